Context: an optimization exercise on an open-source flow, tuned for small area. The choices shown serve that exercise and are no tape-out recipe. RTL that was checked went through simulation tests only; none was proved equivalent to the original. The runs stand in the order in which they began. Some may have run side by side, so a run need not build on the results above it, and the first need not be the original design. Not every run is shown, and edits may drop behaviour that the tests do not exercise. For runs 4 to 6 and 14, only the layout was checked, not whether the RTL still works. Power and IR drop assume default switching activity.

File: flow/config.mk
export PLATFORM = sky130hd
export DESIGN_NAME = udp_ip_mac_top
export DESIGN_NICKNAME = udp_ip_mac_top
export VERILOG_FILES = /design/flow/design.v
export SDC_FILE = /design/flow/constraint.sdc
export NUM_CORES = 4
export LEC_CHECK = 0
export CAP_MARGIN = 20
export CORE_MARGIN = 2
export CORE_UTILIZATION = 40
export PLACE_DENSITY = 0.6
export SLEW_MARGIN = 20
File: flow/constraint.sdc
create_clock -name core_clock -period 8.0 [get_ports {rgmii_clk}]
set_input_delay 1.6000 -clock core_clock [delete_from_list [all_inputs] [get_ports {rgmii_clk}]]
set_output_delay 1.6000 -clock core_clock [all_outputs]
set_load 0.01 [all_outputs]
File: flow/design.v
`timescale 1ns / 1ps
module crc32_gen(
	input         clk,
    input         rstn,
	input         crc32_init,       
	input         crc32_en,         
	input         crc_read, 
    input  [7:0]  data,	 
	output [7:0]  crc_out 
);
    reg [31:0]   crc_temp;
    assign crc_out = crc_read ? ~{crc_temp[24], crc_temp[25], crc_temp[26], crc_temp[27],
    	                          crc_temp[28], crc_temp[29], crc_temp[30], crc_temp[31]} : 8'h00;			  
    always@(posedge clk) 
    begin        
       if(!rstn)
    	    crc_temp <= 32'hffffffff;		  
       else if(crc32_init)
    	    crc_temp <= 32'hffffffff;
       else if(crc32_en)
    	  begin
    		 crc_temp[0]  <= crc_temp[24] ^ crc_temp[30] ^ data[1] ^ data[7];
    		 crc_temp[1]  <= crc_temp[25] ^ crc_temp[31] ^ data[0] ^ data[6] ^ crc_temp[24] ^ crc_temp[30] ^ data[1] ^ data[7];
    		 crc_temp[2]  <= crc_temp[26] ^ data[5]      ^ crc_temp[25] ^ crc_temp[31]^data[0] ^ data[6]^crc_temp[24]^crc_temp[30]^data[1]^data[7];
    		 crc_temp[3]  <= crc_temp[27] ^ data[4]      ^ crc_temp[26] ^ data[5]^crc_temp[25] ^ crc_temp[31]^data[0]^data[6];
    		 crc_temp[4]  <= crc_temp[28] ^ data[3]      ^ crc_temp[27] ^ data[4]^crc_temp[26] ^ data[5]^crc_temp[24]^crc_temp[30]^data[1]^data[7];
    		 crc_temp[5]  <= crc_temp[29] ^ data[2]      ^ crc_temp[28] ^ data[3]^crc_temp[27] ^ data[4]^crc_temp[25]^crc_temp[31]^data[0]^data[6]^crc_temp[24]^crc_temp[30]^data[1]^data[7];
    		 crc_temp[6]  <= crc_temp[30] ^ data[1]      ^ crc_temp[29] ^ data[2]^crc_temp[28] ^ data[3]^crc_temp[26]^data[5]^crc_temp[25]^crc_temp[31]^data[0]^data[6];
    		 crc_temp[7]  <= crc_temp[31] ^ data[0]      ^ crc_temp[29] ^ data[2]^crc_temp[27] ^ data[4]^crc_temp[26]^data[5]^crc_temp[24]^data[7];
    		 crc_temp[8]  <= crc_temp[ 0] ^ crc_temp[28] ^ data[3] ^crc_temp[27] ^ data[4] ^ crc_temp[25]^data[6]^crc_temp[24]^data[7];
    		 crc_temp[9]  <= crc_temp[ 1] ^ crc_temp[29] ^ data[2] ^crc_temp[28] ^ data[3] ^ crc_temp[26]^data[5]^crc_temp[25]^data[6];
    		 crc_temp[10] <= crc_temp[ 2] ^ crc_temp[29] ^ data[2] ^crc_temp[27] ^ data[4] ^ crc_temp[26]^data[5]^crc_temp[24]^data[7];
    		 crc_temp[11] <= crc_temp[ 3] ^ crc_temp[28] ^ data[3] ^crc_temp[27] ^ data[4] ^ crc_temp[25]^data[6]^crc_temp[24]^data[7];
    		 crc_temp[12] <= crc_temp[ 4] ^ crc_temp[29] ^ data[2] ^crc_temp[28] ^ data[3] ^ crc_temp[26]^data[5]^crc_temp[25]^data[6]^crc_temp[24]^crc_temp[30]^data[1]^data[7];
    		 crc_temp[13] <= crc_temp[ 5] ^ crc_temp[30] ^ data[1] ^crc_temp[29] ^ data[2] ^ crc_temp[27]^data[4]^crc_temp[26]^data[5]^crc_temp[25]^crc_temp[31]^data[0]^data[6];
    		 crc_temp[14] <= crc_temp[ 6] ^ crc_temp[31] ^ data[0] ^crc_temp[30] ^ data[1] ^ crc_temp[28]^data[3]^crc_temp[27]^data[4]^crc_temp[26]^data[5];
    		 crc_temp[15] <= crc_temp[ 7] ^ crc_temp[31] ^ data[0] ^crc_temp[29] ^ data[2] ^ crc_temp[28]^data[3]^crc_temp[27]^data[4];
    		 crc_temp[16] <= crc_temp[ 8] ^ crc_temp[29] ^ data[2] ^crc_temp[28] ^ data[3] ^ crc_temp[24]^data[7];
    		 crc_temp[17] <= crc_temp[ 9] ^ crc_temp[30] ^ data[1] ^crc_temp[29] ^ data[2] ^ crc_temp[25]^data[6];
    		 crc_temp[18] <= crc_temp[10] ^ crc_temp[31] ^ data[0] ^crc_temp[30] ^ data[1] ^ crc_temp[26]^data[5];
    		 crc_temp[19] <= crc_temp[11] ^ crc_temp[31] ^ data[0] ^crc_temp[27] ^ data[4];
    		 crc_temp[20] <= crc_temp[12] ^ crc_temp[28] ^ data[3];                    
    		 crc_temp[21] <= crc_temp[13] ^ crc_temp[29] ^ data[2];                    
    		 crc_temp[22] <= crc_temp[14] ^ crc_temp[24] ^ data[7];                    
    		 crc_temp[23] <= crc_temp[15] ^ crc_temp[25] ^ data[6] ^crc_temp[24] ^ crc_temp[30] ^ data[1] ^ data[7];
    		 crc_temp[24] <= crc_temp[16] ^ crc_temp[26] ^ data[5] ^crc_temp[25] ^ crc_temp[31] ^ data[0] ^ data[6];
    		 crc_temp[25] <= crc_temp[17] ^ crc_temp[27] ^ data[4] ^crc_temp[26] ^ data[5];
    		 crc_temp[26] <= crc_temp[18] ^ crc_temp[28] ^ data[3] ^crc_temp[27] ^ data[4] ^ crc_temp[24] ^ crc_temp[30]^data[1]^data[7];
    		 crc_temp[27] <= crc_temp[19] ^ crc_temp[29] ^ data[2] ^crc_temp[28] ^ data[3] ^ crc_temp[25] ^ crc_temp[31]^data[0]^data[6];
    		 crc_temp[28] <= crc_temp[20] ^ crc_temp[30] ^ data[1] ^crc_temp[29] ^ data[2] ^ crc_temp[26] ^ data[5];
    		 crc_temp[29] <= crc_temp[21] ^ crc_temp[31] ^ data[0] ^crc_temp[30] ^ data[1] ^ crc_temp[27] ^ data[4];
    		 crc_temp[30] <= crc_temp[22] ^ crc_temp[31] ^ data[0] ^crc_temp[28] ^ data[3];
    		 crc_temp[31] <= crc_temp[23] ^ crc_temp[29] ^ data[2];
    	  end
    	else if(crc_read)
    	    crc_temp <= {crc_temp[23:0], 8'hff};
    end
endmodule
`timescale 1ns / 1ps
module mac_tx_mode(
    input               clk ,
    input               rstn,
    input               mac_send_end,
    input               arp_tx_req,
    input               arp_tx_ready ,
    input      [7:0]    arp_tx_data,
    input               arp_tx_end,
    output reg          arp_tx_ack,
    input               ip_tx_req,
    input               ip_tx_ready,
    input      [7:0]    ip_tx_data,
    input               ip_tx_end,
    output reg          ip_tx_ack,
    input               mac_tx_ack,
    output reg          mac_tx_req,         
    output reg          mac_tx_ready,
    output reg [7:0]    mac_tx_data,
    output reg          mac_tx_end
);
    reg [15:0]    timeout ;
    parameter IDLE       = 5'b00001 ;
    parameter ARP_WAIT   = 5'b00010 ;
    parameter ARP        = 5'b00100 ;
    parameter IP_WAIT    = 5'b01000 ;
    parameter IP         = 5'b10000 ;
    reg [4:0]    state  ;
    reg [4:0]    state_n ;
    always @(posedge clk)
    begin
        if (~rstn)
          state  <=  IDLE  ;
        else
          state  <= state_n ;
    end
    always @(*)
    begin
        case(state)
            IDLE        :
            begin
                if (arp_tx_req)
                    state_n = ARP_WAIT ;
                else if (ip_tx_req)
                    state_n = IP_WAIT  ;
                else
                    state_n = IDLE ;
            end
            ARP_WAIT  :
            begin
                if (mac_tx_ack)
                    state_n = ARP ;
                else
                    state_n = ARP_WAIT ;
            end        
            ARP         :
            begin
                if (mac_send_end)
                    state_n = IDLE ;
                else if (timeout == 16'hffff)
                    state_n = IDLE ;
                else
                    state_n = ARP ;
            end
            IP_WAIT  :
            begin
                if (mac_tx_ack)
                    state_n = IP ;
                else
                    state_n = IP_WAIT ;
            end    
            IP          :
            begin
                if (mac_send_end)
                    state_n = IDLE ;
                else if (timeout == 16'hffff)
                    state_n = IDLE ;
                else
                    state_n = IP ;
            end
            default     :
                state_n = IDLE ;
      endcase
    end
    always @(posedge clk)
    begin
        if (~rstn)
            timeout <= 16'd0 ;
        else if (state == ARP || state == IP)
            timeout <= timeout + 1'b1 ;
        else
            timeout <= 16'd0 ;
    end
    always @(posedge clk)
    begin
        if (~rstn)
            arp_tx_ack <= 1'b0 ;
        else if (state == ARP)
            arp_tx_ack <= 1'b1 ;
        else
            arp_tx_ack <= 1'b0 ;
    end  
    always @(posedge clk)
    begin
        if (~rstn)
            ip_tx_ack <= 1'b0 ;
        else if (state == IP)
            ip_tx_ack <= 1'b1 ;
        else
            ip_tx_ack <= 1'b0 ;
    end 
    always @(posedge clk)
    begin
        if (~rstn)
            mac_tx_req <= 1'b0 ;
        else if (state == ARP_WAIT || state == IP_WAIT)
            mac_tx_req <= 1'b1 ;
        else
            mac_tx_req <= 1'b0 ;
    end   
    always @(posedge clk)
    begin
        if (~rstn)
        begin
            mac_tx_ready      <= 1'b0  ;
            mac_tx_data       <= 8'h00 ;
            mac_tx_end        <= 1'b0  ;
        end
        else if (state == ARP)
        begin
            mac_tx_ready      <= arp_tx_ready ;
            mac_tx_data       <= arp_tx_data ;
            mac_tx_end        <= arp_tx_end ;
        end
        else if (state == IP)
        begin
            mac_tx_ready      <= ip_tx_ready ;
            mac_tx_data       <= ip_tx_data ;
            mac_tx_end        <= ip_tx_end ;
        end
        else
        begin
            mac_tx_ready      <= 1'b0  ;
            mac_tx_data       <= 8'h00 ;
            mac_tx_end        <= 1'b0  ;
        end
    end
endmodule
`timescale 1ns / 1ps
module mac_tx(
    input                  clk,
    input                  rstn,
    input                  mac_tx_req,       
    input                  mac_tx_ready,     
    input      [7:0]       mac_frame_data,   
    input                  mac_tx_end,       
    output reg             mac_tx_ack,       
    output reg             mac_data_req,     
    output reg             mac_send_end,     
    output reg [7:0]       mac_tx_data,      
    output reg             mac_data_valid    
) ;
    reg  [3:0]          mac_tx_cnt    ;     
    reg  [7:0]          mac_frame_data_1d ; 
    reg                 mac_tx_end_dly_1d,mac_tx_end_dly_2d ; 
    reg  [7:0]          mac_tx_data_tmp ;   
    reg                 mac_data_valid_tmp ;
    reg  [15:0]         timeout ;           
    parameter SEND_IDLE         =  6'b000_001  ;
    parameter SEND_START        =  6'b000_010  ;
    parameter SEND_PREAMBLE     =  6'b000_100  ;
    parameter SEND_DATA         =  6'b001_000  ;
    parameter SEND_FCS          =  6'b010_000  ;
    parameter SEND_END          =  6'b100_000  ;
    reg [5:0]     send_state   ;
    reg [5:0]     send_state_n ;
    always @(posedge clk)
    begin
        if (~rstn)
            send_state <= SEND_IDLE ;
        else
            send_state <= send_state_n ;
    end
    always @(*)
    begin
        case(send_state)
          SEND_IDLE    :
          begin
              if (mac_tx_req)
                  send_state_n = SEND_START ;
              else
                  send_state_n = SEND_IDLE ;
          end
          SEND_START     :
          begin
              if (mac_tx_ready)
                  send_state_n = SEND_PREAMBLE ;
              else
                  send_state_n = SEND_START ;
          end
          SEND_PREAMBLE   :
          begin
              if (mac_tx_cnt == 7)
                  send_state_n = SEND_DATA ;
              else
                  send_state_n = SEND_PREAMBLE ;
          end
          SEND_DATA       :
          begin
              if (mac_tx_end_dly_2d)
                  send_state_n = SEND_FCS ;
              else if (timeout == 16'hffff)
                  send_state_n = SEND_END ;
              else
                  send_state_n = SEND_DATA ;
          end
          SEND_FCS        :
          begin
              if (mac_tx_cnt == 4)
                  send_state_n = SEND_END ;
              else
                  send_state_n = SEND_FCS ;
          end
          SEND_END        :
              send_state_n = SEND_IDLE  ;
          default         :
              send_state_n = SEND_IDLE  ;
        endcase
    end
    always @(posedge clk)
    begin
       if (~rstn)
           mac_tx_ack <= 1'b0 ;
       else if (send_state == SEND_START)
           mac_tx_ack <= 1'b1 ;
       else
           mac_tx_ack <= 1'b0 ;
    end 
    always @(posedge clk)
    begin
        if (~rstn)
            mac_send_end <= 1'b0 ;
        else if (send_state == SEND_END)
            mac_send_end <= 1'b1 ;
        else
            mac_send_end <= 1'b0 ;
    end
    reg             crcen;
    reg             crcre;
    reg [7:0]       crc_din;
    always @(posedge clk)
    begin
        if (~rstn)
        begin
            crcre   <= 1'b1 ;
            crcen   <= 1'b0 ;
            crc_din <= 8'd0 ;
        end
        else if (send_state == SEND_DATA)
        begin
            crcre   <= 1'b0 ;
            crcen   <= 1'b1 ;
            crc_din <= mac_frame_data_1d;
        end
        else if(mac_send_end)
        begin
            crcre   <= 1'b1 ;
            crcen   <= 1'b0 ;
            crc_din <= 8'd0 ;
        end
        else
        begin
            crcre   <= 1'b0 ;
            crcen   <= 1'b0 ;
            crc_din <= 8'd0 ;
        end
    end
    wire [7:0] crc_data;
    wire       crc_out_en;
    assign crc_out_en = (send_state == SEND_FCS);
    crc32_gen crc32_gen(
        .clk           (  clk        ), 
        .rstn          (  rstn       ), 
        .crc32_init    (  crcre      ), 
        .crc32_en      (  crcen      ), 
        .crc_read      (  crc_out_en ), 
        .data          (  crc_din    ), 
        .crc_out       (  crc_data   )  
    );
    always @(posedge clk)
    begin
        if (~rstn)
            mac_data_valid_tmp <= 1'b0 ;
        else if (send_state == SEND_PREAMBLE || send_state == SEND_DATA || (send_state == SEND_FCS && mac_tx_cnt < 4))
            mac_data_valid_tmp <= 1'b1 ;
        else
            mac_data_valid_tmp <= 1'b0 ;
    end
    always @(posedge clk)
    begin
        if (~rstn)
            mac_data_valid <= 1'b0 ;
        else
            mac_data_valid <= mac_data_valid_tmp ;
    end
    always @(posedge clk)
    begin
        if (~rstn)
            mac_data_req <= 1'b0 ;
        else if (send_state == SEND_PREAMBLE && mac_tx_cnt == 4'd3)
            mac_data_req <= 1'b1 ;
        else
            mac_data_req <= 1'b0 ;
    end
    always @(posedge clk)
    begin
        if (~rstn)
            timeout <= 16'd0 ;
        else if (send_state == SEND_DATA)
            timeout <= timeout + 1'b1 ;
        else
            timeout <= 16'd0 ;
    end
    always @(posedge clk)
    begin
        if (~rstn)
        begin
            mac_frame_data_1d <= 8'd0 ;
            mac_tx_end_dly_1d <= 1'b0 ;
            mac_tx_end_dly_2d <= 1'b0;
        end
        else
        begin
            mac_frame_data_1d <= mac_frame_data ;
            mac_tx_end_dly_1d     <= mac_tx_end ;
            mac_tx_end_dly_2d     <= mac_tx_end_dly_1d ;
        end
    end
    always @(posedge clk)
    begin
        if (~rstn)
            mac_tx_cnt <= 4'd0 ;
        else if (send_state == SEND_PREAMBLE || send_state == SEND_FCS)
            mac_tx_cnt <= mac_tx_cnt + 1'b1 ;
        else
            mac_tx_cnt <= 4'd0 ;
    end
    always @(posedge clk)
    begin
        if (~rstn)
            mac_tx_data_tmp <= 8'h00 ;
        else if (send_state == SEND_PREAMBLE)
        begin
            if (mac_tx_cnt < 7)
                mac_tx_data_tmp <= 8'h55 ;
            else
                mac_tx_data_tmp <= 8'hd5 ;
        end
        else if (send_state == SEND_DATA)
            mac_tx_data_tmp <= mac_frame_data_1d ;
    end
    always @(posedge clk)
    begin
        if (~rstn)
            mac_tx_data <= 8'h00 ;
        else if (send_state == SEND_FCS)
        begin
            case(mac_tx_cnt)
                4'd0    : mac_tx_data <= mac_tx_data_tmp ;
                4'd1    , 
                4'd2    , 
                4'd3    , 
                4'd4    : mac_tx_data <= crc_data;
                default : mac_tx_data <= 8'h00 ;
            endcase
        end
        else
            mac_tx_data <= mac_tx_data_tmp ;
    end
endmodule
`timescale 1ns / 1ps
module mac_rx(
    input                  clk,   
    input                  rstn,    
    input                  rx_en,
    input      [7:0]       mac_rx_datain,
    input                  checksum_err,      
    input                  ip_rx_end,         
    input                  arp_rx_end,        
    output reg             ip_rx_req,         
    output reg             arp_rx_req,        
    output     [7:0]       mac_rx_dataout,
    output reg             mac_rec_error ,
    output reg [47:0]      mac_rx_dest_mac_addr,
    output reg [47:0]      mac_rx_sour_mac_addr
);
    reg [4:0]               mac_rx_cnt        ;
    reg [15:0]              mac_crc_cnt      ;
    reg [63:0]              preamble         ;        
    reg [3:0]               preamble_cnt     ;
    reg [15:0]              frame_type       ;    
    wire                    rx_en_posedge    ;
    reg                     rx_en_1d         ;
    reg                     rx_en_2d         ;
    reg [7:0]               mac_rx_data_1d   ;
    reg [7:0]               mac_rx_data_2d   ;
    reg [7:0]               mac_rx_data_3d   ;
    reg  [15:0]             timeout          ;   
    reg                     crc_error        ;
    assign mac_rx_dataout = mac_rx_data_3d ;
    assign rx_en_posedge  = ~rx_en_1d & rx_en ;
    parameter IDLE                =  8'b0000_0001 ;
    parameter REC_PREAMBLE        =  8'b0000_0010 ;
    parameter REC_MAC_HEAD        =  8'b0000_0100 ;
    parameter REC_IDENTIFY        =  8'b0000_1000 ;
    parameter REC_DATA            =  8'b0001_0000 ;
    parameter REC_FCS             =  8'b0010_0000 ;
    parameter REC_ERROR           =  8'b0100_0000 ;
    parameter REC_END             =  8'b1000_0000 ;
    reg [7:0]     rec_state    ;
    reg [7:0]     rec_state_n ;
    always @(posedge clk)
    begin
        if (~rstn)
            rec_state <= IDLE ;
        else 
            rec_state <= rec_state_n ;
    end
    always @(*)
    begin
        case(rec_state)
            IDLE            :  
            begin
                if (rx_en_posedge == 1'b1)
                    rec_state_n = REC_PREAMBLE ;
                else
                    rec_state_n = IDLE ;
            end
            REC_PREAMBLE    :  
            begin
                if (mac_rx_cnt == 7)
                    rec_state_n =  REC_MAC_HEAD  ;
                else
                    rec_state_n =  REC_PREAMBLE    ;
            end
            REC_MAC_HEAD    : 
            begin
                if (preamble != 64'h55_55_55_55_55_55_55_d5)
                    rec_state_n = REC_ERROR ;
                else if ( mac_rx_cnt == 16'd21)
                    rec_state_n = REC_IDENTIFY ;
                else
                    rec_state_n = REC_MAC_HEAD ; 
            end
            REC_IDENTIFY    : 
            begin
                if (frame_type == 16'h0800 || frame_type == 16'h0806)
                    rec_state_n = REC_DATA ;
                else
                    rec_state_n = REC_ERROR ;
            end
            REC_DATA        : 
            begin
                if (checksum_err)
                    rec_state_n = REC_ERROR ;
                else if (ip_rx_end|arp_rx_end)
                    rec_state_n = REC_FCS ;
                else if (timeout == 16'hffff)
                    rec_state_n = REC_ERROR ;
                else
                    rec_state_n = REC_DATA ;
            end                               
            REC_FCS         : 
            begin
                if (crc_error)
                    rec_state_n = REC_ERROR ;
                else if (mac_rx_cnt == 5'd27)
                    rec_state_n = REC_END ;
                else
                    rec_state_n = REC_FCS ;
            end
            REC_ERROR :  rec_state_n = IDLE  ;
            REC_END   :  rec_state_n = IDLE  ;
            default   :  rec_state_n = IDLE  ;
        endcase
    end
    always @(posedge clk)
    begin
        if (~rstn)
        begin
            rx_en_1d       <= 1'b0 ;
            rx_en_2d       <= 1'b0 ;
            mac_rx_data_1d <= 8'd0 ;
            mac_rx_data_2d <= 8'd0 ;
            mac_rx_data_3d <= 8'd0 ;
        end
        else
        begin
            rx_en_1d        <= rx_en ;                         
            rx_en_2d        <= rx_en_1d ;                      
            mac_rx_data_1d  <= mac_rx_datain ;                 
            mac_rx_data_2d  <= mac_rx_data_1d ;                
            mac_rx_data_3d  <= mac_rx_data_2d ;                
        end
    end
    always @(posedge clk)
    begin
        if (~rstn)
           timeout <= 16'd0 ;
        else if (rec_state == REC_DATA)
           timeout <= timeout + 1'b1 ;
        else
           timeout <= 16'd0 ;
    end
    always @(posedge clk)
    begin
        if (~rstn)
            mac_rx_cnt <= 5'd0 ;
        else if (rec_state == REC_PREAMBLE || rec_state == REC_MAC_HEAD || rec_state == REC_FCS)
            mac_rx_cnt <= mac_rx_cnt + 1'b1 ;
        else
            mac_rx_cnt <= 5'd0 ;
    end
    always @(posedge clk)
    begin
        if (~rstn)
            mac_crc_cnt <= 16'd0 ;
        else if (rx_en_2d)
            mac_crc_cnt <= mac_crc_cnt + 1'b1 ;
        else
            mac_crc_cnt <= 16'd0 ;
    end
    always @(posedge clk)
    begin
        if (~rstn)
            mac_rec_error <= 1'b0 ;
        else if (rx_en_posedge)
            mac_rec_error <= 1'b0 ;
        else if (rec_state == REC_ERROR)
            mac_rec_error <= 1'b1 ;
    end
    reg  [31:0] crc_check    ;                      
    reg         crcen        ;          
    reg         crcre        ; 
    reg  [7:0]  crc_din      ;
    reg  [31:0] crc_rec      ;
    always @(posedge clk)
    begin
        if (~rstn)
        begin
            crcen   <= 1'b0 ;
            crcre   <= 1'b1 ;
            crc_din <= 8'd0 ;
        end
        else if ((rec_state == REC_MAC_HEAD && mac_rx_cnt >8) || rec_state == REC_IDENTIFY || rec_state == REC_DATA)
        begin
            crcen   <= 1'b1 ;
            crcre   <= 1'b0 ;
            crc_din <= mac_rx_data_2d ;
        end
        else if(rec_state == REC_FCS && mac_rx_cnt == 5)
        begin
            crcen   <= 1'b0 ;
            crcre   <= 1'b1 ;
            crc_din <= 8'd0 ;
        end
        else
        begin
            crcen   <= 1'b0 ;
            crcre   <= 1'b0 ;
            crc_din <= 8'd0 ;
        end
    end
    wire [7:0] crc_data;
    wire       crc_out_en;
    assign crc_out_en = rec_state == REC_FCS;
    crc32_gen crc32_gen(
        .clk           (  clk        ), 
        .rstn          (  rstn       ), 
        .crc32_init    (  crcre      ), 
        .crc32_en      (  crcen      ), 
        .crc_read      (  crc_out_en ), 
        .data          (  crc_din    ), 
        .crc_out       (  crc_data   )  
    );
    always @(posedge clk)
    begin
        if (~rstn)
            crc_check <= 32'd0 ;
        else if (rec_state == REC_FCS)
        begin
            case(mac_rx_cnt)
                5'd1  :  crc_check[31:24] <= crc_data ;
                5'd2  :  crc_check[23:16] <= crc_data;
                5'd3  :  crc_check[15:8]  <= crc_data;
                5'd4  :  crc_check[7:0]   <= crc_data;
                default :  crc_check <= crc_check ;
            endcase
        end
        else 
            crc_check <= 32'd0 ;
    end
    always @(posedge clk)
    begin
        if (~rstn) 
            crc_rec  <= 48'd0 ;
        else if (rec_state == REC_FCS)
        begin
            case(mac_rx_cnt)
                5'd1   : crc_rec[31:24]      <= mac_rx_data_3d ;
                5'd2   : crc_rec[23:16]      <= mac_rx_data_3d ;
                5'd3   : crc_rec[15:8]       <= mac_rx_data_3d ;
                5'd4   : crc_rec[7:0]        <= mac_rx_data_3d ;
                default : crc_rec            <= crc_rec     ;
            endcase
        end
        else
            crc_rec <= crc_rec ;
    end 
    always @(posedge clk)
    begin
        if (~rstn)
            crc_error <= 1'b0 ;
        else if (rec_state == REC_FCS && mac_rx_cnt == 5)
        begin
            if (crc_check == crc_rec)
                crc_error <= 1'b0 ;
            else
                crc_error <= 1'b1 ;
        end
        else
            crc_error <= 1'b0 ;
    end
    always @(posedge clk)
    begin
        if (~rstn) 
            preamble_cnt  <= 4'd0 ;
        else if (rx_en)
        begin
            if (preamble_cnt < 8)
                preamble_cnt <= preamble_cnt + 1'b1 ;
        end
        else
            preamble_cnt <= 4'd0 ;
    end
    always @(posedge clk)
    begin
        if (~rstn) 
          preamble  <= 64'd0 ;
        else if (rx_en)
        begin
            case(preamble_cnt)
                4'd0: preamble[63:56] <= mac_rx_datain ;
                4'd1: preamble[55:48] <= mac_rx_datain ;
                4'd2: preamble[47:40] <= mac_rx_datain ;
                4'd3: preamble[39:32] <= mac_rx_datain ;
                4'd4: preamble[31:24] <= mac_rx_datain ;
                4'd5: preamble[23:16] <= mac_rx_datain ; 
                4'd6: preamble[15:8]  <= mac_rx_datain ;
                4'd7: preamble[7:0]   <= mac_rx_datain ; 
            endcase
        end
        else
            preamble <= 64'd0 ;
    end   
    always @(posedge clk)
    begin
      if (~rstn) 
          mac_rx_dest_mac_addr  <= 48'd0 ;
      else if (rec_state == REC_MAC_HEAD)
      begin
          case(mac_rx_cnt)
              5'd8    : mac_rx_dest_mac_addr[47:40] <= mac_rx_data_1d ;
              5'd9    : mac_rx_dest_mac_addr[39:32] <= mac_rx_data_1d ;
              5'd10   : mac_rx_dest_mac_addr[31:24] <= mac_rx_data_1d ;
              5'd11   : mac_rx_dest_mac_addr[23:16] <= mac_rx_data_1d ;
              5'd12   : mac_rx_dest_mac_addr[15:8]  <= mac_rx_data_1d ;
              5'd13   : mac_rx_dest_mac_addr[7:0]   <= mac_rx_data_1d ;
              default : mac_rx_dest_mac_addr <= mac_rx_dest_mac_addr ;
          endcase
      end
      else
          mac_rx_dest_mac_addr <= mac_rx_dest_mac_addr ;
    end
    always @(posedge clk)
    begin
        if (~rstn) 
            mac_rx_sour_mac_addr  <= 48'd0 ;
        else if (rec_state == REC_MAC_HEAD)
        begin
            case(mac_rx_cnt)
                5'd14   : mac_rx_sour_mac_addr[47:40] <= mac_rx_data_1d ;
                5'd15   : mac_rx_sour_mac_addr[39:32] <= mac_rx_data_1d ;
                5'd16   : mac_rx_sour_mac_addr[31:24] <= mac_rx_data_1d ;
                5'd17   : mac_rx_sour_mac_addr[23:16] <= mac_rx_data_1d ;
                5'd18   : mac_rx_sour_mac_addr[15:8]  <= mac_rx_data_1d ;
                5'd19   : mac_rx_sour_mac_addr[7:0]   <= mac_rx_data_1d ;
                default : mac_rx_sour_mac_addr        <= mac_rx_sour_mac_addr ;
            endcase
        end
        else
            mac_rx_sour_mac_addr <= mac_rx_sour_mac_addr ;
    end
    always @(posedge clk)
    begin
        if (~rstn) 
            frame_type  <= 16'd0 ;
        else if (rec_state == REC_MAC_HEAD)
        begin
            case(mac_rx_cnt)
                5'd20   : frame_type[15:8] <= mac_rx_data_1d ;
                5'd21   : frame_type[7:0]  <= mac_rx_data_1d ;
                default : frame_type       <= frame_type     ;
            endcase
        end
        else
            frame_type <= frame_type ;
    end 
    always @(posedge clk)
    begin
        if (~rstn)
            ip_rx_req <=     1'b0 ;
        else if (rec_state == REC_IDENTIFY &&  frame_type == 16'h0800)
            ip_rx_req <=  1'b1 ;
        else
            ip_rx_req <=  1'b0 ;
    end
    always @(posedge clk)
    begin
        if (~rstn)
            arp_rx_req <= 1'b0 ;
        else if (rec_state == REC_IDENTIFY &&  frame_type == 16'h0806)
            arp_rx_req <= 1'b1 ;
        else
            arp_rx_req <= 1'b0 ;
    end
endmodule
`timescale 1ns / 1ps
module mac_layer(
    input           clk,          
    input           rstn,         
    input           arp_tx_req,   
    input           arp_tx_ready,
    input  [7:0]    arp_tx_data,  
    input           arp_tx_end,   
    output          arp_tx_ack,   
    input           ip_tx_req,    
    input           ip_tx_ready,  
    input  [7:0]    ip_tx_data,   
    input           ip_tx_end,    
    output          ip_tx_ack,    
    output          mac_data_req, 
    output          mac_send_end,  
    output  [7:0]   mac_tx_data,  
    output          mac_data_valid, 
    input           rx_en,               
    input   [7:0]   mac_rx_datain,       
    input           checksum_err,        
    input           ip_rx_end,          
    output          ip_rx_req,          
    input           arp_rx_end,            
    output          arp_rx_req,          
    output  [7:0]   mac_rx_dataout,      
    output          mac_rec_error ,      
    output  [47:0]  mac_rx_dest_mac_addr,
    output  [47:0]  mac_rx_sour_mac_addr 
);
    wire               mac_tx_req;   
    wire     [7:0]     mac_frame_data;
    wire               mac_tx_ready; 
    wire               mac_tx_end;   
    wire               mac_tx_ack;  
    mac_tx_mode mac_tx_mode(
        .clk                  (  clk              ), 
        .rstn                 (  rstn             ), 
        .mac_send_end         (  mac_send_end     ), 
        .arp_tx_req           (  arp_tx_req       ), 
        .arp_tx_ready         (  arp_tx_ready     ), 
        .arp_tx_data          (  arp_tx_data      ), 
        .arp_tx_end           (  arp_tx_end       ), 
        .arp_tx_ack           (  arp_tx_ack       ), 
        .ip_tx_req            (  ip_tx_req        ), 
        .ip_tx_ready          (  ip_tx_ready      ), 
        .ip_tx_data           (  ip_tx_data       ), 
        .ip_tx_end            (  ip_tx_end        ), 
        .ip_tx_ack            (  ip_tx_ack        ), 
        .mac_tx_ack           (  mac_tx_ack       ), 
        .mac_tx_req           (  mac_tx_req       ), 
        .mac_tx_ready         (  mac_tx_ready     ), 
        .mac_tx_data          (  mac_frame_data   ), 
        .mac_tx_end           (  mac_tx_end       )  
    );
    mac_tx mac_tx(
        .clk                  (  clk                   ), 
        .rstn                 (  rstn                  ), 
        .mac_tx_req           (  mac_tx_req            ), 
        .mac_frame_data       (  mac_frame_data        ), 
        .mac_tx_ready         (  mac_tx_ready          ), 
        .mac_tx_end           (  mac_tx_end            ), 
        .mac_tx_ack           (  mac_tx_ack            ), 
        .mac_data_req         (  mac_data_req          ), 
        .mac_tx_data          (  mac_tx_data           ), 
        .mac_send_end         (  mac_send_end          ), 
        .mac_data_valid       (  mac_data_valid        )  
    ) ;
    mac_rx mac_rx(
        .clk                  (  clk                   ), 
        .rstn                 (  rstn                  ), 
        .rx_en                (  rx_en                 ), 
        .mac_rx_datain        (  mac_rx_datain         ), 
        .checksum_err         (  checksum_err          ), 
        .ip_rx_end            (  ip_rx_end             ), 
        .arp_rx_end           (  arp_rx_end            ), 
        .ip_rx_req            (  ip_rx_req             ), 
        .arp_rx_req           (  arp_rx_req            ), 
        .mac_rx_dataout       (  mac_rx_dataout        ), 
        .mac_rec_error        (  mac_rec_error         ), 
        .mac_rx_dest_mac_addr (  mac_rx_dest_mac_addr  ), 
        .mac_rx_sour_mac_addr (  mac_rx_sour_mac_addr  )  
    );
endmodule
`timescale 1ns / 1ps
module arp_cache(
    input                clk ,
    input                rst_n ,
    input                arp_found,
    input      [31:0]    arp_rec_source_ip_addr,
    input      [47:0]    arp_rec_source_mac_addr,
    input      [31:0]    dest_ip_addr,
    output reg [47:0]    dest_mac_addr,
    output reg           mac_not_exist
) ;
    reg [79:0]  arp_cache ;
    always @(posedge clk or negedge rst_n)
    begin
        if (~rst_n)
            arp_cache  <= 80'h00_00_00_00_ff_ff_ff_ff_ff_ff ;
        else if (arp_found)
            arp_cache  <= {arp_rec_source_ip_addr, arp_rec_source_mac_addr} ;
        else
            arp_cache  <= arp_cache ;
    end
    always @(posedge clk or negedge rst_n)
    begin
        if (~rst_n)
            dest_mac_addr  <= 48'hff_ff_ff_ff_ff_ff ;
        else if (dest_ip_addr == arp_cache[79:48])
            dest_mac_addr  <= arp_cache[47:0] ;
        else
            dest_mac_addr  <= 48'hff_ff_ff_ff_ff_ff ;
    end
    always @(posedge clk or negedge rst_n)
    begin
        if (~rst_n)
            mac_not_exist  <= 1'b0 ;
        else if (dest_ip_addr != arp_cache[79:48])
            mac_not_exist  <= 1'b1 ;
        else if (dest_ip_addr == arp_cache[79:48] && arp_cache[47:0] == 48'hff_ff_ff_ff_ff_ff)
            mac_not_exist  <= 1'b1 ;
        else
            mac_not_exist  <= 1'b0 ;
    end
endmodule
`timescale 1ns / 1ps
module arp_tx(
    input                clk             ,                 
    input                rstn            ,                 
    input  [47:0]        sour_mac_addr   ,      
    input  [31:0]        sour_ip_addr    ,  
    input  [47:0]        dest_mac_addr   ,        
    input  [31:0]        dest_ip_addr    , 
    input                arp_request_req,         
    input                arp_reply_req,           
    output reg           arp_reply_ack,           
    input  [31:0]        arp_rec_sour_ip_addr,
    input  [47:0]        arp_rec_sour_mac_addr ,
    input                mac_data_req,           
    output reg           arp_tx_req,
    input                mac_send_end,
    input                mac_tx_ack,
    output reg           arp_tx_ready,
    output reg [7:0]     arp_tx_data,
    output reg           arp_tx_end
) ;
    localparam MAC_TYPE         = 16'h0806 ;
    localparam HARDWARE_TYPE    = 16'h0001 ;
    localparam PROTOCOL_TYPE    = 16'h0800 ;
    localparam MAC_LENGTH       = 8'h06    ;
    localparam IP_LENGTH        = 8'h04    ;
    localparam ARP_REQUEST_CODE = 16'h0001 ;
    localparam ARP_REPLY_CODE   = 16'h0002 ;
    reg  [15:0]        op ;
    reg  [31:0]        arp_dest_ip_addr ;
    reg  [47:0]        arp_dest_mac_addr  ;
    reg  [15:0]        arp_send_cnt ;
    reg  [15:0]        timeout ;
    reg                mac_send_end_d0 ;
    parameter IDLE               = 8'b00000001 ;
    parameter ARP_REQUEST_WAIT_0 = 8'b00000010 ;
    parameter ARP_REQUEST_WAIT_1 = 8'b00000100 ;
    parameter ARP_REQUEST        = 8'b00001000 ;
    parameter ARP_REPLY_WAIT_0   = 8'b00010000 ;
    parameter ARP_REPLY_WAIT_1   = 8'b00100000 ;
    parameter ARP_REPLY          = 8'b01000000 ;
    parameter ARP_END            = 8'b10000000 ;
    reg [7:0]    state  ;
    reg [7:0]    next_state ;
    always @(posedge clk)
    begin
        if (~rstn)
            state  <=  IDLE  ;
        else
            state  <= next_state ;
    end
    always @(*)
    begin
        case(state)
            IDLE             :
            begin
                if (arp_request_req)
                    next_state = ARP_REQUEST_WAIT_0 ;
                else if (arp_reply_req)
                    next_state = ARP_REPLY_WAIT_0  ;
                else
                    next_state = IDLE ;
            end
    	    ARP_REQUEST_WAIT_0 :
            begin
                if (mac_tx_ack)
                    next_state = ARP_REQUEST_WAIT_1     ;
                else
                    next_state = ARP_REQUEST_WAIT_0 ;
            end
            ARP_REQUEST_WAIT_1 :
            begin
                if (mac_data_req)
                    next_state = ARP_REQUEST     ;
                else if (timeout == 16'hffff)
                    next_state = IDLE ;
                else
                    next_state = ARP_REQUEST_WAIT_1 ;
            end
            ARP_REQUEST      :
            begin
                if (arp_tx_end)
                    next_state = ARP_END     ;
                else
                    next_state = ARP_REQUEST ;
            end
    	    ARP_REPLY_WAIT_0   :
            begin
                if (mac_tx_ack)
                    next_state = ARP_REPLY_WAIT_1     ;
                else
                    next_state = ARP_REPLY_WAIT_0 ;
            end
            ARP_REPLY_WAIT_1   :
            begin
                if (mac_data_req)
                    next_state = ARP_REPLY     ;
                else if (timeout == 16'hffff)
                    next_state = IDLE ;
                else
                    next_state = ARP_REPLY_WAIT_1 ;
            end
            ARP_REPLY        :
            begin
                if (arp_tx_end)
                    next_state = ARP_END ;
                else
                    next_state = ARP_REPLY ;
            end
    	    ARP_END :
    		begin
                if (mac_send_end_d0)
                    next_state = IDLE ;
                else
                    next_state = ARP_END ;
            end
            default          :
                next_state = IDLE ;
        endcase
    end
    always @(posedge clk)
    begin
        if (~rstn)
            mac_send_end_d0 <= 1'b0 ;
        else 
            mac_send_end_d0 <= mac_send_end ;
    end  
     always @(posedge clk)
    begin
        if (~rstn)
            arp_tx_req <= 1'b0 ;
        else if (state == ARP_REQUEST_WAIT_0 || state == ARP_REPLY_WAIT_0)
            arp_tx_req <= 1'b1  ;
        else
            arp_tx_req <= 1'b0 ;
    end 
    always @(posedge clk)
    begin
        if (~rstn)
            op <= 16'd0 ;
        else if (state == ARP_REPLY)
            op <= ARP_REPLY_CODE  ;
        else
            op <= ARP_REQUEST_CODE ;
    end
    always @(posedge clk)
    begin
        if (~rstn)
            arp_tx_ready <= 1'b0 ;
        else if (state == ARP_REQUEST_WAIT_1 || state == ARP_REPLY_WAIT_1)
            arp_tx_ready <= 1'b1 ;
        else
            arp_tx_ready <= 1'b0 ;
    end
    always @(posedge clk)
    begin
        if (~rstn)
            arp_tx_end <= 1'b0 ;
        else if ((state == ARP_REQUEST && arp_send_cnt == 13 + 46 ) || (state == ARP_REPLY && arp_send_cnt == 13 + 46 ))
            arp_tx_end <= 1'b1 ;
        else
            arp_tx_end <= 1'b0 ;
    end
    always @(posedge clk)
    begin
        if (~rstn)
            timeout <= 16'd0 ;
        else if (state == ARP_REQUEST_WAIT_1 || state == ARP_REPLY_WAIT_1)
            timeout <= timeout + 1'b1 ;
        else
            timeout <= 16'd0 ;
    end
    always @(posedge clk)
    begin
        if (~rstn)
            arp_dest_ip_addr  <=  32'd0  ;
        else if (state == ARP_REQUEST_WAIT_1)
            arp_dest_ip_addr  <= dest_ip_addr ;
        else if (state == ARP_REPLY_WAIT_1)
            arp_dest_ip_addr  <= arp_rec_sour_ip_addr ;
    end
    always @(posedge clk)
    begin
        if (~rstn)
            arp_dest_mac_addr  <=  48'd0  ;
        else if (state == ARP_REQUEST_WAIT_1)
            arp_dest_mac_addr  <= dest_mac_addr ;
        else if (state == ARP_REPLY_WAIT_1)
            arp_dest_mac_addr  <= arp_rec_sour_mac_addr ;
    end
    always @(posedge clk)
    begin
        if (~rstn)
            arp_reply_ack  <=  1'b0 ;
        else if (state == ARP_REPLY_WAIT_1)
            arp_reply_ack  <= 1'b1 ;
        else
            arp_reply_ack  <=  1'b0 ;
    end
    always @(posedge clk)
    begin
        if (~rstn)
            arp_send_cnt  <= 16'd0 ;
        else if (state == ARP_REQUEST || state == ARP_REPLY)
            arp_send_cnt <= arp_send_cnt + 1'b1 ;
        else
            arp_send_cnt <= 16'd0 ;
    end
    always @(posedge clk)
    begin
        if (~rstn)
            arp_tx_data <= 8'd0 ;
        else if(state == ARP_REQUEST || state == ARP_REPLY)
        begin
            case(arp_send_cnt)
                16'd0   :  arp_tx_data <= arp_dest_mac_addr[47:40];
                16'd1   :  arp_tx_data <= arp_dest_mac_addr[39:32];
                16'd2   :  arp_tx_data <= arp_dest_mac_addr[31:24];
                16'd3   :  arp_tx_data <= arp_dest_mac_addr[23:16];
                16'd4   :  arp_tx_data <= arp_dest_mac_addr[15:8] ;
                16'd5   :  arp_tx_data <= arp_dest_mac_addr[7:0]  ;
                16'd6   :  arp_tx_data <= sour_mac_addr[47:40]    ;
                16'd7   :  arp_tx_data <= sour_mac_addr[39:32]    ;
                16'd8   :  arp_tx_data <= sour_mac_addr[31:24]    ;
                16'd9   :  arp_tx_data <= sour_mac_addr[23:16]    ;
                16'd10  :  arp_tx_data <= sour_mac_addr[15:8]     ;
                16'd11  :  arp_tx_data <= sour_mac_addr[7:0]      ;
                16'd12  :  arp_tx_data <= MAC_TYPE[15:8]          ;     
                16'd13  :  arp_tx_data <= MAC_TYPE[7:0]           ;
                16'd14  :  arp_tx_data <= HARDWARE_TYPE[15:8]     ;      
                16'd15  :  arp_tx_data <= HARDWARE_TYPE[7:0]      ;
                16'd16  :  arp_tx_data <= PROTOCOL_TYPE[15:8]     ;      
                16'd17  :  arp_tx_data <= PROTOCOL_TYPE[7:0]      ;
                16'd18  :  arp_tx_data <= MAC_LENGTH              ;      
                16'd19  :  arp_tx_data <= IP_LENGTH               ;     
                16'd20  :  arp_tx_data <= op[15:8]                ;
                16'd21  :  arp_tx_data <= op[7:0]                 ;
                16'd22  :  arp_tx_data <= sour_mac_addr[47:40]    ;
                16'd23  :  arp_tx_data <= sour_mac_addr[39:32]    ;
                16'd24  :  arp_tx_data <= sour_mac_addr[31:24]    ;
                16'd25  :  arp_tx_data <= sour_mac_addr[23:16]    ;
                16'd26  :  arp_tx_data <= sour_mac_addr[15:8]     ;
                16'd27  :  arp_tx_data <= sour_mac_addr[7:0]      ;
                16'd28  :  arp_tx_data <= sour_ip_addr[31:24]     ;
                16'd29  :  arp_tx_data <= sour_ip_addr[23:16]     ;
                16'd30  :  arp_tx_data <= sour_ip_addr[15:8]      ;
                16'd31  :  arp_tx_data <= sour_ip_addr[7:0]       ;
                16'd32  :  arp_tx_data <= arp_dest_mac_addr[47:40];
                16'd33  :  arp_tx_data <= arp_dest_mac_addr[39:32];
                16'd34  :  arp_tx_data <= arp_dest_mac_addr[31:24];
                16'd35  :  arp_tx_data <= arp_dest_mac_addr[23:16];
                16'd36  :  arp_tx_data <= arp_dest_mac_addr[15:8] ;
                16'd37  :  arp_tx_data <= arp_dest_mac_addr[7:0]  ;
                16'd38  :  arp_tx_data <= arp_dest_ip_addr[31:24] ;
                16'd39  :  arp_tx_data <= arp_dest_ip_addr[23:16] ;
                16'd40  :  arp_tx_data <= arp_dest_ip_addr[15:8]  ;
                16'd41  :  arp_tx_data <= arp_dest_ip_addr[7:0]   ;
                default :  arp_tx_data <= 8'd0                    ;
            endcase
        end
        else if(state == ARP_END)
            arp_tx_data  <= 8'hA5 ;
        else
            arp_tx_data  <= 8'd0 ;
    end
endmodule
`timescale 1ns / 1ps
module arp_rx(
    input                  clk,   
    input                  rstn,    
    input       [31:0]     local_ip_addr,
    input       [47:0]     local_mac_addr,
    input       [ 7:0]     arp_rx_data,                            
    input                  arp_rx_req,                          
    output reg             arp_rx_end,                                      
    input                  arp_reply_ack,           
    output reg             arp_reply_req,           
    output reg [31:0]      arp_rec_sour_ip_addr,          
    output reg [47:0]      arp_rec_sour_mac_addr,               
    output reg             arp_found                       
) ;
    localparam ARP_REQUEST_CODE = 16'h0001 ;
    localparam ARP_REPLY_CODE   = 16'h0002 ;
    reg [31:0]              arp_rec_dest_ip_addr ;
    reg [47:0]              arp_rec_dest_mac_addr ;
    reg [15:0]              arp_rec_op ;
    reg [7:0]               arp_rx_cnt ;
    parameter IDLE          = 4'b0001 ;
    parameter ARP_REC_DATA  = 4'b0010 ;
    parameter ARP_WAIT      = 4'b0100 ;
    parameter ARP_END       = 4'b1000 ;
    reg [3:0]    state  ;
    reg [3:0]    state_n ;
    always @(posedge clk)
    begin
        if (~rstn)
            state  <=  IDLE  ;
        else
            state  <= state_n ;
    end
    always @(*)
    begin
        case(state)
            IDLE         : 
            begin
                if (arp_rx_req)
                    state_n = ARP_REC_DATA ;
                else
                    state_n = IDLE ;
            end
            ARP_REC_DATA : 
            begin
                if (arp_rx_cnt == 45)
                    state_n = ARP_WAIT     ;
                else
                    state_n = ARP_REC_DATA ;
            end    
            ARP_WAIT     : 
            begin
                if (arp_rx_cnt == 99)
                    state_n = ARP_END     ;
                else
                    state_n = ARP_WAIT ;
            end              
            ARP_END      : state_n = IDLE ; 
            default      : state_n = IDLE ;
        endcase
    end
    always @(posedge clk)
    begin
        if (~rstn)
            arp_rx_end <= 1'b0 ;
        else if (state == ARP_REC_DATA && arp_rx_cnt == 44)
            arp_rx_end <= 1'b1 ;
        else
            arp_rx_end <= 1'b0 ;
    end
    always @(posedge clk)
    begin
        if (~rstn)
            arp_reply_req  <= 1'b0 ;
        else if (arp_rx_req)
            arp_reply_req  <= 1'b0 ;
        else if (arp_reply_ack)
            arp_reply_req  <= 1'b0 ;
        else if (state == ARP_END)
        begin 
            if (arp_rec_op == ARP_REQUEST_CODE && (arp_rec_dest_ip_addr | local_ip_addr) == local_ip_addr)          
                arp_reply_req <= 1'b1 ;
        end
    end
    always @(posedge clk)
    begin
      if (~rstn)
        arp_found  <= 1'b0 ;
      else if (state == ARP_END)
      begin 
          if (arp_rec_op == ARP_REPLY_CODE && (arp_rec_dest_ip_addr == local_ip_addr) && (arp_rec_dest_mac_addr == local_mac_addr))          
              arp_found <= 1'b1 ;
          else
              arp_found  <= 1'b0 ;
      end
      else
          arp_found  <= 1'b0 ;
    end
    always @(posedge clk)
    begin
        if (~rstn)
            arp_rx_cnt  <= 8'd0 ;
        else if (state == ARP_REC_DATA || state == ARP_WAIT)
            arp_rx_cnt <= arp_rx_cnt + 1'b1 ;
        else
            arp_rx_cnt <= 8'd0 ;
    end
    always @(posedge clk)
    begin
        if (~rstn)
            arp_rec_op <= 16'd0 ;
        else if (state == ARP_REC_DATA && arp_rx_cnt == 8'd6)
            arp_rec_op[15:8] <= arp_rx_data ;
        else if (state == ARP_REC_DATA && arp_rx_cnt == 8'd7)
            arp_rec_op[7:0] <= arp_rx_data ;
    end
    always @(posedge clk)
    begin
        if (~rstn)
            arp_rec_sour_mac_addr <= 48'd0 ;
        else if (state == ARP_REC_DATA && arp_rx_cnt == 8'd8)
            arp_rec_sour_mac_addr[47:40] <= arp_rx_data ;
        else if (state == ARP_REC_DATA && arp_rx_cnt == 8'd9)
            arp_rec_sour_mac_addr[39:32] <= arp_rx_data ;
        else if (state == ARP_REC_DATA && arp_rx_cnt == 8'd10)
            arp_rec_sour_mac_addr[31:24] <= arp_rx_data ;
        else if (state == ARP_REC_DATA && arp_rx_cnt == 8'd11)
            arp_rec_sour_mac_addr[23:16] <= arp_rx_data ;
        else if (state == ARP_REC_DATA && arp_rx_cnt == 8'd12)
            arp_rec_sour_mac_addr[15:8] <= arp_rx_data ;
        else if (state == ARP_REC_DATA && arp_rx_cnt == 8'd13)
            arp_rec_sour_mac_addr[7:0] <= arp_rx_data ;
    end
    always @(posedge clk)
    begin
        if (~rstn)
            arp_rec_sour_ip_addr <= 32'd0 ;
        else if (state == ARP_REC_DATA && arp_rx_cnt == 8'd14)
            arp_rec_sour_ip_addr[31:24] <= arp_rx_data ;
        else if (state == ARP_REC_DATA && arp_rx_cnt == 8'd15)
            arp_rec_sour_ip_addr[23:16] <= arp_rx_data ;
        else if (state == ARP_REC_DATA && arp_rx_cnt == 8'd16)
            arp_rec_sour_ip_addr[15:8] <= arp_rx_data ;
        else if (state == ARP_REC_DATA && arp_rx_cnt == 8'd17)
            arp_rec_sour_ip_addr[7:0] <= arp_rx_data ;
    end
    always @(posedge clk)
    begin
        if (~rstn)
            arp_rec_dest_mac_addr <= 48'd0 ;
        else if (state == ARP_REC_DATA && arp_rx_cnt == 8'd18)
            arp_rec_dest_mac_addr[47:40] <= arp_rx_data ;
        else if (state == ARP_REC_DATA && arp_rx_cnt == 8'd19)
            arp_rec_dest_mac_addr[39:32] <= arp_rx_data ;
        else if (state == ARP_REC_DATA && arp_rx_cnt == 8'd20)
            arp_rec_dest_mac_addr[31:24] <= arp_rx_data ;
        else if (state == ARP_REC_DATA && arp_rx_cnt == 8'd21)
            arp_rec_dest_mac_addr[23:16] <= arp_rx_data ;
        else if (state == ARP_REC_DATA && arp_rx_cnt == 8'd22)
            arp_rec_dest_mac_addr[15:8] <= arp_rx_data ;
        else if (state == ARP_REC_DATA && arp_rx_cnt == 8'd23)
            arp_rec_dest_mac_addr[7:0] <= arp_rx_data ;
    end
    always @(posedge clk)
    begin
        if (~rstn)
            arp_rec_dest_ip_addr <= 32'd0 ;
        else if (state == ARP_REC_DATA && arp_rx_cnt == 8'd24)
            arp_rec_dest_ip_addr[31:24] <= arp_rx_data ;
        else if (state == ARP_REC_DATA && arp_rx_cnt == 8'd25)
            arp_rec_dest_ip_addr[23:16] <= arp_rx_data ;
        else if (state == ARP_REC_DATA && arp_rx_cnt == 8'd26)
            arp_rec_dest_ip_addr[15:8] <= arp_rx_data ;
        else if (state == ARP_REC_DATA && arp_rx_cnt == 8'd27)
            arp_rec_dest_ip_addr[7:0] <= arp_rx_data ;
    end
endmodule
`timescale 1ns / 1ps
module arp_mac_top#(
    parameter LOCAL_MAC_ADDR = 48'h3C_2B_1A_09_4D_5E,
    parameter LOCAL_IP_ADDR  = 32'hC0_A8_00_02
) (
    input           clk,
    input           rstn,
    input           checksum_err,
    input           ip_tx_req  ,
    input           ip_tx_ready,
    input  [7:0]    ip_tx_data ,
    input           ip_tx_end  ,
    output          ip_tx_ack  ,
    output          mac_data_req,  
    output          mac_send_end,
    input           ip_rx_end  ,
    output          ip_rx_req,
    output  [7:0]   mac_rx_dataout,
    output  [47:0]  mac_rx_dest_mac_addr, 
    output  [47:0]  mac_rx_sour_mac_addr,
    input           arp_request_req, 
    output          arp_found,
    output          mac_not_exist,
    output [47:0]   arp_dest_mac_addr,
    input   [31:0]  dest_ip_addr,
    output          mac_rec_error,
    output  [7:0]   mac_tx_data,  
    output          mac_data_valid, 
    input           rx_en,               
    input   [7:0]   mac_rx_datain 
);    
    wire          arp_tx_req;  
    wire          arp_tx_ready;
    wire [7:0]    arp_tx_data; 
    wire          arp_tx_end;  
    wire          arp_tx_ack;  
    wire          arp_rx_end;
    wire          arp_rx_req;
    wire [31:0]   arp_rec_source_ip; 
    wire [47:0]   arp_rec_source_mac;
    wire [47:0]   dest_mac_addr;
    assign arp_dest_mac_addr = dest_mac_addr;
    arp_cache arp_cache(
        .clk                    (  clk                   ), 
        .rst_n                  (  rstn                  ), 
        .arp_found              (  arp_found             ), 
        .arp_rec_source_ip_addr (  arp_rec_source_ip     ), 
        .arp_rec_source_mac_addr(  arp_rec_source_mac    ), 
        .dest_ip_addr           (  dest_ip_addr          ), 
        .dest_mac_addr          (  dest_mac_addr         ), 
        .mac_not_exist          (  mac_not_exist         )  
    ) ;
    wire    arp_reply_req; 
    arp_tx arp_tx(
        .clk                    (  clk                   ), 
        .rstn                   (  rstn                  ), 
        .dest_mac_addr          (  48'hFF_FF_FF_FF_FF_FF ), 
        .sour_mac_addr          (  LOCAL_MAC_ADDR        ), 
        .sour_ip_addr           (  LOCAL_IP_ADDR         ), 
        .dest_ip_addr           (  dest_ip_addr          ), 
        .mac_data_req           (  mac_data_req          ), 
        .arp_request_req        (  arp_request_req       ), 
        .arp_reply_ack          (  arp_reply_ack         ), 
        .arp_reply_req          (  arp_reply_req         ), 
        .arp_tx_req             (  arp_tx_req            ), 
        .arp_rec_sour_ip_addr   (  arp_rec_source_ip     ), 
        .arp_rec_sour_mac_addr  (  arp_rec_source_mac    ), 
        .mac_send_end           (  mac_send_end          ), 
        .mac_tx_ack             (  arp_tx_ack            ), 
        .arp_tx_ready           (  arp_tx_ready          ), 
        .arp_tx_data            (  arp_tx_data           ), 
        .arp_tx_end             (  arp_tx_end            )  
    ) ;                         
    arp_rx arp_rx(              
        .clk                    (  clk                   ), 
        .rstn                   (  rstn                  ), 
        .local_ip_addr          (  LOCAL_IP_ADDR         ), 
        .local_mac_addr         (  LOCAL_MAC_ADDR        ), 
        .arp_rx_data            (  mac_rx_dataout        ), 
        .arp_rx_req             (  arp_rx_req            ), 
        .arp_rx_end             (  arp_rx_end            ), 
        .arp_reply_ack          (  arp_reply_ack         ), 
        .arp_reply_req          (  arp_reply_req         ), 
        .arp_rec_sour_ip_addr   (  arp_rec_source_ip     ), 
        .arp_rec_sour_mac_addr  (  arp_rec_source_mac    ), 
        .arp_found              (  arp_found             )  
    ) ;                         
    mac_layer mac_layer(        
        .clk                    (  clk                   ), 
        .rstn                   (  rstn                  ), 
        .arp_tx_req             (  arp_tx_req            ), 
        .arp_tx_ready           (  arp_tx_ready          ), 
        .arp_tx_data            (  arp_tx_data           ), 
        .arp_tx_end             (  arp_tx_end            ), 
        .arp_tx_ack             (  arp_tx_ack            ), 
        .ip_tx_req              (  ip_tx_req             ), 
        .ip_tx_ready            (  ip_tx_ready           ), 
        .ip_tx_data             (  ip_tx_data            ), 
        .ip_tx_end              (  ip_tx_end             ), 
        .ip_tx_ack              (  ip_tx_ack             ), 
        .mac_data_req           (  mac_data_req          ), 
        .mac_send_end           (  mac_send_end          ), 
        .mac_tx_data            (  mac_tx_data           ), 
        .mac_data_valid         (  mac_data_valid        ), 
        .rx_en                  (  rx_en                 ), 
        .mac_rx_datain          (  mac_rx_datain         ), 
        .checksum_err           (  checksum_err          ), 
        .ip_rx_end              (  ip_rx_end             ), 
        .arp_rx_end             (  arp_rx_end            ), 
        .ip_rx_req              (  ip_rx_req             ), 
        .arp_rx_req             (  arp_rx_req            ), 
        .mac_rx_dataout         (  mac_rx_dataout        ), 
        .mac_rec_error          (  mac_rec_error         ), 
        .mac_rx_dest_mac_addr   (  mac_rx_dest_mac_addr  ), 
        .mac_rx_sour_mac_addr   (  mac_rx_sour_mac_addr  )  
    );
endmodule
`timescale 1ns / 1ps
module icmp_rx_ram_8_256 (
    input  [7:0]  wr_data,
    input  [10:0] wr_addr,
    input         wr_en,
    input         wr_clk,
    input         wr_rst,
    output reg [7:0] rd_data,
    input  [10:0] rd_addr,
    input         rd_clk,
    input         rd_rst
);
    reg [7:0] mem [0:255];
    reg [7:0] rd_data_0;
    always @(posedge wr_clk)
    begin
        if (wr_en)
            mem[wr_addr[7:0]] <= wr_data;
    end
    always @(posedge rd_clk)
    begin
        if (rd_rst)
        begin
            rd_data_0 <= 8'd0;
            rd_data   <= 8'd0;
        end
        else
        begin
            rd_data_0 <= mem[rd_addr[7:0]];
            rd_data   <= rd_data_0;
        end
    end
endmodule
`timescale 1ns / 1ps
module icmp(
    input                  clk,
    input                  rstn,
    input                  mac_send_end,
    input                  ip_tx_ack,
    input  [7:0]           icmp_rx_data ,              
    input                  icmp_rx_req,               
    input                  icmp_rev_error ,            
    input  [15:0]          upper_layer_data_length,   
    input                  icmp_data_req,             
    output reg             icmp_tx_ready,             
    output reg [7:0]       icmp_tx_data,              
    output                 icmp_tx_end,               
    output reg             icmp_tx_req                
);
    localparam ECHO_REQUEST = 8'h08 ;
    localparam ECHO_REPLY   = 8'h00 ;
    reg  [15:0]             icmp_rx_cnt ;
    reg                     icmp_rx_end ;
    reg                     icmp_checksum_error ;      
    reg                     icmp_type_error ;          
    reg  [15:0]             icmp_data_length ;         
    reg  [15:0]             icmp_data_length_1d ;
    reg  [10:0]             icmp_rec_ram_read_addr ;   
    wire [7:0]              icmp_rec_ram_rdata ;       
    reg  [7:0]              icmp_code  ;               
    reg  [15:0]             icmp_id  ;                 
    reg  [15:0]             icmp_seq ;                 
    reg                     checksum_finish ;          
    reg [10:0]              ram_write_addr ;           
    reg                     ram_wr_en ;                
    reg                     icmp_rev_error_1d ;
    reg  [15:0]             timeout ;                  
    reg  [7:0]              icmp_rx_data_1d ;          
    reg                     mac_send_end_1d ;
    parameter IDLE             =  12'b00000_0000_001  ;
    parameter REC_DATA         =  12'b00000_0000_010  ;
    parameter REC_ODD_DATA     =  12'b00000_0000_100  ;
    parameter VERIFY_CHECKSUM  =  12'b00000_0001_000  ;
    parameter REC_ERROR        =  12'b00000_0010_000  ;
    parameter REC_END_WAIT     =  12'b00000_0100_000  ;
    parameter GEN_CHECKSUM     =  12'b00000_1000_000  ;
    parameter SEND_WAIT_0      =  12'b00001_0000_000  ;
    parameter SEND_WAIT_1      =  12'b00010_0000_000  ;
    parameter SEND             =  12'b00100_0000_000  ;
    parameter REC_END          =  12'b01000_0000_000  ;
    parameter SEND_END         =  12'b10000_0000_000  ;
    reg [11:0]     state      ;
    reg [11:0]     state_n ;
    always @(posedge clk)
    begin
        if (~rstn)
            state <= IDLE ;
        else
            state <= state_n ;
    end
    always @(*)
    begin
        case(state)
          IDLE            :
          begin
              if (icmp_rx_req == 1'b1)
                  state_n = REC_DATA ;
              else
                  state_n = IDLE ;
          end
          REC_DATA       :
          begin
              if (icmp_rev_error_1d || icmp_type_error)
                  state_n = REC_ERROR ;
              else if (icmp_data_length[0] == 1'b0 && icmp_rx_cnt == icmp_data_length - 1)
                  state_n = VERIFY_CHECKSUM ;
              else if (icmp_data_length[0] == 1'b1 && icmp_rx_cnt == icmp_data_length - 2)
                  state_n = REC_ODD_DATA ;
              else if (icmp_rx_cnt == 16'hffff)
                  state_n = IDLE ;
              else
                  state_n = REC_DATA ;
          end
          REC_ODD_DATA   :
          begin
              if (icmp_rev_error_1d || icmp_type_error)
                  state_n = REC_ERROR ;
              else if (icmp_rx_cnt == icmp_data_length - 1)
                  state_n = VERIFY_CHECKSUM ;
              else
                  state_n = REC_ODD_DATA ;
          end
          VERIFY_CHECKSUM:
          begin
              if (icmp_checksum_error)
                  state_n = REC_ERROR ;
              else if (icmp_rx_end && checksum_finish)
                  state_n = REC_END_WAIT ;
              else if (icmp_rx_cnt == 16'hffff)
                  state_n = IDLE ;
              else
                  state_n = VERIFY_CHECKSUM ;
          end
          REC_ERROR      :
              state_n = IDLE  ;
          REC_END_WAIT   :
          begin
              if (icmp_rx_cnt == 16'd63)
                  state_n = REC_END ;
              else
                  state_n = REC_END_WAIT ;
          end
    	  SEND_WAIT_0      :
          begin
              if (ip_tx_ack)
                  state_n = SEND_WAIT_1 ;
              else
                  state_n = SEND_WAIT_0 ;
          end
          SEND_WAIT_1      :
          begin
              if (icmp_data_req)
                  state_n = SEND ;
              else if (timeout == 16'hffff)
                  state_n = IDLE ;
              else
                  state_n = SEND_WAIT_1 ;
          end
          SEND           :
          begin
              if (icmp_rx_cnt == icmp_data_length)
                  state_n = SEND_END ;
              else if (icmp_rx_cnt == 16'hffff)
                  state_n = IDLE ;
              else
                  state_n = SEND ;
          end
          REC_END        :
              state_n = SEND_WAIT_0  ;
          SEND_END       :
    	  begin
    		  if (mac_send_end_1d)
    		      state_n = IDLE  ;
    		  else
    		      state_n = SEND_END  ;
    	  end        
          default        :
              state_n = IDLE  ;
      endcase
    end
    always @(posedge clk)
    begin
        if (~rstn)
            mac_send_end_1d <= 1'b0 ;
        else 
            mac_send_end_1d <= mac_send_end ;
    end   
    always @(posedge clk)
    begin
        if (~rstn)
            icmp_tx_req <=  1'b0 ;
    	else if (state == SEND_WAIT_1)
    	    icmp_tx_req <=  1'b0 ;
        else if (state == REC_END)
            icmp_tx_req <=  1'b1 ;
    end
    always @(posedge clk)
    begin
        if (~rstn)
            icmp_tx_ready <=  1'b0 ;
        else if (state == SEND_WAIT_1)
            icmp_tx_ready <=  1'b1 ;
        else
            icmp_tx_ready <=  1'b0 ;
    end
    always @(posedge clk)
    begin
        if (~rstn)
            ram_wr_en <=  1'b0 ;
        else if (state == REC_DATA  || state == REC_ODD_DATA)
        begin
            if (icmp_rx_cnt < icmp_data_length && icmp_rx_cnt > 16'd7)
                ram_wr_en <=  1'b1 ;
            else
                ram_wr_en <=  1'b0 ;
        end
        else
            ram_wr_en <=  1'b0 ;
    end
    always @(posedge clk)
    begin
        if (~rstn)
            ram_write_addr <=  11'b0 ;
        else if (state == REC_DATA  || state == REC_ODD_DATA)
            ram_write_addr <=  icmp_rx_cnt - 8 ;
        else
            ram_write_addr <=  11'b0 ;
    end
    always @(posedge clk)
    begin
        if (~rstn)
            timeout <= 16'd0 ;
        else if (state == SEND_WAIT_1)
            timeout <= timeout + 1'b1 ;
        else
            timeout <= 16'd0 ;
    end
    always @(posedge clk)
    begin
        if (~rstn)
            icmp_rx_data_1d <= 8'd0 ;
        else
            icmp_rx_data_1d <= icmp_rx_data ;
    end
    always @(posedge clk)
    begin
        if (~rstn)
            icmp_rev_error_1d <= 1'b0 ;
        else
            icmp_rev_error_1d <= icmp_rev_error ;
    end
    always @(posedge clk)
    begin
        if (~rstn)
            icmp_data_length <= 16'd0 ;
        else if (state == IDLE)
            icmp_data_length <= upper_layer_data_length ;
    end
    always @(posedge clk)
    begin
        if (~rstn)
            icmp_rx_cnt <= 16'd0 ;
        else if (state == REC_DATA  || state == REC_END_WAIT ||  state == SEND)
            icmp_rx_cnt <= icmp_rx_cnt + 1'b1 ;
        else
            icmp_rx_cnt <= 16'd0 ;
    end
    always @(posedge clk)
    begin
        if (~rstn)
            icmp_type_error <= 1'b0 ;
        else if (state == REC_DATA && icmp_rx_cnt == 16'd0 && icmp_rx_data != ECHO_REQUEST)
            icmp_type_error <= 1'b1 ;
        else
            icmp_type_error <= 1'b0 ;
    end
    always @(posedge clk)
    begin
        if (~rstn)
            icmp_code <= 8'd0 ;
        else if (state == REC_DATA && icmp_rx_cnt == 16'd1)
            icmp_code <= icmp_rx_data ;
    end
    always @(posedge clk)
    begin
        if (~rstn)
            icmp_id <= 16'd0 ;
        else if (state == REC_DATA && icmp_rx_cnt == 16'd4)
            icmp_id[15:8] <= icmp_rx_data ;
        else if (state == REC_DATA && icmp_rx_cnt == 16'd5)
            icmp_id[7:0] <= icmp_rx_data ;
    end
    always @(posedge clk)
    begin
        if (~rstn)
            icmp_seq <= 16'd0 ;
        else if (state == REC_DATA && icmp_rx_cnt == 16'd6)
            icmp_seq[15:8] <= icmp_rx_data ;
        else if (state == REC_DATA && icmp_rx_cnt == 16'd7)
            icmp_seq[7:0] <= icmp_rx_data ;
    end
    always @(posedge clk)
    begin
        if (~rstn)
            icmp_rec_ram_read_addr <= 11'd0 ;
        else if (state == SEND && icmp_rx_cnt > 5)
            icmp_rec_ram_read_addr <= icmp_rx_cnt - 6 ;
        else
            icmp_rec_ram_read_addr <= 11'd0 ;
    end
    icmp_rx_ram_8_256 icmp_receive_ram(		 
        .wr_data        (  icmp_rx_data_1d         ), 
        .wr_addr        (  ram_write_addr          ), 
        .wr_en          (  ram_wr_en               ), 
        .wr_clk         (  clk                     ), 
        .wr_rst         (  ~rstn                   ), 
        .rd_addr        (  icmp_rec_ram_read_addr  ), 
        .rd_data        (  icmp_rec_ram_rdata      ), 
        .rd_clk         (  clk                     ), 
        .rd_rst         (  ~rstn                   )  
    );
    reg  [31:0] checksum_tmp ;
    reg  [31:0] checksum_buf ;
    reg  [31:0] check_out ;
    reg  [31:0] checkout_buf ;
    wire [15:0] checksum ;
    reg  [2:0]  checksum_cnt ;
    function [31:0] checksum_adder;
        input [31:0] dataina;
        input [31:0] datainb;
        begin
            checksum_adder = dataina + datainb;
        end
    endfunction
    function [31:0] checksum_out;
        input [31:0] dataina;
        begin
            checksum_out = dataina[15:0] + dataina[31:16];
        end
    endfunction
    always @(posedge clk)
    begin
        if(rstn == 1'b0)
            checksum_tmp <= 32'd0;
        else if (state == REC_DATA)
        begin
            if(icmp_rx_cnt[0] == 1'b1)
                checksum_tmp <= checksum_adder({icmp_rx_data_1d,icmp_rx_data},checksum_buf);
        end
        else if (state == REC_ODD_DATA)
            checksum_tmp <= checksum_adder({icmp_rx_data,8'h00},checksum_tmp);    
        else if (state == IDLE)
            checksum_tmp <= 32'd0;
    end
    always @(posedge clk)
    begin
        if(rstn == 1'b0)
            checksum_cnt <= 3'd0 ;
        else if (state ==  VERIFY_CHECKSUM)
            checksum_cnt <= checksum_cnt + 1'b1 ;
        else
            checksum_cnt <= 3'd0 ;
    end
    always @(posedge clk)
    begin
        if(rstn == 1'b0)
            check_out <= 32'd0;
        else if (state ==  VERIFY_CHECKSUM)
        begin
            if (checksum_cnt == 3'd0)
                check_out <= checksum_out(checksum_tmp) ;
            else if (checksum_cnt == 3'd1)
                check_out <= checksum_out(check_out) ;
        end
    end
    always @(posedge clk)
    begin
        if (~rstn)
            checksum_buf <= 32'd0 ;
        else if (state == REC_DATA)
            checksum_buf <= checksum_tmp ;
        else
            checksum_buf <= 32'd0 ;
    end
    always @(posedge clk)
    begin
        if (~rstn)
            checkout_buf <= 32'd0 ;
        else
            checkout_buf <= check_out ;
    end
    assign checksum = ~checkout_buf[15:0] ;
    always @(posedge clk)
    begin
        if (~rstn)
        begin
            icmp_checksum_error <= 1'b0 ;
            icmp_rx_end <= 1'b0 ;
        end
        else if (state == VERIFY_CHECKSUM && checksum_cnt == 3'd3)
        begin
            if (checksum == 16'd0)
            begin
                icmp_checksum_error <= 1'b0 ;
                icmp_rx_end <= 1'b1 ;
            end
            else
            begin
                icmp_checksum_error <= 1'b1 ;
                icmp_rx_end <= 1'b0 ;
            end
        end
        else
        begin
            icmp_checksum_error <= 1'b0 ;
            icmp_rx_end <= 1'b0 ;
        end
    end
    reg  [31:0] reply_checksum_tmp ;
    reg  [31:0] reply_checksum_buf ;
    reg  [31:0] reply_check_out ;
    reg  [31:0] reply_checkout_buf ;
    wire [15:0] reply_checksum ;
    always @(posedge clk)
    begin
        if(rstn == 1'b0)
            reply_checksum_tmp <= 32'd0;
        else if (state == REC_DATA)
        begin
            if (icmp_rx_cnt == 16'd1)
                reply_checksum_tmp <= checksum_adder({8'h00,icmp_rx_data}, 16'h0000);   
            else if (icmp_rx_cnt == 16'd3)
                reply_checksum_tmp <= reply_checksum_tmp ;   
            else
            begin
                if(icmp_rx_cnt[0] == 1'b1)
                    reply_checksum_tmp <= checksum_adder({icmp_rx_data_1d,icmp_rx_data},reply_checksum_buf);
            end
        end
        else if (state == REC_ODD_DATA)
            reply_checksum_tmp <= checksum_adder({icmp_rx_data,8'h00},reply_checksum_tmp);    
        else if (state == IDLE)
            reply_checksum_tmp <= 32'd0;
    end
    always @(posedge clk)
    begin
        if(rstn == 1'b0)
            reply_check_out <= 32'd0;
        else if (state ==  VERIFY_CHECKSUM)
        begin
            if (checksum_cnt == 3'd0)
                reply_check_out <= checksum_out(reply_checksum_tmp) ;
            else if (checksum_cnt == 3'd1)
                reply_check_out <= checksum_out(reply_check_out) ;
        end
    end
    always @(posedge clk)
    begin
        if (~rstn)
            reply_checksum_buf <= 32'd0 ;
        else if (state == REC_DATA)
            reply_checksum_buf <= reply_checksum_tmp ;
        else
            reply_checksum_buf <= 32'd0 ;
    end
    always @(posedge clk)
    begin
        if (~rstn)
            reply_checkout_buf <= 32'd0 ;
        else if (state == VERIFY_CHECKSUM)
            reply_checkout_buf <= reply_check_out ;
    end
    assign reply_checksum = ~reply_checkout_buf[15:0] ;
    always @(posedge clk)
    begin
        if (~rstn)
            checksum_finish <= 1'b0 ;
        else if (state == VERIFY_CHECKSUM && checksum_cnt == 3'd3)
            checksum_finish <= 1'b1 ;
        else
            checksum_finish <= 1'b0 ;
    end
    always @(posedge clk)
    begin
        if (~rstn)
           icmp_tx_data <= 8'h00  ;
        else if (state == SEND)
        begin
            case(icmp_rx_cnt)
                16'd1    :   icmp_tx_data <= ECHO_REPLY ;
                16'd2    :   icmp_tx_data <= icmp_code ;
                16'd3    :   icmp_tx_data <= reply_checksum[15:8];
                16'd4    :   icmp_tx_data <= reply_checksum[7:0] ;
                16'd5    :   icmp_tx_data <= icmp_id[15:8] ;
                16'd6    :   icmp_tx_data <= icmp_id[7:0] ;
                16'd7    :   icmp_tx_data <= icmp_seq[15:8] ;
                16'd8    :   icmp_tx_data <= icmp_seq[7:0] ;
                default  :   icmp_tx_data <= icmp_rec_ram_rdata ;
            endcase
        end
        else
           icmp_tx_data <= 8'h00 ;
    end
endmodule
`timescale 1ns / 1ps
module ip_tx_mode(
    input                    clk ,
    input                    rstn,
    input                    mac_send_end,
    input                    udp_tx_req,
    input                    udp_tx_ready ,
    input      [7:0]         udp_tx_data,
    input      [15:0]        udp_send_data_length,
    output reg               udp_tx_ack,
    input                    icmp_tx_req,
    input                    icmp_tx_ready,
    input      [7:0]         icmp_tx_data,
    input      [15:0]        icmp_send_data_length,
    output reg               icmp_tx_ack,
    input                    ip_tx_ack,
    output reg               ip_tx_req,
    output reg               ip_tx_ready,
    output reg [7:0]         ip_tx_data,
    output reg [7:0]         ip_send_type,
    output reg [15:0]        ip_send_data_length
);
    localparam ip_udp_type  = 8'h11 ;
    localparam ip_icmp_type = 8'h01 ;
    reg [15:0]    timeout ;
    parameter IDLE      = 5'b00001 ;
    parameter UDP_WAIT  = 5'b00010 ;
    parameter UDP       = 5'b00100 ;
    parameter ICMP_WAIT = 5'b01000 ;
    parameter ICMP      = 5'b10000 ;
    reg [4:0]    state  ;
    reg [4:0]    next_state ;
    always @(posedge clk)
    begin
        if (~rstn)
            state  <=  IDLE  ;
        else
            state  <= next_state ;
    end
    always @(*)
    begin
        case(state)
          IDLE        :
          begin
              if (udp_tx_req)
                  next_state = UDP_WAIT ;
              else if (icmp_tx_req)
                  next_state = ICMP_WAIT  ;
              else
                  next_state = IDLE ;
          end
          UDP_WAIT    :
          begin
    		  if (ip_tx_ack)
    		      next_state = UDP ;
    		  else
    		      next_state = UDP_WAIT ;
          end		
          UDP         :
          begin
              if (mac_send_end)
                  next_state = IDLE ;
              else if (timeout == 16'hffff)
                  next_state = IDLE ;
              else
                  next_state = UDP ;
          end
    	  ICMP_WAIT    :
          begin
    		  if (ip_tx_ack)
    		      next_state = ICMP ;
    		  else
    		      next_state = ICMP_WAIT ;
          end	
          ICMP        :
          begin
              if (mac_send_end)
                  next_state = IDLE ;
              else if (timeout == 16'hffff)
                  next_state = IDLE ;
              else
                  next_state = ICMP ;
          end
          default     :
              next_state = IDLE ;
      endcase
    end
    always @(posedge clk)
    begin
        if (~rstn)
            timeout <= 16'd0 ;
        else if (state == UDP || state == ICMP)
            timeout <= timeout + 1'b1 ;
        else
            timeout <= 16'd0 ;
    end
    always @(posedge clk)
    begin
        if (~rstn)
            ip_send_data_length <= 16'd0 ;
        else if (state == ICMP_WAIT || state == ICMP)
            ip_send_data_length <= icmp_send_data_length ;
        else
            ip_send_data_length <= udp_send_data_length + 16'd20 ;
    end
    always @(posedge clk)
    begin
        if (~rstn)
            ip_tx_req  <= 1'b0  ;
        else if (state == UDP_WAIT || state == ICMP_WAIT)
    	    ip_tx_req  <= 1'b1  ;
        else 
    	    ip_tx_req  <= 1'b0  ;
    end
    always @(posedge clk)
    begin
        if (~rstn)
            udp_tx_ack  <= 1'b0  ;
        else if (state == UDP)
    	    udp_tx_ack  <= ip_tx_ack  ;
        else 
    	    udp_tx_ack  <= 1'b0  ;
    end
    always @(posedge clk)
    begin
        if (~rstn)
            icmp_tx_ack  <= 1'b0  ;
        else if (state == ICMP)
    	    icmp_tx_ack  <= ip_tx_ack  ;
        else 
    	    icmp_tx_ack  <= 1'b0  ;
    end
    always @(posedge clk)
    begin
        if (~rstn)
        begin
            ip_tx_ready       <= 1'b0 ;
            ip_tx_data        <= 8'h00 ;
            ip_send_type      <= ip_udp_type ;
        end
        else if (state == UDP)
        begin
            ip_tx_ready       <= udp_tx_ready ;
            ip_tx_data        <= udp_tx_data ;
            ip_send_type      <= ip_udp_type ;
        end
        else if (state == ICMP)
        begin
            ip_tx_ready       <= icmp_tx_ready ;
            ip_tx_data        <= icmp_tx_data ;
            ip_send_type      <= ip_icmp_type ;
        end
        else
        begin
            ip_tx_ready       <= 1'b0 ;
            ip_tx_data        <= 8'h00 ;
            ip_send_type      <= ip_udp_type ;
        end
    end
endmodule
`timescale 1ns / 1ps
module ip_tx(
    input                clk         ,
    input                rstn        ,
    input  [47:0]        dest_mac_addr,   
    input  [47:0]        sour_mac_addr,   
    input  [7:0]         ttl,
    input  [7:0]         ip_send_type,
    input  [31:0]        sour_ip_addr,
    input  [31:0]        dest_ip_addr,
    input  [7:0]         upper_layer_data, 
    output reg           upper_data_req,   
    input                upper_tx_ready,
    input                ip_tx_req,  
    output reg           ip_tx_ack,
    input  [15:0]        ip_send_data_length ,
    input                mac_tx_ack,
    input                mac_send_end,
    input                mac_data_req,
    output reg           ip_tx_ready,
    output reg [7:0]     ip_tx_data,
    output reg           ip_tx_end
) ;
    function [31:0] checksum_adder;
        input [31:0] dataina;
        input [31:0] datainb;
        begin
            checksum_adder = dataina + datainb;
        end
    endfunction
    function [31:0] checksum_out;
        input [31:0] dataina;
        begin
            checksum_out = dataina[15:0] + dataina[31:16];
        end
    endfunction
    localparam MAC_TYPE      = 16'h0800 ;
    localparam IP_VERSION    = 4'h4     ;   
    localparam HEADER_LEN    = 4'h5     ;   
    reg            checksum_finish ;
    reg  [15:0]    identify_code ;
    reg  [15:0]    send_length_1d ;
    reg  [15:0]    ip_send_cnt ;
    reg  [15:0]    timeout ;
    reg  [3:0]     wait_cnt ;
    reg            mac_send_end_1d ;
    parameter IDLE             = 8'b0000_0001 ;
    parameter START            = 8'b0000_0010 ;
    parameter WAIT_DATA_LENGTH = 8'b0000_0100 ;
    parameter GEN_CHECKSUM     = 8'b0000_1000 ;
    parameter SEND_WAIT        = 8'b0001_0000 ;
    parameter WAIT_MAC         = 8'b0010_0000 ;
    parameter IP_SEND          = 8'b0100_0000 ;
    parameter IP_END           = 8'b1000_0000 ;
    reg [7:0]    state  ;
    reg [7:0]    next_state ;
    always @(posedge clk )
    begin
        if (~rstn)
            state  <=  IDLE  ;
        else
            state  <= next_state ;
    end
    always @(*)
    begin
        case(state)
            IDLE            :
            begin
                if (ip_tx_req)
                    next_state = START ;
                else
                    next_state = IDLE ;
            end
            START            :
            begin
                if (mac_tx_ack)
                    next_state = WAIT_DATA_LENGTH ;
                else
                    next_state = START ;
            end  
            WAIT_DATA_LENGTH   :
            begin
                if (wait_cnt == 4'd7)
                    next_state = GEN_CHECKSUM ;
                else
                    next_state = WAIT_DATA_LENGTH ;
            end
            GEN_CHECKSUM     :
            begin
                if (checksum_finish)
                    next_state = SEND_WAIT ;
                else
                    next_state = GEN_CHECKSUM ;
            end
            SEND_WAIT       :
            begin
                if (upper_tx_ready)
                    next_state = WAIT_MAC ;
                else if (timeout == 16'hffff)
                    next_state = IDLE ;
                else
                    next_state = SEND_WAIT ;
            end
            WAIT_MAC         :
            begin
                if (mac_data_req)
                    next_state = IP_SEND ;
                else if (timeout == 16'hffff)
                    next_state = IDLE ;
                else
                    next_state = WAIT_MAC ;
            end
            IP_SEND         :
            begin
                if (ip_send_cnt == 14 + send_length_1d)
                    next_state = IP_END ;
                else
                    next_state = IP_SEND ;
            end
    	    IP_END         :
            begin
                if (mac_send_end_1d)
                    next_state = IDLE ;
                else
                    next_state = IP_END ;
            end
            default          :
                next_state = IDLE ;
        endcase
    end
    always @(posedge clk )
    begin
        if (~rstn)
          mac_send_end_1d <= 1'b0 ;
        else 
          mac_send_end_1d <= mac_send_end ;
    end  
    always @(posedge clk )
    begin
        if (~rstn)
            ip_tx_ack <= 1'b0 ;
        else if (state == WAIT_DATA_LENGTH)
            ip_tx_ack <= 1'b1 ;
        else
            ip_tx_ack <= 1'b0 ;
    end  
    always @(posedge clk )
    begin
        if (~rstn)
            ip_tx_ready <= 1'b0 ;
        else if (state == WAIT_MAC)
            ip_tx_ready <= upper_tx_ready ;
        else
            ip_tx_ready <= 1'b0 ;
    end
    always @(posedge clk )
    begin
        if (~rstn)
            ip_tx_end <= 1'b0 ;
        else if ((state == IP_SEND) && (ip_send_cnt == 12 + send_length_1d))
            ip_tx_end <= 1'b1 ;
        else
            ip_tx_end <= 1'b0 ;
    end
    always @(posedge clk )
    begin
        if (~rstn)
            upper_data_req <= 1'b0 ;
        else if (state == IP_SEND && ip_send_cnt == 16'd29)
            upper_data_req <= 1'b1 ;
        else
            upper_data_req <= 1'b0 ;
    end
    always @(posedge clk )
    begin
        if (~rstn)
            timeout <= 16'd0 ;
        else if (upper_tx_ready)
            timeout <= 16'd0 ;
        else if (state == SEND_WAIT || state == WAIT_MAC)
            timeout <= timeout + 1'b1 ;
        else
            timeout <= 16'd0 ;
    end
    always @(posedge clk )
    begin
        if (~rstn)
            wait_cnt <= 4'd0 ;
        else if (state == WAIT_DATA_LENGTH)
            wait_cnt <= wait_cnt + 1'b1 ;
        else
            wait_cnt <= 4'd0 ;
    end
    always @(posedge clk )
    begin
        if (~rstn)
            identify_code  <= 16'd0 ;
        else if (ip_tx_end)
            identify_code  <= identify_code + 1'b1 ;
    end
    always @(posedge clk )
    begin
        if (~rstn)
            send_length_1d  <= 16'd0 ;
        else
        begin
            if (ip_send_data_length < 46)
                send_length_1d  <= 16'd46 ;
            else
                send_length_1d  <= ip_send_data_length ;
        end
    end
    always @(posedge clk )
    begin
        if (~rstn)
          ip_send_cnt  <= 16'd0 ;
        else if (state == GEN_CHECKSUM || state == IP_SEND)
          ip_send_cnt <= ip_send_cnt + 1'b1 ;
        else
          ip_send_cnt <= 16'd0 ;
    end
    reg  [16:0] checksum_tmp0 ;
    reg  [16:0] checksum_tmp1 ;
    reg  [16:0] checksum_tmp2 ;
    reg  [16:0] checksum_tmp3 ;
    reg  [16:0] checksum_tmp4 ;
    reg  [17:0] checksum_tmp5 ;
    reg  [17:0] checksum_tmp6 ;
    reg  [18:0] checksum_tmp7 ;
    reg  [19:0] checksum_tmp8 ;
    reg  [19:0] check_out ;
    reg  [19:0] checkout_buf ;
    reg  [15:0] checksum ;
    always @(posedge clk )
    begin
        if (~rstn)
        begin
            checksum_tmp0 <= 17'd0 ;
            checksum_tmp1 <= 17'd0 ;
            checksum_tmp2 <= 17'd0 ;
            checksum_tmp3 <= 17'd0 ;
            checksum_tmp4 <= 17'd0 ;
            checksum_tmp5 <= 18'd0 ;
            checksum_tmp6 <= 18'd0 ;
            checksum_tmp7 <= 19'd0 ;
            checksum_tmp8 <= 20'd0 ;
            check_out     <= 20'd0 ;
            checkout_buf  <= 20'd0 ;
        end
        else if (state == GEN_CHECKSUM)
        begin
            checksum_tmp0 <= checksum_adder(16'h4500,ip_send_data_length);
            checksum_tmp1 <= checksum_adder(identify_code, 16'h4000) ;
            checksum_tmp2 <= checksum_adder({ttl,ip_send_type}, 16'h0000) ;
            checksum_tmp3 <= checksum_adder(sour_ip_addr[31:16], sour_ip_addr[15:0]) ;
            checksum_tmp4 <= checksum_adder(dest_ip_addr[31:16], dest_ip_addr[15:0]) ;
            checksum_tmp5 <= checksum_adder(checksum_tmp0, checksum_tmp1) ;
            checksum_tmp6 <= checksum_adder(checksum_tmp2, checksum_tmp3) ;
            checksum_tmp7 <= checksum_adder(checksum_tmp5, checksum_tmp6) ;
            checksum_tmp8 <= checksum_adder(checksum_tmp4, checksum_tmp7) ;
            check_out     <= checksum_out(checksum_tmp8) ;
            checkout_buf  <= checksum_out(check_out) ;
        end
        else if (state == IDLE)
        begin
            checksum_tmp0 <= 17'd0 ;
            checksum_tmp1 <= 17'd0 ;
            checksum_tmp2 <= 17'd0 ;
            checksum_tmp3 <= 17'd0 ;
            checksum_tmp4 <= 17'd0 ;
            checksum_tmp5 <= 18'd0 ;
            checksum_tmp6 <= 18'd0 ;
            checksum_tmp7 <= 19'd0 ;
            checksum_tmp8 <= 20'd0 ;
            check_out     <= 20'd0 ;
            checkout_buf  <= 20'd0 ;
        end
    end
    always @(posedge clk )
    begin
        if (~rstn)
            checksum <= 32'd0 ;
        else if (state == GEN_CHECKSUM)
            checksum <= ~checkout_buf[15:0] ;
    end
    always @(posedge clk )
    begin
        if (~rstn)
            checksum_finish <= 1'b0 ;
        else if (state == GEN_CHECKSUM && ip_send_cnt == 16'd13)
            checksum_finish <= 1'b1 ;
        else
            checksum_finish <= 1'b0 ;
    end
    always @(posedge clk )
    begin
        if (~rstn)
            ip_tx_data <= 8'h00 ;
        else if (state == IP_SEND)
        begin
            case(ip_send_cnt)
                16'd0   :  ip_tx_data <= dest_mac_addr[47:40]     ;
                16'd1   :  ip_tx_data <= dest_mac_addr[39:32]     ;
                16'd2   :  ip_tx_data <= dest_mac_addr[31:24]     ;
                16'd3   :  ip_tx_data <= dest_mac_addr[23:16]     ;
                16'd4   :  ip_tx_data <= dest_mac_addr[15:8]      ;
                16'd5   :  ip_tx_data <= dest_mac_addr[7:0]       ;
                16'd6   :  ip_tx_data <= sour_mac_addr[47:40]     ;
                16'd7   :  ip_tx_data <= sour_mac_addr[39:32]     ;
                16'd8   :  ip_tx_data <= sour_mac_addr[31:24]     ;
                16'd9   :  ip_tx_data <= sour_mac_addr[23:16]     ;
                16'd10  :  ip_tx_data <= sour_mac_addr[15:8]      ;
                16'd11  :  ip_tx_data <= sour_mac_addr[7:0]       ;
                16'd12  :  ip_tx_data <= MAC_TYPE[15:8]           ;
                16'd13  :  ip_tx_data <= MAC_TYPE[7:0]            ; 
                16'd14  :  ip_tx_data <= {IP_VERSION, HEADER_LEN} ;
                16'd15  :  ip_tx_data <= 8'h00                    ;
                16'd16  :  ip_tx_data <= ip_send_data_length[15:8];
                16'd17  :  ip_tx_data <= ip_send_data_length[7:0] ;
                16'd18  :  ip_tx_data <= identify_code[15:8]      ;
                16'd19  :  ip_tx_data <= identify_code[7:0]       ;
                16'd20  :  ip_tx_data <= 8'h40                    ;
                16'd21  :  ip_tx_data <= 8'h00                    ;
                16'd22  :  ip_tx_data <= ttl                      ;
                16'd23  :  ip_tx_data <= ip_send_type             ;
                16'd24  :  ip_tx_data <= checksum[15:8]           ;
                16'd25  :  ip_tx_data <= checksum[7:0]            ;
                16'd26  :  ip_tx_data <= sour_ip_addr[31:24]      ;
                16'd27  :  ip_tx_data <= sour_ip_addr[23:16]      ;
                16'd28  :  ip_tx_data <= sour_ip_addr[15:8]       ;
                16'd29  :  ip_tx_data <= sour_ip_addr[7:0]        ;
                16'd30  :  ip_tx_data <= dest_ip_addr[31:24]      ;
                16'd31  :  ip_tx_data <= dest_ip_addr[23:16]      ;
                16'd32  :  ip_tx_data <= dest_ip_addr[15:8]       ;
                16'd33  :  ip_tx_data <= dest_ip_addr[7:0]        ; 
                default :  ip_tx_data <= upper_layer_data         ;
            endcase
        end
        else
            ip_tx_data  <= 8'h00 ;
    end
endmodule
`timescale 1ns / 1ps
module ip_rx(
    input                  clk,   
    input                  rstn,  
    input    [31:0]        local_ip_addr,
    input    [47:0]        local_mac_addr,
    input  [7:0]           ip_rx_data,
    input                  ip_rx_req,  
    input  [47:0]          mac_rx_dest_mac_addr, 
    output reg             udp_rx_req,                    
    output reg             icmp_rx_req,                   
    output reg             ip_addr_check_error,           
    output reg [15:0]      upper_layer_data_length,       
    output reg [15:0]      ip_total_data_length,          
    output reg [7:0]       net_protocol,                  
    output reg [31:0]      ip_rec_source_addr,            
    output reg [31:0]      ip_rec_dest_addr,       
    output reg             ip_rx_end,
    output reg             ip_checksum_error
) ;
    function [31:0] checksum_adder;
        input [31:0] dataina;
        input [31:0] datainb;
        begin
            checksum_adder = dataina + datainb;
        end
    endfunction
    function [31:0] checksum_out;
        input [31:0] dataina;
        begin
            checksum_out = dataina[15:0] + dataina[31:16];
        end
    endfunction
    reg  [15:0]            ip_rx_cnt ;
    reg  [15:0]            ip_rec_data_length ;
    reg  [7:0]             ip_rx_data_1d ;
    reg  [7:0]             ip_rx_data_2d ;
    reg  [3:0]             header_length_buf ;
    wire [5:0]             header_length ;
    parameter IDLE             =  5'b00001  ;
    parameter REC_HEADER0      =  5'b00010  ;
    parameter REC_HEADER1      =  5'b00100  ;
    parameter REC_DATA         =  5'b01000  ;
    parameter REC_END          =  5'b10000  ;
    reg [4:0]     state      ;
    reg [4:0]     state_n ;
    always @(posedge clk)
    begin
      if (~rstn)
        state <= IDLE ;
      else 
        state <= state_n ;
    end
    always @(*)
    begin
        case(state)
         IDLE            :  
         begin
             if (ip_rx_req == 1'b1)
                 state_n = REC_HEADER0 ;
             else
                 state_n = IDLE ;
         end
         REC_HEADER0    :      
         begin
             if (ip_rx_cnt == 16'd3)
                 state_n = REC_HEADER1 ;
             else
                 state_n = REC_HEADER0 ;
         end
         REC_HEADER1    :      
         begin
             if (ip_rx_cnt == header_length - 1)
                 state_n = REC_DATA ;
             else
                 state_n = REC_HEADER1 ;
         end
         REC_DATA       :   
         begin
             if (ip_checksum_error || ip_rx_end)
                 state_n = REC_END ;        
             else if (ip_rx_cnt == 16'hffff)
                 state_n = REC_END ;                         
             else
                state_n = REC_DATA ;
         end    
         REC_END        :   state_n = IDLE  ;
         default        :   state_n = IDLE  ;
         endcase
    end
    assign header_length = {header_length_buf,2'd0} ; 
    always @(posedge clk)
    begin
        if (~rstn)
            ip_rx_end <= 1'b0 ;
        else if (state == REC_DATA && ip_rx_cnt == ip_total_data_length - 3)
            ip_rx_end <= 1'b1 ;
        else
            ip_rx_end <= 1'b0 ;
    end
    always @(posedge clk)
    begin
        if (~rstn)
            ip_addr_check_error <= 1'b0 ;
        else if (state == REC_DATA)
        begin
            if (mac_rx_dest_mac_addr == local_mac_addr && ip_rec_dest_addr == local_ip_addr)                        
                ip_addr_check_error <= 1'b0 ;
            else
                ip_addr_check_error <= 1'b1 ;
        end
        else
            ip_addr_check_error <= 1'b0 ;
    end
    always @(posedge clk)
    begin
        if (~rstn)
            udp_rx_req <= 1'b0 ;
        else if (state == REC_HEADER1 && net_protocol == 8'h11 && ip_rx_cnt == header_length - 2)
            udp_rx_req <= 1'b1 ;
        else
            udp_rx_req <= 1'b0 ;
    end
    always @(posedge clk)
    begin
        if (~rstn)
            icmp_rx_req <= 1'b0 ;
        else if (state == REC_HEADER1 && net_protocol == 8'h01 && ip_rx_cnt == header_length - 2)
            icmp_rx_req <= 1'b1 ;
        else
            icmp_rx_req <= 1'b0 ;
    end
    always @(posedge clk)
    begin
        if (~rstn)
            upper_layer_data_length <= 16'd0 ;
        else
            upper_layer_data_length <= ip_rec_data_length - header_length  ;
    end 
    always @(posedge clk)
    begin
        if (~rstn)
        begin
            ip_rx_data_1d <= 8'd0 ;
            ip_rx_data_2d <= 8'd0 ;
        end
        else
        begin
            ip_rx_data_1d <= ip_rx_data ;
            ip_rx_data_2d <= ip_rx_data_1d ;
        end
    end  
    always @(posedge clk)
    begin
        if (~rstn)
            ip_rx_cnt <= 16'd0 ;
        else if (state == REC_HEADER0 || state == REC_HEADER1 || state == REC_DATA)
            ip_rx_cnt <= ip_rx_cnt + 1'b1 ;
        else
            ip_rx_cnt <= 16'd0 ;
    end
    always @(posedge clk)
    begin
        if (~rstn)
            ip_total_data_length <= 16'd0 ;
        else if (state == REC_HEADER1)
        begin
            if (ip_rec_data_length < 16'd46)
                ip_total_data_length <= 16'd46 ;
            else
                ip_total_data_length <= ip_rec_data_length ;
        end
    end
    always @(posedge clk)
    begin
        if (~rstn)
            header_length_buf <= 4'd0 ;
        else if (state == REC_HEADER0 && ip_rx_cnt == 16'd0)
            header_length_buf <= ip_rx_data[3:0] ;
    end
    always @(posedge clk)
    begin
        if (~rstn)
            ip_rec_data_length <= 16'd0 ;
        else if (state == REC_HEADER0 && ip_rx_cnt == 16'd2)
            ip_rec_data_length[15:8] <= ip_rx_data  ;
        else if (state == REC_HEADER0 && ip_rx_cnt == 16'd3)
            ip_rec_data_length[7:0] <= ip_rx_data  ;
    end
    always @(posedge clk)
    begin
        if (~rstn)
            net_protocol <= 8'd0 ;
        else if (state == REC_HEADER1 && ip_rx_cnt == 16'd9)
            net_protocol <= ip_rx_data ;
    end
    always @(posedge clk)
    begin
        if (~rstn)
            ip_rec_source_addr <= 32'd0 ;
        else if (state == REC_HEADER1 && ip_rx_cnt == 16'd12)
            ip_rec_source_addr[31:24] <= ip_rx_data ;
        else if (state == REC_HEADER1 && ip_rx_cnt == 16'd13)
            ip_rec_source_addr[23:16] <= ip_rx_data ;
        else if (state == REC_HEADER1 && ip_rx_cnt == 16'd14)
            ip_rec_source_addr[15:8] <= ip_rx_data ;
        else if (state == REC_HEADER1 && ip_rx_cnt == 16'd15)
            ip_rec_source_addr[7:0] <= ip_rx_data ;
    end
    always @(posedge clk)
    begin
        if (~rstn)
            ip_rec_dest_addr <= 32'd0 ;
        else if (state == REC_HEADER1 && ip_rx_cnt == 16'd16)
            ip_rec_dest_addr[31:24] <= ip_rx_data ;
        else if (state == REC_HEADER1 && ip_rx_cnt == 16'd17)
            ip_rec_dest_addr[23:16] <= ip_rx_data ;
        else if (state == REC_HEADER1 && ip_rx_cnt == 16'd18)
            ip_rec_dest_addr[15:8] <= ip_rx_data ;
        else if (state == REC_HEADER1 && ip_rx_cnt == 16'd19)
            ip_rec_dest_addr[7:0] <= ip_rx_data ;
    end
    reg  [31:0] checksum_tmp ;
    reg  [31:0] checksum_buf ;
    reg  [31:0] check_out ;
    reg  [31:0] checkout_buf ;
    wire [15:0] checksum ;
    reg  [2:0]  checksum_cnt ;
    always @(posedge clk)
    begin
        if (~rstn)
            checksum_tmp <= 32'd0; 
        else if (state == REC_HEADER0 || state == REC_HEADER1)
        begin
            if (ip_rx_cnt[0] == 1'b1)
                checksum_tmp <= checksum_adder({ip_rx_data_1d, ip_rx_data},checksum_buf);
        end
        else if (state == IDLE)
            checksum_tmp <= 32'd0; 
    end
    always @(posedge clk)
    begin
      if (~rstn)
          check_out <= 32'd0; 
      else if (state == REC_DATA)   
          check_out <= checksum_out(checksum_tmp) ;
    end
    always @(posedge clk)
    begin
      if(rstn == 1'b0)
          checksum_cnt <= 3'd0 ; 
      else if (state ==     REC_DATA)
      begin
          if (checksum_cnt == 3'd7)
              checksum_cnt <= checksum_cnt ;    
          else    
              checksum_cnt <= checksum_cnt + 1'b1 ;
      end
      else
          checksum_cnt <= 3'd0 ;    
    end
    always @(posedge clk)
    begin
        if (~rstn)
            checksum_buf <= 32'd0 ;
        else
            checksum_buf <= checksum_tmp ;
    end
    always @(posedge clk)
    begin
        if (~rstn)
            checkout_buf <= 32'd0 ;
        else
            checkout_buf <= check_out ;
    end
    assign checksum = ~checkout_buf[15:0] ;
    always @(posedge clk)
    begin
        if (~rstn)
            ip_checksum_error <= 1'b0 ;
        else if (state == REC_DATA && checksum_cnt == 3'd2)
        begin
            if (checksum == 16'd0)     
                ip_checksum_error <= 1'b0 ;
            else
                ip_checksum_error <= 1'b1 ;
        end
        else
            ip_checksum_error <= 1'b0 ;
    end 
endmodule
`timescale 1ns / 1ps
module ip_layer#(
    parameter    LOCAL_IP  = 32'hC0_A8_00_02,
    parameter    LOCAL_MAC = 48'h3C_2B_1A_09_4D_5E
) (
    input              clk, 
    input              rstn,
    input              mac_tx_ack,  
    input              mac_send_end,
    input              mac_data_req,
    output             ip_tx_req, 
    output             ip_tx_ready, 
    output [7:0]       ip_tx_data,  
    output             ip_tx_end,    
    input  [7:0]       ip_rx_data,          
    input              ip_rx_req,           
    input  [47:0]      mac_rx_dest_mac_addr,
    output             ip_rx_end,  
    input              mac_rec_err ,  
    input  [47:0]      dest_mac_addr,
    input  [31:0]      dest_ip_addr,
    input              udp_tx_req,          
    input              udp_tx_ready ,       
    input      [7:0]   udp_tx_data,         
    input      [15:0]  udp_send_data_length,
    output             udp_tx_ack,     
    output             upper_data_req,    
    output             udp_rx_req,
    output             ip_addr_check_error ,                                                       
    output [7:0]       net_protocol,           
    output [31:0]      ip_rec_source_addr,     
    output [31:0]      ip_rec_dest_addr,   
    output [15:0]      upper_layer_data_length,
    output             ip_checksum_error        
);
    wire [7:0]         upper_layer_data;      
    wire               upper_tx_ready;                             
    wire               icmp_rx_req;
    wire [15:0]        ip_send_data_length;                                  
    wire               ip_tx_ack;
    wire               icmp_tx_ready;
    wire [7:0]         icmp_tx_data; 
    wire               icmp_tx_end;  
    wire               icmp_tx_req;
    wire               icmp_tx_ack;  
    wire  [7:0]        ip_send_type;
    wire [15:0]        icmp_send_data_length;  
    wire               icmp_rev_error;
    assign  icmp_rev_error = (mac_rec_err | ip_addr_check_error | ip_checksum_error);
    icmp icmp(
        .clk                      (  clk                      ), 
        .rstn                     (  rstn                     ), 
        .mac_send_end             (  mac_send_end             ), 
        .ip_tx_ack                (  icmp_tx_ack              ), 
        .icmp_rx_data             (  ip_rx_data               ), 
        .icmp_rx_req              (  icmp_rx_req              ), 
        .icmp_rev_error           (  icmp_rev_error           ), 
        .upper_layer_data_length  (  upper_layer_data_length  ), 
        .icmp_data_req            (  upper_data_req           ), 
        .icmp_tx_ready            (  icmp_tx_ready            ), 
        .icmp_tx_data             (  icmp_tx_data             ), 
        .icmp_tx_end              (                           ), 
        .icmp_tx_req              (  icmp_tx_req              )  
    );
    wire       tx_ack;  
    wire       tx_req;  
    wire       tx_ready ;
    wire[7:0]  tx_data; 
    assign ip_tx_req= tx_req;
    ip_tx_mode ip_tx_mode(
        .clk                      (  clk                      ), 
        .rstn                     (  rstn                     ), 
        .mac_send_end             (  mac_send_end             ), 
        .udp_tx_req               (  udp_tx_req               ), 
        .udp_tx_ready             (  udp_tx_ready             ), 
        .udp_tx_data              (  udp_tx_data              ), 
        .udp_send_data_length     (  udp_send_data_length     ), 
        .udp_tx_ack               (  udp_tx_ack               ), 
        .icmp_tx_req              (  icmp_tx_req              ), 
        .icmp_tx_ready            (  icmp_tx_ready            ), 
        .icmp_tx_data             (  icmp_tx_data             ), 
        .icmp_send_data_length    (  icmp_send_data_length    ), 
        .icmp_tx_ack              (  icmp_tx_ack              ), 
        .ip_tx_ack                (  tx_ack                   ), 
        .ip_tx_req                (  tx_req                   ), 
        .ip_tx_ready              (  tx_ready                 ), 
        .ip_tx_data               (  tx_data                  ), 
        .ip_send_type             (  ip_send_type             ), 
        .ip_send_data_length      (  ip_send_data_length      )  
    );
    ip_tx ip_tx(
        .clk                      (  clk                      ), 
        .rstn                     (  rstn                     ), 
        .dest_mac_addr            (  dest_mac_addr            ), 
        .sour_mac_addr            (  LOCAL_MAC                ), 
        .ttl                      (  8'h80                    ), 
        .ip_send_type             (  ip_send_type             ), 
        .sour_ip_addr             (  LOCAL_IP                 ), 
        .dest_ip_addr             (  dest_ip_addr             ), 
        .upper_layer_data         (  tx_data                  ), 
        .upper_data_req           (  upper_data_req           ), 
        .upper_tx_ready           (  tx_ready                 ), 
        .ip_tx_req                (  tx_req                   ), 
        .ip_tx_ack                (  tx_ack                   ), 
        .ip_send_data_length      (  ip_send_data_length      ), 
        .mac_tx_ack               (  mac_tx_ack               ), 
        .mac_send_end             (  mac_send_end             ), 
        .mac_data_req             (  mac_data_req             ), 
        .ip_tx_ready              (  ip_tx_ready              ), 
        .ip_tx_data               (  ip_tx_data               ), 
        .ip_tx_end                (  ip_tx_end                )  
    ) ;
    ip_rx ip_rx(
        .clk                      (  clk                      ), 
        .rstn                     (  rstn                     ), 
        .local_ip_addr            (  LOCAL_IP                 ), 
        .local_mac_addr           (  LOCAL_MAC                ), 
        .ip_rx_data               (  ip_rx_data               ), 
        .ip_rx_req                (  ip_rx_req                ), 
        .mac_rx_dest_mac_addr     (  mac_rx_dest_mac_addr     ), 
        .udp_rx_req               (  udp_rx_req               ), 
        .icmp_rx_req              (  icmp_rx_req              ), 
        .ip_addr_check_error      (  ip_addr_check_error      ), 
        .upper_layer_data_length  (  upper_layer_data_length  ), 
        .ip_total_data_length     (  icmp_send_data_length    ), 
        .net_protocol             (  net_protocol             ), 
        .ip_rec_source_addr       (  ip_rec_source_addr       ), 
        .ip_rec_dest_addr         (  ip_rec_dest_addr         ), 
        .ip_rx_end                (  ip_rx_end                ), 
        .ip_checksum_error        (  ip_checksum_error        )  
    ) ;
endmodule
`timescale 1ns / 1ps
module udp_shift_register (
    input  [7:0] din,
    input        clk,
    input        rst,
    output [7:0] dout
);
    reg [7:0] sr [0:7];
    integer i;
    always @(posedge clk)
    begin
        sr[0] <= din;
        for (i = 1; i < 8; i = i + 1)
            sr[i] <= sr[i-1];
    end
    assign dout = sr[7];
endmodule
`timescale 1ns / 1ps
module udp_tx #(
    parameter LOCAL_PORT_NUM = 16'hf000    
) (
    input wire         udp_send_clk,                                                                                                                                                                                                                                                                                                                                                                    
    input wire         rstn,                                                                                                                                                                                                                                                                                                                                                              
    input wire         app_data_in_valid,                                                                                                                                                                                                                                                                                                                    
    input wire [7:0]   app_data_in,                                                                                                                                                                                                                                                                                                                                          
    input wire [15:0]  app_data_length,                                                                                                                                                                                                                                                                                               
    input wire [15:0]  udp_dest_port,                                                                                                                                                                                                                                                                                                                                      
    input wire         app_data_request,                                                                                                                                                                                                                                                                                                                                    
    output wire        udp_send_ready,                                                                                                                                                                                                                                                                                                                          
    output wire        udp_send_ack,                                                                                                                                                                                                                                                                                                                             
    input wire         ip_send_ready,                                                                                                                                                                                                                                                                                                                             
    input wire         ip_send_ack,                                                                                                                                                                                                                                                                                                                              
    output wire        udp_send_request,                                                                                                                                                                                                                                                                                                                                        
    output reg         udp_data_out_valid,                                                                                                                                                                                                                                                                                                                                  
    output reg [7:0]   udp_data_out,                                                                                                                                                                                                                                                                                                                                               
    output reg [15:0]  udp_packet_length                                                                                                                                                                                                                                                                                                                    
);
    reg [3:0]   cnt; 
    wire [7:0]  shift_data_out;
    reg  [15:0] trans_data_cnt;
    localparam  CHECKSUM = 16'h0000;        
    assign udp_send_ready = state != IDLE; 
    assign udp_send_request = app_data_request;
    assign udp_send_ack = ip_send_ready;
    udp_shift_register udp_shift_register    (           
          .din  (   app_data_in           ), 
          .clk  (   udp_send_clk          ), 
          .rst  (   ~rstn                 ), 
          .dout (   shift_data_out        )  
    );
    localparam  IDLE = 2'd0;
    localparam  WAIT_ACK = 2'd1;
    localparam  SEND_UDP_HEADER = 2'd2;
    localparam  SEND_UDP_PACKET = 2'd3;
    reg  [1:0]  state;
    reg  [1:0]  state_n;
    always @(posedge udp_send_clk) 
    begin
        if(~rstn)
            state <= IDLE;
        else
            state <= state_n;
    end
    always @(*) 
    begin
        case(state)
            IDLE:
            begin
                if(udp_send_request) 
                    state_n = WAIT_ACK;
                else
                    state_n = IDLE;
            end
            WAIT_ACK:
            begin
                if(ip_send_ready)
                    state_n = SEND_UDP_HEADER;
                else
                    state_n = WAIT_ACK;
            end
            SEND_UDP_HEADER:
            begin
                if(cnt == 4'd7)
                    state_n = SEND_UDP_PACKET;
                else
                    state_n = SEND_UDP_HEADER;
            end
            SEND_UDP_PACKET:
            begin
                if (trans_data_cnt != (udp_packet_length - 16'd8)) 
                    state_n = SEND_UDP_PACKET;
                else 
                    state_n = IDLE;
            end
            default: state_n = IDLE;
        endcase  
    end
    always @(posedge udp_send_clk) 
    begin
        if(~rstn) 
            udp_packet_length <= 16'h0008;       
        else
            udp_packet_length <= app_data_length + 16'h0008;       
    end
    always @(posedge udp_send_clk) 
    begin
        if(~rstn) 
        begin
             cnt <= 4'h0;
             udp_data_out_valid <= 1'b0;
             udp_data_out <= 8'd0;
             trans_data_cnt <= 16'd0;
        end
        else 
        begin
            if(state == SEND_UDP_HEADER)
            begin
                case (cnt) 
                    4'd0: 
                    begin
                        if(app_data_in_valid) begin
                            udp_data_out <= LOCAL_PORT_NUM[15:8];
                            udp_data_out_valid <= 1'b1;
                            cnt <= cnt + 1'b1;
                        end
                        else
                            cnt <= 4'd0;
                    end
                    4'd1: 
                    begin
                        udp_data_out <= LOCAL_PORT_NUM[7:0];
                        cnt <= cnt + 1'b1;
                    end
                    4'd2: 
                    begin
                        udp_data_out <= udp_dest_port[15:8];
                        cnt <= cnt + 1'b1;
                    end
                    4'd3: 
                    begin
                        udp_data_out <= udp_dest_port[7:0];
                        cnt <= cnt + 1'b1;
                    end
                    4'd4: 
                    begin
                        udp_data_out <= udp_packet_length[15:8];
                        cnt <= cnt + 1'b1;
                    end
                    4'd5: 
                    begin
                        udp_data_out <= udp_packet_length[7:0];
                        cnt <= cnt + 1'b1;
                    end
                    4'd6: 
                    begin    
                        udp_data_out <= CHECKSUM[15:8];
                        cnt <= cnt + 1'b1;
                    end
                    4'd7:
                    begin
                        udp_data_out <= CHECKSUM[7:0];
                        cnt <= 4'h0;
                    end
                    default: cnt <= 4'h0;
                endcase
            end
            else if(state == SEND_UDP_PACKET)
            begin
                if (trans_data_cnt != (udp_packet_length - 16'd8)) 
                begin
                    udp_data_out_valid <= 1'b1;
                    udp_data_out <= shift_data_out;
                    trans_data_cnt <= trans_data_cnt + 1'b1;
                end
                else 
                begin
                    trans_data_cnt <= 16'd0;
                    udp_data_out_valid <= 1'b0;
                    udp_data_out <= 8'd0;
                    cnt <= 4'h0;
                end
            end
        end    
    end
endmodule
`timescale 1ns / 1ps
module udp_rx #(
    parameter              LOCAL_PORT= 16'hF000
)(
    input                  clk,   
    input                  rstn,  
    input      [7:0]       udp_rx_data,
    input                  udp_rx_req,
    input                  ip_checksum_error,
    input                  ip_addr_check_error,
    output reg [7:0]       udp_rec_rdata ,       
    output reg [15:0]      udp_rec_data_length,      
    output reg             udp_rec_data_valid        
);
    reg  [15:0]             udp_rx_cnt ;
    reg  [15:0]             udp_data_length ;
    reg  [15:0]             udp_dest_port;
    localparam IDLE             =  8'b0000_0001  ;
    localparam REC_HEAD         =  8'b0000_0010  ;
    localparam REC_DATA         =  8'b0000_0100  ;
    localparam REC_ODD_DATA     =  8'b0000_1000  ;
    localparam VERIFY_CHECKSUM  =  8'b0001_0000  ;
    localparam REC_ERROR        =  8'b0010_0000  ;
    localparam REC_END_WAIT     =  8'b0100_0000  ;
    localparam REC_END          =  8'b1000_0000  ;
    reg [7:0]     state      ;
    reg [7:0]     state_n ;
    always @(posedge clk)
    begin
      if (~rstn)
        state <= IDLE ;
      else 
        state <= state_n ;
    end
    always @(*)
    begin
        case(state)
         IDLE            :
         begin
             if (udp_rx_req == 1'b1)
                 state_n = REC_HEAD ;
             else
                 state_n = IDLE ;
         end
         REC_HEAD       :
         begin
             if (ip_checksum_error | ip_addr_check_error)
                 state_n = REC_ERROR ;
             else if (udp_rx_cnt == 16'd7)
             begin
                 if(udp_dest_port == LOCAL_PORT)
                     state_n = REC_DATA ;
                 else
                     state_n = REC_ERROR ;
             end
             else
                 state_n = REC_HEAD ;
         end
         REC_DATA       :
         begin
             if (udp_rx_cnt == udp_data_length - 1)
                 state_n = REC_END ;
             else
                 state_n = REC_DATA ;
         end
         REC_ERROR      : state_n = IDLE  ; 
         REC_END        : state_n = IDLE  ;
         default        : state_n = IDLE  ;
         endcase
    end
    always @(posedge clk)
    begin
        if (~rstn)
            udp_dest_port <= 16'd0 ;
        else if (state == REC_HEAD && udp_rx_cnt > 16'd1 && udp_rx_cnt < 16'd4)
            udp_dest_port <= {udp_dest_port[7:0],udp_rx_data};
    end
    always @(posedge clk)
    begin
        if (~rstn)
            udp_data_length <= 16'd0 ;
        else if (state == REC_HEAD && udp_rx_cnt > 16'd3 && udp_rx_cnt < 16'd6)
            udp_data_length <= {udp_data_length[7:0],udp_rx_data};
    end
    always @(posedge clk)
    begin
        if (~rstn)
            udp_rec_data_length <= 16'd0 ;
        else if (state == REC_END)
            udp_rec_data_length <= udp_data_length - 16'd8;
    end
    always @(posedge clk)
    begin
        if (~rstn)
            udp_rx_cnt <= 16'd0 ;
        else if (state == REC_HEAD || state == REC_DATA)
            udp_rx_cnt <= udp_rx_cnt + 1'b1 ;
        else
            udp_rx_cnt <= 16'd0 ;
    end
    always @(posedge clk)
    begin
        if (~rstn)
            udp_rec_rdata <= 8'd0 ;
        else if(udp_rx_cnt > 16'd7 && udp_rx_cnt < udp_data_length)
            udp_rec_rdata <= udp_rx_data ;
    end
    reg  udp_rx_end;
    always @(posedge clk)
    begin
        if (~rstn)
            udp_rx_end <= 1'b0 ;       
        else if (state == REC_END)    
            udp_rx_end <= 1'b1 ;   
        else
            udp_rx_end <= 1'b0 ;    
    end 
    always @(posedge clk)
    begin
        if (~rstn)
            udp_rec_data_valid <= 1'b0 ;
        else if (state == REC_DATA)
            udp_rec_data_valid <= 1'b1 ;
        else
            udp_rec_data_valid <= 1'b0 ;
    end
endmodule
`timescale 1ns / 1ps
module udp_layer #(
    parameter LOCAL_PORT_NUM = 16'hf000    
) (
    input              udp_send_clk,                                                                                                                                                                                                                                                                                                                                                                  
    input              rstn,                                                                                                                                                                                                                                                                                                                                                              
    input              app_data_in_valid,                                                                                                                                                                                                                                                                                                                       
    input      [7:0]   app_data_in,                                                                                                                                                                                                                                                                                                                                        
    input      [15:0]  app_data_length,                                                                                                                                                                                                                                                                                               
    input      [15:0]  udp_dest_port,                                                                                                                                                                                                                                                                                                                              
    input              app_data_request,                                                                                                                                                                                                                                                                                                                                 
    output             udp_send_ready,                                                                                                                                                                                                                                                                                                                      
    output             udp_send_ack,                                                                                                                                                                                                                                                                                                                          
    input              ip_send_ready,                                                                                                                                                                                                                                                                                                                         
    input              ip_send_ack,                                                                                                                                                                                                                                                                                                                              
    output             udp_send_request,                                                                                                                                                                                                                                                                                                                                       
    output             udp_data_out_valid,                                                                                                                                                                                                                                                                                                                                    
    output     [7:0]   udp_data_out,                                                                                                                                                                                                                                                                                                                                                             
    output     [15:0]  udp_packet_length, 
    input      [7:0]   udp_rx_data,
    input              udp_rx_req,
    input              ip_checksum_error,
    input              ip_addr_check_error,
    output     [7:0]   udp_rec_rdata ,      
    output     [15:0]  udp_rec_data_length, 
    output             udp_rec_data_valid   
);
    udp_tx #(
        .LOCAL_PORT_NUM        (  LOCAL_PORT_NUM      )  
    )udp_tx (
        .udp_send_clk          (  udp_send_clk        ), 
        .rstn                  (  rstn                ), 
        .app_data_in_valid     (  app_data_in_valid   ), 
        .app_data_in           (  app_data_in         ), 
        .app_data_length       (  app_data_length     ), 
        .udp_dest_port         (  udp_dest_port       ), 
        .app_data_request      (  app_data_request    ), 
        .udp_send_ready        (  udp_send_ready      ), 
        .udp_send_ack          (  udp_send_ack        ), 
        .ip_send_ready         (  ip_send_ready       ), 
        .ip_send_ack           (  ip_send_ack         ), 
        .udp_send_request      (  udp_send_request    ), 
        .udp_data_out_valid    (  udp_data_out_valid  ), 
        .udp_data_out          (  udp_data_out        ), 
        .udp_packet_length     (  udp_packet_length   )  
    );
    udp_rx #(
        .LOCAL_PORT            (  LOCAL_PORT_NUM      )  
    )udp_rx (
        .clk                   (  udp_send_clk        ), 
        .rstn                  (  rstn                ), 
        .udp_rx_data           (  udp_rx_data         ), 
        .udp_rx_req            (  udp_rx_req          ), 
        .ip_checksum_error     (  ip_checksum_error   ), 
        .ip_addr_check_error   (  ip_addr_check_error ), 
        .udp_rec_rdata         (  udp_rec_rdata       ), 
        .udp_rec_data_length   (  udp_rec_data_length ), 
        .udp_rec_data_valid    (  udp_rec_data_valid  )  
    );
endmodule
`timescale 1ns / 1ps
module udp_ip_mac_top #(
    parameter       LOCAL_MAC = 48'h3C_2B_1A_09_4D_5E,
    parameter       LOCAL_IP  = 32'hC0_A8_01_6E,
    parameter       LOCL_PORT = 16'hF0F0,
    parameter       DEST_MAC  = 48'h04_D9_F5_89_43_66,
    parameter       DEST_IP   = 32'hC0_A8_01_69,
    parameter       DEST_PORT = 16'hA0A0 
)(
    input           rgmii_clk,
    input           rstn,
    input           app_data_in_valid,
    input   [7:0]   app_data_in,      
    input   [15:0]  app_data_length,    
    input           app_data_request, 
    output          udp_send_ack,   
    input           arp_req,
    output          arp_found,
    output          mac_not_exist,
    output          mac_send_end,
    output  [7:0]   udp_rec_rdata ,       
    output  [15:0]  udp_rec_data_length,      
    output          udp_rec_data_valid,        
    output          mac_data_valid,
    output  [7:0]   mac_tx_data,   
    input           rx_en,         
    input   [7:0]   mac_rx_datain
);
    wire             udp_tx_req;         
    wire             udp_tx_ready;       
    wire     [7:0]   udp_tx_data;         
    wire     [15:0]  udp_send_data_length;
    wire             udp_tx_ack;         
    wire             upper_data_req;  
    wire             udp_rx_req; 
    wire             ip_addr_check_error;
    wire [7:0]       net_protocol;      
    wire [31:0]      ip_rec_source_addr;
    wire [31:0]      ip_rec_dest_addr; 
    wire             ip_checksum_error;
    wire [15:0]      upper_layer_data_length;
    wire             mac_data_req;
    wire             mac_rec_err;
    wire  [7:0]      mac_rx_dataout;   
    udp_layer #(
        .LOCAL_PORT_NUM          (  LOCL_PORT                )  
    )udp_layer (                                             
        .udp_send_clk            (  rgmii_clk                ), 
        .rstn                    (  rstn                     ), 
        .app_data_in_valid       (  app_data_in_valid        ), 
        .app_data_in             (  app_data_in              ), 
        .app_data_length         (  app_data_length          ), 
        .udp_dest_port           (  DEST_PORT                ), 
        .app_data_request        (  app_data_request         ), 
        .udp_send_ack            (  udp_send_ack             ), 
        .udp_send_ready          (  udp_tx_ready             ), 
        .ip_send_ready           (  upper_data_req           ), 
        .ip_send_ack             (  udp_tx_ack               ), 
        .udp_send_request        (  udp_tx_req               ), 
        .udp_data_out_valid      (                           ), 
        .udp_data_out            (  udp_tx_data              ), 
        .udp_packet_length       (  udp_send_data_length     ), 
        .udp_rx_data             (  mac_rx_dataout           ), 
        .udp_rx_req              (  udp_rx_req               ), 
        .ip_checksum_error       (  ip_checksum_error        ), 
        .ip_addr_check_error     (  ip_addr_check_error      ), 
        .udp_rec_rdata           (  udp_rec_rdata            ), 
        .udp_rec_data_length     (  udp_rec_data_length      ), 
        .udp_rec_data_valid      (  udp_rec_data_valid       )  
    );
    wire          ip_tx_ready;
    wire [7:0]    ip_tx_data ;
    wire          ip_tx_end  ;
    wire          ip_tx_ack  ; 
    wire          mac_tx_req;
    wire          ip_rx_end  ;
    wire          ip_rx_req  ;       
    wire  [47:0]  mac_rx_dest_mac_addr;
    wire  [47:0]  mac_rx_sour_mac_addr;
    wire  [47:0]  arp_dest_mac_addr;
    ip_layer#(
        .LOCAL_IP                (  LOCAL_IP                 ), 
        .LOCAL_MAC               (  LOCAL_MAC                )  
    ) ip_layer (                                              
        .clk                     (  rgmii_clk                ), 
        .rstn                    (  rstn                     ), 
        .mac_tx_ack              (  ip_tx_ack                ), 
        .mac_send_end            (  mac_send_end             ), 
        .mac_data_req            (  mac_data_req             ), 
        .ip_tx_req               (  ip_tx_req               ), 
        .ip_tx_ready             (  ip_tx_ready              ), 
        .ip_tx_data              (  ip_tx_data               ), 
        .ip_tx_end               (  ip_tx_end                ), 
        .ip_rx_data              (  mac_rx_dataout           ), 
        .ip_rx_req               (  ip_rx_req                ), 
        .mac_rx_dest_mac_addr    (  mac_rx_dest_mac_addr     ), 
        .ip_rx_end               (  ip_rx_end                ), 
        .mac_rec_err             (  mac_rec_err              ), 
        .dest_mac_addr           (  arp_dest_mac_addr        ), 
        .dest_ip_addr            (  DEST_IP                  ), 
        .udp_tx_req              (  udp_tx_req               ), 
        .udp_tx_ready            (  udp_tx_ready             ), 
        .udp_tx_data             (  udp_tx_data              ), 
        .udp_send_data_length    (  udp_send_data_length     ), 
        .udp_tx_ack              (  udp_tx_ack               ), 
        .upper_data_req          (  upper_data_req           ), 
        .udp_rx_req              (  udp_rx_req               ), 
        .ip_addr_check_error     (  ip_addr_check_error      ), 
        .net_protocol            (  net_protocol             ), 
        .ip_rec_source_addr      (  ip_rec_source_addr       ), 
        .ip_rec_dest_addr        (  ip_rec_dest_addr         ), 
        .upper_layer_data_length (  upper_layer_data_length  ), 
        .ip_checksum_error       (  ip_checksum_error        )  
    );                                                       
    arp_mac_top#(                                            
        .LOCAL_MAC_ADDR          (  LOCAL_MAC                ), 
        .LOCAL_IP_ADDR           (  LOCAL_IP                 )  
    ) arp_mac_top_U1 (                                       
        .clk                     (  rgmii_clk                ), 
        .rstn                    (  rstn                     ), 
        .checksum_err            (  ip_checksum_error        ), 
        .ip_tx_req               (  ip_tx_req                ), 
        .ip_tx_ready             (  ip_tx_ready              ), 
        .ip_tx_data              (  ip_tx_data               ), 
        .ip_tx_end               (  ip_tx_end                ), 
        .ip_tx_ack               (  ip_tx_ack                ), 
        .mac_data_req            (  mac_data_req             ), 
        .mac_send_end            (  mac_send_end             ), 
        .ip_rx_end               (  ip_rx_end                ), 
        .ip_rx_req               (  ip_rx_req                ), 
        .mac_rx_dataout          (  mac_rx_dataout           ), 
        .mac_rx_dest_mac_addr    (  mac_rx_dest_mac_addr     ), 
        .mac_rx_sour_mac_addr    (  mac_rx_sour_mac_addr     ), 
        .arp_request_req         (  arp_req                  ), 
        .arp_found               (  arp_found                ), 
        .mac_not_exist           (  mac_not_exist            ), 
        .arp_dest_mac_addr       (  arp_dest_mac_addr        ), 
        .dest_ip_addr            (  DEST_IP                  ), 
        .mac_rec_error           (  mac_rec_err              ), 
        .mac_data_valid          (  mac_data_valid           ), 
        .mac_tx_data             (  mac_tx_data              ), 
        .rx_en                   (  rx_en                    ), 
        .mac_rx_datain           (  mac_rx_datain            )  
    );
endmodule
File: flow/run.sh
#!/bin/bash
# synth_recipe.tcl (not shown) runs the flow's synth.tcl, then flattens the netlist and writes it again
# the make line also repeats each setting of config.mk as NAME=value (left out here)
make -C /OpenROAD-flow-scripts/flow DESIGN_CONFIG=/design/flow/config.mk WORK_HOME=/design/flow/orfs CLKGATE_MAP_FILE= SYNTH_SCRIPT=/design/flow/synth_recipe.tcl finish
==> results.py, run 1 <==
metrics = {
    "floorplan": {
        "die_width_um": 647,
        "num_rows": 236,
        "die_area_um2": 418000,
        "initial_core_util_pct": 40.1,
        "ios": 76,
        "die_y_um": 647,
        "design.core.area_um2": 412000,
    },
    "sta": {
        "tns_ns": 0,
        "rsz0062_at_grt": "false",
        "fmax_ghz": 0.226,
        "hold_viol_final": 0,
        "whs_ns": 0.309,
        "tightestPinTransition_ns": 1.14,
        "drv_slew": 0,
        "slew_headroom_pct": 23.4,
        "fin_skew_ns": 0.0911,
        "setup_viol": 0,
        "min_period_ns": 4.42,
        "post-route-period-util_pct": 55.2,
    },
    "min_path": {
        "min_from": "udp_layer.udp_tx.udp_shift_register.sr[5][5]",
        "hp-class": "reg -> reg",
        "min_to": "udp_layer.udp_tx.udp_shift_register.sr[6][5]",
        "hold_depth": 0,
    },
    "run_status": {
        "outcome": "complete, no violations",
    },
    "synth": {
        "synth_edf_count": 2048,
        "synth_fp_nets": 13546,
        "syn_area_um2": 165000,
        "postSynthAreaPerCell_um2": 12.5,
        "syn_inst": 13229,
        "synth_cell_types": 99,
        "synth_seq_cells": 3972,
        "ys_async_sr_fraction_pct": 3.25,
        "ys.warnings.count": 18,
        "synth_seq_area_share_pct": 61.0,
        "ys.flop_type": "edfxtp_1",
    },
    "routing": {
        "drt_iter0_markers": 9592,
        "wl_per_cell_um": 22.2,
        "route.detailed.drc": 0,
        "firstDrtPassIters": 8,
        "antenna_left": 0,
        "vias": 104071,
        "routed_wl_mm": 421,
        "vias_per_cell": 5.49,
    },
    "critical_path": {
        "r2r-end": "ip_layer.icmp.icmp_receive_ram.rd_data_0[6]",
        "cp_top_family": "multiplexers",
        "crit_fanout": 106,
        "crit_path_end_kind": "flip-flop",
        "worstSetupPathType": "reg -> reg",
        "critPathMaxStageDelay_ns": 0.83,
        "startpoint_type": "flip-flop",
        "reg2reg_slack_ns": 3.58,
        "worstPathRequired_ns": 8.88,
        "crit_arrival_ns": 5.29,
        "cpMaxStageDelayCell": "dfxtp_4",
        "rr_worst_depth": 7,
        "path_buf_inv": 2,
        "reg2reg_from": "ip_layer.icmp.icmp_rec_ram_read_addr[1]",
        "crit_chain": "buf_12 > buf_12 > mux4_2 > mux4_2 > mux2i_1 > o22ai_1 > or4_1",
    },
    "clocking": {
        "htreeDepth": 5,
        "cts_resized": 0,
        "cts_sinks": 3972,
        "cts_setup_buffers": 0,
        "cts_made_buffers": 415,
        "cts.path.max_buffers": 4,
        "cts_tree": "done",
        "path_clk_slew_ns": 0.06,
        "clk_latency_ns": 1.00,
        "hold_buffers": 0,
        "root_buffer": "clkbuf_16",
    },
    "grt": {
        "grt_pass1_wl_mm": 640,
        "grt_pass1_vias": 101237,
        "grt_usage_pct": 19.7,
        "globalRoute.totalOverflow": 0,
        "grt_max_degree": 203,
        "antenna_found_initial": 9,
    },
    "final_layout": {
        "ff_latch_area_um2": 101000,
        "syn2layout_area_growth_pct": 12.4,
        "fillers": 37139,
        "nNetsFinal": 13452,
        "multi_input_area_um2": 61100,
        "drive_gt1_share_pct": 12.8,
    },
    "placement": {
        "numPortBuffers": 75,
        "place_congestion": 0.864,
        "dp_hpwl_mm": 267,
    },
    "pwr": {
        "p_leak_nw": 66.6,
        "power.density_nw_per_um2": 224,
        "ir_worst_vdd_mv": 0.198,
    },
    "job": {
        "drv_cap": 0,
    },
}
-- flip-flops by register name (all words and copies together), names as in the netlist, 48 cells and up --
name,cells
ip_layer.icmp.icmp_receive_ram.mem,2048
arp_mac_top_U1.arp_cache.arp_cache,80
arp_mac_top_U1.mac_layer.mac_rx.preamble,64
udp_layer.udp_tx.udp_shift_register.sr,64
arp_mac_top_U1.arp_cache.dest_mac_addr,48
arp_mac_top_U1.arp_rx.arp_rec_dest_mac_addr,48
arp_mac_top_U1.arp_rx.arp_rec_sour_mac_addr,48
arp_mac_top_U1.arp_tx.arp_dest_mac_addr,48
arp_mac_top_U1.mac_layer.mac_rx.mac_rx_dest_mac_addr,48
-- stage by stage --
stage / std cells / power (W) / util [%] / instance area (um^2) / setup slack [ns]
after floorplan: 13229 / 0.0221 / - / 165000 / 2.18
after global placement: 18188 / 0.0222 / 41.7 / 172000 / 3.31
after detailed placement: 18188 / 0.0223 / 41.7 / 172000 / 3.35
after CTS: 18954 / 0.0419 / 45.1 / 186000 / 3.52
after global routing: 18960 / 0.0428 / 45.1 / 186000 / 3.32
final: 18961 / 0.0415 / 45.1 / 186000 / 3.58
-- cells in the mapped netlist, drive strengths merged, types with 43 or more instances --
library cell  count  area (um^2)
a21oi           662         3310
nor2           1492         5600
buf             124          549
nor2b            88          551
a211oi          102          766
nand4           142          888
nand3           355         1780
mux2             82          923
o22ai           144          901
and3            220         1380
edfxtp         2048        61500
xnor2           397         3480
or3             123          769
dfxtp          1795        35900
nor4             89          624
dfstp            96         2520
ha              267         3340
o21ai           369         1850
a31oi            59          375
a22o             61          534
o211ai           43          323
xor2            306         2680
nand2b           50          313
a21o             49          368
mux4            641        14400
nor3            180          906
nand2          1208         4540
and2            178         1110
a22oi            70          526
inv             188          706
mux2i           329         3290
clkbuf          633         2380
-- cell usage in the layout (no fill, tap or decap), types with 144 or more instances in the layout --
master	count
xor2_1	306
xnor2_1	397
o21ai_0	365
edfxtp_1	2048
inv_1	187
nand2_1	1204
clkbuf_16	418
ha_1	267
buf_4	146
mux2i_1	329
o22ai_1	144
mux4_2	641
dfxtp_1	1773
and3_1	220
and2_1	176
a21oi_1	661
nand3_1	355
nor3_1	173
nor2_1	1474
-- routing by layer --
metal	up-vias	wire length (um)	GRT usage, %
met5	-	13	0
met4	2	13200	6.16
met1	51781	184000	27.0
met2	2921	198000	32.0
met3	693	25900	3.09
li1	48674	-	-
-- layout make-up --
class	count	share of cell area, %
Antenna cell	3	0.00404
Timing Repair Buffer	246	1.25
Inverter	190	0.388
Clock buffer	544	6.08
Tap cell	5474	3.69
Sequential cell	3972	54.3
Multi-Input combinational cell	8310	32.9
Clock inverter	222	1.46
-- power breakdown --
group,switching [W],internal (W)
registers,0.0000838,0.0213
logic,0.000309,0.000111
clock network,0.00827,0.0115
total,0.00866,0.0329
-- cells by family after synthesis --
kind of cell             count (synthesis)  share of synthesized area (%)
AND/OR/NAND/NOR                       4366                           12.4
flip-flops                            3972                           61.0
AO/OA/AOI/OAI                         1909                           7.25
buffers and inverters                  947                           2.20
adder cells (fa/ha/maj)                279                           2.17
multiplexers                          1052                           11.3
XOR/XNOR                               704                           3.74
-- worst max path at each step --
stage / slack [ns] / from / cells past startpoint / endpoint
3_5_place_dp: 3.35 / rstn / 7 / arp_mac_top_U1.mac_layer.mac_rx.arp_rx_req
6_report: 3.58 / ip_layer.icmp.icmp_rec_ram_read_addr[1] / 7 / ip_layer.icmp.icmp_receive_ram.rd_data_0[6]
3_3_place_gp: 3.31 / rstn / 7 / arp_mac_top_U1.mac_layer.mac_rx.arp_rx_req
5_1_grt: 3.32 / ip_layer.icmp.icmp_rec_ram_read_addr[0] / 6 / ip_layer.icmp.icmp_receive_ram.rd_data_0[1]
2_1_floorplan: 2.18 / ip_layer.icmp.icmp_rx_data_1d[2] / 11 / ip_layer.icmp.checksum_tmp[27]
4_1_cts: 3.52 / ip_layer.icmp.icmp_rec_ram_read_addr[0] / 6 / ip_layer.icmp.icmp_receive_ram.rd_data_0[6]
==> inputs of run 2 (changes only) <==
--- a/flow/design.v
+++ b/flow/design.v
@@ -1483,34 +1483,47 @@
 `timescale 1ns / 1ps
 module icmp_rx_ram_8_256 (
-    input  [7:0]  wr_data,
-    input  [10:0] wr_addr,
+    input         clk,
     input         wr_en,
-    input         wr_clk,
-    input         wr_rst,
-    output reg [7:0] rd_data,
-    input  [10:0] rd_addr,
-    input         rd_clk,
-    input         rd_rst
+    input         wr_first,    
+    input  [7:0]  wr_data,
+    input         rd_start,    
+    output [7:0]  rd_data      
 );
-    reg [7:0] mem [0:255];
-    reg [7:0] rd_data_0;
-    always @(posedge wr_clk)
+    reg [7:0] ring [0:255];
+    reg [7:0] pos0;            
+    reg [4:0] csel;
+    reg [2:0] ksel;
+    reg [7:0] dly [1:7];
+    wire [7:0] pstart = pos0 + 8'd9;
+    integer i;
+    always @(posedge clk)
     begin
-        if (wr_en)
-            mem[wr_addr[7:0]] <= wr_data;
+        ring[0] <= wr_en ? wr_data : ring[255];
+        for (i = 1; i < 256; i = i + 1)
+            ring[i] <= ring[i-1];
     end
-    always @(posedge rd_clk)
+    always @(posedge clk)
     begin
-        if (rd_rst)
-        begin
-            rd_data_0 <= 8'd0;
-            rd_data   <= 8'd0;
-        end
+        if (wr_en && wr_first)
+            pos0 <= 8'd0;
         else
+            pos0 <= pos0 + 8'd1;
+    end
+    always @(posedge clk)
+    begin
+        if (rd_start)
         begin
-            rd_data_0 <= mem[rd_addr[7:0]];
-            rd_data   <= rd_data_0;
+            csel <= pstart[7:3];
+            ksel <= pstart[2:0];
         end
     end
+    wire [7:0] tap = ring[{csel, 3'b000}];
+    always @(posedge clk)
+    begin
+        dly[1] <= tap;
+        for (i = 2; i < 8; i = i + 1)
+            dly[i] <= dly[i-1];
+    end
+    assign rd_data = (ksel == 3'd0) ? tap : dly[ksel];
 endmodule
 `timescale 1ns / 1ps
@@ -1538,5 +1551,4 @@
     reg  [15:0]             icmp_data_length ;         
     reg  [15:0]             icmp_data_length_1d ;
-    reg  [10:0]             icmp_rec_ram_read_addr ;   
     wire [7:0]              icmp_rec_ram_rdata ;       
     reg  [7:0]              icmp_code  ;               
@@ -1544,5 +1556,4 @@
     reg  [15:0]             icmp_seq ;                 
     reg                     checksum_finish ;          
-    reg [10:0]              ram_write_addr ;           
     reg                     ram_wr_en ;                
     reg                     icmp_rev_error_1d ;
@@ -1703,13 +1714,4 @@
     begin
         if (~rstn)
-            ram_write_addr <=  11'b0 ;
-        else if (state == REC_DATA  || state == REC_ODD_DATA)
-            ram_write_addr <=  icmp_rx_cnt - 8 ;
-        else
-            ram_write_addr <=  11'b0 ;
-    end
-    always @(posedge clk)
-    begin
-        if (~rstn)
             timeout <= 16'd0 ;
         else if (state == SEND_WAIT_1)
@@ -1782,23 +1784,19 @@
             icmp_seq[7:0] <= icmp_rx_data ;
     end
+    reg ram_wr_first ;
     always @(posedge clk)
     begin
         if (~rstn)
-            icmp_rec_ram_read_addr <= 11'd0 ;
-        else if (state == SEND && icmp_rx_cnt > 5)
-            icmp_rec_ram_read_addr <= icmp_rx_cnt - 6 ;
+            ram_wr_first <= 1'b0 ;
         else
-            icmp_rec_ram_read_addr <= 11'd0 ;
+            ram_wr_first <= (icmp_rx_cnt[7:0] == 8'd8) ;
     end
-    icmp_rx_ram_8_256 icmp_receive_ram(		 
-        .wr_data        (  icmp_rx_data_1d         ), 
-        .wr_addr        (  ram_write_addr          ), 
-        .wr_en          (  ram_wr_en               ), 
-        .wr_clk         (  clk                     ), 
-        .wr_rst         (  ~rstn                   ), 
-        .rd_addr        (  icmp_rec_ram_read_addr  ), 
-        .rd_data        (  icmp_rec_ram_rdata      ), 
-        .rd_clk         (  clk                     ), 
-        .rd_rst         (  ~rstn                   )  
+    icmp_rx_ram_8_256 icmp_receive_ram(
+        .clk      (  clk                          ),
+        .wr_en    (  ram_wr_en                    ),
+        .wr_first (  ram_wr_first                 ),
+        .wr_data  (  icmp_rx_data_1d              ),
+        .rd_start (  state == SEND && icmp_rx_cnt == 16'd0 ),
+        .rd_data  (  icmp_rec_ram_rdata           )
     );
     reg  [31:0] checksum_tmp ;
==> run 2 against run 1 <==
  * Still clean on timing, DRC and antenna
  * Synthesized cell count decreased by 7.6%
  * Non-clock buffer count decreased by 58
  * First-iteration DRC count decreased by 31%
  * Utilization increased by 0.75 points
  * Design area decreased by 20%
  * Sequential cell count increased by 41
  * Worst setup slack improved by 0.40 ns
  * Area after synthesis decreased by 21%
  * Hold slack got worse by 0.032 ns
  * Sequential power decreased by 6%
  * Largest cell class unchanged
  * Highest routed layer unchanged
==> results.py, run 2 <==
metrics = {
    "critical_path": {
        "crit_fanout": 5,
        "cp_top_family": "buffers and inverters",
        "worstPathRequired_ns": 6.40,
        "path_buf_inv": 1,
        "crit_arrival_ns": 2.42,
        "worstSetupPathType": "reg -> out",
        "crit_path_end_kind": "primary output",
        "critPathMaxStageDelay_ns": 0.77,
        "reg2reg_from": "arp_mac_top_U1.mac_layer.mac_rx.mac_rx_data_3d[3]",
        "reg2reg_slack_ns": 4.00,
        "cpMaxStageDelayCell": "clkdlybuf4s50_1",
        "startpoint_type": "flip-flop",
        "crit_chain": "clkdlybuf4s50_1",
        "critPathLaunch": "ip_layer.ip_tx.upper_data_req",
    },
    "routing": {
        "antenna_left": 0,
        "vias_per_cell": 5.04,
        "wl_per_cell_um": 18.1,
        "vias": 85094,
        "drt_iter0_markers": 6666,
        "firstDrtPassIters": 24,
        "route.detailed.drc": 0,
        "routed_wl_mm": 305,
    },
    "sta": {
        "setup_viol": 0,
        "hold_viol_final": 0,
        "tightestPinTransition_ns": 1.19,
        "drv_slew": 0,
        "tns_ns": 0,
        "fin_skew_ns": 0.0565,
        "fmax_ghz": 0.249,
        "rsz0062_at_grt": "false",
        "post-route-period-util_pct": 50.2,
        "slew_headroom_pct": 19.9,
        "min_period_ns": 4.02,
    },
    "grt": {
        "grt_max_degree": 195,
        "antenna_found_initial": 7,
        "use_met1_pct": 26.7,
        "grt_pass1_wl_mm": 476,
        "grt_usage_pct": 18.0,
        "globalRoute.totalOverflow": 0,
        "grt_pass1_vias": 80603,
        "met2_usage_pct": 27.0,
        "grt.met3_usage_pct": 2.89,
        "top_usage_layer": "met2",
    },
    "pwr": {
        "seqPwrFrac_pct": 51.2,
        "clkPwrFrac_pct": 47.9,
        "p_leak_nw": 56.9,
        "pwr-share-comb_pct": 0.9,
        "switching_power_w": 0.00812,
        "p_sw_share_pct": 20.7,
        "ir_worst_vdd_mv": 0.206,
        "power.density_nw_per_um2": 265,
        "cell_internal_pwr_w": 0.0312,
    },
    "clocking": {
        "clk_latency_ns": 0.97,
        "cts_made_buffers": 388,
        "cts_tree": "done",
        "cts.path.max_buffers": 4,
        "root_buffer": "clkbuf_16",
        "cts_setup_buffers": 0,
        "hold_buffers": 0,
        "cts_resized": 0,
        "path_clk_slew_ns": 0.06,
        "htreeDepth": 5,
        "cts_sinks": 4013,
    },
    "synth": {
        "synth_seq_cells": 4013,
        "ys.warnings.count": 28,
        "syn_area_um2": 130000,
        "ys_async_sr_fraction_pct": 3.21,
        "syn_inst": 12226,
        "synth_fp_nets": 12537,
        "synthMostInstantiatedCell": "dfxtp_1",
        "synth_top_area_cell": "dfxtp_1",
        "yosysTopAreaCellShare_pct": 59.7,
        "synth_commonest_cells": "3876 x dfxtp_1, 1355 x nor2_1, 1024 x nand2_1",
        "ys.flop_type": "dfxtp_1",
        "synth_cell_types": 92,
        "synth_edf_count": 8,
        "postSynthAreaPerCell_um2": 10.6,
        "synth_seq_area_share_pct": 62.4,
        "synthTopCellsByArea": "dfxtp_1 60%, nor2_1 3.9%, nand2_1 3.0%, mux2i_1 2.7%, xnor2_1 2.7%",
    },
    "floorplan": {
        "die_y_um": 574,
        "num_rows": 209,
        "die_area_um2": 330000,
        "initial_core_util_pct": 40.1,
        "ios": 76,
        "design.core.area_um2": 324000,
        "die_width_um": 574,
    },
    "min_path": {
        "hp-class": "reg -> reg",
        "min_from": "ip_layer.icmp.icmp_receive_ram.ring[196][5]",
    },
    "final_layout": {
        "layoutNonFillerInstCount": 16880,
        "syn2layout_area_growth_pct": 14.2,
        "fin_util_pct": 45.8,
        "final_common_cell": "dfxtp_1",
        "layout_common_cells": "3867 x dfxtp_1, 1345 x nor2_1, 1021 x nand2_1, 638 x a21oi_1, 406 x o21ai_0",
        "largest_reg_flops": 2048,
        "nNetsFinal": 12545,
        "drive_gt1_share_pct": 8.23,
    },
    "job": {
        "drv_cap": 0,
    },
    "placement": {
        "place_congestion": 0.903,
        "dp_hpwl_mm": 201,
        "dp_cells": 16169,
        "numPortBuffers": 75,
    },
    "run_status": {
        "outcome": "complete, no violations",
    },
}
run 2: cell types whose count changed after synthesis, sizes merged, moves of 26 or more:
cell / before / now
clkbuf: 633 / 544
a211oi: 102 / 61
mux4: 641 / 2
dfxtp: 1795 / 3876
nand2: 1208 / 1024
o22ai: 144 / 118
nor2: 1492 / 1355
edfxtp: 2048 / 8
a22oi: 70 / 197
buf: 124 / 26
o21ai: 369 / 409
run 2: layout make-up:
| cell class | count | area [um^2] |
|---|---|---|
| fillers | 29966 | 175000 |
| flip-flops and latches | 4013 | 81200 |
| multi-input cells | 7453 | 46100 |
| clock buffers | 566 | 11400 |
| well taps | 4325 | 5410 |
| clock inverters | 143 | 2010 |
| repair buffers | 188 | 1640 |
| inverters | 190 | 721 |
| diodes | 2 | 5.00 |
run 2: path summary, 6_finish.rpt:
check	to	depth (start not counted)
setup / recovery	udp_send_ack	1
hold / removal	ip_layer.icmp.icmp_receive_ram.ring[197][5]	0
setup reg to reg	ip_layer.icmp.checksum_tmp[28]	10
hold reg to reg	ip_layer.icmp.icmp_receive_ram.ring[197][5]	0
max in group asynchronous	arp_mac_top_U1.arp_cache.arp_cache[79]	2
min in group asynchronous	arp_mac_top_U1.arp_cache.arp_cache[63]	2
run 2: stage by stage:
stage | setup slack, ns | hold WS, ns | cell area (um^2) | total power, W
final | 3.98 | 0.277 | 149000 | 0.0393
after global routing | 3.69 | 0.299 | 149000 | 0.0406
after CTS | 3.92 | 0.283 | 148000 | 0.0397
after detailed placement | 3.54 | 0.312 | 135000 | 0.0209
after global placement | 3.49 | 0.310 | 135000 | 0.0209
after floorplan | 4.73 | 0.310 | 130000 | 0.0207
run 2: cell families after synthesis:
logic type | after synthesis | synth area share (%)
buffers and inverters | 760 | 2.20
muxes | 443 | 3.52
and+or+nand+nor | 4023 | 14.6
DFF | 4013 | 62.4
AOI/OAI and AO/OA | 2002 | 9.74
xor gates and xnor gates | 712 | 4.79
adders and majority gates | 273 | 2.70
run 2: power by group through the flow:
stage                     combinational (W)  clock [W]  sequential (W)
after global routing               0.000387     0.0201          0.0201
after global placement             0.000352          0          0.0206
after detailed placement           0.000351          0          0.0206
final                              0.000351     0.0188          0.0201
after floorplan                    0.000243          0          0.0205
after CTS                          0.000353     0.0192          0.0201
run 2: metal layers:
| layer | share of wire (%) | wire, um |
|---|---|---|
| met1 | 50 | 152000 |
| met4 | 2.3 | 6970 |
| met3 | 5.5 | 16900 |
| met5 | 0.0062 | 19 |
| met2 | 42 | 130000 |
==> inputs of run 3 (changes only) <==
--- a/flow/design.v
+++ b/flow/design.v
@@ -306,5 +306,4 @@
     reg             crcen;
     reg             crcre;
-    reg [7:0]       crc_din;
     always @(posedge clk)
     begin
@@ -313,5 +312,4 @@
             crcre   <= 1'b1 ;
             crcen   <= 1'b0 ;
-            crc_din <= 8'd0 ;
         end
         else if (send_state == SEND_DATA)
@@ -319,5 +317,4 @@
             crcre   <= 1'b0 ;
             crcen   <= 1'b1 ;
-            crc_din <= mac_frame_data_1d;
         end
         else if(mac_send_end)
@@ -325,5 +322,4 @@
             crcre   <= 1'b1 ;
             crcen   <= 1'b0 ;
-            crc_din <= 8'd0 ;
         end
         else
@@ -331,5 +327,4 @@
             crcre   <= 1'b0 ;
             crcen   <= 1'b0 ;
-            crc_din <= 8'd0 ;
         end
     end
@@ -343,5 +338,5 @@
         .crc32_en      (  crcen      ), 
         .crc_read      (  crc_out_en ), 
-        .data          (  crc_din    ), 
+        .data          (  mac_tx_data_tmp ),   
         .crc_out       (  crc_data   )  
     );
@@ -438,5 +433,7 @@
 endmodule
 `timescale 1ns / 1ps
-module mac_rx(
+module mac_rx #(
+    parameter              LOCAL_MAC = 48'h3C_2B_1A_09_4D_5E
+)(
     input                  clk,   
     input                  rstn,    
@@ -450,15 +447,15 @@
     output     [7:0]       mac_rx_dataout,
     output reg             mac_rec_error ,
-    output reg [47:0]      mac_rx_dest_mac_addr,
-    output reg [47:0]      mac_rx_sour_mac_addr
+    output                 mac_rx_dest_mac_ok     
 );
     reg [4:0]               mac_rx_cnt        ;
-    reg [15:0]              mac_crc_cnt      ;
-    reg [63:0]              preamble         ;        
+    reg                     preamble_m       ;    
     reg [3:0]               preamble_cnt     ;
-    reg [15:0]              frame_type       ;    
+    reg                     ft_hi08, ft_lo00, ft_lo06 ;    
+    wire                    ft_ip  = ft_hi08 & ft_lo00 ;
+    wire                    ft_arp = ft_hi08 & ft_lo06 ;
+    wire                    preamble_ok = preamble_m & (preamble_cnt == 4'd8) ;
     wire                    rx_en_posedge    ;
     reg                     rx_en_1d         ;
-    reg                     rx_en_2d         ;
     reg [7:0]               mac_rx_data_1d   ;
     reg [7:0]               mac_rx_data_2d   ;
@@ -504,5 +501,5 @@
             REC_MAC_HEAD    : 
             begin
-                if (preamble != 64'h55_55_55_55_55_55_55_d5)
+                if (!preamble_ok)
                     rec_state_n = REC_ERROR ;
                 else if ( mac_rx_cnt == 16'd21)
@@ -513,5 +510,5 @@
             REC_IDENTIFY    : 
             begin
-                if (frame_type == 16'h0800 || frame_type == 16'h0806)
+                if (ft_ip || ft_arp)
                     rec_state_n = REC_DATA ;
                 else
@@ -548,5 +545,4 @@
         begin
             rx_en_1d       <= 1'b0 ;
-            rx_en_2d       <= 1'b0 ;
             mac_rx_data_1d <= 8'd0 ;
             mac_rx_data_2d <= 8'd0 ;
@@ -556,5 +552,4 @@
         begin
             rx_en_1d        <= rx_en ;                         
-            rx_en_2d        <= rx_en_1d ;                      
             mac_rx_data_1d  <= mac_rx_datain ;                 
             mac_rx_data_2d  <= mac_rx_data_1d ;                
@@ -583,13 +578,4 @@
     begin
         if (~rstn)
-            mac_crc_cnt <= 16'd0 ;
-        else if (rx_en_2d)
-            mac_crc_cnt <= mac_crc_cnt + 1'b1 ;
-        else
-            mac_crc_cnt <= 16'd0 ;
-    end
-    always @(posedge clk)
-    begin
-        if (~rstn)
             mac_rec_error <= 1'b0 ;
         else if (rx_en_posedge)
@@ -598,9 +584,7 @@
             mac_rec_error <= 1'b1 ;
     end
-    reg  [31:0] crc_check    ;                      
-    reg         crcen        ;          
-    reg         crcre        ; 
-    reg  [7:0]  crc_din      ;
-    reg  [31:0] crc_rec      ;
+    reg         crcen        ;
+    reg         crcre        ;
+    reg         crc_eq       ;
     always @(posedge clk)
     begin
@@ -609,5 +593,4 @@
             crcen   <= 1'b0 ;
             crcre   <= 1'b1 ;
-            crc_din <= 8'd0 ;
         end
         else if ((rec_state == REC_MAC_HEAD && mac_rx_cnt >8) || rec_state == REC_IDENTIFY || rec_state == REC_DATA)
@@ -615,5 +598,4 @@
             crcen   <= 1'b1 ;
             crcre   <= 1'b0 ;
-            crc_din <= mac_rx_data_2d ;
         end
         else if(rec_state == REC_FCS && mac_rx_cnt == 5)
@@ -621,5 +603,4 @@
             crcen   <= 1'b0 ;
             crcre   <= 1'b1 ;
-            crc_din <= 8'd0 ;
         end
         else
@@ -627,5 +608,4 @@
             crcen   <= 1'b0 ;
             crcre   <= 1'b0 ;
-            crc_din <= 8'd0 ;
         end
     end
@@ -634,57 +614,25 @@
     assign crc_out_en = rec_state == REC_FCS;
     crc32_gen crc32_gen(
-        .clk           (  clk        ), 
-        .rstn          (  rstn       ), 
-        .crc32_init    (  crcre      ), 
-        .crc32_en      (  crcen      ), 
-        .crc_read      (  crc_out_en ), 
-        .data          (  crc_din    ), 
-        .crc_out       (  crc_data   )  
+        .clk           (  clk            ),
+        .rstn          (  rstn           ),
+        .crc32_init    (  crcre          ),
+        .crc32_en      (  crcen          ),
+        .crc_read      (  crc_out_en     ),
+        .data          (  mac_rx_data_3d ),
+        .crc_out       (  crc_data       )
     );
     always @(posedge clk)
     begin
         if (~rstn)
-            crc_check <= 32'd0 ;
-        else if (rec_state == REC_FCS)
-        begin
-            case(mac_rx_cnt)
-                5'd1  :  crc_check[31:24] <= crc_data ;
-                5'd2  :  crc_check[23:16] <= crc_data;
-                5'd3  :  crc_check[15:8]  <= crc_data;
-                5'd4  :  crc_check[7:0]   <= crc_data;
-                default :  crc_check <= crc_check ;
-            endcase
-        end
-        else 
-            crc_check <= 32'd0 ;
+            crc_eq <= 1'b1 ;
+        else if (rec_state == REC_FCS && mac_rx_cnt >= 5'd1 && mac_rx_cnt <= 5'd4)
+            crc_eq <= (crc_eq | (mac_rx_cnt == 5'd1)) & (crc_data == mac_rx_data_3d) ;
     end
     always @(posedge clk)
     begin
-        if (~rstn) 
-            crc_rec  <= 48'd0 ;
-        else if (rec_state == REC_FCS)
-        begin
-            case(mac_rx_cnt)
-                5'd1   : crc_rec[31:24]      <= mac_rx_data_3d ;
-                5'd2   : crc_rec[23:16]      <= mac_rx_data_3d ;
-                5'd3   : crc_rec[15:8]       <= mac_rx_data_3d ;
-                5'd4   : crc_rec[7:0]        <= mac_rx_data_3d ;
-                default : crc_rec            <= crc_rec     ;
-            endcase
-        end
-        else
-            crc_rec <= crc_rec ;
-    end 
-    always @(posedge clk)
-    begin
         if (~rstn)
             crc_error <= 1'b0 ;
         else if (rec_state == REC_FCS && mac_rx_cnt == 5)
-        begin
-            if (crc_check == crc_rec)
-                crc_error <= 1'b0 ;
-            else
-                crc_error <= 1'b1 ;
-        end
+            crc_error <= ~crc_eq ;
         else
             crc_error <= 1'b0 ;
@@ -704,80 +652,58 @@
     always @(posedge clk)
     begin
-        if (~rstn) 
-          preamble  <= 64'd0 ;
+        if (~rstn)
+            preamble_m <= 1'b0 ;
         else if (rx_en)
         begin
-            case(preamble_cnt)
-                4'd0: preamble[63:56] <= mac_rx_datain ;
-                4'd1: preamble[55:48] <= mac_rx_datain ;
-                4'd2: preamble[47:40] <= mac_rx_datain ;
-                4'd3: preamble[39:32] <= mac_rx_datain ;
-                4'd4: preamble[31:24] <= mac_rx_datain ;
-                4'd5: preamble[23:16] <= mac_rx_datain ; 
-                4'd6: preamble[15:8]  <= mac_rx_datain ;
-                4'd7: preamble[7:0]   <= mac_rx_datain ; 
-            endcase
+            if (preamble_cnt < 8)
+                preamble_m <= (preamble_m | (preamble_cnt == 4'd0)) &
+                              (mac_rx_datain == ((preamble_cnt == 4'd7) ? 8'hd5 : 8'h55)) ;
         end
         else
-            preamble <= 64'd0 ;
-    end   
-    always @(posedge clk)
-    begin
-      if (~rstn) 
-          mac_rx_dest_mac_addr  <= 48'd0 ;
-      else if (rec_state == REC_MAC_HEAD)
-      begin
-          case(mac_rx_cnt)
-              5'd8    : mac_rx_dest_mac_addr[47:40] <= mac_rx_data_1d ;
-              5'd9    : mac_rx_dest_mac_addr[39:32] <= mac_rx_data_1d ;
-              5'd10   : mac_rx_dest_mac_addr[31:24] <= mac_rx_data_1d ;
-              5'd11   : mac_rx_dest_mac_addr[23:16] <= mac_rx_data_1d ;
-              5'd12   : mac_rx_dest_mac_addr[15:8]  <= mac_rx_data_1d ;
-              5'd13   : mac_rx_dest_mac_addr[7:0]   <= mac_rx_data_1d ;
-              default : mac_rx_dest_mac_addr <= mac_rx_dest_mac_addr ;
-          endcase
-      end
-      else
-          mac_rx_dest_mac_addr <= mac_rx_dest_mac_addr ;
+            preamble_m <= 1'b0 ;
     end
+    reg [5:0] dmac_m ;
     always @(posedge clk)
     begin
-        if (~rstn) 
-            mac_rx_sour_mac_addr  <= 48'd0 ;
+        if (~rstn)
+            dmac_m <= 6'd0 ;
         else if (rec_state == REC_MAC_HEAD)
         begin
             case(mac_rx_cnt)
-                5'd14   : mac_rx_sour_mac_addr[47:40] <= mac_rx_data_1d ;
-                5'd15   : mac_rx_sour_mac_addr[39:32] <= mac_rx_data_1d ;
-                5'd16   : mac_rx_sour_mac_addr[31:24] <= mac_rx_data_1d ;
-                5'd17   : mac_rx_sour_mac_addr[23:16] <= mac_rx_data_1d ;
-                5'd18   : mac_rx_sour_mac_addr[15:8]  <= mac_rx_data_1d ;
-                5'd19   : mac_rx_sour_mac_addr[7:0]   <= mac_rx_data_1d ;
-                default : mac_rx_sour_mac_addr        <= mac_rx_sour_mac_addr ;
+                5'd8    : dmac_m[5] <= (mac_rx_data_1d == LOCAL_MAC[47:40]) ;
+                5'd9    : dmac_m[4] <= (mac_rx_data_1d == LOCAL_MAC[39:32]) ;
+                5'd10   : dmac_m[3] <= (mac_rx_data_1d == LOCAL_MAC[31:24]) ;
+                5'd11   : dmac_m[2] <= (mac_rx_data_1d == LOCAL_MAC[23:16]) ;
+                5'd12   : dmac_m[1] <= (mac_rx_data_1d == LOCAL_MAC[15:8]) ;
+                5'd13   : dmac_m[0] <= (mac_rx_data_1d == LOCAL_MAC[7:0]) ;
+                default : ;
             endcase
         end
-        else
-            mac_rx_sour_mac_addr <= mac_rx_sour_mac_addr ;
     end
+    assign mac_rx_dest_mac_ok = &dmac_m ;
     always @(posedge clk)
     begin
-        if (~rstn) 
-            frame_type  <= 16'd0 ;
+        if (~rstn)
+        begin
+            ft_hi08 <= 1'b0 ;
+            ft_lo00 <= 1'b1 ;
+            ft_lo06 <= 1'b0 ;
+        end
         else if (rec_state == REC_MAC_HEAD)
         begin
-            case(mac_rx_cnt)
-                5'd20   : frame_type[15:8] <= mac_rx_data_1d ;
-                5'd21   : frame_type[7:0]  <= mac_rx_data_1d ;
-                default : frame_type       <= frame_type     ;
-            endcase
+            if (mac_rx_cnt == 5'd20)
+                ft_hi08 <= (mac_rx_data_1d == 8'h08) ;
+            if (mac_rx_cnt == 5'd21)
+            begin
+                ft_lo00 <= (mac_rx_data_1d == 8'h00) ;
+                ft_lo06 <= (mac_rx_data_1d == 8'h06) ;
+            end
         end
-        else
-            frame_type <= frame_type ;
-    end 
+    end
     always @(posedge clk)
     begin
         if (~rstn)
             ip_rx_req <=     1'b0 ;
-        else if (rec_state == REC_IDENTIFY &&  frame_type == 16'h0800)
+        else if (rec_state == REC_IDENTIFY &&  ft_ip)
             ip_rx_req <=  1'b1 ;
         else
@@ -788,5 +714,5 @@
         if (~rstn)
             arp_rx_req <= 1'b0 ;
-        else if (rec_state == REC_IDENTIFY &&  frame_type == 16'h0806)
+        else if (rec_state == REC_IDENTIFY &&  ft_arp)
             arp_rx_req <= 1'b1 ;
         else
@@ -795,5 +721,7 @@
 endmodule
 `timescale 1ns / 1ps
-module mac_layer(
+module mac_layer #(
+    parameter       LOCAL_MAC = 48'h3C_2B_1A_09_4D_5E
+)(
     input           clk,          
     input           rstn,         
@@ -821,6 +749,5 @@
     output  [7:0]   mac_rx_dataout,      
     output          mac_rec_error ,      
-    output  [47:0]  mac_rx_dest_mac_addr,
-    output  [47:0]  mac_rx_sour_mac_addr 
+    output          mac_rx_dest_mac_ok
 );
     wire               mac_tx_req;   
@@ -862,5 +789,5 @@
         .mac_data_valid       (  mac_data_valid        )  
     ) ;
-    mac_rx mac_rx(
+    mac_rx #(.LOCAL_MAC(LOCAL_MAC)) mac_rx(
         .clk                  (  clk                   ), 
         .rstn                 (  rstn                  ), 
@@ -874,6 +801,5 @@
         .mac_rx_dataout       (  mac_rx_dataout        ), 
         .mac_rec_error        (  mac_rec_error         ), 
-        .mac_rx_dest_mac_addr (  mac_rx_dest_mac_addr  ), 
-        .mac_rx_sour_mac_addr (  mac_rx_sour_mac_addr  )  
+        .mac_rx_dest_mac_ok   (  mac_rx_dest_mac_ok    )
     );
 endmodule
@@ -889,22 +815,33 @@
     output reg           mac_not_exist
 ) ;
-    reg [79:0]  arp_cache ;
-    always @(posedge clk or negedge rst_n)
+    reg  ip_match ;       
+    reg  mac_ones ;       
+    reg  arp_found_1d ;
+    always @(posedge clk)
     begin
         if (~rst_n)
-            arp_cache  <= 80'h00_00_00_00_ff_ff_ff_ff_ff_ff ;
+        begin
+            ip_match <= (dest_ip_addr == 32'h00_00_00_00) ;
+            mac_ones <= 1'b1 ;
+        end
         else if (arp_found)
-            arp_cache  <= {arp_rec_source_ip_addr, arp_rec_source_mac_addr} ;
-        else
-            arp_cache  <= arp_cache ;
+        begin
+            ip_match <= (dest_ip_addr == arp_rec_source_ip_addr) ;
+            mac_ones <= (arp_rec_source_mac_addr == 48'hff_ff_ff_ff_ff_ff) ;
+        end
     end
-    always @(posedge clk or negedge rst_n)
+    always @(posedge clk)
     begin
         if (~rst_n)
-            dest_mac_addr  <= 48'hff_ff_ff_ff_ff_ff ;
-        else if (dest_ip_addr == arp_cache[79:48])
-            dest_mac_addr  <= arp_cache[47:0] ;
+            arp_found_1d <= 1'b0 ;
         else
+            arp_found_1d <= arp_found ;
+    end
+    always @(posedge clk)
+    begin
+        if (~rst_n)
             dest_mac_addr  <= 48'hff_ff_ff_ff_ff_ff ;
+        else if (arp_found_1d)
+            dest_mac_addr  <= ip_match ? arp_rec_source_mac_addr : 48'hff_ff_ff_ff_ff_ff ;
     end
     always @(posedge clk or negedge rst_n)
@@ -912,10 +849,6 @@
         if (~rst_n)
             mac_not_exist  <= 1'b0 ;
-        else if (dest_ip_addr != arp_cache[79:48])
-            mac_not_exist  <= 1'b1 ;
-        else if (dest_ip_addr == arp_cache[79:48] && arp_cache[47:0] == 48'hff_ff_ff_ff_ff_ff)
-            mac_not_exist  <= 1'b1 ;
         else
-            mac_not_exist  <= 1'b0 ;
+            mac_not_exist  <= ~ip_match | mac_ones ;
     end
 endmodule
@@ -951,5 +884,5 @@
     reg  [31:0]        arp_dest_ip_addr ;
     reg  [47:0]        arp_dest_mac_addr  ;
-    reg  [15:0]        arp_send_cnt ;
+    reg  [5:0]         arp_send_cnt ;
     reg  [15:0]        timeout ;
     reg                mac_send_end_d0 ;
@@ -1122,9 +1055,9 @@
     begin
         if (~rstn)
-            arp_send_cnt  <= 16'd0 ;
+            arp_send_cnt  <= 6'd0 ;
         else if (state == ARP_REQUEST || state == ARP_REPLY)
             arp_send_cnt <= arp_send_cnt + 1'b1 ;
         else
-            arp_send_cnt <= 16'd0 ;
+            arp_send_cnt <= 6'd0 ;
     end
     always @(posedge clk)
@@ -1203,8 +1136,11 @@
     localparam ARP_REQUEST_CODE = 16'h0001 ;
     localparam ARP_REPLY_CODE   = 16'h0002 ;
-    reg [31:0]              arp_rec_dest_ip_addr ;
-    reg [47:0]              arp_rec_dest_mac_addr ;
-    reg [15:0]              arp_rec_op ;
-    reg [7:0]               arp_rx_cnt ;
+    reg [3:0]               dip_eq ;       
+    reg [3:0]               dip_sub ;      
+    reg [5:0]               dmac_eq ;      
+    reg                     op_hi0, op_lo1, op_lo2 ;
+    reg [6:0]               arp_rx_cnt ;
+    wire                    op_request = op_hi0 & op_lo1 ;
+    wire                    op_reply   = op_hi0 & op_lo2 ;
     parameter IDLE          = 4'b0001 ;
     parameter ARP_REC_DATA  = 4'b0010 ;
@@ -1267,5 +1203,5 @@
         else if (state == ARP_END)
         begin 
-            if (arp_rec_op == ARP_REQUEST_CODE && (arp_rec_dest_ip_addr | local_ip_addr) == local_ip_addr)          
+            if (op_request && (&dip_sub))          
                 arp_reply_req <= 1'b1 ;
         end
@@ -1277,5 +1213,5 @@
       else if (state == ARP_END)
       begin 
-          if (arp_rec_op == ARP_REPLY_CODE && (arp_rec_dest_ip_addr == local_ip_addr) && (arp_rec_dest_mac_addr == local_mac_addr))          
+          if (op_reply && (&dip_eq) && (&dmac_eq))          
               arp_found <= 1'b1 ;
           else
@@ -1288,18 +1224,25 @@
     begin
         if (~rstn)
-            arp_rx_cnt  <= 8'd0 ;
+            arp_rx_cnt  <= 7'd0 ;
         else if (state == ARP_REC_DATA || state == ARP_WAIT)
             arp_rx_cnt <= arp_rx_cnt + 1'b1 ;
         else
-            arp_rx_cnt <= 8'd0 ;
+            arp_rx_cnt <= 7'd0 ;
     end
     always @(posedge clk)
     begin
         if (~rstn)
-            arp_rec_op <= 16'd0 ;
-        else if (state == ARP_REC_DATA && arp_rx_cnt == 8'd6)
-            arp_rec_op[15:8] <= arp_rx_data ;
-        else if (state == ARP_REC_DATA && arp_rx_cnt == 8'd7)
-            arp_rec_op[7:0] <= arp_rx_data ;
+        begin
+            op_hi0 <= 1'b1 ;
+            op_lo1 <= 1'b0 ;
+            op_lo2 <= 1'b0 ;
+        end
+        else if (state == ARP_REC_DATA && arp_rx_cnt == 7'd6)
+            op_hi0 <= (arp_rx_data == 8'h00) ;
+        else if (state == ARP_REC_DATA && arp_rx_cnt == 7'd7)
+        begin
+            op_lo1 <= (arp_rx_data == 8'h01) ;
+            op_lo2 <= (arp_rx_data == 8'h02) ;
+        end
     end
     always @(posedge clk)
@@ -1307,15 +1250,15 @@
         if (~rstn)
             arp_rec_sour_mac_addr <= 48'd0 ;
-        else if (state == ARP_REC_DATA && arp_rx_cnt == 8'd8)
+        else if (state == ARP_REC_DATA && arp_rx_cnt == 7'd8)
             arp_rec_sour_mac_addr[47:40] <= arp_rx_data ;
-        else if (state == ARP_REC_DATA && arp_rx_cnt == 8'd9)
+        else if (state == ARP_REC_DATA && arp_rx_cnt == 7'd9)
             arp_rec_sour_mac_addr[39:32] <= arp_rx_data ;
-        else if (state == ARP_REC_DATA && arp_rx_cnt == 8'd10)
+        else if (state == ARP_REC_DATA && arp_rx_cnt == 7'd10)
             arp_rec_sour_mac_addr[31:24] <= arp_rx_data ;
-        else if (state == ARP_REC_DATA && arp_rx_cnt == 8'd11)
+        else if (state == ARP_REC_DATA && arp_rx_cnt == 7'd11)
             arp_rec_sour_mac_addr[23:16] <= arp_rx_data ;
-        else if (state == ARP_REC_DATA && arp_rx_cnt == 8'd12)
+        else if (state == ARP_REC_DATA && arp_rx_cnt == 7'd12)
             arp_rec_sour_mac_addr[15:8] <= arp_rx_data ;
-        else if (state == ARP_REC_DATA && arp_rx_cnt == 8'd13)
+        else if (state == ARP_REC_DATA && arp_rx_cnt == 7'd13)
             arp_rec_sour_mac_addr[7:0] <= arp_rx_data ;
     end
@@ -1324,42 +1267,66 @@
         if (~rstn)
             arp_rec_sour_ip_addr <= 32'd0 ;
-        else if (state == ARP_REC_DATA && arp_rx_cnt == 8'd14)
+        else if (state == ARP_REC_DATA && arp_rx_cnt == 7'd14)
             arp_rec_sour_ip_addr[31:24] <= arp_rx_data ;
-        else if (state == ARP_REC_DATA && arp_rx_cnt == 8'd15)
+        else if (state == ARP_REC_DATA && arp_rx_cnt == 7'd15)
             arp_rec_sour_ip_addr[23:16] <= arp_rx_data ;
-        else if (state == ARP_REC_DATA && arp_rx_cnt == 8'd16)
+        else if (state == ARP_REC_DATA && arp_rx_cnt == 7'd16)
             arp_rec_sour_ip_addr[15:8] <= arp_rx_data ;
-        else if (state == ARP_REC_DATA && arp_rx_cnt == 8'd17)
+        else if (state == ARP_REC_DATA && arp_rx_cnt == 7'd17)
             arp_rec_sour_ip_addr[7:0] <= arp_rx_data ;
     end
+    function [5:0] mac_byte_eq_rst;
+        input [47:0] m;
+        integer k;
+        begin
+            for (k = 0; k < 6; k = k + 1)
+                mac_byte_eq_rst[k] = (m[8*k +: 8] == 8'h00);
+        end
+    endfunction
     always @(posedge clk)
     begin
         if (~rstn)
-            arp_rec_dest_mac_addr <= 48'd0 ;
-        else if (state == ARP_REC_DATA && arp_rx_cnt == 8'd18)
-            arp_rec_dest_mac_addr[47:40] <= arp_rx_data ;
-        else if (state == ARP_REC_DATA && arp_rx_cnt == 8'd19)
-            arp_rec_dest_mac_addr[39:32] <= arp_rx_data ;
-        else if (state == ARP_REC_DATA && arp_rx_cnt == 8'd20)
-            arp_rec_dest_mac_addr[31:24] <= arp_rx_data ;
-        else if (state == ARP_REC_DATA && arp_rx_cnt == 8'd21)
-            arp_rec_dest_mac_addr[23:16] <= arp_rx_data ;
-        else if (state == ARP_REC_DATA && arp_rx_cnt == 8'd22)
-            arp_rec_dest_mac_addr[15:8] <= arp_rx_data ;
-        else if (state == ARP_REC_DATA && arp_rx_cnt == 8'd23)
-            arp_rec_dest_mac_addr[7:0] <= arp_rx_data ;
+            dmac_eq <= mac_byte_eq_rst(local_mac_addr) ;
+        else if (state == ARP_REC_DATA && arp_rx_cnt == 7'd18)
+            dmac_eq[5] <= (arp_rx_data == local_mac_addr[47:40]) ;
+        else if (state == ARP_REC_DATA && arp_rx_cnt == 7'd19)
+            dmac_eq[4] <= (arp_rx_data == local_mac_addr[39:32]) ;
+        else if (state == ARP_REC_DATA && arp_rx_cnt == 7'd20)
+            dmac_eq[3] <= (arp_rx_data == local_mac_addr[31:24]) ;
+        else if (state == ARP_REC_DATA && arp_rx_cnt == 7'd21)
+            dmac_eq[2] <= (arp_rx_data == local_mac_addr[23:16]) ;
+        else if (state == ARP_REC_DATA && arp_rx_cnt == 7'd22)
+            dmac_eq[1] <= (arp_rx_data == local_mac_addr[15:8]) ;
+        else if (state == ARP_REC_DATA && arp_rx_cnt == 7'd23)
+            dmac_eq[0] <= (arp_rx_data == local_mac_addr[7:0]) ;
     end
     always @(posedge clk)
     begin
         if (~rstn)
-            arp_rec_dest_ip_addr <= 32'd0 ;
-        else if (state == ARP_REC_DATA && arp_rx_cnt == 8'd24)
-            arp_rec_dest_ip_addr[31:24] <= arp_rx_data ;
-        else if (state == ARP_REC_DATA && arp_rx_cnt == 8'd25)
-            arp_rec_dest_ip_addr[23:16] <= arp_rx_data ;
-        else if (state == ARP_REC_DATA && arp_rx_cnt == 8'd26)
-            arp_rec_dest_ip_addr[15:8] <= arp_rx_data ;
-        else if (state == ARP_REC_DATA && arp_rx_cnt == 8'd27)
-            arp_rec_dest_ip_addr[7:0] <= arp_rx_data ;
+        begin
+            dip_eq  <= {local_ip_addr[31:24] == 8'h00, local_ip_addr[23:16] == 8'h00,
+                        local_ip_addr[15:8]  == 8'h00, local_ip_addr[7:0]   == 8'h00} ;
+            dip_sub <= 4'hf ;
+        end
+        else if (state == ARP_REC_DATA && arp_rx_cnt == 7'd24)
+        begin
+            dip_eq[3]  <= (arp_rx_data == local_ip_addr[31:24]) ;
+            dip_sub[3] <= ((arp_rx_data | local_ip_addr[31:24]) == local_ip_addr[31:24]) ;
+        end
+        else if (state == ARP_REC_DATA && arp_rx_cnt == 7'd25)
+        begin
+            dip_eq[2]  <= (arp_rx_data == local_ip_addr[23:16]) ;
+            dip_sub[2] <= ((arp_rx_data | local_ip_addr[23:16]) == local_ip_addr[23:16]) ;
+        end
+        else if (state == ARP_REC_DATA && arp_rx_cnt == 7'd26)
+        begin
+            dip_eq[1]  <= (arp_rx_data == local_ip_addr[15:8]) ;
+            dip_sub[1] <= ((arp_rx_data | local_ip_addr[15:8]) == local_ip_addr[15:8]) ;
+        end
+        else if (state == ARP_REC_DATA && arp_rx_cnt == 7'd27)
+        begin
+            dip_eq[0]  <= (arp_rx_data == local_ip_addr[7:0]) ;
+            dip_sub[0] <= ((arp_rx_data | local_ip_addr[7:0]) == local_ip_addr[7:0]) ;
+        end
     end
 endmodule
@@ -1382,6 +1349,5 @@
     output          ip_rx_req,
     output  [7:0]   mac_rx_dataout,
-    output  [47:0]  mac_rx_dest_mac_addr, 
-    output  [47:0]  mac_rx_sour_mac_addr,
+    output          mac_rx_dest_mac_ok,
     input           arp_request_req, 
     output          arp_found,
@@ -1451,5 +1417,5 @@
         .arp_found              (  arp_found             )  
     ) ;                         
-    mac_layer mac_layer(        
+    mac_layer #(.LOCAL_MAC(LOCAL_MAC_ADDR)) mac_layer(        
         .clk                    (  clk                   ), 
         .rstn                   (  rstn                  ), 
@@ -1477,6 +1443,5 @@
         .mac_rx_dataout         (  mac_rx_dataout        ), 
         .mac_rec_error          (  mac_rec_error         ), 
-        .mac_rx_dest_mac_addr   (  mac_rx_dest_mac_addr  ), 
-        .mac_rx_sour_mac_addr   (  mac_rx_sour_mac_addr  )  
+        .mac_rx_dest_mac_ok     (  mac_rx_dest_mac_ok    )
     );
 endmodule
@@ -1800,36 +1765,24 @@
         .rd_data  (  icmp_rec_ram_rdata           )
     );
-    reg  [31:0] checksum_tmp ;
-    reg  [31:0] checksum_buf ;
-    reg  [31:0] check_out ;
-    reg  [31:0] checkout_buf ;
-    wire [15:0] checksum ;
+    reg  [16:0] checksum_acc ;         
+    reg  [16:0] reply_acc ;            
     reg  [2:0]  checksum_cnt ;
-    function [31:0] checksum_adder;
-        input [31:0] dataina;
-        input [31:0] datainb;
-        begin
-            checksum_adder = dataina + datainb;
-        end
-    endfunction
-    function [31:0] checksum_out;
-        input [31:0] dataina;
-        begin
-            checksum_out = dataina[15:0] + dataina[31:16];
-        end
-    endfunction
+    wire [15:0] rx_word = {icmp_rx_data_1d, icmp_rx_data} ;
+    wire [15:0] odd_word = {icmp_rx_data, 8'h00} ;
+    wire        checksum_ok = checksum_acc[16] ? (checksum_acc[15:0] == 16'hfffe) : (checksum_acc[15:0] == 16'hffff) ;
+    wire [15:0] reply_checksum = ~reply_acc[15:0] ;
     always @(posedge clk)
     begin
         if(rstn == 1'b0)
-            checksum_tmp <= 32'd0;
+            checksum_acc <= 17'd0;
         else if (state == REC_DATA)
         begin
             if(icmp_rx_cnt[0] == 1'b1)
-                checksum_tmp <= checksum_adder({icmp_rx_data_1d,icmp_rx_data},checksum_buf);
+                checksum_acc <= {1'b0, checksum_acc[15:0]} + checksum_acc[16] + rx_word;
         end
         else if (state == REC_ODD_DATA)
-            checksum_tmp <= checksum_adder({icmp_rx_data,8'h00},checksum_tmp);    
+            checksum_acc <= {1'b0, checksum_acc[15:0]} + checksum_acc[16] + odd_word;
         else if (state == IDLE)
-            checksum_tmp <= 32'd0;
+            checksum_acc <= 17'd0;
     end
     always @(posedge clk)
@@ -1844,33 +1797,4 @@
     always @(posedge clk)
     begin
-        if(rstn == 1'b0)
-            check_out <= 32'd0;
-        else if (state ==  VERIFY_CHECKSUM)
-        begin
-            if (checksum_cnt == 3'd0)
-                check_out <= checksum_out(checksum_tmp) ;
-            else if (checksum_cnt == 3'd1)
-                check_out <= checksum_out(check_out) ;
-        end
-    end
-    always @(posedge clk)
-    begin
-        if (~rstn)
-            checksum_buf <= 32'd0 ;
-        else if (state == REC_DATA)
-            checksum_buf <= checksum_tmp ;
-        else
-            checksum_buf <= 32'd0 ;
-    end
-    always @(posedge clk)
-    begin
-        if (~rstn)
-            checkout_buf <= 32'd0 ;
-        else
-            checkout_buf <= check_out ;
-    end
-    assign checksum = ~checkout_buf[15:0] ;
-    always @(posedge clk)
-    begin
         if (~rstn)
         begin
@@ -1880,14 +1804,6 @@
         else if (state == VERIFY_CHECKSUM && checksum_cnt == 3'd3)
         begin
-            if (checksum == 16'd0)
-            begin
-                icmp_checksum_error <= 1'b0 ;
-                icmp_rx_end <= 1'b1 ;
-            end
-            else
-            begin
-                icmp_checksum_error <= 1'b1 ;
-                icmp_rx_end <= 1'b0 ;
-            end
+            icmp_checksum_error <= ~checksum_ok ;
+            icmp_rx_end <= checksum_ok ;
         end
         else
@@ -1897,62 +1813,27 @@
         end
     end
-    reg  [31:0] reply_checksum_tmp ;
-    reg  [31:0] reply_checksum_buf ;
-    reg  [31:0] reply_check_out ;
-    reg  [31:0] reply_checkout_buf ;
-    wire [15:0] reply_checksum ;
     always @(posedge clk)
     begin
         if(rstn == 1'b0)
-            reply_checksum_tmp <= 32'd0;
+            reply_acc <= 17'd0;
         else if (state == REC_DATA)
         begin
             if (icmp_rx_cnt == 16'd1)
-                reply_checksum_tmp <= checksum_adder({8'h00,icmp_rx_data}, 16'h0000);   
+                reply_acc <= {9'h000, icmp_rx_data};
             else if (icmp_rx_cnt == 16'd3)
-                reply_checksum_tmp <= reply_checksum_tmp ;   
-            else
-            begin
-                if(icmp_rx_cnt[0] == 1'b1)
-                    reply_checksum_tmp <= checksum_adder({icmp_rx_data_1d,icmp_rx_data},reply_checksum_buf);
-            end
+                reply_acc <= reply_acc ;
+            else if(icmp_rx_cnt[0] == 1'b1)
+                reply_acc <= {1'b0, reply_acc[15:0]} + reply_acc[16] + rx_word;
         end
         else if (state == REC_ODD_DATA)
-            reply_checksum_tmp <= checksum_adder({icmp_rx_data,8'h00},reply_checksum_tmp);    
+            reply_acc <= {1'b0, reply_acc[15:0]} + reply_acc[16] + odd_word;
+        else if (state == VERIFY_CHECKSUM && checksum_cnt == 3'd0)
+            reply_acc <= {1'b0, reply_acc[15:0]} + reply_acc[16];
         else if (state == IDLE)
-            reply_checksum_tmp <= 32'd0;
-    end
-    always @(posedge clk)
-    begin
-        if(rstn == 1'b0)
-            reply_check_out <= 32'd0;
-        else if (state ==  VERIFY_CHECKSUM)
-        begin
-            if (checksum_cnt == 3'd0)
-                reply_check_out <= checksum_out(reply_checksum_tmp) ;
-            else if (checksum_cnt == 3'd1)
-                reply_check_out <= checksum_out(reply_check_out) ;
-        end
-    end
-    always @(posedge clk)
-    begin
-        if (~rstn)
-            reply_checksum_buf <= 32'd0 ;
-        else if (state == REC_DATA)
-            reply_checksum_buf <= reply_checksum_tmp ;
-        else
-            reply_checksum_buf <= 32'd0 ;
+            reply_acc <= 17'd0;
     end
     always @(posedge clk)
     begin
         if (~rstn)
-            reply_checkout_buf <= 32'd0 ;
-        else if (state == VERIFY_CHECKSUM)
-            reply_checkout_buf <= reply_check_out ;
-    end
-    assign reply_checksum = ~reply_checkout_buf[15:0] ;
-    always @(posedge clk)
-    begin
-        if (~rstn)
             checksum_finish <= 1'b0 ;
         else if (state == VERIFY_CHECKSUM && checksum_cnt == 3'd3)
@@ -2364,67 +2245,15 @@
           ip_send_cnt <= 16'd0 ;
     end
-    reg  [16:0] checksum_tmp0 ;
-    reg  [16:0] checksum_tmp1 ;
-    reg  [16:0] checksum_tmp2 ;
-    reg  [16:0] checksum_tmp3 ;
-    reg  [16:0] checksum_tmp4 ;
-    reg  [17:0] checksum_tmp5 ;
-    reg  [17:0] checksum_tmp6 ;
-    reg  [18:0] checksum_tmp7 ;
-    reg  [19:0] checksum_tmp8 ;
-    reg  [19:0] check_out ;
-    reg  [19:0] checkout_buf ;
     reg  [15:0] checksum ;
+    wire [31:0] hdr_sum = 32'h4500 + ip_send_data_length + identify_code + 32'h4000 + {ttl,ip_send_type}
+                        + sour_ip_addr[31:16] + sour_ip_addr[15:0] + dest_ip_addr[31:16] + dest_ip_addr[15:0] ;
+    wire [16:0] hdr_fold1 = hdr_sum[15:0] + hdr_sum[31:16] ;
+    wire [15:0] hdr_fold2 = hdr_fold1[15:0] + hdr_fold1[16] ;
     always @(posedge clk )
     begin
         if (~rstn)
-        begin
-            checksum_tmp0 <= 17'd0 ;
-            checksum_tmp1 <= 17'd0 ;
-            checksum_tmp2 <= 17'd0 ;
-            checksum_tmp3 <= 17'd0 ;
-            checksum_tmp4 <= 17'd0 ;
-            checksum_tmp5 <= 18'd0 ;
-            checksum_tmp6 <= 18'd0 ;
-            checksum_tmp7 <= 19'd0 ;
-            checksum_tmp8 <= 20'd0 ;
-            check_out     <= 20'd0 ;
-            checkout_buf  <= 20'd0 ;
-        end
-        else if (state == GEN_CHECKSUM)
-        begin
-            checksum_tmp0 <= checksum_adder(16'h4500,ip_send_data_length);
-            checksum_tmp1 <= checksum_adder(identify_code, 16'h4000) ;
-            checksum_tmp2 <= checksum_adder({ttl,ip_send_type}, 16'h0000) ;
-            checksum_tmp3 <= checksum_adder(sour_ip_addr[31:16], sour_ip_addr[15:0]) ;
-            checksum_tmp4 <= checksum_adder(dest_ip_addr[31:16], dest_ip_addr[15:0]) ;
-            checksum_tmp5 <= checksum_adder(checksum_tmp0, checksum_tmp1) ;
-            checksum_tmp6 <= checksum_adder(checksum_tmp2, checksum_tmp3) ;
-            checksum_tmp7 <= checksum_adder(checksum_tmp5, checksum_tmp6) ;
-            checksum_tmp8 <= checksum_adder(checksum_tmp4, checksum_tmp7) ;
-            check_out     <= checksum_out(checksum_tmp8) ;
-            checkout_buf  <= checksum_out(check_out) ;
-        end
-        else if (state == IDLE)
-        begin
-            checksum_tmp0 <= 17'd0 ;
-            checksum_tmp1 <= 17'd0 ;
-            checksum_tmp2 <= 17'd0 ;
-            checksum_tmp3 <= 17'd0 ;
-            checksum_tmp4 <= 17'd0 ;
-            checksum_tmp5 <= 18'd0 ;
-            checksum_tmp6 <= 18'd0 ;
-            checksum_tmp7 <= 19'd0 ;
-            checksum_tmp8 <= 20'd0 ;
-            check_out     <= 20'd0 ;
-            checkout_buf  <= 20'd0 ;
-        end
-    end
-    always @(posedge clk )
-    begin
-        if (~rstn)
-            checksum <= 32'd0 ;
-        else if (state == GEN_CHECKSUM)
-            checksum <= ~checkout_buf[15:0] ;
+            checksum <= 16'd0 ;
+        else if (state == GEN_CHECKSUM && ip_send_cnt == 16'd8)
+            checksum <= ~hdr_fold2 ;
     end
     always @(posedge clk )
@@ -2493,13 +2322,11 @@
     input  [7:0]           ip_rx_data,
     input                  ip_rx_req,  
-    input  [47:0]          mac_rx_dest_mac_addr, 
+    input                  mac_rx_dest_mac_ok, 
     output reg             udp_rx_req,                    
     output reg             icmp_rx_req,                   
     output reg             ip_addr_check_error,           
-    output reg [15:0]      upper_layer_data_length,       
+    output     [15:0]      upper_layer_data_length,       
     output reg [15:0]      ip_total_data_length,          
     output reg [7:0]       net_protocol,                  
-    output reg [31:0]      ip_rec_source_addr,            
-    output reg [31:0]      ip_rec_dest_addr,       
     output reg             ip_rx_end,
     output reg             ip_checksum_error
@@ -2521,5 +2348,4 @@
     reg  [15:0]            ip_rec_data_length ;
     reg  [7:0]             ip_rx_data_1d ;
-    reg  [7:0]             ip_rx_data_2d ;
     reg  [3:0]             header_length_buf ;
     wire [5:0]             header_length ;
@@ -2591,5 +2417,5 @@
         else if (state == REC_DATA)
         begin
-            if (mac_rx_dest_mac_addr == local_mac_addr && ip_rec_dest_addr == local_ip_addr)                        
+            if (mac_rx_dest_mac_ok && (&dip_m))                        
                 ip_addr_check_error <= 1'b0 ;
             else
@@ -2617,11 +2443,5 @@
             icmp_rx_req <= 1'b0 ;
     end
-    always @(posedge clk)
-    begin
-        if (~rstn)
-            upper_layer_data_length <= 16'd0 ;
-        else
-            upper_layer_data_length <= ip_rec_data_length - header_length  ;
-    end 
+    assign upper_layer_data_length = ip_rec_data_length - header_length ;
     always @(posedge clk)
     begin
@@ -2629,10 +2449,8 @@
         begin
             ip_rx_data_1d <= 8'd0 ;
-            ip_rx_data_2d <= 8'd0 ;
         end
         else
         begin
             ip_rx_data_1d <= ip_rx_data ;
-            ip_rx_data_2d <= ip_rx_data_1d ;
         end
     end  
@@ -2681,98 +2499,55 @@
             net_protocol <= ip_rx_data ;
     end
+    reg [3:0] dip_m ;
     always @(posedge clk)
     begin
         if (~rstn)
-            ip_rec_source_addr <= 32'd0 ;
-        else if (state == REC_HEADER1 && ip_rx_cnt == 16'd12)
-            ip_rec_source_addr[31:24] <= ip_rx_data ;
-        else if (state == REC_HEADER1 && ip_rx_cnt == 16'd13)
-            ip_rec_source_addr[23:16] <= ip_rx_data ;
-        else if (state == REC_HEADER1 && ip_rx_cnt == 16'd14)
-            ip_rec_source_addr[15:8] <= ip_rx_data ;
-        else if (state == REC_HEADER1 && ip_rx_cnt == 16'd15)
-            ip_rec_source_addr[7:0] <= ip_rx_data ;
+            dip_m <= 4'd0 ;
+        else if (state == REC_HEADER1)
+        begin
+            if (ip_rx_cnt == 16'd16) dip_m[3] <= (ip_rx_data == local_ip_addr[31:24]) ;
+            if (ip_rx_cnt == 16'd17) dip_m[2] <= (ip_rx_data == local_ip_addr[23:16]) ;
+            if (ip_rx_cnt == 16'd18) dip_m[1] <= (ip_rx_data == local_ip_addr[15:8]) ;
+            if (ip_rx_cnt == 16'd19) dip_m[0] <= (ip_rx_data == local_ip_addr[7:0]) ;
+        end
     end
-    always @(posedge clk)
-    begin
-        if (~rstn)
-            ip_rec_dest_addr <= 32'd0 ;
-        else if (state == REC_HEADER1 && ip_rx_cnt == 16'd16)
-            ip_rec_dest_addr[31:24] <= ip_rx_data ;
-        else if (state == REC_HEADER1 && ip_rx_cnt == 16'd17)
-            ip_rec_dest_addr[23:16] <= ip_rx_data ;
-        else if (state == REC_HEADER1 && ip_rx_cnt == 16'd18)
-            ip_rec_dest_addr[15:8] <= ip_rx_data ;
-        else if (state == REC_HEADER1 && ip_rx_cnt == 16'd19)
-            ip_rec_dest_addr[7:0] <= ip_rx_data ;
-    end
-    reg  [31:0] checksum_tmp ;
-    reg  [31:0] checksum_buf ;
-    reg  [31:0] check_out ;
-    reg  [31:0] checkout_buf ;
-    wire [15:0] checksum ;
+    reg  [16:0] checksum_acc ;
     reg  [2:0]  checksum_cnt ;
+    wire        checksum_ok = checksum_acc[16] ? (checksum_acc[15:0] == 16'hfffe) : (checksum_acc[15:0] == 16'hffff) ;
     always @(posedge clk)
     begin
         if (~rstn)
-            checksum_tmp <= 32'd0; 
+            checksum_acc <= 17'd0;
         else if (state == REC_HEADER0 || state == REC_HEADER1)
         begin
             if (ip_rx_cnt[0] == 1'b1)
-                checksum_tmp <= checksum_adder({ip_rx_data_1d, ip_rx_data},checksum_buf);
+                checksum_acc <= {1'b0, checksum_acc[15:0]} + checksum_acc[16] + {ip_rx_data_1d, ip_rx_data};
         end
         else if (state == IDLE)
-            checksum_tmp <= 32'd0; 
-    end
-    always @(posedge clk)
-    begin
-      if (~rstn)
-          check_out <= 32'd0; 
-      else if (state == REC_DATA)   
-          check_out <= checksum_out(checksum_tmp) ;
+            checksum_acc <= 17'd0;
     end
     always @(posedge clk)
     begin
       if(rstn == 1'b0)
-          checksum_cnt <= 3'd0 ; 
+          checksum_cnt <= 3'd0 ;
       else if (state ==     REC_DATA)
       begin
           if (checksum_cnt == 3'd7)
-              checksum_cnt <= checksum_cnt ;    
-          else    
+              checksum_cnt <= checksum_cnt ;
+          else
               checksum_cnt <= checksum_cnt + 1'b1 ;
       end
       else
-          checksum_cnt <= 3'd0 ;    
+          checksum_cnt <= 3'd0 ;
     end
     always @(posedge clk)
     begin
         if (~rstn)
-            checksum_buf <= 32'd0 ;
-        else
-            checksum_buf <= checksum_tmp ;
-    end
-    always @(posedge clk)
-    begin
-        if (~rstn)
-            checkout_buf <= 32'd0 ;
-        else
-            checkout_buf <= check_out ;
-    end
-    assign checksum = ~checkout_buf[15:0] ;
-    always @(posedge clk)
-    begin
-        if (~rstn)
             ip_checksum_error <= 1'b0 ;
         else if (state == REC_DATA && checksum_cnt == 3'd2)
-        begin
-            if (checksum == 16'd0)     
-                ip_checksum_error <= 1'b0 ;
-            else
-                ip_checksum_error <= 1'b1 ;
-        end
+            ip_checksum_error <= ~checksum_ok ;
         else
             ip_checksum_error <= 1'b0 ;
-    end 
+    end
 endmodule
 `timescale 1ns / 1ps
@@ -2792,5 +2567,5 @@
     input  [7:0]       ip_rx_data,          
     input              ip_rx_req,           
-    input  [47:0]      mac_rx_dest_mac_addr,
+    input              mac_rx_dest_mac_ok,
     output             ip_rx_end,  
     input              mac_rec_err ,  
@@ -2806,6 +2581,4 @@
     output             ip_addr_check_error ,                                                       
     output [7:0]       net_protocol,           
-    output [31:0]      ip_rec_source_addr,     
-    output [31:0]      ip_rec_dest_addr,   
     output [15:0]      upper_layer_data_length,
     output             ip_checksum_error        
@@ -2895,5 +2668,5 @@
         .ip_rx_data               (  ip_rx_data               ), 
         .ip_rx_req                (  ip_rx_req                ), 
-        .mac_rx_dest_mac_addr     (  mac_rx_dest_mac_addr     ), 
+        .mac_rx_dest_mac_ok       (  mac_rx_dest_mac_ok       ),
         .udp_rx_req               (  udp_rx_req               ), 
         .icmp_rx_req              (  icmp_rx_req              ), 
@@ -2902,6 +2675,4 @@
         .ip_total_data_length     (  icmp_send_data_length    ), 
         .net_protocol             (  net_protocol             ), 
-        .ip_rec_source_addr       (  ip_rec_source_addr       ), 
-        .ip_rec_dest_addr         (  ip_rec_dest_addr         ), 
         .ip_rx_end                (  ip_rx_end                ), 
         .ip_checksum_error        (  ip_checksum_error        )  
@@ -3109,5 +2880,5 @@
     reg  [15:0]             udp_rx_cnt ;
     reg  [15:0]             udp_data_length ;
-    reg  [15:0]             udp_dest_port;
+    reg                     port_hi_eq, port_lo_eq ;    
     localparam IDLE             =  8'b0000_0001  ;
     localparam REC_HEAD         =  8'b0000_0010  ;
@@ -3143,5 +2914,5 @@
              else if (udp_rx_cnt == 16'd7)
              begin
-                 if(udp_dest_port == LOCAL_PORT)
+                 if(port_hi_eq && port_lo_eq)
                      state_n = REC_DATA ;
                  else
@@ -3166,7 +2937,12 @@
     begin
         if (~rstn)
-            udp_dest_port <= 16'd0 ;
-        else if (state == REC_HEAD && udp_rx_cnt > 16'd1 && udp_rx_cnt < 16'd4)
-            udp_dest_port <= {udp_dest_port[7:0],udp_rx_data};
+        begin
+            port_hi_eq <= (LOCAL_PORT == 16'd0) ;
+            port_lo_eq <= (LOCAL_PORT == 16'd0) ;
+        end
+        else if (state == REC_HEAD && udp_rx_cnt == 16'd2)
+            port_hi_eq <= (udp_rx_data == LOCAL_PORT[15:8]) ;
+        else if (state == REC_HEAD && udp_rx_cnt == 16'd3)
+            port_lo_eq <= (udp_rx_data == LOCAL_PORT[7:0]) ;
     end
     always @(posedge clk)
@@ -3357,6 +3133,5 @@
     wire          ip_rx_end  ;
     wire          ip_rx_req  ;       
-    wire  [47:0]  mac_rx_dest_mac_addr;
-    wire  [47:0]  mac_rx_sour_mac_addr;
+    wire          mac_rx_dest_mac_ok;
     wire  [47:0]  arp_dest_mac_addr;
     ip_layer#(
@@ -3375,5 +3150,5 @@
         .ip_rx_data              (  mac_rx_dataout           ), 
         .ip_rx_req               (  ip_rx_req                ), 
-        .mac_rx_dest_mac_addr    (  mac_rx_dest_mac_addr     ), 
+        .mac_rx_dest_mac_ok      (  mac_rx_dest_mac_ok       ),
         .ip_rx_end               (  ip_rx_end                ), 
         .mac_rec_err             (  mac_rec_err              ), 
@@ -3389,6 +3164,4 @@
         .ip_addr_check_error     (  ip_addr_check_error      ), 
         .net_protocol            (  net_protocol             ), 
-        .ip_rec_source_addr      (  ip_rec_source_addr       ), 
-        .ip_rec_dest_addr        (  ip_rec_dest_addr         ), 
         .upper_layer_data_length (  upper_layer_data_length  ), 
         .ip_checksum_error       (  ip_checksum_error        )  
@@ -3411,6 +3184,5 @@
         .ip_rx_req               (  ip_rx_req                ), 
         .mac_rx_dataout          (  mac_rx_dataout           ), 
-        .mac_rx_dest_mac_addr    (  mac_rx_dest_mac_addr     ), 
-        .mac_rx_sour_mac_addr    (  mac_rx_sour_mac_addr     ), 
+        .mac_rx_dest_mac_ok      (  mac_rx_dest_mac_ok       ),                
         .arp_request_req         (  arp_req                  ), 
         .arp_found               (  arp_found                ), 
==> run 3 against run 2 <==
  * Still clean
  * Maximum frequency down 38%
  * Area after synthesis shrank 24%
  * Via count is 25% lower
  * Clock-buffer cell count shrank 133
  * Final cell count down 26%
  * Sequential share of layout area rose by 2.2 points
  * Utilization is 0.38 points higher
  * Design area fell by 24%
  * Worst setup slack worse by 2.4 ns
  * Largest cell class unchanged
  * Highest routed layer is now met4
==> results.py, run 3 <==
metrics = {
    "routing": {
        "drt_iter0_markers": 4518,
        "vias_per_cell": 5.08,
        "vias": 63718,
        "routed_wl_mm": 236,
        "route.detailed.drc": 0,
        "wl_per_cell_um": 18.8,
        "antenna_left": 0,
        "firstDrtPassIters": 6,
    },
    "sta": {
        "fmax_ghz": 0.155,
        "tns_ns": 0,
        "worst_slack_ns": 1.55,
        "min_period_ns": 6.45,
        "whs_ns": 0.271,
        "tightestPinTransition_ns": 1.07,
        "drv_slew": 0,
        "rsz0062_at_grt": "false",
        "hold_viol_final": 0,
        "slew_headroom_pct": 28.3,
        "fin_skew_ns": 0.0727,
        "setup_viol": 0,
        "post-route-period-util_pct": 80.6,
    },
    "synth": {
        "syn_area_um2": 98700,
        "syn_inst": 8967,
        "postSynthAreaPerCell_um2": 11.0,
        "synthTopCellsByArea": "dfxtp_1 65%, nor2_1 3.6%, xnor2_1 2.9%, nand2_1 2.8%, ha_1 2.6%",
        "synth_fp_nets": 9220,
        "synth_cell_types": 106,
        "yosysTopAreaCellShare_pct": 65.2,
        "synth_seq_area_share_pct": 65.4,
        "ys_async_sr_fraction_pct": 0.0310,
        "synth_top_area_cell": "dfxtp_1",
        "synth_seq_cells": 3223,
        "synthMostInstantiatedCell": "dfxtp_1",
        "ys.flop_type": "dfxtp_1",
        "synth_commonest_cells": "3214 x dfxtp_1, 946 x nor2_1, 731 x nand2_1",
        "ys.warnings.count": 28,
        "synth_edf_count": 8,
    },
    "critical_path": {
        "path_buf_inv": 0,
        "crit_arrival_ns": 7.20,
        "worstSetupPathType": "reg -> reg",
        "crit_fanout": 5,
        "crit_path_end_kind": "flip-flop",
        "cp.depth": 26,
        "cpMostUsedCell": "a21oi_1",
        "startpoint_type": "flip-flop",
        "worstPathRequired_ns": 8.75,
        "cpMaxStageDelayCell": "fa_1",
        "cp_top_family": "simple AND/OR/NAND/NOR gates",
        "critPathMaxStageDelay_ns": 0.49,
        "reg2reg_slack_ns": 1.55,
        "rr_worst_depth": 26,
    },
    "placement": {
        "place_congestion": 0.863,
        "numPortBuffers": 75,
        "place_ws_ns": 1.55,
        "dp_hpwl_mm": 158,
    },
    "grt": {
        "grt_pass1_vias": 62043,
        "grt_pass1_wl_mm": 364,
        "grt_max_degree": 184,
        "grt_usage_pct": 18.3,
        "globalRoute.totalOverflow": 0,
        "antenna_found_initial": 2,
    },
    "final_layout": {
        "layout_common_cells": "3206 x dfxtp_1, 916 x nor2_1, 730 x nand2_1, 443 x a21oi_1",
        "fin_util_pct": 46.2,
        "final_common_cell": "dfxtp_1",
        "syn2layout_area_growth_pct": 15.0,
        "largest_reg_flops": 2048,
        "nNetsFinal": 9340,
        "drive_gt1_share_pct": 7.72,
        "fillers": 22281,
    },
    "clocking": {
        "hold_buffers": 0,
        "cts_setup_buffers": 0,
        "root_buffer": "clkbuf_16",
        "cts_tree": "done",
        "cts_resized": 0,
        "cts_sinks": 3223,
        "cts.path.max_buffers": 4,
        "htreeDepth": 5,
        "clk_latency_ns": 0.94,
        "cts_made_buffers": 319,
        "path_clk_slew_ns": 0.06,
    },
    "pwr": {
        "switching_power_w": 0.00638,
        "clkPwrFrac_pct": 47.5,
        "p_total_w": 0.0316,
        "seqPwrFrac_pct": 51.2,
        "p_sw_share_pct": 20.2,
        "p_leak_nw": 43.4,
        "pwr-share-comb_pct": 1.3,
        "ir_worst_vdd_mv": 0.237,
        "power.density_nw_per_um2": 278,
        "cell_internal_pwr_w": 0.0252,
    },
    "floorplan": {
        "num_rows": 182,
        "ios": 76,
        "die_width_um": 501,
        "initial_core_util_pct": 40.2,
        "die_area_um2": 251000,
        "die_y_um": 501,
        "design.core.area_um2": 246000,
    },
    "min_path": {
        "hp-class": "reg -> reg",
        "hold_depth": 0,
    },
    "run_status": {
        "outcome": "complete, no violations",
    },
    "job": {
        "drv_cap": 0,
    },
}
[run 3: cell types whose count changed in the layout (fill, tap and decap cells not counted), moves of 78 or more]
cell,delta
a21oi_1,-195
and3_1,-97
and2_1,-86
mux2i_1,-230
dfstp_2,-96
o21ai_0,-163
dfxtp_1,-661
a22oi_1,-115
nor2_1,-429
mux2_2,-78
nand2_1,-291
nand3_1,-100
nor3_1,-82
[run 3: layout make-up]
type	instances	area, um^2	area share [%]
repair buffers	158	1410	1.24
clock buffers	433	9130	8.04
diodes	3	7.51	0.00661
well taps	3220	4030	3.55
clock inverters	124	1470	1.29
flip-flops and latches	3223	64600	56.9
inverters	189	717	0.631
multi-input cells	5196	32200	28.3
[run 3: routing by layer]
layer | routed length [um] | vias up | track usage, %
met5 | 0 | - | 0
met4 | 7680 | 0 | 6.27
met3 | 11200 | 464 | 2.71
met2 | 109000 | 1579 | 30.2
met1 | 108000 | 30614 | 24.6
li1 | - | 31061 | -
[run 3: power groups by stage]
| stage | clock (W) | combinational (W) | sequential (W) |
|---|---|---|---|
| global placement | 0 | 0.000410 | 0.0165 |
| floorplan | 0 | 0.000290 | 0.0165 |
| finish | 0.0150 | 0.000413 | 0.0161 |
| global route | 0.0160 | 0.000453 | 0.0161 |
| detailed placement | 0 | 0.000412 | 0.0165 |
| CTS | 0.0153 | 0.000414 | 0.0161 |
[run 3: worst paths after layout]
check | from | to
worst max-delay path | ip_layer.ip_tx.identify_code[4] | ip_layer.ip_tx.checksum[11]
worst min-delay path | ip_layer.icmp.icmp_receive_ram.ring[3][1] | ip_layer.icmp.icmp_receive_ram.ring[4][1]
worst max register to register | ip_layer.ip_tx.identify_code[4] | ip_layer.ip_tx.checksum[11]
worst min register to register | ip_layer.icmp.icmp_receive_ram.ring[3][1] | ip_layer.icmp.icmp_receive_ram.ring[4][1]
max in group asynchronous | rstn | arp_mac_top_U1.arp_cache.mac_not_exist
min in group asynchronous | rstn | arp_mac_top_U1.arp_cache.mac_not_exist
[run 3: cell families (layout without fill, tap and decap cells)]
| kind of cell | count (synthesis) | count (layout) | share of synthesized area, % |
|---|---|---|---|
| AO/OA/AOI/OAI | 1486 | 1486 | 9.85 |
| other | 0 | 3 | 0 |
| AND/OR/NAND/NOR | 2788 | 2788 | 13.3 |
| buffers and inverters | 548 | 904 | 2.11 |
| adder cells (fa/ha/maj) | 215 | 215 | 2.80 |
| multiplexers | 133 | 133 | 1.37 |
| XOR/XNOR | 574 | 574 | 5.11 |
| flip-flops | 3223 | 3223 | 65.4 |
[run 3: stage by stage]
step | cell area [um^2] | instances
after CTS | 114000 | 12541
after floorplan | 98700 | 8967
final | 114000 | 12546
after detailed placement | 103000 | 11984
after global routing | 114000 | 12544
after global placement | 103000 | 11983
==> inputs of run 4 (changes only) <==
--- a/flow/design.v
+++ b/flow/design.v
@@ -14,7 +14,5 @@
     always@(posedge clk) 
     begin        
-       if(!rstn)
-    	    crc_temp <= 32'hffffffff;		  
-       else if(crc32_init)
+       if(crc32_init)
     	    crc_temp <= 32'hffffffff;
        else if(crc32_en)
@@ -57,4 +55,20 @@
     end
 endmodule
+module timeout_lfsr (
+    input  clk,
+    input  rstn,
+    input  run,
+    output hit
+);
+    reg [16:0] lfsr ;
+    always @(posedge clk)
+    begin
+        if (run)
+            lfsr <= {lfsr[15:0], ~(lfsr[16] ^ lfsr[13])} ;
+        else
+            lfsr <= 17'd0 ;
+    end
+    assign hit = (lfsr == 17'h1ff01) ;
+endmodule
 `timescale 1ns / 1ps
 module mac_tx_mode(
@@ -78,12 +92,12 @@
     output reg          mac_tx_end
 );
-    reg [15:0]    timeout ;
-    parameter IDLE       = 5'b00001 ;
-    parameter ARP_WAIT   = 5'b00010 ;
-    parameter ARP        = 5'b00100 ;
-    parameter IP_WAIT    = 5'b01000 ;
-    parameter IP         = 5'b10000 ;
-    reg [4:0]    state  ;
-    reg [4:0]    state_n ;
+    wire timeout_hit ;
+    parameter IDLE       = 3'd0 ;
+    parameter ARP_WAIT   = 3'd1 ;
+    parameter ARP        = 3'd2 ;
+    parameter IP_WAIT    = 3'd3 ;
+    parameter IP         = 3'd4 ;
+    reg [2:0]    state  ;
+    reg [2:0]    state_n ;
     always @(posedge clk)
     begin
@@ -116,5 +130,5 @@
                 if (mac_send_end)
                     state_n = IDLE ;
-                else if (timeout == 16'hffff)
+                else if (timeout_hit)
                     state_n = IDLE ;
                 else
@@ -132,5 +146,5 @@
                 if (mac_send_end)
                     state_n = IDLE ;
-                else if (timeout == 16'hffff)
+                else if (timeout_hit)
                     state_n = IDLE ;
                 else
@@ -141,13 +155,10 @@
       endcase
     end
-    always @(posedge clk)
-    begin
-        if (~rstn)
-            timeout <= 16'd0 ;
-        else if (state == ARP || state == IP)
-            timeout <= timeout + 1'b1 ;
-        else
-            timeout <= 16'd0 ;
-    end
+    timeout_lfsr timeout_cnt (
+        .clk  ( clk ),
+        .rstn ( rstn ),
+        .run  ( state == ARP || state == IP ),
+        .hit  ( timeout_hit )
+    );
     always @(posedge clk)
     begin
@@ -224,13 +235,13 @@
     reg  [7:0]          mac_tx_data_tmp ;   
     reg                 mac_data_valid_tmp ;
-    reg  [15:0]         timeout ;           
-    parameter SEND_IDLE         =  6'b000_001  ;
-    parameter SEND_START        =  6'b000_010  ;
-    parameter SEND_PREAMBLE     =  6'b000_100  ;
-    parameter SEND_DATA         =  6'b001_000  ;
-    parameter SEND_FCS          =  6'b010_000  ;
-    parameter SEND_END          =  6'b100_000  ;
-    reg [5:0]     send_state   ;
-    reg [5:0]     send_state_n ;
+    wire timeout_hit ;
+    parameter SEND_IDLE         =  3'd0  ;
+    parameter SEND_START        =  3'd1  ;
+    parameter SEND_PREAMBLE     =  3'd2  ;
+    parameter SEND_DATA         =  3'd3  ;
+    parameter SEND_FCS          =  3'd4  ;
+    parameter SEND_END          =  3'd5  ;
+    reg [2:0]     send_state   ;
+    reg [2:0]     send_state_n ;
     always @(posedge clk)
     begin
@@ -268,5 +279,5 @@
               if (mac_tx_end_dly_2d)
                   send_state_n = SEND_FCS ;
-              else if (timeout == 16'hffff)
+              else if (timeout_hit)
                   send_state_n = SEND_END ;
               else
@@ -366,18 +377,14 @@
             mac_data_req <= 1'b0 ;
     end
-    always @(posedge clk)
-    begin
-        if (~rstn)
-            timeout <= 16'd0 ;
-        else if (send_state == SEND_DATA)
-            timeout <= timeout + 1'b1 ;
-        else
-            timeout <= 16'd0 ;
-    end
+    timeout_lfsr timeout_cnt (
+        .clk  ( clk ),
+        .rstn ( rstn ),
+        .run  ( send_state == SEND_DATA ),
+        .hit  ( timeout_hit )
+    );
     always @(posedge clk)
     begin
         if (~rstn)
         begin
-            mac_frame_data_1d <= 8'd0 ;
             mac_tx_end_dly_1d <= 1'b0 ;
             mac_tx_end_dly_2d <= 1'b0;
@@ -385,5 +392,4 @@
         else
         begin
-            mac_frame_data_1d <= mac_frame_data ;
             mac_tx_end_dly_1d     <= mac_tx_end ;
             mac_tx_end_dly_2d     <= mac_tx_end_dly_1d ;
@@ -391,4 +397,6 @@
     end
     always @(posedge clk)
+        mac_frame_data_1d <= mac_frame_data ;
+    always @(posedge clk)
     begin
         if (~rstn)
@@ -461,18 +469,18 @@
     reg [7:0]               mac_rx_data_2d   ;
     reg [7:0]               mac_rx_data_3d   ;
-    reg  [15:0]             timeout          ;   
+    wire timeout_hit ;
     reg                     crc_error        ;
     assign mac_rx_dataout = mac_rx_data_3d ;
     assign rx_en_posedge  = ~rx_en_1d & rx_en ;
-    parameter IDLE                =  8'b0000_0001 ;
-    parameter REC_PREAMBLE        =  8'b0000_0010 ;
-    parameter REC_MAC_HEAD        =  8'b0000_0100 ;
-    parameter REC_IDENTIFY        =  8'b0000_1000 ;
-    parameter REC_DATA            =  8'b0001_0000 ;
-    parameter REC_FCS             =  8'b0010_0000 ;
-    parameter REC_ERROR           =  8'b0100_0000 ;
-    parameter REC_END             =  8'b1000_0000 ;
-    reg [7:0]     rec_state    ;
-    reg [7:0]     rec_state_n ;
+    parameter IDLE                =  3'd0 ;
+    parameter REC_PREAMBLE        =  3'd1 ;
+    parameter REC_MAC_HEAD        =  3'd2 ;
+    parameter REC_IDENTIFY        =  3'd3 ;
+    parameter REC_DATA            =  3'd4 ;
+    parameter REC_FCS             =  3'd5 ;
+    parameter REC_ERROR           =  3'd6 ;
+    parameter REC_END             =  3'd7 ;
+    reg [2:0]     rec_state    ;
+    reg [2:0]     rec_state_n ;
     always @(posedge clk)
     begin
@@ -521,5 +529,5 @@
                 else if (ip_rx_end|arp_rx_end)
                     rec_state_n = REC_FCS ;
-                else if (timeout == 16'hffff)
+                else if (timeout_hit)
                     rec_state_n = REC_ERROR ;
                 else
@@ -545,25 +553,22 @@
         begin
             rx_en_1d       <= 1'b0 ;
-            mac_rx_data_1d <= 8'd0 ;
-            mac_rx_data_2d <= 8'd0 ;
-            mac_rx_data_3d <= 8'd0 ;
         end
         else
         begin
             rx_en_1d        <= rx_en ;                         
-            mac_rx_data_1d  <= mac_rx_datain ;                 
-            mac_rx_data_2d  <= mac_rx_data_1d ;                
-            mac_rx_data_3d  <= mac_rx_data_2d ;                
         end
     end
     always @(posedge clk)
     begin
-        if (~rstn)
-           timeout <= 16'd0 ;
-        else if (rec_state == REC_DATA)
-           timeout <= timeout + 1'b1 ;
-        else
-           timeout <= 16'd0 ;
-    end
+        mac_rx_data_1d  <= mac_rx_datain ;
+        mac_rx_data_2d  <= mac_rx_data_1d ;
+        mac_rx_data_3d  <= mac_rx_data_2d ;
+    end
+    timeout_lfsr timeout_cnt (
+        .clk  ( clk ),
+        .rstn ( rstn ),
+        .run  ( rec_state == REC_DATA ),
+        .hit  ( timeout_hit )
+    );
     always @(posedge clk)
     begin
@@ -885,16 +890,16 @@
     reg  [47:0]        arp_dest_mac_addr  ;
     reg  [5:0]         arp_send_cnt ;
-    reg  [15:0]        timeout ;
+    wire timeout_hit ;
     reg                mac_send_end_d0 ;
-    parameter IDLE               = 8'b00000001 ;
-    parameter ARP_REQUEST_WAIT_0 = 8'b00000010 ;
-    parameter ARP_REQUEST_WAIT_1 = 8'b00000100 ;
-    parameter ARP_REQUEST        = 8'b00001000 ;
-    parameter ARP_REPLY_WAIT_0   = 8'b00010000 ;
-    parameter ARP_REPLY_WAIT_1   = 8'b00100000 ;
-    parameter ARP_REPLY          = 8'b01000000 ;
-    parameter ARP_END            = 8'b10000000 ;
-    reg [7:0]    state  ;
-    reg [7:0]    next_state ;
+    parameter IDLE               = 3'd0 ;
+    parameter ARP_REQUEST_WAIT_0 = 3'd1 ;
+    parameter ARP_REQUEST_WAIT_1 = 3'd2 ;
+    parameter ARP_REQUEST        = 3'd3 ;
+    parameter ARP_REPLY_WAIT_0   = 3'd4 ;
+    parameter ARP_REPLY_WAIT_1   = 3'd5 ;
+    parameter ARP_REPLY          = 3'd6 ;
+    parameter ARP_END            = 3'd7 ;
+    reg [2:0]    state  ;
+    reg [2:0]    next_state ;
     always @(posedge clk)
     begin
@@ -927,5 +932,5 @@
                 if (mac_data_req)
                     next_state = ARP_REQUEST     ;
-                else if (timeout == 16'hffff)
+                else if (timeout_hit)
                     next_state = IDLE ;
                 else
@@ -950,5 +955,5 @@
                 if (mac_data_req)
                     next_state = ARP_REPLY     ;
-                else if (timeout == 16'hffff)
+                else if (timeout_hit)
                     next_state = IDLE ;
                 else
@@ -1016,18 +1021,13 @@
             arp_tx_end <= 1'b0 ;
     end
+    timeout_lfsr timeout_cnt (
+        .clk  ( clk ),
+        .rstn ( rstn ),
+        .run  ( state == ARP_REQUEST_WAIT_1 || state == ARP_REPLY_WAIT_1 ),
+        .hit  ( timeout_hit )
+    );
     always @(posedge clk)
     begin
-        if (~rstn)
-            timeout <= 16'd0 ;
-        else if (state == ARP_REQUEST_WAIT_1 || state == ARP_REPLY_WAIT_1)
-            timeout <= timeout + 1'b1 ;
-        else
-            timeout <= 16'd0 ;
-    end
-    always @(posedge clk)
-    begin
-        if (~rstn)
-            arp_dest_ip_addr  <=  32'd0  ;
-        else if (state == ARP_REQUEST_WAIT_1)
+        if (state == ARP_REQUEST_WAIT_1)
             arp_dest_ip_addr  <= dest_ip_addr ;
         else if (state == ARP_REPLY_WAIT_1)
@@ -1036,7 +1036,5 @@
     always @(posedge clk)
     begin
-        if (~rstn)
-            arp_dest_mac_addr  <=  48'd0  ;
-        else if (state == ARP_REQUEST_WAIT_1)
+        if (state == ARP_REQUEST_WAIT_1)
             arp_dest_mac_addr  <= dest_mac_addr ;
         else if (state == ARP_REPLY_WAIT_1)
@@ -1143,10 +1141,10 @@
     wire                    op_request = op_hi0 & op_lo1 ;
     wire                    op_reply   = op_hi0 & op_lo2 ;
-    parameter IDLE          = 4'b0001 ;
-    parameter ARP_REC_DATA  = 4'b0010 ;
-    parameter ARP_WAIT      = 4'b0100 ;
-    parameter ARP_END       = 4'b1000 ;
-    reg [3:0]    state  ;
-    reg [3:0]    state_n ;
+    parameter IDLE          = 2'd0 ;
+    parameter ARP_REC_DATA  = 2'd1 ;
+    parameter ARP_WAIT      = 2'd2 ;
+    parameter ARP_END       = 2'd3 ;
+    reg [1:0]    state  ;
+    reg [1:0]    state_n ;
     always @(posedge clk)
     begin
@@ -1248,7 +1246,5 @@
     always @(posedge clk)
     begin
-        if (~rstn)
-            arp_rec_sour_mac_addr <= 48'd0 ;
-        else if (state == ARP_REC_DATA && arp_rx_cnt == 7'd8)
+        if (state == ARP_REC_DATA && arp_rx_cnt == 7'd8)
             arp_rec_sour_mac_addr[47:40] <= arp_rx_data ;
         else if (state == ARP_REC_DATA && arp_rx_cnt == 7'd9)
@@ -1265,7 +1261,5 @@
     always @(posedge clk)
     begin
-        if (~rstn)
-            arp_rec_sour_ip_addr <= 32'd0 ;
-        else if (state == ARP_REC_DATA && arp_rx_cnt == 7'd14)
+        if (state == ARP_REC_DATA && arp_rx_cnt == 7'd14)
             arp_rec_sour_ip_addr[31:24] <= arp_rx_data ;
         else if (state == ARP_REC_DATA && arp_rx_cnt == 7'd15)
@@ -1523,21 +1517,21 @@
     reg                     ram_wr_en ;                
     reg                     icmp_rev_error_1d ;
-    reg  [15:0]             timeout ;                  
+    wire timeout_hit ;
     reg  [7:0]              icmp_rx_data_1d ;          
     reg                     mac_send_end_1d ;
-    parameter IDLE             =  12'b00000_0000_001  ;
-    parameter REC_DATA         =  12'b00000_0000_010  ;
-    parameter REC_ODD_DATA     =  12'b00000_0000_100  ;
-    parameter VERIFY_CHECKSUM  =  12'b00000_0001_000  ;
-    parameter REC_ERROR        =  12'b00000_0010_000  ;
-    parameter REC_END_WAIT     =  12'b00000_0100_000  ;
-    parameter GEN_CHECKSUM     =  12'b00000_1000_000  ;
-    parameter SEND_WAIT_0      =  12'b00001_0000_000  ;
-    parameter SEND_WAIT_1      =  12'b00010_0000_000  ;
-    parameter SEND             =  12'b00100_0000_000  ;
-    parameter REC_END          =  12'b01000_0000_000  ;
-    parameter SEND_END         =  12'b10000_0000_000  ;
-    reg [11:0]     state      ;
-    reg [11:0]     state_n ;
+    parameter IDLE             =  4'd0  ;
+    parameter REC_DATA         =  4'd1  ;
+    parameter REC_ODD_DATA     =  4'd2  ;
+    parameter VERIFY_CHECKSUM  =  4'd3  ;
+    parameter REC_ERROR        =  4'd4  ;
+    parameter REC_END_WAIT     =  4'd5  ;
+    parameter GEN_CHECKSUM     =  4'd6  ;
+    parameter SEND_WAIT_0      =  4'd7  ;
+    parameter SEND_WAIT_1      =  4'd8  ;
+    parameter SEND             =  4'd9  ;
+    parameter REC_END          =  4'd10  ;
+    parameter SEND_END         =  4'd11  ;
+    reg [3:0]     state      ;
+    reg [3:0]     state_n ;
     always @(posedge clk)
     begin
@@ -1610,5 +1604,5 @@
               if (icmp_data_req)
                   state_n = SEND ;
-              else if (timeout == 16'hffff)
+              else if (timeout_hit)
                   state_n = IDLE ;
               else
@@ -1676,19 +1670,13 @@
             ram_wr_en <=  1'b0 ;
     end
+    timeout_lfsr timeout_cnt (
+        .clk  ( clk ),
+        .rstn ( rstn ),
+        .run  ( state == SEND_WAIT_1 ),
+        .hit  ( timeout_hit )
+    );
     always @(posedge clk)
     begin
-        if (~rstn)
-            timeout <= 16'd0 ;
-        else if (state == SEND_WAIT_1)
-            timeout <= timeout + 1'b1 ;
-        else
-            timeout <= 16'd0 ;
-    end
-    always @(posedge clk)
-    begin
-        if (~rstn)
-            icmp_rx_data_1d <= 8'd0 ;
-        else
-            icmp_rx_data_1d <= icmp_rx_data ;
+        icmp_rx_data_1d <= icmp_rx_data ;
     end
     always @(posedge clk)
@@ -1701,7 +1689,5 @@
     always @(posedge clk)
     begin
-        if (~rstn)
-            icmp_data_length <= 16'd0 ;
-        else if (state == IDLE)
+        if (state == IDLE)
             icmp_data_length <= upper_layer_data_length ;
     end
@@ -1726,14 +1712,10 @@
     always @(posedge clk)
     begin
-        if (~rstn)
-            icmp_code <= 8'd0 ;
-        else if (state == REC_DATA && icmp_rx_cnt == 16'd1)
+        if (state == REC_DATA && icmp_rx_cnt == 16'd1)
             icmp_code <= icmp_rx_data ;
     end
     always @(posedge clk)
     begin
-        if (~rstn)
-            icmp_id <= 16'd0 ;
-        else if (state == REC_DATA && icmp_rx_cnt == 16'd4)
+        if (state == REC_DATA && icmp_rx_cnt == 16'd4)
             icmp_id[15:8] <= icmp_rx_data ;
         else if (state == REC_DATA && icmp_rx_cnt == 16'd5)
@@ -1742,7 +1724,5 @@
     always @(posedge clk)
     begin
-        if (~rstn)
-            icmp_seq <= 16'd0 ;
-        else if (state == REC_DATA && icmp_rx_cnt == 16'd6)
+        if (state == REC_DATA && icmp_rx_cnt == 16'd6)
             icmp_seq[15:8] <= icmp_rx_data ;
         else if (state == REC_DATA && icmp_rx_cnt == 16'd7)
@@ -1774,7 +1754,5 @@
     always @(posedge clk)
     begin
-        if(rstn == 1'b0)
-            checksum_acc <= 17'd0;
-        else if (state == REC_DATA)
+        if (state == REC_DATA)
         begin
             if(icmp_rx_cnt[0] == 1'b1)
@@ -1815,7 +1793,5 @@
     always @(posedge clk)
     begin
-        if(rstn == 1'b0)
-            reply_acc <= 17'd0;
-        else if (state == REC_DATA)
+        if (state == REC_DATA)
         begin
             if (icmp_rx_cnt == 16'd1)
@@ -1888,12 +1864,12 @@
     localparam ip_udp_type  = 8'h11 ;
     localparam ip_icmp_type = 8'h01 ;
-    reg [15:0]    timeout ;
-    parameter IDLE      = 5'b00001 ;
-    parameter UDP_WAIT  = 5'b00010 ;
-    parameter UDP       = 5'b00100 ;
-    parameter ICMP_WAIT = 5'b01000 ;
-    parameter ICMP      = 5'b10000 ;
-    reg [4:0]    state  ;
-    reg [4:0]    next_state ;
+    wire timeout_hit ;
+    parameter IDLE      = 3'd0 ;
+    parameter UDP_WAIT  = 3'd1 ;
+    parameter UDP       = 3'd2 ;
+    parameter ICMP_WAIT = 3'd3 ;
+    parameter ICMP      = 3'd4 ;
+    reg [2:0]    state  ;
+    reg [2:0]    next_state ;
     always @(posedge clk)
     begin
@@ -1926,5 +1902,5 @@
               if (mac_send_end)
                   next_state = IDLE ;
-              else if (timeout == 16'hffff)
+              else if (timeout_hit)
                   next_state = IDLE ;
               else
@@ -1942,5 +1918,5 @@
               if (mac_send_end)
                   next_state = IDLE ;
-              else if (timeout == 16'hffff)
+              else if (timeout_hit)
                   next_state = IDLE ;
               else
@@ -1951,18 +1927,13 @@
       endcase
     end
+    timeout_lfsr timeout_cnt (
+        .clk  ( clk ),
+        .rstn ( rstn ),
+        .run  ( state == UDP || state == ICMP ),
+        .hit  ( timeout_hit )
+    );
     always @(posedge clk)
     begin
-        if (~rstn)
-            timeout <= 16'd0 ;
-        else if (state == UDP || state == ICMP)
-            timeout <= timeout + 1'b1 ;
-        else
-            timeout <= 16'd0 ;
-    end
-    always @(posedge clk)
-    begin
-        if (~rstn)
-            ip_send_data_length <= 16'd0 ;
-        else if (state == ICMP_WAIT || state == ICMP)
+        if (state == ICMP_WAIT || state == ICMP)
             ip_send_data_length <= icmp_send_data_length ;
         else
@@ -2067,17 +2038,17 @@
     reg  [15:0]    send_length_1d ;
     reg  [15:0]    ip_send_cnt ;
-    reg  [15:0]    timeout ;
+    wire timeout_hit ;
     reg  [3:0]     wait_cnt ;
     reg            mac_send_end_1d ;
-    parameter IDLE             = 8'b0000_0001 ;
-    parameter START            = 8'b0000_0010 ;
-    parameter WAIT_DATA_LENGTH = 8'b0000_0100 ;
-    parameter GEN_CHECKSUM     = 8'b0000_1000 ;
-    parameter SEND_WAIT        = 8'b0001_0000 ;
-    parameter WAIT_MAC         = 8'b0010_0000 ;
-    parameter IP_SEND          = 8'b0100_0000 ;
-    parameter IP_END           = 8'b1000_0000 ;
-    reg [7:0]    state  ;
-    reg [7:0]    next_state ;
+    parameter IDLE             = 3'd0 ;
+    parameter START            = 3'd1 ;
+    parameter WAIT_DATA_LENGTH = 3'd2 ;
+    parameter GEN_CHECKSUM     = 3'd3 ;
+    parameter SEND_WAIT        = 3'd4 ;
+    parameter WAIT_MAC         = 3'd5 ;
+    parameter IP_SEND          = 3'd6 ;
+    parameter IP_END           = 3'd7 ;
+    reg [2:0]    state  ;
+    reg [2:0]    next_state ;
     always @(posedge clk )
     begin
@@ -2122,5 +2093,5 @@
                 if (upper_tx_ready)
                     next_state = WAIT_MAC ;
-                else if (timeout == 16'hffff)
+                else if (timeout_hit)
                     next_state = IDLE ;
                 else
@@ -2131,5 +2102,5 @@
                 if (mac_data_req)
                     next_state = IP_SEND ;
-                else if (timeout == 16'hffff)
+                else if (timeout_hit)
                     next_state = IDLE ;
                 else
@@ -2197,15 +2168,10 @@
             upper_data_req <= 1'b0 ;
     end
-    always @(posedge clk )
-    begin
-        if (~rstn)
-            timeout <= 16'd0 ;
-        else if (upper_tx_ready)
-            timeout <= 16'd0 ;
-        else if (state == SEND_WAIT || state == WAIT_MAC)
-            timeout <= timeout + 1'b1 ;
-        else
-            timeout <= 16'd0 ;
-    end
+    timeout_lfsr timeout_cnt (
+        .clk  ( clk ),
+        .rstn ( rstn ),
+        .run  ( ~upper_tx_ready && (state == SEND_WAIT || state == WAIT_MAC) ),
+        .hit  ( timeout_hit )
+    );
     always @(posedge clk )
     begin
@@ -2226,7 +2192,4 @@
     always @(posedge clk )
     begin
-        if (~rstn)
-            send_length_1d  <= 16'd0 ;
-        else
         begin
             if (ip_send_data_length < 46)
@@ -2252,7 +2215,5 @@
     always @(posedge clk )
     begin
-        if (~rstn)
-            checksum <= 16'd0 ;
-        else if (state == GEN_CHECKSUM && ip_send_cnt == 16'd8)
+        if (state == GEN_CHECKSUM && ip_send_cnt == 16'd8)
             checksum <= ~hdr_fold2 ;
     end
@@ -2328,5 +2289,4 @@
     output     [15:0]      upper_layer_data_length,       
     output reg [15:0]      ip_total_data_length,          
-    output reg [7:0]       net_protocol,                  
     output reg             ip_rx_end,
     output reg             ip_checksum_error
@@ -2346,15 +2306,16 @@
     endfunction
     reg  [15:0]            ip_rx_cnt ;
+    reg                    proto_udp, proto_icmp ;    
     reg  [15:0]            ip_rec_data_length ;
     reg  [7:0]             ip_rx_data_1d ;
     reg  [3:0]             header_length_buf ;
     wire [5:0]             header_length ;
-    parameter IDLE             =  5'b00001  ;
-    parameter REC_HEADER0      =  5'b00010  ;
-    parameter REC_HEADER1      =  5'b00100  ;
-    parameter REC_DATA         =  5'b01000  ;
-    parameter REC_END          =  5'b10000  ;
-    reg [4:0]     state      ;
-    reg [4:0]     state_n ;
+    parameter IDLE             =  3'd0  ;
+    parameter REC_HEADER0      =  3'd1  ;
+    parameter REC_HEADER1      =  3'd2  ;
+    parameter REC_DATA         =  3'd3  ;
+    parameter REC_END          =  3'd4  ;
+    reg [2:0]     state      ;
+    reg [2:0]     state_n ;
     always @(posedge clk)
     begin
@@ -2429,5 +2390,5 @@
         if (~rstn)
             udp_rx_req <= 1'b0 ;
-        else if (state == REC_HEADER1 && net_protocol == 8'h11 && ip_rx_cnt == header_length - 2)
+        else if (state == REC_HEADER1 && proto_udp && ip_rx_cnt == header_length - 2)
             udp_rx_req <= 1'b1 ;
         else
@@ -2438,5 +2399,5 @@
         if (~rstn)
             icmp_rx_req <= 1'b0 ;
-        else if (state == REC_HEADER1 && net_protocol == 8'h01 && ip_rx_cnt == header_length - 2)
+        else if (state == REC_HEADER1 && proto_icmp && ip_rx_cnt == header_length - 2)
             icmp_rx_req <= 1'b1 ;
         else
@@ -2445,14 +2406,5 @@
     assign upper_layer_data_length = ip_rec_data_length - header_length ;
     always @(posedge clk)
-    begin
-        if (~rstn)
-        begin
-            ip_rx_data_1d <= 8'd0 ;
-        end
-        else
-        begin
-            ip_rx_data_1d <= ip_rx_data ;
-        end
-    end  
+        ip_rx_data_1d <= ip_rx_data ;
     always @(posedge clk)
     begin
@@ -2466,7 +2418,5 @@
     always @(posedge clk)
     begin
-        if (~rstn)
-            ip_total_data_length <= 16'd0 ;
-        else if (state == REC_HEADER1)
+        if (state == REC_HEADER1)
         begin
             if (ip_rec_data_length < 16'd46)
@@ -2478,14 +2428,10 @@
     always @(posedge clk)
     begin
-        if (~rstn)
-            header_length_buf <= 4'd0 ;
-        else if (state == REC_HEADER0 && ip_rx_cnt == 16'd0)
+        if (state == REC_HEADER0 && ip_rx_cnt == 16'd0)
             header_length_buf <= ip_rx_data[3:0] ;
     end
     always @(posedge clk)
     begin
-        if (~rstn)
-            ip_rec_data_length <= 16'd0 ;
-        else if (state == REC_HEADER0 && ip_rx_cnt == 16'd2)
+        if (state == REC_HEADER0 && ip_rx_cnt == 16'd2)
             ip_rec_data_length[15:8] <= ip_rx_data  ;
         else if (state == REC_HEADER0 && ip_rx_cnt == 16'd3)
@@ -2495,7 +2441,7 @@
     begin
         if (~rstn)
-            net_protocol <= 8'd0 ;
+            begin proto_udp <= 1'b0 ; proto_icmp <= 1'b0 ; end
         else if (state == REC_HEADER1 && ip_rx_cnt == 16'd9)
-            net_protocol <= ip_rx_data ;
+            begin proto_udp <= (ip_rx_data == 8'h11) ; proto_icmp <= (ip_rx_data == 8'h01) ; end
     end
     reg [3:0] dip_m ;
@@ -2517,7 +2463,5 @@
     always @(posedge clk)
     begin
-        if (~rstn)
-            checksum_acc <= 17'd0;
-        else if (state == REC_HEADER0 || state == REC_HEADER1)
+        if (state == REC_HEADER0 || state == REC_HEADER1)
         begin
             if (ip_rx_cnt[0] == 1'b1)
@@ -2580,5 +2524,4 @@
     output             udp_rx_req,
     output             ip_addr_check_error ,                                                       
-    output [7:0]       net_protocol,           
     output [15:0]      upper_layer_data_length,
     output             ip_checksum_error        
@@ -2674,5 +2617,4 @@
         .upper_layer_data_length  (  upper_layer_data_length  ), 
         .ip_total_data_length     (  icmp_send_data_length    ), 
-        .net_protocol             (  net_protocol             ), 
         .ip_rx_end                (  ip_rx_end                ), 
         .ip_checksum_error        (  ip_checksum_error        )  
@@ -2778,8 +2720,5 @@
     always @(posedge udp_send_clk) 
     begin
-        if(~rstn) 
-            udp_packet_length <= 16'h0008;       
-        else
-            udp_packet_length <= app_data_length + 16'h0008;       
+        udp_packet_length <= app_data_length + 16'h0008;       
     end
     always @(posedge udp_send_clk) 
@@ -2881,14 +2820,14 @@
     reg  [15:0]             udp_data_length ;
     reg                     port_hi_eq, port_lo_eq ;    
-    localparam IDLE             =  8'b0000_0001  ;
-    localparam REC_HEAD         =  8'b0000_0010  ;
-    localparam REC_DATA         =  8'b0000_0100  ;
-    localparam REC_ODD_DATA     =  8'b0000_1000  ;
-    localparam VERIFY_CHECKSUM  =  8'b0001_0000  ;
-    localparam REC_ERROR        =  8'b0010_0000  ;
-    localparam REC_END_WAIT     =  8'b0100_0000  ;
-    localparam REC_END          =  8'b1000_0000  ;
-    reg [7:0]     state      ;
-    reg [7:0]     state_n ;
+    localparam IDLE             =  3'd0  ;
+    localparam REC_HEAD         =  3'd1  ;
+    localparam REC_DATA         =  3'd2  ;
+    localparam REC_ODD_DATA     =  3'd3  ;
+    localparam VERIFY_CHECKSUM  =  3'd4  ;
+    localparam REC_ERROR        =  3'd5  ;
+    localparam REC_END_WAIT     =  3'd6  ;
+    localparam REC_END          =  3'd7  ;
+    reg [2:0]     state      ;
+    reg [2:0]     state_n ;
     always @(posedge clk)
     begin
@@ -2948,7 +2887,5 @@
     always @(posedge clk)
     begin
-        if (~rstn)
-            udp_data_length <= 16'd0 ;
-        else if (state == REC_HEAD && udp_rx_cnt > 16'd3 && udp_rx_cnt < 16'd6)
+        if (state == REC_HEAD && udp_rx_cnt > 16'd3 && udp_rx_cnt < 16'd6)
             udp_data_length <= {udp_data_length[7:0],udp_rx_data};
     end
@@ -3163,5 +3100,4 @@
         .udp_rx_req              (  udp_rx_req               ), 
         .ip_addr_check_error     (  ip_addr_check_error      ), 
-        .net_protocol            (  net_protocol             ), 
         .upper_layer_data_length (  upper_layer_data_length  ), 
         .ip_checksum_error       (  ip_checksum_error        )  
--- a/flow/config.mk
+++ b/flow/config.mk
@@ -9,4 +9,7 @@
 export CORE_MARGIN = 2
 export CORE_UTILIZATION = 40
+export CTS_BUF_LIST = sky130_fd_sc_hd__clkbuf_8
+export CTS_CLUSTER_DIAMETER = 50
+export CTS_CLUSTER_SIZE = 20
 export PLACE_DENSITY = 0.6
 export SLEW_MARGIN = 20
==> run 4 against run 3 <==
  * Still clean on timing, DRC and antenna
  * Critical path depth rose by 4
  * Clock skew fell by 0.0049 ns
  * Design area fell by 8.8%
  * Critical endpoint is now ip_layer.ip_tx.checksum[14]
  * Highest routed layer is now met5
==> results.py, run 4 <==
metrics = {
    "routing": {
        "antenna_left": 0,
        "routed_wl_mm": 210,
        "route.detailed.drc": 0,
        "vias": 54756,
        "drt_iter0_markers": 3722,
        "wl_per_cell_um": 19.0,
        "vias_per_cell": 4.95,
        "firstDrtPassIters": 7,
    },
    "synth": {
        "synth_edf_count": 263,
        "ys.flop_type": "dfxtp_1",
        "syn_inst": 7684,
        "synthMostInstantiatedCell": "dfxtp_1",
        "syn_area_um2": 94600,
        "ys.warnings.count": 29,
        "synth_cell_types": 98,
        "synthTopCellsByArea": "dfxtp_1 62%, edfxtp_1 8.3%, xnor2_1 2.8%, ha_1 2.7%, nor2_1 2.2%",
        "synth_seq_cells": 3189,
        "synth_top_area_cell": "dfxtp_1",
        "synth_seq_area_share_pct": 70.3,
        "ys_async_sr_fraction_pct": 0.0314,
        "postSynthAreaPerCell_um2": 12.3,
        "synth_commonest_cells": "2925 x dfxtp_1, 558 x nor2_1, 444 x nand2_1",
        "synth_fp_nets": 7933,
        "yosysTopAreaCellShare_pct": 61.9,
    },
    "final_layout": {
        "final_common_cell": "dfxtp_1",
        "syn2layout_area_growth_pct": 9.45,
        "drive_gt1_share_pct": 7.10,
        "layoutNonFillerInstCount": 11053,
        "layout_common_cells": "2915 x dfxtp_1, 536 x nor2_1, 443 x nand2_1, 301 x xnor2_1, 271 x a21oi_1",
        "fillers": 21581,
        "nNetsFinal": 8027,
        "largest_reg_flops": 2048,
    },
    "placement": {
        "place_congestion": 0.919,
        "numPortBuffers": 75,
        "dp_cells": 10701,
        "dp_hpwl_mm": 144,
        "place_ws_ns": 0.959,
    },
    "clocking": {
        "cts_sinks": 3189,
        "cts_resized": 0,
        "root_buffer": "clkbuf_8",
        "path_clk_slew_ns": 0.11,
        "hold_buffers": 0,
        "cts_setup_buffers": 0,
        "htreeDepth": 4,
        "cts.path.max_buffers": 3,
        "cts_tree": "done",
        "clk_latency_ns": 1.07,
        "cts_made_buffers": 224,
    },
    "critical_path": {
        "cp-endpoint": "ip_layer.ip_tx.checksum[14]",
        "reg2reg_slack_ns": 0.90,
        "critPathLaunch": "ip_layer.ip_tx.identify_code[8]",
        "critPathMaxStageDelay_ns": 0.50,
        "crit_arrival_ns": 7.86,
        "rr_worst_depth": 30,
        "cpMaxStageDelayCell": "nor4_2",
        "crit_fanout": 5,
        "r2r-end": "ip_layer.ip_tx.checksum[14]",
        "worstPathRequired_ns": 8.76,
        "worstSetupPathType": "reg -> reg",
        "startpoint_type": "flip-flop",
        "reg2reg_from": "ip_layer.ip_tx.identify_code[8]",
        "crit_path_end_kind": "flip-flop",
    },
    "pwr": {
        "p_leak_nw": 39.0,
        "p_total_w": 0.0253,
        "power.density_nw_per_um2": 245,
        "ir_worst_vdd_mv": 0.198,
    },
    "sta": {
        "tns_ns": 0,
        "post-route-period-util_pct": 88.8,
        "tightestPinTransition_ns": 1.09,
        "hold_viol_final": 0,
        "drv_slew": 0,
        "min_period_ns": 7.10,
        "rsz0062_at_grt": "false",
        "worst_slack_ns": 0.899,
        "slew_headroom_pct": 26.7,
        "fmax_ghz": 0.141,
        "setup_viol": 0,
        "fin_skew_ns": 0.0678,
    },
    "grt": {
        "grt_pass1_wl_mm": 320,
        "grt_max_degree": 75,
        "grt_usage_pct": 17.0,
        "antenna_found_initial": 6,
        "globalRoute.totalOverflow": 0,
        "grt_pass1_vias": 53174,
    },
    "job": {
        "drv_cap": 0,
    },
    "floorplan": {
        "die_width_um": 490,
        "design.core.area_um2": 235000,
        "num_rows": 178,
        "die_area_um2": 240000,
        "initial_core_util_pct": 40.2,
        "die_y_um": 490,
        "ios": 76,
    },
    "run_status": {
        "outcome": "complete, no violations",
    },
    "min_path": {
        "hold_depth": 0,
        "hp-class": "reg -> reg",
    },
}
[run 4: routing by layer]
layer  part of all wire [%]  global-route usage (%)  vias up
met5                 0.0048                       0        -
met4                    3.3                    5.90        2
met3                    4.5                    2.50      391
met2                     46                    27.9     1225
met1                     46                    23.0    26391
li1                       -                       -    26747
[run 4: worst min-delay path by stage]
stage / from / endpoint / slack (ns)
floorplan: arp_mac_top_U1.mac_layer.mac_rx.mac_rx_data_2d[0] / arp_mac_top_U1.mac_layer.mac_rx.mac_rx_data_3d[0] / 0.31
global placement: ip_layer.icmp.icmp_receive_ram.ring[145][0] / ip_layer.icmp.icmp_receive_ram.ring[146][0] / 0.31
detailed placement: ip_layer.icmp.icmp_receive_ram.ring[99][1] / ip_layer.icmp.icmp_receive_ram.ring[100][1] / 0.31
CTS: ip_layer.icmp.icmp_receive_ram.ring[211][1] / ip_layer.icmp.icmp_receive_ram.ring[212][1] / 0.27
global route: ip_layer.icmp.icmp_receive_ram.ring[25][1] / ip_layer.icmp.icmp_receive_ram.ring[26][1] / 0.29
finish: ip_layer.icmp.icmp_receive_ram.ring[211][1] / ip_layer.icmp.icmp_receive_ram.ring[212][1] / 0.27
[run 4: stage by stage]
stage / area (um^2) / hold WS (ns) / util (%)
6_report: 104000 / 0.272 / 44.0
5_1_grt: 104000 / 0.293 / 44.0
2_1_floorplan: 94600 / 0.310 / -
4_1_cts: 103000 / 0.270 / 44.0
3_5_place_dp: 98900 / 0.312 / 42.0
3_3_place_gp: 98900 / 0.310 / 42.0
[run 4: power by group]
part	total, W	internal [W]	switching, W
combinational	0.000586	0.000223	0.000363
sequential	0.0162	0.0161	0.0000924
clock	0.00850	0.00311	0.00538
total	0.0253	0.0195	0.00584
[run 4: area by class of cell]
class                      count  area, um^2  share of cell area (%)
antenna                        4        10.0                 0.00967
timing repair buffer         149        1300                    1.26
multi-input combinational   4037       26500                    25.6
clock inverter               115        1430                    1.39
sequential                  3189       66500                    64.2
tap                         3150        3940                    3.81
inverter                     177         667                   0.644
clock buffer                 232        3190                    3.08
[run 4: critical path, delay by kind of cell, from the launching register on]
kind	cells	cell delay, ns
AOI/OAI and AO/OA	9	1.93
buffers and inverters	2	0.13
DFF	1	0.40
xor gates and xnor gates	2	0.24
adders and majority gates	5	1.25
and+or+nand+nor	12	2.88
[run 4: cell families after synthesis]
family	share of synthesized area (%)
simple gates	10.8
fa+ha+maj	2.89
mux	0.876
compound gates	8.77
flops	70.3
buf+inv	1.84
xor+xnor	4.51
==> inputs of run 5 (changes only) <==
--- a/flow/config.mk
+++ b/flow/config.mk
@@ -9,7 +9,7 @@
 export CORE_MARGIN = 2
 export CORE_UTILIZATION = 40
-export CTS_BUF_LIST = sky130_fd_sc_hd__clkbuf_8
-export CTS_CLUSTER_DIAMETER = 50
-export CTS_CLUSTER_SIZE = 20
+export CTS_BUF_LIST = sky130_fd_sc_hd__clkbuf_4
+export CTS_CLUSTER_DIAMETER = 40
+export CTS_CLUSTER_SIZE = 10
 export PLACE_DENSITY = 0.6
 export SLEW_MARGIN = 20
==> run 5 against run 4 <==
  * Final cell count up 2.3%
  * Global-route usage up 0.25 points
  * Non-clock buffer count unchanged
  * Via count up 2.6%
  * Clock power up 5.3%
  * Synthesized cell count unchanged
  * Highest routed layer is now met4
  * Clock skew up 0.063 ns
  * Critical endpoint unchanged
==> results.py, run 5 <==
metrics = {
    "run_status": {
        "outcome": "complete, no violations",
    },
    "critical_path": {
        "crit_arrival_ns": 8.18,
        "worstPathRequired_ns": 9.10,
        "critPathMaxStageDelay_ns": 0.49,
        "worstSetupPathType": "reg -> reg",
        "crit_path_end_kind": "flip-flop",
        "startpoint_type": "flip-flop",
        "path_buf_inv": 0,
        "cp_top_family": "simple AND/OR/NAND/NOR gates",
        "cpMaxStageDelayCell": "nor4_2",
        "crit_fanout": 5,
        "cpMostUsedCell": "a21oi_1",
    },
    "floorplan": {
        "initial_core_util_pct": 40.2,
        "ios": 76,
        "die_area_um2": 240000,
        "die_y_um": 490,
        "die_width_um": 490,
        "num_rows": 178,
        "design.core.area_um2": 235000,
    },
    "grt": {
        "grt_usage_pct": 17.3,
        "grt_pass1_wl_mm": 325,
        "grt_pass1_vias": 54929,
        "globalRoute.totalOverflow": 0,
        "antenna_found_initial": 5,
        "grt_max_degree": 75,
    },
    "final_layout": {
        "syn2layout_area_growth_pct": 9.84,
        "nNetsFinal": 8225,
        "drive_gt1_share_pct": 9.89,
        "final_common_cell": "dfxtp_1",
        "layoutNonFillerInstCount": 11307,
        "largest_reg_flops": 2048,
        "layout_common_cells": "2915 x dfxtp_1, 536 x nor2_1, 469 x clkbuf_4, 443 x nand2_1, 301 x xnor2_1",
        "fin_util_pct": 44.2,
    },
    "clocking": {
        "clk_latency_ns": 1.43,
        "cts.path.max_buffers": 4,
        "htreeDepth": 5,
        "cts_made_buffers": 422,
        "cts_sinks": 3189,
        "cts_tree": "done",
        "root_buffer": "clkbuf_4",
        "path_clk_slew_ns": 0.11,
    },
    "routing": {
        "vias_per_cell": 4.97,
        "routed_wl_mm": 213,
        "antenna_left": 0,
        "firstDrtPassIters": 8,
        "wl_per_cell_um": 18.8,
        "route.detailed.drc": 0,
        "vias": 56168,
        "drt_iter0_markers": 3864,
    },
    "synth": {
        "postSynthAreaPerCell_um2": 12.3,
        "synthTopCellsByArea": "dfxtp_1 62%, edfxtp_1 8.3%, xnor2_1 2.8%, ha_1 2.7%, nor2_1 2.2%",
        "synthMostInstantiatedCell": "dfxtp_1",
        "synth_seq_cells": 3189,
        "syn_area_um2": 94600,
        "ys.warnings.count": 29,
        "yosysTopAreaCellShare_pct": 61.9,
        "synth_commonest_cells": "2925 x dfxtp_1, 558 x nor2_1, 444 x nand2_1",
        "synth_edf_count": 263,
        "syn_inst": 7684,
        "synth_fp_nets": 7933,
        "ys_async_sr_fraction_pct": 0.0314,
        "synth_cell_types": 98,
        "synth_seq_area_share_pct": 70.3,
        "synth_top_area_cell": "dfxtp_1",
        "ys.flop_type": "dfxtp_1",
    },
    "pwr": {
        "ir_worst_vdd_mv": 0.184,
        "p_leak_nw": 39.5,
        "power.density_nw_per_um2": 248,
    },
    "placement": {
        "place_congestion": 0.919,
        "numPortBuffers": 75,
        "dp_hpwl_mm": 144,
        "dp_cells": 10701,
    },
    "sta": {
        "hold_viol_final": 0,
        "drv_slew": 0,
        "whs_ns": 0.206,
        "slew_headroom_pct": 24.9,
        "fmax_ghz": 0.141,
        "fin_skew_ns": 0.131,
        "tns_ns": 0,
        "setup_viol": 0,
        "post-route-period-util_pct": 88.5,
        "min_period_ns": 7.08,
        "tightestPinTransition_ns": 1.13,
        "rsz0062_at_grt": "false",
    },
    "job": {
        "drv_cap": 0,
    },
    "min_path": {
        "hp-class": "reg -> reg",
    },
}
## run 5: cell counts after synthesis
No cell type changed its count.
## run 5: what timing repair did
action	in CTS	in global routing
hold buffers	1	0
endpoints found under the hold margin	1	0
gates resized for setup	0	0
buffers inserted	0	0
## run 5: logic make-up (layout without fill, tap and decap cells)
kind of cell | Yosys count | after routing | share of synthesized area (%)
DFF | 3189 | 3189 | 70.3
and+or+nand+nor | 2052 | 2052 | 10.8
AOI/OAI and AO/OA | 1214 | 1214 | 8.77
xor gates and xnor gates | 487 | 487 | 4.51
buffers and inverters | 458 | 920 | 1.84
adders and majority gates | 213 | 213 | 2.89
muxes | 71 | 71 | 0.876
other | 0 | 11 | 0
## run 5: layout make-up
cell class	instances	area [um^2]
fill	21738	131000
clock inverter	125	1450
tap	3150	3940
multi-input combinational	4037	26500
timing repair buffer	149	1310
inverter	177	667
antenna	11	27.5
clock buffer	469	3520
sequential	3189	66500
## run 5: per-layer routing
layer	part of all wire, %	GRT usage, %	routed length, um	vias to the layer above
met1	46	23.0	96900	26924
met5	0	0	0	-
li1	-	-	-	27317
met2	46	28.1	98200	1440
met4	3.6	6.69	7690	0
met3	4.7	3.05	10000	487
## run 5: worst paths after layout
kind	start	depth (start not counted)	endpoint	slack, ns
setup reg to reg	ip_layer.ip_tx.identify_code[4]	29	ip_layer.ip_tx.checksum[14]	0.92
hold / removal	ip_layer.icmp.icmp_receive_ram.ring[250][1]	0	ip_layer.icmp.icmp_receive_ram.ring[251][1]	0.21
min in group asynchronous	rstn	2	arp_mac_top_U1.arp_cache.mac_not_exist	0.67
max in group asynchronous	rstn	2	arp_mac_top_U1.arp_cache.mac_not_exist	7.15
hold reg to reg	ip_layer.icmp.icmp_receive_ram.ring[250][1]	0	ip_layer.icmp.icmp_receive_ram.ring[251][1]	0.21
setup / recovery	ip_layer.ip_tx.identify_code[4]	29	ip_layer.ip_tx.checksum[14]	0.92
## run 5: through the flow
step / power [W] / setup WS [ns] / area [um^2]
after detailed placement: 0.0172 / 0.959 / 98900
after floorplan: 0.0170 / 2.11 / 94600
after CTS: 0.0261 / 0.947 / 104000
after global placement: 0.0172 / 0.834 / 98900
after global routing: 0.0268 / 0.208 / 104000
final: 0.0258 / 0.924 / 104000
## run 5: worst register-to-register path, delay by kind of cell, from the launching register on
family | cells | cell delay, ns
fa+ha+maj | 5 | 1.43
xor+xnor | 2 | 0.25
compound gates | 10 | 1.85
simple gates | 12 | 2.86
flops | 1 | 0.44
## run 5: power breakdown
group | switching, W | leakage (nW) | internal (W)
Sequential | 0.0000917 | 26.2 | 0.0161
Combinational | 0.000361 | 10.5 | 0.000223
Clock | 0.00523 | 2.86 | 0.00372
Total | 0.00569 | 39.5 | 0.0201
==> inputs of run 6 (changes only) <==
--- a/flow/design.v
+++ b/flow/design.v
@@ -1509,5 +1509,6 @@
     reg                     icmp_type_error ;          
     reg  [15:0]             icmp_data_length ;         
-    reg  [15:0]             icmp_data_length_1d ;
+    wire                    len_ge2 = |icmp_data_length[15:1] ;
+    wire                    rec_last_word = len_ge2 && icmp_rx_cnt[0] && (icmp_rx_cnt[15:1] == icmp_data_length[15:1] - 15'd1) ;
     wire [7:0]              icmp_rec_ram_rdata ;       
     reg  [7:0]              icmp_code  ;               
@@ -1555,8 +1556,6 @@
               if (icmp_rev_error_1d || icmp_type_error)
                   state_n = REC_ERROR ;
-              else if (icmp_data_length[0] == 1'b0 && icmp_rx_cnt == icmp_data_length - 1)
-                  state_n = VERIFY_CHECKSUM ;
-              else if (icmp_data_length[0] == 1'b1 && icmp_rx_cnt == icmp_data_length - 2)
-                  state_n = REC_ODD_DATA ;
+              else if (rec_last_word)
+                  state_n = icmp_data_length[0] ? REC_ODD_DATA : VERIFY_CHECKSUM ;
               else if (icmp_rx_cnt == 16'hffff)
                   state_n = IDLE ;
@@ -1568,8 +1567,6 @@
               if (icmp_rev_error_1d || icmp_type_error)
                   state_n = REC_ERROR ;
-              else if (icmp_rx_cnt == icmp_data_length - 1)
+              else    
                   state_n = VERIFY_CHECKSUM ;
-              else
-                  state_n = REC_ODD_DATA ;
           end
           VERIFY_CHECKSUM:
@@ -1662,5 +1659,5 @@
         else if (state == REC_DATA  || state == REC_ODD_DATA)
         begin
-            if (icmp_rx_cnt < icmp_data_length && icmp_rx_cnt > 16'd7)
+            if (len_ge2 && icmp_rx_cnt > 16'd7)    
                 ram_wr_en <=  1'b1 ;
             else
@@ -1938,5 +1935,5 @@
             ip_send_data_length <= icmp_send_data_length ;
         else
-            ip_send_data_length <= udp_send_data_length + 16'd20 ;
+            ip_send_data_length <= udp_send_data_length + 16'd28 ;    
     end
     always @(posedge clk)
@@ -2656,7 +2653,10 @@
     output reg         udp_data_out_valid,                                                                                                                                                                                                                                                                                                                                  
     output reg [7:0]   udp_data_out,                                                                                                                                                                                                                                                                                                                                               
-    output reg [15:0]  udp_packet_length                                                                                                                                                                                                                                                                                                                    
+    output     [15:0]  udp_packet_length     
 );
     reg [3:0]   cnt; 
+    reg [15:0]  app_len_1d;
+    wire [15:0] udp_length = app_len_1d + 16'h0008;    
+    assign udp_packet_length = app_len_1d;
     wire [7:0]  shift_data_out;
     reg  [15:0] trans_data_cnt;
@@ -2710,5 +2710,5 @@
             SEND_UDP_PACKET:
             begin
-                if (trans_data_cnt != (udp_packet_length - 16'd8)) 
+                if (trans_data_cnt != udp_packet_length) 
                     state_n = SEND_UDP_PACKET;
                 else 
@@ -2720,5 +2720,5 @@
     always @(posedge udp_send_clk) 
     begin
-        udp_packet_length <= app_data_length + 16'h0008;       
+        app_len_1d <= app_data_length;       
     end
     always @(posedge udp_send_clk) 
@@ -2763,10 +2763,10 @@
                     4'd4: 
                     begin
-                        udp_data_out <= udp_packet_length[15:8];
+                        udp_data_out <= udp_length[15:8];
                         cnt <= cnt + 1'b1;
                     end
                     4'd5: 
                     begin
-                        udp_data_out <= udp_packet_length[7:0];
+                        udp_data_out <= udp_length[7:0];
                         cnt <= cnt + 1'b1;
                     end
@@ -2786,5 +2786,5 @@
             else if(state == SEND_UDP_PACKET)
             begin
-                if (trans_data_cnt != (udp_packet_length - 16'd8)) 
+                if (trans_data_cnt != udp_packet_length) 
                 begin
                     udp_data_out_valid <= 1'b1;
==> flow/flow/run.sh (new file) <==
#!/bin/bash
# Layout flow: the standard ORFS flow (standard.sh), with these changes:
#  - synthesis maps adders as plain logic (no full-adder extraction, no
#    Kogge-Stone carry map) and uses an area-oriented ABC script (flow/abc_speed.script)
#  - CTS builds the tree from clkbuf_8 with up to 20 sinks per cluster and
#    inserts no dummy loads
# Each tool's output stays in ORFS's own logs (orfs/logs); make's output is in
# standard_flow.log in this folder.
set -euo pipefail
WORK=$(pwd)
SX=$WORK/scripts_x
mkdir -p "$SX"
for f in "$FLOW_HOME"/scripts/*; do ln -sf "$f" "$SX/"; done
rm -f "$SX/abc_speed.script"
cp "$WORK/flow/abc_speed.script" "$SX/abc_speed.script"
export CTS_ARGS="-sink_clustering_enable -repair_clock_nets -dont_use_dummy_load -buf_list sky130_fd_sc_hd__clkbuf_8 -sink_clustering_size 20 -sink_clustering_max_diameter 50"
export MAKEFLAGS="ADDER_MAP_FILE= SYNTH_OPERATIONS_ARGS=-nofsm SCRIPTS_DIR=$SX"
bash standard.sh > "$WORK/standard_flow.log" 2>&1
==> flow/flow/abc_speed.script (new file) <==
strash
&get -n
&fraig -x
&put
dc2
strash
&get -n
&dch -f
&nf
&put
==> flow/standard.sh (new file) <==
#!/bin/bash
# synth_recipe.tcl (not shown) runs the flow's synth.tcl, then flattens the netlist and writes it again
# the make line also repeats each setting of config.mk as NAME=value (left out here)
make -C /OpenROAD-flow-scripts/flow DESIGN_CONFIG=/design/flow/config.mk WORK_HOME=/design/flow/orfs CLKGATE_MAP_FILE= SYNTH_SCRIPT=/design/flow/synth_recipe.tcl "${@:-finish}"
--- a/flow/config.mk
+++ b/flow/config.mk
@@ -9,7 +9,4 @@
 export CORE_MARGIN = 2
 export CORE_UTILIZATION = 40
-export CTS_BUF_LIST = sky130_fd_sc_hd__clkbuf_4
-export CTS_CLUSTER_DIAMETER = 40
-export CTS_CLUSTER_SIZE = 10
 export PLACE_DENSITY = 0.6
 export SLEW_MARGIN = 20
removed: flow/run.sh
==> run 6 against run 5 <==
  * First-iteration DRC count grew 5.8%
  * Area after synthesis shrank 5.5%
  * Power shrank 5.8%
  * Largest cell class unchanged
  * Largest power group unchanged
==> results.py, run 6 <==
metrics = {
    "run_status": {
        "outcome": "complete, no violations",
    },
    "clocking": {
        "htreeDepth": 4,
        "cts_made_buffers": 241,
        "hold_buffers": 0,
        "cts_setup_buffers": 0,
        "cts_tree": "done",
        "cts.path.max_buffers": 3,
        "clk_latency_ns": 1.12,
        "path_clk_slew_ns": 0.11,
        "root_buffer": "clkbuf_8",
        "cts_sinks": 3189,
        "cts_resized": 0,
    },
    "pwr": {
        "ir_worst_vdd_mv": 0.194,
        "power.density_nw_per_um2": 248,
        "p_total_w": 0.0243,
        "p_leak_nw": 35.7,
    },
    "sta": {
        "drv_slew": 0,
        "post-route-period-util_pct": 81.1,
        "min_period_ns": 6.48,
        "slew_headroom_pct": 22.1,
        "tightestPinTransition_ns": 1.17,
        "tns_ns": 0,
        "hold_viol_final": 0,
        "fmax_ghz": 0.154,
        "rsz0062_at_grt": "false",
        "fin_skew_ns": 0.160,
        "setup_viol": 0,
    },
    "final_layout": {
        "drive_gt1_share_pct": 5.02,
        "final_cell_area_um2": 97900,
        "nNetsFinal": 7367,
        "syn2layout_area_growth_pct": 9.53,
        "fin_util_pct": 44.1,
        "final_common_cell": "dfxtp_1",
        "largest_reg_flops": 2048,
        "layout_common_cells": "2914 x dfxtp_1, 423 x nor2_1, 358 x a21oi_1, 336 x nand2_1, 302 x o21ai_0",
    },
    "critical_path": {
        "worstPathRequired_ns": 8.71,
        "cpMostUsedCell": "maj3_1",
        "cp_top_family": "adder cells",
        "crit_chain": "and3_1 > xnor2_1 > xnor2_1 > o21ai_0 > maj3_1 > maj3_1 > maj3_1 > maj3_1 > maj3_1 > maj3_1 > maj3_1 > maj3_1 > maj3_1 > maj3_1 > nand2_1 > a21oi_1 > or3_1 > nand3_1 > o221ai_1",
        "critPathMaxStageDelay_ns": 0.44,
        "startpoint_type": "flip-flop",
        "cpMaxStageDelayCell": "edfxtp_1",
        "crit_path_end_kind": "flip-flop",
        "worstSetupPathType": "reg -> reg",
        "crit_arrival_ns": 7.19,
        "crit_fanout": 4,
        "path_buf_inv": 0,
    },
    "job": {
        "drv_cap": 0,
    },
    "routing": {
        "drt_iter0_markers": 4089,
        "antenna_left": 0,
        "wl_per_cell_um": 19.1,
        "route.detailed.drc": 0,
        "routed_wl_mm": 197,
        "firstDrtPassIters": 6,
        "vias": 51763,
        "vias_per_cell": 5.02,
    },
    "placement": {
        "placed_area_um2": 94500,
        "place_congestion": 0.914,
        "dp_hpwl_mm": 133,
        "numPortBuffers": 75,
    },
    "grt": {
        "grt_max_degree": 97,
        "globalRoute.totalOverflow": 0,
        "grt_pass1_wl_mm": 300,
        "antenna_found_initial": 5,
        "grt_pass1_vias": 50194,
        "grt_usage_pct": 16.9,
    },
    "synth": {
        "synth_seq_cells": 3189,
        "synth_top_area_cell": "dfxtp_1",
        "yosys.area_share.adder_pct": 0.336,
        "synth_compound_area_share_pct": 9.45,
        "synth_cell_types": 71,
        "synth_edf_count": 263,
        "postSynthAreaPerCell_um2": 12.9,
        "yosysTopAreaCellShare_pct": 65.5,
        "synthSimpleGateAreaFrac_pct": 10.5,
        "syn_inst": 6946,
        "synthTopCellsByArea": "dfxtp_1 66%, edfxtp_1 8.8%, xnor2_1 2.9%, a21oi_1 2.0%, nor2_1 1.8%",
        "muxShareOfSynthArea_pct": 0.192,
        "synthXorXnorAreaFrac_pct": 4.71,
        "synth_fp_nets": 6984,
        "synth_commonest_cells": "2925 x dfxtp_1, 435 x nor2_1, 358 x a21oi_1",
        "ys.warnings.count": 29,
        "ys.flop_type": "dfxtp_1",
        "syn_area_um2": 89400,
        "synth_top_family_by_area": "simple AND/OR/NAND/NOR gates",
        "ys_async_sr_fraction_pct": 0.0314,
        "synthMostInstantiatedCell": "dfxtp_1",
        "synth_seq_area_share_pct": 74.4,
    },
    "floorplan": {
        "die_area_um2": 227000,
        "num_rows": 173,
        "die_y_um": 477,
        "ios": 76,
        "initial_core_util_pct": 40.2,
        "die_width_um": 477,
        "design.core.area_um2": 222000,
    },
    "min_path": {
        "hp-class": "reg -> reg",
    },
}
run 6: cell types whose count changed after synthesis, moves of 121 or more:
cell | before | now
o21ai_0 | 181 | 302
clkbuf_1 | 257 | 0
inv_1 | 175 | 0
nor2_1 | 558 | 435
ha_1 | 201 | 0
and2_0 | 0 | 133
and2_1 | 143 | 0
run 6: final timing paths:
kind	startpoint	endpoint	slack, ns	depth (start not counted)
setup / recovery	ip_layer.icmp.reply_acc[0]	ip_layer.icmp.reply_acc[15]	1.52	19
hold / removal	ip_layer.icmp.icmp_receive_ram.ring[109][4]	ip_layer.icmp.icmp_receive_ram.ring[110][4]	0.24	0
setup reg to reg	ip_layer.icmp.reply_acc[0]	ip_layer.icmp.reply_acc[15]	1.52	19
hold reg to reg	ip_layer.icmp.icmp_receive_ram.ring[109][4]	ip_layer.icmp.icmp_receive_ram.ring[110][4]	0.24	0
max in group asynchronous	rstn	arp_mac_top_U1.arp_cache.mac_not_exist	6.79	2
min in group asynchronous	rstn	arp_mac_top_U1.arp_cache.mac_not_exist	0.81	2
run 6: per-stage QoR:
| stage | setup slack, ns | hold slack (ns) | cells |
|---|---|---|---|
| 2_1_floorplan | 1.49 | 0.310 | 6946 |
| 3_3_place_gp | 1.52 | 0.310 | 10060 |
| 3_5_place_dp | 1.55 | 0.312 | 10061 |
| 4_1_cts | 1.57 | 0.234 | 10302 |
| 5_1_grt | 1.21 | 0.251 | 10313 |
| 6_report | 1.52 | 0.242 | 10315 |
run 6: layout make-up:
class                      instances  area [um^2]
fill                           20269       124000
sequential                      3189        66500
multi-input combinational       3653        22600
tap                             2975         3720
clock buffer                     241         3320
timing repair buffer             160         1390
inverter                          84          317
antenna                           13         32.5
run 6: worst register-to-register path: stages, from the launching register on:
cell	delay, ns
edfxtp_1	0.44
and3_1	0.24
xnor2_1	0.28
xnor2_1	0.20
o21ai_0	0.19
maj3_1	0.42
maj3_1	0.41
maj3_1	0.41
maj3_1	0.42
maj3_1	0.42
maj3_1	0.41
maj3_1	0.41
maj3_1	0.40
maj3_1	0.41
maj3_1	0.40
nand2_1	0.10
a21oi_1	0.12
or3_1	0.36
nand3_1	0.09
o221ai_1	0.10
run 6: cell families after synthesis:
logic type	Yosys count
and+or+nand+nor	1846
DFF	3189
buffers and inverters	104
AOI/OAI and AO/OA	1280
xor gates and xnor gates	481
muxes	16
adders and majority gates	30
run 6: power by group:
part	internal, W	switching (W)
Combinational	0.000247	0.000256
Sequential	0.0163	0.000192
Clock	0.00267	0.00462
Total	0.0192	0.00506
run 6: routing by layer:
layer / up-vias / global-route usage [%] / part of all wire [%]
met3: 367 / 2.70 / 5.1
met5: - / 0 / 0.0066
met4: 2 / 5.66 / 3.1
met1: 25004 / 22.7 / 45
met2: 1307 / 27.8 / 47
li1: 25083 / - / -
==> inputs of run 7 (changes only) <==
--- a/flow/design.v
+++ b/flow/design.v
@@ -10,4 +10,5 @@
 );
     reg [31:0]   crc_temp;
+    wire [7:0]   x = crc_temp[31:24] ^ {data[0], data[1], data[2], data[3], data[4], data[5], data[6], data[7]};
     assign crc_out = crc_read ? ~{crc_temp[24], crc_temp[25], crc_temp[26], crc_temp[27],
     	                          crc_temp[28], crc_temp[29], crc_temp[30], crc_temp[31]} : 8'h00;			  
@@ -18,36 +19,36 @@
        else if(crc32_en)
     	  begin
-    		 crc_temp[0]  <= crc_temp[24] ^ crc_temp[30] ^ data[1] ^ data[7];
-    		 crc_temp[1]  <= crc_temp[25] ^ crc_temp[31] ^ data[0] ^ data[6] ^ crc_temp[24] ^ crc_temp[30] ^ data[1] ^ data[7];
-    		 crc_temp[2]  <= crc_temp[26] ^ data[5]      ^ crc_temp[25] ^ crc_temp[31]^data[0] ^ data[6]^crc_temp[24]^crc_temp[30]^data[1]^data[7];
-    		 crc_temp[3]  <= crc_temp[27] ^ data[4]      ^ crc_temp[26] ^ data[5]^crc_temp[25] ^ crc_temp[31]^data[0]^data[6];
-    		 crc_temp[4]  <= crc_temp[28] ^ data[3]      ^ crc_temp[27] ^ data[4]^crc_temp[26] ^ data[5]^crc_temp[24]^crc_temp[30]^data[1]^data[7];
-    		 crc_temp[5]  <= crc_temp[29] ^ data[2]      ^ crc_temp[28] ^ data[3]^crc_temp[27] ^ data[4]^crc_temp[25]^crc_temp[31]^data[0]^data[6]^crc_temp[24]^crc_temp[30]^data[1]^data[7];
-    		 crc_temp[6]  <= crc_temp[30] ^ data[1]      ^ crc_temp[29] ^ data[2]^crc_temp[28] ^ data[3]^crc_temp[26]^data[5]^crc_temp[25]^crc_temp[31]^data[0]^data[6];
-    		 crc_temp[7]  <= crc_temp[31] ^ data[0]      ^ crc_temp[29] ^ data[2]^crc_temp[27] ^ data[4]^crc_temp[26]^data[5]^crc_temp[24]^data[7];
-    		 crc_temp[8]  <= crc_temp[ 0] ^ crc_temp[28] ^ data[3] ^crc_temp[27] ^ data[4] ^ crc_temp[25]^data[6]^crc_temp[24]^data[7];
-    		 crc_temp[9]  <= crc_temp[ 1] ^ crc_temp[29] ^ data[2] ^crc_temp[28] ^ data[3] ^ crc_temp[26]^data[5]^crc_temp[25]^data[6];
-    		 crc_temp[10] <= crc_temp[ 2] ^ crc_temp[29] ^ data[2] ^crc_temp[27] ^ data[4] ^ crc_temp[26]^data[5]^crc_temp[24]^data[7];
-    		 crc_temp[11] <= crc_temp[ 3] ^ crc_temp[28] ^ data[3] ^crc_temp[27] ^ data[4] ^ crc_temp[25]^data[6]^crc_temp[24]^data[7];
-    		 crc_temp[12] <= crc_temp[ 4] ^ crc_temp[29] ^ data[2] ^crc_temp[28] ^ data[3] ^ crc_temp[26]^data[5]^crc_temp[25]^data[6]^crc_temp[24]^crc_temp[30]^data[1]^data[7];
-    		 crc_temp[13] <= crc_temp[ 5] ^ crc_temp[30] ^ data[1] ^crc_temp[29] ^ data[2] ^ crc_temp[27]^data[4]^crc_temp[26]^data[5]^crc_temp[25]^crc_temp[31]^data[0]^data[6];
-    		 crc_temp[14] <= crc_temp[ 6] ^ crc_temp[31] ^ data[0] ^crc_temp[30] ^ data[1] ^ crc_temp[28]^data[3]^crc_temp[27]^data[4]^crc_temp[26]^data[5];
-    		 crc_temp[15] <= crc_temp[ 7] ^ crc_temp[31] ^ data[0] ^crc_temp[29] ^ data[2] ^ crc_temp[28]^data[3]^crc_temp[27]^data[4];
-    		 crc_temp[16] <= crc_temp[ 8] ^ crc_temp[29] ^ data[2] ^crc_temp[28] ^ data[3] ^ crc_temp[24]^data[7];
-    		 crc_temp[17] <= crc_temp[ 9] ^ crc_temp[30] ^ data[1] ^crc_temp[29] ^ data[2] ^ crc_temp[25]^data[6];
-    		 crc_temp[18] <= crc_temp[10] ^ crc_temp[31] ^ data[0] ^crc_temp[30] ^ data[1] ^ crc_temp[26]^data[5];
-    		 crc_temp[19] <= crc_temp[11] ^ crc_temp[31] ^ data[0] ^crc_temp[27] ^ data[4];
-    		 crc_temp[20] <= crc_temp[12] ^ crc_temp[28] ^ data[3];                    
-    		 crc_temp[21] <= crc_temp[13] ^ crc_temp[29] ^ data[2];                    
-    		 crc_temp[22] <= crc_temp[14] ^ crc_temp[24] ^ data[7];                    
-    		 crc_temp[23] <= crc_temp[15] ^ crc_temp[25] ^ data[6] ^crc_temp[24] ^ crc_temp[30] ^ data[1] ^ data[7];
-    		 crc_temp[24] <= crc_temp[16] ^ crc_temp[26] ^ data[5] ^crc_temp[25] ^ crc_temp[31] ^ data[0] ^ data[6];
-    		 crc_temp[25] <= crc_temp[17] ^ crc_temp[27] ^ data[4] ^crc_temp[26] ^ data[5];
-    		 crc_temp[26] <= crc_temp[18] ^ crc_temp[28] ^ data[3] ^crc_temp[27] ^ data[4] ^ crc_temp[24] ^ crc_temp[30]^data[1]^data[7];
-    		 crc_temp[27] <= crc_temp[19] ^ crc_temp[29] ^ data[2] ^crc_temp[28] ^ data[3] ^ crc_temp[25] ^ crc_temp[31]^data[0]^data[6];
-    		 crc_temp[28] <= crc_temp[20] ^ crc_temp[30] ^ data[1] ^crc_temp[29] ^ data[2] ^ crc_temp[26] ^ data[5];
-    		 crc_temp[29] <= crc_temp[21] ^ crc_temp[31] ^ data[0] ^crc_temp[30] ^ data[1] ^ crc_temp[27] ^ data[4];
-    		 crc_temp[30] <= crc_temp[22] ^ crc_temp[31] ^ data[0] ^crc_temp[28] ^ data[3];
-    		 crc_temp[31] <= crc_temp[23] ^ crc_temp[29] ^ data[2];
+    		 crc_temp[0] <= x[0] ^ x[6];
+    		 crc_temp[1] <= x[0] ^ x[1] ^ x[6] ^ x[7];
+    		 crc_temp[2] <= x[0] ^ x[1] ^ x[2] ^ x[6] ^ x[7];
+    		 crc_temp[3] <= x[1] ^ x[2] ^ x[3] ^ x[7];
+    		 crc_temp[4] <= x[0] ^ x[2] ^ x[3] ^ x[4] ^ x[6];
+    		 crc_temp[5] <= x[0] ^ x[1] ^ x[3] ^ x[4] ^ x[5] ^ x[6] ^ x[7];
+    		 crc_temp[6] <= x[1] ^ x[2] ^ x[4] ^ x[5] ^ x[6] ^ x[7];
+    		 crc_temp[7] <= x[0] ^ x[2] ^ x[3] ^ x[5] ^ x[7];
+    		 crc_temp[8] <= crc_temp[0] ^ x[0] ^ x[1] ^ x[3] ^ x[4];
+    		 crc_temp[9] <= crc_temp[1] ^ x[1] ^ x[2] ^ x[4] ^ x[5];
+    		 crc_temp[10] <= crc_temp[2] ^ x[0] ^ x[2] ^ x[3] ^ x[5];
+    		 crc_temp[11] <= crc_temp[3] ^ x[0] ^ x[1] ^ x[3] ^ x[4];
+    		 crc_temp[12] <= crc_temp[4] ^ x[0] ^ x[1] ^ x[2] ^ x[4] ^ x[5] ^ x[6];
+    		 crc_temp[13] <= crc_temp[5] ^ x[1] ^ x[2] ^ x[3] ^ x[5] ^ x[6] ^ x[7];
+    		 crc_temp[14] <= crc_temp[6] ^ x[2] ^ x[3] ^ x[4] ^ x[6] ^ x[7];
+    		 crc_temp[15] <= crc_temp[7] ^ x[3] ^ x[4] ^ x[5] ^ x[7];
+    		 crc_temp[16] <= crc_temp[8] ^ x[0] ^ x[4] ^ x[5];
+    		 crc_temp[17] <= crc_temp[9] ^ x[1] ^ x[5] ^ x[6];
+    		 crc_temp[18] <= crc_temp[10] ^ x[2] ^ x[6] ^ x[7];
+    		 crc_temp[19] <= crc_temp[11] ^ x[3] ^ x[7];
+    		 crc_temp[20] <= crc_temp[12] ^ x[4];
+    		 crc_temp[21] <= crc_temp[13] ^ x[5];
+    		 crc_temp[22] <= crc_temp[14] ^ x[0];
+    		 crc_temp[23] <= crc_temp[15] ^ x[0] ^ x[1] ^ x[6];
+    		 crc_temp[24] <= crc_temp[16] ^ x[1] ^ x[2] ^ x[7];
+    		 crc_temp[25] <= crc_temp[17] ^ x[2] ^ x[3];
+    		 crc_temp[26] <= crc_temp[18] ^ x[0] ^ x[3] ^ x[4] ^ x[6];
+    		 crc_temp[27] <= crc_temp[19] ^ x[1] ^ x[4] ^ x[5] ^ x[7];
+    		 crc_temp[28] <= crc_temp[20] ^ x[2] ^ x[5] ^ x[6];
+    		 crc_temp[29] <= crc_temp[21] ^ x[3] ^ x[6] ^ x[7];
+    		 crc_temp[30] <= crc_temp[22] ^ x[4] ^ x[7];
+    		 crc_temp[31] <= crc_temp[23] ^ x[5];
     	  end
     	else if(crc_read)
@@ -193,5 +194,4 @@
         begin
             mac_tx_ready      <= 1'b0  ;
-            mac_tx_data       <= 8'h00 ;
             mac_tx_end        <= 1'b0  ;
         end
@@ -199,5 +199,4 @@
         begin
             mac_tx_ready      <= arp_tx_ready ;
-            mac_tx_data       <= arp_tx_data ;
             mac_tx_end        <= arp_tx_end ;
         end
@@ -205,5 +204,4 @@
         begin
             mac_tx_ready      <= ip_tx_ready ;
-            mac_tx_data       <= ip_tx_data ;
             mac_tx_end        <= ip_tx_end ;
         end
@@ -211,8 +209,16 @@
         begin
             mac_tx_ready      <= 1'b0  ;
-            mac_tx_data       <= 8'h00 ;
             mac_tx_end        <= 1'b0  ;
         end
     end
+    always @(posedge clk)
+    begin
+        if (state == ARP)
+            mac_tx_data <= arp_tx_data ;
+        else if (state == IP)
+            mac_tx_data <= ip_tx_data ;
+        else
+            mac_tx_data <= 8'h00 ;
+    end
 endmodule
 `timescale 1ns / 1ps
@@ -400,7 +406,5 @@
     always @(posedge clk)
     begin
-        if (~rstn)
-            mac_tx_cnt <= 4'd0 ;
-        else if (send_state == SEND_PREAMBLE || send_state == SEND_FCS)
+        if (send_state == SEND_PREAMBLE || send_state == SEND_FCS)
             mac_tx_cnt <= mac_tx_cnt + 1'b1 ;
         else
@@ -573,7 +577,5 @@
     always @(posedge clk)
     begin
-        if (~rstn)
-            mac_rx_cnt <= 5'd0 ;
-        else if (rec_state == REC_PREAMBLE || rec_state == REC_MAC_HEAD || rec_state == REC_FCS)
+        if (rec_state == REC_PREAMBLE || rec_state == REC_MAC_HEAD || rec_state == REC_FCS)
             mac_rx_cnt <= mac_rx_cnt + 1'b1 ;
         else
@@ -1052,7 +1054,5 @@
     always @(posedge clk)
     begin
-        if (~rstn)
-            arp_send_cnt  <= 6'd0 ;
-        else if (state == ARP_REQUEST || state == ARP_REPLY)
+        if (state == ARP_REQUEST || state == ARP_REPLY)
             arp_send_cnt <= arp_send_cnt + 1'b1 ;
         else
@@ -1061,7 +1061,5 @@
     always @(posedge clk)
     begin
-        if (~rstn)
-            arp_tx_data <= 8'd0 ;
-        else if(state == ARP_REQUEST || state == ARP_REPLY)
+        if(state == ARP_REQUEST || state == ARP_REPLY)
         begin
             case(arp_send_cnt)
@@ -1143,6 +1141,6 @@
     parameter IDLE          = 2'd0 ;
     parameter ARP_REC_DATA  = 2'd1 ;
-    parameter ARP_WAIT      = 2'd2 ;
-    parameter ARP_END       = 2'd3 ;
+    parameter ARP_WAIT      = 2'd3 ;
+    parameter ARP_END       = 2'd2 ;
     reg [1:0]    state  ;
     reg [1:0]    state_n ;
@@ -1221,7 +1219,5 @@
     always @(posedge clk)
     begin
-        if (~rstn)
-            arp_rx_cnt  <= 7'd0 ;
-        else if (state == ARP_REC_DATA || state == ARP_WAIT)
+        if (state == ARP_REC_DATA || state == ARP_WAIT)
             arp_rx_cnt <= arp_rx_cnt + 1'b1 ;
         else
@@ -1691,7 +1687,5 @@
     always @(posedge clk)
     begin
-        if (~rstn)
-            icmp_rx_cnt <= 16'd0 ;
-        else if (state == REC_DATA  || state == REC_END_WAIT ||  state == SEND)
+        if (state == REC_DATA  || state == REC_END_WAIT ||  state == SEND)
             icmp_rx_cnt <= icmp_rx_cnt + 1'b1 ;
         else
@@ -1763,7 +1757,5 @@
     always @(posedge clk)
     begin
-        if(rstn == 1'b0)
-            checksum_cnt <= 3'd0 ;
-        else if (state ==  VERIFY_CHECKSUM)
+        if (state ==  VERIFY_CHECKSUM)
             checksum_cnt <= checksum_cnt + 1'b1 ;
         else
@@ -1817,7 +1809,5 @@
     always @(posedge clk)
     begin
-        if (~rstn)
-           icmp_tx_data <= 8'h00  ;
-        else if (state == SEND)
+        if (state == SEND)
         begin
             case(icmp_rx_cnt)
@@ -1969,5 +1959,4 @@
         begin
             ip_tx_ready       <= 1'b0 ;
-            ip_tx_data        <= 8'h00 ;
             ip_send_type      <= ip_udp_type ;
         end
@@ -1975,5 +1964,4 @@
         begin
             ip_tx_ready       <= udp_tx_ready ;
-            ip_tx_data        <= udp_tx_data ;
             ip_send_type      <= ip_udp_type ;
         end
@@ -1981,5 +1969,4 @@
         begin
             ip_tx_ready       <= icmp_tx_ready ;
-            ip_tx_data        <= icmp_tx_data ;
             ip_send_type      <= ip_icmp_type ;
         end
@@ -1987,8 +1974,16 @@
         begin
             ip_tx_ready       <= 1'b0 ;
-            ip_tx_data        <= 8'h00 ;
             ip_send_type      <= ip_udp_type ;
         end
     end
+    always @(posedge clk)
+    begin
+        if (state == UDP)
+            ip_tx_data <= udp_tx_data ;
+        else if (state == ICMP)
+            ip_tx_data <= icmp_tx_data ;
+        else
+            ip_tx_data <= 8'h00 ;
+    end
 endmodule
 `timescale 1ns / 1ps
@@ -2173,7 +2168,5 @@
     always @(posedge clk )
     begin
-        if (~rstn)
-            wait_cnt <= 4'd0 ;
-        else if (state == WAIT_DATA_LENGTH)
+        if (state == WAIT_DATA_LENGTH)
             wait_cnt <= wait_cnt + 1'b1 ;
         else
@@ -2198,20 +2191,32 @@
     always @(posedge clk )
     begin
-        if (~rstn)
-          ip_send_cnt  <= 16'd0 ;
-        else if (state == GEN_CHECKSUM || state == IP_SEND)
+        if (state == GEN_CHECKSUM || state == IP_SEND)
           ip_send_cnt <= ip_send_cnt + 1'b1 ;
         else
           ip_send_cnt <= 16'd0 ;
     end
+    function [15:0] ones_fold;         
+        input [18:0] v;
+        reg   [16:0] f;
+        begin
+            f         = v[15:0] + v[18:16];
+            ones_fold = f[15:0] + f[16];
+        end
+    endfunction
+    wire [18:0] hdr_const = 19'h4500 + 19'h4000 + sour_ip_addr[31:16] + sour_ip_addr[15:0]
+                          + dest_ip_addr[31:16] + dest_ip_addr[15:0] ;
+    wire [15:0] hdr_t_udp  = ones_fold(hdr_const + {ttl, 8'h11}) ;
+    wire [15:0] hdr_t_icmp = ones_fold(hdr_const + {ttl, 8'h01}) ;
     reg  [15:0] checksum ;
-    wire [31:0] hdr_sum = 32'h4500 + ip_send_data_length + identify_code + 32'h4000 + {ttl,ip_send_type}
-                        + sour_ip_addr[31:16] + sour_ip_addr[15:0] + dest_ip_addr[31:16] + dest_ip_addr[15:0] ;
-    wire [16:0] hdr_fold1 = hdr_sum[15:0] + hdr_sum[31:16] ;
-    wire [15:0] hdr_fold2 = hdr_fold1[15:0] + hdr_fold1[16] ;
+    reg         chk_c ;
+    wire        chk_first = (ip_send_cnt == 16'd8) ;
+    wire [15:0] chk_a = chk_first ? ip_send_data_length : checksum ;
+    wire [15:0] chk_b = chk_first ? ((ip_send_type == 8'h01) ? hdr_t_icmp : hdr_t_udp) :
+                        (ip_send_cnt == 16'd9) ? identify_code : 16'd0 ;
+    wire [16:0] chk_sum = chk_a + chk_b + (chk_first ? 1'b0 : chk_c) ;
     always @(posedge clk )
     begin
-        if (state == GEN_CHECKSUM && ip_send_cnt == 16'd8)
-            checksum <= ~hdr_fold2 ;
+        if (state == GEN_CHECKSUM && ip_send_cnt >= 16'd8 && ip_send_cnt <= 16'd11)
+            {chk_c, checksum} <= chk_sum ;
     end
     always @(posedge clk )
@@ -2226,7 +2231,5 @@
     always @(posedge clk )
     begin
-        if (~rstn)
-            ip_tx_data <= 8'h00 ;
-        else if (state == IP_SEND)
+        if (state == IP_SEND)
         begin
             case(ip_send_cnt)
@@ -2255,6 +2258,6 @@
                 16'd22  :  ip_tx_data <= ttl                      ;
                 16'd23  :  ip_tx_data <= ip_send_type             ;
-                16'd24  :  ip_tx_data <= checksum[15:8]           ;
-                16'd25  :  ip_tx_data <= checksum[7:0]            ;
+                16'd24  :  ip_tx_data <= ~checksum[15:8]          ;
+                16'd25  :  ip_tx_data <= ~checksum[7:0]           ;
                 16'd26  :  ip_tx_data <= sour_ip_addr[31:24]      ;
                 16'd27  :  ip_tx_data <= sour_ip_addr[23:16]      ;
@@ -2341,5 +2344,5 @@
          REC_HEADER1    :      
          begin
-             if (ip_rx_cnt == header_length - 1)
+             if (cnt_is_hl_m1)
                  state_n = REC_DATA ;
              else
@@ -2360,4 +2363,8 @@
     end
     assign header_length = {header_length_buf,2'd0} ; 
+    wire [3:0]             hl_words_m1 = header_length_buf - 4'd1 ;
+    wire                   cnt_in_last_word = (header_length_buf != 4'd0) && (ip_rx_cnt[15:6] == 10'd0) && (ip_rx_cnt[5:2] == hl_words_m1) ;
+    wire                   cnt_is_hl_m1 = cnt_in_last_word && (ip_rx_cnt[1:0] == 2'b11) ;
+    wire                   cnt_is_hl_m2 = cnt_in_last_word && (ip_rx_cnt[1:0] == 2'b10) ;
     always @(posedge clk)
     begin
@@ -2387,5 +2394,5 @@
         if (~rstn)
             udp_rx_req <= 1'b0 ;
-        else if (state == REC_HEADER1 && proto_udp && ip_rx_cnt == header_length - 2)
+        else if (state == REC_HEADER1 && proto_udp && cnt_is_hl_m2)
             udp_rx_req <= 1'b1 ;
         else
@@ -2396,5 +2403,5 @@
         if (~rstn)
             icmp_rx_req <= 1'b0 ;
-        else if (state == REC_HEADER1 && proto_icmp && ip_rx_cnt == header_length - 2)
+        else if (state == REC_HEADER1 && proto_icmp && cnt_is_hl_m2)
             icmp_rx_req <= 1'b1 ;
         else
@@ -2406,7 +2413,5 @@
     always @(posedge clk)
     begin
-        if (~rstn)
-            ip_rx_cnt <= 16'd0 ;
-        else if (state == REC_HEADER0 || state == REC_HEADER1 || state == REC_DATA)
+        if (state == REC_HEADER0 || state == REC_HEADER1 || state == REC_DATA)
             ip_rx_cnt <= ip_rx_cnt + 1'b1 ;
         else
@@ -2470,7 +2475,5 @@
     always @(posedge clk)
     begin
-      if(rstn == 1'b0)
-          checksum_cnt <= 3'd0 ;
-      else if (state ==     REC_DATA)
+      if (state ==     REC_DATA)
       begin
           if (checksum_cnt == 3'd7)
@@ -2819,4 +2822,5 @@
     reg  [15:0]             udp_rx_cnt ;
     reg  [15:0]             udp_data_length ;
+    wire [16:0]             udp_rx_cnt_inc = udp_rx_cnt + 17'd1 ;
     reg                     port_hi_eq, port_lo_eq ;    
     localparam IDLE             =  3'd0  ;
@@ -2863,5 +2867,5 @@
          REC_DATA       :
          begin
-             if (udp_rx_cnt == udp_data_length - 1)
+             if (udp_rx_cnt_inc == {1'b0, udp_data_length})    
                  state_n = REC_END ;
              else
@@ -2902,5 +2906,5 @@
             udp_rx_cnt <= 16'd0 ;
         else if (state == REC_HEAD || state == REC_DATA)
-            udp_rx_cnt <= udp_rx_cnt + 1'b1 ;
+            udp_rx_cnt <= udp_rx_cnt_inc[15:0] ;
         else
             udp_rx_cnt <= 16'd0 ;
==> flow/flow/run.sh (replaced) <==
#!/bin/bash
# Layout flow: the standard ORFS flow (standard.sh), with these changes:
#  - synthesis maps adders as plain logic (no full-adder extraction, no
#    Kogge-Stone carry map) and uses an area-oriented ABC script (flow/abc_speed.script)
#  - port buffers are buf_1
#  - CTS builds the tree from clkbuf_8 with up to 18 sinks per cluster and
#    inserts no dummy loads
# Each tool's output stays in ORFS's own logs (orfs/logs); make's output is in
# standard_flow.log in this folder.
set -euo pipefail
WORK=$(pwd)
SX=$WORK/scripts_x
mkdir -p "$SX"
for f in "$FLOW_HOME"/scripts/*; do ln -sf "$f" "$SX/"; done
rm -f "$SX/abc_speed.script"
cp "$WORK/flow/abc_speed.script" "$SX/abc_speed.script"
export CTS_ARGS="-sink_clustering_enable -repair_clock_nets -dont_use_dummy_load -buf_list sky130_fd_sc_hd__clkbuf_8 -sink_clustering_size 18 -sink_clustering_max_diameter 45"
export BUFFER_PORTS_ARGS="-buffer_cell sky130_fd_sc_hd__buf_1"
export MAKEFLAGS="ADDER_MAP_FILE= SYNTH_OPERATIONS_ARGS=-nofsm SCRIPTS_DIR=$SX"
bash standard.sh > "$WORK/standard_flow.log" 2>&1
--- a/flow/config.mk
+++ b/flow/config.mk
@@ -9,4 +9,5 @@
 export CORE_MARGIN = 2
 export CORE_UTILIZATION = 40
+export GPL_TIMING_DRIVEN = 0
 export PLACE_DENSITY = 0.6
 export SLEW_MARGIN = 20
==> run 7 against run 6 <==
  * Still clean on timing, DRC and antenna
  * Final cell count fell by 0.61%
  * Die area decreased by 0.77%
  * Critical path depth decreased by 1
  * First-iteration DRC count grew 3.1%
  * Combinational power shrank 14%
  * Sequential cell count increased by 1
  * Worst setup slack gained 0.11 ns
  * Routed wire length decreased by 1.7%
  * Global-route usage about the same
  * Maximum frequency increased by 1.7%
==> results.py, run 7 <==
metrics = {
    "final_layout": {
        "syn2layout_area_growth_pct": 10.5,
        "drive_gt1_share_pct": 6.39,
        "final_common_cell": "dfxtp_1",
        "fillers": 19919,
        "largest_reg_flops": 2048,
        "layout_common_cells": "2912 x dfxtp_1, 394 x nor2_1, 365 x nand2_1, 348 x a21oi_1, 298 x clkbuf_8",
        "nNetsFinal": 7328,
        "layoutNonFillerInstCount": 10252,
    },
    "synth": {
        "synth_edf_count": 264,
        "synth_seq_cells": 3190,
        "syn_area_um2": 88700,
        "postSynthAreaPerCell_um2": 12.9,
        "ys_async_sr_fraction_pct": 0.0313,
        "syn_inst": 6850,
        "yosysTopAreaCellShare_pct": 66.0,
        "synth_seq_area_share_pct": 75.0,
        "synth_commonest_cells": "2925 x dfxtp_1, 431 x nor2_1, 365 x nand2_1",
        "synthMostInstantiatedCell": "dfxtp_1",
        "synth_fp_nets": 6888,
        "synth_top_area_cell": "dfxtp_1",
        "synthTopCellsByArea": "dfxtp_1 66%, edfxtp_1 8.9%, xnor2_1 2.6%, a21oi_1 2.0%, nor2_1 1.8%",
        "ys.flop_type": "dfxtp_1",
        "ys.warnings.count": 29,
        "synth_cell_types": 69,
    },
    "floorplan": {
        "ios": 76,
        "design.core.area_um2": 220000,
        "num_rows": 172,
        "die_area_um2": 225000,
        "initial_core_util_pct": 40.3,
        "die_width_um": 475,
        "die_y_um": 475,
    },
    "clocking": {
        "cts_resized": 0,
        "cts_sinks": 3190,
        "cts_setup_buffers": 0,
        "path_clk_slew_ns": 0.10,
        "cts_tree": "done",
        "root_buffer": "clkbuf_8",
        "htreeDepth": 5,
        "cts_made_buffers": 298,
        "cts.path.max_buffers": 4,
        "hold_buffers": 0,
        "clk_latency_ns": 1.05,
    },
    "routing": {
        "vias": 51546,
        "drt_iter0_markers": 4214,
        "route.detailed.drc": 0,
        "routed_wl_mm": 193,
        "firstDrtPassIters": 7,
        "wl_per_cell_um": 18.9,
        "antenna_left": 0,
        "vias_per_cell": 5.03,
    },
    "grt": {
        "grt_usage_pct": 16.9,
        "grt_pass1_vias": 49128,
        "top_usage_layer": "met1",
        "grt_pass1_wl_mm": 294,
        "grt.met3_usage_pct": 3.12,
        "grt_max_degree": 75,
        "globalRoute.totalOverflow": 0,
        "met2_usage_pct": 24.1,
        "antenna_found_initial": 17,
        "use_met1_pct": 25.7,
    },
    "sta": {
        "hold_viol_final": 0,
        "fin_skew_ns": 0.0974,
        "post-route-period-util_pct": 79.7,
        "worst_slack_ns": 1.62,
        "setup_viol": 0,
        "slew_headroom_pct": 22.8,
        "fmax_ghz": 0.157,
        "rsz0062_at_grt": "false",
        "min_period_ns": 6.38,
        "tightestPinTransition_ns": 1.15,
        "drv_slew": 0,
    },
    "job": {
        "drv_cap": 0,
    },
    "critical_path": {
        "startpoint_type": "flip-flop",
        "crit_fanout": 9,
        "worstPathRequired_ns": 8.73,
        "worstSetupPathType": "reg -> reg",
        "crit_path_end_kind": "flip-flop",
        "crit_arrival_ns": 7.11,
    },
    "pwr": {
        "seqPwrFrac_pct": 66.0,
        "p_leak_nw": 35.9,
        "power.density_nw_per_um2": 255,
        "p_sw_share_pct": 20.7,
        "pwr-share-comb_pct": 1.7,
        "clkPwrFrac_pct": 32.3,
        "ir_worst_vdd_mv": 0.170,
        "cell_internal_pwr_w": 0.0198,
        "switching_power_w": 0.00517,
    },
    "placement": {
        "place_congestion": 0.870,
        "dp_hpwl_mm": 133,
        "numPortBuffers": 75,
        "dp_cells": 9947,
        "place_ws_ns": 1.56,
    },
    "min_path": {
        "hp-class": "reg -> reg",
    },
    "run_status": {
        "outcome": "complete, no violations",
    },
}
==> run 7: cell types whose count changed after synthesis, sizes merged, moves of 11 or more <==
cell    previous run  this run
mux2i              7        18
xor2             184       145
and2             133       101
o21ai            302       277
xnor2            297       260
nand2            337       365
clkinv            84        72
o211ai            26        39
==> run 7: area by class of cell <==
type | count | area [um^2] | share of cell area, %
Sequential cell | 3190 | 66500 | 67.9
Multi-Input combinational cell | 3568 | 22200 | 22.6
Clock buffer | 298 | 4100 | 4.19
Tap cell | 2958 | 3700 | 3.78
Timing Repair Buffer | 140 | 1090 | 1.11
Inverter | 72 | 275 | 0.281
Buffer | 20 | 75.1 | 0.0766
Antenna cell | 6 | 15.0 | 0.0153
==> run 7: per-layer routing <==
layer | vias up | part of all wire (%) | wire length, um
met5 | - | 0.0067 | 13
met4 | 2 | 2.4 | 4640
met3 | 324 | 5.8 | 11200
met2 | 1393 | 41 | 79300
met1 | 24899 | 51 | 98300
li1 | 24928 | - | -
==> run 7: power groups by stage <==
stage          Combinational, W  Sequential (W)  Clock, W
2_1_floorplan          0.000305          0.0168         0
3_3_place_gp           0.000390          0.0169         0
6_report               0.000431          0.0165   0.00807
5_1_grt                0.000478          0.0165   0.00897
4_1_cts                0.000430          0.0165   0.00837
3_5_place_dp           0.000427          0.0169         0
==> run 7: cell families after synthesis <==
kind of cell	synth area share [%]
XOR/XNOR	4.00
multiplexers	0.343
adder cells (fa/ha/maj)	0.282
buffers and inverters	0.389
AO/OA/AOI/OAI	9.43
flip-flops	75.0
AND/OR/NAND/NOR	10.5
==> run 7: path summary, 6_finish.rpt <==
check | depth (start not counted) | slack [ns] | startpoint | to
worst max register to register | 18 | 1.62 | ip_layer.ip_tx.ip_send_cnt[12] | ip_layer.ip_tx.checksum[15]
worst min-delay path | 0 | 0.26 | ip_layer.icmp.icmp_receive_ram.ring[137][2] | ip_layer.icmp.icmp_receive_ram.ring[138][2]
max in group asynchronous | 3 | 6.56 | rstn | arp_mac_top_U1.arp_cache.mac_not_exist
worst max-delay path | 18 | 1.62 | ip_layer.ip_tx.ip_send_cnt[12] | ip_layer.ip_tx.checksum[15]
worst min register to register | 0 | 0.26 | ip_layer.icmp.icmp_receive_ram.ring[137][2] | ip_layer.icmp.icmp_receive_ram.ring[138][2]
min in group asynchronous | 3 | 1.27 | rstn | arp_mac_top_U1.arp_cache.mac_not_exist
==> run 7: metrics by stage <==
step | setup TNS [ns] | util (%) | hold slack [ns] | instance area, um^2 | total power, W
after global placement | -642.00 | 42.1 | 0.310 | 92600 | 0.0173
after CTS | 0 | 44.5 | 0.255 | 97900 | 0.0253
final | 0 | 44.6 | 0.263 | 98000 | 0.0250
after detailed placement | 0 | 42.6 | 0.312 | 93800 | 0.0173
after global routing | 0 | 44.5 | 0.266 | 98000 | 0.0260
after floorplan | 0 | - | 0.310 | 88700 | 0.0171
==> run 7: worst max-delay path, stage by stage (launching register included) <==
cell	delay, ns
dfxtp_1	0.39
nor4_1	0.53
nand4_1	0.46
nor3_2	0.74
buf_6	0.25
mux2i_1	0.28
maj3_1	0.31
o22ai_1	0.15
a21o_1	0.22
a21boi_0	0.35
nor2_1	0.12
o311a_1	0.34
o311ai_0	0.58
a311oi_1	0.27
o31ai_1	0.42
o22a_1	0.23
maj3_1	0.22
maj3_1	0.19
xnor2_1	0.06
==> inputs of run 8 (changes only) <==
--- a/flow/flow/run.sh
+++ b/flow/flow/run.sh
@@ -15,5 +15,5 @@
 rm -f "$SX/abc_speed.script"
 cp "$WORK/flow/abc_speed.script" "$SX/abc_speed.script"
-export CTS_ARGS="-sink_clustering_enable -repair_clock_nets -dont_use_dummy_load -buf_list sky130_fd_sc_hd__clkbuf_8 -sink_clustering_size 18 -sink_clustering_max_diameter 45"
+export CTS_ARGS="-sink_clustering_enable -repair_clock_nets -dont_use_dummy_load -buf_list sky130_fd_sc_hd__clkbuf_16 -sink_clustering_size 36 -sink_clustering_max_diameter 60"
 export BUFFER_PORTS_ARGS="-buffer_cell sky130_fd_sc_hd__buf_1"
 export MAKEFLAGS="ADDER_MAP_FILE= SYNTH_OPERATIONS_ARGS=-nofsm SCRIPTS_DIR=$SX"
==> run 8 against run 7 <==
  * Critical endpoint unchanged
  * Worst setup slack lost 0.030 ns
  * Final cell count shrank 1.4%
  * Maximum frequency shrank 0.47%
  * Sequential share of layout area grew 0.15 points
  * Highest routed layer is now met4
==> results.py, run 8 <==
metrics = {
    "synth": {
        "synth_seq_cells": 3190,
        "yosysTopAreaCellShare_pct": 66.0,
        "synthTopCellsByArea": "dfxtp_1 66%, edfxtp_1 8.9%, xnor2_1 2.6%, a21oi_1 2.0%, nor2_1 1.8%",
        "ys_async_sr_fraction_pct": 0.0313,
        "synth_top_area_cell": "dfxtp_1",
        "syn_inst": 6850,
        "synth_seq_area_share_pct": 75.0,
        "postSynthAreaPerCell_um2": 12.9,
        "ys.warnings.count": 29,
        "syn_area_um2": 88700,
        "ys.flop_type": "dfxtp_1",
        "synth_fp_nets": 6888,
        "synth_commonest_cells": "2925 x dfxtp_1, 431 x nor2_1, 365 x nand2_1",
        "synthMostInstantiatedCell": "dfxtp_1",
        "synth_cell_types": 69,
        "synth_edf_count": 264,
    },
    "sta": {
        "whs_ns": 0.270,
        "rsz0062_at_grt": "false",
        "fin_skew_ns": 0.117,
        "post-route-period-util_pct": 80.1,
        "tns_ns": 0,
        "fmax_ghz": 0.156,
        "hold_viol_final": 0,
        "min_period_ns": 6.41,
        "drv_slew": 0,
        "slew_headroom_pct": 20.1,
        "tightestPinTransition_ns": 1.19,
        "setup_viol": 0,
    },
    "critical_path": {
        "cp-endpoint": "ip_layer.ip_tx.checksum[15]",
        "reg2reg_from": "ip_layer.ip_tx.ip_send_cnt[12]",
        "worstSetupPathType": "reg -> reg",
        "reg2reg_slack_ns": 1.59,
        "crit_fanout": 9,
        "critPathLaunch": "ip_layer.ip_tx.ip_send_cnt[12]",
        "crit_path_end_kind": "flip-flop",
        "rr_worst_depth": 18,
        "worstPathRequired_ns": 8.59,
        "startpoint_type": "flip-flop",
        "crit_arrival_ns": 7.00,
        "r2r-end": "ip_layer.ip_tx.checksum[15]",
    },
    "routing": {
        "drt_iter0_markers": 4540,
        "routed_wl_mm": 191,
        "wl_per_cell_um": 18.9,
        "firstDrtPassIters": 6,
        "vias": 50710,
        "route.detailed.drc": 0,
        "vias_per_cell": 5.01,
        "antenna_left": 0,
    },
    "pwr": {
        "p_total_w": 0.0250,
        "p_leak_nw": 35.6,
        "power.density_nw_per_um2": 255,
        "ir_worst_vdd_mv": 0.208,
    },
    "floorplan": {
        "die_y_um": 475,
        "ios": 76,
        "initial_core_util_pct": 40.3,
        "die_width_um": 475,
        "num_rows": 172,
        "die_area_um2": 225000,
        "design.core.area_um2": 220000,
    },
    "placement": {
        "dp_cells": 9947,
        "place_congestion": 0.870,
        "numPortBuffers": 75,
        "dp_hpwl_mm": 133,
        "placed_area_um2": 93800,
    },
    "grt": {
        "grt_pass1_vias": 47824,
        "grt_pass1_wl_mm": 289,
        "globalRoute.totalOverflow": 0,
        "grt_usage_pct": 16.7,
        "grt_max_degree": 75,
        "antenna_found_initial": 20,
    },
    "clocking": {
        "cts_made_buffers": 155,
        "cts_tree": "done",
        "hold_buffers": 0,
        "htreeDepth": 4,
        "clk_latency_ns": 0.87,
        "cts_sinks": 3190,
        "root_buffer": "clkbuf_16",
        "cts_resized": 0,
        "cts_setup_buffers": 0,
        "cts.path.max_buffers": 3,
        "path_clk_slew_ns": 0.12,
    },
    "final_layout": {
        "syn2layout_area_growth_pct": 10.3,
        "nNetsFinal": 7184,
        "drive_gt1_share_pct": 4.52,
        "layout_common_cells": "2912 x dfxtp_1, 394 x nor2_1, 365 x nand2_1, 348 x a21oi_1, 277 x o21ai_0",
        "final_common_cell": "dfxtp_1",
        "largest_reg_flops": 2048,
        "layoutNonFillerInstCount": 10113,
        "fillers": 19878,
        "final_cell_area_um2": 97800,
    },
    "run_status": {
        "outcome": "complete, no violations",
    },
    "min_path": {
        "hp-class": "reg -> reg",
        "hold_depth": 0,
    },
    "job": {
        "drv_cap": 0,
    },
}
==> run 8: cell counts after synthesis <==
No cell type changed its count.
==> run 8: layout make-up <==
class	count	area [um^2]	area share, %
antenna	11	27.5	0.0282
buffer	20	75.1	0.0768
clock buffer	155	3880	3.97
inverter	72	275	0.282
multi-input combinational	3568	22200	22.7
sequential	3190	66500	68.1
tap	2958	3700	3.79
timing repair buffer	139	1080	1.11
==> run 8: per-stage QoR <==
stage / setup WS [ns] / util (%)
finish: 1.59 / 44.5
global route: 1.11 / 44.4
CTS: 1.58 / 44.4
detailed placement: 1.56 / 42.6
global placement: -9.07 / 42.1
floorplan: 2.32 / -
==> run 8: logic make-up after synthesis <==
family	count (synthesis)	share of synthesized area, %
adders and majority gates	25	0.282
AOI/OAI and AO/OA	1258	9.43
muxes	29	0.343
buffers and inverters	92	0.389
xor gates and xnor gates	405	4.00
DFF	3190	75.0
and+or+nand+nor	1851	10.5
==> run 8: metal layers <==
| layer | vias to the layer above | GRT usage [%] | wire length (um) |
|---|---|---|---|
| li1 | 24669 | - | - |
| met1 | 24570 | 25.8 | 97700 |
| met2 | 1211 | 23.9 | 78700 |
| met3 | 260 | 2.41 | 10500 |
| met4 | 0 | 4.82 | 4590 |
| met5 | - | 0 | 0 |
==> run 8: worst min path at each step <==
stage | from | end | slack, ns
6_report | ip_layer.icmp.icmp_receive_ram.ring[254][2] | ip_layer.icmp.icmp_receive_ram.ring[255][2] | 0.27
5_1_grt | ip_layer.icmp.icmp_receive_ram.ring[254][2] | ip_layer.icmp.icmp_receive_ram.ring[255][2] | 0.27
4_1_cts | ip_layer.icmp.icmp_receive_ram.ring[254][2] | ip_layer.icmp.icmp_receive_ram.ring[255][2] | 0.26
3_5_place_dp | arp_mac_top_U1.mac_layer.mac_rx.mac_rx_data_2d[2] | arp_mac_top_U1.mac_layer.mac_rx.mac_rx_data_3d[2] | 0.31
3_3_place_gp | ip_layer.icmp.icmp_receive_ram.ring[194][5] | ip_layer.icmp.icmp_receive_ram.ring[195][5] | 0.31
2_1_floorplan | arp_mac_top_U1.mac_layer.mac_rx.mac_rx_data_2d[0] | arp_mac_top_U1.mac_layer.mac_rx.mac_rx_data_3d[0] | 0.31
==> run 8: power by group <==
group | internal (W) | total, W | switching (W) | leakage (nW)
registers | 0.0163 | 0.0165 | 0.000207 | 26.2
logic | 0.000213 | 0.000431 | 0.000218 | 7.51
clock network | 0.00346 | 0.00804 | 0.00459 | 1.91
==> run 8: critical path, stage by stage, from the launching register on <==
cell and delay, ns:
dfxtp_1 0.39, nor4_1 0.56, nand4_1 0.48, nor3_2 0.75, buf_6 0.25, mux2i_1 0.28
maj3_1 0.31, o22ai_1 0.15, a21o_1 0.23, a21boi_0 0.34, nor2_1 0.11, o311a_1 0.34
o311ai_0 0.58, a311oi_1 0.27, o31ai_1 0.41, o22a_1 0.23, maj3_1 0.22, maj3_1 0.19
xnor2_1 0.06
==> inputs of run 9 (changes only) <==
--- a/flow/flow/run.sh
+++ b/flow/flow/run.sh
@@ -15,5 +15,5 @@
 rm -f "$SX/abc_speed.script"
 cp "$WORK/flow/abc_speed.script" "$SX/abc_speed.script"
-export CTS_ARGS="-sink_clustering_enable -repair_clock_nets -dont_use_dummy_load -buf_list sky130_fd_sc_hd__clkbuf_16 -sink_clustering_size 36 -sink_clustering_max_diameter 60"
+export CTS_ARGS="-sink_clustering_enable -repair_clock_nets -dont_use_dummy_load -buf_list sky130_fd_sc_hd__clkbuf_8 -sink_clustering_size 18 -sink_clustering_max_diameter 45"
 export BUFFER_PORTS_ARGS="-buffer_cell sky130_fd_sc_hd__buf_1"
 export MAKEFLAGS="ADDER_MAP_FILE= SYNTH_OPERATIONS_ARGS=-nofsm SCRIPTS_DIR=$SX"
--- a/flow/config.mk
+++ b/flow/config.mk
@@ -8,6 +8,6 @@
 export CAP_MARGIN = 20
 export CORE_MARGIN = 2
-export CORE_UTILIZATION = 40
+export CORE_UTILIZATION = 55
 export GPL_TIMING_DRIVEN = 0
-export PLACE_DENSITY = 0.6
+export PLACE_DENSITY = 0.7
 export SLEW_MARGIN = 20
==> run 9 against run 8 <==
  * Still clean
  * First-iteration DRC count grew 5.2%
  * Die area shrank 27%
  * Global-route usage grew 5.9 points
  * Register-to-register slack gained 0.23 ns
  * Routed wire length shrank 1.5%
  * Sequential cell count is the same
  * Combinational power shrank 2%
  * Final cell count shrank 6.8%
  * Non-clock buffer count shrank 2
  * Power shrank 1.1%
  * Worst setup slack gained 0.23 ns
  * Critical path depth is the same
  * Critical path type unchanged
==> results.py, run 9 <==
metrics = {
    "min_path": {
        "min_from": "ip_layer.icmp.icmp_receive_ram.ring[253][6]",
        "hp-class": "reg -> reg",
        "hold_depth": 0,
        "min_to": "ip_layer.icmp.icmp_receive_ram.ring[254][6]",
    },
    "routing": {
        "antenna_left": 0,
        "wl_per_cell_um": 20.0,
        "vias_per_cell": 5.46,
        "routed_wl_mm": 189,
        "vias": 51484,
        "route.detailed.drc": 0,
        "firstDrtPassIters": 6,
        "drt_iter0_markers": 4774,
    },
    "synth": {
        "ys.warnings.count": 29,
        "synth_top_area_cell": "dfxtp_1",
        "yosysTopAreaCellShare_pct": 66.0,
        "synthMostInstantiatedCell": "dfxtp_1",
        "syn_area_um2": 88700,
        "syn_inst": 6850,
        "synth_cell_types": 69,
        "synthTopCellsByArea": "dfxtp_1 66%, edfxtp_1 8.9%, xnor2_1 2.6%, a21oi_1 2.0%, nor2_1 1.8%",
        "synth_edf_count": 264,
        "synth_fp_nets": 6888,
        "ys.flop_type": "dfxtp_1",
        "synth_commonest_cells": "2925 x dfxtp_1, 431 x nor2_1, 365 x nand2_1",
        "synth_seq_area_share_pct": 75.0,
        "postSynthAreaPerCell_um2": 12.9,
        "ys_async_sr_fraction_pct": 0.0313,
        "synth_seq_cells": 3190,
    },
    "final_layout": {
        "layout_common_cells": "2912 x dfxtp_1, 397 x nor2_1, 365 x nand2_1, 348 x a21oi_1, 277 x o21ai_0",
        "final_cell_area_um2": 96700,
        "fin_util_pct": 60.3,
        "largest_reg_flops": 2048,
        "final_common_cell": "dfxtp_1",
        "ff_latch_area_um2": 66500,
        "drive_gt1_share_pct": 6.02,
        "fillers": 12538,
        "layoutNonFillerInstCount": 9430,
        "syn2layout_area_growth_pct": 9.06,
        "nNetsFinal": 7303,
        "multi_input_area_um2": 22200,
    },
    "clocking": {
        "cts_sinks": 3190,
        "htreeDepth": 5,
        "cts.path.max_buffers": 4,
        "cts_setup_buffers": 0,
        "cts_made_buffers": 276,
        "cts_resized": 0,
        "root_buffer": "clkbuf_8",
        "path_clk_slew_ns": 0.06,
        "hold_buffers": 0,
        "clk_latency_ns": 1.07,
        "cts_tree": "done",
    },
    "critical_path": {
        "worstPathRequired_ns": 8.72,
        "crit_fanout": 7,
        "worstSetupPathType": "reg -> reg",
        "crit_arrival_ns": 6.90,
        "rr_worst_depth": 18,
        "crit_path_end_kind": "flip-flop",
        "r2r-end": "ip_layer.ip_tx.checksum[15]",
        "path_buf_inv": 1,
        "critPathMaxStageDelay_ns": 0.63,
        "cp_top_family": "compound AO/OA/AOI/OAI gates",
        "reg2reg_from": "ip_layer.ip_tx.ip_send_cnt[12]",
        "cpMaxStageDelayCell": "o311ai_0",
        "startpoint_type": "flip-flop",
        "crit_chain": "nor4_1 > nand4_1 > nor3_2 > buf_4 > mux2i_1 > maj3_1 > o22ai_1 > a21o_1 > a21boi_0 > nor2_1 > o311a_1 > o311ai_0 > a311oi_1 > o31ai_1 > o22a_1 > maj3_1 > maj3_1 > xnor2_1",
        "cpMostUsedCell": "maj3_1",
        "reg2reg_slack_ns": 1.82,
    },
    "placement": {
        "place_congestion": 0.909,
        "dp_cells": 9147,
        "dp_hpwl_mm": 129,
        "placed_area_um2": 92800,
        "numPortBuffers": 75,
    },
    "grt": {
        "grt_pass1_wl_mm": 284,
        "antenna_found_initial": 12,
        "grt_usage_pct": 22.6,
        "grt_max_degree": 70,
        "grt_pass1_vias": 49215,
        "globalRoute.totalOverflow": 0,
    },
    "sta": {
        "hold_viol_final": 0,
        "slew_headroom_pct": 20.7,
        "whs_ns": 0.263,
        "post-route-period-util_pct": 77.3,
        "drv_slew": 0,
        "min_period_ns": 6.18,
        "rsz0062_at_grt": "false",
        "setup_viol": 0,
        "tns_ns": 0,
        "fin_skew_ns": 0.122,
        "fmax_ghz": 0.162,
        "tightestPinTransition_ns": 1.18,
    },
    "pwr": {
        "power.density_nw_per_um2": 255,
        "p_leak_nw": 35.7,
        "ir_worst_vdd_mv": 0.185,
    },
    "floorplan": {
        "design.core.area_um2": 160000,
        "ios": 76,
        "num_rows": 147,
        "die_width_um": 406,
        "initial_core_util_pct": 55.3,
        "die_area_um2": 164000,
        "die_y_um": 406,
    },
    "job": {
        "drv_cap": 0,
    },
    "run_status": {
        "outcome": "complete, no violations",
    },
}
==> run 9: changes by cell type in the layout (fill, tap and decap cells not counted), sizes merged <==
cell    delta
inv        -1
buf        -2
clkinv     +1
diode      -4
clkbuf   +121
==> run 9: power by group <==
part	internal, W	switching (W)
Combinational	0.000212	0.000212
Sequential	0.0163	0.000228
Clock	0.00310	0.00465
Total	0.0196	0.00509
==> run 9: worst max-delay path by stage <==
stage,slack (ns),start,end,depth (start not counted)
floorplan,2.32,ip_layer.ip_tx.ip_send_cnt[9],ip_layer.ip_tx.checksum[15],17
global placement,-8.15,rstn,ip_layer.ip_rx.ip_rx_end,10
detailed placement,1.87,ip_layer.ip_tx.ip_send_cnt[12],ip_layer.ip_tx.checksum[15],18
CTS,1.87,ip_layer.ip_tx.ip_send_cnt[12],ip_layer.ip_tx.checksum[15],18
global route,1.36,ip_layer.ip_tx.ip_send_cnt[12],ip_layer.ip_tx.checksum[15],18
finish,1.82,ip_layer.ip_tx.ip_send_cnt[12],ip_layer.ip_tx.checksum[15],18
==> run 9: layout make-up <==
type	count	area share [%]
Timing Repair Buffer	137	1.13
Sequential cell	3190	68.8
Tap cell	2160	2.80
Buffer	20	0.0776
Multi-Input combinational cell	3568	22.9
Clock buffer	276	3.93
Inverter	72	0.285
Antenna cell	7	0.0181
==> run 9: kinds of logic after synthesis <==
family	share of synthesized area, %
simple gates	10.5
mux	0.343
buf+inv	0.389
fa+ha+maj	0.282
flops	75.0
xor+xnor	4.00
compound gates	9.43
==> run 9: per-stage QoR <==
stage          setup slack, ns  total power (W)
6_report                  1.82           0.0247
5_1_grt                   1.36           0.0255
4_1_cts                   1.87           0.0249
3_5_place_dp              1.87           0.0173
3_3_place_gp             -8.15           0.0173
2_1_floorplan             2.32           0.0171
==> run 9: routing by layer <==
layer	wire length [um]	global-route usage (%)	vias to the layer above
li1	-	-	24862
met1	87200	31.8	24690
met2	82600	34.4	1538
met3	12400	4.70	390
met4	6410	8.55	4
met5	21	0	-
==> inputs of run 10 (changes only) <==
==> flow/flow/abc_speed.script (replaced) <==
strash
&get -n
&fraig -x
&put
dc2
strash
dc2
strash
dc2
strash
&get -n
&dch -f
&nf
&dch -f
&nf
&dch -f
&nf
&put
==> run 10 against run 9 <==
  * Global-route usage down 0.47 points
  * Sequential cell count unchanged
  * Register-to-register slack lost 0.25 ns
  * Combinational power up 1%
  * Final cell count fell by 1.7%
  * Sequential share of layout area grew 0.79 points
  * Critical path type unchanged
  * Highest routed layer is now met4
==> results.py, run 10 <==
metrics = {
    "synth": {
        "synth_top_area_cell": "dfxtp_1",
        "ys.flop_type": "dfxtp_1",
        "postSynthAreaPerCell_um2": 12.9,
        "synth_edf_count": 264,
        "synth_seq_area_share_pct": 75.4,
        "ys_async_sr_fraction_pct": 0.0313,
        "synth_commonest_cells": "2925 x dfxtp_1, 498 x nor2_1, 334 x a21oi_1",
        "synth_fp_nets": 6864,
        "syn_inst": 6826,
        "ys.warnings.count": 29,
        "yosysTopAreaCellShare_pct": 66.4,
        "synthMostInstantiatedCell": "dfxtp_1",
        "synthTopCellsByArea": "dfxtp_1 66%, edfxtp_1 9.0%, nor2_1 2.1%, xnor2_1 2.1%, a21oi_1 1.9%",
        "synth_cell_types": 71,
        "synth_seq_cells": 3190,
        "syn_area_um2": 88200,
    },
    "sta": {
        "drv_slew": 0,
        "slew_headroom_pct": 18.4,
        "setup_viol": 0,
        "tightestPinTransition_ns": 1.22,
        "rsz0062_at_grt": "false",
        "hold_viol_final": 0,
        "worst_slack_ns": 1.56,
        "fmax_ghz": 0.155,
        "post-route-period-util_pct": 80.4,
        "fin_skew_ns": 0.142,
        "min_period_ns": 6.44,
        "whs_ns": 0.276,
    },
    "clocking": {
        "cts_resized": 0,
        "hold_buffers": 0,
        "clk_latency_ns": 0.99,
        "htreeDepth": 4,
        "cts.path.max_buffers": 3,
        "cts_setup_buffers": 0,
        "path_clk_slew_ns": 0.09,
        "cts_made_buffers": 237,
        "cts_tree": "done",
        "cts_sinks": 3190,
        "root_buffer": "clkbuf_8",
    },
    "floorplan": {
        "die_y_um": 405,
        "design.core.area_um2": 159000,
        "die_width_um": 405,
        "initial_core_util_pct": 55.5,
        "die_area_um2": 164000,
        "ios": 76,
        "num_rows": 146,
    },
    "min_path": {
        "hp-class": "reg -> reg",
        "min_to": "udp_layer.udp_tx.udp_shift_register.sr[1][4]",
        "hold_depth": 0,
        "min_from": "udp_layer.udp_tx.udp_shift_register.sr[0][4]",
    },
    "placement": {
        "numPortBuffers": 75,
        "place_congestion": 0.900,
        "place_ws_ns": 1.68,
        "placed_area_um2": 92200,
        "dp_hpwl_mm": 124,
    },
    "routing": {
        "wl_per_cell_um": 19.8,
        "firstDrtPassIters": 7,
        "vias": 51239,
        "antenna_left": 0,
        "routed_wl_mm": 184,
        "route.detailed.drc": 0,
        "vias_per_cell": 5.53,
        "drt_iter0_markers": 4513,
    },
    "final_layout": {
        "nNetsFinal": 7236,
        "largest_reg_flops": 2048,
        "final_cell_area_um2": 95600,
        "final_common_cell": "dfxtp_1",
        "fillers": 12370,
        "layout_common_cells": "2912 x dfxtp_1, 460 x nor2_1, 332 x nand2_1, 332 x a21oi_1, 300 x o21ai_0",
        "drive_gt1_share_pct": 5.39,
        "syn2layout_area_growth_pct": 8.33,
    },
    "critical_path": {
        "crit_fanout": 7,
        "worstPathRequired_ns": 8.64,
        "worstSetupPathType": "reg -> reg",
        "reg2reg_from": "ip_layer.ip_tx.ip_send_cnt[12]",
        "r2r-end": "ip_layer.ip_tx.checksum[15]",
        "crit_arrival_ns": 7.07,
        "rr_worst_depth": 19,
        "startpoint_type": "flip-flop",
        "crit_path_end_kind": "flip-flop",
        "reg2reg_slack_ns": 1.56,
    },
    "grt": {
        "grt_pass1_wl_mm": 281,
        "globalRoute.totalOverflow": 0,
        "antenna_found_initial": 5,
        "grt_pass1_vias": 48971,
        "grt_usage_pct": 22.1,
        "grt_max_degree": 78,
    },
    "run_status": {
        "outcome": "complete, no violations",
    },
    "pwr": {
        "p_leak_nw": 35.1,
        "power.density_nw_per_um2": 252,
        "ir_worst_vdd_mv": 0.284,
    },
    "job": {
        "drv_cap": 0,
    },
}
run 10: changes by cell type in the layout (fill, tap and decap cells not counted), sizes merged, moves of 18 or more:
cell    before  now
a222oi      53   80
a22o        74   56
a22oi       94   69
and3        91  115
clkbuf     276  237
nand2      365  333
nand4      101   76
nor2       431  498
nor3       169  151
o21ai      277  300
xnor2      260  212
run 10: per-layer routing:
| metal | wire length [um] | global-route usage (%) | vias up |
|---|---|---|---|
| met2 | 83400 | 35.2 | 1551 |
| met5 | 0 | 0 | - |
| met3 | 10400 | 3.51 | 384 |
| li1 | - | - | 24735 |
| met4 | 7470 | 9.32 | 0 |
| met1 | 82400 | 30.1 | 24569 |
run 10: cell families (layout without fill, tap and decap cells):
family | count (synthesis) | count (layout) | synth area share [%]
AO/OA/AOI/OAI | 1273 | 1273 | 9.59
XOR/XNOR | 343 | 343 | 3.41
adder cells (fa/ha/maj) | 30 | 30 | 0.340
buffers and inverters | 109 | 479 | 0.464
flip-flops | 3190 | 3190 | 75.4
multiplexers | 25 | 25 | 0.294
other | 0 | 5 | 0
AND/OR/NAND/NOR | 1856 | 1856 | 10.5
run 10: worst max path at each step:
stage               cells past startpoint                            from                          end
CTS                                    19  ip_layer.ip_tx.ip_send_cnt[12]  ip_layer.ip_tx.checksum[15]
global placement                       11                            rstn    udp_layer.udp_rx.state[0]
floorplan                              18   ip_layer.ip_tx.ip_send_cnt[9]  ip_layer.ip_tx.checksum[15]
finish                                 19  ip_layer.ip_tx.ip_send_cnt[12]  ip_layer.ip_tx.checksum[15]
global route                           19  ip_layer.ip_tx.ip_send_cnt[12]  ip_layer.ip_tx.checksum[15]
detailed placement                     19  ip_layer.ip_tx.ip_send_cnt[12]  ip_layer.ip_tx.checksum[15]
run 10: critical path, cell delays in order, from the launching register on:
cell and delay, ns:
dfxtp_1 0.37, nor4_1 0.50, nand4b_1 0.40, nor4_2 0.68, buf_4 0.28, mux2i_1 0.11
maj3_1 0.39, o22ai_1 0.24, maj3_1 0.28, a21oi_1 0.16, o211ai_1 0.24, a31oi_1 0.19
a211oi_1 0.33, o31ai_1 0.19, maj3_1 0.42, o22ai_1 0.25, a21oi_1 0.15, maj3_1 0.41
maj3_1 0.41, xnor2_1 0.15
run 10: metrics by stage:
stage / utilization [%] / instances / power, W / setup TNS (ns)
floorplan: - / 6826 / 0.0171 / 0
global placement: 57.3 / 8973 / 0.0172 / -582.46
CTS: 60.1 / 9268 / 0.0242 / 0
finish: 60.1 / 9273 / 0.0240 / 0
detailed placement: 58.0 / 9031 / 0.0173 / 0
global route: 60.1 / 9272 / 0.0249 / 0
run 10: layout make-up:
type                            instances  area, um^2  area share [%]
Antenna cell                            5        12.5          0.0131
Buffer                                 20        75.1          0.0785
Clock buffer                          237        3260            3.41
Inverter                               89         339           0.355
Multi-Input combinational cell       3527       21700            22.7
Sequential cell                      3190       66500            69.6
Tap cell                             2072        2590            2.71
Timing Repair Buffer                  133        1070            1.12
run 10: where the power goes:
group	internal [W]	switching, W	leakage [nW]
clock	0.00263	0.00451	1.70
combinational	0.000213	0.000217	7.19
sequential	0.0163	0.000188	26.2
==> inputs of run 11 (changes only) <==
--- a/flow/flow/run.sh
+++ b/flow/flow/run.sh
@@ -15,5 +15,5 @@
 rm -f "$SX/abc_speed.script"
 cp "$WORK/flow/abc_speed.script" "$SX/abc_speed.script"
-export CTS_ARGS="-sink_clustering_enable -repair_clock_nets -dont_use_dummy_load -buf_list sky130_fd_sc_hd__clkbuf_8 -sink_clustering_size 18 -sink_clustering_max_diameter 45"
+export CTS_ARGS="-sink_clustering_enable -repair_clock_nets -dont_use_dummy_load -buf_list sky130_fd_sc_hd__clkbuf_8 -sink_clustering_size 22 -sink_clustering_max_diameter 45"
 export BUFFER_PORTS_ARGS="-buffer_cell sky130_fd_sc_hd__buf_1"
 export MAKEFLAGS="ADDER_MAP_FILE= SYNTH_OPERATIONS_ARGS=-nofsm SCRIPTS_DIR=$SX"
==> run 11 against run 10 <==
  * Still clean on timing, DRC and antenna
  * Final cell count is 0.19% lower
  * Critical path depth stayed put
  * First-iteration DRC count is 0.71% higher
  * Sequential power hardly changed
  * Worst setup slack better by 0.015 ns
  * Design area is 0.25% lower
  * Maximum frequency is 0.23% higher
  * Combinational power hardly changed
  * Die area stayed put
  * Via count is 0.33% lower
  * Utilization is 0.15 points lower
==> results.py, run 11 <==
metrics = {
    "min_path": {
        "min_from": "ip_layer.icmp.icmp_receive_ram.ring[112][1]",
        "min_to": "ip_layer.icmp.icmp_receive_ram.ring[113][1]",
        "hp-class": "reg -> reg",
        "hold_depth": 0,
    },
    "synth": {
        "ys_async_sr_fraction_pct": 0.0313,
        "synth_cell_types": 71,
        "synthXorXnorAreaFrac_pct": 3.41,
        "postSynthAreaPerCell_um2": 12.9,
        "synthSimpleGateAreaFrac_pct": 10.5,
        "synth_seq_cells": 3190,
        "synth_top_family_by_area": "simple AND/OR/NAND/NOR gates",
        "synth_edf_count": 264,
        "muxShareOfSynthArea_pct": 0.294,
        "synthMostInstantiatedCell": "dfxtp_1",
        "synth_top_area_cell": "dfxtp_1",
        "ys.flop_type": "dfxtp_1",
        "synthTopCellsByArea": "dfxtp_1 66%, edfxtp_1 9.0%, nor2_1 2.1%, xnor2_1 2.1%, a21oi_1 1.9%",
        "yosysTopAreaCellShare_pct": 66.4,
        "synth_commonest_cells": "2925 x dfxtp_1, 498 x nor2_1, 334 x a21oi_1",
        "synth_compound_area_share_pct": 9.59,
        "ys.warnings.count": 29,
        "synth_fp_nets": 6864,
        "syn_area_um2": 88200,
        "yosys.area_share.adder_pct": 0.340,
        "syn_inst": 6826,
        "synth_seq_area_share_pct": 75.4,
    },
    "placement": {
        "place_congestion": 0.900,
        "numPortBuffers": 75,
        "place_ws_ns": 1.68,
        "dp_hpwl_mm": 124,
    },
    "critical_path": {
        "path_buf_inv": 1,
        "reg2reg_slack_ns": 1.58,
        "worstPathRequired_ns": 8.63,
        "cpMostUsedCell": "maj3_1",
        "r2r-end": "ip_layer.ip_tx.checksum[15]",
        "reg2reg_from": "ip_layer.ip_tx.ip_send_cnt[12]",
        "cpMaxStageDelayCell": "nor4_2",
        "crit_chain": "nor4_1 > nand4b_1 > nor4_2 > buf_4 > mux2i_1 > maj3_1 > o22ai_1 > maj3_1 > a21oi_1 > o211ai_1 > a31oi_1 > a211oi_1 > o31ai_1 > maj3_1 > o22ai_1 > a21oi_1 > maj3_1 > maj3_1 > xnor2_1",
        "crit_path_end_kind": "flip-flop",
        "cp_top_family": "adder cells",
        "critPathMaxStageDelay_ns": 0.68,
        "crit_arrival_ns": 7.05,
        "startpoint_type": "flip-flop",
        "rr_worst_depth": 19,
        "worstSetupPathType": "reg -> reg",
        "crit_fanout": 7,
    },
    "clocking": {
        "cts_tree": "done",
        "path_clk_slew_ns": 0.12,
        "cts_sinks": 3190,
        "htreeDepth": 4,
        "cts_setup_buffers": 0,
        "hold_buffers": 0,
        "cts.path.max_buffers": 3,
        "cts_resized": 0,
        "clk_latency_ns": 0.98,
        "cts_made_buffers": 219,
        "root_buffer": "clkbuf_8",
    },
    "grt": {
        "globalRoute.totalOverflow": 0,
        "grt_max_degree": 78,
        "grt_pass1_wl_mm": 280,
        "grt_usage_pct": 22.0,
        "antenna_found_initial": 6,
        "grt_pass1_vias": 48757,
    },
    "final_layout": {
        "layout_common_cells": "2912 x dfxtp_1, 460 x nor2_1, 332 x nand2_1, 332 x a21oi_1, 300 x o21ai_0",
        "fillers": 12395,
        "nNetsFinal": 7218,
        "largest_reg_flops": 2048,
        "syn2layout_area_growth_pct": 8.06,
        "drive_gt1_share_pct": 5.17,
        "final_common_cell": "dfxtp_1",
    },
    "routing": {
        "met3_length_mm": 10.3,
        "firstDrtPassIters": 6,
        "m1WireLength_mm": 82.4,
        "wl_met2_mm": 83.1,
        "wl_per_cell_um": 19.8,
        "route.top_layer_used": "met4",
        "antenna_left": 0,
        "routed_wl_mm": 183,
        "drt_iter0_markers": 4545,
        "vias": 51069,
        "route.detailed.drc": 0,
        "vias_per_cell": 5.52,
    },
    "floorplan": {
        "die_y_um": 405,
        "die_width_um": 405,
        "design.core.area_um2": 159000,
        "ios": 76,
        "die_area_um2": 164000,
        "num_rows": 146,
        "initial_core_util_pct": 55.5,
    },
    "sta": {
        "min_period_ns": 6.42,
        "hold_viol_final": 0,
        "slew_headroom_pct": 26.6,
        "drv_slew": 0,
        "setup_viol": 0,
        "post-route-period-util_pct": 80.3,
        "rsz0062_at_grt": "false",
        "worst_slack_ns": 1.58,
        "fin_skew_ns": 0.132,
        "fmax_ghz": 0.156,
        "tightestPinTransition_ns": 1.09,
    },
    "pwr": {
        "clkPwrFrac_pct": 28.9,
        "seqPwrFrac_pct": 69.3,
        "cell_internal_pwr_w": 0.0189,
        "ir_worst_vdd_mv": 0.237,
        "p_total_w": 0.0238,
        "p_leak_nw": 35.0,
        "pwr-share-comb_pct": 1.8,
        "power.density_nw_per_um2": 250,
        "switching_power_w": 0.00485,
        "p_sw_share_pct": 20.4,
    },
    "run_status": {
        "outcome": "complete, no violations",
    },
    "job": {
        "drv_cap": 0,
    },
}
-- run 11: cell counts after synthesis --
Identical to the previous run, type by type.
-- run 11: through the flow --
step	cells	hold slack (ns)	area, um^2	setup TNS [ns]	utilization, %
floorplan	6826	0.310	88200	0	-
global placement	8973	0.310	91100	-582.46	57.3
detailed placement	9031	0.312	92200	0	58.0
CTS	9250	0.256	95200	0	59.9
global route	9253	0.251	95300	0	60.0
finish	9255	0.255	95300	0	60.0
-- run 11: power by group through the flow --
stage / Sequential, W / Combinational [W] / Clock (W)
2_1_floorplan: 0.0168 / 0.000304 / 0
3_3_place_gp: 0.0169 / 0.000379 / 0
3_5_place_dp: 0.0168 / 0.000428 / 0
4_1_cts: 0.0165 / 0.000429 / 0.00707
5_1_grt: 0.0165 / 0.000474 / 0.00763
6_report: 0.0165 / 0.000430 / 0.00689
-- run 11: cell type report --
cell class,instances,area [um^2],area share [%]
clock buffer,219,3010,3.16
sequential,3190,66500,69.8
timing repair buffer,133,1070,1.12
tap,2072,2590,2.72
multi-input combinational,3527,21700,22.8
inverter,89,339,0.356
buffer,20,75.1,0.0787
antenna,5,12.5,0.0131
-- run 11: worst max-delay path by stage --
stage,from,to,depth (start not counted)
floorplan,ip_layer.ip_tx.ip_send_cnt[9],ip_layer.ip_tx.checksum[15],18
global placement,rstn,udp_layer.udp_rx.state[0],11
detailed placement,ip_layer.ip_tx.ip_send_cnt[12],ip_layer.ip_tx.checksum[15],19
CTS,ip_layer.ip_tx.ip_send_cnt[12],ip_layer.ip_tx.checksum[15],19
global route,ip_layer.ip_tx.ip_send_cnt[12],ip_layer.ip_tx.checksum[15],19
finish,ip_layer.ip_tx.ip_send_cnt[12],ip_layer.ip_tx.checksum[15],19
-- run 11: kinds of logic after synthesis --
| family | after synthesis |
|---|---|
| flops | 3190 |
| simple gates | 1856 |
| compound gates | 1273 |
| xor+xnor | 343 |
| buf+inv | 109 |
| fa+ha+maj | 30 |
| mux | 25 |
-- run 11: layer usage --
metal	global-route usage [%]	vias up
met5	0	-
met4	9.22	0
met3	3.53	367
met2	35.0	1490
met1	30.1	24498
li1	-	24714
-- run 11: worst register-to-register path: cells and delay by family (launching register included) --
| kind | cells | cell delay [ns] |
|---|---|---|
| buffers and inverters | 1 | 0.28 |
| XOR/XNOR | 1 | 0.15 |
| adder cells (fa/ha/maj) | 5 | 1.90 |
| AND/OR/NAND/NOR | 3 | 1.58 |
| flip-flops | 1 | 0.37 |
| multiplexers | 1 | 0.11 |
| AO/OA/AOI/OAI | 8 | 1.74 |
==> inputs of run 12 (changes only) <==
==> flow/flow/run.sh (replaced) <==
#!/bin/bash
# Layout flow: the standard ORFS flow (standard.sh), with these changes:
#  - synthesis maps adders as plain logic (no full-adder extraction, no
#    Kogge-Stone carry map) and uses an area-oriented ABC script (flow/abc_speed.script, replacing
#    ORFS's abc_speed.script in a linked copy of the scripts folder)
#  - port buffers are buf_1
#  - CTS builds the tree from clkbuf_8 with up to 18 sinks per cluster and
#    inserts no dummy loads
# Each tool's output stays in ORFS's own logs (orfs/logs); make's output is in
# standard_flow.log in this folder.
set -euo pipefail
WORK=$(pwd)
SX=$WORK/scripts_x
mkdir -p "$SX"
for f in "$FLOW_HOME"/scripts/*; do ln -sf "$f" "$SX/"; done
rm -f "$SX/abc_speed.script"
cp "$WORK/flow/abc_speed.script" "$SX/abc_speed.script"
export CTS_ARGS="-sink_clustering_enable -repair_clock_nets -dont_use_dummy_load -buf_list sky130_fd_sc_hd__clkbuf_8 -sink_clustering_size 18 -sink_clustering_max_diameter 45"
export BUFFER_PORTS_ARGS="-buffer_cell sky130_fd_sc_hd__buf_1"
export MAKEFLAGS="ADDER_MAP_FILE= SYNTH_OPERATIONS_ARGS=-nofsm SCRIPTS_DIR=$SX"
bash standard.sh > "$WORK/standard_flow.log" 2>&1
==> run 12 against run 11 <==
  * Worst setup slack lost 0.015 ns
  * Hold slack gained 0.021 ns
  * Utilization grew 0.15 points
  * Clock-buffer cell count grew 18
  * Non-clock buffer count is the same
  * Largest power group unchanged
==> results.py, run 12 <==
metrics = {
    "clocking": {
        "cts_made_buffers": 237,
        "cts.path.max_buffers": 3,
        "htreeDepth": 4,
        "cts_resized": 0,
        "clk_latency_ns": 0.99,
        "hold_buffers": 0,
        "path_clk_slew_ns": 0.09,
        "cts_sinks": 3190,
        "cts_setup_buffers": 0,
        "cts_tree": "done",
        "root_buffer": "clkbuf_8",
    },
    "final_layout": {
        "layout_common_cells": "2912 x dfxtp_1, 460 x nor2_1, 332 x nand2_1, 332 x a21oi_1, 300 x o21ai_0",
        "nNetsFinal": 7236,
        "largest_reg_flops": 2048,
        "fin_util_pct": 60.1,
        "final_common_cell": "dfxtp_1",
        "syn2layout_area_growth_pct": 8.33,
        "final_cell_area_um2": 95600,
        "drive_gt1_share_pct": 5.39,
    },
    "critical_path": {
        "path_buf_inv": 1,
        "cpMaxStageDelayCell": "nor4_2",
        "crit_arrival_ns": 7.07,
        "cp_top_family": "adder cells",
        "reg2reg_slack_ns": 1.56,
        "worstPathRequired_ns": 8.64,
        "r2r-end": "ip_layer.ip_tx.checksum[15]",
        "cpMostUsedCell": "maj3_1",
        "worstSetupPathType": "reg -> reg",
        "crit_chain": "nor4_1 > nand4b_1 > nor4_2 > buf_4 > mux2i_1 > maj3_1 > o22ai_1 > maj3_1 > a21oi_1 > o211ai_1 > a31oi_1 > a211oi_1 > o31ai_1 > maj3_1 > o22ai_1 > a21oi_1 > maj3_1 > maj3_1 > xnor2_1",
        "crit_fanout": 7,
        "rr_worst_depth": 19,
        "crit_path_end_kind": "flip-flop",
        "critPathMaxStageDelay_ns": 0.68,
        "startpoint_type": "flip-flop",
        "reg2reg_from": "ip_layer.ip_tx.ip_send_cnt[12]",
        "cp.depth": 19,
    },
    "routing": {
        "vias": 51239,
        "wl_per_cell_um": 19.8,
        "antenna_left": 0,
        "route.detailed.drc": 0,
        "drt_iter0_markers": 4513,
        "firstDrtPassIters": 7,
        "routed_wl_mm": 184,
        "vias_per_cell": 5.53,
    },
    "synth": {
        "synthXorXnorAreaFrac_pct": 3.41,
        "synth_seq_cells": 3190,
        "synth_compound_area_share_pct": 9.59,
        "synth_top_family_by_area": "simple AND/OR/NAND/NOR gates",
        "yosysTopAreaCellShare_pct": 66.4,
        "synth_seq_area_share_pct": 75.4,
        "postSynthAreaPerCell_um2": 12.9,
        "yosys.area_share.adder_pct": 0.340,
        "syn_area_um2": 88200,
        "muxShareOfSynthArea_pct": 0.294,
        "synth_fp_nets": 6864,
        "ys_async_sr_fraction_pct": 0.0313,
        "synth_top_area_cell": "dfxtp_1",
        "ys.flop_type": "dfxtp_1",
        "synthTopCellsByArea": "dfxtp_1 66%, edfxtp_1 9.0%, nor2_1 2.1%, xnor2_1 2.1%, a21oi_1 1.9%",
        "ys.warnings.count": 29,
        "synthMostInstantiatedCell": "dfxtp_1",
        "synth_edf_count": 264,
        "synth_cell_types": 71,
        "synthSimpleGateAreaFrac_pct": 10.5,
        "syn_inst": 6826,
        "synth_commonest_cells": "2925 x dfxtp_1, 498 x nor2_1, 334 x a21oi_1",
    },
    "min_path": {
        "hold_depth": 0,
        "min_to": "udp_layer.udp_tx.udp_shift_register.sr[1][4]",
        "min_from": "udp_layer.udp_tx.udp_shift_register.sr[0][4]",
        "hp-class": "reg -> reg",
    },
    "placement": {
        "placed_area_um2": 92200,
        "numPortBuffers": 75,
        "place_congestion": 0.900,
        "dp_hpwl_mm": 124,
    },
    "sta": {
        "fmax_ghz": 0.155,
        "post-route-period-util_pct": 80.4,
        "drv_slew": 0,
        "fin_skew_ns": 0.142,
        "setup_viol": 0,
        "min_period_ns": 6.44,
        "rsz0062_at_grt": "false",
        "hold_viol_final": 0,
        "slew_headroom_pct": 18.4,
        "tightestPinTransition_ns": 1.22,
    },
    "pwr": {
        "ir_worst_vdd_mv": 0.284,
        "power.density_nw_per_um2": 252,
        "p_leak_nw": 35.1,
    },
    "floorplan": {
        "die_width_um": 405,
        "die_area_um2": 164000,
        "design.core.area_um2": 159000,
        "initial_core_util_pct": 55.5,
        "ios": 76,
        "num_rows": 146,
        "die_y_um": 405,
    },
    "grt": {
        "grt_pass1_vias": 48971,
        "use_met1_pct": 30.1,
        "globalRoute.totalOverflow": 0,
        "grt_usage_pct": 22.1,
        "top_usage_layer": "met2",
        "grt_pass1_wl_mm": 281,
        "grt_max_degree": 78,
        "met2_usage_pct": 35.2,
        "grt.met3_usage_pct": 3.51,
        "antenna_found_initial": 5,
    },
    "run_status": {
        "outcome": "complete, no violations",
    },
    "job": {
        "drv_cap": 0,
    },
}
-- run 12: routing by layer --
layer | vias to the layer above | routed length (um)
met1 | 24569 | 82400
li1 | 24735 | -
met5 | - | 0
met4 | 0 | 7470
met2 | 1551 | 83400
met3 | 384 | 10400
-- run 12: how the worst max path moves through the flow --
stage	start	endpoint	slack [ns]
3_3_place_gp	rstn	udp_layer.udp_rx.state[0]	-6.48
6_report	ip_layer.ip_tx.ip_send_cnt[12]	ip_layer.ip_tx.checksum[15]	1.56
2_1_floorplan	ip_layer.ip_tx.ip_send_cnt[9]	ip_layer.ip_tx.checksum[15]	0.79
3_5_place_dp	ip_layer.ip_tx.ip_send_cnt[12]	ip_layer.ip_tx.checksum[15]	1.68
4_1_cts	ip_layer.ip_tx.ip_send_cnt[12]	ip_layer.ip_tx.checksum[15]	1.59
5_1_grt	ip_layer.ip_tx.ip_send_cnt[12]	ip_layer.ip_tx.checksum[15]	1.12
-- run 12: metrics by stage --
| stage | total power, W | TNS [ns] | worst slack [ns] | hold slack (ns) | std cells |
|---|---|---|---|---|---|
| 2_1_floorplan | 0.0171 | 0 | 0.792 | 0.310 | 6826 |
| 3_3_place_gp | 0.0172 | -582.46 | -6.48 | 0.310 | 8973 |
| 3_5_place_dp | 0.0173 | 0 | 1.68 | 0.312 | 9031 |
| 4_1_cts | 0.0242 | 0 | 1.59 | 0.272 | 9268 |
| 5_1_grt | 0.0249 | 0 | 1.12 | 0.287 | 9272 |
| 6_report | 0.0240 | 0 | 1.56 | 0.276 | 9273 |
-- run 12: cell type report --
type	instances	area [um^2]
Clock buffer	237	3260
Multi-Input combinational cell	3527	21700
Timing Repair Buffer	133	1070
Tap cell	2072	2590
Inverter	89	339
Buffer	20	75.1
Sequential cell	3190	66500
Antenna cell	5	12.5
Fill cell	12370	63300
-- run 12: power breakdown --
| group | switching, W | internal, W |
|---|---|---|
| combinational | 0.000217 | 0.000213 |
| sequential | 0.000188 | 0.0163 |
| clock | 0.00451 | 0.00263 |
-- run 12: kinds of logic (layout without fill, tap and decap cells) --
logic type	count (synthesis)	after routing
flip-flops	3190	3190
AND/OR/NAND/NOR	1856	1856
AO/OA/AOI/OAI	1273	1273
XOR/XNOR	343	343
buffers and inverters	109	479
adder cells (fa/ha/maj)	30	30
multiplexers	25	25
other	0	5
==> inputs of run 13 (changes only) <==
--- a/flow/config.mk
+++ b/flow/config.mk
@@ -6,8 +6,8 @@
 export NUM_CORES = 4
 export LEC_CHECK = 0
-export CAP_MARGIN = 20
+export CAP_MARGIN = 5
 export CORE_MARGIN = 2
 export CORE_UTILIZATION = 55
 export GPL_TIMING_DRIVEN = 0
 export PLACE_DENSITY = 0.7
-export SLEW_MARGIN = 20
+export SLEW_MARGIN = 5
==> run 13 against run 12 <==
  * Still clean on timing, DRC and antenna
  * Critical path depth increased by 1
  * Design area increased by 0.18%
  * Register-to-register slack improved by 0.32 ns
  * Sequential power about the same
  * Sequential cell count unchanged
  * Sequential share of layout area decreased by 0.13 points
  * Worst setup slack improved by 0.32 ns
  * Global-route usage increased by 0.13 points
  * Critical path type unchanged
  * Highest routed layer unchanged
==> results.py, run 13 <==
metrics = {
    "run_status": {
        "outcome": "complete, no violations",
    },
    "sta": {
        "post-route-period-util_pct": 76.5,
        "fmax_ghz": 0.163,
        "whs_ns": 0.272,
        "setup_viol": 0,
        "fin_skew_ns": 0.123,
        "min_period_ns": 6.12,
        "slew_headroom_pct": 8.61,
        "hold_viol_final": 0,
        "tns_ns": 0,
        "rsz0062_at_grt": "false",
        "tightestPinTransition_ns": 1.36,
        "drv_slew": 0,
    },
    "final_layout": {
        "layout_common_cells": "2915 x dfxtp_1, 462 x nor2_1, 332 x nand2_1, 332 x a21oi_1, 300 x o21ai_0",
        "fin_util_pct": 60.2,
        "syn2layout_area_growth_pct": 8.53,
        "drive_gt1_share_pct": 5.22,
        "final_common_cell": "dfxtp_1",
        "nNetsFinal": 7249,
        "largest_reg_flops": 2048,
        "fillers": 12214,
        "layoutNonFillerInstCount": 9286,
    },
    "routing": {
        "route.detailed.drc": 0,
        "met3_length_mm": 10.4,
        "wl_met2_mm": 83.3,
        "wl_per_cell_um": 19.8,
        "vias_per_cell": 5.51,
        "m1WireLength_mm": 82.0,
        "antenna_left": 0,
        "routed_wl_mm": 184,
        "route.top_layer_used": "met4",
        "vias": 51183,
        "drt_iter0_markers": 4625,
        "firstDrtPassIters": 7,
    },
    "clocking": {
        "cts.path.max_buffers": 3,
        "hold_buffers": 0,
        "cts_made_buffers": 240,
        "cts_resized": 0,
        "path_clk_slew_ns": 0.10,
        "cts_setup_buffers": 0,
        "htreeDepth": 4,
        "cts_tree": "done",
        "root_buffer": "clkbuf_8",
        "clk_latency_ns": 1.00,
        "cts_sinks": 3190,
    },
    "synth": {
        "syn_inst": 6826,
        "yosysTopAreaCellShare_pct": 66.4,
        "synth_seq_area_share_pct": 75.4,
        "synthMostInstantiatedCell": "dfxtp_1",
        "synth_fp_nets": 6864,
        "synth_commonest_cells": "2925 x dfxtp_1, 498 x nor2_1, 334 x a21oi_1",
        "synth_top_area_cell": "dfxtp_1",
        "syn_area_um2": 88200,
        "synthTopCellsByArea": "dfxtp_1 66%, edfxtp_1 9.0%, nor2_1 2.1%, xnor2_1 2.1%, a21oi_1 1.9%",
        "synth_edf_count": 264,
        "ys.warnings.count": 29,
        "ys_async_sr_fraction_pct": 0.0313,
        "ys.flop_type": "dfxtp_1",
        "synth_seq_cells": 3190,
        "synth_cell_types": 71,
        "postSynthAreaPerCell_um2": 12.9,
    },
    "critical_path": {
        "cpMostUsedCell": "maj3_1",
        "path_buf_inv": 2,
        "worstPathRequired_ns": 8.71,
        "crit_fanout": 11,
        "cp_top_family": "adder cells",
        "crit_chain": "nor4_1 > nand4b_1 > nor4_2 > buf_4 > buf_6 > nand2_1 > maj3_1 > o22ai_1 > maj3_1 > a21oi_1 > o211ai_1 > a31oi_1 > a211oi_1 > o31ai_1 > maj3_1 > o22ai_1 > a21oi_1 > maj3_1 > maj3_1 > xnor2_1",
        "cpMaxStageDelayCell": "nor4_1",
        "worstSetupPathType": "reg -> reg",
        "startpoint_type": "flip-flop",
        "crit_arrival_ns": 6.83,
        "critPathMaxStageDelay_ns": 0.50,
        "crit_path_end_kind": "flip-flop",
    },
    "pwr": {
        "power.density_nw_per_um2": 252,
        "p_leak_nw": 35.2,
        "ir_worst_vdd_mv": 0.221,
        "p_total_w": 0.0241,
    },
    "floorplan": {
        "num_rows": 146,
        "design.core.area_um2": 159000,
        "ios": 76,
        "initial_core_util_pct": 55.5,
        "die_width_um": 405,
        "die_area_um2": 164000,
        "die_y_um": 405,
    },
    "placement": {
        "numPortBuffers": 75,
        "place_congestion": 0.900,
        "dp_hpwl_mm": 127,
        "dp_cells": 9040,
    },
    "job": {
        "drv_cap": 0,
    },
    "grt": {
        "grt_usage_pct": 22.2,
        "grt_max_degree": 92,
        "grt_pass1_vias": 49262,
        "globalRoute.totalOverflow": 0,
        "grt_pass1_wl_mm": 283,
        "antenna_found_initial": 3,
    },
    "min_path": {
        "hp-class": "reg -> reg",
    },
}
[run 13: cell counts after synthesis]
No cell type changed its count.
[run 13: worst paths after layout]
path	start	endpoint	slack, ns	depth (start not counted)
min	ip_layer.icmp.icmp_receive_ram.ring[247][1]	ip_layer.icmp.icmp_receive_ram.ring[248][1]	0.27	0
max reg2reg	ip_layer.ip_tx.ip_send_cnt[12]	ip_layer.ip_tx.checksum[15]	1.88	20
max	ip_layer.ip_tx.ip_send_cnt[12]	ip_layer.ip_tx.checksum[15]	1.88	20
min in group asynchronous	rstn	arp_mac_top_U1.arp_cache.mac_not_exist	1.24	3
max in group asynchronous	rstn	arp_mac_top_U1.arp_cache.mac_not_exist	6.58	3
min reg2reg	ip_layer.icmp.icmp_receive_ram.ring[247][1]	ip_layer.icmp.icmp_receive_ram.ring[248][1]	0.27	0
[run 13: metrics by stage]
step | cell area [um^2] | setup WS, ns
6_report | 95800 | 1.88
5_1_grt | 95700 | 1.49
4_1_cts | 95700 | 1.89
3_5_place_dp | 92400 | 1.88
3_3_place_gp | 91100 | -6.48
2_1_floorplan | 88200 | 0.792
[run 13: power by group]
part	internal (W)	switching (W)	total (W)
sequential	0.0163	0.000176	0.0165
combinational	0.000213	0.000228	0.000441
clock	0.00266	0.00454	0.00720
[run 13: final cells by class]
type	instances	area, um^2	share of cell area [%]
Multi-Input combinational cell	3527	21500	22.5
Tap cell	2072	2590	2.71
Antenna cell	5	12.5	0.0131
Inverter	89	339	0.354
Timing Repair Buffer	143	1400	1.46
Clock buffer	240	3300	3.45
Sequential cell	3190	66500	69.5
Buffer	20	75.1	0.0784
[run 13: cells by family after synthesis]
group | synth area share (%)
AOI/OAI and AO/OA | 9.59
DFF | 75.4
and+or+nand+nor | 10.5
buffers and inverters | 0.464
xor gates and xnor gates | 3.41
adders and majority gates | 0.340
muxes | 0.294
[run 13: worst register-to-register path: stages, from the launching register on]
cell and delay [ns]:
dfxtp_1 0.37, nor4_1 0.50, nand4b_1 0.39, nor4_2 0.38, buf_4 0.25, buf_6 0.16
nand2_1 0.09, maj3_1 0.40, o22ai_1 0.24, maj3_1 0.28, a21oi_1 0.16, o211ai_1 0.24
a31oi_1 0.18, a211oi_1 0.32, o31ai_1 0.18, maj3_1 0.42, o22ai_1 0.25, a21oi_1 0.15
maj3_1 0.41, maj3_1 0.41, xnor2_1 0.15
[run 13: layer usage]
layer / GRT usage (%) / vias to the layer above
met5: 0 / -
met4: 10.3 / 0
met3: 3.87 / 415
met2: 35.3 / 1451
met1: 29.8 / 24534
li1: - / 24783
==> inputs of run 14 (changes only) <==
--- a/flow/design.v
+++ b/flow/design.v
@@ -631,7 +631,5 @@
     always @(posedge clk)
     begin
-        if (~rstn)
-            crc_eq <= 1'b1 ;
-        else if (rec_state == REC_FCS && mac_rx_cnt >= 5'd1 && mac_rx_cnt <= 5'd4)
+        if (rec_state == REC_FCS && mac_rx_cnt >= 5'd1 && mac_rx_cnt <= 5'd4)
             crc_eq <= (crc_eq | (mac_rx_cnt == 5'd1)) & (crc_data == mac_rx_data_3d) ;
     end
@@ -659,7 +657,5 @@
     always @(posedge clk)
     begin
-        if (~rstn)
-            preamble_m <= 1'b0 ;
-        else if (rx_en)
+        if (rx_en)
         begin
             if (preamble_cnt < 8)
@@ -673,7 +669,5 @@
     always @(posedge clk)
     begin
-        if (~rstn)
-            dmac_m <= 6'd0 ;
-        else if (rec_state == REC_MAC_HEAD)
+        if (rec_state == REC_MAC_HEAD)
         begin
             case(mac_rx_cnt)
@@ -691,11 +685,5 @@
     always @(posedge clk)
     begin
-        if (~rstn)
-        begin
-            ft_hi08 <= 1'b0 ;
-            ft_lo00 <= 1'b1 ;
-            ft_lo06 <= 1'b0 ;
-        end
-        else if (rec_state == REC_MAC_HEAD)
+        if (rec_state == REC_MAC_HEAD)
         begin
             if (mac_rx_cnt == 5'd20)
@@ -1226,11 +1214,5 @@
     always @(posedge clk)
     begin
-        if (~rstn)
-        begin
-            op_hi0 <= 1'b1 ;
-            op_lo1 <= 1'b0 ;
-            op_lo2 <= 1'b0 ;
-        end
-        else if (state == ARP_REC_DATA && arp_rx_cnt == 7'd6)
+        if (state == ARP_REC_DATA && arp_rx_cnt == 7'd6)
             op_hi0 <= (arp_rx_data == 8'h00) ;
         else if (state == ARP_REC_DATA && arp_rx_cnt == 7'd7)
@@ -1276,7 +1258,5 @@
     always @(posedge clk)
     begin
-        if (~rstn)
-            dmac_eq <= mac_byte_eq_rst(local_mac_addr) ;
-        else if (state == ARP_REC_DATA && arp_rx_cnt == 7'd18)
+        if (state == ARP_REC_DATA && arp_rx_cnt == 7'd18)
             dmac_eq[5] <= (arp_rx_data == local_mac_addr[47:40]) ;
         else if (state == ARP_REC_DATA && arp_rx_cnt == 7'd19)
@@ -1293,11 +1273,5 @@
     always @(posedge clk)
     begin
-        if (~rstn)
-        begin
-            dip_eq  <= {local_ip_addr[31:24] == 8'h00, local_ip_addr[23:16] == 8'h00,
-                        local_ip_addr[15:8]  == 8'h00, local_ip_addr[7:0]   == 8'h00} ;
-            dip_sub <= 4'hf ;
-        end
-        else if (state == ARP_REC_DATA && arp_rx_cnt == 7'd24)
+        if (state == ARP_REC_DATA && arp_rx_cnt == 7'd24)
         begin
             dip_eq[3]  <= (arp_rx_data == local_ip_addr[31:24]) ;
@@ -2442,7 +2416,5 @@
     always @(posedge clk)
     begin
-        if (~rstn)
-            begin proto_udp <= 1'b0 ; proto_icmp <= 1'b0 ; end
-        else if (state == REC_HEADER1 && ip_rx_cnt == 16'd9)
+        if (state == REC_HEADER1 && ip_rx_cnt == 16'd9)
             begin proto_udp <= (ip_rx_data == 8'h11) ; proto_icmp <= (ip_rx_data == 8'h01) ; end
     end
@@ -2450,7 +2422,5 @@
     always @(posedge clk)
     begin
-        if (~rstn)
-            dip_m <= 4'd0 ;
-        else if (state == REC_HEADER1)
+        if (state == REC_HEADER1)
         begin
             if (ip_rx_cnt == 16'd16) dip_m[3] <= (ip_rx_data == local_ip_addr[31:24]) ;
@@ -2879,10 +2849,5 @@
     always @(posedge clk)
     begin
-        if (~rstn)
-        begin
-            port_hi_eq <= (LOCAL_PORT == 16'd0) ;
-            port_lo_eq <= (LOCAL_PORT == 16'd0) ;
-        end
-        else if (state == REC_HEAD && udp_rx_cnt == 16'd2)
+        if (state == REC_HEAD && udp_rx_cnt == 16'd2)
             port_hi_eq <= (udp_rx_data == LOCAL_PORT[15:8]) ;
         else if (state == REC_HEAD && udp_rx_cnt == 16'd3)
--- a/flow/config.mk
+++ b/flow/config.mk
@@ -6,8 +6,8 @@
 export NUM_CORES = 4
 export LEC_CHECK = 0
-export CAP_MARGIN = 5
+export CAP_MARGIN = 20
 export CORE_MARGIN = 2
 export CORE_UTILIZATION = 55
 export GPL_TIMING_DRIVEN = 0
 export PLACE_DENSITY = 0.7
-export SLEW_MARGIN = 5
+export SLEW_MARGIN = 20
==> run 14 against run 13 <==
  * Routed wire length is 0.87% higher
  * Clock skew is 0.040 ns higher
  * Clock-buffer cell count is 1 higher
  * Hold slack worse by 0.0013 ns
  * Power is 0.62% higher
  * Critical path depth is 4 lower
  * Sequential share of layout area is 0.22 points higher
  * Worst setup slack worse by 0.37 ns
  * Design area is 0.22% higher
  * Critical path type unchanged
  * Highest routed layer is now met5
==> results.py, run 14 <==
metrics = {
    "placement": {
        "dp_cells": 9015,
        "placed_area_um2": 92500,
        "place_congestion": 0.914,
        "dp_hpwl_mm": 126,
        "numPortBuffers": 75,
    },
    "pwr": {
        "switching_power_w": 0.00500,
        "pwr-share-comb_pct": 2.0,
        "p_total_w": 0.0243,
        "seqPwrFrac_pct": 68.3,
        "p_leak_nw": 35.4,
        "ir_worst_vdd_mv": 0.280,
        "clkPwrFrac_pct": 29.7,
        "p_sw_share_pct": 20.6,
        "power.density_nw_per_um2": 253,
        "cell_internal_pwr_w": 0.0193,
    },
    "critical_path": {
        "worstPathRequired_ns": 8.68,
        "startpoint_type": "flip-flop",
        "crit_path_end_kind": "flip-flop",
        "crit_arrival_ns": 7.18,
        "critPathLaunch": "ip_layer.ip_tx.ip_send_cnt[14]",
        "reg2reg_from": "ip_layer.ip_tx.ip_send_cnt[14]",
        "crit_fanout": 18,
        "worstSetupPathType": "reg -> reg",
    },
    "sta": {
        "rsz0062_at_grt": "false",
        "post-route-period-util_pct": 81.1,
        "setup_viol": 0,
        "min_period_ns": 6.49,
        "fin_skew_ns": 0.163,
        "tightestPinTransition_ns": 1.14,
        "fmax_ghz": 0.154,
        "slew_headroom_pct": 23.5,
        "drv_slew": 0,
        "hold_viol_final": 0,
    },
    "floorplan": {
        "die_y_um": 405,
        "num_rows": 147,
        "ios": 76,
        "die_area_um2": 164000,
        "die_width_um": 405,
        "design.core.area_um2": 160000,
        "initial_core_util_pct": 55.2,
    },
    "run_status": {
        "outcome": "complete, no violations",
    },
    "routing": {
        "vias": 51017,
        "drt_iter0_markers": 4294,
        "firstDrtPassIters": 6,
        "routed_wl_mm": 186,
        "wl_per_cell_um": 20.0,
        "route.detailed.drc": 0,
        "antenna_left": 0,
        "vias_per_cell": 5.50,
    },
    "grt": {
        "grt_pass1_wl_mm": 283,
        "grt_max_degree": 75,
        "grt_pass1_vias": 49290,
        "grt_usage_pct": 22.4,
        "globalRoute.totalOverflow": 0,
        "antenna_found_initial": 6,
    },
    "clocking": {
        "cts_resized": 0,
        "hold_buffers": 0,
        "path_clk_slew_ns": 0.08,
        "cts.path.max_buffers": 3,
        "root_buffer": "clkbuf_8",
        "cts_made_buffers": 241,
        "cts_tree": "done",
        "clk_latency_ns": 1.08,
        "htreeDepth": 4,
        "cts_sinks": 3190,
        "cts_setup_buffers": 0,
    },
    "synth": {
        "synth_cell_types": 71,
        "synth_edf_count": 299,
        "synth_top_area_cell": "dfxtp_1",
        "syn_area_um2": 88300,
        "postSynthAreaPerCell_um2": 13.0,
        "ys.warnings.count": 29,
        "synthTopCellsByArea": "dfxtp_1 65%, edfxtp_1 10%, xnor2_1 2.0%, nor2_1 2.0%, a21oi_1 1.8%",
        "synth_seq_area_share_pct": 75.7,
        "synth_fp_nets": 6810,
        "synth_commonest_cells": "2890 x dfxtp_1, 473 x nor2_1, 323 x nand2_1",
        "ys_async_sr_fraction_pct": 0.0313,
        "synthMostInstantiatedCell": "dfxtp_1",
        "yosysTopAreaCellShare_pct": 65.5,
        "ys.flop_type": "dfxtp_1",
        "syn_inst": 6772,
        "synth_seq_cells": 3190,
    },
    "min_path": {
        "hp-class": "reg -> reg",
        "min_from": "ip_layer.icmp.icmp_receive_ram.ring[83][3]",
    },
    "final_layout": {
        "fillers": 12459,
        "final_common_cell": "dfxtp_1",
        "drive_gt1_share_pct": 5.80,
        "largest_reg_flops": 2048,
        "fin_util_pct": 60.0,
        "final_cell_area_um2": 96000,
        "layout_common_cells": "2877 x dfxtp_1, 451 x nor2_1, 323 x nand2_1, 313 x a21oi_1, 299 x edfxtp_1",
        "syn2layout_area_growth_pct": 8.64,
        "nNetsFinal": 7214,
        "layoutNonFillerInstCount": 9268,
    },
    "job": {
        "drv_cap": 0,
    },
}
==> run 14: cell count changes in the layout (fill, tap and decap cells not counted), moves of 23 or more <==
cell,before,now
nor3_2,2,27
o21ai_0,300,272
dfxtp_1,2915,2877
and2_0,88,111
buf_4,9,33
edfxtp_1,264,299
nor2_2,35,12
==> run 14: metal layers <==
metal	share of wire [%]	track usage (%)	vias to the layer above
met4	4.0	9.45	2
met5	0.0075	0	-
li1	-	-	24629
met3	5.6	3.59	390
met1	45	30.4	24461
met2	46	35.9	1535
==> run 14: logic make-up after synthesis <==
logic type / share of synthesized area, %
flops: 75.7
simple gates: 10.7
compound gates: 9.13
xor+xnor: 3.50
buf+inv: 0.455
fa+ha+maj: 0.306
mux: 0.273
==> run 14: power groups by stage <==
| stage | clock network, W | logic (W) | registers (W) |
|---|---|---|---|
| 2_1_floorplan | 0 | 0.000349 | 0.0168 |
| 3_3_place_gp | 0 | 0.000423 | 0.0169 |
| 3_5_place_dp | 0 | 0.000470 | 0.0169 |
| 4_1_cts | 0.00740 | 0.000474 | 0.0166 |
| 5_1_grt | 0.00797 | 0.000529 | 0.0166 |
| 6_report | 0.00721 | 0.000476 | 0.0166 |
==> run 14: final timing paths <==
kind,endpoint,slack [ns],depth (start not counted)
max in group asynchronous,arp_mac_top_U1.arp_cache.mac_not_exist,7.05,1
min in group asynchronous,arp_mac_top_U1.arp_cache.mac_not_exist,0.61,1
worst min register to register,ip_layer.icmp.icmp_receive_ram.ring[84][3],0.27,0
worst max-delay path,ip_layer.ip_tx.checksum[15],1.51,16
worst max register to register,ip_layer.ip_tx.checksum[15],1.51,16
worst min-delay path,ip_layer.icmp.icmp_receive_ram.ring[84][3],0.27,0
==> run 14: layout make-up <==
cell class	count	area [um^2]	share of cell area (%)
plain buffers	20	75.1	0.0782
flip-flops and latches	3190	66900	69.7
well taps	2086	2610	2.72
repair buffers	161	1260	1.31
clock buffers	241	3320	3.46
diodes	8	20.0	0.0209
inverters	87	332	0.346
multi-input cells	3475	21500	22.4
==> run 14: stage by stage <==
step                TNS [ns]  hold WS [ns]  setup WS, ns
floorplan                  0         0.310          2.06
global placement     -395.45         0.309         -5.06
detailed placement         0         0.312          1.61
CTS                        0         0.275          1.56
global route               0         0.274          1.14
finish                     0         0.271          1.51
==> run 14: critical path, stage by stage, from the launching register on <==
cell       delay, ns
dfxtp_1         0.38
nor4_1          0.65
and4b_1         0.48
and4_1          0.85
mux2i_1         0.23
maj3_1          0.43
o22ai_1         0.30
a211oi_1        0.16
o311ai_0        0.52
a31oi_1         0.25
a2111oi_0       0.77
o31a_1          0.24
a21o_1          0.17
a21o_1          0.18
a211oi_1        0.10
o32a_1          0.35
xnor2_1         0.14
==> inputs of run 15 (changes only) <==
==> flow/design.v: back to that of run 7 <==
--- a/flow/flow/abc_speed.script
+++ b/flow/flow/abc_speed.script
@@ -17,2 +17,6 @@
 &nf
 &put
+topo
+buffer -c
+upsize -c
+dnsize -c
==> run 15 against run 14 <==
  * Area after synthesis is 1.0% higher
  * Sequential power hardly changed
  * Non-clock buffer count is 174 higher
  * Final cell count is 3.2% higher
  * Worst setup slack better by 1.2 ns
  * Clock skew is 0.027 ns lower
  * Clock power hardly changed
  * Largest cell class unchanged
==> results.py, run 15 <==
metrics = {
    "synth": {
        "syn_area_um2": 89200,
        "synth_cell_types": 91,
        "ys.warnings.count": 29,
        "synthMostInstantiatedCell": "dfxtp_1",
        "synth_edf_count": 264,
        "postSynthAreaPerCell_um2": 12.7,
        "synth_commonest_cells": "2925 x dfxtp_1, 498 x nor2_1, 333 x nand2_1",
        "syn_inst": 7044,
        "synthSimpleGateAreaFrac_pct": 10.5,
        "synth_fp_nets": 7082,
        "synthXorXnorAreaFrac_pct": 3.38,
        "ys_async_sr_fraction_pct": 0.0313,
        "yosys.area_share.adder_pct": 0.353,
        "synth_top_area_cell": "dfxtp_1",
        "synth_top_family_by_area": "simple AND/OR/NAND/NOR gates",
        "synth_compound_area_share_pct": 9.56,
        "synth_seq_cells": 3190,
        "synthTopCellsByArea": "dfxtp_1 66%, edfxtp_1 8.9%, nor2_1 2.1%, xnor2_1 2.1%, a21oi_1 1.9%",
        "ys.flop_type": "dfxtp_1",
        "yosysTopAreaCellShare_pct": 65.6,
        "synth_seq_area_share_pct": 74.5,
        "muxShareOfSynthArea_pct": 0.304,
    },
    "critical_path": {
        "worstPathRequired_ns": 8.79,
        "critPathMaxStageDelay_ns": 0.41,
        "crit_path_end_kind": "flip-flop",
        "worstSetupPathType": "reg -> reg",
        "startpoint_type": "flip-flop",
        "cpMaxStageDelayCell": "maj3_1",
        "crit_fanout": 20,
        "reg2reg_slack_ns": 2.67,
        "crit_arrival_ns": 6.12,
        "crit_chain": "buf_12 > buf_2 > maj3_1 > maj3_1 > maj3_1 > maj3_1 > and2_1 > a21oi_1 > a21oi_1 > a21oi_1 > a211oi_1 > a21oi_1 > a211oi_1 > a21oi_1 > a211oi_1 > a21oi_1 > a211oi_1 > a21oi_1 > xnor2_1 > nor2_1",
        "cpMostUsedCell": "a21oi_1",
    },
    "sta": {
        "setup_viol": 0,
        "post-route-period-util_pct": 66.6,
        "fmax_ghz": 0.188,
        "slew_headroom_pct": 19.4,
        "worst_slack_ns": 2.67,
        "hold_viol_final": 0,
        "min_period_ns": 5.33,
        "fin_skew_ns": 0.136,
        "tns_ns": 0,
        "rsz0062_at_grt": "false",
        "drv_slew": 0,
        "whs_ns": 0.231,
        "tightestPinTransition_ns": 1.21,
    },
    "clocking": {
        "cts_tree": "done",
        "clk_latency_ns": 1.03,
        "hold_buffers": 0,
        "cts_sinks": 3190,
        "htreeDepth": 4,
        "root_buffer": "clkbuf_8",
        "cts_made_buffers": 240,
        "cts_resized": 0,
        "cts_setup_buffers": 0,
        "cts.path.max_buffers": 3,
        "path_clk_slew_ns": 0.10,
    },
    "final_layout": {
        "largest_reg_flops": 2048,
        "nNetsFinal": 7441,
        "fillers": 12619,
        "ff_latch_area_um2": 66500,
        "syn2layout_area_growth_pct": 8.02,
        "layout_common_cells": "2917 x dfxtp_1, 464 x nor2_1, 333 x nand2_1, 331 x a21oi_1, 297 x o21ai_0",
        "multi_input_area_um2": 21800,
        "final_common_cell": "dfxtp_1",
        "drive_gt1_share_pct": 5.76,
    },
    "pwr": {
        "p_sw_share_pct": 20.8,
        "clkPwrFrac_pct": 29.8,
        "power.density_nw_per_um2": 251,
        "p_leak_nw": 35.6,
        "seqPwrFrac_pct": 68.1,
        "cell_internal_pwr_w": 0.0192,
        "ir_worst_vdd_mv": 0.219,
        "switching_power_w": 0.00504,
        "pwr-share-comb_pct": 2.1,
    },
    "grt": {
        "grt_usage_pct": 24.0,
        "grt_max_degree": 22,
        "grt_pass1_wl_mm": 301,
        "antenna_found_initial": 6,
        "globalRoute.totalOverflow": 0,
        "grt_pass1_vias": 50186,
    },
    "routing": {
        "drt_iter0_markers": 4641,
        "firstDrtPassIters": 10,
        "routed_wl_mm": 201,
        "antenna_left": 0,
        "route.detailed.drc": 0,
        "vias_per_cell": 5.50,
        "wl_per_cell_um": 21.0,
        "vias": 52581,
    },
    "run_status": {
        "outcome": "complete, no violations",
    },
    "placement": {
        "numPortBuffers": 75,
        "place_congestion": 0.931,
        "dp_hpwl_mm": 141,
        "place_ws_ns": 2.72,
    },
    "job": {
        "drv_cap": 0,
    },
    "floorplan": {
        "die_y_um": 407,
        "die_width_um": 407,
        "design.core.area_um2": 161000,
        "num_rows": 147,
        "initial_core_util_pct": 55.5,
        "ios": 76,
        "die_area_um2": 165000,
    },
    "min_path": {
        "hp-class": "reg -> reg",
    },
}
## run 15: cell count changes after synthesis, moves of 18 or more
| cell | before | now |
|---|---|---|
| clkbuf_1 | 0 | 218 |
| and2_0 | 111 | 1 |
| and2_1 | 0 | 88 |
| clkinv_1 | 87 | 1 |
| inv_1 | 0 | 86 |
| dfxtp_1 | 2890 | 2925 |
| edfxtp_1 | 299 | 264 |
| nor2_1 | 473 | 498 |
| o21ai_0 | 272 | 297 |
| or2_0 | 21 | 0 |
| nand2b_1 | 138 | 120 |
| or2_2 | 0 | 18 |
## run 15: worst paths after layout
check,to,start,cells past startpoint
max in group asynchronous,arp_mac_top_U1.arp_cache.mac_not_exist,rstn,1
worst max-delay path,ip_layer.ip_rx.checksum_acc[15],arp_mac_top_U1.mac_layer.mac_rx.mac_rx_data_3d[0],20
worst max register to register,ip_layer.ip_rx.checksum_acc[15],arp_mac_top_U1.mac_layer.mac_rx.mac_rx_data_3d[0],20
min in group asynchronous,arp_mac_top_U1.arp_cache.mac_not_exist,rstn,1
worst min register to register,ip_layer.icmp.icmp_receive_ram.ring[248][2],ip_layer.icmp.icmp_receive_ram.ring[247][2],0
worst min-delay path,ip_layer.icmp.icmp_receive_ram.ring[248][2],ip_layer.icmp.icmp_receive_ram.ring[247][2],0
## run 15: layer usage
layer | share of wire [%] | up-vias | routed length, um | track usage [%]
li1 | - | 25171 | - | -
met1 | 44 | 25239 | 88100 | 32.1
met2 | 46 | 1703 | 92500 | 38.6
met3 | 5.9 | 468 | 11800 | 3.73
met4 | 4.4 | 0 | 8870 | 10.4
met5 | 0 | - | 0 | 0
## run 15: area by class of cell
| type | count | area share, % |
|---|---|---|
| Sequential cell | 3190 | 69.0 |
| Multi-Input combinational cell | 3527 | 22.6 |
| Clock buffer | 240 | 3.43 |
| Tap cell | 2160 | 2.80 |
| Buffer | 238 | 0.937 |
| Timing Repair Buffer | 117 | 0.883 |
| Inverter | 89 | 0.347 |
| Antenna cell | 3 | 0.00779 |
## run 15: power by group through the flow
stage / clock, W / sequential, W / combinational, W
2_1_floorplan: 0 / 0.0168 / 0.000341
3_3_place_gp: 0 / 0.0169 / 0.000450
3_5_place_dp: 0 / 0.0169 / 0.000495
4_1_cts: 0.00739 / 0.0165 / 0.000500
5_1_grt: 0.00796 / 0.0165 / 0.000545
6_report: 0.00721 / 0.0165 / 0.000503
## run 15: stage by stage
| step | total power, W | utilization [%] | std cells | area [um^2] |
|---|---|---|---|---|
| global route | 0.0250 | 59.9 | 9562 | 96400 |
| finish | 0.0242 | 60.0 | 9564 | 96400 |
| CTS | 0.0244 | 59.9 | 9561 | 96300 |
| global placement | 0.0173 | 57.4 | 9279 | 92200 |
| floorplan | 0.0171 | - | 7044 | 89200 |
| detailed placement | 0.0173 | 57.9 | 9321 | 93000 |
## run 15: worst max-delay path: cells and delay by family (launching register included)
kind                     cells  cell delay (ns)
adder cells (fa/ha/maj)      4             1.61
flip-flops                   1             0.37
AO/OA/AOI/OAI               11             2.33
AND/OR/NAND/NOR              2             0.25
buffers and inverters        2             0.41
XOR/XNOR                     1             0.15
## run 15: cells by family (layout without fill, tap and decap cells)
logic type,Yosys count,after routing
AO/OA/AOI/OAI,1273,1273
flip-flops,3190,3190
buffers and inverters,327,684
adder cells (fa/ha/maj),30,30
XOR/XNOR,343,343
other,0,3
AND/OR/NAND/NOR,1856,1856
multiplexers,25,25
==> inputs of run 16 (changes only) <==
==> flow/run.sh (new file) <==
#!/bin/bash
# synth_recipe.tcl (not shown) runs the flow's synth.tcl, then flattens the netlist and writes it again
# the make line also repeats each setting of config.mk as NAME=value (left out here)
make -C /OpenROAD-flow-scripts/flow DESIGN_CONFIG=/design/flow/config.mk WORK_HOME=/design/flow/orfs CLKGATE_MAP_FILE= SYNTH_SCRIPT=/design/flow/synth_recipe.tcl finish
--- a/flow/config.mk
+++ b/flow/config.mk
@@ -9,4 +9,7 @@
 export CORE_MARGIN = 2
 export CORE_UTILIZATION = 55
+export CTS_BUF_LIST = sky130_fd_sc_hd__clkbuf_8
+export CTS_CLUSTER_DIAMETER = 45
+export CTS_CLUSTER_SIZE = 18
 export GPL_TIMING_DRIVEN = 0
 export PLACE_DENSITY = 0.7
removed: flow/flow/run.sh
removed: flow/flow/abc_speed.script
removed: flow/standard.sh
==> run 16 against run 15 <==
  * Sequential power hardly changed
  * Clock power is 37% higher
  * Final cell count is 9.9% higher
  * Routed wire length is 9.7% higher
  * Non-clock buffer count is 94 higher
  * Power is 11% higher
  * Critical endpoint is now ip_layer.ip_tx.checksum[15]
  * Largest power group unchanged
  * Highest routed layer is now met5
==> results.py, run 16 <==
metrics = {
    "synth": {
        "ys_async_sr_fraction_pct": 0.0313,
        "syn_inst": 7746,
        "synthMostInstantiatedCell": "dfxtp_1",
        "synth_commonest_cells": "2925 x dfxtp_1, 475 x nor2_1, 407 x nand3_1",
        "synth_top_area_cell": "dfxtp_1",
        "ys.flop_type": "dfxtp_1",
        "ys.warnings.count": 29,
        "synth_cell_types": 86,
        "synth_edf_count": 264,
        "synth_seq_cells": 3190,
        "syn_area_um2": 94300,
        "synth_seq_area_share_pct": 70.5,
        "postSynthAreaPerCell_um2": 12.2,
        "synthTopCellsByArea": "dfxtp_1 62%, edfxtp_1 8.4%, xnor2_1 2.5%, nand3_1 2.2%, ha_1 2.1%",
        "yosysTopAreaCellShare_pct": 62.1,
        "synth_fp_nets": 7953,
    },
    "grt": {
        "grt_max_degree": 24,
        "grt_pass1_vias": 56165,
        "grt_usage_pct": 24.8,
        "globalRoute.totalOverflow": 0,
        "antenna_found_initial": 6,
        "grt_pass1_wl_mm": 332,
    },
    "clocking": {
        "cts_tree": "done",
        "cts_setup_buffers": 0,
        "htreeDepth": 5,
        "root_buffer": "clkbuf_8",
        "cts.path.max_buffers": 4,
        "cts_made_buffers": 290,
        "cts_sinks": 3190,
        "path_clk_slew_ns": 0.10,
        "clk_latency_ns": 1.11,
        "cts_resized": 0,
        "hold_buffers": 0,
    },
    "floorplan": {
        "die_y_um": 418,
        "initial_core_util_pct": 55.5,
        "num_rows": 151,
        "ios": 76,
        "die_area_um2": 175000,
        "die_width_um": 418,
        "design.core.area_um2": 170000,
    },
    "sta": {
        "whs_ns": 0.275,
        "fmax_ghz": 0.195,
        "min_period_ns": 5.12,
        "setup_viol": 0,
        "fin_skew_ns": 0.0899,
        "post-route-period-util_pct": 64.0,
        "rsz0062_at_grt": "false",
        "tns_ns": 0,
        "tightestPinTransition_ns": 1.20,
        "drv_slew": 0,
        "hold_viol_final": 0,
        "slew_headroom_pct": 20.0,
    },
    "final_layout": {
        "layout_common_cells": "2917 x dfxtp_1, 474 x nor2_1, 407 x nand3_1, 404 x nand2_1, 313 x clkbuf_1",
        "largest_reg_flops": 2048,
        "final_common_cell": "dfxtp_1",
        "drive_gt1_share_pct": 7.23,
        "nNetsFinal": 8337,
        "syn2layout_area_growth_pct": 10.5,
    },
    "pwr": {
        "clkPwrFrac_pct": 36.6,
        "seqPwrFrac_pct": 61.2,
        "pwr-share-comb_pct": 2.2,
        "ir_worst_vdd_mv": 0.222,
        "p_sw_share_pct": 22.1,
        "power.density_nw_per_um2": 258,
        "switching_power_w": 0.00595,
        "cell_internal_pwr_w": 0.0210,
        "p_leak_nw": 39.3,
    },
    "critical_path": {
        "crit_path_end_kind": "flip-flop",
        "startpoint_type": "flip-flop",
        "crit_chain": "clkbuf_1 > nor4_1 > and3_1 > nand2_1 > nor2_1 > clkbuf_1 > mux2_2 > ha_1 > nor2_1 > or2_2 > a2111oi_0 > o31ai_1 > nand2_1 > o211ai_1",
        "crit_fanout": 10,
        "crit_arrival_ns": 5.85,
        "worstSetupPathType": "reg -> reg",
        "critPathMaxStageDelay_ns": 0.60,
        "worstPathRequired_ns": 8.73,
        "cpMaxStageDelayCell": "a2111oi_0",
    },
    "routing": {
        "antenna_left": 0,
        "vias": 58164,
        "vias_per_cell": 5.53,
        "drt_iter0_markers": 4977,
        "routed_wl_mm": 221,
        "route.detailed.drc": 0,
        "firstDrtPassIters": 6,
        "wl_per_cell_um": 21.0,
    },
    "placement": {
        "dp_hpwl_mm": 156,
        "place_congestion": 0.961,
        "numPortBuffers": 75,
    },
    "job": {
        "drv_cap": 0,
    },
    "run_status": {
        "outcome": "complete, no violations",
    },
    "min_path": {
        "hp-class": "reg -> reg",
    },
}
run 16: logic make-up after synthesis:
family          after synthesis  synth area share, %
buf+inv                     493                 1.98
mux                          84                0.966
fa+ha+maj                   171                 2.34
xor+xnor                    434                 4.08
simple gates               2230                 12.0
flops                      3190                 70.5
compound gates             1144                 8.09
run 16: worst paths after layout:
path / start / to / slack [ns] / depth (start not counted)
worst max-delay path: ip_layer.ip_tx.ip_send_cnt[12] / ip_layer.ip_tx.checksum[15] / 2.88 / 14
worst min-delay path: ip_layer.icmp.icmp_receive_ram.ring[235][6] / ip_layer.icmp.icmp_receive_ram.ring[236][6] / 0.28 / 0
worst max register to register: ip_layer.ip_tx.ip_send_cnt[12] / ip_layer.ip_tx.checksum[15] / 2.88 / 14
worst min register to register: ip_layer.icmp.icmp_receive_ram.ring[235][6] / ip_layer.icmp.icmp_receive_ram.ring[236][6] / 0.28 / 0
max in group asynchronous: rstn / arp_mac_top_U1.arp_cache.mac_not_exist / 6.95 / 1
min in group asynchronous: rstn / arp_mac_top_U1.arp_cache.mac_not_exist / 0.82 / 1
run 16: per-layer routing:
layer | share of wire (%) | GRT usage, %
met2 | 46 | 39.8
met3 | 6.1 | 4.05
met5 | 0.013 | 0
met4 | 4.1 | 10.4
met1 | 44 | 33.5
run 16: area by class of cell:
cell class	instances	area [um^2]
Antenna cell	6	15.0
Sequential cell	3190	66500
Timing Repair Buffer	92	1030
Tap cell	2218	2780
Clock inverter	141	1620
Fill cell	13195	65700
Clock buffer	311	4280
Inverter	136	510
Buffer	357	1370
Multi-Input combinational cell	4063	26000
run 16: critical path, delay by kind of cell (launching register included):
family	cells	cell delay, ns
adder cells (fa/ha/maj)	1	0.32
multiplexers	1	0.42
flip-flops	1	0.29
buffers and inverters	2	0.74
AO/OA/AOI/OAI	3	0.97
AND/OR/NAND/NOR	7	2.13
run 16: through the flow:
| step | std cells | total power [W] | instance area [um^2] | util, % | worst slack [ns] |
|---|---|---|---|---|---|
| floorplan | 7746 | 0.0172 | 94300 | - | 4.03 |
| global placement | 10039 | 0.0174 | 97800 | 57.6 | 1.89 |
| detailed placement | 10056 | 0.0174 | 98200 | 57.8 | 2.88 |
| CTS | 10508 | 0.0271 | 104000 | 61.3 | 2.91 |
| global route | 10512 | 0.0278 | 104000 | 61.3 | 2.50 |
| finish | 10514 | 0.0269 | 104000 | 61.3 | 2.88 |
run 16: power by group through the flow:
| stage | clock network, W | logic (W) | registers [W] |
|---|---|---|---|
| after floorplan | 0 | 0.000415 | 0.0168 |
| after global placement | 0 | 0.000552 | 0.0168 |
| after detailed placement | 0 | 0.000597 | 0.0168 |
| after CTS | 0.0101 | 0.000600 | 0.0165 |
| after global routing | 0.0106 | 0.000660 | 0.0165 |
| final | 0.00985 | 0.000603 | 0.0165 |
==> inputs of run 17 (changes only) <==
==> flow/flow/run.sh (new file) <==
#!/bin/bash
# Layout flow: the standard ORFS flow (standard.sh), with these changes:
#  - synthesis maps adders as plain logic (no full-adder extraction, no
#    Kogge-Stone carry map) and uses an area-oriented ABC script (flow/abc_speed.script, replacing
#    ORFS's abc_speed.script in a linked copy of the scripts folder)
#  - port buffers are buf_1
#  - CTS builds the tree from clkbuf_8 with up to 18 sinks per cluster and
#    inserts no dummy loads
# Each tool's output stays in ORFS's own logs (orfs/logs); make's output is in
# standard_flow.log in this folder.
set -euo pipefail
WORK=$(pwd)
SX=$WORK/scripts_x
mkdir -p "$SX"
for f in "$FLOW_HOME"/scripts/*; do ln -sf "$f" "$SX/"; done
rm -f "$SX/abc_speed.script"
cp "$WORK/flow/abc_speed.script" "$SX/abc_speed.script"
export CTS_ARGS="-sink_clustering_enable -repair_clock_nets -dont_use_dummy_load -buf_list sky130_fd_sc_hd__clkbuf_8 -sink_clustering_size 18 -sink_clustering_max_diameter 45"
export BUFFER_PORTS_ARGS="-buffer_cell sky130_fd_sc_hd__buf_1"
export MAKEFLAGS="ADDER_MAP_FILE= SYNTH_OPERATIONS_ARGS=-nofsm SCRIPTS_DIR=$SX"
bash standard.sh > "$WORK/standard_flow.log" 2>&1
==> flow/flow/abc_speed.script (new file) <==
strash
&get -n
&fraig -x
&put
dc2
strash
dc2
strash
dc2
strash
&get -n
&dch -f
&nf
&dch -f
&nf
&dch -f
&nf
&put
==> flow/standard.sh (new file) <==
#!/bin/bash
# synth_recipe.tcl (not shown) runs the flow's synth.tcl, then flattens the netlist and writes it again
# the make line also repeats each setting of config.mk as NAME=value (left out here)
make -C /OpenROAD-flow-scripts/flow DESIGN_CONFIG=/design/flow/config.mk WORK_HOME=/design/flow/orfs CLKGATE_MAP_FILE= SYNTH_SCRIPT=/design/flow/synth_recipe.tcl "${@:-finish}"
--- a/flow/config.mk
+++ b/flow/config.mk
@@ -8,9 +8,6 @@
 export CAP_MARGIN = 20
 export CORE_MARGIN = 2
-export CORE_UTILIZATION = 55
-export CTS_BUF_LIST = sky130_fd_sc_hd__clkbuf_8
-export CTS_CLUSTER_DIAMETER = 45
-export CTS_CLUSTER_SIZE = 18
+export CORE_UTILIZATION = 65
 export GPL_TIMING_DRIVEN = 0
-export PLACE_DENSITY = 0.7
+export PLACE_DENSITY = 0.78
 export SLEW_MARGIN = 20
removed: flow/run.sh
==> run 17 against run 16 <==
  * Critical path depth increased by 5
  * Hold slack worse by 0.043 ns
  * Design area is 8.7% lower
  * Clock skew is 0.036 ns higher
  * Synthesized cell count is 12% lower
  * Final cell count fell by 15%
==> results.py, run 17 <==
metrics = {
    "run_status": {
        "outcome": "complete, no violations",
    },
    "pwr": {
        "clkPwrFrac_pct": 29.4,
        "power.density_nw_per_um2": 252,
        "seqPwrFrac_pct": 68.8,
        "p_total_w": 0.0240,
        "ir_worst_vdd_mv": 0.232,
        "cell_internal_pwr_w": 0.0190,
        "pwr-share-comb_pct": 1.8,
        "switching_power_w": 0.00495,
        "p_leak_nw": 35.1,
        "p_sw_share_pct": 20.7,
    },
    "critical_path": {
        "critPathLaunch": "ip_layer.ip_tx.ip_send_cnt[15]",
        "crit_arrival_ns": 7.14,
        "worstPathRequired_ns": 8.65,
        "startpoint_type": "flip-flop",
        "worstSetupPathType": "reg -> reg",
        "reg2reg_from": "ip_layer.ip_tx.ip_send_cnt[15]",
        "crit_fanout": 7,
        "crit_path_end_kind": "flip-flop",
        "reg2reg_slack_ns": 1.51,
    },
    "floorplan": {
        "design.core.area_um2": 135000,
        "ios": 76,
        "die_width_um": 372,
        "num_rows": 135,
        "die_area_um2": 139000,
        "die_y_um": 372,
        "initial_core_util_pct": 65.3,
    },
    "placement": {
        "place_congestion": 0.893,
        "numPortBuffers": 75,
        "dp_cells": 8750,
        "dp_hpwl_mm": 131,
        "place_ws_ns": 1.64,
    },
    "synth": {
        "synth_seq_cells": 3190,
        "synth_fp_nets": 6864,
        "synthMostInstantiatedCell": "dfxtp_1",
        "syn_inst": 6826,
        "synth_cell_types": 71,
        "synth_top_area_cell": "dfxtp_1",
        "ys.flop_type": "dfxtp_1",
        "postSynthAreaPerCell_um2": 12.9,
        "synth_edf_count": 264,
        "ys_async_sr_fraction_pct": 0.0313,
        "yosysTopAreaCellShare_pct": 66.4,
        "synthTopCellsByArea": "dfxtp_1 66%, edfxtp_1 9.0%, nor2_1 2.1%, xnor2_1 2.1%, a21oi_1 1.9%",
        "synth_commonest_cells": "2925 x dfxtp_1, 498 x nor2_1, 334 x a21oi_1",
        "ys.warnings.count": 29,
        "synth_seq_area_share_pct": 75.4,
        "syn_area_um2": 88200,
    },
    "routing": {
        "drt_iter0_markers": 4851,
        "route.detailed.drc": 0,
        "antenna_left": 0,
        "vias_per_cell": 5.79,
        "wl_per_cell_um": 21.2,
        "vias": 51943,
        "routed_wl_mm": 190,
        "firstDrtPassIters": 8,
    },
    "sta": {
        "min_period_ns": 6.49,
        "tightestPinTransition_ns": 1.20,
        "rsz0062_at_grt": "false",
        "fin_skew_ns": 0.126,
        "fmax_ghz": 0.154,
        "worst_slack_ns": 1.51,
        "hold_viol_final": 0,
        "post-route-period-util_pct": 81.1,
        "drv_slew": 0,
        "setup_viol": 0,
        "slew_headroom_pct": 19.1,
    },
    "final_layout": {
        "fin_util_pct": 70.4,
        "drive_gt1_share_pct": 5.37,
        "largest_reg_flops": 2048,
        "nNetsFinal": 7234,
        "final_common_cell": "dfxtp_1",
        "layoutNonFillerInstCount": 8976,
        "fillers": 9027,
        "layout_common_cells": "2913 x dfxtp_1, 458 x nor2_1, 332 x nand2_1, 331 x a21oi_1, 300 x o21ai_0",
        "syn2layout_area_growth_pct": 7.79,
    },
    "min_path": {
        "min_from": "ip_layer.icmp.icmp_receive_ram.ring[191][6]",
        "hp-class": "reg -> reg",
    },
    "grt": {
        "grt_usage_pct": 27.1,
        "grt_pass1_vias": 50035,
        "globalRoute.totalOverflow": 0,
        "antenna_found_initial": 6,
        "grt_max_degree": 75,
        "grt_pass1_wl_mm": 288,
    },
    "clocking": {
        "root_buffer": "clkbuf_8",
        "htreeDepth": 4,
        "clk_latency_ns": 0.98,
        "cts_setup_buffers": 0,
        "cts_made_buffers": 225,
        "hold_buffers": 0,
        "path_clk_slew_ns": 0.10,
        "cts_sinks": 3190,
        "cts_resized": 0,
        "cts.path.max_buffers": 3,
        "cts_tree": "done",
    },
    "job": {
        "drv_cap": 0,
    },
}
## run 17: metal layers
metal	vias up	wire, um	global-route usage [%]
li1	24763	-	-
met1	24995	81300	36.0
met2	1747	88800	44.1
met3	434	11400	4.21
met4	4	8630	12.1
met5	-	30	0
## run 17: cell families after synthesis
group,synth area share (%)
AND/OR/NAND/NOR,10.5
XOR/XNOR,3.41
adder cells (fa/ha/maj),0.340
AO/OA/AOI/OAI,9.59
multiplexers,0.294
buffers and inverters,0.464
flip-flops,75.4
## run 17: cell type report
cell class	instances	area [um^2]	share of cell area (%)
Timing Repair Buffer	143	1200	1.27
Clock buffer	225	3100	3.26
Inverter	89	339	0.357
Multi-Input combinational cell	3527	21600	22.7
Sequential cell	3190	66500	70.0
Antenna cell	1	2.50	0.00263
Buffer	20	75.1	0.0789
Tap cell	1781	2230	2.34
## run 17: metrics by stage
step	hold slack, ns	area [um^2]	TNS, ns
2_1_floorplan	0.310	88200	0
3_3_place_gp	0.310	90700	-572.14
3_5_place_dp	0.312	91900	0
4_1_cts	0.225	95000	0
5_1_grt	0.237	95100	0
6_report	0.232	95100	0
## run 17: power groups by stage
stage | Combinational (W) | Clock (W) | Sequential, W
after global placement | 0.000374 | 0 | 0.0169
after floorplan | 0.000304 | 0 | 0.0168
after global routing | 0.000479 | 0.00768 | 0.0165
after CTS | 0.000436 | 0.00714 | 0.0165
after detailed placement | 0.000428 | 0 | 0.0168
final | 0.000439 | 0.00703 | 0.0165
## run 17: worst paths after layout
| check | to | depth (start not counted) |
|---|---|---|
| setup / recovery | ip_layer.ip_tx.checksum[15] | 19 |
| hold / removal | ip_layer.icmp.icmp_receive_ram.ring[192][6] | 0 |
| setup reg to reg | ip_layer.ip_tx.checksum[15] | 19 |
| hold reg to reg | ip_layer.icmp.icmp_receive_ram.ring[192][6] | 0 |
| max in group asynchronous | arp_mac_top_U1.arp_cache.mac_not_exist | 1 |
| min in group asynchronous | arp_mac_top_U1.arp_cache.mac_not_exist | 1 |
## run 17: critical path: stages (launching register included)
cell and delay [ns]:
dfxtp_1 0.37, nor4_1 0.47, nand4b_1 0.43, nor4_2 0.68, buf_4 0.27, mux2i_1 0.11
maj3_1 0.40, o22ai_1 0.26, maj3_1 0.28, a21oi_1 0.17, o211ai_1 0.27, a31oi_1 0.20
a211oi_1 0.36, o31ai_1 0.16, maj3_1 0.42, o22ai_1 0.26, a21oi_1 0.16, maj3_1 0.42
maj3_1 0.41, xnor2_1 0.15
==> inputs of run 18 (changes only) <==
--- a/flow/flow/run.sh
+++ b/flow/flow/run.sh
@@ -16,5 +16,5 @@
 rm -f "$SX/abc_speed.script"
 cp "$WORK/flow/abc_speed.script" "$SX/abc_speed.script"
-export CTS_ARGS="-sink_clustering_enable -repair_clock_nets -dont_use_dummy_load -buf_list sky130_fd_sc_hd__clkbuf_8 -sink_clustering_size 18 -sink_clustering_max_diameter 45"
+export CTS_ARGS="-sink_clustering_enable -repair_clock_nets -dont_use_dummy_load -buf_list sky130_fd_sc_hd__clkbuf_8 -sink_clustering_size 20 -sink_clustering_max_diameter 45"
 export BUFFER_PORTS_ARGS="-buffer_cell sky130_fd_sc_hd__buf_1"
 export MAKEFLAGS="ADDER_MAP_FILE= SYNTH_OPERATIONS_ARGS=-nofsm SCRIPTS_DIR=$SX"
--- a/flow/config.mk
+++ b/flow/config.mk
@@ -8,6 +8,6 @@
 export CAP_MARGIN = 20
 export CORE_MARGIN = 2
-export CORE_UTILIZATION = 65
+export CORE_UTILIZATION = 55
 export GPL_TIMING_DRIVEN = 0
-export PLACE_DENSITY = 0.78
+export PLACE_DENSITY = 0.7
 export SLEW_MARGIN = 20
==> run 18 against run 17 <==
  * Highest routed layer unchanged
  * Critical path depth is the same
  * Critical path type unchanged
  * Largest cell class unchanged
  * Still clean
  * Critical endpoint unchanged
  * Hold slack gained 0.041 ns
  * Die area grew 18%
  * Routed wire length shrank 3.5%
  * Largest power group unchanged
  * Register-to-register slack gained 0.098 ns
==> results.py, run 18 <==
metrics = {
    "grt": {
        "antenna_found_initial": 6,
        "grt_max_degree": 78,
        "grt_usage_pct": 22.1,
        "globalRoute.totalOverflow": 0,
        "grt_pass1_vias": 48872,
        "grt_pass1_wl_mm": 281,
    },
    "synth": {
        "synthTopCellsByArea": "dfxtp_1 66%, edfxtp_1 9.0%, nor2_1 2.1%, xnor2_1 2.1%, a21oi_1 1.9%",
        "ys.warnings.count": 29,
        "synth_commonest_cells": "2925 x dfxtp_1, 498 x nor2_1, 334 x a21oi_1",
        "muxShareOfSynthArea_pct": 0.294,
        "synth_cell_types": 71,
        "synthMostInstantiatedCell": "dfxtp_1",
        "synth_top_family_by_area": "simple AND/OR/NAND/NOR gates",
        "yosysTopAreaCellShare_pct": 66.4,
        "synth_compound_area_share_pct": 9.59,
        "synth_seq_cells": 3190,
        "postSynthAreaPerCell_um2": 12.9,
        "synth_seq_area_share_pct": 75.4,
        "synthSimpleGateAreaFrac_pct": 10.5,
        "synth_edf_count": 264,
        "yosys.area_share.adder_pct": 0.340,
        "ys.flop_type": "dfxtp_1",
        "ys_async_sr_fraction_pct": 0.0313,
        "syn_inst": 6826,
        "syn_area_um2": 88200,
        "synth_top_area_cell": "dfxtp_1",
        "synth_fp_nets": 6864,
        "synthXorXnorAreaFrac_pct": 3.41,
    },
    "run_status": {
        "outcome": "complete, no violations",
    },
    "placement": {
        "dp_hpwl_mm": 124,
        "place_congestion": 0.900,
        "numPortBuffers": 75,
        "dp_cells": 9031,
    },
    "floorplan": {
        "num_rows": 146,
        "die_width_um": 405,
        "die_area_um2": 164000,
        "die_y_um": 405,
        "ios": 76,
        "design.core.area_um2": 159000,
        "initial_core_util_pct": 55.5,
    },
    "sta": {
        "setup_viol": 0,
        "min_period_ns": 6.39,
        "tns_ns": 0,
        "hold_viol_final": 0,
        "post-route-period-util_pct": 79.9,
        "fmax_ghz": 0.156,
        "rsz0062_at_grt": "false",
        "tightestPinTransition_ns": 1.10,
        "fin_skew_ns": 0.127,
        "slew_headroom_pct": 26.0,
        "drv_slew": 0,
    },
    "critical_path": {
        "crit_arrival_ns": 7.05,
        "crit_chain": "nor4_1 > nand4b_1 > nor4_2 > buf_4 > mux2i_1 > maj3_1 > o22ai_1 > maj3_1 > a21oi_1 > o211ai_1 > a31oi_1 > a211oi_1 > o31ai_1 > maj3_1 > o22ai_1 > a21oi_1 > maj3_1 > maj3_1 > xnor2_1",
        "worstSetupPathType": "reg -> reg",
        "crit_fanout": 7,
        "worstPathRequired_ns": 8.66,
        "startpoint_type": "flip-flop",
        "crit_path_end_kind": "flip-flop",
        "cpMostUsedCell": "maj3_1",
        "cpMaxStageDelayCell": "nor4_2",
        "critPathMaxStageDelay_ns": 0.68,
    },
    "final_layout": {
        "largest_reg_flops": 2048,
        "layoutNonFillerInstCount": 9262,
        "ff_latch_area_um2": 66500,
        "syn2layout_area_growth_pct": 8.15,
        "drive_gt1_share_pct": 5.25,
        "final_common_cell": "dfxtp_1",
        "fillers": 12378,
        "multi_input_area_um2": 21700,
        "layout_common_cells": "2912 x dfxtp_1, 460 x nor2_1, 332 x nand2_1, 332 x a21oi_1, 300 x o21ai_0",
        "nNetsFinal": 7225,
    },
    "clocking": {
        "cts_tree": "done",
        "hold_buffers": 0,
        "root_buffer": "clkbuf_8",
        "cts_made_buffers": 225,
        "cts.path.max_buffers": 3,
        "cts_setup_buffers": 0,
        "cts_resized": 0,
        "path_clk_slew_ns": 0.10,
        "htreeDepth": 4,
        "cts_sinks": 3190,
        "clk_latency_ns": 0.98,
    },
    "pwr": {
        "p_total_w": 0.0239,
        "p_leak_nw": 35.0,
        "ir_worst_vdd_mv": 0.215,
        "power.density_nw_per_um2": 250,
    },
    "routing": {
        "firstDrtPassIters": 6,
        "wl_per_cell_um": 19.8,
        "drt_iter0_markers": 4689,
        "vias_per_cell": 5.53,
        "vias": 51242,
        "antenna_left": 0,
        "routed_wl_mm": 184,
        "route.detailed.drc": 0,
    },
    "job": {
        "drv_cap": 0,
    },
    "min_path": {
        "hp-class": "reg -> reg",
    },
}
==> run 18: final cells by class <==
class                   instances  share of cell area (%)
multi-input cells            3527                    22.7
plain buffers                  20                  0.0787
well taps                    2072                    2.72
flip-flops and latches       3190                    69.7
repair buffers                134                    1.12
inverters                      89                   0.355
clock buffers                 225                    3.25
diodes                          5                  0.0131
==> run 18: report_power, final <==
part	internal, W	switching (W)	leakage [nW]
Combinational	0.000213	0.000217	7.20
Sequential	0.0163	0.000187	26.2
Clock	0.00250	0.00449	1.62
==> run 18: critical path: cells and delay by family (launching register included) <==
family,cells,cell delay [ns]
AO/OA/AOI/OAI,8,1.76
XOR/XNOR,1,0.15
adder cells (fa/ha/maj),5,1.90
buffers and inverters,1,0.28
flip-flops,1,0.37
multiplexers,1,0.11
AND/OR/NAND/NOR,3,1.56
==> run 18: metal layers <==
layer  vias up  wire, um  track usage, %
met4         2      7260            9.29
met1     24614     82200            30.2
li1      24729         -               -
met5         -        18               0
met3       392     10300            3.29
met2      1505     83800            35.2
==> run 18: cell families (layout without fill, tap and decap cells) <==
kind of cell / after synthesis / in the layout
buffers and inverters: 109 / 468
other: 0 / 5
multiplexers: 25 / 25
AO/OA/AOI/OAI: 1273 / 1273
XOR/XNOR: 343 / 343
AND/OR/NAND/NOR: 1856 / 1856
adder cells (fa/ha/maj): 30 / 30
flip-flops: 3190 / 3190
==> run 18: final timing paths <==
check,endpoint,slack [ns],depth (start not counted),startpoint
setup reg to reg,ip_layer.ip_tx.checksum[15],1.61,19,ip_layer.ip_tx.ip_send_cnt[12]
setup / recovery,ip_layer.ip_tx.checksum[15],1.61,19,ip_layer.ip_tx.ip_send_cnt[12]
max in group asynchronous,arp_mac_top_U1.arp_cache.mac_not_exist,7.02,2,rstn
hold / removal,ip_layer.icmp.icmp_receive_ram.ring[94][5],0.27,0,ip_layer.icmp.icmp_receive_ram.ring[93][5]
hold reg to reg,ip_layer.icmp.icmp_receive_ram.ring[94][5],0.27,0,ip_layer.icmp.icmp_receive_ram.ring[93][5]
min in group asynchronous,arp_mac_top_U1.arp_cache.mac_not_exist,0.81,2,rstn
==> run 18: metrics by stage <==
step	area, um^2	util, %	hold WS (ns)	setup WS (ns)
finish	95400	60.0	0.273	1.61
global route	95400	60.0	0.267	1.18
CTS	95300	60.0	0.264	1.64
detailed placement	92200	58.0	0.312	1.68
global placement	91100	57.3	0.310	-6.48
floorplan	88200	-	0.310	0.792
==> inputs of run 19 (changes only) <==
--- a/flow/flow/run.sh
+++ b/flow/flow/run.sh
@@ -5,5 +5,5 @@
 #    ORFS's abc_speed.script in a linked copy of the scripts folder)
 #  - port buffers are buf_1
-#  - CTS builds the tree from clkbuf_8 with up to 18 sinks per cluster and
+#  - CTS builds the tree from clkbuf_8 with up to 20 sinks per cluster and
 #    inserts no dummy loads
 # Each tool's output stays in ORFS's own logs (orfs/logs); make's output is in
==> run 19 against run 18 <==
  * Still clean
  * Via count unchanged
  * Die area unchanged
  * Worst setup slack unchanged
  * Area after synthesis unchanged
  * Routed wire length unchanged
  * Power unchanged
  * Design area unchanged
  * Register-to-register slack about the same
  * Critical path depth unchanged
  * Global-route usage unchanged
  * Utilization unchanged
  * Largest cell class unchanged
==> results.py, run 19 <==
metrics = {
    "final_layout": {
        "syn2layout_area_growth_pct": 8.15,
        "largest_reg_flops": 2048,
        "nNetsFinal": 7225,
        "final_common_cell": "dfxtp_1",
        "drive_gt1_share_pct": 5.25,
        "layout_common_cells": "2912 x dfxtp_1, 460 x nor2_1, 332 x nand2_1, 332 x a21oi_1, 300 x o21ai_0",
        "fillers": 12378,
        "fin_util_pct": 60.0,
    },
    "sta": {
        "fmax_ghz": 0.156,
        "fin_skew_ns": 0.127,
        "drv_slew": 0,
        "tightestPinTransition_ns": 1.10,
        "post-route-period-util_pct": 79.9,
        "min_period_ns": 6.39,
        "setup_viol": 0,
        "slew_headroom_pct": 26.0,
        "tns_ns": 0,
        "rsz0062_at_grt": "false",
        "hold_viol_final": 0,
    },
    "critical_path": {
        "startpoint_type": "flip-flop",
        "cpMaxStageDelayCell": "nor4_2",
        "worstSetupPathType": "reg -> reg",
        "cpMostUsedCell": "maj3_1",
        "crit_arrival_ns": 7.05,
        "path_buf_inv": 1,
        "rr_worst_depth": 19,
        "cp_top_family": "adder cells",
        "crit_path_end_kind": "flip-flop",
        "crit_fanout": 7,
        "r2r-end": "ip_layer.ip_tx.checksum[15]",
        "cp.depth": 19,
        "worstPathRequired_ns": 8.66,
        "crit_chain": "nor4_1 > nand4b_1 > nor4_2 > buf_4 > mux2i_1 > maj3_1 > o22ai_1 > maj3_1 > a21oi_1 > o211ai_1 > a31oi_1 > a211oi_1 > o31ai_1 > maj3_1 > o22ai_1 > a21oi_1 > maj3_1 > maj3_1 > xnor2_1",
        "critPathMaxStageDelay_ns": 0.68,
        "reg2reg_slack_ns": 1.61,
        "reg2reg_from": "ip_layer.ip_tx.ip_send_cnt[12]",
    },
    "synth": {
        "postSynthAreaPerCell_um2": 12.9,
        "ys_async_sr_fraction_pct": 0.0313,
        "synthTopCellsByArea": "dfxtp_1 66%, edfxtp_1 9.0%, nor2_1 2.1%, xnor2_1 2.1%, a21oi_1 1.9%",
        "synth_edf_count": 264,
        "ys.warnings.count": 29,
        "synth_commonest_cells": "2925 x dfxtp_1, 498 x nor2_1, 334 x a21oi_1",
        "syn_inst": 6826,
        "synth_top_area_cell": "dfxtp_1",
        "syn_area_um2": 88200,
        "synth_seq_cells": 3190,
        "ys.flop_type": "dfxtp_1",
        "synthMostInstantiatedCell": "dfxtp_1",
        "synth_seq_area_share_pct": 75.4,
        "synth_fp_nets": 6864,
        "yosysTopAreaCellShare_pct": 66.4,
        "synth_cell_types": 71,
    },
    "placement": {
        "place_congestion": 0.900,
        "dp_hpwl_mm": 124,
        "numPortBuffers": 75,
    },
    "grt": {
        "grt_usage_pct": 22.1,
        "antenna_found_initial": 6,
        "grt_pass1_wl_mm": 281,
        "globalRoute.totalOverflow": 0,
        "grt_pass1_vias": 48872,
        "grt_max_degree": 78,
    },
    "floorplan": {
        "ios": 76,
        "num_rows": 146,
        "die_width_um": 405,
        "design.core.area_um2": 159000,
        "die_area_um2": 164000,
        "die_y_um": 405,
        "initial_core_util_pct": 55.5,
    },
    "clocking": {
        "htreeDepth": 4,
        "cts.path.max_buffers": 3,
        "root_buffer": "clkbuf_8",
        "cts_made_buffers": 225,
        "cts_setup_buffers": 0,
        "hold_buffers": 0,
        "cts_sinks": 3190,
        "cts_resized": 0,
        "clk_latency_ns": 0.98,
        "cts_tree": "done",
        "path_clk_slew_ns": 0.10,
    },
    "routing": {
        "routed_wl_mm": 184,
        "antenna_left": 0,
        "firstDrtPassIters": 6,
        "wl_per_cell_um": 19.8,
        "route.detailed.drc": 0,
        "drt_iter0_markers": 4689,
        "vias": 51242,
        "vias_per_cell": 5.53,
    },
    "pwr": {
        "ir_worst_vdd_mv": 0.215,
        "power.density_nw_per_um2": 250,
        "p_leak_nw": 35.0,
    },
    "job": {
        "drv_cap": 0,
    },
    "min_path": {
        "hp-class": "reg -> reg",
        "min_from": "ip_layer.icmp.icmp_receive_ram.ring[93][5]",
        "hold_depth": 0,
        "min_to": "ip_layer.icmp.icmp_receive_ram.ring[94][5]",
    },
    "run_status": {
        "outcome": "complete, no violations",
    },
}
-- run 19: area by class of cell --
| type | count | area (um^2) | area share (%) |
|---|---|---|---|
| diodes | 5 | 12.5 | 0.0131 |
| plain buffers | 20 | 75.1 | 0.0787 |
| clock buffers | 225 | 3100 | 3.25 |
| inverters | 89 | 339 | 0.355 |
| multi-input cells | 3527 | 21700 | 22.7 |
| flip-flops and latches | 3190 | 66500 | 69.7 |
| well taps | 2072 | 2590 | 2.72 |
| repair buffers | 134 | 1070 | 1.12 |
-- run 19: metrics by stage --
| stage | setup slack (ns) | total power, W | hold slack [ns] | instance area, um^2 | cells |
|---|---|---|---|---|---|
| floorplan | 0.792 | 0.0171 | 0.310 | 88200 | 6826 |
| global placement | -6.48 | 0.0172 | 0.310 | 91100 | 8973 |
| detailed placement | 1.68 | 0.0173 | 0.312 | 92200 | 9031 |
| CTS | 1.64 | 0.0241 | 0.264 | 95300 | 9256 |
| global route | 1.18 | 0.0247 | 0.267 | 95400 | 9262 |
| finish | 1.61 | 0.0239 | 0.273 | 95400 | 9262 |
-- run 19: worst max-delay path by stage --
stage	endpoint	slack, ns	from
2_1_floorplan	ip_layer.ip_tx.checksum[15]	0.79	ip_layer.ip_tx.ip_send_cnt[9]
3_3_place_gp	udp_layer.udp_rx.state[0]	-6.48	rstn
3_5_place_dp	ip_layer.ip_tx.checksum[15]	1.68	ip_layer.ip_tx.ip_send_cnt[12]
4_1_cts	ip_layer.ip_tx.checksum[15]	1.64	ip_layer.ip_tx.ip_send_cnt[12]
5_1_grt	ip_layer.ip_tx.checksum[15]	1.18	ip_layer.ip_tx.ip_send_cnt[12]
6_report	ip_layer.ip_tx.checksum[15]	1.61	ip_layer.ip_tx.ip_send_cnt[12]
-- run 19: cell families after synthesis --
group / share of synthesized area, %
AO/OA/AOI/OAI: 9.59
XOR/XNOR: 3.41
adder cells (fa/ha/maj): 0.340
buffers and inverters: 0.464
flip-flops: 75.4
multiplexers: 0.294
AND/OR/NAND/NOR: 10.5
-- run 19: power breakdown --
group	switching, W	internal (W)	total, W
sequential	0.000187	0.0163	0.0165
clock	0.00449	0.00250	0.00699
combinational	0.000217	0.000213	0.000430
-- run 19: layer usage --
metal | routed length, um | track usage (%) | up-vias
li1 | - | - | 24729
met1 | 82200 | 30.2 | 24614
met2 | 83800 | 35.2 | 1505
met3 | 10300 | 3.29 | 392
met4 | 7260 | 9.29 | 2
met5 | 18 | 0 | -
==> inputs of run 20 (changes only) <==
--- a/flow/design.v
+++ b/flow/design.v
@@ -7,7 +7,9 @@
 	input         crc_read, 
     input  [7:0]  data,	 
-	output [7:0]  crc_out 
+	output [7:0]  crc_out,
+    output [31:0] crc_state     
 );
     reg [31:0]   crc_temp;
+    assign crc_state = crc_temp;
     wire [7:0]   x = crc_temp[31:24] ^ {data[0], data[1], data[2], data[3], data[4], data[5], data[6], data[7]};
     assign crc_out = crc_read ? ~{crc_temp[24], crc_temp[25], crc_temp[26], crc_temp[27],
@@ -356,5 +358,6 @@
         .crc_read      (  crc_out_en ), 
         .data          (  mac_tx_data_tmp ),   
-        .crc_out       (  crc_data   )  
+        .crc_out       (  crc_data   ),  
+        .crc_state     (             )
     );
     always @(posedge clk)
@@ -593,5 +596,4 @@
     reg         crcen        ;
     reg         crcre        ;
-    reg         crc_eq       ;
     always @(posedge clk)
     begin
@@ -601,5 +603,6 @@
             crcre   <= 1'b1 ;
         end
-        else if ((rec_state == REC_MAC_HEAD && mac_rx_cnt >8) || rec_state == REC_IDENTIFY || rec_state == REC_DATA)
+        else if ((rec_state == REC_MAC_HEAD && mac_rx_cnt >8) || rec_state == REC_IDENTIFY || rec_state == REC_DATA ||
+                 (rec_state == REC_FCS && mac_rx_cnt < 5'd4))
         begin
             crcen   <= 1'b1 ;
@@ -617,7 +620,5 @@
         end
     end
-    wire [7:0] crc_data;
-    wire       crc_out_en;
-    assign crc_out_en = rec_state == REC_FCS;
+    wire [31:0] crc_state;
     crc32_gen crc32_gen(
         .clk           (  clk            ),
@@ -625,21 +626,15 @@
         .crc32_init    (  crcre          ),
         .crc32_en      (  crcen          ),
-        .crc_read      (  crc_out_en     ),
+        .crc_read      (  1'b0           ),
         .data          (  mac_rx_data_3d ),
-        .crc_out       (  crc_data       )
+        .crc_out       (                 ),
+        .crc_state     (  crc_state      )
     );
     always @(posedge clk)
     begin
         if (~rstn)
-            crc_eq <= 1'b1 ;
-        else if (rec_state == REC_FCS && mac_rx_cnt >= 5'd1 && mac_rx_cnt <= 5'd4)
-            crc_eq <= (crc_eq | (mac_rx_cnt == 5'd1)) & (crc_data == mac_rx_data_3d) ;
-    end
-    always @(posedge clk)
-    begin
-        if (~rstn)
             crc_error <= 1'b0 ;
         else if (rec_state == REC_FCS && mac_rx_cnt == 5)
-            crc_error <= ~crc_eq ;
+            crc_error <= (crc_state != 32'hc704dd7b) ;
         else
             crc_error <= 1'b0 ;
@@ -1737,10 +1732,13 @@
     );
     reg  [16:0] checksum_acc ;         
-    reg  [16:0] reply_acc ;            
+    reg  [15:0] rx_csum ;              
+    reg         reply_zero ;           
     reg  [2:0]  checksum_cnt ;
     wire [15:0] rx_word = {icmp_rx_data_1d, icmp_rx_data} ;
     wire [15:0] odd_word = {icmp_rx_data, 8'h00} ;
     wire        checksum_ok = checksum_acc[16] ? (checksum_acc[15:0] == 16'hfffe) : (checksum_acc[15:0] == 16'hffff) ;
-    wire [15:0] reply_checksum = ~reply_acc[15:0] ;
+    wire [16:0] csum_t  = 17'h00800 + rx_csum ;
+    wire [15:0] csum_tf = csum_t[15:0] + csum_t[16] ;
+    wire [15:0] reply_checksum = reply_zero ? 16'hffff : ((csum_tf == 16'hffff) ? 16'h0000 : csum_tf) ;
     always @(posedge clk)
     begin
@@ -1785,16 +1783,16 @@
         begin
             if (icmp_rx_cnt == 16'd1)
-                reply_acc <= {9'h000, icmp_rx_data};
+                reply_zero <= (icmp_rx_data == 8'h00) ;
+            else if (icmp_rx_cnt == 16'd2)
+                rx_csum[15:8] <= icmp_rx_data ;
             else if (icmp_rx_cnt == 16'd3)
-                reply_acc <= reply_acc ;
-            else if(icmp_rx_cnt[0] == 1'b1)
-                reply_acc <= {1'b0, reply_acc[15:0]} + reply_acc[16] + rx_word;
+                rx_csum[7:0] <= icmp_rx_data ;
+            else if (icmp_rx_cnt[0] == 1'b1)
+                reply_zero <= reply_zero & (rx_word == 16'h0000) ;
         end
         else if (state == REC_ODD_DATA)
-            reply_acc <= {1'b0, reply_acc[15:0]} + reply_acc[16] + odd_word;
-        else if (state == VERIFY_CHECKSUM && checksum_cnt == 3'd0)
-            reply_acc <= {1'b0, reply_acc[15:0]} + reply_acc[16];
+            reply_zero <= reply_zero & (icmp_rx_data == 8'h00) ;
         else if (state == IDLE)
-            reply_acc <= 17'd0;
+            rx_csum <= 16'h0000 ;
     end
     always @(posedge clk)
==> run 20 against run 19 <==
  * Still clean
  * Maximum frequency fell by 2.4%
  * Sequential share of layout area rose by 0.25 points
  * Combinational power decreased by 1%
  * Die area is 0.69% lower
  * Sequential power is essentially flat
  * Via count down 1.9%
  * Hold slack got worse by 0.010 ns
  * Final cell count fell by 1.1%
==> results.py, run 20 <==
metrics = {
    "run_status": {
        "outcome": "complete, no violations",
    },
    "floorplan": {
        "die_width_um": 403,
        "initial_core_util_pct": 55.4,
        "num_rows": 146,
        "design.core.area_um2": 158000,
        "die_y_um": 403,
        "ios": 76,
        "die_area_um2": 162000,
    },
    "critical_path": {
        "reg2reg_from": "ip_layer.ip_tx.ip_send_cnt[14]",
        "startpoint_type": "flip-flop",
        "rr_worst_depth": 21,
        "worstSetupPathType": "reg -> reg",
        "crit_arrival_ns": 7.22,
        "crit_path_end_kind": "flip-flop",
        "reg2reg_slack_ns": 1.45,
        "r2r-end": "ip_layer.ip_tx.chk_c",
        "worstPathRequired_ns": 8.66,
        "crit_fanout": 8,
    },
    "final_layout": {
        "fillers": 12388,
        "final_common_cell": "dfxtp_1",
        "syn2layout_area_growth_pct": 8.48,
        "fin_util_pct": 60.1,
        "nNetsFinal": 7120,
        "drive_gt1_share_pct": 5.64,
        "largest_reg_flops": 2048,
        "layout_common_cells": "2913 x dfxtp_1, 438 x nor2_1, 310 x a21oi_1, 302 x nand2_1, 269 x o21ai_0",
    },
    "clocking": {
        "cts_tree": "done",
        "cts_setup_buffers": 0,
        "cts_made_buffers": 229,
        "cts.path.max_buffers": 3,
        "clk_latency_ns": 1.00,
        "cts_resized": 0,
        "path_clk_slew_ns": 0.11,
        "hold_buffers": 0,
        "cts_sinks": 3189,
        "htreeDepth": 4,
        "root_buffer": "clkbuf_8",
    },
    "synth": {
        "synth_seq_area_share_pct": 75.9,
        "synth_seq_cells": 3189,
        "synthMostInstantiatedCell": "dfxtp_1",
        "ys.flop_type": "dfxtp_1",
        "synth_fp_nets": 6739,
        "syn_inst": 6701,
        "ys.warnings.count": 29,
        "synthTopCellsByArea": "dfxtp_1 67%, edfxtp_1 9.0%, xnor2_1 2.1%, nor2_1 2.0%, a21oi_1 1.8%",
        "yosysTopAreaCellShare_pct": 66.8,
        "ys_async_sr_fraction_pct": 0.0314,
        "synth_cell_types": 70,
        "syn_area_um2": 87600,
        "synth_commonest_cells": "2924 x dfxtp_1, 467 x nor2_1, 313 x a21oi_1",
        "synth_edf_count": 264,
        "synth_top_area_cell": "dfxtp_1",
        "postSynthAreaPerCell_um2": 13.1,
    },
    "sta": {
        "hold_viol_final": 0,
        "worst_slack_ns": 1.45,
        "rsz0062_at_grt": "false",
        "slew_headroom_pct": 28.6,
        "tightestPinTransition_ns": 1.07,
        "fmax_ghz": 0.153,
        "min_period_ns": 6.55,
        "setup_viol": 0,
        "post-route-period-util_pct": 81.9,
        "drv_slew": 0,
        "fin_skew_ns": 0.138,
    },
    "min_path": {
        "min_from": "ip_layer.icmp.icmp_receive_ram.ring[6][6]",
        "min_to": "ip_layer.icmp.icmp_receive_ram.ring[7][6]",
        "hp-class": "reg -> reg",
        "hold_depth": 0,
    },
    "routing": {
        "antenna_left": 0,
        "vias": 50245,
        "vias_per_cell": 5.49,
        "firstDrtPassIters": 9,
        "drt_iter0_markers": 4382,
        "wl_per_cell_um": 20.3,
        "routed_wl_mm": 186,
        "route.detailed.drc": 0,
    },
    "pwr": {
        "power.density_nw_per_um2": 252,
        "p_total_w": 0.0239,
        "ir_worst_vdd_mv": 0.234,
        "p_leak_nw": 34.9,
    },
    "grt": {
        "grt_usage_pct": 22.6,
        "grt_pass1_vias": 48534,
        "grt_max_degree": 74,
        "grt_pass1_wl_mm": 284,
        "globalRoute.totalOverflow": 0,
        "antenna_found_initial": 8,
    },
    "job": {
        "drv_cap": 0,
    },
    "placement": {
        "dp_hpwl_mm": 127,
        "place_congestion": 0.924,
        "place_ws_ns": 1.54,
        "numPortBuffers": 75,
    },
}
run 20: routing by layer:
| metal | up-vias | share of wire (%) | GRT usage, % |
|---|---|---|---|
| li1 | 24300 | - | - |
| met1 | 24041 | 44 | 30.6 |
| met2 | 1484 | 46 | 36.4 |
| met3 | 414 | 5.5 | 3.60 |
| met4 | 6 | 4.2 | 9.47 |
| met5 | - | 0.017 | 0 |
run 20: critical path: stages (launching register included):
cell and delay (ns):
dfxtp_1 0.38, nor4_1 0.44, nand4b_1 0.35, nor4_2 0.39, buf_2 0.28, buf_2 0.23
buf_4 0.19, mux2_1 0.36, maj3_1 0.38, a21oi_1 0.25, maj3_1 0.27, o22ai_1 0.15
a211oi_1 0.37, o32ai_1 0.17, maj3_1 0.42, a21oi_1 0.26, o21bai_1 0.16, a211o_1 0.34
a31oi_1 0.30, o21a_1 0.19, o21bai_1 0.10, a2bb2o_1 0.29
run 20: cells by family (layout without fill, tap and decap cells):
kind of cell | after synthesis | in the layout | synth area share [%]
compound gates | 1187 | 1187 | 9.06
xor+xnor | 338 | 338 | 3.40
fa+ha+maj | 14 | 14 | 0.160
buf+inv | 99 | 478 | 0.424
flops | 3189 | 3189 | 75.9
mux | 30 | 30 | 0.360
other cells | 0 | 5 | 0
simple gates | 1844 | 1844 | 10.7
run 20: layout make-up:
| type | instances | area, um^2 | area share, % |
|---|---|---|---|
| Antenna cell | 5 | 12.5 | 0.0132 |
| Inverter | 79 | 303 | 0.319 |
| Multi-Input combinational cell | 3413 | 21200 | 22.3 |
| Tap cell | 2072 | 2590 | 2.73 |
| Buffer | 20 | 75.1 | 0.0790 |
| Clock buffer | 229 | 3150 | 3.32 |
| Timing Repair Buffer | 150 | 1230 | 1.29 |
| Sequential cell | 3189 | 66500 | 70.0 |
run 20: power by group:
part | switching, W | total [W] | internal, W
sequential | 0.000188 | 0.0165 | 0.0163
combinational | 0.000213 | 0.000425 | 0.000211
clock | 0.00450 | 0.00704 | 0.00254
run 20: per-stage QoR:
stage	area [um^2]	hold slack [ns]	TNS, ns	cells
floorplan	87600	0.310	0	6701
global placement	90500	0.310	-703.81	8848
detailed placement	91800	0.312	0	8919
CTS	95000	0.267	0	9148
global route	95000	0.263	0	9154
finish	95000	0.263	0	9157
run 20: worst max-delay path by stage:
stage                                     endpoint  cells after the start                            from  slack [ns]
after floorplan               ip_layer.ip_tx.chk_c                     18  ip_layer.ip_tx.ip_send_cnt[11]        0.75
after global placement    ip_layer.ip_rx.ip_rx_end                      8                            rstn       -7.36
after detailed placement      ip_layer.ip_tx.chk_c                     21  ip_layer.ip_tx.ip_send_cnt[14]        1.54
after CTS                     ip_layer.ip_tx.chk_c                     21  ip_layer.ip_tx.ip_send_cnt[14]        1.50
after global routing          ip_layer.ip_tx.chk_c                     21  ip_layer.ip_tx.ip_send_cnt[14]        1.13
final                         ip_layer.ip_tx.chk_c                     21  ip_layer.ip_tx.ip_send_cnt[14]        1.45

re-timing with driven ports:
The flow's constraints put no driver on any port. The routed layouts listed below were extracted and timed again, unchanged, in two steps.
Step 1 (the two cells are an assumption about what drives the block):
set clk [get_ports {rgmii_clk}]
set_driving_cell -lib_cell sky130_fd_sc_hd__clkbuf_16 $clk
set_driving_cell -lib_cell sky130_fd_sc_hd__buf_2 [delete_from_list [all_inputs] $clk]
Step 2 also shifts input and output timing later by t, the mid clock arrival at the registers, as if the neighbouring blocks saw the same clock.
Slacks: ideal ports / drivers / drivers and shift; pairs: ideal ports / drivers.
run	t (ns)	setup WS [ns]	worst hold slack (ns)	worst register clock-pin slew, ns	pins driven straight from the clock port
run 1	1.065	3.582 / 3.582 / 3.182	0.309 / 0.309 / 0.309	0.07 / 0.07	1
run 2	1.026	3.981 / 3.882 / 3.522	0.277 / 0.277 / 0.277	0.07 / 0.07	1
run 3	0.997	1.551 / 1.551 / 1.551	0.271 / 0.271 / 0.271	0.07 / 0.07	1
run 4	1.115	0.899 / 0.899 / 0.899	0.272 / 0.272 / 0.272	0.12 / 0.12	1
run 5	1.451	0.924 / 0.924 / 0.924	0.206 / 0.206 / 0.206	0.11 / 0.11	1
run 6	1.083	1.516 / 1.516 / 1.516	0.242 / 0.242 / 0.242	0.12 / 0.12	1
run 7	1.091	1.623 / 1.623 / 1.517	0.263 / 0.263 / 0.263	0.10 / 0.10	1
run 8	0.886	1.592 / 1.592 / 1.385	0.270 / 0.270 / 0.270	0.12 / 0.12	1
run 9	1.066	1.818 / 1.818 / 1.818	0.263 / 0.263 / 0.263	0.11 / 0.11	1
run 10	1.009	1.564 / 1.564 / 1.564	0.276 / 0.276 / 0.276	0.11 / 0.11	1
run 11	1.008	1.579 / 1.579 / 1.579	0.255 / 0.255 / 0.255	0.13 / 0.13	1
run 12	1.009	1.564 / 1.564 / 1.564	0.276 / 0.276 / 0.276	0.11 / 0.11	1
run 13	1.020	1.883 / 1.883 / 1.883	0.272 / 0.272 / 0.272	0.11 / 0.11	1
run 14	1.067	1.509 / 1.509 / 1.509	0.271 / 0.271 / 0.271	0.11 / 0.11	1
run 15	1.042	2.669 / 2.669 / 2.669	0.231 / 0.231 / 0.231	0.11 / 0.11	1
run 16	1.129	2.881 / 2.881 / 2.824	0.275 / 0.275 / 0.275	0.11 / 0.11	1
run 17	0.998	1.510 / 1.510 / 1.510	0.232 / 0.232 / 0.232	0.12 / 0.12	1
run 18	1.006	1.607 / 1.607 / 1.607	0.273 / 0.273 / 0.273	0.12 / 0.12	1
run 19	1.006	1.607 / 1.607 / 1.607	0.273 / 0.273 / 0.273	0.12 / 0.12	1
run 20	1.012	1.447 / 1.447 / 1.447	0.263 / 0.263 / 0.263	0.12 / 0.12	1
After both steps setup and hold are still met in every run listed. For run 2, which loses most, drivers alone change the setup slack by -0.099 ns; drivers and shift together by -0.459 ns.
